This design comes from an exercise in tuning for small area, a short achievable clock period and few clock cycles on the open sky130 flow, not from production work. At most, simulation tests tie the RTL to the original design; equivalence was not proved. The runs stand in the order in which they began. Some may have run side by side, so a run need not build on the results above it, and the first need not be the original design. The series may have gaps, and a smaller design here may also do less where the tests do not look. For runs 1 and 24, only the layout was checked, not whether the RTL still works.

==> flow/design.v <==
`timescale 1ns/100ps
`default_nettype none
module M1 (
	input logic Clock,
	input logic resetn,
	input logic [15:0] SRAM_read_data,
	input logic start,
	output logic [17:0] SRAM_address,
	output logic done,
	output logic [15:0] SRAM_write_data,
	output logic SRAM_we_n
);
typedef enum logic[5:0] {
	M1_IDLE,
	leadIn_0,
	leadIn_1,
	leadIn_2,
	leadIn_3,
	leadIn_4,
	leadIn_5,
	leadIn_6,
	leadIn_7,
	leadIn_8,
	leadIn_9,
	cc_0,
	cc_1,
	cc_2,
	cc_3,
	cc_4,
	cc_5,
	leadOut_0,
	leadOut_1,
	leadOut_2,
	leadOut_3,
	leadOut_4,
	leadOut_5,
	leadOut_6,
	leadOut_7,
	leadOut_8,
	leadOut_9,
	leadOut_10,
	leadOut_11,
	leadOut_12,
	leadOut_13,
	leadOut_14,
	leadOut_15,
	leadOut_16,
	leadOut_17,
	leadOut_18,
	leadOut_19,
	leadOut_20,
	leadOut_21,
	leadOut_22,
	leadOut_23,
	leadOut_24,
	leadOut_25,
	leadOut_26,
	leadOut_27,
	leadOut_28,
	leadOut_29,
	leadOut_30,
	leadOut_31,
	leadOut_32,
	M1_finish
} M1_state_type;
M1_state_type M1_state;	
logic [7:0] u_minus_5;
logic [7:0] u_minus_3;
logic [7:0] u_minus_1;
logic [7:0] u_plus_1;
logic [7:0] u_plus_3;
logic [7:0] u_plus_5;
logic [7:0] v_minus_5;
logic [7:0] v_minus_3;
logic [7:0] v_minus_1;
logic [7:0] v_plus_1;
logic [7:0] v_plus_3;
logic [7:0] v_plus_5;
logic signed [31:0] u_odd_prime;	
logic signed [31:0] u_even_prime;	
logic signed [31:0] v_odd_prime;	
logic signed [31:0] v_even_prime;	
logic signed [31:0] R[1:0];
logic signed [31:0] G[1:0];
logic signed [31:0] B[1:0];
logic [7:0] R_write[1:0];
logic [7:0] G_write[1:0];
logic [7:0] B_write[1:0];
logic [15:0] u_buf;
logic [15:0] v_buf;
logic [15:0] y_buf;
logic signed [31:0] a00y_odd_buff;	
logic signed [31:0] Mult1_op_1;
logic signed [31:0] Mult1_op_2;
logic signed [31:0] Mult1_result;
logic signed [31:0] Mult2_op_1;
logic signed [31:0] Mult2_op_2;
logic signed [31:0] Mult2_result;
logic signed [31:0] Mult3_op_1;
logic signed [31:0] Mult3_op_2;
logic signed [31:0] Mult3_result;
logic signed [31:0] Mult4_op_1;
logic signed [31:0] Mult4_op_2;
logic signed [31:0] Mult4_result;
logic [17:0] u_address;
logic [17:0] v_address;
logic [17:0] y_address;
logic [17:0] rgb_address;
logic signed [31:0] uAC;
logic signed [31:0] vAC;
logic [31:0]cc_num;	
assign Mult1_result = Mult1_op_1*Mult1_op_2;
assign Mult2_result = Mult2_op_1*Mult2_op_2;
assign Mult3_result = Mult3_op_1*Mult3_op_2;
assign Mult4_result = Mult4_op_1*Mult4_op_2;
assign R_write[1] = (R[1][31]) ? 8'd0 : (|R[1][30:24]) ? 8'd255 : R[1][23:16];
assign R_write[0] = (R[0][31]) ? 8'd0 : (|R[0][30:24]) ? 8'd255 : R[0][23:16];
assign G_write[1] = (G[1][31]) ? 8'd0 : (|G[1][30:24]) ? 8'd255 : G[1][23:16];
assign G_write[0] = (G[0][31]) ? 8'd0 : (|G[0][30:24]) ? 8'd255 : G[0][23:16];
assign B_write[1] = (B[1][31]) ? 8'd0 : (|B[1][30:24]) ? 8'd255 : B[1][23:16];
assign B_write[0] = (B[0][31]) ? 8'd0 : (|B[0][30:24]) ? 8'd255 : B[0][23:16];
always @(posedge Clock or negedge resetn) begin
	if (~resetn)begin
		done <= 1'b0;
		u_minus_5 <= 8'd0;
		u_minus_3 <= 8'd0;
		u_minus_1 <= 8'd0;
		u_plus_1 <= 8'd0;
		u_plus_3 <= 8'd0;
		u_plus_5 <= 8'd0;
		v_minus_5 <= 8'd0;
		v_minus_3 <= 8'd0;
		v_minus_1 <= 8'd0;
		v_plus_1 <= 8'd0;
		v_plus_3 <= 8'd0;
		v_plus_5 <= 8'd0;
		u_even_prime <= 32'd0;	
		u_odd_prime <= 32'd0;	
		v_even_prime <= 32'd0;	
		v_odd_prime <= 32'd0;	
		R[0] <= 32'd0;
		R[1] <= 32'd0;
		G[0] <= 32'd0;
		G[1] <= 32'd0;
		B[0] <= 32'd0;
		B[1] <= 32'd0;
		u_buf <= 16'd0;
		v_buf <= 16'd0;
		y_buf <= 16'd0;
		a00y_odd_buff <= 32'd0;
		Mult1_op_1 <= 32'd0;
		Mult1_op_2 <= 32'd0;
		Mult2_op_1 <= 32'd0;
		Mult2_op_2 <= 32'd0;
		Mult3_op_1 <= 32'd0;
		Mult3_op_2 <= 32'd0;
		Mult4_op_1 <= 32'd0;
		Mult4_op_2 <= 32'd0;
		u_address <= 18'd38400;
		v_address <= 18'd57600;
		y_address <= 18'd0;
		rgb_address <= 18'd146944;
		uAC <= 32'd0;	
		vAC <= 32'd0; 
		cc_num <= 16'd0;	
		SRAM_we_n <= 1'b1;
		SRAM_address <= 18'd0;
		SRAM_write_data <= 16'd0;
		M1_state <= M1_IDLE;
	end 
	else begin
		case (M1_state)
			M1_IDLE: begin
				done <= 1'b0;
				if(start)begin
					M1_state <= leadIn_0;
					SRAM_we_n <= 1'b1;
					cc_num <= 2;
					u_address <= 18'd38400;
					v_address <= 18'd57600;
					y_address <= 18'd0;
					rgb_address <= 18'd146944;
				end
			end		 
			leadIn_0: begin
				SRAM_we_n <= 1'b1;
				SRAM_address <= u_address;
				u_address <= u_address + 1'd1;
				M1_state <= leadIn_1;		 
			end
			leadIn_1: begin
	           SRAM_address <= v_address;
				  v_address <= v_address + 1'd1;
				  M1_state <= leadIn_2;	
			end
			leadIn_2: begin	
				SRAM_address <= u_address;
				u_address <= u_address + 1'd1;
				M1_state <= leadIn_3;	
			end
			leadIn_3: begin
				SRAM_address <= v_address;
				v_address <= v_address + 1'd1;
				u_even_prime <= SRAM_read_data[15:8];	
				u_minus_5 <= SRAM_read_data[15:8];
				u_minus_3 <= SRAM_read_data[15:8];
				u_minus_1 <= SRAM_read_data[15:8];
				u_plus_1 <= SRAM_read_data[7:0];				  
				u_buf <= SRAM_read_data;
				M1_state <= leadIn_4;
			 end
			leadIn_4: begin
			     SRAM_address <= y_address;
				  y_address <= y_address + 1'd1;
				  v_even_prime <= SRAM_read_data[15:8];		
				  v_minus_5 <= SRAM_read_data[15:8];
				  v_minus_3 <= SRAM_read_data[15:8];
				  v_minus_1 <= SRAM_read_data[15:8];
				  v_plus_1   <= SRAM_read_data[7:0];
				  v_buf <= SRAM_read_data;
				  Mult1_op_1 <= u_minus_5;
				  Mult1_op_2 <= 21;
				  Mult2_op_1 <= u_minus_3;
				  Mult2_op_2 <= -52;
				  Mult3_op_1 <= u_minus_1;
				  Mult3_op_2 <= 159;
				  Mult4_op_1 <= u_plus_1;
				  Mult4_op_2 <= 159;
				  M1_state <= leadIn_5;
			 end
			leadIn_5: begin	
			     SRAM_address <= u_address;
				  u_address <= u_address + 1'd1;
				  uAC <= Mult1_result+Mult2_result+Mult3_result+Mult4_result;	
				  u_plus_3 <= SRAM_read_data[15:8];
         	  u_plus_5 <= SRAM_read_data[7:0];
				  u_buf <= SRAM_read_data;
				  Mult1_op_1 <= {24'd0, SRAM_read_data[15:8]};
				  Mult1_op_2 <= -52;
				  Mult2_op_1 <= {24'd0, SRAM_read_data[7:0]};
				  Mult2_op_2 <= 21;
				  Mult3_op_1 <= v_minus_5;
				  Mult3_op_2 <= 21;
				  Mult4_op_1 <= v_minus_3;
				  Mult4_op_2 <= -52;		
				  M1_state <= leadIn_6;		  
			 end
			leadIn_6: begin
			     SRAM_address <= v_address;
				  v_address <= v_address + 1'd1;
				  uAC <= (uAC+Mult1_result+Mult2_result+128)>>>8;	
				  vAC <= Mult3_result+Mult4_result;
				  v_plus_3 <= SRAM_read_data[15:8];
		        v_plus_5 <= SRAM_read_data[7:0];
				  v_buf <= SRAM_read_data;
				  Mult1_op_1 <= v_minus_1;
				  Mult1_op_2 <= 159;
				  Mult2_op_1 <= v_plus_1;
				  Mult2_op_2 <= 159;
				  Mult3_op_1 <= {24'd0, SRAM_read_data[15:8]};
				  Mult3_op_2 <= -52;
				  Mult4_op_1 <= {24'd0, SRAM_read_data[7:0]};
				  Mult4_op_2 <= 21;		
				  M1_state <= leadIn_7;
			 end
			 leadIn_7: begin
				y_buf <= SRAM_read_data;
				u_odd_prime <= uAC;
				vAC <= (vAC+Mult1_result+Mult2_result+Mult3_result+Mult4_result+128)>>>8;
				Mult1_op_1 <= {24'd0, SRAM_read_data[15:8]}-32'd16;
				Mult1_op_2 <= 76284;
				Mult2_op_1 <= v_even_prime-128;
				Mult2_op_2 <= 104595;
				Mult3_op_1 <= u_even_prime-128;
				Mult3_op_2 <= -25624;
				Mult4_op_1 <= v_even_prime-128;
				Mult4_op_2 <= -53281;					  
				M1_state <= leadIn_8;
			 end
			 leadIn_8: begin
				u_buf <= SRAM_read_data;
				v_odd_prime <= vAC;
				u_plus_3 <= u_plus_5;
				u_plus_1 <= u_plus_3;	
				u_minus_1 <= u_plus_1;
				u_minus_3 <= u_minus_1;
				u_minus_5 <= u_minus_3;
				u_plus_5 <= SRAM_read_data[15:8];
				Mult3_op_1 <= u_even_prime-128;
				Mult3_op_2 <= 132251;
				Mult4_op_1 <= y_buf[7:0]-16;
				Mult4_op_2 <= 76284;		
				R[1] <= (Mult1_result+Mult2_result);
				G[1] <= (Mult1_result+Mult3_result+Mult4_result);
				M1_state <= leadIn_9;
			 end
			 leadIn_9: begin
					SRAM_address <= y_address;
					y_address <= y_address+1'd1;
					v_buf <= SRAM_read_data;
					v_minus_5 <= v_minus_3;
					v_minus_3 <= v_minus_1;
					v_minus_1 <= v_plus_1;
					v_plus_1 <= v_plus_3;		
					v_plus_3 <= v_plus_5;
					v_plus_5 <= SRAM_read_data[15:8];
					Mult1_op_1 <= v_odd_prime-128;
					Mult1_op_2 <= 104595;
					Mult2_op_1 <= u_odd_prime-128;
					Mult2_op_2 <= -25624;
					Mult3_op_1 <= v_odd_prime-128;
					Mult3_op_2 <= -53281;
					Mult4_op_1 <= u_odd_prime-128;
					Mult4_op_2 <= 132251;	
					a00y_odd_buff <= Mult4_result;
					B[1] <= (Mult1_result+Mult3_result);
					M1_state <= cc_0;
			 end
			 cc_0:begin
				SRAM_address <= rgb_address;
				rgb_address <= rgb_address+1'd1;
				SRAM_we_n <= 1'b0;
				SRAM_write_data[15:8] <= R_write[1];
				SRAM_write_data[7:0] <= G_write[1];
				R[0] <= (a00y_odd_buff+Mult1_result);
				G[0] <= (a00y_odd_buff+Mult2_result+Mult3_result);
				B[0] <= (a00y_odd_buff+Mult4_result);
				Mult1_op_1 <= u_minus_5;
				Mult1_op_2 <= 21;
				Mult2_op_1 <= u_minus_3;
				Mult2_op_2 <= -52;
				Mult3_op_1 <= u_minus_1;
				Mult3_op_2 <= 159;
				Mult4_op_1 <= u_plus_1;
				Mult4_op_2 <= 159;
				if(cc_num%2 == 1'd1)begin
					u_buf <= SRAM_read_data;
				end
				M1_state <= cc_1;
			 end
			cc_1:begin
				SRAM_address <= rgb_address;
				rgb_address <= rgb_address+1'd1;
				SRAM_write_data[15:8] <= B_write[1];
				SRAM_write_data[7:0] <= R_write[0];
				u_even_prime <= u_minus_1;
				v_even_prime <= v_minus_1;
				uAC <= Mult1_result+Mult2_result+Mult3_result+Mult4_result;	
				Mult1_op_1 <= u_plus_3;
				Mult1_op_2 <= -52;
				Mult2_op_1 <= u_plus_5;
				Mult2_op_2 <= 21;
				Mult3_op_1 <= v_minus_5;
				Mult3_op_2 <= 21;
				Mult4_op_1 <= v_minus_3;
				Mult4_op_2 <= -52;		
				M1_state <= leadIn_6;		
				if(cc_num%2 == 1'd1)begin
					v_buf <= SRAM_read_data;
				end
				M1_state <= cc_2;
			end
			cc_2:begin
				SRAM_address <= rgb_address;
				rgb_address <= rgb_address+1'd1;
				SRAM_write_data[15:8] <= G_write[0];
				SRAM_write_data[7:0] <= B_write[0];
				y_buf <= SRAM_read_data;
				u_odd_prime <= (uAC+Mult1_result+Mult2_result+128)>>>8;
				vAC <= Mult3_result+Mult4_result;
				Mult1_op_1 <= v_minus_1;
				Mult1_op_2 <= 159;
				Mult2_op_1 <= v_plus_1;
				Mult2_op_2 <= 159;
				Mult3_op_1 <= v_plus_3;
				Mult3_op_2 <= -52;
				Mult4_op_1 <= v_plus_5;
				Mult4_op_2 <= 21;		
				M1_state <= cc_3;
			end
			 cc_3:begin
				if(cc_num%2 != 1'd1)begin
					SRAM_address <= u_address;
					u_address <= u_address+1'd1;
				end
				v_odd_prime <= (vAC+Mult1_result+Mult2_result+Mult3_result+Mult4_result+128)>>>8;
				Mult1_op_1 <= {24'd0, y_buf[15:8]}-32'd16;
				Mult1_op_2 <= 76284;
				Mult2_op_1 <= v_even_prime-128;
				Mult2_op_2 <= 104595;
				Mult3_op_1 <= u_even_prime-128;
				Mult3_op_2 <= -25624;
				Mult4_op_1 <= v_even_prime-128;
				Mult4_op_2 <= -53281;		
				SRAM_we_n <= 1'b1;
				M1_state <= cc_4;
			 end
			  cc_4:begin
				  if(cc_num%2 != 1'd1)begin
						SRAM_address <= v_address;
						v_address <= v_address+1'd1;
				  end
					u_minus_5 <= u_minus_3;
					u_minus_3 <= u_minus_1;
					u_minus_1 <= u_plus_1;
					u_plus_1 <= u_plus_3;		
					u_plus_3 <= u_plus_5;
					if(cc_num%2 == 1'd1)begin
						u_plus_5 <= u_buf[15:8];
					end 
					else begin
						u_plus_5 <= u_buf[7:0];
					end
					v_minus_5 <= v_minus_3;
					v_minus_3 <= v_minus_1;
					v_minus_1 <= v_plus_1;
					v_plus_1 <= v_plus_3;		
					v_plus_3 <= v_plus_5;
					if(cc_num%2 == 1'd1)begin
						v_plus_5 <= v_buf[15:8];
					end
					else begin
						v_plus_5 <= v_buf[7:0];
					end
					R[1] <= (Mult1_result+Mult2_result);
					G[1] <= (Mult1_result+Mult3_result+Mult4_result);
					Mult3_op_1 <= u_even_prime-128;
					Mult3_op_2 <= 132251;
					Mult4_op_1 <= {24'd0,y_buf[7:0]} - 32'd16;
					Mult4_op_2 <= 76284;	
					M1_state <= cc_5;
			  end
			 cc_5:begin
				SRAM_address <= y_address;
				y_address <= y_address+1'd1;
				Mult1_op_1 <= v_odd_prime-128;
				Mult1_op_2 <= 104595;
				Mult2_op_1 <= u_odd_prime-128;
				Mult2_op_2 <= -25624;
				Mult3_op_1 <= v_odd_prime-128;
				Mult3_op_2 <= -53281;
				Mult4_op_1 <= u_odd_prime-128;
				Mult4_op_2 <= 132251;	
				a00y_odd_buff <= Mult4_result;
				B[1] <= (Mult1_result+Mult3_result);
				cc_num <= cc_num+1'd1;
				if(cc_num == 155)begin
					M1_state <= leadOut_0;
				end
				else begin
					M1_state <= cc_0;
				end
			 end
			 leadOut_0:begin
				SRAM_address <= rgb_address;
				rgb_address <= rgb_address+1'd1;
				SRAM_we_n <= 1'b0;
				SRAM_write_data[15:8] <= R_write[1];
				SRAM_write_data[7:0] <= G_write[1];
				R[0] <= a00y_odd_buff+Mult1_result;
				G[0] <= a00y_odd_buff+Mult2_result+Mult3_result;
				B[0] <= a00y_odd_buff+Mult4_result;
				Mult1_op_1 <= u_minus_5;
				Mult1_op_2 <= 21;
				Mult2_op_1 <= u_minus_3;
				Mult2_op_2 <= -52;
				Mult3_op_1 <= u_minus_1;
				Mult3_op_2 <= 159;
				Mult4_op_1 <= u_plus_1;
				Mult4_op_2 <= 159;
				M1_state <= leadOut_1;
			 end
			 leadOut_1:begin
				SRAM_address <= rgb_address;
				rgb_address <= rgb_address+1'd1;
				SRAM_write_data[15:8] <= B_write[1];
				SRAM_write_data[7:0] <= R_write[0];
				u_even_prime <= u_minus_1;
				v_even_prime <= v_minus_1;
				uAC <= Mult1_result+Mult2_result+Mult3_result+Mult4_result;	
				Mult1_op_1 <= u_plus_3;
				Mult1_op_2 <= -52;
				Mult2_op_1 <= u_plus_5;
				Mult2_op_2 <= 21;
				Mult3_op_1 <= v_minus_5;
				Mult3_op_2 <= 21;
				Mult4_op_1 <= v_minus_3;
				Mult4_op_2 <= -52;			
				M1_state <= leadOut_2;
			 end
			 leadOut_2:begin
				SRAM_address <= rgb_address;
				rgb_address <= rgb_address+1'd1;
				SRAM_write_data[15:8] <= G_write[0];
				SRAM_write_data[7:0] <= B_write[0];
				y_buf <= SRAM_read_data;
				u_odd_prime <= (uAC+Mult1_result+Mult2_result+128)>>>8;
				vAC <= Mult3_result+Mult4_result;
				Mult1_op_1 <= v_minus_1;
				Mult1_op_2 <= 159;
				Mult2_op_1 <= v_plus_1;
				Mult2_op_2 <= 159;
				Mult3_op_1 <= v_plus_3;
				Mult3_op_2 <= -52;
				Mult4_op_1 <= v_plus_5;
				Mult4_op_2 <= 21;		
				M1_state <= leadOut_3;
			 end
			 leadOut_3:begin
				v_odd_prime <= (vAC+Mult1_result+Mult2_result+Mult3_result+Mult4_result+128)>>>8;
				Mult1_op_1 <= {24'd0, y_buf[15:8]}-32'd16;
				Mult1_op_2 <= 76284;
				Mult2_op_1 <= v_even_prime-128;
				Mult2_op_2 <= 104595;
				Mult3_op_1 <= u_even_prime-128;
				Mult3_op_2 <= -25624;
				Mult4_op_1 <= v_even_prime-128;
				Mult4_op_2 <= -53281;		
				SRAM_we_n <= 1'b1;
				M1_state <= leadOut_4;
			 end
			 leadOut_4:begin
				u_minus_5 <= u_minus_3;
				u_minus_3 <= u_minus_1;
				u_minus_1 <= u_plus_1;
				u_plus_1 <= u_plus_3;		
				u_plus_3 <= u_plus_5;
				u_plus_5 <= u_buf[7:0];
				v_minus_5 <= v_minus_3;
				v_minus_3 <= v_minus_1;
				v_minus_1 <= v_plus_1;
				v_plus_1 <= v_plus_3;		
				v_plus_3 <= v_plus_5;
				v_plus_5 <= v_buf[7:0];
				R[1] <= Mult1_result+Mult2_result;
				G[1] <= Mult1_result+Mult3_result+Mult4_result;
				Mult3_op_1 <= u_even_prime-128;
				Mult3_op_2 <= 132251;
				Mult4_op_1 <= {24'd0,y_buf[7:0]} - 32'd16;
				Mult4_op_2 <= 76284;	
				M1_state <= leadOut_5;
			 end
			 leadOut_5:begin
				SRAM_address <= y_address;
				y_address <= y_address+1'd1;
				Mult1_op_1 <= v_odd_prime-128;
				Mult1_op_2 <= 104595;
				Mult2_op_1 <= u_odd_prime-128;
				Mult2_op_2 <= -25624;
				Mult3_op_1 <= v_odd_prime-128;
				Mult3_op_2 <= -53281;
				Mult4_op_1 <= u_odd_prime-128;
				Mult4_op_2 <= 132251;	
				a00y_odd_buff <= Mult4_result;
				B[1] <= Mult1_result+Mult3_result;
				M1_state <= leadOut_6;
			 end
			 leadOut_6:begin
				SRAM_address <= rgb_address;
				rgb_address <= rgb_address+1'd1;
				SRAM_we_n <= 1'b0;
				SRAM_write_data[15:8] <= R_write[1];
				SRAM_write_data[7:0] <= G_write[1];
				R[0] <= a00y_odd_buff+Mult1_result;
				G[0] <= a00y_odd_buff+Mult2_result+Mult3_result;
				B[0] <= a00y_odd_buff+Mult4_result;
				Mult1_op_1 <= u_minus_5;
				Mult1_op_2 <= 21;
				Mult2_op_1 <= u_minus_3;
				Mult2_op_2 <= -52;
				Mult3_op_1 <= u_minus_1;
				Mult3_op_2 <= 159;
				Mult4_op_1 <= u_plus_1;
				Mult4_op_2 <= 159;
				M1_state <= leadOut_7;
			 end
			 leadOut_7:begin
				SRAM_address <= rgb_address;
				rgb_address <= rgb_address+1'd1;
				SRAM_write_data[15:8] <= B_write[1];
				SRAM_write_data[7:0] <= R_write[0];
				u_even_prime <= u_minus_1;
				v_even_prime <= v_minus_1;
				uAC <= Mult1_result+Mult2_result+Mult3_result+Mult4_result;	
				Mult1_op_1 <= u_plus_3;
				Mult1_op_2 <= -52;
				Mult2_op_1 <= u_plus_5;
				Mult2_op_2 <= 21;
				Mult3_op_1 <= v_minus_5;
				Mult3_op_2 <= 21;
				Mult4_op_1 <= v_minus_3;
				Mult4_op_2 <= -52;			
				M1_state <= leadOut_8;
			 end
			 leadOut_8:begin
				SRAM_address <= rgb_address;
				rgb_address <= rgb_address+1'd1;
				SRAM_write_data[15:8] <= G_write[0];
				SRAM_write_data[7:0] <= B_write[0];
				y_buf <= SRAM_read_data;
				u_odd_prime <= (uAC+Mult1_result+Mult2_result+128)>>>8;
				vAC <= Mult3_result+Mult4_result;
				Mult1_op_1 <= v_minus_1;
				Mult1_op_2 <= 159;
				Mult2_op_1 <= v_plus_1;
				Mult2_op_2 <= 159;
				Mult3_op_1 <= v_plus_3;
				Mult3_op_2 <= -52;
				Mult4_op_1 <= v_plus_5;
				Mult4_op_2 <= 21;		
				M1_state <= leadOut_9;
			 end
			 leadOut_9:begin
				v_odd_prime <= (vAC+Mult1_result+Mult2_result+Mult3_result+Mult4_result+128)>>>8;
				Mult1_op_1 <={24'd0, y_buf[15:8]}-32'd16;
				Mult1_op_2 <= 76284;
				Mult2_op_1 <= v_even_prime-128;
				Mult2_op_2 <= 104595;
				Mult3_op_1 <= u_even_prime-128;
				Mult3_op_2 <= -25624;
				Mult4_op_1 <= v_even_prime-128;
				Mult4_op_2 <= -53281;		
				SRAM_we_n <= 1'b1;
				M1_state <= leadOut_10;
			 end
			  leadOut_10:begin
					u_minus_5 <= u_minus_3;
					u_minus_3 <= u_minus_1;
					u_minus_1 <= u_plus_1;
					u_plus_1 <= u_plus_3;		
					u_plus_3 <= u_plus_5;
					v_minus_5 <= v_minus_3;
					v_minus_3 <= v_minus_1;
					v_minus_1 <= v_plus_1;
					v_plus_1 <= v_plus_3;		
					v_plus_3 <= v_plus_5;
					R[1] <= Mult1_result+Mult2_result;
					G[1] <= Mult1_result+Mult3_result+Mult4_result;
					Mult3_op_1 <= u_even_prime-128;
					Mult3_op_2 <= 132251;
					Mult4_op_1 <= {24'd0,y_buf[7:0]} - 32'd16;
					Mult4_op_2 <= 76284;	
					M1_state <= leadOut_11;
			  end
			 leadOut_11:begin
			   SRAM_address <= y_address;
				y_address <= y_address+1'd1;
				Mult1_op_1 <= v_odd_prime-128;
				Mult1_op_2 <= 104595;
				Mult2_op_1 <= u_odd_prime-128;
				Mult2_op_2 <= -25624;
				Mult3_op_1 <= v_odd_prime-128;
				Mult3_op_2 <= -53281;
				Mult4_op_1 <= u_odd_prime-128;
				Mult4_op_2 <= 132251;	
				a00y_odd_buff <= Mult4_result;
				B[1] <= Mult1_result+Mult3_result;
				M1_state <= leadOut_12;
			 end
			 leadOut_12:begin
				SRAM_address <= rgb_address;
				rgb_address <= rgb_address+1'd1;
				SRAM_we_n <= 1'b0;
				SRAM_write_data[15:8] <= R_write[1];
				SRAM_write_data[7:0] <= G_write[1];
				R[0] <= a00y_odd_buff+Mult1_result;
				G[0] <= a00y_odd_buff+Mult2_result+Mult3_result;
				B[0] <= a00y_odd_buff+Mult4_result;
				Mult1_op_1 <= u_minus_5;
				Mult1_op_2 <= 21;
				Mult2_op_1 <= u_minus_3;
				Mult2_op_2 <= -52;
				Mult3_op_1 <= u_minus_1;
				Mult3_op_2 <= 159;
				Mult4_op_1 <= u_plus_1;
				Mult4_op_2 <= 159;
				M1_state <= leadOut_13;
			 end
			 leadOut_13:begin
				SRAM_address <= rgb_address;
				rgb_address <= rgb_address+1'd1;
				SRAM_write_data[15:8] <= B_write[1];
				SRAM_write_data[7:0] <= R_write[0];
				u_even_prime <= u_minus_1;
				v_even_prime <= v_minus_1;
				uAC <= Mult1_result+Mult2_result+Mult3_result+Mult4_result;	
				Mult1_op_1 <= u_plus_3;
				Mult1_op_2 <= -52;
				Mult2_op_1 <= u_plus_5;
				Mult2_op_2 <= 21;
				Mult3_op_1 <= v_minus_5;
				Mult3_op_2 <= 21;
				Mult4_op_1 <= v_minus_3;
				Mult4_op_2 <= -52;			
				M1_state <= leadOut_14;
			 end
			 leadOut_14:begin
				SRAM_address <= rgb_address;
				rgb_address <= rgb_address+1'd1;
				SRAM_write_data[15:8] <= G_write[0];
				SRAM_write_data[7:0] <= B_write[0];
				y_buf <= SRAM_read_data;
				u_odd_prime <= (uAC+Mult1_result+Mult2_result+128)>>>8;
				vAC <= Mult3_result+Mult4_result;
				Mult1_op_1 <= v_minus_1;
				Mult1_op_2 <= 159;
				Mult2_op_1 <= v_plus_1;
				Mult2_op_2 <= 159;
				Mult3_op_1 <= v_plus_3;
				Mult3_op_2 <= -52;
				Mult4_op_1 <= v_plus_5;
				Mult4_op_2 <= 21;		
				M1_state <= leadOut_15;
			 end
			 leadOut_15:begin
				v_odd_prime <= (vAC+Mult1_result+Mult2_result+Mult3_result+Mult4_result+128)>>>8;
				Mult1_op_1 <={24'd0, y_buf[15:8]}-32'd16;
				Mult1_op_2 <= 76284;
				Mult2_op_1 <= v_even_prime-128;
				Mult2_op_2 <= 104595;
				Mult3_op_1 <= u_even_prime-128;
				Mult3_op_2 <= -25624;
				Mult4_op_1 <= v_even_prime-128;
				Mult4_op_2 <= -53281;		
				SRAM_we_n <= 1'b1;
				M1_state <= leadOut_16;
			 end
			 leadOut_16:begin
				u_minus_5 <= u_minus_3;
				u_minus_3 <= u_minus_1;
				u_minus_1 <= u_plus_1;
				u_plus_1 <= u_plus_3;		
				u_plus_3 <= u_plus_5;
				v_minus_5 <= v_minus_3;
				v_minus_3 <= v_minus_1;
				v_minus_1 <= v_plus_1;
				v_plus_1 <= v_plus_3;		
				v_plus_3 <= v_plus_5;
				R[1] <= Mult1_result+Mult2_result;
				G[1] <= Mult1_result+Mult3_result+Mult4_result;
				Mult3_op_1 <= u_even_prime-128;
				Mult3_op_2 <= 132251;
				Mult4_op_1 <= {24'd0,y_buf[7:0]} - 32'd16;
				Mult4_op_2 <= 76284;	
				M1_state <= leadOut_17;
			 end
			 leadOut_17:begin
				SRAM_address <= y_address;
				y_address <= y_address+1'd1;
				Mult1_op_1 <= v_odd_prime-128;
				Mult1_op_2 <= 104595;
				Mult2_op_1 <= u_odd_prime-128;
				Mult2_op_2 <= -25624;
				Mult3_op_1 <= v_odd_prime-128;
				Mult3_op_2 <= -53281;
				Mult4_op_1 <= u_odd_prime-128;
				Mult4_op_2 <= 132251;	
				a00y_odd_buff <= Mult4_result;
				B[1] <= Mult1_result+Mult3_result;
				M1_state <= leadOut_18;
			 end
			 leadOut_18:begin
				SRAM_address <= rgb_address;
				rgb_address <= rgb_address+1'd1;
				SRAM_we_n <= 1'b0;
				SRAM_write_data[15:8] <= R_write[1];
				SRAM_write_data[7:0] <= G_write[1];
				R[0] <= a00y_odd_buff+Mult1_result;
				G[0] <= a00y_odd_buff+Mult2_result+Mult3_result;
				B[0] <= a00y_odd_buff+Mult4_result;
				Mult1_op_1 <= u_minus_5;
				Mult1_op_2 <= 21;
				Mult2_op_1 <= u_minus_3;
				Mult2_op_2 <= -52;
				Mult3_op_1 <= u_minus_1;
				Mult3_op_2 <= 159;
				Mult4_op_1 <= u_plus_1;
				Mult4_op_2 <= 159;
				M1_state <= leadOut_19;
			 end
			 leadOut_19:begin
				SRAM_address <= rgb_address;
				rgb_address <= rgb_address+1'd1;
				SRAM_write_data[15:8] <= B_write[1];
				SRAM_write_data[7:0] <= R_write[0];
				u_even_prime <= u_minus_1;
				v_even_prime <= v_minus_1;
				uAC <= Mult1_result+Mult2_result+Mult3_result+Mult4_result;	
				Mult1_op_1 <= u_plus_3;
				Mult1_op_2 <= -52;
				Mult2_op_1 <= u_plus_5;
				Mult2_op_2 <= 21;
				Mult3_op_1 <= v_minus_5;
				Mult3_op_2 <= 21;
				Mult4_op_1 <= v_minus_3;
				Mult4_op_2 <= -52;			
				M1_state <= leadOut_20;
			 end
			 leadOut_20:begin
				SRAM_address <= rgb_address;
				rgb_address <= rgb_address+1'd1;
				SRAM_write_data[15:8] <= G_write[0];
				SRAM_write_data[7:0] <= B_write[0];
				y_buf <= SRAM_read_data;
				u_odd_prime <= (uAC+Mult1_result+Mult2_result+128)>>>8;
				vAC <= Mult3_result+Mult4_result;
				Mult1_op_1 <= v_minus_1;
				Mult1_op_2 <= 159;
				Mult2_op_1 <= v_plus_1;
				Mult2_op_2 <= 159;
				Mult3_op_1 <= v_plus_3;
				Mult3_op_2 <= -52;
				Mult4_op_1 <= v_plus_5;
				Mult4_op_2 <= 21;		
				M1_state <= leadOut_21;
			 end
			 leadOut_21:begin
				v_odd_prime <= (vAC+Mult1_result+Mult2_result+Mult3_result+Mult4_result+128)>>>8;
				Mult1_op_1 <= {24'd0, y_buf[15:8]}-32'd16;
				Mult1_op_2 <= 76284;
				Mult2_op_1 <= v_even_prime-128;
				Mult2_op_2 <= 104595;
				Mult3_op_1 <= u_even_prime-128;
				Mult3_op_2 <= -25624;
				Mult4_op_1 <= v_even_prime-128;
				Mult4_op_2 <= -53281;		
				SRAM_we_n <= 1'b1;
				M1_state <= leadOut_22;
			 end
			 leadOut_22:begin
				u_minus_5 <= u_minus_3;
				u_minus_3 <= u_minus_1;
				u_minus_1 <= u_plus_1;
				u_plus_1 <= u_plus_3;		
				u_plus_3 <= u_plus_5;
				v_minus_5 <= v_minus_3;
				v_minus_3 <= v_minus_1;
				v_minus_1 <= v_plus_1;
				v_plus_1 <= v_plus_3;		
				v_plus_3 <= v_plus_5;
				R[1] <= Mult1_result+Mult2_result;
				G[1] <= Mult1_result+Mult3_result+Mult4_result;
				Mult3_op_1 <= u_even_prime-128;
				Mult3_op_2 <= 132251;
				Mult4_op_1 <= {24'd0,y_buf[7:0]} - 32'd16;
				Mult4_op_2 <= 76284;	
				M1_state <= leadOut_23;
			 end
			 leadOut_23:begin
				SRAM_address <= y_address;
				y_address <= y_address+1'd1;
				Mult1_op_1 <= v_odd_prime-128;
				Mult1_op_2 <= 104595;
				Mult2_op_1 <= u_odd_prime-128;
				Mult2_op_2 <= -25624;
				Mult3_op_1 <= v_odd_prime-128;
				Mult3_op_2 <= -53281;
				Mult4_op_1 <= u_odd_prime-128;
				Mult4_op_2 <= 132251;	
				a00y_odd_buff <= Mult4_result;
				B[1] <= Mult1_result+Mult3_result;
				M1_state <= leadOut_24;
			 end
			 leadOut_24:begin
				SRAM_address <= rgb_address;
				rgb_address <= rgb_address+1'd1;
				SRAM_we_n <= 1'b0;
				SRAM_write_data[15:8] <= R_write[1];
				SRAM_write_data[7:0] <= G_write[1];
				R[0] <= a00y_odd_buff+Mult1_result;
				G[0] <= a00y_odd_buff+Mult2_result+Mult3_result;
				B[0] <= a00y_odd_buff+Mult4_result;
				Mult1_op_1 <= u_minus_5;
				Mult1_op_2 <= 21;
				Mult2_op_1 <= u_minus_3;
				Mult2_op_2 <= -52;
				Mult3_op_1 <= u_minus_1;
				Mult3_op_2 <= 159;
				Mult4_op_1 <= u_plus_1;
				Mult4_op_2 <= 159;
				M1_state <= leadOut_25;
			 end
			 leadOut_25:begin
				SRAM_address <= rgb_address;
				rgb_address <= rgb_address+1'd1;
				SRAM_write_data[15:8] <= B_write[1];
				SRAM_write_data[7:0] <= R_write[0];
				u_even_prime <= u_minus_1;
				v_even_prime <= v_minus_1;
				uAC <= Mult1_result+Mult2_result+Mult3_result+Mult4_result;	
				Mult1_op_1 <= u_plus_3;
				Mult1_op_2 <= -52;
				Mult2_op_1 <= u_plus_5;
				Mult2_op_2 <= 21;
				Mult3_op_1 <= v_minus_5;
				Mult3_op_2 <= 21;
				Mult4_op_1 <= v_minus_3;
				Mult4_op_2 <= -52;			
				M1_state <= leadOut_26;
			 end
			 leadOut_26:begin
				SRAM_address <= rgb_address;
				rgb_address <= rgb_address+1'd1;
				SRAM_write_data[15:8] <= G_write[0];
				SRAM_write_data[7:0] <= B_write[0];
				y_buf <= SRAM_read_data;
				u_odd_prime <= (uAC+Mult1_result+Mult2_result+128)>>>8;
				vAC <= Mult3_result+Mult4_result;
				Mult1_op_1 <= v_minus_1;
				Mult1_op_2 <= 159;
				Mult2_op_1 <= v_plus_1;
				Mult2_op_2 <= 159;
				Mult3_op_1 <= v_plus_3;
				Mult3_op_2 <= -52;
				Mult4_op_1 <= v_plus_5;
				Mult4_op_2 <= 21;		
				M1_state <= leadOut_27;
			 end
			 leadOut_27:begin
				v_odd_prime <= (vAC+Mult1_result+Mult2_result+Mult3_result+Mult4_result+128)>>>8;
				Mult1_op_1 <= {24'd0, y_buf[15:8]}-32'd16;
				Mult1_op_2 <= 76284;
				Mult2_op_1 <= v_even_prime-128;
				Mult2_op_2 <= 104595;
				Mult3_op_1 <= u_even_prime-128;
				Mult3_op_2 <= -25624;
				Mult4_op_1 <= v_even_prime-128;
				Mult4_op_2 <= -53281;		
				SRAM_we_n <= 1'b1;
				M1_state <= leadOut_28;
			 end
			leadOut_28:begin
				R[1] <= Mult1_result+Mult2_result;
				G[1] <= Mult1_result+Mult3_result+Mult4_result;
				Mult3_op_1 <= u_even_prime-128;
				Mult3_op_2 <= 132251;
				Mult4_op_1 <= {24'd0,y_buf[7:0]} - 32'd16;
				Mult4_op_2 <= 76284;	
				M1_state <= leadOut_29;
			 end
			 leadOut_29:begin
				Mult1_op_1 <= v_odd_prime-128;
				Mult1_op_2 <= 104595;
				Mult2_op_1 <= u_odd_prime-128;
				Mult2_op_2 <= -25624;
				Mult3_op_1 <= v_odd_prime-128;
				Mult3_op_2 <= -53281;
				Mult4_op_1 <= u_odd_prime-128;
				Mult4_op_2 <= 132251;	
				a00y_odd_buff <= Mult4_result;
				B[1] <= Mult1_result+Mult3_result;
				M1_state <= leadOut_30;
			 end
			 leadOut_30:begin
				SRAM_address <= rgb_address;
				rgb_address <= rgb_address+1'd1;
				SRAM_we_n <= 1'b0;
				SRAM_write_data[15:8] <= R_write[1];
				SRAM_write_data[7:0] <= G_write[1];
				R[0] <= a00y_odd_buff+Mult1_result;
				G[0] <= a00y_odd_buff+Mult2_result+Mult3_result;
				B[0] <= a00y_odd_buff+Mult4_result;
				M1_state <= leadOut_31;
			 end
			 leadOut_31:begin
				SRAM_address <= rgb_address;
				rgb_address <= rgb_address+1'd1;
				SRAM_write_data[15:8] <= B_write[1];
				SRAM_write_data[7:0] <= R_write[0];	
				M1_state <= leadOut_32;
			 end
			 leadOut_32:begin
				SRAM_address <= rgb_address;
				rgb_address <= rgb_address+1'd1;
				SRAM_write_data[15:8] <= G_write[0];
				SRAM_write_data[7:0] <= B_write[0];
				if(y_address >= 38400)begin
					M1_state <= M1_finish;
				end else begin
					M1_state <= leadIn_0;
					cc_num <= 2;
				end
			 end
			 M1_finish:begin
				SRAM_we_n <= 1'b1;
				done <= 1'b1;
				M1_state <= M1_IDLE;
			 end
			endcase
	end
end
endmodule
==> flow/run.sh <==
#!/bin/bash
# synth_recipe.tcl (not shown) runs the flow's synth.tcl, then flattens the netlist and writes it again
# the make line also repeats each setting of config.mk as NAME=value (left out here)
make -C /OpenROAD-flow-scripts/flow DESIGN_CONFIG=/design/flow/config.mk WORK_HOME=/design/flow/orfs CLKGATE_MAP_FILE= SYNTH_SCRIPT=/design/flow/synth_recipe.tcl finish
==> flow/config.mk <==
export PLATFORM = sky130hd
export DESIGN_NAME = M1
export DESIGN_NICKNAME = M1
export VERILOG_FILES = /design/flow/design.v
export SDC_FILE = /design/flow/constraint.sdc
export NUM_CORES = 4
export LEC_CHECK = 0
export CAP_MARGIN = 20
export CORE_MARGIN = 2
export CORE_UTILIZATION = 45
export PLACE_DENSITY = 0.6
export SLEW_MARGIN = 20
==> flow/constraint.sdc <==
create_clock -name core_clock -period 14.0 [get_ports {Clock}]
set_input_delay 2.8000 -clock core_clock [delete_from_list [all_inputs] [get_ports {Clock}]]
set_output_delay 2.8000 -clock core_clock [all_outputs]
set_load 0.01 [all_outputs]
==> out/metrics.csv, run 1 <==
stage;metric;value;unit
worst_setup_path;Max FO, Critical Path;40;
finish;filler instances;22500;
yosys;number of flops mapped to enable cells by yosys;0;
cts;CTS tree;yes;
finish;Final #Nets;14200;
finish;layout cells sized above 1;0.0474;
drt;DR vias/cell;5.55;
worst_setup_path;Setup CP Type;flip-flop to flip-flop;
sta;max-slew violation count;0;
yosys;Yosys warnings;7;
cts;CTS H-tree depth;3;
yosys;Main synth FF type;dfrtp_1;
sta;Final Hold Fails;0;
floorplanning;CORE AREA;0.238;mm2
yosys;sequential cell area fraction in the yosys report;0.169;
cts;cts hold-fix bufs;0;
cts;Clock Tree Root;clkbuf_16;
sta;RSZ-0062 raised after global routing;no;
sta;period utilization;0.907;
worst_setup_path;CP peak stage delay;970;ps
worst_setup_path;CP most frequent cell;fa_1;
yosys;synthesized area;0.108;mm2
worst_setup_path;Buf/Inv on CP;7;
cts;CTS max path bufs;3;
drt;Wirelength per Cell;24.2;um
drt;Vias;81800;
cts;clock latency on the worst-skew pair;740;ps
drt;residual DRC count;0;
floorplanning;# rows;179;
worst_setup_path;Worst setup SP type;flip-flop;
yosys;top post-synthesis cells by count;inv_1, fa_1, nand2_1;
worst_setup_path;CP endpoint kind;flip-flop;
grt;vias in the first global route;86100;
worst_setup_path;CP arrival;13220;ps
sta;final setup TNS;0;ps
worst_setup_path;Top delay family on crit path;adder cells;
floorplanning;initial core utilization;0.453;
floorplanning;die area;0.243;mm2
yosys;syn_area_per_cell;9.29;um2
yosys;#FFs+latches synth;727;
yosys;area share of the largest cell type after synthesis;0.327;
finish;Area growth, synth to finish;7.19;%
sta;setup violators final;0;
cts;PostCTS Resize Cnt;0;
finish;area of the multi-input gates;0.0792;mm2
cts;Clk pin slew, worst setup/hold paths;60;ps
drt;WL final;357000;um
yosys;Netlist cell types;105;
finish;FF/Latch Area;0.0182;mm2
sta;Slew @ Worst Pin;1320;ps
grt;global-route wire length before repair;546000;um
grt;total track usage;0.298;
grt;remaining global-route overflow;0;
sta;Max Clk Rate;78.8;MHz
place;IO Port Bufs;54;
worst_setup_path;WP data required;14530;ps
sta;Relative slew margins;0.110;
cts;clock sink total;727;
floorplanning;# IOs;55;
run;MaxCap Viol Count;0;
sta;clock skew;78.9;ps
yosys;post-synthesis net count;14300;
place;final HPWL from detailed placement;297000;um
yosys;post-synth top area cell;fa_1;
min_path;class of the worst hold path;flip-flop to flip-flop;
drt;drt first pass iters;10;
floorplanning;Die H;493;um
floorplanning;die width;493;um
yosys;async set-reset flop share out of synthesis;1.00;
status;status;complete, no violations;
drt;Detail Route Antenna Nets;0;
drt;DR iter-0 viols;7479;
grt;pin count of the biggest net entering global routing;132;
yosys;most frequent cell after synthesis;inv_1;
cts;Post-CTS Setup Bufs;0;
sta;crit path time final;12700;ps
grt;initial antenna violation count;16;
worst_setup_path;reg2reg setup slack;1300;ps
worst_setup_path;Worst path slowest cell;xor2_1;
yosys;Post-Synthesis Cells;11600;
cts;CTS buffer count;85;
place;gp weighted congestion;0.991;
yosys;Synth area leaders;fa_1, dfrtp_1, ha_1, inv_1, nand2_1;
[layer usage]
metal / GRT usage / vias to the layer above / part of all wire
met5: 0 / - / 0.00029
met4: 0.120 / 16 / 0.050
met3: 0.0554 / 653 / 0.077
met2: 0.447 / 3094 / 0.43
met1: 0.427 / 41800 / 0.44
li1: - / 36300 / -
[logic make-up (layout without fill, tap and decap cells)]
group                      count (synthesis)  after routing  share of synthesized area
AOI/OAI and AO/OA                       1708           1708                      0.105
xor gates and xnor gates                 658            658                     0.0547
adders and majority gates               2716           2716                      0.438
buffers and inverters                   2809           2785                     0.0983
DFF                                      727            727                      0.169
muxes                                     71             71                    0.00723
other                                      0              6                          0
and+or+nand+nor                         2897           2897                      0.127
[stage by stage]
stage | setup WS (ps) | utilization | cells | hold slack, ps | area [um2]
6_report | 1300 | 0.485 | 14700 | 468 | 115000
5_1_grt | 516 | 0.485 | 14700 | 489 | 115000
4_1_cts | 1270 | 0.485 | 14700 | 472 | 115000
3_5_place_dp | 1390 | 0.472 | 14600 | 459 | 112000
3_3_place_gp | 1440 | 0.472 | 14600 | 449 | 112000
2_1_floorplan | 2990 | - | 11600 | 438 | 108000
[placed cells by master (no fill, tap or decap), types with 39 or more instances in the layout]
cell,count
and3_1,59
nand2_1,1252
a31oi_1,78
o21ai_0,438
a222oi_1,70
nand3_1,114
inv_1,2372
mux2_2,54
a21oi_1,394
fa_1,1756
o21a_1,60
or3_1,45
nor3_1,90
and2_1,627
clkbuf_16,85
xor2_1,237
dfrtp_1,705
a211o_1,72
nand2b_1,57
nand4_1,54
a22oi_1,61
nor2_1,433
a221o_1,39
a21o_1,159
ha_1,959
clkdlybuf4s50_1,53
xnor2_1,401
buf_4,197
nor2b_1,45
[tightest hold or removal path, delay by kind of cell (launching register included)]
| kind | cells | cell delay, ps |
|---|---|---|
| AND/OR/NAND/NOR | 2 | 100 |
| flip-flops | 1 | 340 |
[area by class of cell]
type / count / area share
inverter: 2373 / 0.0772
timing repair buffer: 253 / 0.0179
clock inverter: 48 / 0.00562
multi-input combinational: 8050 / 0.686
tap: 3167 / 0.0343
clock buffer: 111 / 0.0208
sequential: 727 / 0.158
antenna: 6 / 0.000130
[worst paths after layout]
kind | depth (start not counted) | endpoint | start
setup / recovery | 38 | v_odd_prime[23] | Mult1_op_2[3]
hold / removal | 2 | G[1][24] | G[1][24]
setup reg to reg | 38 | v_odd_prime[23] | Mult1_op_2[3]
hold reg to reg | 2 | G[1][24] | G[1][24]
max in group asynchronous | 3 | u_buf[13] | resetn
min in group asynchronous | 1 | R[0][25] | resetn
Power of run 1 is left out: the tool's default activity adds up to more than one toggle a clock period on the data nets, which glitch-free logic cannot reach.
==> inputs of run 2 (changes only) <==
==> flow/design.v (replaced) <==
`timescale 1ns/100ps
`default_nettype none
module M1 (
	input logic Clock,
	input logic resetn,
	input logic [15:0] SRAM_read_data,
	input logic start,
	output logic [17:0] SRAM_address,
	output logic done,
	output logic [15:0] SRAM_write_data,
	output logic SRAM_we_n
);
localparam logic [1:0] S_IDLE = 2'd0, S_RUN = 2'd1, S_LEAD = 2'd2, S_FIN = 2'd3;
logic [1:0]  state;
logic [2:0]  ph;         
logic [7:0]  m;          
logic [2:0]  lc;         
logic        first;      
logic [15:0] y_cnt;      
logic [14:0] uv_cnt;     
logic [17:0] rgb_cnt;    
wire last_row = (uv_cnt == 15'd19200);    
wire run = (state == S_RUN);
wire t0 = run && ph == 3'd0;
wire t1 = run && ph == 3'd1;
wire t2 = run && ph == 3'd2;
wire t3 = run && ph == 3'd3;
wire t4 = run && ph == 3'd4;
wire wr_ok = (m != 8'd0) && !first;                
wire cr_u_norm = !m[0] && (m <= 8'd154);
wire cr_v_norm =  m[0] && (m <= 8'd155);
wire lead_u0 = (m == 8'd159) && !last_row;        
wire lead_v0 = (m == 8'd160) && !last_row;        
logic [7:0]  win [0:11];
logic [15:0] uw, vw, ybuf;
logic signed [9:0] uo, vo;
logic       ins;
logic       ins_u;      
logic       ins_hi;     
wire  [7:0] ins_data = ins_u ? (ins_hi ? uw[15:8] : uw[7:0]) : (ins_hi ? vw[15:8] : vw[7:0]);
wire [7:0] kk = m - 8'd1;
wire ins_hi_norm = !kk[0] && (kk < 8'd156);
always_comb begin
	ins = 1'b0; ins_u = 1'b0; ins_hi = 1'b0;
	if (state == S_LEAD) begin
		ins = 1'b1;
		ins_u = !lc[0];
		ins_hi = !(lc == 3'd4 || lc == 3'd5);
	end else if (run) begin
		if (m == 8'd160 && ph == 3'd3) begin ins = 1'b1; ins_u = 1'b1; ins_hi = 1'b1; end        
		else if (m == 8'd160 && ph == 3'd4) begin ins = 1'b1; ins_u = 1'b0; ins_hi = 1'b1; end   
		else if (ph == 3'd0) begin ins = 1'b1; ins_u = 1'b1; ins_hi = ins_hi_norm; end
		else if (ph == 3'd4) begin ins = 1'b1; ins_u = 1'b0; ins_hi = ins_hi_norm; end
	end
end
wire [8:0] s1 = win[0] + win[10];
wire [8:0] s2 = win[2] + win[8];
wire [8:0] s3 = win[4] + win[6];
wire signed [17:0] fs1 = {9'd0, s1};
wire signed [17:0] fs2 = {9'd0, s2};
wire signed [17:0] fs3 = {9'd0, s3};
wire signed [17:0] fsum = fs1 * 18'sd21 - fs2 * 18'sd52 + fs3 * 18'sd159 + 18'sd128;
wire signed [9:0] filt = fsum[17:8];
wire odd = (ph == 3'd3) || (ph == 3'd4);
wire [7:0] opy = odd ? ybuf[7:0] : ybuf[15:8];
wire signed [9:0] opu = odd ? uo : {2'b00, win[3]};
wire signed [9:0] opv = odd ? vo : {2'b00, win[4]};
wire sel_b = (ph == 3'd2) || (ph == 3'd4);
wire signed [27:0] yx = {20'd0, opy};
wire signed [27:0] ux = {{18{opu[9]}}, opu};
wire signed [27:0] vx = {{18{opv[9]}}, opv};
wire signed [27:0] yt = yx * 28'sd76284 - 28'sd1220544;
wire signed [27:0] ut = ux - 28'sd128;
wire signed [27:0] vt = vx - 28'sd128;
wire signed [27:0] rb = yt + (sel_b ? ut * 28'sd132251 : vt * 28'sd104595);
wire signed [27:0] gg = yt - ut * 28'sd25624 - vt * 28'sd53281;
function automatic [7:0] clip(input logic signed [27:0] x);
	clip = x[27] ? 8'd0 : (|x[26:24]) ? 8'd255 : x[23:16];
endfunction
wire [7:0] rb8 = clip(rb);
wire [7:0] g8  = clip(gg);
always_ff @(posedge Clock) begin
	if (ins) begin
		for (int i = 0; i < 11; i++) win[i] <= win[i+1];
		win[11] <= ins_data;
	end
	if (t0) begin
		ybuf <= SRAM_read_data;
		uo <= filt;
	end
	if (t1) vo <= filt;
	if (t3 && (cr_u_norm || lead_u0)) uw <= SRAM_read_data;
	if (t3 && (cr_v_norm || lead_v0)) vw <= SRAM_read_data;
	if (state == S_LEAD && lc == 3'd4) uw <= SRAM_read_data;    
	if (state == S_LEAD && lc == 3'd5) vw <= SRAM_read_data;    
	if (t1) SRAM_write_data <= {rb8, g8};
	if (t2) SRAM_write_data[15:8] <= rb8;
	if (t3) SRAM_write_data[7:0] <= rb8;
	if (t4) SRAM_write_data <= {g8, rb8};
end
always_ff @(posedge Clock or negedge resetn) begin
	if (!resetn) begin
		state <= S_IDLE;
		ph <= 3'd0;
		m <= 8'd0;
		lc <= 3'd0;
		first <= 1'b0;
		y_cnt <= 16'd0;
		uv_cnt <= 15'd0;
		rgb_cnt <= 18'd146944;
		SRAM_address <= 18'd0;
		SRAM_we_n <= 1'b1;
		done <= 1'b0;
	end else begin
		case (state)
		S_IDLE: begin
			done <= 1'b0;
			SRAM_we_n <= 1'b1;
			if (start) begin
				state <= S_RUN;
				ph <= 3'd0;
				m <= 8'd159;
				first <= 1'b1;
				y_cnt <= 16'd0;
				uv_cnt <= 15'd0;
				rgb_cnt <= 18'd146944;
			end
		end
		S_RUN: begin
			ph <= (ph == 3'd4) ? 3'd0 : ph + 3'd1;
			case (ph)
			3'd0: begin
				SRAM_we_n <= 1'b1;
				if (cr_u_norm || lead_u0) SRAM_address <= 18'd38400 + uv_cnt;
				else if (cr_v_norm || lead_v0) begin
					SRAM_address <= 18'd57600 + uv_cnt;
					uv_cnt <= uv_cnt + 15'd1;
				end
			end
			3'd1, 3'd3, 3'd4: begin
				if (wr_ok) begin
					SRAM_we_n <= 1'b0;
					SRAM_address <= rgb_cnt;
					rgb_cnt <= rgb_cnt + 18'd1;
				end else SRAM_we_n <= 1'b1;
			end
			3'd2: begin
				SRAM_we_n <= 1'b1;
				if (m <= 8'd159 && !first) begin
					SRAM_address <= {2'b00, y_cnt};
					y_cnt <= y_cnt + 16'd1;
				end
			end
			default: ;
			endcase
			if (ph == 3'd4) begin
				if (m == 8'd160) begin
					first <= 1'b0;
					if (last_row && !first) state <= S_FIN;
					else begin state <= S_LEAD; lc <= 3'd0; end
				end else m <= m + 8'd1;
			end
		end
		S_LEAD: begin
			lc <= lc + 3'd1;
			SRAM_we_n <= 1'b1;
			if (lc == 3'd1) SRAM_address <= 18'd38400 + uv_cnt;
			if (lc == 3'd2) begin
				SRAM_address <= 18'd57600 + uv_cnt;
				uv_cnt <= uv_cnt + 15'd1;
			end
			if (lc == 3'd7) begin
				state <= S_RUN;
				m <= 8'd0;
				ph <= 3'd0;
			end
		end
		S_FIN: begin
			SRAM_we_n <= 1'b1;
			done <= 1'b1;
			state <= S_IDLE;
		end
		endcase
	end
end
endmodule
==> out/metrics.csv, run 2 <==
stage;metric;value;unit
status;status;complete, no violations;
sta;clock skew;30.8;ps
finish;fin area;0.0336;mm2
yosys;post-synthesis net count;3977;
finish;area of the multi-input gates;0.0210;mm2
finish;layout cells sized above 1;0.0432;
grt;initial antenna violation count;0;
yosys;most frequent cell after synthesis;ha_1;
finish;filler instances;6249;
worst_setup_path;Reg2Reg Depth;37;
place;IO Port Bufs;54;
yosys;async set-reset flop share out of synthesis;0.323;
worst_setup_path;Worst path slowest cell;mux2i_1;
yosys;Yosys warnings;2;
drt;Wirelength per Cell;18.0;um
worst_setup_path;WP data required;14290;ps
cts;PostCTS Resize Cnt;0;
yosys;top post-synthesis cells by count;ha_1, inv_1, fa_1;
floorplanning;Die H;266;um
yosys;Main synth FF type;edfxtp_1;
cts;CTS max path bufs;3;
drt;drt first pass iters;5;
grt;remaining global-route overflow;0;
finish;commonest non-fill, non-tap cell in the layout;ha_1;
grt;global-route wire length before repair;119000;um
yosys;#FFs+latches synth;266;
cts;clock latency on the worst-skew pair;580;ps
sta;Max Clk Rate;87.6;MHz
cts;CTS tree;yes;
worst_setup_path;CP arrival;11710;ps
yosys;number of flops mapped to enable cells by yosys;180;
cts;Clock Tree Root;clkbuf_16;
sta;Final Hold Fails;0;
sta;RSZ-0062 raised after global routing;no;
cts;Clk pin slew, worst setup/hold paths;70;ps
sta;crit path time final;11420;ps
finish;leading registers by flop count;win (96), SRAM_address (18), rgb_cnt (18);
drt;Detail Route Antenna Nets;0;
drt;residual DRC count;0;
place;gp weighted congestion;0.941;
sta;Relative slew margins;0.298;
worst_setup_path;RR Startpoint;ph[0];
min_path;worst hold path endpoint;win[8][2];
sta;Slew @ Worst Pin;1020;ps
floorplanning;# IOs;55;
cts;clock sink total;266;
worst_setup_path;Max FO, Critical Path;9;
cts;cts hold-fix bufs;0;
finish;largest register by flop count;win;
cts;Post-CTS Setup Bufs;0;
sta;period utilization;0.816;
yosys;post-synth top area cell;ha_1;
grt;vias in the first global route;22600;
drt;DR vias/cell;5.38;
finish;n_diodes;0;
worst_setup_path;Crit Reg-Reg Endpoint;SRAM_write_data[10];
cts;CTS H-tree depth;1;
floorplanning;die area;0.0709;mm2
grt;total track usage;0.211;
finish;Final #Nets;4042;
min_path;hold path depth;0;
floorplanning;die width;266;um
cts;CTS buffer count;30;
floorplanning;# rows;96;
place;Placed Instance Area;0.0326;mm2
run;MaxCap Viol Count;0;
worst_setup_path;CP endpoint kind;flip-flop;
sta;setup violators final;0;
min_path;class of the worst hold path;flip-flop to flip-flop;
drt;DR iter-0 viols;1207;
place;final HPWL from detailed placement;62100;um
yosys;Post-Synthesis Cells;3127;
worst_setup_path;CP most frequent cell;ha_1;
yosys;Netlist cell types;91;
floorplanning;initial core utilization;0.453;
yosys;syn_area_per_cell;9.90;um2
yosys;Synth area leaders;ha_1, edfxtp_1, fa_1, inv_1, dfrtp_1;
drt;Vias;22000;
sta;final setup TNS;0;ps
grt;pin count of the biggest net entering global routing;90;
worst_setup_path;CP peak stage delay;860;ps
yosys;synthesized area;0.0309;mm2
floorplanning;CORE AREA;0.0683;mm2
finish;commonest non-fill, non-tap cells in the layout;ha_1, inv_1, fa_1, edfxtp_1, a21oi_1;
drt;WL final;73800;um
worst_setup_path;Setup CP Type;flip-flop to flip-flop;
yosys;sequential cell area fraction in the yosys report;0.245;
worst_setup_path;Worst setup SP type;flip-flop;
yosys;area share of the largest cell type after synthesis;0.245;
worst_setup_path;reg2reg setup slack;2580;ps
finish;FF/Latch Area;0.00757;mm2
finish;max reg flops;96;
finish;Area growth, synth to finish;8.69;%
sta;max-slew violation count;0;
min_path;Hold Crit Start;win[9][2];
run 2: cell types whose count changed after synthesis, sizes merged, moves of 344 or more:
cell    change
and2      -612
dfrtp     -633
clkbuf    -344
nand2    -1095
fa       -1532
ha        -352
inv      -1790
run 2: worst max path at each step:
stage,start,end,slack (ps),depth (start not counted)
finish,ph[0],SRAM_write_data[10],2580,37
global route,ph[0],SRAM_write_data[12],2050,34
CTS,ph[0],SRAM_write_data[10],2620,34
detailed placement,ph[0],SRAM_write_data[9],2680,34
global placement,ph[0],SRAM_write_data[9],2910,34
floorplan,ph[0],SRAM_write_data[9],3720,35
run 2: area by class of cell:
class,instances,area share
sequential,266,0.225
clock inverter,22,0.00632
tap,882,0.0328
clock buffer,34,0.0241
timing repair buffer,76,0.0210
multi-input combinational,2236,0.626
inverter,582,0.0650
run 2: kinds of logic (layout without fill, tap and decap cells):
family,Yosys count,after routing,share of synthesized area
adder cells (fa/ha/maj),831,831,0.390
AND/OR/NAND/NOR,545,545,0.0835
XOR/XNOR,205,205,0.0585
flip-flops,266,266,0.245
buffers and inverters,625,714,0.0761
multiplexers,62,62,0.0211
AO/OA/AOI/OAI,593,593,0.126
run 2: stage by stage:
stage	hold slack, ps	cells	setup slack, ps	util
detailed placement	405	4042	2680	0.477
global route	427	4098	2050	0.492
global placement	401	4042	2910	0.477
finish	419	4098	2580	0.492
CTS	420	4098	2620	0.492
floorplan	400	3127	3720	-
run 2: routing by layer:
metal / up-vias / routed length [um] / part of all wire / GRT usage
li1: 10800 / - / - / -
met1: 10700 / 34800 / 0.47 / 0.298
met2: 390 / 34600 / 0.47 / 0.352
met3: 87 / 2750 / 0.037 / 0.0195
met4: 0 / 1650 / 0.022 / 0.0489
met5: - / 0 / 0 / 0
run 2: critical path, delay by kind of cell, from the launching register on:
kind                       cells  cell delay (ps)
DFF                            1              420
muxes                          2             1150
and+or+nand+nor                2              750
AOI/OAI and AO/OA             10             2040
xor gates and xnor gates       3              730
adders and majority gates     14             5690
buffers and inverters          6              360
Testbench counts for the RTL of run 2, summed over its fixed seeds: cycles 780,528.
Power of run 2 is left out for the same reason.
==> inputs of run 3 (changes only) <==
--- a/flow/design.v
+++ b/flow/design.v
@@ -56,24 +56,570 @@
 wire [8:0] s1 = win[0] + win[10];
 wire [8:0] s2 = win[2] + win[8];
 wire [8:0] s3 = win[4] + win[6];
-wire signed [17:0] fs1 = {9'd0, s1};
-wire signed [17:0] fs2 = {9'd0, s2};
-wire signed [17:0] fs3 = {9'd0, s3};
-wire signed [17:0] fsum = fs1 * 18'sd21 - fs2 * 18'sd52 + fs3 * 18'sd159 + 18'sd128;
+wire [17:0] fsum;
+wire fl_w1 = s1[0] ^ ~s3[0] ^ 1'b1;
+wire fl_w2 = (s1[0] & ~s3[0]) | (s1[0] & 1'b1) | (~s3[0] & 1'b1);
+wire fl_w3 = s1[1] ^ ~s3[1] ^ fl_w2;
+wire fl_w4 = (s1[1] & ~s3[1]) | (s1[1] & fl_w2) | (~s3[1] & fl_w2);
+wire fl_w5 = s1[0] ^ s1[2] ^ ~s2[0];
+wire fl_w6 = (s1[0] & s1[2]) | (s1[0] & ~s2[0]) | (s1[2] & ~s2[0]);
+wire fl_w7 = ~s3[2] ^ 1'b1 ^ fl_w5;
+wire fl_w8 = (~s3[2] & 1'b1) | (~s3[2] & fl_w5) | (1'b1 & fl_w5);
+wire fl_w9 = s1[1] ^ s1[3] ^ ~s2[1];
+wire fl_w10 = (s1[1] & s1[3]) | (s1[1] & ~s2[1]) | (s1[3] & ~s2[1]);
+wire fl_w11 = ~s3[3] ^ fl_w6 ^ fl_w9;
+wire fl_w12 = (~s3[3] & fl_w6) | (~s3[3] & fl_w9) | (fl_w6 & fl_w9);
+wire fl_w13 = s1[0] ^ s1[2] ^ s1[4];
+wire fl_w14 = (s1[0] & s1[2]) | (s1[0] & s1[4]) | (s1[2] & s1[4]);
+wire fl_w15 = s2[0] ^ ~s2[2] ^ ~s3[4];
+wire fl_w16 = (s2[0] & ~s2[2]) | (s2[0] & ~s3[4]) | (~s2[2] & ~s3[4]);
+wire fl_w17 = fl_w10 ^ fl_w13 ^ fl_w15;
+wire fl_w18 = (fl_w10 & fl_w13) | (fl_w10 & fl_w15) | (fl_w13 & fl_w15);
+wire fl_w19 = s1[1] ^ s1[3] ^ s1[5];
+wire fl_w20 = (s1[1] & s1[3]) | (s1[1] & s1[5]) | (s1[3] & s1[5]);
+wire fl_w21 = s2[1] ^ ~s2[3] ^ s3[0];
+wire fl_w22 = (s2[1] & ~s2[3]) | (s2[1] & s3[0]) | (~s2[3] & s3[0]);
+wire fl_w23 = ~s3[5] ^ fl_w14 ^ fl_w16;
+wire fl_w24 = (~s3[5] & fl_w14) | (~s3[5] & fl_w16) | (fl_w14 & fl_w16);
+wire fl_w25 = fl_w19 ^ fl_w21 ^ fl_w18;
+wire fl_w26 = (fl_w19 & fl_w21) | (fl_w19 & fl_w18) | (fl_w21 & fl_w18);
+wire fl_w27 = s1[2] ^ s1[4] ^ s1[6];
+wire fl_w28 = (s1[2] & s1[4]) | (s1[2] & s1[6]) | (s1[4] & s1[6]);
+wire fl_w29 = ~s2[0] ^ s2[2] ^ ~s2[4];
+wire fl_w30 = (~s2[0] & s2[2]) | (~s2[0] & ~s2[4]) | (s2[2] & ~s2[4]);
+wire fl_w31 = s3[1] ^ ~s3[6] ^ 1'b1;
+wire fl_w32 = (s3[1] & ~s3[6]) | (s3[1] & 1'b1) | (~s3[6] & 1'b1);
+wire fl_w33 = fl_w20 ^ fl_w22 ^ fl_w27;
+wire fl_w34 = (fl_w20 & fl_w22) | (fl_w20 & fl_w27) | (fl_w22 & fl_w27);
+wire fl_w35 = fl_w29 ^ fl_w31 ^ fl_w24;
+wire fl_w36 = (fl_w29 & fl_w31) | (fl_w29 & fl_w24) | (fl_w31 & fl_w24);
+wire fl_w37 = fl_w33 ^ fl_w26 ^ fl_w35;
+wire fl_w38 = (fl_w33 & fl_w26) | (fl_w33 & fl_w35) | (fl_w26 & fl_w35);
+wire fl_w39 = s1[3] ^ s1[5] ^ s1[7];
+wire fl_w40 = (s1[3] & s1[5]) | (s1[3] & s1[7]) | (s1[5] & s1[7]);
+wire fl_w41 = ~s2[1] ^ s2[3] ^ ~s2[5];
+wire fl_w42 = (~s2[1] & s2[3]) | (~s2[1] & ~s2[5]) | (s2[3] & ~s2[5]);
+wire fl_w43 = s3[0] ^ s3[2] ^ ~s3[7];
+wire fl_w44 = (s3[0] & s3[2]) | (s3[0] & ~s3[7]) | (s3[2] & ~s3[7]);
+wire fl_w45 = 1'b1 ^ fl_w28 ^ fl_w30;
+wire fl_w46 = (1'b1 & fl_w28) | (1'b1 & fl_w30) | (fl_w28 & fl_w30);
+wire fl_w47 = fl_w32 ^ fl_w39 ^ fl_w41;
+wire fl_w48 = (fl_w32 & fl_w39) | (fl_w32 & fl_w41) | (fl_w39 & fl_w41);
+wire fl_w49 = fl_w43 ^ fl_w34 ^ fl_w45;
+wire fl_w50 = (fl_w43 & fl_w34) | (fl_w43 & fl_w45) | (fl_w34 & fl_w45);
+wire fl_w51 = fl_w47 ^ fl_w36 ^ fl_w49;
+wire fl_w52 = (fl_w47 & fl_w36) | (fl_w47 & fl_w49) | (fl_w36 & fl_w49);
+wire fl_w53 = s1[4] ^ s1[6] ^ s1[8];
+wire fl_w54 = (s1[4] & s1[6]) | (s1[4] & s1[8]) | (s1[6] & s1[8]);
+wire fl_w55 = ~s2[2] ^ s2[4] ^ ~s2[6];
+wire fl_w56 = (~s2[2] & s2[4]) | (~s2[2] & ~s2[6]) | (s2[4] & ~s2[6]);
+wire fl_w57 = s3[1] ^ s3[3] ^ ~s3[8];
+wire fl_w58 = (s3[1] & s3[3]) | (s3[1] & ~s3[8]) | (s3[3] & ~s3[8]);
+wire fl_w59 = fl_w40 ^ fl_w42 ^ fl_w44;
+wire fl_w60 = (fl_w40 & fl_w42) | (fl_w40 & fl_w44) | (fl_w42 & fl_w44);
+wire fl_w61 = fl_w53 ^ fl_w55 ^ fl_w57;
+wire fl_w62 = (fl_w53 & fl_w55) | (fl_w53 & fl_w57) | (fl_w55 & fl_w57);
+wire fl_w63 = fl_w46 ^ fl_w48 ^ fl_w59;
+wire fl_w64 = (fl_w46 & fl_w48) | (fl_w46 & fl_w59) | (fl_w48 & fl_w59);
+wire fl_w65 = fl_w61 ^ fl_w50 ^ fl_w63;
+wire fl_w66 = (fl_w61 & fl_w50) | (fl_w61 & fl_w63) | (fl_w50 & fl_w63);
+wire fl_w67 = s1[5] ^ s1[7] ^ ~s2[3];
+wire fl_w68 = (s1[5] & s1[7]) | (s1[5] & ~s2[3]) | (s1[7] & ~s2[3]);
+wire fl_w69 = s2[5] ^ ~s2[7] ^ s3[2];
+wire fl_w70 = (s2[5] & ~s2[7]) | (s2[5] & s3[2]) | (~s2[7] & s3[2]);
+wire fl_w71 = s3[4] ^ 1'b1 ^ fl_w54;
+wire fl_w72 = (s3[4] & 1'b1) | (s3[4] & fl_w54) | (1'b1 & fl_w54);
+wire fl_w73 = fl_w56 ^ fl_w58 ^ fl_w67;
+wire fl_w74 = (fl_w56 & fl_w58) | (fl_w56 & fl_w67) | (fl_w58 & fl_w67);
+wire fl_w75 = fl_w69 ^ fl_w60 ^ fl_w62;
+wire fl_w76 = (fl_w69 & fl_w60) | (fl_w69 & fl_w62) | (fl_w60 & fl_w62);
+wire fl_w77 = fl_w71 ^ fl_w73 ^ fl_w64;
+wire fl_w78 = (fl_w71 & fl_w73) | (fl_w71 & fl_w64) | (fl_w73 & fl_w64);
+wire fl_w79 = fl_w75 ^ fl_w66 ^ fl_w77;
+wire fl_w80 = (fl_w75 & fl_w66) | (fl_w75 & fl_w77) | (fl_w66 & fl_w77);
+wire fl_w81 = s1[6] ^ s1[8] ^ ~s2[4];
+wire fl_w82 = (s1[6] & s1[8]) | (s1[6] & ~s2[4]) | (s1[8] & ~s2[4]);
+wire fl_w83 = s2[6] ^ ~s2[8] ^ s3[3];
+wire fl_w84 = (s2[6] & ~s2[8]) | (s2[6] & s3[3]) | (~s2[8] & s3[3]);
+wire fl_w85 = s3[5] ^ 1'b1 ^ fl_w68;
+wire fl_w86 = (s3[5] & 1'b1) | (s3[5] & fl_w68) | (1'b1 & fl_w68);
+wire fl_w87 = fl_w70 ^ fl_w81 ^ fl_w83;
+wire fl_w88 = (fl_w70 & fl_w81) | (fl_w70 & fl_w83) | (fl_w81 & fl_w83);
+wire fl_w89 = fl_w72 ^ fl_w74 ^ fl_w85;
+wire fl_w90 = (fl_w72 & fl_w74) | (fl_w72 & fl_w85) | (fl_w74 & fl_w85);
+wire fl_w91 = fl_w87 ^ fl_w76 ^ fl_w89;
+wire fl_w92 = (fl_w87 & fl_w76) | (fl_w87 & fl_w89) | (fl_w76 & fl_w89);
+wire fl_w93 = fl_w78 ^ fl_w91 ^ fl_w80;
+wire fl_w94 = (fl_w78 & fl_w91) | (fl_w78 & fl_w80) | (fl_w91 & fl_w80);
+wire fl_w95 = s1[7] ^ ~s2[5] ^ s2[7];
+wire fl_w96 = (s1[7] & ~s2[5]) | (s1[7] & s2[7]) | (~s2[5] & s2[7]);
+wire fl_w97 = s3[4] ^ s3[6] ^ fl_w82;
+wire fl_w98 = (s3[4] & s3[6]) | (s3[4] & fl_w82) | (s3[6] & fl_w82);
+wire fl_w99 = fl_w84 ^ fl_w95 ^ fl_w86;
+wire fl_w100 = (fl_w84 & fl_w95) | (fl_w84 & fl_w86) | (fl_w95 & fl_w86);
+wire fl_w101 = fl_w88 ^ fl_w97 ^ fl_w90;
+wire fl_w102 = (fl_w88 & fl_w97) | (fl_w88 & fl_w90) | (fl_w97 & fl_w90);
+wire fl_w103 = fl_w99 ^ fl_w92 ^ fl_w101;
+wire fl_w104 = (fl_w99 & fl_w92) | (fl_w99 & fl_w101) | (fl_w92 & fl_w101);
+wire fl_w105 = s1[8] ^ ~s2[6] ^ s2[8];
+wire fl_w106 = (s1[8] & ~s2[6]) | (s1[8] & s2[8]) | (~s2[6] & s2[8]);
+wire fl_w107 = s3[5] ^ s3[7] ^ 1'b1;
+wire fl_w108 = (s3[5] & s3[7]) | (s3[5] & 1'b1) | (s3[7] & 1'b1);
+wire fl_w109 = fl_w96 ^ fl_w105 ^ fl_w107;
+wire fl_w110 = (fl_w96 & fl_w105) | (fl_w96 & fl_w107) | (fl_w105 & fl_w107);
+wire fl_w111 = fl_w98 ^ fl_w109 ^ fl_w100;
+wire fl_w112 = (fl_w98 & fl_w109) | (fl_w98 & fl_w100) | (fl_w109 & fl_w100);
+wire fl_w113 = fl_w102 ^ fl_w111 ^ fl_w104;
+wire fl_w114 = (fl_w102 & fl_w111) | (fl_w102 & fl_w104) | (fl_w111 & fl_w104);
+wire fl_w115 = ~s2[7] ^ s3[6] ^ s3[8];
+wire fl_w116 = (~s2[7] & s3[6]) | (~s2[7] & s3[8]) | (s3[6] & s3[8]);
+wire fl_w117 = 1'b1 ^ fl_w106 ^ fl_w108;
+wire fl_w118 = (1'b1 & fl_w106) | (1'b1 & fl_w108) | (fl_w106 & fl_w108);
+wire fl_w119 = fl_w115 ^ fl_w110 ^ fl_w117;
+wire fl_w120 = (fl_w115 & fl_w110) | (fl_w115 & fl_w117) | (fl_w110 & fl_w117);
+wire fl_w121 = fl_w119 ^ fl_w112 ^ fl_w114;
+wire fl_w122 = (fl_w119 & fl_w112) | (fl_w119 & fl_w114) | (fl_w112 & fl_w114);
+wire fl_w123 = ~s2[8] ^ s3[7] ^ 1'b1;
+wire fl_w124 = (~s2[8] & s3[7]) | (~s2[8] & 1'b1) | (s3[7] & 1'b1);
+wire fl_w125 = fl_w116 ^ fl_w123 ^ fl_w118;
+wire fl_w126 = (fl_w116 & fl_w123) | (fl_w116 & fl_w118) | (fl_w123 & fl_w118);
+wire fl_w127 = fl_w120 ^ fl_w125 ^ fl_w122;
+wire fl_w128 = (fl_w120 & fl_w125) | (fl_w120 & fl_w122) | (fl_w125 & fl_w122);
+wire fl_w129 = s3[8] ^ fl_w124 ^ fl_w126;
+wire fl_w130 = (s3[8] & fl_w124) | (s3[8] & fl_w126) | (fl_w124 & fl_w126);
+wire [17:0] fl_a = {1'b1, 1'b1, fl_w128, fl_w127, fl_w121, fl_w113, fl_w94, fl_w93, fl_w79, fl_w52, fl_w38, fl_w37, fl_w23, fl_w12, fl_w8, fl_w4, fl_w3, fl_w1};
+wire [17:0] fl_b = {1'b0, fl_w130, fl_w129, 1'b0, 1'b0, 1'b0, fl_w103, 1'b0, 1'b0, fl_w65, fl_w51, 1'b0, fl_w25, fl_w17, fl_w11, fl_w7, 1'b0, 1'b0};
+assign fsum = fl_a + fl_b;
 wire signed [9:0] filt = fsum[17:8];
 wire odd = (ph == 3'd3) || (ph == 3'd4);
 wire [7:0] opy = odd ? ybuf[7:0] : ybuf[15:8];
 wire signed [9:0] opu = odd ? uo : {2'b00, win[3]};
 wire signed [9:0] opv = odd ? vo : {2'b00, win[4]};
 wire sel_b = (ph == 3'd2) || (ph == 3'd4);
-wire signed [27:0] yx = {20'd0, opy};
-wire signed [27:0] ux = {{18{opu[9]}}, opu};
-wire signed [27:0] vx = {{18{opv[9]}}, opv};
-wire signed [27:0] yt = yx * 28'sd76284 - 28'sd1220544;
-wire signed [27:0] ut = ux - 28'sd128;
-wire signed [27:0] vt = vx - 28'sd128;
-wire signed [27:0] rb = yt + (sel_b ? ut * 28'sd132251 : vt * 28'sd104595);
-wire signed [27:0] gg = yt - ut * 28'sd25624 - vt * 28'sd53281;
+wire [9:0] up = {~opu[9], opu[8:0]};
+wire [9:0] vp = {~opv[9], opv[8:0]};
+wire [9:0] xp = sel_b ? up : vp;
+wire [26:0] rbsum, gsum;
+wire rb_w1 = ~opy[0] ^ ~xp[2] ^ (xp[0] ^ sel_b);
+wire rb_w2 = (~opy[0] & ~xp[2]) | (~opy[0] & (xp[0] ^ sel_b)) | (~xp[2] & (xp[0] ^ sel_b));
+wire rb_w3 = ~opy[1] ^ ~xp[3] ^ (xp[1] ^ sel_b);
+wire rb_w4 = (~opy[1] & ~xp[3]) | (~opy[1] & (xp[1] ^ sel_b)) | (~xp[3] & (xp[1] ^ sel_b));
+wire rb_w5 = sel_b ^ rb_w2 ^ rb_w3;
+wire rb_w6 = (sel_b & rb_w2) | (sel_b & rb_w3) | (rb_w2 & rb_w3);
+wire rb_w7 = ~opy[2] ^ ~xp[4] ^ (xp[2] ^ sel_b);
+wire rb_w8 = (~opy[2] & ~xp[4]) | (~opy[2] & (xp[2] ^ sel_b)) | (~xp[4] & (xp[2] ^ sel_b));
+wire rb_w9 = (sel_b ? 1'b0 : xp[0]) ^ rb_w4 ^ rb_w7;
+wire rb_w10 = ((sel_b ? 1'b0 : xp[0]) & rb_w4) | ((sel_b ? 1'b0 : xp[0]) & rb_w7) | (rb_w4 & rb_w7);
+wire rb_w11 = ~opy[3] ^ ~xp[5] ^ (xp[3] ^ sel_b);
+wire rb_w12 = (~opy[3] & ~xp[5]) | (~opy[3] & (xp[3] ^ sel_b)) | (~xp[5] & (xp[3] ^ sel_b));
+wire rb_w13 = (sel_b ? xp[0] : xp[1]) ^ rb_w8 ^ rb_w11;
+wire rb_w14 = ((sel_b ? xp[0] : xp[1]) & rb_w8) | ((sel_b ? xp[0] : xp[1]) & rb_w11) | (rb_w8 & rb_w11);
+wire rb_w15 = ~opy[4] ^ ~xp[6] ^ 1'b1;
+wire rb_w16 = (~opy[4] & ~xp[6]) | (~opy[4] & 1'b1) | (~xp[6] & 1'b1);
+wire rb_w17 = (xp[4] ^ sel_b) ^ (sel_b ? xp[1] : xp[2]) ^ rb_w12;
+wire rb_w18 = ((xp[4] ^ sel_b) & (sel_b ? xp[1] : xp[2])) | ((xp[4] ^ sel_b) & rb_w12) | ((sel_b ? xp[1] : xp[2]) & rb_w12);
+wire rb_w19 = rb_w15 ^ rb_w14 ^ rb_w17;
+wire rb_w20 = (rb_w15 & rb_w14) | (rb_w15 & rb_w17) | (rb_w14 & rb_w17);
+wire rb_w21 = ~opy[5] ^ ~xp[7] ^ xp[0];
+wire rb_w22 = (~opy[5] & ~xp[7]) | (~opy[5] & xp[0]) | (~xp[7] & xp[0]);
+wire rb_w23 = 1'b1 ^ (xp[5] ^ sel_b) ^ (sel_b ? xp[2] : xp[3]);
+wire rb_w24 = (1'b1 & (xp[5] ^ sel_b)) | (1'b1 & (sel_b ? xp[2] : xp[3])) | ((xp[5] ^ sel_b) & (sel_b ? xp[2] : xp[3]));
+wire rb_w25 = rb_w16 ^ rb_w21 ^ rb_w23;
+wire rb_w26 = (rb_w16 & rb_w21) | (rb_w16 & rb_w23) | (rb_w21 & rb_w23);
+wire rb_w27 = rb_w18 ^ rb_w25 ^ rb_w20;
+wire rb_w28 = (rb_w18 & rb_w25) | (rb_w18 & rb_w20) | (rb_w25 & rb_w20);
+wire rb_w29 = ~opy[6] ^ ~xp[8] ^ xp[1];
+wire rb_w30 = (~opy[6] & ~xp[8]) | (~opy[6] & xp[1]) | (~xp[8] & xp[1]);
+wire rb_w31 = (xp[6] ^ sel_b) ^ (sel_b ? xp[3] : xp[4]) ^ rb_w22;
+wire rb_w32 = ((xp[6] ^ sel_b) & (sel_b ? xp[3] : xp[4])) | ((xp[6] ^ sel_b) & rb_w22) | ((sel_b ? xp[3] : xp[4]) & rb_w22);
+wire rb_w33 = rb_w24 ^ rb_w29 ^ rb_w31;
+wire rb_w34 = (rb_w24 & rb_w29) | (rb_w24 & rb_w31) | (rb_w29 & rb_w31);
+wire rb_w35 = rb_w26 ^ rb_w33 ^ rb_w28;
+wire rb_w36 = (rb_w26 & rb_w33) | (rb_w26 & rb_w28) | (rb_w33 & rb_w28);
+wire rb_w37 = opy[0] ^ ~opy[7] ^ ~xp[9];
+wire rb_w38 = (opy[0] & ~opy[7]) | (opy[0] & ~xp[9]) | (~opy[7] & ~xp[9]);
+wire rb_w39 = xp[2] ^ (xp[7] ^ sel_b) ^ (sel_b ? xp[4] : xp[5]);
+wire rb_w40 = (xp[2] & (xp[7] ^ sel_b)) | (xp[2] & (sel_b ? xp[4] : xp[5])) | ((xp[7] ^ sel_b) & (sel_b ? xp[4] : xp[5]));
+wire rb_w41 = rb_w30 ^ rb_w37 ^ rb_w39;
+wire rb_w42 = (rb_w30 & rb_w37) | (rb_w30 & rb_w39) | (rb_w37 & rb_w39);
+wire rb_w43 = rb_w32 ^ rb_w41 ^ rb_w34;
+wire rb_w44 = (rb_w32 & rb_w41) | (rb_w32 & rb_w34) | (rb_w41 & rb_w34);
+wire rb_w45 = opy[1] ^ xp[3] ^ (xp[8] ^ sel_b);
+wire rb_w46 = (opy[1] & xp[3]) | (opy[1] & (xp[8] ^ sel_b)) | (xp[3] & (xp[8] ^ sel_b));
+wire rb_w47 = (sel_b ? xp[5] : xp[6]) ^ (sel_b ? xp[0] : 1'b0) ^ sel_b;
+wire rb_w48 = ((sel_b ? xp[5] : xp[6]) & (sel_b ? xp[0] : 1'b0)) | ((sel_b ? xp[5] : xp[6]) & sel_b) | ((sel_b ? xp[0] : 1'b0) & sel_b);
+wire rb_w49 = rb_w38 ^ rb_w40 ^ rb_w45;
+wire rb_w50 = (rb_w38 & rb_w40) | (rb_w38 & rb_w45) | (rb_w40 & rb_w45);
+wire rb_w51 = rb_w47 ^ rb_w42 ^ rb_w49;
+wire rb_w52 = (rb_w47 & rb_w42) | (rb_w47 & rb_w49) | (rb_w42 & rb_w49);
+wire rb_w53 = opy[0] ^ opy[2] ^ xp[4];
+wire rb_w54 = (opy[0] & opy[2]) | (opy[0] & xp[4]) | (opy[2] & xp[4]);
+wire rb_w55 = (xp[9] ^ sel_b) ^ (sel_b ? xp[6] : xp[7]) ^ (sel_b ? xp[1] : ~xp[0]);
+wire rb_w56 = ((xp[9] ^ sel_b) & (sel_b ? xp[6] : xp[7])) | ((xp[9] ^ sel_b) & (sel_b ? xp[1] : ~xp[0])) | ((sel_b ? xp[6] : xp[7]) & (sel_b ? xp[1] : ~xp[0]));
+wire rb_w57 = rb_w46 ^ rb_w48 ^ rb_w53;
+wire rb_w58 = (rb_w46 & rb_w48) | (rb_w46 & rb_w53) | (rb_w48 & rb_w53);
+wire rb_w59 = rb_w55 ^ rb_w50 ^ rb_w57;
+wire rb_w60 = (rb_w55 & rb_w50) | (rb_w55 & rb_w57) | (rb_w50 & rb_w57);
+wire rb_w61 = opy[1] ^ opy[3] ^ xp[5];
+wire rb_w62 = (opy[1] & opy[3]) | (opy[1] & xp[5]) | (opy[3] & xp[5]);
+wire rb_w63 = (sel_b ? xp[7] : xp[8]) ^ (sel_b ? xp[2] : ~xp[1]) ^ ~sel_b;
+wire rb_w64 = ((sel_b ? xp[7] : xp[8]) & (sel_b ? xp[2] : ~xp[1])) | ((sel_b ? xp[7] : xp[8]) & ~sel_b) | ((sel_b ? xp[2] : ~xp[1]) & ~sel_b);
+wire rb_w65 = rb_w54 ^ rb_w56 ^ rb_w61;
+wire rb_w66 = (rb_w54 & rb_w56) | (rb_w54 & rb_w61) | (rb_w56 & rb_w61);
+wire rb_w67 = rb_w63 ^ rb_w58 ^ rb_w65;
+wire rb_w68 = (rb_w63 & rb_w58) | (rb_w63 & rb_w65) | (rb_w58 & rb_w65);
+wire rb_w69 = opy[0] ^ opy[2] ^ opy[4];
+wire rb_w70 = (opy[0] & opy[2]) | (opy[0] & opy[4]) | (opy[2] & opy[4]);
+wire rb_w71 = xp[6] ^ (sel_b ? xp[8] : xp[9]) ^ (sel_b ? xp[3] : ~xp[2]);
+wire rb_w72 = (xp[6] & (sel_b ? xp[8] : xp[9])) | (xp[6] & (sel_b ? xp[3] : ~xp[2])) | ((sel_b ? xp[8] : xp[9]) & (sel_b ? xp[3] : ~xp[2]));
+wire rb_w73 = (xp[0] & ~sel_b) ^ ~sel_b ^ rb_w62;
+wire rb_w74 = ((xp[0] & ~sel_b) & ~sel_b) | ((xp[0] & ~sel_b) & rb_w62) | (~sel_b & rb_w62);
+wire rb_w75 = rb_w64 ^ rb_w69 ^ rb_w71;
+wire rb_w76 = (rb_w64 & rb_w69) | (rb_w64 & rb_w71) | (rb_w69 & rb_w71);
+wire rb_w77 = rb_w66 ^ rb_w73 ^ rb_w75;
+wire rb_w78 = (rb_w66 & rb_w73) | (rb_w66 & rb_w75) | (rb_w73 & rb_w75);
+wire rb_w79 = opy[1] ^ opy[3] ^ opy[5];
+wire rb_w80 = (opy[1] & opy[3]) | (opy[1] & opy[5]) | (opy[3] & opy[5]);
+wire rb_w81 = xp[7] ^ 1'b1 ^ (sel_b ? xp[9] : 1'b0);
+wire rb_w82 = (xp[7] & 1'b1) | (xp[7] & (sel_b ? xp[9] : 1'b0)) | (1'b1 & (sel_b ? xp[9] : 1'b0));
+wire rb_w83 = (sel_b ? xp[4] : ~xp[3]) ^ (xp[1] & ~sel_b) ^ rb_w70;
+wire rb_w84 = ((sel_b ? xp[4] : ~xp[3]) & (xp[1] & ~sel_b)) | ((sel_b ? xp[4] : ~xp[3]) & rb_w70) | ((xp[1] & ~sel_b) & rb_w70);
+wire rb_w85 = rb_w72 ^ rb_w79 ^ rb_w81;
+wire rb_w86 = (rb_w72 & rb_w79) | (rb_w72 & rb_w81) | (rb_w79 & rb_w81);
+wire rb_w87 = rb_w74 ^ rb_w83 ^ rb_w76;
+wire rb_w88 = (rb_w74 & rb_w83) | (rb_w74 & rb_w76) | (rb_w83 & rb_w76);
+wire rb_w89 = rb_w85 ^ rb_w78 ^ rb_w87;
+wire rb_w90 = (rb_w85 & rb_w78) | (rb_w85 & rb_w87) | (rb_w78 & rb_w87);
+wire rb_w91 = opy[2] ^ opy[4] ^ opy[6];
+wire rb_w92 = (opy[2] & opy[4]) | (opy[2] & opy[6]) | (opy[4] & opy[6]);
+wire rb_w93 = xp[8] ^ (sel_b ? xp[5] : ~xp[4]) ^ (xp[2] & ~sel_b);
+wire rb_w94 = (xp[8] & (sel_b ? xp[5] : ~xp[4])) | (xp[8] & (xp[2] & ~sel_b)) | ((sel_b ? xp[5] : ~xp[4]) & (xp[2] & ~sel_b));
+wire rb_w95 = (~xp[0] & ~sel_b) ^ sel_b ^ rb_w80;
+wire rb_w96 = ((~xp[0] & ~sel_b) & sel_b) | ((~xp[0] & ~sel_b) & rb_w80) | (sel_b & rb_w80);
+wire rb_w97 = rb_w82 ^ rb_w91 ^ rb_w93;
+wire rb_w98 = (rb_w82 & rb_w91) | (rb_w82 & rb_w93) | (rb_w91 & rb_w93);
+wire rb_w99 = rb_w84 ^ rb_w95 ^ rb_w86;
+wire rb_w100 = (rb_w84 & rb_w95) | (rb_w84 & rb_w86) | (rb_w95 & rb_w86);
+wire rb_w101 = rb_w97 ^ rb_w88 ^ rb_w99;
+wire rb_w102 = (rb_w97 & rb_w88) | (rb_w97 & rb_w99) | (rb_w88 & rb_w99);
+wire rb_w103 = opy[0] ^ opy[3] ^ opy[5];
+wire rb_w104 = (opy[0] & opy[3]) | (opy[0] & opy[5]) | (opy[3] & opy[5]);
+wire rb_w105 = opy[7] ^ xp[9] ^ (sel_b ? xp[6] : ~xp[5]);
+wire rb_w106 = (opy[7] & xp[9]) | (opy[7] & (sel_b ? xp[6] : ~xp[5])) | (xp[9] & (sel_b ? xp[6] : ~xp[5]));
+wire rb_w107 = (xp[3] & ~sel_b) ^ (~xp[1] & ~sel_b) ^ sel_b;
+wire rb_w108 = ((xp[3] & ~sel_b) & (~xp[1] & ~sel_b)) | ((xp[3] & ~sel_b) & sel_b) | ((~xp[1] & ~sel_b) & sel_b);
+wire rb_w109 = rb_w92 ^ rb_w94 ^ rb_w103;
+wire rb_w110 = (rb_w92 & rb_w94) | (rb_w92 & rb_w103) | (rb_w94 & rb_w103);
+wire rb_w111 = rb_w105 ^ rb_w107 ^ rb_w96;
+wire rb_w112 = (rb_w105 & rb_w107) | (rb_w105 & rb_w96) | (rb_w107 & rb_w96);
+wire rb_w113 = rb_w98 ^ rb_w109 ^ rb_w111;
+wire rb_w114 = (rb_w98 & rb_w109) | (rb_w98 & rb_w111) | (rb_w109 & rb_w111);
+wire rb_w115 = rb_w100 ^ rb_w113 ^ rb_w102;
+wire rb_w116 = (rb_w100 & rb_w113) | (rb_w100 & rb_w102) | (rb_w113 & rb_w102);
+wire rb_w117 = opy[1] ^ opy[4] ^ opy[6];
+wire rb_w118 = (opy[1] & opy[4]) | (opy[1] & opy[6]) | (opy[4] & opy[6]);
+wire rb_w119 = xp[0] ^ (sel_b ? xp[7] : ~xp[6]) ^ (xp[4] & ~sel_b);
+wire rb_w120 = (xp[0] & (sel_b ? xp[7] : ~xp[6])) | (xp[0] & (xp[4] & ~sel_b)) | ((sel_b ? xp[7] : ~xp[6]) & (xp[4] & ~sel_b));
+wire rb_w121 = (~xp[2] & ~sel_b) ^ rb_w104 ^ rb_w106;
+wire rb_w122 = ((~xp[2] & ~sel_b) & rb_w104) | ((~xp[2] & ~sel_b) & rb_w106) | (rb_w104 & rb_w106);
+wire rb_w123 = rb_w108 ^ rb_w117 ^ rb_w119;
+wire rb_w124 = (rb_w108 & rb_w117) | (rb_w108 & rb_w119) | (rb_w117 & rb_w119);
+wire rb_w125 = rb_w110 ^ rb_w121 ^ rb_w112;
+wire rb_w126 = (rb_w110 & rb_w121) | (rb_w110 & rb_w112) | (rb_w121 & rb_w112);
+wire rb_w127 = rb_w123 ^ rb_w114 ^ rb_w125;
+wire rb_w128 = (rb_w123 & rb_w114) | (rb_w123 & rb_w125) | (rb_w114 & rb_w125);
+wire rb_w129 = opy[2] ^ opy[5] ^ opy[7];
+wire rb_w130 = (opy[2] & opy[5]) | (opy[2] & opy[7]) | (opy[5] & opy[7]);
+wire rb_w131 = xp[1] ^ (sel_b ? xp[8] : ~xp[7]) ^ (xp[5] & ~sel_b);
+wire rb_w132 = (xp[1] & (sel_b ? xp[8] : ~xp[7])) | (xp[1] & (xp[5] & ~sel_b)) | ((sel_b ? xp[8] : ~xp[7]) & (xp[5] & ~sel_b));
+wire rb_w133 = (~xp[3] & ~sel_b) ^ rb_w118 ^ rb_w120;
+wire rb_w134 = ((~xp[3] & ~sel_b) & rb_w118) | ((~xp[3] & ~sel_b) & rb_w120) | (rb_w118 & rb_w120);
+wire rb_w135 = rb_w129 ^ rb_w131 ^ rb_w122;
+wire rb_w136 = (rb_w129 & rb_w131) | (rb_w129 & rb_w122) | (rb_w131 & rb_w122);
+wire rb_w137 = rb_w124 ^ rb_w133 ^ rb_w135;
+wire rb_w138 = (rb_w124 & rb_w133) | (rb_w124 & rb_w135) | (rb_w133 & rb_w135);
+wire rb_w139 = rb_w126 ^ rb_w137 ^ rb_w128;
+wire rb_w140 = (rb_w126 & rb_w137) | (rb_w126 & rb_w128) | (rb_w137 & rb_w128);
+wire rb_w141 = opy[3] ^ opy[6] ^ xp[2];
+wire rb_w142 = (opy[3] & opy[6]) | (opy[3] & xp[2]) | (opy[6] & xp[2]);
+wire rb_w143 = (sel_b ? xp[9] : ~xp[8]) ^ (xp[6] & ~sel_b) ^ (~xp[4] & ~sel_b);
+wire rb_w144 = ((sel_b ? xp[9] : ~xp[8]) & (xp[6] & ~sel_b)) | ((sel_b ? xp[9] : ~xp[8]) & (~xp[4] & ~sel_b)) | ((xp[6] & ~sel_b) & (~xp[4] & ~sel_b));
+wire rb_w145 = rb_w130 ^ rb_w132 ^ rb_w141;
+wire rb_w146 = (rb_w130 & rb_w132) | (rb_w130 & rb_w141) | (rb_w132 & rb_w141);
+wire rb_w147 = rb_w143 ^ rb_w134 ^ rb_w145;
+wire rb_w148 = (rb_w143 & rb_w134) | (rb_w143 & rb_w145) | (rb_w134 & rb_w145);
+wire rb_w149 = rb_w136 ^ rb_w147 ^ rb_w138;
+wire rb_w150 = (rb_w136 & rb_w147) | (rb_w136 & rb_w138) | (rb_w147 & rb_w138);
+wire rb_w151 = opy[4] ^ opy[7] ^ xp[3];
+wire rb_w152 = (opy[4] & opy[7]) | (opy[4] & xp[3]) | (opy[7] & xp[3]);
+wire rb_w153 = (sel_b ? 1'b0 : ~xp[9]) ^ (xp[7] & ~sel_b) ^ (~xp[5] & ~sel_b);
+wire rb_w154 = ((sel_b ? 1'b0 : ~xp[9]) & (xp[7] & ~sel_b)) | ((sel_b ? 1'b0 : ~xp[9]) & (~xp[5] & ~sel_b)) | ((xp[7] & ~sel_b) & (~xp[5] & ~sel_b));
+wire rb_w155 = ~sel_b ^ rb_w142 ^ rb_w144;
+wire rb_w156 = (~sel_b & rb_w142) | (~sel_b & rb_w144) | (rb_w142 & rb_w144);
+wire rb_w157 = rb_w151 ^ rb_w153 ^ rb_w146;
+wire rb_w158 = (rb_w151 & rb_w153) | (rb_w151 & rb_w146) | (rb_w153 & rb_w146);
+wire rb_w159 = rb_w155 ^ rb_w148 ^ rb_w157;
+wire rb_w160 = (rb_w155 & rb_w148) | (rb_w155 & rb_w157) | (rb_w148 & rb_w157);
+wire rb_w161 = opy[5] ^ xp[4] ^ (xp[8] & ~sel_b);
+wire rb_w162 = (opy[5] & xp[4]) | (opy[5] & (xp[8] & ~sel_b)) | (xp[4] & (xp[8] & ~sel_b));
+wire rb_w163 = (~xp[6] & ~sel_b) ^ sel_b ^ rb_w152;
+wire rb_w164 = ((~xp[6] & ~sel_b) & sel_b) | ((~xp[6] & ~sel_b) & rb_w152) | (sel_b & rb_w152);
+wire rb_w165 = rb_w154 ^ rb_w161 ^ rb_w156;
+wire rb_w166 = (rb_w154 & rb_w161) | (rb_w154 & rb_w156) | (rb_w161 & rb_w156);
+wire rb_w167 = rb_w163 ^ rb_w158 ^ rb_w165;
+wire rb_w168 = (rb_w163 & rb_w158) | (rb_w163 & rb_w165) | (rb_w158 & rb_w165);
+wire rb_w169 = opy[6] ^ xp[5] ^ 1'b1;
+wire rb_w170 = (opy[6] & xp[5]) | (opy[6] & 1'b1) | (xp[5] & 1'b1);
+wire rb_w171 = (xp[9] & ~sel_b) ^ (~xp[7] & ~sel_b) ^ rb_w162;
+wire rb_w172 = ((xp[9] & ~sel_b) & (~xp[7] & ~sel_b)) | ((xp[9] & ~sel_b) & rb_w162) | ((~xp[7] & ~sel_b) & rb_w162);
+wire rb_w173 = rb_w169 ^ rb_w164 ^ rb_w171;
+wire rb_w174 = (rb_w169 & rb_w164) | (rb_w169 & rb_w171) | (rb_w164 & rb_w171);
+wire rb_w175 = rb_w166 ^ rb_w173 ^ rb_w168;
+wire rb_w176 = (rb_w166 & rb_w173) | (rb_w166 & rb_w168) | (rb_w173 & rb_w168);
+wire rb_w177 = opy[7] ^ xp[6] ^ 1'b1;
+wire rb_w178 = (opy[7] & xp[6]) | (opy[7] & 1'b1) | (xp[6] & 1'b1);
+wire rb_w179 = (~xp[8] & ~sel_b) ^ rb_w170 ^ rb_w177;
+wire rb_w180 = ((~xp[8] & ~sel_b) & rb_w170) | ((~xp[8] & ~sel_b) & rb_w177) | (rb_w170 & rb_w177);
+wire rb_w181 = rb_w172 ^ rb_w179 ^ rb_w174;
+wire rb_w182 = (rb_w172 & rb_w179) | (rb_w172 & rb_w174) | (rb_w179 & rb_w174);
+wire rb_w183 = xp[7] ^ (~xp[9] & ~sel_b) ^ ~sel_b;
+wire rb_w184 = (xp[7] & (~xp[9] & ~sel_b)) | (xp[7] & ~sel_b) | ((~xp[9] & ~sel_b) & ~sel_b);
+wire rb_w185 = rb_w178 ^ rb_w183 ^ rb_w180;
+wire rb_w186 = (rb_w178 & rb_w183) | (rb_w178 & rb_w180) | (rb_w183 & rb_w180);
+wire rb_w187 = xp[8] ^ sel_b ^ rb_w184;
+wire rb_w188 = (xp[8] & sel_b) | (xp[8] & rb_w184) | (sel_b & rb_w184);
+wire [26:0] rb_a = {xp[9], rb_w186, rb_w182, rb_w176, rb_w175, rb_w160, rb_w150, rb_w140, rb_w139, rb_w116, rb_w115, rb_w90, rb_w89, rb_w68, rb_w60, rb_w52, rb_w44, rb_w36, rb_w35, rb_w27, rb_w19, rb_w10, rb_w6, rb_w5, ~sel_b, ~xp[1], ~xp[0]};
+wire [26:0] rb_b = {rb_w188, rb_w187, rb_w185, rb_w181, 1'b0, rb_w167, rb_w159, rb_w149, 1'b0, rb_w127, 1'b0, rb_w101, 1'b0, rb_w77, rb_w67, rb_w59, rb_w51, rb_w43, 1'b0, 1'b0, 1'b0, rb_w13, rb_w9, 1'b0, rb_w1, 1'b0, 1'b1};
+assign rbsum = rb_a + rb_b;
+wire gg_w1 = ~opy[0] ^ ~vp[2] ^ 1'b1;
+wire gg_w2 = (~opy[0] & ~vp[2]) | (~opy[0] & 1'b1) | (~vp[2] & 1'b1);
+wire gg_w3 = ~opy[1] ^ up[0] ^ ~vp[3];
+wire gg_w4 = (~opy[1] & up[0]) | (~opy[1] & ~vp[3]) | (up[0] & ~vp[3]);
+wire gg_w5 = ~opy[2] ^ up[1] ^ ~vp[4];
+wire gg_w6 = (~opy[2] & up[1]) | (~opy[2] & ~vp[4]) | (up[1] & ~vp[4]);
+wire gg_w7 = ~opy[3] ^ up[2] ^ ~up[0];
+wire gg_w8 = (~opy[3] & up[2]) | (~opy[3] & ~up[0]) | (up[2] & ~up[0]);
+wire gg_w9 = ~vp[5] ^ ~vp[0] ^ gg_w6;
+wire gg_w10 = (~vp[5] & ~vp[0]) | (~vp[5] & gg_w6) | (~vp[0] & gg_w6);
+wire gg_w11 = ~opy[4] ^ up[3] ^ ~up[1];
+wire gg_w12 = (~opy[4] & up[3]) | (~opy[4] & ~up[1]) | (up[3] & ~up[1]);
+wire gg_w13 = ~vp[6] ^ ~vp[1] ^ gg_w8;
+wire gg_w14 = (~vp[6] & ~vp[1]) | (~vp[6] & gg_w8) | (~vp[1] & gg_w8);
+wire gg_w15 = gg_w11 ^ gg_w10 ^ gg_w13;
+wire gg_w16 = (gg_w11 & gg_w10) | (gg_w11 & gg_w13) | (gg_w10 & gg_w13);
+wire gg_w17 = ~opy[5] ^ up[4] ^ ~up[2];
+wire gg_w18 = (~opy[5] & up[4]) | (~opy[5] & ~up[2]) | (up[4] & ~up[2]);
+wire gg_w19 = ~vp[7] ^ ~vp[2] ^ gg_w12;
+wire gg_w20 = (~vp[7] & ~vp[2]) | (~vp[7] & gg_w12) | (~vp[2] & gg_w12);
+wire gg_w21 = gg_w17 ^ gg_w14 ^ gg_w19;
+wire gg_w22 = (gg_w17 & gg_w14) | (gg_w17 & gg_w19) | (gg_w14 & gg_w19);
+wire gg_w23 = ~opy[6] ^ up[5] ^ ~up[3];
+wire gg_w24 = (~opy[6] & up[5]) | (~opy[6] & ~up[3]) | (up[5] & ~up[3]);
+wire gg_w25 = ~vp[8] ^ ~vp[3] ^ 1'b1;
+wire gg_w26 = (~vp[8] & ~vp[3]) | (~vp[8] & 1'b1) | (~vp[3] & 1'b1);
+wire gg_w27 = gg_w18 ^ gg_w23 ^ gg_w25;
+wire gg_w28 = (gg_w18 & gg_w23) | (gg_w18 & gg_w25) | (gg_w23 & gg_w25);
+wire gg_w29 = gg_w20 ^ gg_w27 ^ gg_w22;
+wire gg_w30 = (gg_w20 & gg_w27) | (gg_w20 & gg_w22) | (gg_w27 & gg_w22);
+wire gg_w31 = opy[0] ^ ~opy[7] ^ up[6];
+wire gg_w32 = (opy[0] & ~opy[7]) | (opy[0] & up[6]) | (~opy[7] & up[6]);
+wire gg_w33 = ~up[4] ^ ~vp[9] ^ ~vp[4];
+wire gg_w34 = (~up[4] & ~vp[9]) | (~up[4] & ~vp[4]) | (~vp[9] & ~vp[4]);
+wire gg_w35 = 1'b1 ^ gg_w24 ^ gg_w26;
+wire gg_w36 = (1'b1 & gg_w24) | (1'b1 & gg_w26) | (gg_w24 & gg_w26);
+wire gg_w37 = gg_w31 ^ gg_w33 ^ gg_w28;
+wire gg_w38 = (gg_w31 & gg_w33) | (gg_w31 & gg_w28) | (gg_w33 & gg_w28);
+wire gg_w39 = gg_w35 ^ gg_w37 ^ gg_w30;
+wire gg_w40 = (gg_w35 & gg_w37) | (gg_w35 & gg_w30) | (gg_w37 & gg_w30);
+wire gg_w41 = opy[1] ^ up[7] ^ ~up[5];
+wire gg_w42 = (opy[1] & up[7]) | (opy[1] & ~up[5]) | (up[7] & ~up[5]);
+wire gg_w43 = ~up[0] ^ ~vp[5] ^ gg_w32;
+wire gg_w44 = (~up[0] & ~vp[5]) | (~up[0] & gg_w32) | (~vp[5] & gg_w32);
+wire gg_w45 = gg_w34 ^ gg_w41 ^ gg_w36;
+wire gg_w46 = (gg_w34 & gg_w41) | (gg_w34 & gg_w36) | (gg_w41 & gg_w36);
+wire gg_w47 = gg_w43 ^ gg_w38 ^ gg_w45;
+wire gg_w48 = (gg_w43 & gg_w38) | (gg_w43 & gg_w45) | (gg_w38 & gg_w45);
+wire gg_w49 = opy[0] ^ opy[2] ^ up[8];
+wire gg_w50 = (opy[0] & opy[2]) | (opy[0] & up[8]) | (opy[2] & up[8]);
+wire gg_w51 = ~up[6] ^ ~up[1] ^ ~vp[6];
+wire gg_w52 = (~up[6] & ~up[1]) | (~up[6] & ~vp[6]) | (~up[1] & ~vp[6]);
+wire gg_w53 = 1'b1 ^ gg_w42 ^ gg_w49;
+wire gg_w54 = (1'b1 & gg_w42) | (1'b1 & gg_w49) | (gg_w42 & gg_w49);
+wire gg_w55 = gg_w51 ^ gg_w44 ^ gg_w53;
+wire gg_w56 = (gg_w51 & gg_w44) | (gg_w51 & gg_w53) | (gg_w44 & gg_w53);
+wire gg_w57 = gg_w46 ^ gg_w55 ^ gg_w48;
+wire gg_w58 = (gg_w46 & gg_w55) | (gg_w46 & gg_w48) | (gg_w55 & gg_w48);
+wire gg_w59 = opy[1] ^ opy[3] ^ up[9];
+wire gg_w60 = (opy[1] & opy[3]) | (opy[1] & up[9]) | (opy[3] & up[9]);
+wire gg_w61 = ~up[7] ^ ~up[2] ^ ~vp[7];
+wire gg_w62 = (~up[7] & ~up[2]) | (~up[7] & ~vp[7]) | (~up[2] & ~vp[7]);
+wire gg_w63 = ~vp[0] ^ 1'b1 ^ gg_w50;
+wire gg_w64 = (~vp[0] & 1'b1) | (~vp[0] & gg_w50) | (1'b1 & gg_w50);
+wire gg_w65 = gg_w52 ^ gg_w59 ^ gg_w61;
+wire gg_w66 = (gg_w52 & gg_w59) | (gg_w52 & gg_w61) | (gg_w59 & gg_w61);
+wire gg_w67 = gg_w54 ^ gg_w63 ^ gg_w65;
+wire gg_w68 = (gg_w54 & gg_w63) | (gg_w54 & gg_w65) | (gg_w63 & gg_w65);
+wire gg_w69 = gg_w56 ^ gg_w67 ^ gg_w58;
+wire gg_w70 = (gg_w56 & gg_w67) | (gg_w56 & gg_w58) | (gg_w67 & gg_w58);
+wire gg_w71 = opy[0] ^ opy[2] ^ opy[4];
+wire gg_w72 = (opy[0] & opy[2]) | (opy[0] & opy[4]) | (opy[2] & opy[4]);
+wire gg_w73 = ~up[8] ^ ~up[3] ^ up[0];
+wire gg_w74 = (~up[8] & ~up[3]) | (~up[8] & up[0]) | (~up[3] & up[0]);
+wire gg_w75 = ~vp[8] ^ ~vp[1] ^ 1'b1;
+wire gg_w76 = (~vp[8] & ~vp[1]) | (~vp[8] & 1'b1) | (~vp[1] & 1'b1);
+wire gg_w77 = gg_w60 ^ gg_w62 ^ gg_w71;
+wire gg_w78 = (gg_w60 & gg_w62) | (gg_w60 & gg_w71) | (gg_w62 & gg_w71);
+wire gg_w79 = gg_w73 ^ gg_w75 ^ gg_w64;
+wire gg_w80 = (gg_w73 & gg_w75) | (gg_w73 & gg_w64) | (gg_w75 & gg_w64);
+wire gg_w81 = gg_w66 ^ gg_w77 ^ gg_w79;
+wire gg_w82 = (gg_w66 & gg_w77) | (gg_w66 & gg_w79) | (gg_w77 & gg_w79);
+wire gg_w83 = gg_w68 ^ gg_w81 ^ gg_w70;
+wire gg_w84 = (gg_w68 & gg_w81) | (gg_w68 & gg_w70) | (gg_w81 & gg_w70);
+wire gg_w85 = opy[1] ^ opy[3] ^ opy[5];
+wire gg_w86 = (opy[1] & opy[3]) | (opy[1] & opy[5]) | (opy[3] & opy[5]);
+wire gg_w87 = ~up[9] ^ ~up[4] ^ up[1];
+wire gg_w88 = (~up[9] & ~up[4]) | (~up[9] & up[1]) | (~up[4] & up[1]);
+wire gg_w89 = ~vp[9] ^ ~vp[2] ^ vp[0];
+wire gg_w90 = (~vp[9] & ~vp[2]) | (~vp[9] & vp[0]) | (~vp[2] & vp[0]);
+wire gg_w91 = 1'b1 ^ gg_w72 ^ gg_w74;
+wire gg_w92 = (1'b1 & gg_w72) | (1'b1 & gg_w74) | (gg_w72 & gg_w74);
+wire gg_w93 = gg_w76 ^ gg_w85 ^ gg_w87;
+wire gg_w94 = (gg_w76 & gg_w85) | (gg_w76 & gg_w87) | (gg_w85 & gg_w87);
+wire gg_w95 = gg_w89 ^ gg_w78 ^ gg_w91;
+wire gg_w96 = (gg_w89 & gg_w78) | (gg_w89 & gg_w91) | (gg_w78 & gg_w91);
+wire gg_w97 = gg_w93 ^ gg_w80 ^ gg_w95;
+wire gg_w98 = (gg_w93 & gg_w80) | (gg_w93 & gg_w95) | (gg_w80 & gg_w95);
+wire gg_w99 = gg_w82 ^ gg_w97 ^ gg_w84;
+wire gg_w100 = (gg_w82 & gg_w97) | (gg_w82 & gg_w84) | (gg_w97 & gg_w84);
+wire gg_w101 = opy[2] ^ opy[4] ^ opy[6];
+wire gg_w102 = (opy[2] & opy[4]) | (opy[2] & opy[6]) | (opy[4] & opy[6]);
+wire gg_w103 = ~up[5] ^ up[2] ^ ~up[0];
+wire gg_w104 = (~up[5] & up[2]) | (~up[5] & ~up[0]) | (up[2] & ~up[0]);
+wire gg_w105 = ~vp[3] ^ vp[1] ^ gg_w86;
+wire gg_w106 = (~vp[3] & vp[1]) | (~vp[3] & gg_w86) | (vp[1] & gg_w86);
+wire gg_w107 = gg_w88 ^ gg_w90 ^ gg_w101;
+wire gg_w108 = (gg_w88 & gg_w90) | (gg_w88 & gg_w101) | (gg_w90 & gg_w101);
+wire gg_w109 = gg_w103 ^ gg_w92 ^ gg_w94;
+wire gg_w110 = (gg_w103 & gg_w92) | (gg_w103 & gg_w94) | (gg_w92 & gg_w94);
+wire gg_w111 = gg_w105 ^ gg_w107 ^ gg_w96;
+wire gg_w112 = (gg_w105 & gg_w107) | (gg_w105 & gg_w96) | (gg_w107 & gg_w96);
+wire gg_w113 = gg_w109 ^ gg_w98 ^ gg_w111;
+wire gg_w114 = (gg_w109 & gg_w98) | (gg_w109 & gg_w111) | (gg_w98 & gg_w111);
+wire gg_w115 = opy[0] ^ opy[3] ^ opy[5];
+wire gg_w116 = (opy[0] & opy[3]) | (opy[0] & opy[5]) | (opy[3] & opy[5]);
+wire gg_w117 = opy[7] ^ ~up[6] ^ up[3];
+wire gg_w118 = (opy[7] & ~up[6]) | (opy[7] & up[3]) | (~up[6] & up[3]);
+wire gg_w119 = ~up[1] ^ ~vp[4] ^ vp[2];
+wire gg_w120 = (~up[1] & ~vp[4]) | (~up[1] & vp[2]) | (~vp[4] & vp[2]);
+wire gg_w121 = ~vp[0] ^ gg_w102 ^ gg_w104;
+wire gg_w122 = (~vp[0] & gg_w102) | (~vp[0] & gg_w104) | (gg_w102 & gg_w104);
+wire gg_w123 = gg_w115 ^ gg_w117 ^ gg_w119;
+wire gg_w124 = (gg_w115 & gg_w117) | (gg_w115 & gg_w119) | (gg_w117 & gg_w119);
+wire gg_w125 = gg_w106 ^ gg_w108 ^ gg_w121;
+wire gg_w126 = (gg_w106 & gg_w108) | (gg_w106 & gg_w121) | (gg_w108 & gg_w121);
+wire gg_w127 = gg_w123 ^ gg_w110 ^ gg_w125;
+wire gg_w128 = (gg_w123 & gg_w110) | (gg_w123 & gg_w125) | (gg_w110 & gg_w125);
+wire gg_w129 = gg_w112 ^ gg_w127 ^ gg_w114;
+wire gg_w130 = (gg_w112 & gg_w127) | (gg_w112 & gg_w114) | (gg_w127 & gg_w114);
+wire gg_w131 = opy[1] ^ opy[4] ^ opy[6];
+wire gg_w132 = (opy[1] & opy[4]) | (opy[1] & opy[6]) | (opy[4] & opy[6]);
+wire gg_w133 = ~up[7] ^ up[4] ^ ~up[2];
+wire gg_w134 = (~up[7] & up[4]) | (~up[7] & ~up[2]) | (up[4] & ~up[2]);
+wire gg_w135 = ~vp[5] ^ vp[3] ^ ~vp[1];
+wire gg_w136 = (~vp[5] & vp[3]) | (~vp[5] & ~vp[1]) | (vp[3] & ~vp[1]);
+wire gg_w137 = gg_w116 ^ gg_w118 ^ gg_w120;
+wire gg_w138 = (gg_w116 & gg_w118) | (gg_w116 & gg_w120) | (gg_w118 & gg_w120);
+wire gg_w139 = gg_w131 ^ gg_w133 ^ gg_w135;
+wire gg_w140 = (gg_w131 & gg_w133) | (gg_w131 & gg_w135) | (gg_w133 & gg_w135);
+wire gg_w141 = gg_w122 ^ gg_w124 ^ gg_w137;
+wire gg_w142 = (gg_w122 & gg_w124) | (gg_w122 & gg_w137) | (gg_w124 & gg_w137);
+wire gg_w143 = gg_w139 ^ gg_w126 ^ gg_w141;
+wire gg_w144 = (gg_w139 & gg_w126) | (gg_w139 & gg_w141) | (gg_w126 & gg_w141);
+wire gg_w145 = gg_w128 ^ gg_w143 ^ gg_w130;
+wire gg_w146 = (gg_w128 & gg_w143) | (gg_w128 & gg_w130) | (gg_w143 & gg_w130);
+wire gg_w147 = opy[2] ^ opy[5] ^ opy[7];
+wire gg_w148 = (opy[2] & opy[5]) | (opy[2] & opy[7]) | (opy[5] & opy[7]);
+wire gg_w149 = ~up[8] ^ up[5] ^ ~up[3];
+wire gg_w150 = (~up[8] & up[5]) | (~up[8] & ~up[3]) | (up[5] & ~up[3]);
+wire gg_w151 = ~vp[6] ^ vp[4] ^ ~vp[2];
+wire gg_w152 = (~vp[6] & vp[4]) | (~vp[6] & ~vp[2]) | (vp[4] & ~vp[2]);
+wire gg_w153 = gg_w132 ^ gg_w134 ^ gg_w136;
+wire gg_w154 = (gg_w132 & gg_w134) | (gg_w132 & gg_w136) | (gg_w134 & gg_w136);
+wire gg_w155 = gg_w147 ^ gg_w149 ^ gg_w151;
+wire gg_w156 = (gg_w147 & gg_w149) | (gg_w147 & gg_w151) | (gg_w149 & gg_w151);
+wire gg_w157 = gg_w138 ^ gg_w140 ^ gg_w153;
+wire gg_w158 = (gg_w138 & gg_w140) | (gg_w138 & gg_w153) | (gg_w140 & gg_w153);
+wire gg_w159 = gg_w155 ^ gg_w142 ^ gg_w157;
+wire gg_w160 = (gg_w155 & gg_w142) | (gg_w155 & gg_w157) | (gg_w142 & gg_w157);
+wire gg_w161 = gg_w144 ^ gg_w159 ^ gg_w146;
+wire gg_w162 = (gg_w144 & gg_w159) | (gg_w144 & gg_w146) | (gg_w159 & gg_w146);
+wire gg_w163 = opy[3] ^ opy[6] ^ ~up[9];
+wire gg_w164 = (opy[3] & opy[6]) | (opy[3] & ~up[9]) | (opy[6] & ~up[9]);
+wire gg_w165 = up[6] ^ ~up[4] ^ ~vp[7];
+wire gg_w166 = (up[6] & ~up[4]) | (up[6] & ~vp[7]) | (~up[4] & ~vp[7]);
+wire gg_w167 = vp[5] ^ ~vp[3] ^ gg_w148;
+wire gg_w168 = (vp[5] & ~vp[3]) | (vp[5] & gg_w148) | (~vp[3] & gg_w148);
+wire gg_w169 = gg_w150 ^ gg_w152 ^ gg_w163;
+wire gg_w170 = (gg_w150 & gg_w152) | (gg_w150 & gg_w163) | (gg_w152 & gg_w163);
+wire gg_w171 = gg_w165 ^ gg_w154 ^ gg_w156;
+wire gg_w172 = (gg_w165 & gg_w154) | (gg_w165 & gg_w156) | (gg_w154 & gg_w156);
+wire gg_w173 = gg_w167 ^ gg_w169 ^ gg_w158;
+wire gg_w174 = (gg_w167 & gg_w169) | (gg_w167 & gg_w158) | (gg_w169 & gg_w158);
+wire gg_w175 = gg_w171 ^ gg_w160 ^ gg_w173;
+wire gg_w176 = (gg_w171 & gg_w160) | (gg_w171 & gg_w173) | (gg_w160 & gg_w173);
+wire gg_w177 = opy[4] ^ opy[7] ^ up[7];
+wire gg_w178 = (opy[4] & opy[7]) | (opy[4] & up[7]) | (opy[7] & up[7]);
+wire gg_w179 = ~up[5] ^ ~vp[8] ^ vp[6];
+wire gg_w180 = (~up[5] & ~vp[8]) | (~up[5] & vp[6]) | (~vp[8] & vp[6]);
+wire gg_w181 = ~vp[4] ^ gg_w164 ^ gg_w166;
+wire gg_w182 = (~vp[4] & gg_w164) | (~vp[4] & gg_w166) | (gg_w164 & gg_w166);
+wire gg_w183 = gg_w177 ^ gg_w179 ^ gg_w168;
+wire gg_w184 = (gg_w177 & gg_w179) | (gg_w177 & gg_w168) | (gg_w179 & gg_w168);
+wire gg_w185 = gg_w170 ^ gg_w181 ^ gg_w172;
+wire gg_w186 = (gg_w170 & gg_w181) | (gg_w170 & gg_w172) | (gg_w181 & gg_w172);
+wire gg_w187 = gg_w183 ^ gg_w174 ^ gg_w185;
+wire gg_w188 = (gg_w183 & gg_w174) | (gg_w183 & gg_w185) | (gg_w174 & gg_w185);
+wire gg_w189 = opy[5] ^ up[8] ^ ~up[6];
+wire gg_w190 = (opy[5] & up[8]) | (opy[5] & ~up[6]) | (up[8] & ~up[6]);
+wire gg_w191 = ~vp[9] ^ vp[7] ^ ~vp[5];
+wire gg_w192 = (~vp[9] & vp[7]) | (~vp[9] & ~vp[5]) | (vp[7] & ~vp[5]);
+wire gg_w193 = 1'b1 ^ gg_w178 ^ gg_w180;
+wire gg_w194 = (1'b1 & gg_w178) | (1'b1 & gg_w180) | (gg_w178 & gg_w180);
+wire gg_w195 = gg_w189 ^ gg_w191 ^ gg_w182;
+wire gg_w196 = (gg_w189 & gg_w191) | (gg_w189 & gg_w182) | (gg_w191 & gg_w182);
+wire gg_w197 = gg_w193 ^ gg_w184 ^ gg_w195;
+wire gg_w198 = (gg_w193 & gg_w184) | (gg_w193 & gg_w195) | (gg_w184 & gg_w195);
+wire gg_w199 = gg_w186 ^ gg_w197 ^ gg_w188;
+wire gg_w200 = (gg_w186 & gg_w197) | (gg_w186 & gg_w188) | (gg_w197 & gg_w188);
+wire gg_w201 = opy[6] ^ up[9] ^ ~up[7];
+wire gg_w202 = (opy[6] & up[9]) | (opy[6] & ~up[7]) | (up[9] & ~up[7]);
+wire gg_w203 = vp[8] ^ ~vp[6] ^ gg_w190;
+wire gg_w204 = (vp[8] & ~vp[6]) | (vp[8] & gg_w190) | (~vp[6] & gg_w190);
+wire gg_w205 = gg_w192 ^ gg_w201 ^ gg_w194;
+wire gg_w206 = (gg_w192 & gg_w201) | (gg_w192 & gg_w194) | (gg_w201 & gg_w194);
+wire gg_w207 = gg_w203 ^ gg_w196 ^ gg_w205;
+wire gg_w208 = (gg_w203 & gg_w196) | (gg_w203 & gg_w205) | (gg_w196 & gg_w205);
+wire gg_w209 = gg_w198 ^ gg_w207 ^ gg_w200;
+wire gg_w210 = (gg_w198 & gg_w207) | (gg_w198 & gg_w200) | (gg_w207 & gg_w200);
+wire gg_w211 = opy[7] ^ ~up[8] ^ vp[9];
+wire gg_w212 = (opy[7] & ~up[8]) | (opy[7] & vp[9]) | (~up[8] & vp[9]);
+wire gg_w213 = ~vp[7] ^ 1'b1 ^ gg_w202;
+wire gg_w214 = (~vp[7] & 1'b1) | (~vp[7] & gg_w202) | (1'b1 & gg_w202);
+wire gg_w215 = gg_w211 ^ gg_w204 ^ gg_w213;
+wire gg_w216 = (gg_w211 & gg_w204) | (gg_w211 & gg_w213) | (gg_w204 & gg_w213);
+wire gg_w217 = gg_w206 ^ gg_w215 ^ gg_w208;
+wire gg_w218 = (gg_w206 & gg_w215) | (gg_w206 & gg_w208) | (gg_w215 & gg_w208);
+wire gg_w219 = ~up[9] ^ ~vp[8] ^ gg_w212;
+wire gg_w220 = (~up[9] & ~vp[8]) | (~up[9] & gg_w212) | (~vp[8] & gg_w212);
+wire gg_w221 = gg_w214 ^ gg_w219 ^ gg_w216;
+wire gg_w222 = (gg_w214 & gg_w219) | (gg_w214 & gg_w216) | (gg_w219 & gg_w216);
+wire gg_w223 = ~vp[9] ^ gg_w220 ^ gg_w222;
+wire gg_w224 = (~vp[9] & gg_w220) | (~vp[9] & gg_w222) | (gg_w220 & gg_w222);
+wire [26:0] gg_a = {1'b1, gg_w223, gg_w218, gg_w210, gg_w209, gg_w199, gg_w176, gg_w162, gg_w161, gg_w145, gg_w129, gg_w100, gg_w99, gg_w83, gg_w69, gg_w57, gg_w40, gg_w39, gg_w29, gg_w16, gg_w15, gg_w7, gg_w4, gg_w2, gg_w1, ~vp[1], ~vp[0]};
+wire [26:0] gg_b = {gg_w224, 1'b0, gg_w221, gg_w217, 1'b0, 1'b0, gg_w187, gg_w175, 1'b0, 1'b0, 1'b0, gg_w113, 1'b0, 1'b0, 1'b0, 1'b0, gg_w47, 1'b0, 1'b0, gg_w21, 1'b0, gg_w9, gg_w5, gg_w3, 1'b0, 1'b0, 1'b1};
+assign gsum = gg_a + gg_b;
+wire signed [27:0] rb = {rbsum[26], rbsum};
+wire signed [27:0] gg = {gsum[26], gsum};
 function automatic [7:0] clip(input logic signed [27:0] x);
 	clip = x[27] ? 8'd0 : (|x[26:24]) ? 8'd255 : x[23:16];
 endfunction
==> out/metrics.csv, run 3 <==
stage;metric;value;unit
grt;GR peak layer;met2;
yosys;Main synth FF type;edfxtp_1;
finish;Area growth, synth to finish;10.9;%
sta;final setup TNS;0;ps
cts;clock sink total;266;
sta;max-slew violation count;0;
sta;clock skew;13.7;ps
floorplanning;CORE AREA;0.0463;mm2
yosys;Synth area leaders;edfxtp_1, fa_1, dfrtp_1, ha_1, inv_1;
worst_setup_path;Worst setup SP type;flip-flop;
drt;residual DRC count;0;
worst_setup_path;worst setup path start;ph[0];
floorplanning;# rows;79;
sta;crit path time final;8420;ps
drt;drt first pass iters;6;
yosys;syn_area_per_cell;10.7;um2
cts;Clk pin slew, worst setup/hold paths;70;ps
finish;max reg flops;96;
floorplanning;die width;220;um
min_path;class of the worst hold path;flip-flop to flip-flop;
drt;WL final;53800;um
grt;remaining global-route overflow;0;
sta;Slew @ Worst Pin;1090;ps
yosys;async set-reset flop share out of synthesis;0.323;
yosys;Yosys warnings;2;
sta;period utilization;0.602;
floorplanning;# IOs;55;
place;gp weighted congestion;0.944;
sta;setup violators final;0;
grt;vias in the first global route;15000;
sta;RSZ-0062 raised after global routing;no;
run;MaxCap Viol Count;0;
yosys;post-synth top area cell;edfxtp_1;
cts;CTS max path bufs;3;
grt;met2 usage;0.375;
place;final HPWL from detailed placement;42500;um
worst_setup_path;Worst path slowest cell;mux2i_4;
yosys;Netlist cell types;82;
cts;Clock Tree Root;clkbuf_16;
finish;commonest non-fill, non-tap cell in the layout;inv_1;
cts;CTS buffer count;31;
cts;PostCTS Resize Cnt;0;
yosys;sequential cell area fraction in the yosys report;0.361;
worst_setup_path;CP most frequent cell;fa_1;
drt;Wirelength per Cell;20.2;um
place;IO Port Bufs;54;
finish;Final #Nets;2391;
worst_setup_path;Crit Reg-Reg Endpoint;SRAM_write_data[0];
status;status;complete, no violations;
grt;global-route wire length before repair;85200;um
yosys;Post-Synthesis Cells;1968;
yosys;area share of the largest cell type after synthesis;0.258;
drt;Detail Route Antenna Nets;0;
cts;cts hold-fix bufs;0;
worst_setup_path;Setup CP Type;flip-flop to flip-flop;
worst_setup_path;RR Startpoint;ph[0];
drt;Vias;14400;
finish;layout cells sized above 1;0.0609;
cts;CTS H-tree depth;1;
floorplanning;Die H;220;um
drt;DR vias/cell;5.41;
floorplanning;initial core utilization;0.454;
grt;met3 usage;0.0344;
grt;pin count of the biggest net entering global routing;61;
finish;commonest non-fill, non-tap cells in the layout;inv_1, fa_1, edfxtp_1, nand2_1, nor2_1;
worst_setup_path;Reg2Reg Depth;22;
worst_setup_path;CP peak stage delay;870;ps
worst_setup_path;critical path capture point;SRAM_write_data[0];
yosys;post-synthesis net count;2332;
worst_setup_path;Max FO, Critical Path;25;
sta;Max Clk Rate;119;MHz
finish;largest register by flop count;win;
worst_setup_path;CP cell instances;inv_1, ha_1, mux2i_4, mux2i_1, inv_1, fa_1, fa_1, fa_1, fa_1, fa_1, fa_1, fa_1, inv_1, fa_1, nand4b_1, a21oi_1, o21ai_0, a21oi_1, nor3_1, o31ai_1, nor2_1, o32ai_1;
sta;Relative slew margins;0.260;
worst_setup_path;WP data required;14390;ps
yosys;most frequent cell after synthesis;inv_1;
grt;initial antenna violation count;1;
grt;met1 Track Usage GR;0.323;
cts;clock latency on the worst-skew pair;590;ps
worst_setup_path;CP arrival;8820;ps
yosys;#FFs+latches synth;266;
yosys;synthesized area;0.0210;mm2
drt;DR iter-0 viols;1050;
worst_setup_path;reg2reg setup slack;5580;ps
floorplanning;die area;0.0484;mm2
grt;total track usage;0.232;
yosys;number of flops mapped to enable cells by yosys;180;
yosys;top post-synthesis cells by count;inv_1, fa_1, edfxtp_1;
finish;leading registers by flop count;win (96), SRAM_address (18), rgb_cnt (18);
cts;CTS tree;yes;
sta;Final Hold Fails;0;
cts;Post-CTS Setup Bufs;0;
worst_setup_path;CP endpoint kind;flip-flop;
run 3: cell families after synthesis:
family,share of synthesized area
compound gates,0.0971
xor+xnor,0.0363
fa+ha+maj,0.289
buf+inv,0.0769
flops,0.361
mux,0.0369
simple gates,0.103
run 3: worst min path at each step:
stage / start / slack, ps / cells after the start / to
global route: win[11][4] / 420 / 0 / win[10][4]
global placement: win[7][7] / 400 / 0 / win[6][7]
floorplan: win[1][0] / 400 / 0 / win[0][0]
CTS: win[9][0] / 410 / 0 / win[8][0]
detailed placement: win[11][4] / 400 / 0 / win[10][4]
finish: win[9][0] / 410 / 0 / win[8][0]
run 3: through the flow:
stage / hold slack, ps / instance area, um2 / util / instances / setup WS (ps)
2_1_floorplan: 400 / 21000 / - / 1968 / 5130
3_3_place_gp: 401 / 22200 / 0.480 / 2599 / 5500
3_5_place_dp: 405 / 22300 / 0.481 / 2600 / 5560
4_1_cts: 414 / 23200 / 0.503 / 2658 / 5490
5_1_grt: 423 / 23300 / 0.503 / 2659 / 5090
6_report: 414 / 23300 / 0.503 / 2660 / 5580
run 3: area by class of cell:
type	count	area, um2
multi-input cells	1278	11800
well taps	607	759
flip-flops and latches	266	7570
fillers	4243	23000
inverters	379	1420
clock inverters	24	209
clock buffers	34	787
repair buffers	71	686
diodes	1	2.50
run 3: per-layer routing:
metal	up-vias	routed length, um
met3	100	3150
met1	7196	23900
li1	6665	-
met5	-	0
met2	430	24900
met4	0	1850
run 3: critical path, delay by kind of cell, from the launching register on:
family | cells | cell delay, ps
fa+ha+maj | 9 | 3990
simple gates | 3 | 490
buf+inv | 3 | 430
flops | 1 | 400
compound gates | 5 | 1280
mux | 2 | 1600
Testbench counts for the RTL of run 3, summed over its fixed seeds: cycles 780,528.
Power of run 3 is left out for the same reason.
==> inputs of run 4 (changes only) <==
--- a/flow/design.v
+++ b/flow/design.v
@@ -12,59 +12,66 @@
 );
 localparam logic [1:0] S_IDLE = 2'd0, S_RUN = 2'd1, S_LEAD = 2'd2, S_FIN = 2'd3;
 logic [1:0]  state;
-logic [2:0]  ph;         
+logic [4:0]  ph;         
 logic [7:0]  m;          
 logic [2:0]  lc;         
 logic        first;      
 logic [15:0] y_cnt;      
 logic [14:0] uv_cnt;     
 logic [17:0] rgb_cnt;    
-wire last_row = (uv_cnt == 15'd19200);    
-wire run = (state == S_RUN);
-wire t0 = run && ph == 3'd0;
-wire t1 = run && ph == 3'd1;
-wire t2 = run && ph == 3'd2;
-wire t3 = run && ph == 3'd3;
-wire t4 = run && ph == 3'd4;
-wire wr_ok = (m != 8'd0) && !first;                
-wire cr_u_norm = !m[0] && (m <= 8'd154);
-wire cr_v_norm =  m[0] && (m <= 8'd155);
-wire lead_u0 = (m == 8'd159) && !last_row;        
-wire lead_v0 = (m == 8'd160) && !last_row;        
+wire run  = (state == S_RUN);
+wire lead = (state == S_LEAD);
+wire t0 = run && ph[0];
+wire t1 = run && ph[1];
+wire t2 = run && ph[2];
+wire t3 = run && ph[3];
+wire t4 = run && ph[4];
+wire last_row = (uv_cnt == 15'd19200);            
+wire wr_ok = (m != 8'd0) && !first;               
+wire cr_u = (m[0] && m <= 8'd153) || (m == 8'd158 && !last_row);
+wire cr_v = (!m[0] && m <= 8'd154 && !first) || (m == 8'd159 && !last_row);
 logic [7:0]  win [0:11];
 logic [15:0] uw, vw, ybuf;
-logic signed [9:0] uo, vo;
-logic       ins;
-logic       ins_u;      
-logic       ins_hi;     
+logic [9:0]  uo;
+logic        cr_u_d, cr_v_d;      
+logic       ins, ins_u, ins_hi;
 wire  [7:0] ins_data = ins_u ? (ins_hi ? uw[15:8] : uw[7:0]) : (ins_hi ? vw[15:8] : vw[7:0]);
-wire [7:0] kk = m - 8'd1;
-wire ins_hi_norm = !kk[0] && (kk < 8'd156);
-always_comb begin
-	ins = 1'b0; ins_u = 1'b0; ins_hi = 1'b0;
-	if (state == S_LEAD) begin
-		ins = 1'b1;
-		ins_u = !lc[0];
-		ins_hi = !(lc == 3'd4 || lc == 3'd5);
+wire  [2:0] lc1 = lc + 3'd1;
+always_ff @(posedge Clock) begin
+	ins <= 1'b0; ins_u <= 1'b0; ins_hi <= 1'b0;
+	if (lead) begin
+		ins <= 1'b1;
+		if (lc == 3'd6) begin
+			ins_u <= 1'b1; ins_hi <= 1'b0;                   
+		end else begin
+			ins_u <= lc1[0];                                 
+			ins_hi <= !(lc1 == 3'd3 || lc1 == 3'd4);
+		end
 	end else if (run) begin
-		if (m == 8'd160 && ph == 3'd3) begin ins = 1'b1; ins_u = 1'b1; ins_hi = 1'b1; end        
-		else if (m == 8'd160 && ph == 3'd4) begin ins = 1'b1; ins_u = 1'b0; ins_hi = 1'b1; end   
-		else if (ph == 3'd0) begin ins = 1'b1; ins_u = 1'b1; ins_hi = ins_hi_norm; end
-		else if (ph == 3'd4) begin ins = 1'b1; ins_u = 1'b0; ins_hi = ins_hi_norm; end
+		if (ph[0]) begin
+			ins <= 1'b1; ins_u <= 1'b0; ins_hi <= m[0] && m < 8'd157;                  
+		end else if (ph[3]) begin
+			ins <= 1'b1; ins_u <= 1'b1; ins_hi <= (!m[0] && m < 8'd156) || m == 8'd160;  
+		end else if (m == 8'd160 && ph[1]) begin
+			ins <= 1'b1; ins_u <= 1'b1; ins_hi <= 1'b1;       
+		end else if (m == 8'd160 && ph[2]) begin
+			ins <= 1'b1; ins_u <= 1'b0; ins_hi <= 1'b1;       
+		end else if (m == 8'd160 && ph[4]) begin
+			ins <= 1'b1; ins_u <= 1'b0; ins_hi <= 1'b1;       
+		end
 	end
 end
 wire [8:0] s1 = win[0] + win[10];
 wire [8:0] s2 = win[2] + win[8];
 wire [8:0] s3 = win[4] + win[6];
-wire [17:0] fsum;
-wire fl_w1 = s1[0] ^ ~s3[0] ^ 1'b1;
-wire fl_w2 = (s1[0] & ~s3[0]) | (s1[0] & 1'b1) | (~s3[0] & 1'b1);
-wire fl_w3 = s1[1] ^ ~s3[1] ^ fl_w2;
-wire fl_w4 = (s1[1] & ~s3[1]) | (s1[1] & fl_w2) | (~s3[1] & fl_w2);
+wire fl_w1 = s1[0] ^ ~s3[0];
+wire fl_w2 = s1[0] & ~s3[0];
+wire fl_w3 = s1[1] ^ ~s3[1];
+wire fl_w4 = s1[1] & ~s3[1];
 wire fl_w5 = s1[0] ^ s1[2] ^ ~s2[0];
 wire fl_w6 = (s1[0] & s1[2]) | (s1[0] & ~s2[0]) | (s1[2] & ~s2[0]);
-wire fl_w7 = ~s3[2] ^ 1'b1 ^ fl_w5;
-wire fl_w8 = (~s3[2] & 1'b1) | (~s3[2] & fl_w5) | (1'b1 & fl_w5);
+wire fl_w7 = ~s3[2] ^ 1'b1 ^ fl_w4;
+wire fl_w8 = (~s3[2] & 1'b1) | (~s3[2] & fl_w4) | (1'b1 & fl_w4);
 wire fl_w9 = s1[1] ^ s1[3] ^ ~s2[1];
 wire fl_w10 = (s1[1] & s1[3]) | (s1[1] & ~s2[1]) | (s1[3] & ~s2[1]);
 wire fl_w11 = ~s3[3] ^ fl_w6 ^ fl_w9;
@@ -93,8 +100,8 @@
 wire fl_w34 = (fl_w20 & fl_w22) | (fl_w20 & fl_w27) | (fl_w22 & fl_w27);
 wire fl_w35 = fl_w29 ^ fl_w31 ^ fl_w24;
 wire fl_w36 = (fl_w29 & fl_w31) | (fl_w29 & fl_w24) | (fl_w31 & fl_w24);
-wire fl_w37 = fl_w33 ^ fl_w26 ^ fl_w35;
-wire fl_w38 = (fl_w33 & fl_w26) | (fl_w33 & fl_w35) | (fl_w26 & fl_w35);
+wire fl_w37 = fl_w33 ^ fl_w26;
+wire fl_w38 = fl_w33 & fl_w26;
 wire fl_w39 = s1[3] ^ s1[5] ^ s1[7];
 wire fl_w40 = (s1[3] & s1[5]) | (s1[3] & s1[7]) | (s1[5] & s1[7]);
 wire fl_w41 = ~s2[1] ^ s2[3] ^ ~s2[5];
@@ -135,8 +142,8 @@
 wire fl_w76 = (fl_w69 & fl_w60) | (fl_w69 & fl_w62) | (fl_w60 & fl_w62);
 wire fl_w77 = fl_w71 ^ fl_w73 ^ fl_w64;
 wire fl_w78 = (fl_w71 & fl_w73) | (fl_w71 & fl_w64) | (fl_w73 & fl_w64);
-wire fl_w79 = fl_w75 ^ fl_w66 ^ fl_w77;
-wire fl_w80 = (fl_w75 & fl_w66) | (fl_w75 & fl_w77) | (fl_w66 & fl_w77);
+wire fl_w79 = fl_w75 ^ fl_w66;
+wire fl_w80 = fl_w75 & fl_w66;
 wire fl_w81 = s1[6] ^ s1[8] ^ ~s2[4];
 wire fl_w82 = (s1[6] & s1[8]) | (s1[6] & ~s2[4]) | (s1[8] & ~s2[4]);
 wire fl_w83 = s2[6] ^ ~s2[8] ^ s3[3];
@@ -149,8 +156,8 @@
 wire fl_w90 = (fl_w72 & fl_w74) | (fl_w72 & fl_w85) | (fl_w74 & fl_w85);
 wire fl_w91 = fl_w87 ^ fl_w76 ^ fl_w89;
 wire fl_w92 = (fl_w87 & fl_w76) | (fl_w87 & fl_w89) | (fl_w76 & fl_w89);
-wire fl_w93 = fl_w78 ^ fl_w91 ^ fl_w80;
-wire fl_w94 = (fl_w78 & fl_w91) | (fl_w78 & fl_w80) | (fl_w91 & fl_w80);
+wire fl_w93 = fl_w78 ^ fl_w91;
+wire fl_w94 = fl_w78 & fl_w91;
 wire fl_w95 = s1[7] ^ ~s2[5] ^ s2[7];
 wire fl_w96 = (s1[7] & ~s2[5]) | (s1[7] & s2[7]) | (~s2[5] & s2[7]);
 wire fl_w97 = s3[4] ^ s3[6] ^ fl_w82;
@@ -169,43 +176,43 @@
 wire fl_w110 = (fl_w96 & fl_w105) | (fl_w96 & fl_w107) | (fl_w105 & fl_w107);
 wire fl_w111 = fl_w98 ^ fl_w109 ^ fl_w100;
 wire fl_w112 = (fl_w98 & fl_w109) | (fl_w98 & fl_w100) | (fl_w109 & fl_w100);
-wire fl_w113 = fl_w102 ^ fl_w111 ^ fl_w104;
-wire fl_w114 = (fl_w102 & fl_w111) | (fl_w102 & fl_w104) | (fl_w111 & fl_w104);
+wire fl_w113 = fl_w102 ^ fl_w111;
+wire fl_w114 = fl_w102 & fl_w111;
 wire fl_w115 = ~s2[7] ^ s3[6] ^ s3[8];
 wire fl_w116 = (~s2[7] & s3[6]) | (~s2[7] & s3[8]) | (s3[6] & s3[8]);
 wire fl_w117 = 1'b1 ^ fl_w106 ^ fl_w108;
 wire fl_w118 = (1'b1 & fl_w106) | (1'b1 & fl_w108) | (fl_w106 & fl_w108);
 wire fl_w119 = fl_w115 ^ fl_w110 ^ fl_w117;
 wire fl_w120 = (fl_w115 & fl_w110) | (fl_w115 & fl_w117) | (fl_w110 & fl_w117);
-wire fl_w121 = fl_w119 ^ fl_w112 ^ fl_w114;
-wire fl_w122 = (fl_w119 & fl_w112) | (fl_w119 & fl_w114) | (fl_w112 & fl_w114);
+wire fl_w121 = fl_w119 ^ fl_w112;
+wire fl_w122 = fl_w119 & fl_w112;
 wire fl_w123 = ~s2[8] ^ s3[7] ^ 1'b1;
 wire fl_w124 = (~s2[8] & s3[7]) | (~s2[8] & 1'b1) | (s3[7] & 1'b1);
 wire fl_w125 = fl_w116 ^ fl_w123 ^ fl_w118;
 wire fl_w126 = (fl_w116 & fl_w123) | (fl_w116 & fl_w118) | (fl_w123 & fl_w118);
-wire fl_w127 = fl_w120 ^ fl_w125 ^ fl_w122;
-wire fl_w128 = (fl_w120 & fl_w125) | (fl_w120 & fl_w122) | (fl_w125 & fl_w122);
+wire fl_w127 = fl_w120 ^ fl_w125;
+wire fl_w128 = fl_w120 & fl_w125;
 wire fl_w129 = s3[8] ^ fl_w124 ^ fl_w126;
 wire fl_w130 = (s3[8] & fl_w124) | (s3[8] & fl_w126) | (fl_w124 & fl_w126);
-wire [17:0] fl_a = {1'b1, 1'b1, fl_w128, fl_w127, fl_w121, fl_w113, fl_w94, fl_w93, fl_w79, fl_w52, fl_w38, fl_w37, fl_w23, fl_w12, fl_w8, fl_w4, fl_w3, fl_w1};
-wire [17:0] fl_b = {1'b0, fl_w130, fl_w129, 1'b0, 1'b0, 1'b0, fl_w103, 1'b0, 1'b0, fl_w65, fl_w51, 1'b0, fl_w25, fl_w17, fl_w11, fl_w7, 1'b0, 1'b0};
-assign fsum = fl_a + fl_b;
-wire signed [9:0] filt = fsum[17:8];
-wire odd = (ph == 3'd3) || (ph == 3'd4);
-wire [7:0] opy = odd ? ybuf[7:0] : ybuf[15:8];
-wire signed [9:0] opu = odd ? uo : {2'b00, win[3]};
-wire signed [9:0] opv = odd ? vo : {2'b00, win[4]};
-wire sel_b = (ph == 3'd2) || (ph == 3'd4);
+wire [17:0] fl_a = {1'b1, 1'b1, fl_w128, fl_w122, fl_w114, fl_w104, fl_w94, fl_w80, fl_w77, fl_w52, fl_w38, fl_w35, fl_w23, fl_w12, fl_w8, fl_w5, fl_w2, 1'b1};
+wire [17:0] fl_b = {1'b0, fl_w130, fl_w129, fl_w127, fl_w121, fl_w113, fl_w103, fl_w93, fl_w79, fl_w65, fl_w51, fl_w37, fl_w25, fl_w17, fl_w11, fl_w7, fl_w3, fl_w1};
+wire [8:0] fl_lo = {1'b0, fl_a[7:0]} + {1'b0, fl_b[7:0]};
+logic [9:0] fla_r, flb_r;
+logic       flc_r;
+wire  [9:0] filt = fla_r + flb_r + {9'd0, flc_r};
+logic [7:0] opy;
+logic [9:0] opu, opv;
+logic selb_r;           
+wire sel_b = selb_r;
 wire [9:0] up = {~opu[9], opu[8:0]};
 wire [9:0] vp = {~opv[9], opv[8:0]};
 wire [9:0] xp = sel_b ? up : vp;
-wire [26:0] rbsum, gsum;
 wire rb_w1 = ~opy[0] ^ ~xp[2] ^ (xp[0] ^ sel_b);
 wire rb_w2 = (~opy[0] & ~xp[2]) | (~opy[0] & (xp[0] ^ sel_b)) | (~xp[2] & (xp[0] ^ sel_b));
 wire rb_w3 = ~opy[1] ^ ~xp[3] ^ (xp[1] ^ sel_b);
 wire rb_w4 = (~opy[1] & ~xp[3]) | (~opy[1] & (xp[1] ^ sel_b)) | (~xp[3] & (xp[1] ^ sel_b));
-wire rb_w5 = sel_b ^ rb_w2 ^ rb_w3;
-wire rb_w6 = (sel_b & rb_w2) | (sel_b & rb_w3) | (rb_w2 & rb_w3);
+wire rb_w5 = sel_b ^ rb_w2;
+wire rb_w6 = sel_b & rb_w2;
 wire rb_w7 = ~opy[2] ^ ~xp[4] ^ (xp[2] ^ sel_b);
 wire rb_w8 = (~opy[2] & ~xp[4]) | (~opy[2] & (xp[2] ^ sel_b)) | (~xp[4] & (xp[2] ^ sel_b));
 wire rb_w9 = (sel_b ? 1'b0 : xp[0]) ^ rb_w4 ^ rb_w7;
@@ -218,24 +225,24 @@
 wire rb_w16 = (~opy[4] & ~xp[6]) | (~opy[4] & 1'b1) | (~xp[6] & 1'b1);
 wire rb_w17 = (xp[4] ^ sel_b) ^ (sel_b ? xp[1] : xp[2]) ^ rb_w12;
 wire rb_w18 = ((xp[4] ^ sel_b) & (sel_b ? xp[1] : xp[2])) | ((xp[4] ^ sel_b) & rb_w12) | ((sel_b ? xp[1] : xp[2]) & rb_w12);
-wire rb_w19 = rb_w15 ^ rb_w14 ^ rb_w17;
-wire rb_w20 = (rb_w15 & rb_w14) | (rb_w15 & rb_w17) | (rb_w14 & rb_w17);
+wire rb_w19 = rb_w15 ^ rb_w14;
+wire rb_w20 = rb_w15 & rb_w14;
 wire rb_w21 = ~opy[5] ^ ~xp[7] ^ xp[0];
 wire rb_w22 = (~opy[5] & ~xp[7]) | (~opy[5] & xp[0]) | (~xp[7] & xp[0]);
 wire rb_w23 = 1'b1 ^ (xp[5] ^ sel_b) ^ (sel_b ? xp[2] : xp[3]);
 wire rb_w24 = (1'b1 & (xp[5] ^ sel_b)) | (1'b1 & (sel_b ? xp[2] : xp[3])) | ((xp[5] ^ sel_b) & (sel_b ? xp[2] : xp[3]));
 wire rb_w25 = rb_w16 ^ rb_w21 ^ rb_w23;
 wire rb_w26 = (rb_w16 & rb_w21) | (rb_w16 & rb_w23) | (rb_w21 & rb_w23);
-wire rb_w27 = rb_w18 ^ rb_w25 ^ rb_w20;
-wire rb_w28 = (rb_w18 & rb_w25) | (rb_w18 & rb_w20) | (rb_w25 & rb_w20);
+wire rb_w27 = rb_w18 ^ rb_w25;
+wire rb_w28 = rb_w18 & rb_w25;
 wire rb_w29 = ~opy[6] ^ ~xp[8] ^ xp[1];
 wire rb_w30 = (~opy[6] & ~xp[8]) | (~opy[6] & xp[1]) | (~xp[8] & xp[1]);
 wire rb_w31 = (xp[6] ^ sel_b) ^ (sel_b ? xp[3] : xp[4]) ^ rb_w22;
 wire rb_w32 = ((xp[6] ^ sel_b) & (sel_b ? xp[3] : xp[4])) | ((xp[6] ^ sel_b) & rb_w22) | ((sel_b ? xp[3] : xp[4]) & rb_w22);
 wire rb_w33 = rb_w24 ^ rb_w29 ^ rb_w31;
 wire rb_w34 = (rb_w24 & rb_w29) | (rb_w24 & rb_w31) | (rb_w29 & rb_w31);
-wire rb_w35 = rb_w26 ^ rb_w33 ^ rb_w28;
-wire rb_w36 = (rb_w26 & rb_w33) | (rb_w26 & rb_w28) | (rb_w33 & rb_w28);
+wire rb_w35 = rb_w26 ^ rb_w28;
+wire rb_w36 = rb_w26 & rb_w28;
 wire rb_w37 = opy[0] ^ ~opy[7] ^ ~xp[9];
 wire rb_w38 = (opy[0] & ~opy[7]) | (opy[0] & ~xp[9]) | (~opy[7] & ~xp[9]);
 wire rb_w39 = xp[2] ^ (xp[7] ^ sel_b) ^ (sel_b ? xp[4] : xp[5]);
@@ -288,8 +295,8 @@
 wire rb_w86 = (rb_w72 & rb_w79) | (rb_w72 & rb_w81) | (rb_w79 & rb_w81);
 wire rb_w87 = rb_w74 ^ rb_w83 ^ rb_w76;
 wire rb_w88 = (rb_w74 & rb_w83) | (rb_w74 & rb_w76) | (rb_w83 & rb_w76);
-wire rb_w89 = rb_w85 ^ rb_w78 ^ rb_w87;
-wire rb_w90 = (rb_w85 & rb_w78) | (rb_w85 & rb_w87) | (rb_w78 & rb_w87);
+wire rb_w89 = rb_w85 ^ rb_w78;
+wire rb_w90 = rb_w85 & rb_w78;
 wire rb_w91 = opy[2] ^ opy[4] ^ opy[6];
 wire rb_w92 = (opy[2] & opy[4]) | (opy[2] & opy[6]) | (opy[4] & opy[6]);
 wire rb_w93 = xp[8] ^ (sel_b ? xp[5] : ~xp[4]) ^ (xp[2] & ~sel_b);
@@ -314,8 +321,8 @@
 wire rb_w112 = (rb_w105 & rb_w107) | (rb_w105 & rb_w96) | (rb_w107 & rb_w96);
 wire rb_w113 = rb_w98 ^ rb_w109 ^ rb_w111;
 wire rb_w114 = (rb_w98 & rb_w109) | (rb_w98 & rb_w111) | (rb_w109 & rb_w111);
-wire rb_w115 = rb_w100 ^ rb_w113 ^ rb_w102;
-wire rb_w116 = (rb_w100 & rb_w113) | (rb_w100 & rb_w102) | (rb_w113 & rb_w102);
+wire rb_w115 = rb_w100 ^ rb_w113;
+wire rb_w116 = rb_w100 & rb_w113;
 wire rb_w117 = opy[1] ^ opy[4] ^ opy[6];
 wire rb_w118 = (opy[1] & opy[4]) | (opy[1] & opy[6]) | (opy[4] & opy[6]);
 wire rb_w119 = xp[0] ^ (sel_b ? xp[7] : ~xp[6]) ^ (xp[4] & ~sel_b);
@@ -338,8 +345,8 @@
 wire rb_w136 = (rb_w129 & rb_w131) | (rb_w129 & rb_w122) | (rb_w131 & rb_w122);
 wire rb_w137 = rb_w124 ^ rb_w133 ^ rb_w135;
 wire rb_w138 = (rb_w124 & rb_w133) | (rb_w124 & rb_w135) | (rb_w133 & rb_w135);
-wire rb_w139 = rb_w126 ^ rb_w137 ^ rb_w128;
-wire rb_w140 = (rb_w126 & rb_w137) | (rb_w126 & rb_w128) | (rb_w137 & rb_w128);
+wire rb_w139 = rb_w126 ^ rb_w137;
+wire rb_w140 = rb_w126 & rb_w137;
 wire rb_w141 = opy[3] ^ opy[6] ^ xp[2];
 wire rb_w142 = (opy[3] & opy[6]) | (opy[3] & xp[2]) | (opy[6] & xp[2]);
 wire rb_w143 = (sel_b ? xp[9] : ~xp[8]) ^ (xp[6] & ~sel_b) ^ (~xp[4] & ~sel_b);
@@ -374,8 +381,8 @@
 wire rb_w172 = ((xp[9] & ~sel_b) & (~xp[7] & ~sel_b)) | ((xp[9] & ~sel_b) & rb_w162) | ((~xp[7] & ~sel_b) & rb_w162);
 wire rb_w173 = rb_w169 ^ rb_w164 ^ rb_w171;
 wire rb_w174 = (rb_w169 & rb_w164) | (rb_w169 & rb_w171) | (rb_w164 & rb_w171);
-wire rb_w175 = rb_w166 ^ rb_w173 ^ rb_w168;
-wire rb_w176 = (rb_w166 & rb_w173) | (rb_w166 & rb_w168) | (rb_w173 & rb_w168);
+wire rb_w175 = rb_w166 ^ rb_w173;
+wire rb_w176 = rb_w166 & rb_w173;
 wire rb_w177 = opy[7] ^ xp[6] ^ 1'b1;
 wire rb_w178 = (opy[7] & xp[6]) | (opy[7] & 1'b1) | (xp[6] & 1'b1);
 wire rb_w179 = (~xp[8] & ~sel_b) ^ rb_w170 ^ rb_w177;
@@ -388,11 +395,10 @@
 wire rb_w186 = (rb_w178 & rb_w183) | (rb_w178 & rb_w180) | (rb_w183 & rb_w180);
 wire rb_w187 = xp[8] ^ sel_b ^ rb_w184;
 wire rb_w188 = (xp[8] & sel_b) | (xp[8] & rb_w184) | (sel_b & rb_w184);
-wire [26:0] rb_a = {xp[9], rb_w186, rb_w182, rb_w176, rb_w175, rb_w160, rb_w150, rb_w140, rb_w139, rb_w116, rb_w115, rb_w90, rb_w89, rb_w68, rb_w60, rb_w52, rb_w44, rb_w36, rb_w35, rb_w27, rb_w19, rb_w10, rb_w6, rb_w5, ~sel_b, ~xp[1], ~xp[0]};
-wire [26:0] rb_b = {rb_w188, rb_w187, rb_w185, rb_w181, 1'b0, rb_w167, rb_w159, rb_w149, 1'b0, rb_w127, 1'b0, rb_w101, 1'b0, rb_w77, rb_w67, rb_w59, rb_w51, rb_w43, 1'b0, 1'b0, 1'b0, rb_w13, rb_w9, 1'b0, rb_w1, 1'b0, 1'b1};
-assign rbsum = rb_a + rb_b;
-wire gg_w1 = ~opy[0] ^ ~vp[2] ^ 1'b1;
-wire gg_w2 = (~opy[0] & ~vp[2]) | (~opy[0] & 1'b1) | (~vp[2] & 1'b1);
+wire [26:0] rb_a = {xp[9], rb_w186, rb_w182, rb_w176, rb_w168, rb_w160, rb_w150, rb_w140, rb_w128, rb_w116, rb_w102, rb_w90, rb_w87, rb_w68, rb_w60, rb_w52, rb_w44, rb_w36, rb_w33, rb_w20, rb_w17, rb_w10, rb_w6, rb_w3, ~sel_b, ~xp[1], ~xp[0]};
+wire [26:0] rb_b = {rb_w188, rb_w187, rb_w185, rb_w181, rb_w175, rb_w167, rb_w159, rb_w149, rb_w139, rb_w127, rb_w115, rb_w101, rb_w89, rb_w77, rb_w67, rb_w59, rb_w51, rb_w43, rb_w35, rb_w27, rb_w19, rb_w13, rb_w9, rb_w5, rb_w1, 1'b0, 1'b1};
+wire gg_w1 = ~opy[0] ^ ~vp[2];
+wire gg_w2 = ~opy[0] & ~vp[2];
 wire gg_w3 = ~opy[1] ^ up[0] ^ ~vp[3];
 wire gg_w4 = (~opy[1] & up[0]) | (~opy[1] & ~vp[3]) | (up[0] & ~vp[3]);
 wire gg_w5 = ~opy[2] ^ up[1] ^ ~vp[4];
@@ -405,8 +411,8 @@
 wire gg_w12 = (~opy[4] & up[3]) | (~opy[4] & ~up[1]) | (up[3] & ~up[1]);
 wire gg_w13 = ~vp[6] ^ ~vp[1] ^ gg_w8;
 wire gg_w14 = (~vp[6] & ~vp[1]) | (~vp[6] & gg_w8) | (~vp[1] & gg_w8);
-wire gg_w15 = gg_w11 ^ gg_w10 ^ gg_w13;
-wire gg_w16 = (gg_w11 & gg_w10) | (gg_w11 & gg_w13) | (gg_w10 & gg_w13);
+wire gg_w15 = gg_w11 ^ gg_w10;
+wire gg_w16 = gg_w11 & gg_w10;
 wire gg_w17 = ~opy[5] ^ up[4] ^ ~up[2];
 wire gg_w18 = (~opy[5] & up[4]) | (~opy[5] & ~up[2]) | (up[4] & ~up[2]);
 wire gg_w19 = ~vp[7] ^ ~vp[2] ^ gg_w12;
@@ -419,8 +425,8 @@
 wire gg_w26 = (~vp[8] & ~vp[3]) | (~vp[8] & 1'b1) | (~vp[3] & 1'b1);
 wire gg_w27 = gg_w18 ^ gg_w23 ^ gg_w25;
 wire gg_w28 = (gg_w18 & gg_w23) | (gg_w18 & gg_w25) | (gg_w23 & gg_w25);
-wire gg_w29 = gg_w20 ^ gg_w27 ^ gg_w22;
-wire gg_w30 = (gg_w20 & gg_w27) | (gg_w20 & gg_w22) | (gg_w27 & gg_w22);
+wire gg_w29 = gg_w20 ^ gg_w27;
+wire gg_w30 = gg_w20 & gg_w27;
 wire gg_w31 = opy[0] ^ ~opy[7] ^ up[6];
 wire gg_w32 = (opy[0] & ~opy[7]) | (opy[0] & up[6]) | (~opy[7] & up[6]);
 wire gg_w33 = ~up[4] ^ ~vp[9] ^ ~vp[4];
@@ -429,8 +435,8 @@
 wire gg_w36 = (1'b1 & gg_w24) | (1'b1 & gg_w26) | (gg_w24 & gg_w26);
 wire gg_w37 = gg_w31 ^ gg_w33 ^ gg_w28;
 wire gg_w38 = (gg_w31 & gg_w33) | (gg_w31 & gg_w28) | (gg_w33 & gg_w28);
-wire gg_w39 = gg_w35 ^ gg_w37 ^ gg_w30;
-wire gg_w40 = (gg_w35 & gg_w37) | (gg_w35 & gg_w30) | (gg_w37 & gg_w30);
+wire gg_w39 = gg_w35 ^ gg_w30;
+wire gg_w40 = gg_w35 & gg_w30;
 wire gg_w41 = opy[1] ^ up[7] ^ ~up[5];
 wire gg_w42 = (opy[1] & up[7]) | (opy[1] & ~up[5]) | (up[7] & ~up[5]);
 wire gg_w43 = ~up[0] ^ ~vp[5] ^ gg_w32;
@@ -447,8 +453,8 @@
 wire gg_w54 = (1'b1 & gg_w42) | (1'b1 & gg_w49) | (gg_w42 & gg_w49);
 wire gg_w55 = gg_w51 ^ gg_w44 ^ gg_w53;
 wire gg_w56 = (gg_w51 & gg_w44) | (gg_w51 & gg_w53) | (gg_w44 & gg_w53);
-wire gg_w57 = gg_w46 ^ gg_w55 ^ gg_w48;
-wire gg_w58 = (gg_w46 & gg_w55) | (gg_w46 & gg_w48) | (gg_w55 & gg_w48);
+wire gg_w57 = gg_w46 ^ gg_w55;
+wire gg_w58 = gg_w46 & gg_w55;
 wire gg_w59 = opy[1] ^ opy[3] ^ up[9];
 wire gg_w60 = (opy[1] & opy[3]) | (opy[1] & up[9]) | (opy[3] & up[9]);
 wire gg_w61 = ~up[7] ^ ~up[2] ^ ~vp[7];
@@ -459,8 +465,8 @@
 wire gg_w66 = (gg_w52 & gg_w59) | (gg_w52 & gg_w61) | (gg_w59 & gg_w61);
 wire gg_w67 = gg_w54 ^ gg_w63 ^ gg_w65;
 wire gg_w68 = (gg_w54 & gg_w63) | (gg_w54 & gg_w65) | (gg_w63 & gg_w65);
-wire gg_w69 = gg_w56 ^ gg_w67 ^ gg_w58;
-wire gg_w70 = (gg_w56 & gg_w67) | (gg_w56 & gg_w58) | (gg_w67 & gg_w58);
+wire gg_w69 = gg_w56 ^ gg_w67;
+wire gg_w70 = gg_w56 & gg_w67;
 wire gg_w71 = opy[0] ^ opy[2] ^ opy[4];
 wire gg_w72 = (opy[0] & opy[2]) | (opy[0] & opy[4]) | (opy[2] & opy[4]);
 wire gg_w73 = ~up[8] ^ ~up[3] ^ up[0];
@@ -473,8 +479,8 @@
 wire gg_w80 = (gg_w73 & gg_w75) | (gg_w73 & gg_w64) | (gg_w75 & gg_w64);
 wire gg_w81 = gg_w66 ^ gg_w77 ^ gg_w79;
 wire gg_w82 = (gg_w66 & gg_w77) | (gg_w66 & gg_w79) | (gg_w77 & gg_w79);
-wire gg_w83 = gg_w68 ^ gg_w81 ^ gg_w70;
-wire gg_w84 = (gg_w68 & gg_w81) | (gg_w68 & gg_w70) | (gg_w81 & gg_w70);
+wire gg_w83 = gg_w68 ^ gg_w70;
+wire gg_w84 = gg_w68 & gg_w70;
 wire gg_w85 = opy[1] ^ opy[3] ^ opy[5];
 wire gg_w86 = (opy[1] & opy[3]) | (opy[1] & opy[5]) | (opy[3] & opy[5]);
 wire gg_w87 = ~up[9] ^ ~up[4] ^ up[1];
@@ -489,8 +495,8 @@
 wire gg_w96 = (gg_w89 & gg_w78) | (gg_w89 & gg_w91) | (gg_w78 & gg_w91);
 wire gg_w97 = gg_w93 ^ gg_w80 ^ gg_w95;
 wire gg_w98 = (gg_w93 & gg_w80) | (gg_w93 & gg_w95) | (gg_w80 & gg_w95);
-wire gg_w99 = gg_w82 ^ gg_w97 ^ gg_w84;
-wire gg_w100 = (gg_w82 & gg_w97) | (gg_w82 & gg_w84) | (gg_w97 & gg_w84);
+wire gg_w99 = gg_w82 ^ gg_w84;
+wire gg_w100 = gg_w82 & gg_w84;
 wire gg_w101 = opy[2] ^ opy[4] ^ opy[6];
 wire gg_w102 = (opy[2] & opy[4]) | (opy[2] & opy[6]) | (opy[4] & opy[6]);
 wire gg_w103 = ~up[5] ^ up[2] ^ ~up[0];
@@ -519,8 +525,8 @@
 wire gg_w126 = (gg_w106 & gg_w108) | (gg_w106 & gg_w121) | (gg_w108 & gg_w121);
 wire gg_w127 = gg_w123 ^ gg_w110 ^ gg_w125;
 wire gg_w128 = (gg_w123 & gg_w110) | (gg_w123 & gg_w125) | (gg_w110 & gg_w125);
-wire gg_w129 = gg_w112 ^ gg_w127 ^ gg_w114;
-wire gg_w130 = (gg_w112 & gg_w127) | (gg_w112 & gg_w114) | (gg_w127 & gg_w114);
+wire gg_w129 = gg_w112 ^ gg_w127;
+wire gg_w130 = gg_w112 & gg_w127;
 wire gg_w131 = opy[1] ^ opy[4] ^ opy[6];
 wire gg_w132 = (opy[1] & opy[4]) | (opy[1] & opy[6]) | (opy[4] & opy[6]);
 wire gg_w133 = ~up[7] ^ up[4] ^ ~up[2];
@@ -535,8 +541,8 @@
 wire gg_w142 = (gg_w122 & gg_w124) | (gg_w122 & gg_w137) | (gg_w124 & gg_w137);
 wire gg_w143 = gg_w139 ^ gg_w126 ^ gg_w141;
 wire gg_w144 = (gg_w139 & gg_w126) | (gg_w139 & gg_w141) | (gg_w126 & gg_w141);
-wire gg_w145 = gg_w128 ^ gg_w143 ^ gg_w130;
-wire gg_w146 = (gg_w128 & gg_w143) | (gg_w128 & gg_w130) | (gg_w143 & gg_w130);
+wire gg_w145 = gg_w128 ^ gg_w143;
+wire gg_w146 = gg_w128 & gg_w143;
 wire gg_w147 = opy[2] ^ opy[5] ^ opy[7];
 wire gg_w148 = (opy[2] & opy[5]) | (opy[2] & opy[7]) | (opy[5] & opy[7]);
 wire gg_w149 = ~up[8] ^ up[5] ^ ~up[3];
@@ -551,8 +557,8 @@
 wire gg_w158 = (gg_w138 & gg_w140) | (gg_w138 & gg_w153) | (gg_w140 & gg_w153);
 wire gg_w159 = gg_w155 ^ gg_w142 ^ gg_w157;
 wire gg_w160 = (gg_w155 & gg_w142) | (gg_w155 & gg_w157) | (gg_w142 & gg_w157);
-wire gg_w161 = gg_w144 ^ gg_w159 ^ gg_w146;
-wire gg_w162 = (gg_w144 & gg_w159) | (gg_w144 & gg_w146) | (gg_w159 & gg_w146);
+wire gg_w161 = gg_w144 ^ gg_w159;
+wire gg_w162 = gg_w144 & gg_w159;
 wire gg_w163 = opy[3] ^ opy[6] ^ ~up[9];
 wire gg_w164 = (opy[3] & opy[6]) | (opy[3] & ~up[9]) | (opy[6] & ~up[9]);
 wire gg_w165 = up[6] ^ ~up[4] ^ ~vp[7];
@@ -589,8 +595,8 @@
 wire gg_w196 = (gg_w189 & gg_w191) | (gg_w189 & gg_w182) | (gg_w191 & gg_w182);
 wire gg_w197 = gg_w193 ^ gg_w184 ^ gg_w195;
 wire gg_w198 = (gg_w193 & gg_w184) | (gg_w193 & gg_w195) | (gg_w184 & gg_w195);
-wire gg_w199 = gg_w186 ^ gg_w197 ^ gg_w188;
-wire gg_w200 = (gg_w186 & gg_w197) | (gg_w186 & gg_w188) | (gg_w197 & gg_w188);
+wire gg_w199 = gg_w186 ^ gg_w197;
+wire gg_w200 = gg_w186 & gg_w197;
 wire gg_w201 = opy[6] ^ up[9] ^ ~up[7];
 wire gg_w202 = (opy[6] & up[9]) | (opy[6] & ~up[7]) | (up[9] & ~up[7]);
 wire gg_w203 = vp[8] ^ ~vp[6] ^ gg_w190;
@@ -599,8 +605,8 @@
 wire gg_w206 = (gg_w192 & gg_w201) | (gg_w192 & gg_w194) | (gg_w201 & gg_w194);
 wire gg_w207 = gg_w203 ^ gg_w196 ^ gg_w205;
 wire gg_w208 = (gg_w203 & gg_w196) | (gg_w203 & gg_w205) | (gg_w196 & gg_w205);
-wire gg_w209 = gg_w198 ^ gg_w207 ^ gg_w200;
-wire gg_w210 = (gg_w198 & gg_w207) | (gg_w198 & gg_w200) | (gg_w207 & gg_w200);
+wire gg_w209 = gg_w198 ^ gg_w207;
+wire gg_w210 = gg_w198 & gg_w207;
 wire gg_w211 = opy[7] ^ ~up[8] ^ vp[9];
 wire gg_w212 = (opy[7] & ~up[8]) | (opy[7] & vp[9]) | (~up[8] & vp[9]);
 wire gg_w213 = ~vp[7] ^ 1'b1 ^ gg_w202;
@@ -613,48 +619,98 @@
 wire gg_w220 = (~up[9] & ~vp[8]) | (~up[9] & gg_w212) | (~vp[8] & gg_w212);
 wire gg_w221 = gg_w214 ^ gg_w219 ^ gg_w216;
 wire gg_w222 = (gg_w214 & gg_w219) | (gg_w214 & gg_w216) | (gg_w219 & gg_w216);
-wire gg_w223 = ~vp[9] ^ gg_w220 ^ gg_w222;
-wire gg_w224 = (~vp[9] & gg_w220) | (~vp[9] & gg_w222) | (gg_w220 & gg_w222);
-wire [26:0] gg_a = {1'b1, gg_w223, gg_w218, gg_w210, gg_w209, gg_w199, gg_w176, gg_w162, gg_w161, gg_w145, gg_w129, gg_w100, gg_w99, gg_w83, gg_w69, gg_w57, gg_w40, gg_w39, gg_w29, gg_w16, gg_w15, gg_w7, gg_w4, gg_w2, gg_w1, ~vp[1], ~vp[0]};
-wire [26:0] gg_b = {gg_w224, 1'b0, gg_w221, gg_w217, 1'b0, 1'b0, gg_w187, gg_w175, 1'b0, 1'b0, 1'b0, gg_w113, 1'b0, 1'b0, 1'b0, 1'b0, gg_w47, 1'b0, 1'b0, gg_w21, 1'b0, gg_w9, gg_w5, gg_w3, 1'b0, 1'b0, 1'b1};
-assign gsum = gg_a + gg_b;
-wire signed [27:0] rb = {rbsum[26], rbsum};
-wire signed [27:0] gg = {gsum[26], gsum};
-function automatic [7:0] clip(input logic signed [27:0] x);
-	clip = x[27] ? 8'd0 : (|x[26:24]) ? 8'd255 : x[23:16];
+wire gg_w223 = ~vp[9] ^ gg_w220;
+wire gg_w224 = ~vp[9] & gg_w220;
+wire [26:0] gg_a = {1'b1, gg_w222, gg_w218, gg_w210, gg_w200, gg_w188, gg_w176, gg_w162, gg_w146, gg_w130, gg_w114, gg_w100, gg_w97, gg_w81, gg_w58, gg_w48, gg_w40, gg_w37, gg_w22, gg_w16, gg_w13, gg_w7, gg_w4, gg_w2, 1'b1, ~vp[1], ~vp[0]};
+wire [26:0] gg_b = {gg_w224, gg_w223, gg_w221, gg_w217, gg_w209, gg_w199, gg_w187, gg_w175, gg_w161, gg_w145, gg_w129, gg_w113, gg_w99, gg_w83, gg_w69, gg_w57, gg_w47, gg_w39, gg_w29, gg_w21, gg_w15, gg_w9, gg_w5, gg_w3, gg_w1, 1'b0, 1'b1};
+wire [16:0] rb_lo = {1'b0, rb_a[15:0]} + {1'b0, rb_b[15:0]};
+wire [16:0] gg_lo = {1'b0, gg_a[15:0]} + {1'b0, gg_b[15:0]};
+logic [10:0] rba_r, rbb_r, gga_r, ggb_r;
+logic        rbc_r, ggc_r;
+wire  [10:0] rb_hi = rba_r + rbb_r + {10'd0, rbc_r};
+wire  [10:0] gg_hi = gga_r + ggb_r + {10'd0, ggc_r};
+function automatic [7:0] clip(input logic [10:0] x);
+	clip = x[10] ? 8'd0 : (|x[9:8]) ? 8'd255 : x[7:0];
 endfunction
-wire [7:0] rb8 = clip(rb);
-wire [7:0] g8  = clip(gg);
+wire [7:0] rb8 = clip(rb_hi);
+wire [7:0] g8  = clip(gg_hi);
 always_ff @(posedge Clock) begin
 	if (ins) begin
 		for (int i = 0; i < 11; i++) win[i] <= win[i+1];
 		win[11] <= ins_data;
 	end
-	if (t0) begin
-		ybuf <= SRAM_read_data;
-		uo <= filt;
+	if (t3) ybuf <= SRAM_read_data;
+	fla_r <= fl_a[17:8]; flb_r <= fl_b[17:8]; flc_r <= fl_lo[8];
+	if (t4) uo <= filt;
+	if (t4) begin
+		opy <= ybuf[15:8];
+		opu <= {2'b00, win[4]};    
+		opv <= {2'b00, win[5]};
+	end
+	if (t1) begin
+		opy <= ybuf[7:0];
+		opu <= uo;
+		opv <= filt;
 	end
-	if (t1) vo <= filt;
-	if (t3 && (cr_u_norm || lead_u0)) uw <= SRAM_read_data;
-	if (t3 && (cr_v_norm || lead_v0)) vw <= SRAM_read_data;
-	if (state == S_LEAD && lc == 3'd4) uw <= SRAM_read_data;    
-	if (state == S_LEAD && lc == 3'd5) vw <= SRAM_read_data;    
+	if (t2) begin
+		cr_u_d <= cr_u;
+		cr_v_d <= cr_v;
+	end else if (lead && lc == 3'd4) begin
+		cr_u_d <= 1'b1;     
+		cr_v_d <= 1'b0;
+	end
+	if ((t0 && cr_u_d) || (lead && lc == 3'd3)) uw <= SRAM_read_data;
+	if ((t0 && cr_v_d) || (lead && lc == 3'd4)) vw <= SRAM_read_data;
+	rba_r <= rb_a[26:16]; rbb_r <= rb_b[26:16]; rbc_r <= rb_lo[16];
+	gga_r <= gg_a[26:16]; ggb_r <= gg_b[26:16]; ggc_r <= gg_lo[16];
+	selb_r <= run && (ph[0] || ph[2]);
 	if (t1) SRAM_write_data <= {rb8, g8};
 	if (t2) SRAM_write_data[15:8] <= rb8;
 	if (t3) SRAM_write_data[7:0] <= rb8;
 	if (t4) SRAM_write_data <= {g8, rb8};
 end
-always_ff @(posedge Clock or negedge resetn) begin
-	if (!resetn) begin
-		state <= S_IDLE;
-		ph <= 3'd0;
-		m <= 8'd0;
-		lc <= 3'd0;
-		first <= 1'b0;
+always_ff @(posedge Clock) begin
+	if (state == S_IDLE) begin
+		m <= 8'd158;
+		first <= 1'b1;
 		y_cnt <= 16'd0;
 		uv_cnt <= 15'd0;
 		rgb_cnt <= 18'd146944;
-		SRAM_address <= 18'd0;
+		lc <= 3'd0;
+	end else if (run) begin
+		if (ph[0] && m <= 8'd159 && !first) begin
+			SRAM_address <= {2'b00, y_cnt};
+			y_cnt <= y_cnt + 16'd1;
+		end
+		if ((ph[1] || ph[3] || ph[4]) && wr_ok) begin
+			SRAM_address <= rgb_cnt;
+			rgb_cnt <= rgb_cnt + 18'd1;
+		end
+		if (ph[2] && cr_u) SRAM_address <= 18'd38400 + {3'd0, uv_cnt};
+		if (ph[2] && cr_v) begin
+			SRAM_address <= 18'd57600 + {3'd0, uv_cnt};
+			uv_cnt <= uv_cnt + 15'd1;
+		end
+		if (ph[4]) begin
+			if (m == 8'd160) begin
+				first <= 1'b0;
+				lc <= 3'd0;
+				m <= 8'd0;
+			end else m <= m + 8'd1;
+		end
+	end else if (lead) begin
+		lc <= lc + 3'd1;
+		if (lc == 3'd0 || lc == 3'd4) SRAM_address <= 18'd38400 + {3'd0, uv_cnt};
+		if (lc == 3'd1) begin
+			SRAM_address <= 18'd57600 + {3'd0, uv_cnt};
+			uv_cnt <= uv_cnt + 15'd1;
+		end
+	end
+end
+always_ff @(posedge Clock or negedge resetn) begin
+	if (!resetn) begin
+		state <= S_IDLE;
+		ph <= 5'b00001;
 		SRAM_we_n <= 1'b1;
 		done <= 1'b0;
 	end else begin
@@ -664,61 +720,22 @@
 			SRAM_we_n <= 1'b1;
 			if (start) begin
 				state <= S_RUN;
-				ph <= 3'd0;
-				m <= 8'd159;
-				first <= 1'b1;
-				y_cnt <= 16'd0;
-				uv_cnt <= 15'd0;
-				rgb_cnt <= 18'd146944;
+				ph <= 5'b00100;        
 			end
 		end
 		S_RUN: begin
-			ph <= (ph == 3'd4) ? 3'd0 : ph + 3'd1;
-			case (ph)
-			3'd0: begin
-				SRAM_we_n <= 1'b1;
-				if (cr_u_norm || lead_u0) SRAM_address <= 18'd38400 + uv_cnt;
-				else if (cr_v_norm || lead_v0) begin
-					SRAM_address <= 18'd57600 + uv_cnt;
-					uv_cnt <= uv_cnt + 15'd1;
-				end
-			end
-			3'd1, 3'd3, 3'd4: begin
-				if (wr_ok) begin
-					SRAM_we_n <= 1'b0;
-					SRAM_address <= rgb_cnt;
-					rgb_cnt <= rgb_cnt + 18'd1;
-				end else SRAM_we_n <= 1'b1;
-			end
-			3'd2: begin
-				SRAM_we_n <= 1'b1;
-				if (m <= 8'd159 && !first) begin
-					SRAM_address <= {2'b00, y_cnt};
-					y_cnt <= y_cnt + 16'd1;
-				end
-			end
-			default: ;
-			endcase
-			if (ph == 3'd4) begin
-				if (m == 8'd160) begin
-					first <= 1'b0;
-					if (last_row && !first) state <= S_FIN;
-					else begin state <= S_LEAD; lc <= 3'd0; end
-				end else m <= m + 8'd1;
+			ph <= {ph[3:0], ph[4]};
+			SRAM_we_n <= !((ph[1] || ph[3] || ph[4]) && wr_ok);
+			if (ph[4] && m == 8'd160) begin
+				if (last_row && !first) state <= S_FIN;
+				else state <= S_LEAD;
 			end
 		end
 		S_LEAD: begin
-			lc <= lc + 3'd1;
 			SRAM_we_n <= 1'b1;
-			if (lc == 3'd1) SRAM_address <= 18'd38400 + uv_cnt;
-			if (lc == 3'd2) begin
-				SRAM_address <= 18'd57600 + uv_cnt;
-				uv_cnt <= uv_cnt + 15'd1;
-			end
-			if (lc == 3'd7) begin
+			if (lc == 3'd6) begin
 				state <= S_RUN;
-				m <= 8'd0;
-				ph <= 3'd0;
+				ph <= 5'b00001;
 			end
 		end
 		S_FIN: begin
==> out/metrics.csv, run 4 <==
stage;metric;value;unit
finish;non-filler cells in the finished layout;2660;
drt;drt first pass iters;5;
worst_setup_path;CP arrival;5150;ps
worst_setup_path;CP endpoint kind;flip-flop;
cts;CTS tree;yes;
worst_setup_path;RR Startpoint;selb_r;
sta;RSZ-0062 raised after global routing;no;
sta;Relative slew margins;0.277;
cts;Clk pin slew, worst setup/hold paths;60;ps
sta;max-slew violation count;0;
min_path;worst hold path endpoint;win[0][7];
yosys;area share of the largest cell type after synthesis;0.293;
finish;Area growth, synth to finish;11.3;%
cts;CTS H-tree depth;2;
finish;commonest non-fill, non-tap cells in the layout;inv_1, edfxtp_1, fa_1, ha_1, nor2_1;
finish;layout cells sized above 1;0.0686;
worst_setup_path;Crit Reg-Reg Endpoint;rbc_r;
status;status;complete, no violations;
min_path;Hold Crit Start;win[1][7];
yosys;Synth Area in Compound Gates;0.0877;
place;IO Port Bufs;54;
yosys;sequential cell area fraction in the yosys report;0.418;
yosys;async set-reset flop share out of synthesis;0.0254;
drt;Detail Route Antenna Nets;0;
worst_setup_path;reg2reg setup slack;9270;ps
finish;commonest non-fill, non-tap cell in the layout;inv_1;
place;pre-CTS setup slack;9330;ps
drt;Vias;14100;
worst_setup_path;WP data required;14430;ps
yosys;Main synth FF type;edfxtp_1;
min_path;class of the worst hold path;flip-flop to flip-flop;
run;MaxCap Viol Count;0;
sta;setup violators final;0;
grt;remaining global-route overflow;0;
sta;Max Clk Rate;212;MHz
cts;clock sink total;355;
sta;Min Hold Slack;413;ps
cts;Post-CTS Setup Bufs;0;
sta;worst setup margin;9270;ps
floorplanning;die width;227;um
cts;cts hold-fix bufs;0;
grt;total track usage;0.204;
yosys;#FFs+latches synth;355;
yosys;main combinational cell family by area after synthesis;adder cells;
yosys;top post-synthesis cells by count;inv_1, edfxtp_1, fa_1;
drt;Wirelength per Cell;19.0;um
place;final HPWL from detailed placement;39600;um
floorplanning;Die H;227;um
worst_setup_path;Max FO, Critical Path;50;
cts;CTS max path bufs;3;
cts;Clock Tree Root;clkbuf_16;
drt;WL final;50500;um
finish;max reg flops;96;
cts;clock latency on the worst-skew pair;560;ps
floorplanning;# rows;81;
sta;final setup TNS;0;ps
finish;leading registers by flop count;win (96), SRAM_address (18), rgb_cnt (18);
sta;crit path time final;4730;ps
floorplanning;initial core utilization;0.457;
grt;global-route wire length before repair;80200;um
yosys;Netlist cell types;84;
floorplanning;CORE AREA;0.0490;mm2
finish;n_diodes;0;
cts;PostCTS Resize Cnt;0;
drt;DR iter-0 viols;925;
yosys;post-synthesis net count;2302;
yosys;most frequent cell after synthesis;inv_1;
yosys;Post-Synthesis Cells;1909;
finish;filler instances;4362;
place;gp weighted congestion;0.937;
finish;Final #Nets;2359;
sta;Final Hold Fails;0;
place;Post-Place Cells;2589;
grt;pin count of the biggest net entering global routing;66;
yosys;post-synthesis mux area share;0.0348;
finish;largest register by flop count;win;
yosys;Synth Area in Simple Gates;0.0790;
floorplanning;# IOs;55;
yosys;Synth Area in Adders;0.280;
grt;vias in the first global route;14600;
yosys;synthesized area;0.0224;mm2
yosys;Yosys warnings;2;
drt;DR vias/cell;5.30;
sta;Slew @ Worst Pin;1080;ps
yosys;number of flops mapped to enable cells by yosys;218;
sta;period utilization;0.338;
drt;residual DRC count;0;
yosys;post-synth top area cell;edfxtp_1;
yosys;syn_area_per_cell;11.7;um2
yosys;Synth area leaders;edfxtp_1, fa_1, dfxtp_1, ha_1, inv_1;
grt;initial antenna violation count;0;
min_path;hold path depth;0;
worst_setup_path;Worst setup SP type;flip-flop;
worst_setup_path;Reg2Reg Depth;19;
cts;CTS buffer count;39;
floorplanning;die area;0.0515;mm2
yosys;XOR/XNOR Fraction of Synth Area;0.0382;
worst_setup_path;Setup CP Type;flip-flop to flip-flop;
sta;clock skew;28.7;ps
==> run 4: final cells by class <==
type / instances / area (um2) / share of cell area
Clock inverter: 17 / 155 / 0.00624
Clock buffer: 54 / 1130 / 0.0453
Tap cell: 664 / 831 / 0.0334
Inverter: 316 / 1190 / 0.0477
Multi-Input combinational cell: 1193 / 11600 / 0.468
Sequential cell: 355 / 9340 / 0.375
Timing Repair Buffer: 61 / 593 / 0.0238
==> run 4: worst max-delay path by stage <==
stage	start	depth (start not counted)	to
2_1_floorplan	win[2][0]	14	flb_r[3]
3_3_place_gp	selb_r	19	rbc_r
3_5_place_dp	selb_r	19	rbc_r
4_1_cts	selb_r	19	rbc_r
5_1_grt	selb_r	19	rbc_r
6_report	selb_r	19	rbc_r
==> run 4: stage by stage <==
stage | utilization | area [um2]
final | 0.508 | 24900
after global routing | 0.508 | 24900
after CTS | 0.508 | 24900
after detailed placement | 0.482 | 23600
after global placement | 0.482 | 23600
after floorplan | - | 22400
==> run 4: layer usage <==
metal,global-route usage,part of all wire,up-vias
li1,-,-,6612
met1,0.273,0.44,7061
met2,0.339,0.48,327
met3,0.0307,0.045,100
met4,0.0700,0.031,0
met5,0,0,-
==> run 4: logic make-up after synthesis <==
| logic type | Yosys count |
|---|---|
| AOI/OAI and AO/OA | 295 |
| xor gates and xnor gates | 96 |
| adders and majority gates | 374 |
| buffers and inverters | 361 |
| DFF | 355 |
| muxes | 63 |
| and+or+nand+nor | 365 |
==> run 4: worst max-delay path, cell delays in order, from the launching register on <==
cell and delay [ps]:
dfxtp_1 320, buf_4 420, inv_1 400, nand2_1 220, inv_1 100, a21oi_1 290, fa_1 240, inv_1 50
fa_1 470, inv_1 50, fa_1 380, fa_1 500, inv_1 50, ha_1 300, a21o_1 160, a21o_1 170
a21oi_1 170, nand2_1 80, a21oi_1 120, o31ai_1 90
Testbench counts for the RTL of run 4, summed over its fixed seeds: cycles 779,580.
Power of run 4 is left out for the same reason.
==> inputs of run 5 (changes only) <==
--- a/flow/design.v
+++ b/flow/design.v
@@ -17,7 +17,6 @@
 logic [2:0]  lc;         
 logic        first;      
 logic [15:0] y_cnt;      
-logic [14:0] uv_cnt;     
 logic [17:0] rgb_cnt;    
 wire run  = (state == S_RUN);
 wire lead = (state == S_LEAD);
@@ -26,10 +25,20 @@
 wire t2 = run && ph[2];
 wire t3 = run && ph[3];
 wire t4 = run && ph[4];
-wire last_row = (uv_cnt == 15'd19200);            
+wire last_row = (y_cnt == 16'd38399) || (y_cnt == 16'd38400);
 wire wr_ok = (m != 8'd0) && !first;               
 wire cr_u = (m[0] && m <= 8'd153) || (m == 8'd158 && !last_row);
 wire cr_v = (!m[0] && m <= 8'd154 && !first) || (m == 8'd159 && !last_row);
+logic [17:0] cr_base;
+logic        cr_cin;
+always_comb begin
+	cr_cin = 1'b0;
+	if (lead) cr_base = (lc == 3'd1) ? 18'd57601 : (lc == 3'd4) ? 18'd38402 : 18'd38401;
+	else if (m == 8'd158) begin cr_base = 18'd38400; cr_cin = y_cnt[0]; end
+	else if (m == 8'd159) cr_base = 18'd57600;
+	else cr_base = cr_u ? 18'd38402 : 18'd57602;
+end
+wire [17:0] cr_addr = cr_base + {3'd0, y_cnt[15:1]} + {17'd0, cr_cin};
 logic [7:0]  win [0:11];
 logic [15:0] uw, vw, ybuf;
 logic [9:0]  uo;
@@ -674,7 +683,6 @@
 		m <= 8'd158;
 		first <= 1'b1;
 		y_cnt <= 16'd0;
-		uv_cnt <= 15'd0;
 		rgb_cnt <= 18'd146944;
 		lc <= 3'd0;
 	end else if (run) begin
@@ -686,11 +694,7 @@
 			SRAM_address <= rgb_cnt;
 			rgb_cnt <= rgb_cnt + 18'd1;
 		end
-		if (ph[2] && cr_u) SRAM_address <= 18'd38400 + {3'd0, uv_cnt};
-		if (ph[2] && cr_v) begin
-			SRAM_address <= 18'd57600 + {3'd0, uv_cnt};
-			uv_cnt <= uv_cnt + 15'd1;
-		end
+		if (ph[2] && (cr_u || cr_v)) SRAM_address <= cr_addr;
 		if (ph[4]) begin
 			if (m == 8'd160) begin
 				first <= 1'b0;
@@ -700,11 +704,7 @@
 		end
 	end else if (lead) begin
 		lc <= lc + 3'd1;
-		if (lc == 3'd0 || lc == 3'd4) SRAM_address <= 18'd38400 + {3'd0, uv_cnt};
-		if (lc == 3'd1) begin
-			SRAM_address <= 18'd57600 + {3'd0, uv_cnt};
-			uv_cnt <= uv_cnt + 15'd1;
-		end
+		if (lc == 3'd0 || lc == 3'd1 || lc == 3'd4) SRAM_address <= cr_addr;
 	end
 end
 always_ff @(posedge Clock or negedge resetn) begin
==> out/metrics.csv, run 5 <==
stage;metric;value;unit
drt;DR vias/cell;5.26;
cts;Clk pin slew, worst setup/hold paths;70;ps
worst_setup_path;CP most frequent cell;fa_1;
yosys;#FFs+latches synth;340;
grt;met2 usage;0.343;
finish;commonest non-fill, non-tap cells in the layout;inv_1, edfxtp_1, fa_1, ha_1, nor2_1;
drt;residual DRC count;0;
grt;vias in the first global route;14500;
yosys;Post-Synthesis Cells;1903;
yosys;number of flops mapped to enable cells by yosys;218;
sta;crit path time final;5130;ps
drt;Detail Route Antenna Nets;0;
status;status;complete, no violations;
yosys;area share of the largest cell type after synthesis;0.297;
finish;layout cells sized above 1;0.0618;
place;gp weighted congestion;0.929;
floorplanning;initial core utilization;0.453;
floorplanning;die width;225;um
yosys;sequential cell area fraction in the yosys report;0.410;
cts;clock sink total;340;
sta;Final Hold Fails;0;
grt;initial antenna violation count;0;
drt;drt first pass iters;5;
grt;global-route wire length before repair;79300;um
yosys;syn_area_per_cell;11.6;um2
finish;Final #Nets;2359;
floorplanning;# rows;81;
sta;clock skew;22.4;ps
min_path;class of the worst hold path;flip-flop to flip-flop;
sta;RSZ-0062 raised after global routing;no;
sta;final setup TNS;0;ps
cts;cts hold-fix bufs;0;
grt;remaining global-route overflow;0;
worst_setup_path;Worst setup SP type;flip-flop;
yosys;Yosys warnings;2;
yosys;Main synth FF type;edfxtp_1;
worst_setup_path;CP cell instances;buf_4, clkinv_1, nand2_1, o21ai_0, fa_1, fa_1, inv_1, fa_1, fa_1, inv_1, ha_1, a21o_1, a21o_1, a21oi_1, nand3b_1, a31oi_1, o21ai_0;
finish;max reg flops;96;
cts;CTS tree;yes;
sta;period utilization;0.366;
grt;pin count of the biggest net entering global routing;66;
finish;leading registers by flop count;win (96), SRAM_address (18), rgb_cnt (18);
cts;Post-CTS Setup Bufs;0;
grt;GR peak layer;met2;
run;MaxCap Viol Count;0;
min_path;hold path depth;0;
cts;CTS H-tree depth;2;
yosys;async set-reset flop share out of synthesis;0.0265;
grt;met3 usage;0.0276;
yosys;most frequent cell after synthesis;inv_1;
floorplanning;# IOs;55;
finish;n_diodes;0;
sta;Slew @ Worst Pin;1090;ps
cts;CTS buffer count;39;
drt;WL final;49500;um
cts;clock latency on the worst-skew pair;550;ps
worst_setup_path;WP data required;14440;ps
worst_setup_path;Max FO, Critical Path;45;
worst_setup_path;Reg2Reg Depth;17;
grt;total track usage;0.205;
grt;met1 Track Usage GR;0.276;
yosys;post-synth top area cell;edfxtp_1;
floorplanning;CORE AREA;0.0486;mm2
place;final HPWL from detailed placement;38600;um
drt;Wirelength per Cell;19.0;um
place;IO Port Bufs;54;
yosys;synthesized area;0.0221;mm2
finish;largest register by flop count;win;
drt;DR iter-0 viols;931;
finish;commonest non-fill, non-tap cell in the layout;inv_1;
cts;PostCTS Resize Cnt;0;
worst_setup_path;Setup CP Type;flip-flop to flip-flop;
sta;setup violators final;0;
cts;CTS max path bufs;3;
yosys;Netlist cell types;90;
yosys;post-synthesis net count;2301;
yosys;top post-synthesis cells by count;inv_1, edfxtp_1, fa_1;
worst_setup_path;Worst path slowest cell;clkinv_1;
worst_setup_path;CP arrival;5560;ps
sta;Relative slew margins;0.271;
finish;Area growth, synth to finish;11.2;%
floorplanning;die area;0.0508;mm2
cts;Clock Tree Root;clkbuf_16;
worst_setup_path;CP peak stage delay;660;ps
sta;max-slew violation count;0;
floorplanning;Die H;225;um
worst_setup_path;CP endpoint kind;flip-flop;
yosys;Synth area leaders;edfxtp_1, fa_1, dfxtp_1, ha_1, inv_1;
drt;Vias;13700;
sta;Max Clk Rate;195;MHz
-- run 5: cell count changes after synthesis, moves of 9 or more --
cell	before	now
a21oi_1	89	79
and3_1	23	7
dfxtp_1	128	113
mux2_2	38	23
nand2_1	79	92
nor2_1	128	117
nor2b_1	11	20
o21ai_1	3	12
xor2_1	48	37
-- run 5: layer usage --
metal / up-vias / share of wire / wire length (um)
met5: - / 0 / 0
met4: 0 / 0.030 / 1490
met3: 91 / 0.041 / 2030
met2: 293 / 0.48 / 23900
met1: 6776 / 0.45 / 22100
li1: 6575 / - / -
-- run 5: final cells by class --
type,instances,area [um2]
clock inverter,16,140
timing repair buffer,62,601
fill,4319,24100
inverter,323,1210
multi-input combinational,1195,11600
sequential,340,9040
tap,622,778
clock buffer,53,1120
-- run 5: final timing paths --
kind | start | end | slack (ps)
min in group asynchronous | resetn | ph[3] | 2580
max in group asynchronous | resetn | ph[0] | 11080
setup / recovery | selb_r | rbc_r | 8870
hold / removal | win[7][5] | win[6][5] | 420
hold reg to reg | win[7][5] | win[6][5] | 420
setup reg to reg | selb_r | rbc_r | 8870
-- run 5: logic make-up after synthesis --
logic type,after synthesis,synth area share
compound gates,290,0.0885
xor+xnor,90,0.0364
fa+ha+maj,379,0.288
buf+inv,368,0.0633
flops,340,0.410
mux,48,0.0283
simple gates,388,0.0863
-- run 5: stage by stage --
step	area, um2	utilization	std cells	setup slack (ps)	hold WS, ps
detailed placement	23300	0.478	2542	8910	405
floorplan	22100	-	1903	9740	400
global placement	23300	0.478	2542	8940	402
global route	24500	0.504	2611	8440	423
CTS	24500	0.504	2611	8910	418
finish	24500	0.504	2611	8870	416
-- run 5: worst max-delay path, delay by kind of cell (launching register included) --
| family | cells | cell delay [ps] |
|---|---|---|
| fa+ha+maj | 5 | 2100 |
| flops | 1 | 310 |
| buf+inv | 4 | 1130 |
| simple gates | 2 | 490 |
| compound gates | 6 | 970 |
Testbench counts for the RTL of run 5, summed over its fixed seeds: cycles 779,580.
Power of run 5 is not shown: the default activity estimate is doubtful for this run.
==> inputs of run 6 (changes only) <==
--- a/flow/config.mk
+++ b/flow/config.mk
@@ -8,5 +8,7 @@
 export CAP_MARGIN = 20
 export CORE_MARGIN = 2
 export CORE_UTILIZATION = 45
+export CTS_BUF_LIST = sky130_fd_sc_hd__clkbuf_4
+export CTS_CLUSTER_SIZE = 20
 export PLACE_DENSITY = 0.6
 export SLEW_MARGIN = 20
==> out/metrics.csv, run 6 <==
stage;metric;value;unit
status;status;complete, no violations;
finish;leading registers by flop count;win (96), SRAM_address (18), rgb_cnt (18);
min_path;class of the worst hold path;flip-flop to flip-flop;
yosys;Netlist cell types;90;
place;gp weighted congestion;0.929;
grt;initial antenna violation count;3;
floorplanning;initial core utilization;0.453;
yosys;async set-reset flop share out of synthesis;0.0265;
yosys;number of flops mapped to enable cells by yosys;218;
drt;WL final;49800;um
cts;clock latency on the worst-skew pair;830;ps
worst_setup_path;Setup CP Type;flip-flop to flip-flop;
yosys;#FFs+latches synth;340;
finish;largest register by flop count;win;
drt;Detail Route Antenna Nets;0;
finish;Area growth, synth to finish;10.9;%
sta;final setup TNS;0;ps
worst_setup_path;CP peak stage delay;660;ps
floorplanning;die area;0.0508;mm2
finish;max reg flops;96;
sta;Final Hold Fails;0;
yosys;Synth area leaders;edfxtp_1, fa_1, dfxtp_1, ha_1, inv_1;
cts;CTS H-tree depth;3;
floorplanning;die width;225;um
cts;Clk pin slew, worst setup/hold paths;70;ps
finish;layout cells sized above 1;0.102;
cts;clock sink total;340;
worst_setup_path;Max FO, Critical Path;45;
cts;Clock Tree Root;clkbuf_4;
sta;RSZ-0062 raised after global routing;no;
worst_setup_path;CP cell instances;buf_4, clkinv_1, nand2_1, o21ai_0, fa_1, fa_1, inv_1, fa_1, fa_1, inv_1, ha_1, a21o_1, a21o_1, a21oi_1, nand3b_1, a31oi_1, o21ai_0;
grt;total track usage;0.207;
sta;Max Clk Rate;195;MHz
floorplanning;Die H;225;um
worst_setup_path;Buf/Inv on CP;4;
cts;CTS buffer count;90;
grt;met2 usage;0.346;
drt;DR iter-0 viols;843;
cts;CTS tree;yes;
cts;CTS max path bufs;3;
drt;Wirelength per Cell;18.4;um
cts;PostCTS Resize Cnt;0;
run;MaxCap Viol Count;0;
grt;pin count of the biggest net entering global routing;66;
sta;clock skew;69.0;ps
floorplanning;# IOs;55;
yosys;Yosys warnings;2;
yosys;sequential cell area fraction in the yosys report;0.410;
yosys;synthesized area;0.0221;mm2
cts;Post-CTS Setup Bufs;0;
grt;met1 Track Usage GR;0.271;
grt;vias in the first global route;15000;
drt;Vias;14100;
drt;DR vias/cell;5.20;
sta;setup violators final;0;
place;final HPWL from detailed placement;38600;um
yosys;post-synthesis net count;2301;
finish;commonest non-fill, non-tap cell in the layout;inv_1;
sta;Slew @ Worst Pin;1090;ps
yosys;Main synth FF type;edfxtp_1;
sta;max-slew violation count;0;
yosys;syn_area_per_cell;11.6;um2
yosys;top post-synthesis cells by count;inv_1, edfxtp_1, fa_1;
worst_setup_path;Worst setup SP type;flip-flop;
finish;post-layout util;0.503;
sta;period utilization;0.367;
drt;drt first pass iters;5;
sta;Relative slew margins;0.270;
finish;Final #Nets;2410;
worst_setup_path;CP arrival;5850;ps
yosys;most frequent cell after synthesis;inv_1;
worst_setup_path;Top delay family on crit path;adder cells;
yosys;post-synth top area cell;edfxtp_1;
sta;crit path time final;5140;ps
grt;GR peak layer;met2;
worst_setup_path;CP endpoint kind;flip-flop;
worst_setup_path;CP most frequent cell;fa_1;
place;IO Port Bufs;54;
yosys;Post-Synthesis Cells;1903;
floorplanning;CORE AREA;0.0486;mm2
finish;commonest non-fill, non-tap cells in the layout;inv_1, edfxtp_1, fa_1, ha_1, clkbuf_4;
grt;met3 usage;0.0314;
drt;residual DRC count;0;
yosys;area share of the largest cell type after synthesis;0.297;
worst_setup_path;Worst path slowest cell;clkinv_1;
cts;cts hold-fix bufs;0;
floorplanning;# rows;81;
grt;remaining global-route overflow;0;
worst_setup_path;WP data required;14710;ps
grt;global-route wire length before repair;80100;um
## run 6: per-layer routing
metal  vias up  share of wire
met5         -        0.00024
met4         2          0.029
met3        94          0.042
met2       324           0.49
met1      6920           0.44
li1       6746              -
## run 6: final timing paths
kind	from	endpoint	slack, ps	cells past startpoint
max	selb_r	rbc_r	8860	17
min	win[7][5]	win[6][5]	410	0
max reg2reg	selb_r	rbc_r	8860	17
min reg2reg	win[7][5]	win[6][5]	410	0
max in group asynchronous	resetn	ph[0]	11350	1
min in group asynchronous	resetn	done	2300	1
## run 6: kinds of logic after synthesis
logic type               synth area share
adder cells (fa/ha/maj)             0.288
XOR/XNOR                           0.0364
AND/OR/NAND/NOR                    0.0863
buffers and inverters              0.0633
flip-flops                          0.410
multiplexers                       0.0283
AO/OA/AOI/OAI                      0.0885
## run 6: cell type report
type,count,area (um2)
clock buffer,135,1010
clock inverter,29,174
sequential,340,9040
timing repair buffer,62,601
tap,622,778
inverter,323,1210
fill,4411,24200
multi-input combinational,1195,11600
antenna,3,7.51
## run 6: per-stage QoR
stage | cell area [um2] | setup WS, ps | cells | hold slack (ps)
2_1_floorplan | 22100 | 9740 | 1903 | 400
3_3_place_gp | 23300 | 8940 | 2542 | 402
3_5_place_dp | 23300 | 8910 | 2542 | 405
4_1_cts | 24500 | 8910 | 2706 | 374
5_1_grt | 24500 | 8440 | 2709 | 379
6_report | 24500 | 8860 | 2709 | 408
Power of run 6 is not shown: the default activity estimate is doubtful for this run.
==> inputs of run 7 (changes only) <==
--- a/flow/design.v
+++ b/flow/design.v
@@ -211,95 +211,94 @@
 wire  [9:0] filt = fla_r + flb_r + {9'd0, flc_r};
 logic [7:0] opy;
 logic [9:0] opu, opv;
-logic selb_r;           
-wire sel_b = selb_r;
+logic sel_x, sel_a, sel_m, sel_r;
 wire [9:0] up = {~opu[9], opu[8:0]};
 wire [9:0] vp = {~opv[9], opv[8:0]};
-wire [9:0] xp = sel_b ? up : vp;
-wire rb_w1 = ~opy[0] ^ ~xp[2] ^ (xp[0] ^ sel_b);
-wire rb_w2 = (~opy[0] & ~xp[2]) | (~opy[0] & (xp[0] ^ sel_b)) | (~xp[2] & (xp[0] ^ sel_b));
-wire rb_w3 = ~opy[1] ^ ~xp[3] ^ (xp[1] ^ sel_b);
-wire rb_w4 = (~opy[1] & ~xp[3]) | (~opy[1] & (xp[1] ^ sel_b)) | (~xp[3] & (xp[1] ^ sel_b));
-wire rb_w5 = sel_b ^ rb_w2;
-wire rb_w6 = sel_b & rb_w2;
-wire rb_w7 = ~opy[2] ^ ~xp[4] ^ (xp[2] ^ sel_b);
-wire rb_w8 = (~opy[2] & ~xp[4]) | (~opy[2] & (xp[2] ^ sel_b)) | (~xp[4] & (xp[2] ^ sel_b));
-wire rb_w9 = (sel_b ? 1'b0 : xp[0]) ^ rb_w4 ^ rb_w7;
-wire rb_w10 = ((sel_b ? 1'b0 : xp[0]) & rb_w4) | ((sel_b ? 1'b0 : xp[0]) & rb_w7) | (rb_w4 & rb_w7);
-wire rb_w11 = ~opy[3] ^ ~xp[5] ^ (xp[3] ^ sel_b);
-wire rb_w12 = (~opy[3] & ~xp[5]) | (~opy[3] & (xp[3] ^ sel_b)) | (~xp[5] & (xp[3] ^ sel_b));
-wire rb_w13 = (sel_b ? xp[0] : xp[1]) ^ rb_w8 ^ rb_w11;
-wire rb_w14 = ((sel_b ? xp[0] : xp[1]) & rb_w8) | ((sel_b ? xp[0] : xp[1]) & rb_w11) | (rb_w8 & rb_w11);
+wire [9:0] xp = sel_x ? up : vp;
+wire rb_w1 = ~opy[0] ^ ~xp[2] ^ (xp[0] ^ sel_a);
+wire rb_w2 = (~opy[0] & ~xp[2]) | (~opy[0] & (xp[0] ^ sel_a)) | (~xp[2] & (xp[0] ^ sel_a));
+wire rb_w3 = ~opy[1] ^ ~xp[3] ^ (xp[1] ^ sel_a);
+wire rb_w4 = (~opy[1] & ~xp[3]) | (~opy[1] & (xp[1] ^ sel_a)) | (~xp[3] & (xp[1] ^ sel_a));
+wire rb_w5 = sel_a ^ rb_w2;
+wire rb_w6 = sel_a & rb_w2;
+wire rb_w7 = ~opy[2] ^ ~xp[4] ^ (xp[2] ^ sel_a);
+wire rb_w8 = (~opy[2] & ~xp[4]) | (~opy[2] & (xp[2] ^ sel_a)) | (~xp[4] & (xp[2] ^ sel_a));
+wire rb_w9 = (sel_m ? 1'b0 : xp[0]) ^ rb_w4 ^ rb_w7;
+wire rb_w10 = ((sel_m ? 1'b0 : xp[0]) & rb_w4) | ((sel_m ? 1'b0 : xp[0]) & rb_w7) | (rb_w4 & rb_w7);
+wire rb_w11 = ~opy[3] ^ ~xp[5] ^ (xp[3] ^ sel_a);
+wire rb_w12 = (~opy[3] & ~xp[5]) | (~opy[3] & (xp[3] ^ sel_a)) | (~xp[5] & (xp[3] ^ sel_a));
+wire rb_w13 = (sel_m ? xp[0] : xp[1]) ^ rb_w8 ^ rb_w11;
+wire rb_w14 = ((sel_m ? xp[0] : xp[1]) & rb_w8) | ((sel_m ? xp[0] : xp[1]) & rb_w11) | (rb_w8 & rb_w11);
 wire rb_w15 = ~opy[4] ^ ~xp[6] ^ 1'b1;
 wire rb_w16 = (~opy[4] & ~xp[6]) | (~opy[4] & 1'b1) | (~xp[6] & 1'b1);
-wire rb_w17 = (xp[4] ^ sel_b) ^ (sel_b ? xp[1] : xp[2]) ^ rb_w12;
-wire rb_w18 = ((xp[4] ^ sel_b) & (sel_b ? xp[1] : xp[2])) | ((xp[4] ^ sel_b) & rb_w12) | ((sel_b ? xp[1] : xp[2]) & rb_w12);
+wire rb_w17 = (xp[4] ^ sel_a) ^ (sel_m ? xp[1] : xp[2]) ^ rb_w12;
+wire rb_w18 = ((xp[4] ^ sel_a) & (sel_m ? xp[1] : xp[2])) | ((xp[4] ^ sel_a) & rb_w12) | ((sel_m ? xp[1] : xp[2]) & rb_w12);
 wire rb_w19 = rb_w15 ^ rb_w14;
 wire rb_w20 = rb_w15 & rb_w14;
 wire rb_w21 = ~opy[5] ^ ~xp[7] ^ xp[0];
 wire rb_w22 = (~opy[5] & ~xp[7]) | (~opy[5] & xp[0]) | (~xp[7] & xp[0]);
-wire rb_w23 = 1'b1 ^ (xp[5] ^ sel_b) ^ (sel_b ? xp[2] : xp[3]);
-wire rb_w24 = (1'b1 & (xp[5] ^ sel_b)) | (1'b1 & (sel_b ? xp[2] : xp[3])) | ((xp[5] ^ sel_b) & (sel_b ? xp[2] : xp[3]));
+wire rb_w23 = 1'b1 ^ (xp[5] ^ sel_a) ^ (sel_m ? xp[2] : xp[3]);
+wire rb_w24 = (1'b1 & (xp[5] ^ sel_a)) | (1'b1 & (sel_m ? xp[2] : xp[3])) | ((xp[5] ^ sel_a) & (sel_m ? xp[2] : xp[3]));
 wire rb_w25 = rb_w16 ^ rb_w21 ^ rb_w23;
 wire rb_w26 = (rb_w16 & rb_w21) | (rb_w16 & rb_w23) | (rb_w21 & rb_w23);
 wire rb_w27 = rb_w18 ^ rb_w25;
 wire rb_w28 = rb_w18 & rb_w25;
 wire rb_w29 = ~opy[6] ^ ~xp[8] ^ xp[1];
 wire rb_w30 = (~opy[6] & ~xp[8]) | (~opy[6] & xp[1]) | (~xp[8] & xp[1]);
-wire rb_w31 = (xp[6] ^ sel_b) ^ (sel_b ? xp[3] : xp[4]) ^ rb_w22;
-wire rb_w32 = ((xp[6] ^ sel_b) & (sel_b ? xp[3] : xp[4])) | ((xp[6] ^ sel_b) & rb_w22) | ((sel_b ? xp[3] : xp[4]) & rb_w22);
+wire rb_w31 = (xp[6] ^ sel_a) ^ (sel_m ? xp[3] : xp[4]) ^ rb_w22;
+wire rb_w32 = ((xp[6] ^ sel_a) & (sel_m ? xp[3] : xp[4])) | ((xp[6] ^ sel_a) & rb_w22) | ((sel_m ? xp[3] : xp[4]) & rb_w22);
 wire rb_w33 = rb_w24 ^ rb_w29 ^ rb_w31;
 wire rb_w34 = (rb_w24 & rb_w29) | (rb_w24 & rb_w31) | (rb_w29 & rb_w31);
 wire rb_w35 = rb_w26 ^ rb_w28;
 wire rb_w36 = rb_w26 & rb_w28;
 wire rb_w37 = opy[0] ^ ~opy[7] ^ ~xp[9];
 wire rb_w38 = (opy[0] & ~opy[7]) | (opy[0] & ~xp[9]) | (~opy[7] & ~xp[9]);
-wire rb_w39 = xp[2] ^ (xp[7] ^ sel_b) ^ (sel_b ? xp[4] : xp[5]);
-wire rb_w40 = (xp[2] & (xp[7] ^ sel_b)) | (xp[2] & (sel_b ? xp[4] : xp[5])) | ((xp[7] ^ sel_b) & (sel_b ? xp[4] : xp[5]));
+wire rb_w39 = xp[2] ^ (xp[7] ^ sel_a) ^ (sel_m ? xp[4] : xp[5]);
+wire rb_w40 = (xp[2] & (xp[7] ^ sel_a)) | (xp[2] & (sel_m ? xp[4] : xp[5])) | ((xp[7] ^ sel_a) & (sel_m ? xp[4] : xp[5]));
 wire rb_w41 = rb_w30 ^ rb_w37 ^ rb_w39;
 wire rb_w42 = (rb_w30 & rb_w37) | (rb_w30 & rb_w39) | (rb_w37 & rb_w39);
 wire rb_w43 = rb_w32 ^ rb_w41 ^ rb_w34;
 wire rb_w44 = (rb_w32 & rb_w41) | (rb_w32 & rb_w34) | (rb_w41 & rb_w34);
-wire rb_w45 = opy[1] ^ xp[3] ^ (xp[8] ^ sel_b);
-wire rb_w46 = (opy[1] & xp[3]) | (opy[1] & (xp[8] ^ sel_b)) | (xp[3] & (xp[8] ^ sel_b));
-wire rb_w47 = (sel_b ? xp[5] : xp[6]) ^ (sel_b ? xp[0] : 1'b0) ^ sel_b;
-wire rb_w48 = ((sel_b ? xp[5] : xp[6]) & (sel_b ? xp[0] : 1'b0)) | ((sel_b ? xp[5] : xp[6]) & sel_b) | ((sel_b ? xp[0] : 1'b0) & sel_b);
+wire rb_w45 = opy[1] ^ xp[3] ^ (xp[8] ^ sel_a);
+wire rb_w46 = (opy[1] & xp[3]) | (opy[1] & (xp[8] ^ sel_a)) | (xp[3] & (xp[8] ^ sel_a));
+wire rb_w47 = (sel_m ? xp[5] : xp[6]) ^ (sel_m ? xp[0] : 1'b0) ^ sel_a;
+wire rb_w48 = ((sel_m ? xp[5] : xp[6]) & (sel_m ? xp[0] : 1'b0)) | ((sel_m ? xp[5] : xp[6]) & sel_a) | ((sel_m ? xp[0] : 1'b0) & sel_a);
 wire rb_w49 = rb_w38 ^ rb_w40 ^ rb_w45;
 wire rb_w50 = (rb_w38 & rb_w40) | (rb_w38 & rb_w45) | (rb_w40 & rb_w45);
 wire rb_w51 = rb_w47 ^ rb_w42 ^ rb_w49;
 wire rb_w52 = (rb_w47 & rb_w42) | (rb_w47 & rb_w49) | (rb_w42 & rb_w49);
 wire rb_w53 = opy[0] ^ opy[2] ^ xp[4];
 wire rb_w54 = (opy[0] & opy[2]) | (opy[0] & xp[4]) | (opy[2] & xp[4]);
-wire rb_w55 = (xp[9] ^ sel_b) ^ (sel_b ? xp[6] : xp[7]) ^ (sel_b ? xp[1] : ~xp[0]);
-wire rb_w56 = ((xp[9] ^ sel_b) & (sel_b ? xp[6] : xp[7])) | ((xp[9] ^ sel_b) & (sel_b ? xp[1] : ~xp[0])) | ((sel_b ? xp[6] : xp[7]) & (sel_b ? xp[1] : ~xp[0]));
+wire rb_w55 = (xp[9] ^ sel_a) ^ (sel_m ? xp[6] : xp[7]) ^ (sel_m ? xp[1] : ~xp[0]);
+wire rb_w56 = ((xp[9] ^ sel_a) & (sel_m ? xp[6] : xp[7])) | ((xp[9] ^ sel_a) & (sel_m ? xp[1] : ~xp[0])) | ((sel_m ? xp[6] : xp[7]) & (sel_m ? xp[1] : ~xp[0]));
 wire rb_w57 = rb_w46 ^ rb_w48 ^ rb_w53;
 wire rb_w58 = (rb_w46 & rb_w48) | (rb_w46 & rb_w53) | (rb_w48 & rb_w53);
 wire rb_w59 = rb_w55 ^ rb_w50 ^ rb_w57;
 wire rb_w60 = (rb_w55 & rb_w50) | (rb_w55 & rb_w57) | (rb_w50 & rb_w57);
 wire rb_w61 = opy[1] ^ opy[3] ^ xp[5];
 wire rb_w62 = (opy[1] & opy[3]) | (opy[1] & xp[5]) | (opy[3] & xp[5]);
-wire rb_w63 = (sel_b ? xp[7] : xp[8]) ^ (sel_b ? xp[2] : ~xp[1]) ^ ~sel_b;
-wire rb_w64 = ((sel_b ? xp[7] : xp[8]) & (sel_b ? xp[2] : ~xp[1])) | ((sel_b ? xp[7] : xp[8]) & ~sel_b) | ((sel_b ? xp[2] : ~xp[1]) & ~sel_b);
+wire rb_w63 = (sel_m ? xp[7] : xp[8]) ^ (sel_m ? xp[2] : ~xp[1]) ^ ~sel_a;
+wire rb_w64 = ((sel_m ? xp[7] : xp[8]) & (sel_m ? xp[2] : ~xp[1])) | ((sel_m ? xp[7] : xp[8]) & ~sel_a) | ((sel_m ? xp[2] : ~xp[1]) & ~sel_a);
 wire rb_w65 = rb_w54 ^ rb_w56 ^ rb_w61;
 wire rb_w66 = (rb_w54 & rb_w56) | (rb_w54 & rb_w61) | (rb_w56 & rb_w61);
 wire rb_w67 = rb_w63 ^ rb_w58 ^ rb_w65;
 wire rb_w68 = (rb_w63 & rb_w58) | (rb_w63 & rb_w65) | (rb_w58 & rb_w65);
 wire rb_w69 = opy[0] ^ opy[2] ^ opy[4];
 wire rb_w70 = (opy[0] & opy[2]) | (opy[0] & opy[4]) | (opy[2] & opy[4]);
-wire rb_w71 = xp[6] ^ (sel_b ? xp[8] : xp[9]) ^ (sel_b ? xp[3] : ~xp[2]);
-wire rb_w72 = (xp[6] & (sel_b ? xp[8] : xp[9])) | (xp[6] & (sel_b ? xp[3] : ~xp[2])) | ((sel_b ? xp[8] : xp[9]) & (sel_b ? xp[3] : ~xp[2]));
-wire rb_w73 = (xp[0] & ~sel_b) ^ ~sel_b ^ rb_w62;
-wire rb_w74 = ((xp[0] & ~sel_b) & ~sel_b) | ((xp[0] & ~sel_b) & rb_w62) | (~sel_b & rb_w62);
+wire rb_w71 = xp[6] ^ (sel_m ? xp[8] : xp[9]) ^ (sel_m ? xp[3] : ~xp[2]);
+wire rb_w72 = (xp[6] & (sel_m ? xp[8] : xp[9])) | (xp[6] & (sel_m ? xp[3] : ~xp[2])) | ((sel_m ? xp[8] : xp[9]) & (sel_m ? xp[3] : ~xp[2]));
+wire rb_w73 = (xp[0] & sel_r) ^ ~sel_a ^ rb_w62;
+wire rb_w74 = ((xp[0] & sel_r) & ~sel_a) | ((xp[0] & sel_r) & rb_w62) | (~sel_a & rb_w62);
 wire rb_w75 = rb_w64 ^ rb_w69 ^ rb_w71;
 wire rb_w76 = (rb_w64 & rb_w69) | (rb_w64 & rb_w71) | (rb_w69 & rb_w71);
 wire rb_w77 = rb_w66 ^ rb_w73 ^ rb_w75;
 wire rb_w78 = (rb_w66 & rb_w73) | (rb_w66 & rb_w75) | (rb_w73 & rb_w75);
 wire rb_w79 = opy[1] ^ opy[3] ^ opy[5];
 wire rb_w80 = (opy[1] & opy[3]) | (opy[1] & opy[5]) | (opy[3] & opy[5]);
-wire rb_w81 = xp[7] ^ 1'b1 ^ (sel_b ? xp[9] : 1'b0);
-wire rb_w82 = (xp[7] & 1'b1) | (xp[7] & (sel_b ? xp[9] : 1'b0)) | (1'b1 & (sel_b ? xp[9] : 1'b0));
-wire rb_w83 = (sel_b ? xp[4] : ~xp[3]) ^ (xp[1] & ~sel_b) ^ rb_w70;
-wire rb_w84 = ((sel_b ? xp[4] : ~xp[3]) & (xp[1] & ~sel_b)) | ((sel_b ? xp[4] : ~xp[3]) & rb_w70) | ((xp[1] & ~sel_b) & rb_w70);
+wire rb_w81 = xp[7] ^ 1'b1 ^ (sel_m ? xp[9] : 1'b0);
+wire rb_w82 = (xp[7] & 1'b1) | (xp[7] & (sel_m ? xp[9] : 1'b0)) | (1'b1 & (sel_m ? xp[9] : 1'b0));
+wire rb_w83 = (sel_m ? xp[4] : ~xp[3]) ^ (xp[1] & sel_r) ^ rb_w70;
+wire rb_w84 = ((sel_m ? xp[4] : ~xp[3]) & (xp[1] & sel_r)) | ((sel_m ? xp[4] : ~xp[3]) & rb_w70) | ((xp[1] & sel_r) & rb_w70);
 wire rb_w85 = rb_w72 ^ rb_w79 ^ rb_w81;
 wire rb_w86 = (rb_w72 & rb_w79) | (rb_w72 & rb_w81) | (rb_w79 & rb_w81);
 wire rb_w87 = rb_w74 ^ rb_w83 ^ rb_w76;
@@ -308,10 +307,10 @@
 wire rb_w90 = rb_w85 & rb_w78;
 wire rb_w91 = opy[2] ^ opy[4] ^ opy[6];
 wire rb_w92 = (opy[2] & opy[4]) | (opy[2] & opy[6]) | (opy[4] & opy[6]);
-wire rb_w93 = xp[8] ^ (sel_b ? xp[5] : ~xp[4]) ^ (xp[2] & ~sel_b);
-wire rb_w94 = (xp[8] & (sel_b ? xp[5] : ~xp[4])) | (xp[8] & (xp[2] & ~sel_b)) | ((sel_b ? xp[5] : ~xp[4]) & (xp[2] & ~sel_b));
-wire rb_w95 = (~xp[0] & ~sel_b) ^ sel_b ^ rb_w80;
-wire rb_w96 = ((~xp[0] & ~sel_b) & sel_b) | ((~xp[0] & ~sel_b) & rb_w80) | (sel_b & rb_w80);
+wire rb_w93 = xp[8] ^ (sel_m ? xp[5] : ~xp[4]) ^ (xp[2] & sel_r);
+wire rb_w94 = (xp[8] & (sel_m ? xp[5] : ~xp[4])) | (xp[8] & (xp[2] & sel_r)) | ((sel_m ? xp[5] : ~xp[4]) & (xp[2] & sel_r));
+wire rb_w95 = (~xp[0] & sel_r) ^ sel_a ^ rb_w80;
+wire rb_w96 = ((~xp[0] & sel_r) & sel_a) | ((~xp[0] & sel_r) & rb_w80) | (sel_a & rb_w80);
 wire rb_w97 = rb_w82 ^ rb_w91 ^ rb_w93;
 wire rb_w98 = (rb_w82 & rb_w91) | (rb_w82 & rb_w93) | (rb_w91 & rb_w93);
 wire rb_w99 = rb_w84 ^ rb_w95 ^ rb_w86;
@@ -320,10 +319,10 @@
 wire rb_w102 = (rb_w97 & rb_w88) | (rb_w97 & rb_w99) | (rb_w88 & rb_w99);
 wire rb_w103 = opy[0] ^ opy[3] ^ opy[5];
 wire rb_w104 = (opy[0] & opy[3]) | (opy[0] & opy[5]) | (opy[3] & opy[5]);
-wire rb_w105 = opy[7] ^ xp[9] ^ (sel_b ? xp[6] : ~xp[5]);
-wire rb_w106 = (opy[7] & xp[9]) | (opy[7] & (sel_b ? xp[6] : ~xp[5])) | (xp[9] & (sel_b ? xp[6] : ~xp[5]));
-wire rb_w107 = (xp[3] & ~sel_b) ^ (~xp[1] & ~sel_b) ^ sel_b;
-wire rb_w108 = ((xp[3] & ~sel_b) & (~xp[1] & ~sel_b)) | ((xp[3] & ~sel_b) & sel_b) | ((~xp[1] & ~sel_b) & sel_b);
+wire rb_w105 = opy[7] ^ xp[9] ^ (sel_m ? xp[6] : ~xp[5]);
+wire rb_w106 = (opy[7] & xp[9]) | (opy[7] & (sel_m ? xp[6] : ~xp[5])) | (xp[9] & (sel_m ? xp[6] : ~xp[5]));
+wire rb_w107 = (xp[3] & sel_r) ^ (~xp[1] & sel_r) ^ sel_a;
+wire rb_w108 = ((xp[3] & sel_r) & (~xp[1] & sel_r)) | ((xp[3] & sel_r) & sel_a) | ((~xp[1] & sel_r) & sel_a);
 wire rb_w109 = rb_w92 ^ rb_w94 ^ rb_w103;
 wire rb_w110 = (rb_w92 & rb_w94) | (rb_w92 & rb_w103) | (rb_w94 & rb_w103);
 wire rb_w111 = rb_w105 ^ rb_w107 ^ rb_w96;
@@ -334,10 +333,10 @@
 wire rb_w116 = rb_w100 & rb_w113;
 wire rb_w117 = opy[1] ^ opy[4] ^ opy[6];
 wire rb_w118 = (opy[1] & opy[4]) | (opy[1] & opy[6]) | (opy[4] & opy[6]);
-wire rb_w119 = xp[0] ^ (sel_b ? xp[7] : ~xp[6]) ^ (xp[4] & ~sel_b);
-wire rb_w120 = (xp[0] & (sel_b ? xp[7] : ~xp[6])) | (xp[0] & (xp[4] & ~sel_b)) | ((sel_b ? xp[7] : ~xp[6]) & (xp[4] & ~sel_b));
-wire rb_w121 = (~xp[2] & ~sel_b) ^ rb_w104 ^ rb_w106;
-wire rb_w122 = ((~xp[2] & ~sel_b) & rb_w104) | ((~xp[2] & ~sel_b) & rb_w106) | (rb_w104 & rb_w106);
+wire rb_w119 = xp[0] ^ (sel_m ? xp[7] : ~xp[6]) ^ (xp[4] & sel_r);
+wire rb_w120 = (xp[0] & (sel_m ? xp[7] : ~xp[6])) | (xp[0] & (xp[4] & sel_r)) | ((sel_m ? xp[7] : ~xp[6]) & (xp[4] & sel_r));
+wire rb_w121 = (~xp[2] & sel_r) ^ rb_w104 ^ rb_w106;
+wire rb_w122 = ((~xp[2] & sel_r) & rb_w104) | ((~xp[2] & sel_r) & rb_w106) | (rb_w104 & rb_w106);
 wire rb_w123 = rb_w108 ^ rb_w117 ^ rb_w119;
 wire rb_w124 = (rb_w108 & rb_w117) | (rb_w108 & rb_w119) | (rb_w117 & rb_w119);
 wire rb_w125 = rb_w110 ^ rb_w121 ^ rb_w112;
@@ -346,10 +345,10 @@
 wire rb_w128 = (rb_w123 & rb_w114) | (rb_w123 & rb_w125) | (rb_w114 & rb_w125);
 wire rb_w129 = opy[2] ^ opy[5] ^ opy[7];
 wire rb_w130 = (opy[2] & opy[5]) | (opy[2] & opy[7]) | (opy[5] & opy[7]);
-wire rb_w131 = xp[1] ^ (sel_b ? xp[8] : ~xp[7]) ^ (xp[5] & ~sel_b);
-wire rb_w132 = (xp[1] & (sel_b ? xp[8] : ~xp[7])) | (xp[1] & (xp[5] & ~sel_b)) | ((sel_b ? xp[8] : ~xp[7]) & (xp[5] & ~sel_b));
-wire rb_w133 = (~xp[3] & ~sel_b) ^ rb_w118 ^ rb_w120;
-wire rb_w134 = ((~xp[3] & ~sel_b) & rb_w118) | ((~xp[3] & ~sel_b) & rb_w120) | (rb_w118 & rb_w120);
+wire rb_w131 = xp[1] ^ (sel_m ? xp[8] : ~xp[7]) ^ (xp[5] & sel_r);
+wire rb_w132 = (xp[1] & (sel_m ? xp[8] : ~xp[7])) | (xp[1] & (xp[5] & sel_r)) | ((sel_m ? xp[8] : ~xp[7]) & (xp[5] & sel_r));
+wire rb_w133 = (~xp[3] & sel_r) ^ rb_w118 ^ rb_w120;
+wire rb_w134 = ((~xp[3] & sel_r) & rb_w118) | ((~xp[3] & sel_r) & rb_w120) | (rb_w118 & rb_w120);
 wire rb_w135 = rb_w129 ^ rb_w131 ^ rb_w122;
 wire rb_w136 = (rb_w129 & rb_w131) | (rb_w129 & rb_w122) | (rb_w131 & rb_w122);
 wire rb_w137 = rb_w124 ^ rb_w133 ^ rb_w135;
@@ -358,8 +357,8 @@
 wire rb_w140 = rb_w126 & rb_w137;
 wire rb_w141 = opy[3] ^ opy[6] ^ xp[2];
 wire rb_w142 = (opy[3] & opy[6]) | (opy[3] & xp[2]) | (opy[6] & xp[2]);
-wire rb_w143 = (sel_b ? xp[9] : ~xp[8]) ^ (xp[6] & ~sel_b) ^ (~xp[4] & ~sel_b);
-wire rb_w144 = ((sel_b ? xp[9] : ~xp[8]) & (xp[6] & ~sel_b)) | ((sel_b ? xp[9] : ~xp[8]) & (~xp[4] & ~sel_b)) | ((xp[6] & ~sel_b) & (~xp[4] & ~sel_b));
+wire rb_w143 = (sel_m ? xp[9] : ~xp[8]) ^ (xp[6] & sel_r) ^ (~xp[4] & sel_r);
+wire rb_w144 = ((sel_m ? xp[9] : ~xp[8]) & (xp[6] & sel_r)) | ((sel_m ? xp[9] : ~xp[8]) & (~xp[4] & sel_r)) | ((xp[6] & sel_r) & (~xp[4] & sel_r));
 wire rb_w145 = rb_w130 ^ rb_w132 ^ rb_w141;
 wire rb_w146 = (rb_w130 & rb_w132) | (rb_w130 & rb_w141) | (rb_w132 & rb_w141);
 wire rb_w147 = rb_w143 ^ rb_w134 ^ rb_w145;
@@ -368,43 +367,43 @@
 wire rb_w150 = (rb_w136 & rb_w147) | (rb_w136 & rb_w138) | (rb_w147 & rb_w138);
 wire rb_w151 = opy[4] ^ opy[7] ^ xp[3];
 wire rb_w152 = (opy[4] & opy[7]) | (opy[4] & xp[3]) | (opy[7] & xp[3]);
-wire rb_w153 = (sel_b ? 1'b0 : ~xp[9]) ^ (xp[7] & ~sel_b) ^ (~xp[5] & ~sel_b);
-wire rb_w154 = ((sel_b ? 1'b0 : ~xp[9]) & (xp[7] & ~sel_b)) | ((sel_b ? 1'b0 : ~xp[9]) & (~xp[5] & ~sel_b)) | ((xp[7] & ~sel_b) & (~xp[5] & ~sel_b));
-wire rb_w155 = ~sel_b ^ rb_w142 ^ rb_w144;
-wire rb_w156 = (~sel_b & rb_w142) | (~sel_b & rb_w144) | (rb_w142 & rb_w144);
+wire rb_w153 = (sel_m ? 1'b0 : ~xp[9]) ^ (xp[7] & sel_r) ^ (~xp[5] & sel_r);
+wire rb_w154 = ((sel_m ? 1'b0 : ~xp[9]) & (xp[7] & sel_r)) | ((sel_m ? 1'b0 : ~xp[9]) & (~xp[5] & sel_r)) | ((xp[7] & sel_r) & (~xp[5] & sel_r));
+wire rb_w155 = ~sel_a ^ rb_w142 ^ rb_w144;
+wire rb_w156 = (~sel_a & rb_w142) | (~sel_a & rb_w144) | (rb_w142 & rb_w144);
 wire rb_w157 = rb_w151 ^ rb_w153 ^ rb_w146;
 wire rb_w158 = (rb_w151 & rb_w153) | (rb_w151 & rb_w146) | (rb_w153 & rb_w146);
 wire rb_w159 = rb_w155 ^ rb_w148 ^ rb_w157;
 wire rb_w160 = (rb_w155 & rb_w148) | (rb_w155 & rb_w157) | (rb_w148 & rb_w157);
-wire rb_w161 = opy[5] ^ xp[4] ^ (xp[8] & ~sel_b);
-wire rb_w162 = (opy[5] & xp[4]) | (opy[5] & (xp[8] & ~sel_b)) | (xp[4] & (xp[8] & ~sel_b));
-wire rb_w163 = (~xp[6] & ~sel_b) ^ sel_b ^ rb_w152;
-wire rb_w164 = ((~xp[6] & ~sel_b) & sel_b) | ((~xp[6] & ~sel_b) & rb_w152) | (sel_b & rb_w152);
+wire rb_w161 = opy[5] ^ xp[4] ^ (xp[8] & sel_r);
+wire rb_w162 = (opy[5] & xp[4]) | (opy[5] & (xp[8] & sel_r)) | (xp[4] & (xp[8] & sel_r));
+wire rb_w163 = (~xp[6] & sel_r) ^ sel_a ^ rb_w152;
+wire rb_w164 = ((~xp[6] & sel_r) & sel_a) | ((~xp[6] & sel_r) & rb_w152) | (sel_a & rb_w152);
 wire rb_w165 = rb_w154 ^ rb_w161 ^ rb_w156;
 wire rb_w166 = (rb_w154 & rb_w161) | (rb_w154 & rb_w156) | (rb_w161 & rb_w156);
 wire rb_w167 = rb_w163 ^ rb_w158 ^ rb_w165;
 wire rb_w168 = (rb_w163 & rb_w158) | (rb_w163 & rb_w165) | (rb_w158 & rb_w165);
 wire rb_w169 = opy[6] ^ xp[5] ^ 1'b1;
 wire rb_w170 = (opy[6] & xp[5]) | (opy[6] & 1'b1) | (xp[5] & 1'b1);
-wire rb_w171 = (xp[9] & ~sel_b) ^ (~xp[7] & ~sel_b) ^ rb_w162;
-wire rb_w172 = ((xp[9] & ~sel_b) & (~xp[7] & ~sel_b)) | ((xp[9] & ~sel_b) & rb_w162) | ((~xp[7] & ~sel_b) & rb_w162);
+wire rb_w171 = (xp[9] & sel_r) ^ (~xp[7] & sel_r) ^ rb_w162;
+wire rb_w172 = ((xp[9] & sel_r) & (~xp[7] & sel_r)) | ((xp[9] & sel_r) & rb_w162) | ((~xp[7] & sel_r) & rb_w162);
 wire rb_w173 = rb_w169 ^ rb_w164 ^ rb_w171;
 wire rb_w174 = (rb_w169 & rb_w164) | (rb_w169 & rb_w171) | (rb_w164 & rb_w171);
 wire rb_w175 = rb_w166 ^ rb_w173;
 wire rb_w176 = rb_w166 & rb_w173;
 wire rb_w177 = opy[7] ^ xp[6] ^ 1'b1;
 wire rb_w178 = (opy[7] & xp[6]) | (opy[7] & 1'b1) | (xp[6] & 1'b1);
-wire rb_w179 = (~xp[8] & ~sel_b) ^ rb_w170 ^ rb_w177;
-wire rb_w180 = ((~xp[8] & ~sel_b) & rb_w170) | ((~xp[8] & ~sel_b) & rb_w177) | (rb_w170 & rb_w177);
+wire rb_w179 = (~xp[8] & sel_r) ^ rb_w170 ^ rb_w177;
+wire rb_w180 = ((~xp[8] & sel_r) & rb_w170) | ((~xp[8] & sel_r) & rb_w177) | (rb_w170 & rb_w177);
 wire rb_w181 = rb_w172 ^ rb_w179 ^ rb_w174;
 wire rb_w182 = (rb_w172 & rb_w179) | (rb_w172 & rb_w174) | (rb_w179 & rb_w174);
-wire rb_w183 = xp[7] ^ (~xp[9] & ~sel_b) ^ ~sel_b;
-wire rb_w184 = (xp[7] & (~xp[9] & ~sel_b)) | (xp[7] & ~sel_b) | ((~xp[9] & ~sel_b) & ~sel_b);
+wire rb_w183 = xp[7] ^ (~xp[9] & sel_r) ^ ~sel_a;
+wire rb_w184 = (xp[7] & (~xp[9] & sel_r)) | (xp[7] & ~sel_a) | ((~xp[9] & sel_r) & ~sel_a);
 wire rb_w185 = rb_w178 ^ rb_w183 ^ rb_w180;
 wire rb_w186 = (rb_w178 & rb_w183) | (rb_w178 & rb_w180) | (rb_w183 & rb_w180);
-wire rb_w187 = xp[8] ^ sel_b ^ rb_w184;
-wire rb_w188 = (xp[8] & sel_b) | (xp[8] & rb_w184) | (sel_b & rb_w184);
-wire [26:0] rb_a = {xp[9], rb_w186, rb_w182, rb_w176, rb_w168, rb_w160, rb_w150, rb_w140, rb_w128, rb_w116, rb_w102, rb_w90, rb_w87, rb_w68, rb_w60, rb_w52, rb_w44, rb_w36, rb_w33, rb_w20, rb_w17, rb_w10, rb_w6, rb_w3, ~sel_b, ~xp[1], ~xp[0]};
+wire rb_w187 = xp[8] ^ sel_a ^ rb_w184;
+wire rb_w188 = (xp[8] & sel_a) | (xp[8] & rb_w184) | (sel_a & rb_w184);
+wire [26:0] rb_a = {xp[9], rb_w186, rb_w182, rb_w176, rb_w168, rb_w160, rb_w150, rb_w140, rb_w128, rb_w116, rb_w102, rb_w90, rb_w87, rb_w68, rb_w60, rb_w52, rb_w44, rb_w36, rb_w33, rb_w20, rb_w17, rb_w10, rb_w6, rb_w3, ~sel_a, ~xp[1], ~xp[0]};
 wire [26:0] rb_b = {rb_w188, rb_w187, rb_w185, rb_w181, rb_w175, rb_w167, rb_w159, rb_w149, rb_w139, rb_w127, rb_w115, rb_w101, rb_w89, rb_w77, rb_w67, rb_w59, rb_w51, rb_w43, rb_w35, rb_w27, rb_w19, rb_w13, rb_w9, rb_w5, rb_w1, 1'b0, 1'b1};
 wire gg_w1 = ~opy[0] ^ ~vp[2];
 wire gg_w2 = ~opy[0] & ~vp[2];
@@ -672,7 +671,10 @@
 	if ((t0 && cr_v_d) || (lead && lc == 3'd4)) vw <= SRAM_read_data;
 	rba_r <= rb_a[26:16]; rbb_r <= rb_b[26:16]; rbc_r <= rb_lo[16];
 	gga_r <= gg_a[26:16]; ggb_r <= gg_b[26:16]; ggc_r <= gg_lo[16];
-	selb_r <= run && (ph[0] || ph[2]);
+	sel_x <= ph[0] || ph[2];
+	sel_a <= run && (ph[0] || ph[2]);
+	sel_m <= (state != S_IDLE) && (ph[0] || ph[2]);
+	sel_r <= !(ph[0] || ph[2]);
 	if (t1) SRAM_write_data <= {rb8, g8};
 	if (t2) SRAM_write_data[15:8] <= rb8;
 	if (t3) SRAM_write_data[7:0] <= rb8;
--- a/flow/config.mk
+++ b/flow/config.mk
@@ -8,7 +8,5 @@
 export CAP_MARGIN = 20
 export CORE_MARGIN = 2
 export CORE_UTILIZATION = 45
-export CTS_BUF_LIST = sky130_fd_sc_hd__clkbuf_4
-export CTS_CLUSTER_SIZE = 20
 export PLACE_DENSITY = 0.6
 export SLEW_MARGIN = 20
==> out/metrics.csv, run 7 <==
stage;metric;value;unit
status;status;complete, no violations;
cts;CTS buffer count;39;
drt;Vias;13300;
drt;Detail Route Antenna Nets;0;
yosys;number of flops mapped to enable cells by yosys;218;
finish;layout cells sized above 1;0.0658;
cts;Post-CTS Setup Bufs;0;
yosys;#FFs+latches synth;343;
min_path;class of the worst hold path;flip-flop to flip-flop;
worst_setup_path;CP arrival;5530;ps
worst_setup_path;Worst setup SP type;flip-flop;
drt;DR vias/cell;5.23;
yosys;Main synth FF type;edfxtp_1;
grt;pin count of the biggest net entering global routing;70;
cts;cts hold-fix bufs;0;
yosys;Netlist cell types;77;
worst_setup_path;CP endpoint kind;flip-flop;
finish;leading registers by flop count;win (96), SRAM_address (18), rgb_cnt (18);
floorplanning;initial core utilization;0.457;
yosys;top post-synthesis cells by count;inv_1, fa_1, edfxtp_1;
finish;commonest non-fill, non-tap cells in the layout;inv_1, fa_1, edfxtp_1, ha_1, dfxtp_1;
yosys;async set-reset flop share out of synthesis;0.0262;
worst_setup_path;WP data required;14470;ps
drt;Wirelength per Cell;19.0;um
cts;PostCTS Resize Cnt;0;
yosys;Yosys warnings;2;
floorplanning;Die H;224;um
run;MaxCap Viol Count;0;
grt;remaining global-route overflow;0;
yosys;most frequent cell after synthesis;inv_1;
floorplanning;CORE AREA;0.0478;mm2
sta;setup violators final;0;
yosys;area share of the largest cell type after synthesis;0.300;
worst_setup_path;Setup CP Type;flip-flop to flip-flop;
sta;RSZ-0062 raised after global routing;no;
floorplanning;die area;0.0503;mm2
finish;max reg flops;96;
floorplanning;die width;224;um
sta;max-slew violation count;0;
place;IO Port Bufs;54;
yosys;Synth area leaders;edfxtp_1, fa_1, dfxtp_1, ha_1, inv_1;
drt;DR iter-0 viols;849;
sta;Slew @ Worst Pin;995;ps
finish;Area growth, synth to finish;11.3;%
drt;WL final;48300;um
drt;drt first pass iters;5;
finish;largest register by flop count;win;
yosys;Post-Synthesis Cells;1837;
grt;initial antenna violation count;0;
cts;clock sink total;343;
sta;Max Clk Rate;198;MHz
drt;residual DRC count;0;
finish;Final #Nets;2305;
cts;Clock Tree Root;clkbuf_16;
worst_setup_path;RR Startpoint;sel_a;
sta;Final Hold Fails;0;
place;gp weighted congestion;0.893;
sta;crit path time final;5060;ps
cts;CTS H-tree depth;2;
worst_setup_path;Max FO, Critical Path;12;
sta;Relative slew margins;0.334;
place;final HPWL from detailed placement;37400;um
finish;commonest non-fill, non-tap cell in the layout;inv_1;
min_path;Hold Crit Start;win[1][3];
cts;clock latency on the worst-skew pair;580;ps
floorplanning;# rows;80;
yosys;syn_area_per_cell;11.9;um2
sta;final setup TNS;0;ps
worst_setup_path;worst setup path start;sel_a;
yosys;synthesized area;0.0219;mm2
yosys;sequential cell area fraction in the yosys report;0.416;
cts;CTS max path bufs;3;
sta;clock skew;29.3;ps
grt;total track usage;0.200;
grt;vias in the first global route;14000;
floorplanning;# IOs;55;
cts;Clk pin slew, worst setup/hold paths;60;ps
yosys;post-synth top area cell;edfxtp_1;
yosys;post-synthesis net count;2243;
finish;n_diodes;0;
cts;CTS tree;yes;
sta;period utilization;0.361;
grt;global-route wire length before repair;77500;um
[run 7: metrics by stage]
step	area [um2]	cells	hold WS [ps]	setup WS, ps	utilization
2_1_floorplan	21900	1837	400	9570	-
3_3_place_gp	23000	2473	401	9150	0.481
6_report	24300	2545	415	8940	0.508
5_1_grt	24300	2545	411	8650	0.508
4_1_cts	24300	2545	410	8960	0.508
3_5_place_dp	23000	2473	405	8960	0.481
[run 7: worst paths after layout]
path                                   to  slack, ps  cells after the start
min in group asynchronous           ph[4]       2520                      1
max in group asynchronous           ph[0]      11160                      1
worst max-delay path                rbc_r       8940                     16
worst min-delay path            win[0][3]        420                      0
worst min register to register  win[0][3]        420                      0
worst max register to register      rbc_r       8940                     16
[run 7: kinds of logic (layout without fill, tap and decap cells)]
logic type / after synthesis / count (layout) / synth area share
XOR/XNOR: 96 / 96 / 0.0385
AO/OA/AOI/OAI: 270 / 270 / 0.0804
buffers and inverters: 360 / 453 / 0.0642
adder cells (fa/ha/maj): 387 / 387 / 0.297
flip-flops: 343 / 343 / 0.416
multiplexers: 49 / 49 / 0.0285
AND/OR/NAND/NOR: 332 / 332 / 0.0751
[run 7: layer usage]
metal / up-vias / share of wire / track usage / wire [um]
li1: 6298 / - / - / -
met1: 6643 / 0.45 / 0.268 / 21700
met2: 297 / 0.47 / 0.327 / 22700
met3: 79 / 0.053 / 0.0427 / 2540
met4: 0 / 0.028 / 0.0600 / 1340
met5: - / 0 / 0 / 0
[run 7: critical path: stages, from the launching register on]
cell,delay (ps)
dfxtp_1,850
clkinv_1,690
ha_1,510
inv_1,50
fa_1,470
fa_1,490
inv_1,50
fa_1,500
inv_1,50
ha_1,300
a21o_1,160
a21o_1,170
a21oi_1,150
nand2_1,100
a41oi_1,200
a21oi_1,70
o31a_1,120
[run 7: final cells by class]
class	instances	area, um2
Fill cell	4213	23500
Multi-Input combinational cell	1134	11400
Sequential cell	343	9100
Inverter	318	1190
Clock buffer	59	1110
Tap cell	615	769
Timing Repair Buffer	63	608
Clock inverter	13	171
Testbench counts for the RTL of run 7, summed over its fixed seeds: cycles 779,580.
Power of run 7 is not shown: the default activity estimate is doubtful for this run.
==> inputs of run 8 (changes only) <==
==> flow/flow/run.sh (new file) <==
#!/bin/bash
cat standard.sh > standard_sh.txt
export SETUP_SLACK_MARGIN=9.0
bash standard.sh > standard.log 2>&1
==> flow/standard.sh (new file) <==
#!/bin/bash
# synth_recipe.tcl (not shown) runs the flow's synth.tcl, then flattens the netlist and writes it again
# the make line also repeats each setting of config.mk as NAME=value (left out here)
make -C /OpenROAD-flow-scripts/flow DESIGN_CONFIG=/design/flow/config.mk WORK_HOME=/design/flow/orfs CLKGATE_MAP_FILE= SYNTH_SCRIPT=/design/flow/synth_recipe.tcl "${@:-finish}"
removed: flow/run.sh
==> out/metrics.csv, run 8 <==
stage;metric;value;unit
floorplanning;initial core utilization;0.457;
yosys;post-synthesis mux area share;0.0285;
min_path;class of the worst hold path;flip-flop to flip-flop;
finish;largest register by flop count;win;
floorplanning;die width;224;um
min_path;hold path depth;0;
drt;Vias;13300;
drt;WL final;48300;um
cts;CTS H-tree depth;2;
yosys;most frequent cell after synthesis;inv_1;
finish;max reg flops;96;
yosys;XOR/XNOR Fraction of Synth Area;0.0385;
finish;leading registers by flop count;win (96), SRAM_address (18), rgb_cnt (18);
grt;initial antenna violation count;0;
worst_setup_path;CP endpoint kind;flip-flop;
cts;CTS max path bufs;3;
yosys;async set-reset flop share out of synthesis;0.0262;
worst_setup_path;CP arrival;5190;ps
worst_setup_path;RR Startpoint;opy[6];
sta;Relative slew margins;0.334;
finish;Final #Nets;2305;
status;status;complete, no violations;
sta;Min Hold Slack;415;ps
worst_setup_path;WP data required;14430;ps
sta;period utilization;0.340;
place;final HPWL from detailed placement;37400;um
yosys;Netlist cell types;77;
grt;remaining global-route overflow;0;
worst_setup_path;Setup CP Type;flip-flop to flip-flop;
yosys;area share of the largest cell type after synthesis;0.300;
worst_setup_path;Worst setup SP type;flip-flop;
finish;Area growth, synth to finish;11.3;%
yosys;post-synth top area cell;edfxtp_1;
sta;Max Clk Rate;210;MHz
drt;DR iter-0 viols;901;
drt;Detail Route Antenna Nets;0;
worst_setup_path;Worst path slowest cell;fa_1;
yosys;Synth Area in Compound Gates;0.0804;
yosys;Synth Area in Adders;0.297;
worst_setup_path;Max FO, Critical Path;5;
floorplanning;# IOs;55;
floorplanning;CORE AREA;0.0478;mm2
yosys;Post-Synthesis Cells;1837;
grt;pin count of the biggest net entering global routing;70;
cts;Clock Tree Root;clkbuf_16;
cts;clock latency on the worst-skew pair;580;ps
min_path;worst hold path endpoint;win[0][3];
drt;Wirelength per Cell;19.0;um
yosys;Main synth FF type;edfxtp_1;
cts;Post-CTS Setup Bufs;0;
drt;DR vias/cell;5.24;
worst_setup_path;Reg2Reg Depth;13;
cts;CTS tree;yes;
finish;n_diodes;0;
sta;RSZ-0062 raised after global routing;no;
worst_setup_path;Crit Reg-Reg Endpoint;ggc_r;
worst_setup_path;CP most frequent cell;fa_1;
sta;setup violators final;0;
finish;layout cells sized above 1;0.0689;
sta;max-slew violation count;0;
sta;crit path time final;4760;ps
cts;Clk pin slew, worst setup/hold paths;60;ps
floorplanning;# rows;80;
sta;Final Hold Fails;0;
cts;CTS buffer count;39;
yosys;post-synthesis net count;2243;
sta;Slew @ Worst Pin;995;ps
run;MaxCap Viol Count;0;
yosys;synthesized area;0.0219;mm2
cts;clock sink total;343;
grt;global-route wire length before repair;77500;um
worst_setup_path;CP cell instances;inv_1, fa_1, inv_1, fa_1, fa_1, fa_1, inv_1, ha_1, and4_1, a221o_1, a31o_2, a2111oi_0, o21bai_1;
yosys;top post-synthesis cells by count;inv_1, fa_1, edfxtp_1;
worst_setup_path;reg2reg setup slack;9240;ps
drt;residual DRC count;0;
yosys;Synth area leaders;edfxtp_1, fa_1, dfxtp_1, ha_1, inv_1;
yosys;Synth Area in Simple Gates;0.0751;
grt;total track usage;0.200;
finish;commonest non-fill, non-tap cell in the layout;inv_1;
worst_setup_path;CP peak stage delay;620;ps
finish;filler instances;4212;
finish;commonest non-fill, non-tap cells in the layout;inv_1, fa_1, edfxtp_1, ha_1, dfxtp_1;
yosys;sequential cell area fraction in the yosys report;0.416;
floorplanning;Die H;224;um
sta;clock skew;29.5;ps
yosys;#FFs+latches synth;343;
place;IO Port Bufs;54;
floorplanning;die area;0.0503;mm2
yosys;main combinational cell family by area after synthesis;adder cells;
yosys;Yosys warnings;2;
min_path;Hold Crit Start;win[1][3];
grt;vias in the first global route;14000;
yosys;syn_area_per_cell;11.9;um2
yosys;number of flops mapped to enable cells by yosys;218;
sta;final setup TNS;0;ps
cts;cts hold-fix bufs;0;
drt;drt first pass iters;5;
place;gp weighted congestion;0.893;
worst_setup_path;worst setup path start;opy[6];
[run 8: how the worst max path moves through the flow]
stage / end / slack [ps] / cells after the start
global route: ggc_r / 9030 / 13
CTS: rbc_r / 9060 / 16
floorplan: rbc_r / 9570 / 17
detailed placement: rbc_r / 8960 / 16
finish: ggc_r / 9240 / 13
global placement: rbc_r / 9150 / 16
[run 8: per-layer routing]
| layer | GRT usage | wire length [um] | vias to the layer above | share of wire |
|---|---|---|---|---|
| li1 | - | - | 6297 | - |
| met1 | 0.268 | 21600 | 6644 | 0.45 |
| met2 | 0.327 | 22700 | 304 | 0.47 |
| met3 | 0.0427 | 2640 | 80 | 0.055 |
| met4 | 0.0600 | 1340 | 0 | 0.028 |
| met5 | 0 | 0 | - | 0 |
[run 8: per-stage QoR]
| step | cell area (um2) | cells | util | worst slack (ps) |
|---|---|---|---|---|
| after floorplan | 21900 | 1837 | - | 9570 |
| after global placement | 23000 | 2473 | 0.481 | 9150 |
| after detailed placement | 23000 | 2473 | 0.481 | 8960 |
| after CTS | 24300 | 2545 | 0.508 | 9060 |
| after global routing | 24300 | 2545 | 0.509 | 9030 |
| final | 24300 | 2545 | 0.509 | 9240 |
[run 8: cell families (layout without fill, tap and decap cells)]
kind of cell,count (synthesis),count (layout)
AND/OR/NAND/NOR,332,332
XOR/XNOR,96,96
flip-flops,343,343
multiplexers,49,49
buffers and inverters,360,453
AO/OA/AOI/OAI,270,270
adder cells (fa/ha/maj),387,387
[run 8: final cells by class]
class,instances,area [um2],share of cell area
clock buffer,59,1110,0.0457
clock inverter,13,171,0.00704
inverter,318,1190,0.0491
multi-input combinational,1134,11400,0.467
sequential,343,9100,0.374
tap,615,769,0.0316
timing repair buffer,63,608,0.0250
[run 8: worst max-delay path, delay by kind of cell (launching register included)]
| family | cells | cell delay (ps) |
|---|---|---|
| adders and majority gates | 5 | 2230 |
| AOI/OAI and AO/OA | 4 | 1150 |
| buffers and inverters | 3 | 410 |
| DFF | 1 | 610 |
| and+or+nand+nor | 1 | 220 |
[run 8: what timing repair did]
item                                    CTS  global route
endpoints found under the setup margin    1             1
gates resized for setup                   1             7
hold endpoints to repair                  0             0
Power of run 8 is not shown: the default activity estimate is doubtful for this run.
==> inputs of run 9 (changes only) <==
==> flow/flow/run.sh (replaced) <==
#!/bin/bash
cat standard.sh > standard_sh.txt
export SETUP_SLACK_MARGIN=11.0
bash standard.sh > standard.log 2>&1
==> out/metrics.csv, run 9 <==
stage;metric;value;unit
worst_setup_path;Worst setup SP type;flip-flop;
status;status;complete, no violations;
sta;crit path time final;4160;ps
cts;CTS buffer count;40;
finish;Area growth, synth to finish;21.9;%
worst_setup_path;Worst path slowest cell;fa_2;
sta;Slew @ Worst Pin;951;ps
yosys;async set-reset flop share out of synthesis;0.0262;
yosys;number of flops mapped to enable cells by yosys;218;
place;gp weighted congestion;0.902;
yosys;post-synthesis net count;2243;
yosys;Netlist cell types;77;
grt;global-route wire length before repair;79500;um
min_path;hold path depth;0;
sta;max-slew violation count;0;
sta;period utilization;0.297;
finish;commonest non-fill, non-tap cell in the layout;inv_1;
place;pre-CTS setup slack;9030;ps
yosys;sequential cell area fraction in the yosys report;0.416;
sta;setup violators final;0;
finish;Final #Nets;2442;
grt;pin count of the biggest net entering global routing;77;
place;IO Port Bufs;54;
worst_setup_path;CP most frequent cell;fa_2;
finish;layout cells sized above 1;0.281;
finish;max reg flops;96;
floorplanning;die area;0.0503;mm2
worst_setup_path;CP peak stage delay;430;ps
min_path;class of the worst hold path;flip-flop to flip-flop;
yosys;most frequent cell after synthesis;inv_1;
cts;CTS H-tree depth;2;
floorplanning;# IOs;55;
drt;Vias;14000;
yosys;Yosys warnings;2;
worst_setup_path;Setup CP Type;flip-flop to flip-flop;
floorplanning;initial core utilization;0.457;
floorplanning;die width;224;um
cts;CTS tree;yes;
floorplanning;CORE AREA;0.0478;mm2
cts;Clock Tree Root;clkbuf_16;
worst_setup_path;CP arrival;4630;ps
worst_setup_path;Max FO, Critical Path;2;
yosys;area share of the largest cell type after synthesis;0.300;
finish;largest register by flop count;win;
worst_setup_path;CP endpoint kind;flip-flop;
drt;Detail Route Antenna Nets;0;
cts;cts hold-fix bufs;0;
grt;remaining global-route overflow;0;
worst_setup_path;RR Startpoint;win[4][0];
yosys;post-synth top area cell;edfxtp_1;
run;MaxCap Viol Count;0;
cts;clock sink total;343;
finish;n_diodes;0;
sta;Relative slew margins;0.366;
grt;initial antenna violation count;1;
grt;vias in the first global route;14500;
finish;leading registers by flop count;win (96), SRAM_address (18), rgb_cnt (18);
sta;clock skew;29.2;ps
drt;DR iter-0 viols;734;
cts;Clk pin slew, worst setup/hold paths;70;ps
drt;WL final;50900;um
yosys;synthesized area;0.0219;mm2
worst_setup_path;WP data required;14470;ps
drt;drt first pass iters;4;
yosys;#FFs+latches synth;343;
cts;CTS max path bufs;3;
drt;Wirelength per Cell;19.0;um
sta;RSZ-0062 raised after global routing;yes;
min_path;worst hold path endpoint;win[0][0];
yosys;syn_area_per_cell;11.9;um2
yosys;top post-synthesis cells by count;inv_1, fa_1, edfxtp_1;
worst_setup_path;Reg2Reg Depth;17;
place;final HPWL from detailed placement;36900;um
floorplanning;Die H;224;um
worst_setup_path;Crit Reg-Reg Endpoint;flb_r[3];
sta;Final Hold Fails;0;
min_path;Hold Crit Start;win[1][0];
yosys;Post-Synthesis Cells;1837;
yosys;Main synth FF type;edfxtp_1;
drt;DR vias/cell;5.22;
yosys;Synth area leaders;edfxtp_1, fa_1, dfxtp_1, ha_1, inv_1;
drt;residual DRC count;0;
sta;final setup TNS;0;ps
worst_setup_path;CP cell instances;ha_2, fa_2, a21o_1, a21oi_2, o21bai_2, a21oi_2, nor2b_1, o21ai_1, nand2b_2, fa_2, inv_2, fa_2, inv_2, fa_1, inv_1, fa_2, fa_1;
grt;total track usage;0.205;
sta;worst setup margin;9840;ps
cts;clock latency on the worst-skew pair;590;ps
sta;Max Clk Rate;240;MHz
worst_setup_path;reg2reg setup slack;9840;ps
finish;commonest non-fill, non-tap cells in the layout;inv_1, edfxtp_1, fa_1, ha_1, buf_4;
floorplanning;# rows;80;
run 9: changes by cell type in the layout (fill, tap and decap cells not counted), sizes merged, moves of 2 or more:
cell           previous run  this run
clkbuf                   59        50
bufinv                    2         4
clkinvlp                  1         5
buf                       9       180
clkinv                    9        16
clkdlybuf4s50            54        17
run 9: logic make-up after synthesis:
family                     share of synthesized area
AOI/OAI and AO/OA                             0.0804
xor gates and xnor gates                      0.0385
adders and majority gates                      0.297
buffers and inverters                         0.0642
DFF                                            0.416
muxes                                         0.0285
and+or+nand+nor                               0.0751
run 9: per-layer routing:
layer	up-vias	part of all wire	GRT usage
met4	2	0.036	0.0731
met1	6993	0.44	0.277
met2	313	0.47	0.332
met3	114	0.048	0.0383
met5	-	0.00024	0
li1	6591	-	-
run 9: final cells by class:
cell class              instances  area [um2]
repair inverters                1        5.00
repair buffers                197        1580
clock buffers                  50        1050
flip-flops and latches        343        9140
fillers                      3993       21200
inverters                     318        1230
well taps                     615         769
multi-input cells            1135       12600
clock inverters                24         278
run 9: worst max-delay path by stage:
| stage | start | cells past startpoint | endpoint | slack (ps) |
|---|---|---|---|---|
| after floorplan | win[10][1] | 14 | flb_r[3] | 9840 |
| after global placement | sel_x | 16 | rbc_r | 9100 |
| after detailed placement | sel_x | 16 | rbc_r | 9030 |
| after CTS | win[0][1] | 14 | flb_r[3] | 9850 |
| after global routing | win[4][0] | 17 | flb_r[3] | 9690 |
| final | win[4][0] | 17 | flb_r[3] | 9840 |
run 9: critical path, delay by kind of cell, from the launching register on:
family / cells / cell delay (ps)
buffers and inverters: 3 / 180
DFF: 1 / 420
adders and majority gates: 7 / 2360
and+or+nand+nor: 2 / 210
AOI/OAI and AO/OA: 5 / 870
run 9: through the flow:
stage           util  hold slack (ps)  std cells  cell area [um2]
3_5_place_dp   0.486              405       2471            23200
4_1_cts        0.541              417       2649            25900
5_1_grt        0.557              422       2683            26600
2_1_floorplan      -              400       1837            22100
6_report       0.557              413       2683            26600
3_3_place_gp   0.486              401       2471            23200
run 9: repair_timing:
action / in CTS / in global routing
setup endpoints to repair: 153 / 142
cloned: 1 / 1
buffers inserted: 103 / 33
resized for setup: 335 / 119
pin swaps: 76 / 89
Power of run 9 is not shown: the default activity estimate is doubtful for this run.
==> inputs of run 10 (changes only) <==
==> flow/flow/run.sh (replaced) <==
#!/bin/bash
cat standard.sh > standard_sh.txt
export SETUP_SLACK_MARGIN=10.5
bash standard.sh > standard.log 2>&1
==> out/metrics.csv, run 10 <==
stage;metric;value;unit
min_path;Hold Crit Start;win[3][1];
worst_setup_path;Worst path slowest cell;fa_1;
yosys;Synth area leaders;edfxtp_1, fa_1, dfxtp_1, ha_1, inv_1;
floorplanning;die area;0.0503;mm2
yosys;number of flops mapped to enable cells by yosys;218;
floorplanning;# IOs;55;
finish;n_diodes;0;
drt;Vias;13800;
cts;clock latency on the worst-skew pair;600;ps
worst_setup_path;Worst setup SP type;flip-flop;
drt;M1 wire length;22700;um
finish;Final #Nets;2396;
floorplanning;die width;224;um
finish;commonest non-fill, non-tap cells in the layout;inv_1, edfxtp_1, fa_1, ha_1, dfxtp_1;
sta;period utilization;0.297;
sta;final setup TNS;0;ps
drt;wire length on met2;24300;um
drt;drt first pass iters;5;
yosys;sequential cell area fraction in the yosys report;0.416;
grt;pin count of the biggest net entering global routing;56;
grt;vias in the first global route;14700;
drt;DR top layer;met5;
finish;layout cells sized above 1;0.199;
worst_setup_path;Crit Reg-Reg Endpoint;rbc_r;
finish;leading registers by flop count;win (96), SRAM_address (18), rgb_cnt (18);
worst_setup_path;CP cell instances;buf_4, mux2i_4, or2_2, a21boi_0, fa_1, inv_1, fa_1, inv_1, fa_1, ha_1, ha_1, a21o_1, a21oi_2, nand2_1, a41oi_2, a21oi_1, o31a_1;
worst_setup_path;Buf/Inv on CP;3;
drt;DR iter-0 viols;778;
worst_setup_path;reg2reg setup slack;9850;ps
yosys;#FFs+latches synth;343;
yosys;syn_area_per_cell;11.9;um2
floorplanning;# rows;80;
grt;remaining global-route overflow;0;
finish;largest register by flop count;win;
drt;Detail Route Antenna Nets;0;
cts;Clk pin slew, worst setup/hold paths;60;ps
yosys;area share of the largest cell type after synthesis;0.300;
worst_setup_path;Max FO, Critical Path;7;
worst_setup_path;CP most frequent cell;fa_1;
worst_setup_path;worst setup path start;sel_x;
place;gp weighted congestion;0.901;
sta;Relative slew margins;0.349;
cts;CTS tree;yes;
run;MaxCap Viol Count;0;
worst_setup_path;Reg2Reg Depth;17;
sta;setup violators final;0;
yosys;post-synthesis net count;2243;
sta;Min Hold Slack;411;ps
yosys;top post-synthesis cells by count;inv_1, fa_1, edfxtp_1;
drt;WL final;50600;um
sta;Slew @ Worst Pin;976;ps
min_path;class of the worst hold path;flip-flop to flip-flop;
finish;max reg flops;96;
cts;CTS max path bufs;3;
yosys;post-synth top area cell;edfxtp_1;
yosys;Netlist cell types;77;
sta;worst setup margin;9850;ps
finish;commonest non-fill, non-tap cell in the layout;inv_1;
worst_setup_path;Setup CP Type;flip-flop to flip-flop;
worst_setup_path;CP peak stage delay;540;ps
worst_setup_path;CP endpoint kind;flip-flop;
grt;initial antenna violation count;2;
drt;Wirelength per Cell;19.2;um
min_path;worst hold path endpoint;win[2][1];
drt;DR WL met3;2270;um
sta;max-slew violation count;0;
floorplanning;CORE AREA;0.0478;mm2
floorplanning;Die H;224;um
grt;global-route wire length before repair;80400;um
grt;total track usage;0.208;
yosys;Main synth FF type;edfxtp_1;
cts;CTS H-tree depth;2;
cts;cts hold-fix bufs;0;
finish;Area growth, synth to finish;16.9;%
sta;Max Clk Rate;241;MHz
sta;RSZ-0062 raised after global routing;yes;
place;Placed Instance Area;0.0231;mm2
yosys;async set-reset flop share out of synthesis;0.0262;
worst_setup_path;RR Startpoint;sel_x;
yosys;Post-Synthesis Cells;1837;
worst_setup_path;CP arrival;4640;ps
drt;residual DRC count;0;
status;status;complete, no violations;
floorplanning;initial core utilization;0.457;
place;pre-CTS setup slack;9160;ps
cts;clock sink total;343;
place;IO Port Bufs;54;
cts;Clock Tree Root;clkbuf_16;
worst_setup_path;WP data required;14480;ps
worst_setup_path;Top delay family on crit path;adder cells;
place;final HPWL from detailed placement;38000;um
sta;crit path time final;4150;ps
finish;filler instances;4141;
drt;DR vias/cell;5.23;
sta;clock skew;36.0;ps
sta;Final Hold Fails;0;
yosys;Yosys warnings;2;
finish;fin area;0.0255;mm2
min_path;hold path depth;0;
yosys;most frequent cell after synthesis;inv_1;
cts;CTS buffer count;39;
yosys;synthesized area;0.0219;mm2
-- run 10: cell counts after synthesis --
No cell type changed its count.
-- run 10: worst max path at each step --
stage / cells past startpoint / end
2_1_floorplan: 19 / rbc_r
3_3_place_gp: 16 / rbc_r
3_5_place_dp: 16 / rbc_r
4_1_cts: 14 / flb_r[3]
5_1_grt: 17 / rbc_r
6_report: 17 / rbc_r
-- run 10: cell families (layout without fill, tap and decap cells) --
family          count (synthesis)  in the layout  share of synthesized area
compound gates                270            270                     0.0804
simple gates                  332            332                     0.0751
xor+xnor                       96             96                     0.0385
buf+inv                       360            543                     0.0642
fa+ha+maj                     387            387                      0.297
mux                            49             49                     0.0285
flops                         343            343                      0.416
-- run 10: area by class of cell --
| class | instances | area (um2) | area share |
|---|---|---|---|
| clock buffer | 56 | 1100 | 0.0431 |
| clock inverter | 15 | 183 | 0.00715 |
| inverter | 318 | 1220 | 0.0476 |
| multi-input combinational | 1134 | 12000 | 0.470 |
| sequential | 343 | 9120 | 0.357 |
| tap | 615 | 769 | 0.0301 |
| timing repair buffer | 154 | 1150 | 0.0452 |
-- run 10: repair_timing --
| item | 4_1_cts | 5_1_grt |
|---|---|---|
| pin swaps | 34 | 44 |
| setup buffers | 53 | 39 |
| resized for setup | 235 | 70 |
| endpoints found under the setup margin | 81 | 67 |
-- run 10: metrics by stage --
stage	cells	utilization
2_1_floorplan	1837	-
3_3_place_gp	2472	0.483
3_5_place_dp	2472	0.483
4_1_cts	2596	0.521
5_1_grt	2635	0.534
6_report	2635	0.534
-- run 10: metal layers --
metal	up-vias	GRT usage
met5	-	0
met4	4	0.0679
met3	85	0.0367
met2	295	0.343
met1	6899	0.280
li1	6492	-
Power of run 10 is not shown: the default activity estimate is doubtful for this run.
==> inputs of run 11 (changes only) <==
==> flow/flow/run.sh (replaced) <==
#!/bin/bash
cat standard.sh > standard_sh.txt
export SETUP_SLACK_MARGIN=10.0
bash standard.sh > standard.log 2>&1
==> out/metrics.csv, run 11 <==
stage;metric;value;unit
floorplanning;initial core utilization;0.457;
drt;WL final;49400;um
yosys;Yosys warnings;2;
finish;layout cells sized above 1;0.167;
floorplanning;Die H;224;um
worst_setup_path;worst setup path start;win[6][0];
min_path;Hold Crit Start;win[7][3];
finish;max reg flops;96;
place;final HPWL from detailed placement;37400;um
floorplanning;CORE AREA;0.0478;mm2
drt;M1 wire length;22600;um
floorplanning;die area;0.0503;mm2
grt;remaining global-route overflow;0;
drt;Wirelength per Cell;18.9;um
yosys;#FFs+latches synth;343;
cts;clock sink total;343;
status;status;complete, no violations;
floorplanning;# IOs;55;
finish;post-layout util;0.530;
place;gp weighted congestion;0.900;
drt;drt first pass iters;5;
finish;Final #Nets;2380;
yosys;Post-Synthesis Cells;1837;
drt;wire length on met2;23900;um
place;IO Port Bufs;54;
yosys;Main synth FF type;edfxtp_1;
floorplanning;die width;224;um
worst_setup_path;CP endpoint kind;flip-flop;
yosys;Synth area leaders;edfxtp_1, fa_1, dfxtp_1, ha_1, inv_1;
grt;pin count of the biggest net entering global routing;79;
yosys;synthesized area;0.0219;mm2
sta;Final Hold Fails;0;
yosys;sequential cell area fraction in the yosys report;0.416;
sta;setup violators final;0;
drt;Vias;13500;
drt;residual DRC count;0;
yosys;top post-synthesis cells by count;inv_1, fa_1, edfxtp_1;
cts;clock latency on the worst-skew pair;580;ps
sta;final setup TNS;0;ps
finish;Area growth, synth to finish;16.0;%
worst_setup_path;Setup CP Type;flip-flop to flip-flop;
worst_setup_path;CP peak stage delay;520;ps
cts;Clk pin slew, worst setup/hold paths;60;ps
sta;max-slew violation count;0;
drt;DR vias/cell;5.14;
yosys;Netlist cell types;77;
yosys;syn_area_per_cell;11.9;um2
sta;clock skew;17.6;ps
grt;vias in the first global route;14300;
worst_setup_path;CP most frequent cell;fa_2;
worst_setup_path;CP cell instances;ha_2, fa_2, a21o_1, a21oi_2, o21bai_2, a21oi_2, nor2b_1, o21ai_1, nand2b_1, fa_2, inv_2, fa_2, inv_2, fa_2, inv_2, fa_1, fa_2;
yosys;async set-reset flop share out of synthesis;0.0262;
worst_setup_path;WP data required;14530;ps
finish;leading registers by flop count;win (96), SRAM_address (18), rgb_cnt (18);
worst_setup_path;RR Startpoint;win[6][0];
yosys;number of flops mapped to enable cells by yosys;218;
drt;Detail Route Antenna Nets;0;
drt;DR iter-0 viols;659;
cts;CTS max path bufs;3;
drt;DR WL met3;1800;um
min_path;class of the worst hold path;flip-flop to flip-flop;
grt;initial antenna violation count;0;
grt;total track usage;0.204;
finish;n_diodes;0;
cts;CTS H-tree depth;2;
yosys;post-synthesis net count;2243;
cts;CTS tree;yes;
cts;Clock Tree Root;clkbuf_16;
worst_setup_path;Worst setup SP type;flip-flop;
sta;Max Clk Rate;243;MHz
worst_setup_path;Worst path slowest cell;fa_2;
finish;largest register by flop count;win;
sta;Relative slew margins;0.359;
worst_setup_path;Max FO, Critical Path;2;
yosys;area share of the largest cell type after synthesis;0.300;
finish;commonest non-fill, non-tap cell in the layout;inv_1;
run;MaxCap Viol Count;0;
floorplanning;# rows;80;
sta;crit path time final;4120;ps
yosys;post-synth top area cell;edfxtp_1;
grt;global-route wire length before repair;79300;um
sta;RSZ-0062 raised after global routing;yes;
finish;commonest non-fill, non-tap cells in the layout;inv_1, edfxtp_1, fa_1, ha_1, dfxtp_1;
drt;DR top layer;met4;
yosys;most frequent cell after synthesis;inv_1;
sta;Slew @ Worst Pin;961;ps
cts;CTS buffer count;38;
sta;period utilization;0.295;
worst_setup_path;CP arrival;4650;ps
[run 11: cell counts after synthesis]
Identical to the previous run, type by type.
[run 11: per-stage QoR]
| step | hold slack [ps] | area (um2) | setup WS (ps) | std cells |
|---|---|---|---|---|
| 3_5_place_dp | 405 | 23100 | 9120 | 2473 |
| 4_1_cts | 415 | 24900 | 9840 | 2586 |
| 3_3_place_gp | 400 | 23100 | 9210 | 2473 |
| 2_1_floorplan | 400 | 21900 | 9810 | 1837 |
| 6_report | 413 | 25300 | 9880 | 2619 |
| 5_1_grt | 423 | 25300 | 9720 | 2619 |
[run 11: final cells by class]
type / instances / area, um2
tap: 615 / 769
clock buffer: 58 / 1110
multi-input combinational: 1134 / 11800
fill: 4154 / 22500
clock inverter: 12 / 230
sequential: 343 / 9110
timing repair buffer: 139 / 1090
inverter: 318 / 1210
[run 11: critical path, delay by kind of cell (launching register included)]
kind / cells / cell delay, ps
fa+ha+maj: 7 / 2410
compound gates: 5 / 870
flops: 1 / 400
simple gates: 2 / 220
buf+inv: 3 / 170
[run 11: worst paths after layout]
path | endpoint | slack, ps | depth (start not counted)
worst max-delay path | flb_r[3] | 9880 | 17
worst max register to register | flb_r[3] | 9880 | 17
worst min register to register | win[6][3] | 410 | 0
min in group asynchronous | done | 2520 | 1
max in group asynchronous | ph[0] | 11150 | 1
worst min-delay path | win[6][3] | 410 | 0
[run 11: cell families (layout without fill, tap and decap cells)]
group           count (synthesis)  count (layout)  share of synthesized area
mux                            49              49                     0.0285
flops                         343             343                      0.416
compound gates                270             270                     0.0804
xor+xnor                       96              96                     0.0385
simple gates                  332             332                     0.0751
buf+inv                       360             527                     0.0642
fa+ha+maj                     387             387                      0.297
[run 11: layer usage]
layer  vias to the layer above  GRT usage
li1                       6455          -
met1                      6688      0.278
met2                       246      0.345
met3                        62     0.0291
met4                         0     0.0566
met5                         -          0
[run 11: what timing repair did]
action | 4_1_cts | 5_1_grt
resized for setup | 174 | 67
pin swaps | 24 | 58
endpoints found under the setup margin | 55 | 28
hold buffers | 0 | 0
gates cloned | 0 | 0
setup buffers | 43 | 33
Power of run 11 is not shown: the default activity estimate is doubtful for this run.
==> inputs of run 12 (changes only) <==
==> flow/flow/run.sh (replaced) <==
#!/bin/bash
export SETUP_SLACK_MARGIN=10.0
export CTS_BUF_LIST=sky130_fd_sc_hd__clkbuf_8
export CTS_CLUSTER_SIZE=30
bash standard.sh > standard.log 2>&1
==> out/metrics.csv, run 12 <==
stage;metric;value;unit
worst_setup_path;reg2reg setup slack;9870;ps
sta;RSZ-0062 raised after global routing;yes;
worst_setup_path;Setup CP Type;flip-flop to flip-flop;
grt;initial antenna violation count;0;
worst_setup_path;CP arrival;4710;ps
floorplanning;die area;0.0503;mm2
drt;Vias;13600;
sta;period utilization;0.295;
drt;DR iter-0 viols;625;
yosys;most frequent cell after synthesis;inv_1;
yosys;#FFs+latches synth;343;
place;gp weighted congestion;0.900;
finish;leading registers by flop count;win (96), SRAM_address (18), rgb_cnt (18);
yosys;top post-synthesis cells by count;inv_1, fa_1, edfxtp_1;
floorplanning;# IOs;55;
worst_setup_path;critical path capture point;rbc_r;
drt;Wirelength per Cell;18.8;um
min_path;hold path depth;0;
worst_setup_path;CP most frequent cell;inv_1;
finish;layout cells sized above 1;0.170;
yosys;syn_area_per_cell;11.9;um2
finish;n_diodes;0;
grt;global-route wire length before repair;80400;um
floorplanning;initial core utilization;0.457;
cts;Clk pin slew, worst setup/hold paths;60;ps
drt;Detail Route Antenna Nets;0;
worst_setup_path;Reg2Reg Depth;18;
min_path;class of the worst hold path;flip-flop to flip-flop;
finish;Area growth, synth to finish;14.6;%
finish;commonest non-fill, non-tap cells in the layout;inv_1, edfxtp_1, fa_1, ha_1, dfxtp_1;
cts;Clock Tree Root;clkbuf_8;
yosys;sequential cell area fraction in the yosys report;0.416;
worst_setup_path;RR Startpoint;opv[7];
sta;Min Hold Slack;411;ps
sta;crit path time final;4130;ps
grt;remaining global-route overflow;0;
cts;CTS max path bufs;3;
sta;final setup TNS;0;ps
worst_setup_path;WP data required;14580;ps
sta;clock skew;28.6;ps
worst_setup_path;CP peak stage delay;520;ps
yosys;area share of the largest cell type after synthesis;0.300;
finish;filler instances;4215;
yosys;synthesized area;0.0219;mm2
floorplanning;# rows;80;
sta;Max Clk Rate;242;MHz
yosys;Netlist cell types;77;
grt;pin count of the biggest net entering global routing;79;
drt;DR vias/cell;5.12;
grt;vias in the first global route;14600;
drt;WL final;49900;um
drt;drt first pass iters;5;
sta;max-slew violation count;0;
sta;Relative slew margins;0.355;
cts;CTS tree;yes;
worst_setup_path;Buf/Inv on CP;5;
yosys;async set-reset flop share out of synthesis;0.0262;
yosys;Main synth FF type;edfxtp_1;
drt;residual DRC count;0;
floorplanning;Die H;224;um
yosys;post-synth top area cell;edfxtp_1;
yosys;post-synthesis net count;2243;
worst_setup_path;Worst setup SP type;flip-flop;
status;status;complete, no violations;
floorplanning;die width;224;um
finish;max reg flops;96;
finish;FF/Latch Area;0.00911;mm2
yosys;number of flops mapped to enable cells by yosys;218;
worst_setup_path;Max FO, Critical Path;7;
floorplanning;CORE AREA;0.0478;mm2
worst_setup_path;worst setup path start;opv[7];
sta;Final Hold Fails;0;
sta;Slew @ Worst Pin;967;ps
finish;area of the multi-input gates;0.0118;mm2
grt;total track usage;0.206;
yosys;Post-Synthesis Cells;1837;
yosys;Yosys warnings;2;
finish;largest register by flop count;win;
run;MaxCap Viol Count;0;
yosys;Synth area leaders;edfxtp_1, fa_1, dfxtp_1, ha_1, inv_1;
worst_setup_path;Worst path slowest cell;fa_1;
cts;CTS buffer count;59;
finish;Final #Nets;2391;
finish;commonest non-fill, non-tap cell in the layout;inv_1;
worst_setup_path;Crit Reg-Reg Endpoint;rbc_r;
worst_setup_path;CP endpoint kind;flip-flop;
cts;clock sink total;343;
worst_setup_path;Critical Path Stages;18;
sta;setup violators final;0;
worst_setup_path;CP cell instances;inv_1, o21a_4, inv_1, ha_1, inv_1, fa_1, fa_1, inv_1, fa_1, inv_1, ha_1, a21o_1, a21o_1, a21oi_1, nand2_1, a41oi_1, a21oi_1, o31a_1;
worst_setup_path;Top delay family on crit path;adder cells;
place;final HPWL from detailed placement;37400;um
cts;clock latency on the worst-skew pair;690;ps
cts;CTS H-tree depth;2;
place;IO Port Bufs;54;
[run 12: kinds of logic after synthesis]
| kind of cell | count (synthesis) | synth area share |
|---|---|---|
| adder cells (fa/ha/maj) | 387 | 0.297 |
| buffers and inverters | 360 | 0.0642 |
| flip-flops | 343 | 0.416 |
| AND/OR/NAND/NOR | 332 | 0.0751 |
| AO/OA/AOI/OAI | 270 | 0.0804 |
| XOR/XNOR | 96 | 0.0385 |
| multiplexers | 49 | 0.0285 |
[run 12: area by class of cell]
cell class              instances  share of cell area
multi-input cells            1134               0.472
flip-flops and latches        343               0.364
inverters                     318              0.0481
repair buffers                129              0.0387
clock buffers                  67              0.0368
well taps                     615              0.0307
clock inverters                45             0.00979
[run 12: per-stage QoR]
stage / util / setup WS (ps) / cell area (um2) / std cells
floorplan: - / 9810 / 21900 / 1837
global placement: 0.482 / 9210 / 23100 / 2473
detailed placement: 0.482 / 9120 / 23100 / 2473
CTS: 0.515 / 9820 / 24600 / 2627
global route: 0.523 / 9700 / 25000 / 2651
finish: 0.523 / 9870 / 25000 / 2651
[run 12: worst min path at each step]
stage | end | start | slack, ps
2_1_floorplan | win[0][0] | win[1][0] | 400
3_3_place_gp | win[6][2] | win[7][2] | 400
3_5_place_dp | win[8][3] | win[9][3] | 410
4_1_cts | win[6][3] | win[7][3] | 410
5_1_grt | win[6][3] | win[7][3] | 420
6_report | win[6][3] | win[7][3] | 410
[run 12: what timing repair did]
| item | 4_1_cts | 5_1_grt |
|---|---|---|
| hold endpoints to repair | 0 | 0 |
| setup endpoints to repair | 55 | 48 |
| hold buffers | 0 | 0 |
| pin swaps | 21 | 38 |
| gates resized for setup | 215 | 50 |
| setup buffers | 42 | 24 |
[run 12: layer usage]
layer | share of wire | GRT usage
met1 | 0.46 | 0.277
met2 | 0.48 | 0.348
met3 | 0.039 | 0.0314
met4 | 0.024 | 0.0617
met5 | 0 | 0
Power of run 12 is not shown: the default activity estimate is doubtful for this run.
==> inputs of run 13 (changes only) <==
==> flow/design.v: back to that of run 4 <==
==> flow/flow/run.sh (replaced) <==
#!/bin/bash
cat standard.sh > standard_sh.txt
export SETUP_SLACK_MARGIN=10.0
bash standard.sh > standard.log 2>&1
==> out/metrics.csv, run 13 <==
stage;metric;value;unit
status;status;complete, no violations;
finish;n_diodes;0;
cts;cts hold-fix bufs;0;
floorplanning;CORE AREA;0.0490;mm2
grt;met3 usage;0.0342;
cts;clock sink total;355;
min_path;class of the worst hold path;flip-flop to flip-flop;
cts;Clock Tree Root;clkbuf_16;
yosys;#FFs+latches synth;355;
place;final HPWL from detailed placement;39600;um
drt;DR vias/cell;5.28;
yosys;async set-reset flop share out of synthesis;0.0254;
finish;largest register by flop count;win;
drt;residual DRC count;0;
yosys;area share of the largest cell type after synthesis;0.293;
sta;final setup TNS;0;ps
min_path;worst hold path endpoint;win[6][7];
cts;CTS buffer count;41;
sta;Relative slew margins;0.324;
grt;total track usage;0.211;
drt;DR iter-0 viols;921;
worst_setup_path;Crit Reg-Reg Endpoint;flc_r;
worst_setup_path;RR Startpoint;win[4][1];
yosys;Netlist cell types;84;
grt;remaining global-route overflow;0;
finish;filler instances;4270;
grt;GR peak layer;met2;
yosys;Main synth FF type;edfxtp_1;
grt;initial antenna violation count;0;
run;MaxCap Viol Count;0;
min_path;Hold Crit Start;win[7][7];
grt;vias in the first global route;15100;
floorplanning;# IOs;55;
yosys;synthesized area;0.0224;mm2
worst_setup_path;Reg2Reg Depth;16;
sta;clock skew;13.5;ps
sta;setup violators final;0;
yosys;syn_area_per_cell;11.7;um2
finish;commonest non-fill, non-tap cells in the layout;inv_1, edfxtp_1, fa_1, ha_1, dfxtp_1;
floorplanning;die area;0.0515;mm2
finish;commonest non-fill, non-tap cell in the layout;inv_1;
cts;Clk pin slew, worst setup/hold paths;70;ps
yosys;post-synth top area cell;edfxtp_1;
finish;FF/Latch Area;0.00934;mm2
grt;global-route wire length before repair;83000;um
drt;Detail Route Antenna Nets;0;
drt;Wirelength per Cell;19.1;um
sta;period utilization;0.290;
grt;met2 usage;0.357;
cts;CTS tree;yes;
worst_setup_path;Setup CP Type;flip-flop to flip-flop;
drt;drt first pass iters;5;
finish;max reg flops;96;
finish;Final #Nets;2423;
place;gp weighted congestion;0.955;
yosys;number of flops mapped to enable cells by yosys;218;
yosys;sequential cell area fraction in the yosys report;0.418;
min_path;hold path depth;0;
yosys;top post-synthesis cells by count;inv_1, edfxtp_1, fa_1;
sta;Slew @ Worst Pin;1010;ps
sta;Final Hold Fails;0;
cts;clock latency on the worst-skew pair;560;ps
floorplanning;# rows;81;
yosys;post-synthesis net count;2302;
floorplanning;initial core utilization;0.457;
sta;RSZ-0062 raised after global routing;yes;
worst_setup_path;Max FO, Critical Path;3;
worst_setup_path;reg2reg setup slack;9940;ps
yosys;most frequent cell after synthesis;inv_1;
grt;met1 Track Usage GR;0.276;
cts;CTS max path bufs;3;
sta;Max Clk Rate;246;MHz
worst_setup_path;CP endpoint kind;flip-flop;
grt;pin count of the biggest net entering global routing;69;
floorplanning;die width;227;um
drt;Vias;14400;
sta;max-slew violation count;0;
floorplanning;Die H;227;um
worst_setup_path;WP data required;14440;ps
yosys;Post-Synthesis Cells;1909;
place;IO Port Bufs;54;
finish;layout cells sized above 1;0.145;
finish;area of the multi-input gates;0.0120;mm2
finish;Area growth, synth to finish;14.7;%
cts;CTS H-tree depth;2;
worst_setup_path;CP arrival;4500;ps
sta;crit path time final;4060;ps
worst_setup_path;Worst setup SP type;flip-flop;
yosys;Yosys warnings;2;
yosys;Synth area leaders;edfxtp_1, fa_1, dfxtp_1, ha_1, inv_1;
drt;WL final;52000;um
finish;leading registers by flop count;win (96), SRAM_address (18), rgb_cnt (18);
[run 13: cell types whose count changed after synthesis, sizes merged, moves of 9 or more]
cell | previous run | this run
nor2 | 91 | 128
mux2 | 25 | 38
dfxtp | 116 | 128
a21oi | 80 | 90
nand3 | 35 | 25
nand4 | 14 | 24
fa | 220 | 211
nor2b | 20 | 11
xnor2 | 56 | 47
[run 13: what timing repair did]
item / CTS / global route
gates cloned: 0 / 2
setup endpoints to repair: 49 / 29
pin swaps: 21 / 23
endpoints found under the hold margin: 0 / 0
setup buffers: 27 / 33
resized for setup: 147 / 59
[run 13: per-layer routing]
layer,part of all wire,wire length (um)
met3,0.047,2420
met4,0.031,1600
met1,0.43,22500
met5,0,0
met2,0.49,25600
[run 13: area by class of cell]
type	count	area share
multi-input cells	1193	0.467
flip-flops and latches	355	0.364
clock buffers	65	0.0479
inverters	316	0.0464
repair buffers	123	0.0387
well taps	664	0.0324
clock inverters	10	0.00327
[run 13: cells by family (layout without fill, tap and decap cells)]
| kind of cell | Yosys count | in the layout | share of synthesized area |
|---|---|---|---|
| AOI/OAI and AO/OA | 295 | 295 | 0.0877 |
| buffers and inverters | 361 | 514 | 0.0625 |
| adders and majority gates | 374 | 374 | 0.280 |
| muxes | 63 | 63 | 0.0348 |
| xor gates and xnor gates | 96 | 96 | 0.0382 |
| and+or+nand+nor | 365 | 365 | 0.0790 |
| DFF | 355 | 355 | 0.418 |
[run 13: through the flow]
step | hold slack, ps | area (um2) | std cells | utilization | worst slack (ps)
final | 417 | 25600 | 2726 | 0.524 | 9940
after global routing | 423 | 25600 | 2726 | 0.524 | 9790
after CTS | 418 | 25300 | 2691 | 0.516 | 9870
after detailed placement | 405 | 23600 | 2589 | 0.482 | 9410
after global placement | 401 | 23600 | 2589 | 0.482 | 9380
after floorplan | 400 | 22400 | 1909 | - | 9980
[run 13: worst max path at each step]
stage | depth (start not counted) | slack, ps | from | end
after global routing | 16 | 9790 | win[4][1] | flc_r
after CTS | 16 | 9870 | opv[2] | rbc_r
final | 16 | 9940 | win[4][1] | flc_r
after detailed placement | 19 | 9410 | selb_r | rbc_r
after floorplan | 13 | 9980 | win[0][1] | flb_r[3]
after global placement | 19 | 9380 | selb_r | rbc_r
[run 13: worst max-delay path: stages, from the launching register on]
cell and delay, ps:
edfxtp_1 430, buf_6 150, buf_4 130, fa_2 370, a21o_1 220, a21oi_2 210
o21bai_1 130, a21oi_2 260, buf_4 190, xnor2_4 100, ha_4 170, fa_2 550
inv_1 60, fa_1 570, ha_4 210, a21oi_2 140, nand2_1 60
Testbench counts for the RTL of run 13, summed over its fixed seeds: cycles 779,580.
Power of run 13 is not shown: default switching activity piles up to over one toggle a cycle in this logic, so the estimate is an artifact.
==> inputs of run 14 (changes only) <==
--- a/flow/design.v
+++ b/flow/design.v
@@ -17,7 +17,6 @@
 logic [2:0]  lc;         
 logic        first;      
 logic [15:0] y_cnt;      
-logic [14:0] uv_cnt;     
 logic [17:0] rgb_cnt;    
 wire run  = (state == S_RUN);
 wire lead = (state == S_LEAD);
@@ -26,10 +25,20 @@
 wire t2 = run && ph[2];
 wire t3 = run && ph[3];
 wire t4 = run && ph[4];
-wire last_row = (uv_cnt == 15'd19200);            
+wire last_row = (y_cnt == 16'd38399) || (y_cnt == 16'd38400);
 wire wr_ok = (m != 8'd0) && !first;               
 wire cr_u = (m[0] && m <= 8'd153) || (m == 8'd158 && !last_row);
 wire cr_v = (!m[0] && m <= 8'd154 && !first) || (m == 8'd159 && !last_row);
+logic [17:0] cr_base;
+logic        cr_cin;
+always_comb begin
+	cr_cin = 1'b0;
+	if (lead) cr_base = (lc == 3'd1) ? 18'd57601 : (lc == 3'd4) ? 18'd38402 : 18'd38401;
+	else if (m == 8'd158) begin cr_base = 18'd38400; cr_cin = y_cnt[0]; end
+	else if (m == 8'd159) cr_base = 18'd57600;
+	else cr_base = cr_u ? 18'd38402 : 18'd57602;
+end
+wire [17:0] cr_addr = cr_base + {3'd0, y_cnt[15:1]} + {17'd0, cr_cin};
 logic [7:0]  win [0:11];
 logic [15:0] uw, vw, ybuf;
 logic [9:0]  uo;
@@ -674,7 +683,6 @@
 		m <= 8'd158;
 		first <= 1'b1;
 		y_cnt <= 16'd0;
-		uv_cnt <= 15'd0;
 		rgb_cnt <= 18'd146944;
 		lc <= 3'd0;
 	end else if (run) begin
@@ -686,11 +694,7 @@
 			SRAM_address <= rgb_cnt;
 			rgb_cnt <= rgb_cnt + 18'd1;
 		end
-		if (ph[2] && cr_u) SRAM_address <= 18'd38400 + {3'd0, uv_cnt};
-		if (ph[2] && cr_v) begin
-			SRAM_address <= 18'd57600 + {3'd0, uv_cnt};
-			uv_cnt <= uv_cnt + 15'd1;
-		end
+		if (ph[2] && (cr_u || cr_v)) SRAM_address <= cr_addr;
 		if (ph[4]) begin
 			if (m == 8'd160) begin
 				first <= 1'b0;
@@ -700,11 +704,7 @@
 		end
 	end else if (lead) begin
 		lc <= lc + 3'd1;
-		if (lc == 3'd0 || lc == 3'd4) SRAM_address <= 18'd38400 + {3'd0, uv_cnt};
-		if (lc == 3'd1) begin
-			SRAM_address <= 18'd57600 + {3'd0, uv_cnt};
-			uv_cnt <= uv_cnt + 15'd1;
-		end
+		if (lc == 3'd0 || lc == 3'd1 || lc == 3'd4) SRAM_address <= cr_addr;
 	end
 end
 always_ff @(posedge Clock or negedge resetn) begin
==> out/metrics.csv, run 14 <==
stage;metric;value;unit
status;status;complete, no violations;
yosys;Netlist cell types;90;
place;IO Port Bufs;54;
worst_setup_path;reg2reg setup slack;9910;ps
cts;cts hold-fix bufs;0;
worst_setup_path;WP data required;14430;ps
floorplanning;# rows;81;
sta;clock skew;30.2;ps
sta;Max Clk Rate;244;MHz
grt;global-route wire length before repair;81800;um
grt;vias in the first global route;14800;
run;MaxCap Viol Count;0;
floorplanning;Die H;225;um
worst_setup_path;CP arrival;4520;ps
finish;leading registers by flop count;win (96), SRAM_address (18), rgb_cnt (18);
finish;largest register by flop count;win;
cts;clock sink total;340;
finish;layout cells sized above 1;0.147;
finish;max reg flops;96;
drt;Wirelength per Cell;19.1;um
yosys;sequential cell area fraction in the yosys report;0.410;
yosys;Post-Synthesis Cells;1903;
finish;commonest non-fill, non-tap cells in the layout;inv_1, edfxtp_1, fa_1, ha_1, nor2_1;
yosys;syn_area_per_cell;11.6;um2
floorplanning;initial core utilization;0.453;
yosys;synthesized area;0.0221;mm2
drt;drt first pass iters;5;
drt;DR iter-0 viols;832;
worst_setup_path;Worst setup SP type;flip-flop;
sta;period utilization;0.292;
min_path;Hold Crit Start;win[7][3];
yosys;async set-reset flop share out of synthesis;0.0265;
yosys;Synth area leaders;edfxtp_1, fa_1, dfxtp_1, ha_1, inv_1;
sta;Slew @ Worst Pin;1050;ps
floorplanning;die width;225;um
cts;CTS H-tree depth;2;
worst_setup_path;RR Startpoint;win[4][1];
drt;DR vias/cell;5.24;
yosys;post-synthesis net count;2301;
sta;Final Hold Fails;0;
yosys;number of flops mapped to enable cells by yosys;218;
yosys;Main synth FF type;edfxtp_1;
finish;commonest non-fill, non-tap cell in the layout;inv_1;
yosys;most frequent cell after synthesis;inv_1;
finish;Final #Nets;2426;
place;final HPWL from detailed placement;38600;um
grt;remaining global-route overflow;0;
floorplanning;# IOs;55;
cts;Clk pin slew, worst setup/hold paths;70;ps
drt;residual DRC count;0;
sta;Relative slew margins;0.299;
place;pre-CTS setup slack;8870;ps
yosys;top post-synthesis cells by count;inv_1, edfxtp_1, fa_1;
sta;RSZ-0062 raised after global routing;yes;
sta;worst setup margin;9910;ps
sta;crit path time final;4090;ps
yosys;#FFs+latches synth;340;
worst_setup_path;Setup CP Type;flip-flop to flip-flop;
cts;CTS buffer count;39;
finish;Area growth, synth to finish;15.1;%
yosys;area share of the largest cell type after synthesis;0.297;
worst_setup_path;Reg2Reg Depth;15;
cts;CTS max path bufs;3;
worst_setup_path;Max FO, Critical Path;4;
worst_setup_path;CP endpoint kind;flip-flop;
grt;pin count of the biggest net entering global routing;68;
floorplanning;die area;0.0508;mm2
drt;Detail Route Antenna Nets;0;
grt;total track usage;0.210;
grt;initial antenna violation count;0;
worst_setup_path;Crit Reg-Reg Endpoint;flb_r[1];
drt;WL final;51100;um
cts;Clock Tree Root;clkbuf_16;
finish;n_diodes;0;
finish;filler instances;4265;
cts;CTS tree;yes;
yosys;post-synth top area cell;edfxtp_1;
sta;final setup TNS;0;ps
place;gp weighted congestion;0.929;
cts;clock latency on the worst-skew pair;560;ps
min_path;class of the worst hold path;flip-flop to flip-flop;
drt;Vias;14100;
min_path;hold path depth;0;
yosys;Yosys warnings;2;
sta;setup violators final;0;
sta;max-slew violation count;0;
min_path;worst hold path endpoint;win[6][3];
floorplanning;CORE AREA;0.0486;mm2
-- run 14: logic make-up (layout without fill, tap and decap cells) --
kind of cell	count (synthesis)	after routing	share of synthesized area
AO/OA/AOI/OAI	290	290	0.0885
XOR/XNOR	90	90	0.0364
adder cells (fa/ha/maj)	379	379	0.288
buffers and inverters	368	524	0.0633
flip-flops	340	340	0.410
multiplexers	48	48	0.0283
AND/OR/NAND/NOR	388	388	0.0863
-- run 14: layer usage --
layer	part of all wire	wire [um]	GRT usage
met1	0.45	22700	0.280
met2	0.48	24300	0.347
met3	0.042	2140	0.0355
met4	0.036	1850	0.0773
met5	0	0	0
-- run 14: cell type report --
class	count	area (um2)	share of cell area
clock inverter	24	180	0.00710
timing repair buffer	129	1090	0.0429
tap	622	778	0.0307
clock buffer	48	1100	0.0435
inverter	323	1240	0.0488
multi-input combinational	1195	11900	0.471
sequential	340	9040	0.356
-- run 14: how the worst max path moves through the flow --
stage / from / to / slack (ps) / cells past startpoint
floorplan: selb_r / rbc_r / 9950 / 17
global placement: selb_r / rbc_r / 8970 / 17
detailed placement: selb_r / rbc_r / 8870 / 17
CTS: opv[3] / rbc_r / 9890 / 15
global route: opv[5] / rbc_r / 9730 / 15
finish: win[4][1] / flb_r[1] / 9910 / 15
-- run 14: per-stage QoR --
step | std cells | instance area (um2) | hold slack, ps | utilization
floorplan | 1903 | 22100 | 400 | -
global placement | 2542 | 23300 | 401 | 0.479
detailed placement | 2543 | 23300 | 405 | 0.479
CTS | 2649 | 25100 | 417 | 0.515
global route | 2681 | 25400 | 408 | 0.522
finish | 2681 | 25400 | 411 | 0.522
-- run 14: worst max-delay path, cell delays in order, from the launching register on --
cell      delay, ps
edfxtp_1        460
ha_1            330
a21o_1          180
a21oi_2         170
nor2b_1          70
o21a_1          190
o41a_1          360
xor2_2          200
fa_2            230
inv_2            40
fa_2            520
inv_2            40
fa_1            510
inv_2            40
fa_2            380
ha_4            250
-- run 14: repair_timing --
action,4_1_cts,5_1_grt
endpoints found under the setup margin,55,38
gates cloned,2,0
setup buffers,32,32
resized for setup,144,66
pin swaps,21,35
Testbench counts for the RTL of run 14, summed over its fixed seeds: cycles 779,580.
Power of run 14 is not shown: the default activity estimate is doubtful for this run.
==> inputs of run 15 (changes only) <==
--- a/flow/design.v
+++ b/flow/design.v
@@ -211,95 +211,94 @@
 wire  [9:0] filt = fla_r + flb_r + {9'd0, flc_r};
 logic [7:0] opy;
 logic [9:0] opu, opv;
-logic selb_r;           
-wire sel_b = selb_r;
+logic sel_x, sel_a, sel_m, sel_r;
 wire [9:0] up = {~opu[9], opu[8:0]};
 wire [9:0] vp = {~opv[9], opv[8:0]};
-wire [9:0] xp = sel_b ? up : vp;
-wire rb_w1 = ~opy[0] ^ ~xp[2] ^ (xp[0] ^ sel_b);
-wire rb_w2 = (~opy[0] & ~xp[2]) | (~opy[0] & (xp[0] ^ sel_b)) | (~xp[2] & (xp[0] ^ sel_b));
-wire rb_w3 = ~opy[1] ^ ~xp[3] ^ (xp[1] ^ sel_b);
-wire rb_w4 = (~opy[1] & ~xp[3]) | (~opy[1] & (xp[1] ^ sel_b)) | (~xp[3] & (xp[1] ^ sel_b));
-wire rb_w5 = sel_b ^ rb_w2;
-wire rb_w6 = sel_b & rb_w2;
-wire rb_w7 = ~opy[2] ^ ~xp[4] ^ (xp[2] ^ sel_b);
-wire rb_w8 = (~opy[2] & ~xp[4]) | (~opy[2] & (xp[2] ^ sel_b)) | (~xp[4] & (xp[2] ^ sel_b));
-wire rb_w9 = (sel_b ? 1'b0 : xp[0]) ^ rb_w4 ^ rb_w7;
-wire rb_w10 = ((sel_b ? 1'b0 : xp[0]) & rb_w4) | ((sel_b ? 1'b0 : xp[0]) & rb_w7) | (rb_w4 & rb_w7);
-wire rb_w11 = ~opy[3] ^ ~xp[5] ^ (xp[3] ^ sel_b);
-wire rb_w12 = (~opy[3] & ~xp[5]) | (~opy[3] & (xp[3] ^ sel_b)) | (~xp[5] & (xp[3] ^ sel_b));
-wire rb_w13 = (sel_b ? xp[0] : xp[1]) ^ rb_w8 ^ rb_w11;
-wire rb_w14 = ((sel_b ? xp[0] : xp[1]) & rb_w8) | ((sel_b ? xp[0] : xp[1]) & rb_w11) | (rb_w8 & rb_w11);
+wire [9:0] xp = sel_x ? up : vp;
+wire rb_w1 = ~opy[0] ^ ~xp[2] ^ (xp[0] ^ sel_a);
+wire rb_w2 = (~opy[0] & ~xp[2]) | (~opy[0] & (xp[0] ^ sel_a)) | (~xp[2] & (xp[0] ^ sel_a));
+wire rb_w3 = ~opy[1] ^ ~xp[3] ^ (xp[1] ^ sel_a);
+wire rb_w4 = (~opy[1] & ~xp[3]) | (~opy[1] & (xp[1] ^ sel_a)) | (~xp[3] & (xp[1] ^ sel_a));
+wire rb_w5 = sel_a ^ rb_w2;
+wire rb_w6 = sel_a & rb_w2;
+wire rb_w7 = ~opy[2] ^ ~xp[4] ^ (xp[2] ^ sel_a);
+wire rb_w8 = (~opy[2] & ~xp[4]) | (~opy[2] & (xp[2] ^ sel_a)) | (~xp[4] & (xp[2] ^ sel_a));
+wire rb_w9 = (sel_m ? 1'b0 : xp[0]) ^ rb_w4 ^ rb_w7;
+wire rb_w10 = ((sel_m ? 1'b0 : xp[0]) & rb_w4) | ((sel_m ? 1'b0 : xp[0]) & rb_w7) | (rb_w4 & rb_w7);
+wire rb_w11 = ~opy[3] ^ ~xp[5] ^ (xp[3] ^ sel_a);
+wire rb_w12 = (~opy[3] & ~xp[5]) | (~opy[3] & (xp[3] ^ sel_a)) | (~xp[5] & (xp[3] ^ sel_a));
+wire rb_w13 = (sel_m ? xp[0] : xp[1]) ^ rb_w8 ^ rb_w11;
+wire rb_w14 = ((sel_m ? xp[0] : xp[1]) & rb_w8) | ((sel_m ? xp[0] : xp[1]) & rb_w11) | (rb_w8 & rb_w11);
 wire rb_w15 = ~opy[4] ^ ~xp[6] ^ 1'b1;
 wire rb_w16 = (~opy[4] & ~xp[6]) | (~opy[4] & 1'b1) | (~xp[6] & 1'b1);
-wire rb_w17 = (xp[4] ^ sel_b) ^ (sel_b ? xp[1] : xp[2]) ^ rb_w12;
-wire rb_w18 = ((xp[4] ^ sel_b) & (sel_b ? xp[1] : xp[2])) | ((xp[4] ^ sel_b) & rb_w12) | ((sel_b ? xp[1] : xp[2]) & rb_w12);
+wire rb_w17 = (xp[4] ^ sel_a) ^ (sel_m ? xp[1] : xp[2]) ^ rb_w12;
+wire rb_w18 = ((xp[4] ^ sel_a) & (sel_m ? xp[1] : xp[2])) | ((xp[4] ^ sel_a) & rb_w12) | ((sel_m ? xp[1] : xp[2]) & rb_w12);
 wire rb_w19 = rb_w15 ^ rb_w14;
 wire rb_w20 = rb_w15 & rb_w14;
 wire rb_w21 = ~opy[5] ^ ~xp[7] ^ xp[0];
 wire rb_w22 = (~opy[5] & ~xp[7]) | (~opy[5] & xp[0]) | (~xp[7] & xp[0]);
-wire rb_w23 = 1'b1 ^ (xp[5] ^ sel_b) ^ (sel_b ? xp[2] : xp[3]);
-wire rb_w24 = (1'b1 & (xp[5] ^ sel_b)) | (1'b1 & (sel_b ? xp[2] : xp[3])) | ((xp[5] ^ sel_b) & (sel_b ? xp[2] : xp[3]));
+wire rb_w23 = 1'b1 ^ (xp[5] ^ sel_a) ^ (sel_m ? xp[2] : xp[3]);
+wire rb_w24 = (1'b1 & (xp[5] ^ sel_a)) | (1'b1 & (sel_m ? xp[2] : xp[3])) | ((xp[5] ^ sel_a) & (sel_m ? xp[2] : xp[3]));
 wire rb_w25 = rb_w16 ^ rb_w21 ^ rb_w23;
 wire rb_w26 = (rb_w16 & rb_w21) | (rb_w16 & rb_w23) | (rb_w21 & rb_w23);
 wire rb_w27 = rb_w18 ^ rb_w25;
 wire rb_w28 = rb_w18 & rb_w25;
 wire rb_w29 = ~opy[6] ^ ~xp[8] ^ xp[1];
 wire rb_w30 = (~opy[6] & ~xp[8]) | (~opy[6] & xp[1]) | (~xp[8] & xp[1]);
-wire rb_w31 = (xp[6] ^ sel_b) ^ (sel_b ? xp[3] : xp[4]) ^ rb_w22;
-wire rb_w32 = ((xp[6] ^ sel_b) & (sel_b ? xp[3] : xp[4])) | ((xp[6] ^ sel_b) & rb_w22) | ((sel_b ? xp[3] : xp[4]) & rb_w22);
+wire rb_w31 = (xp[6] ^ sel_a) ^ (sel_m ? xp[3] : xp[4]) ^ rb_w22;
+wire rb_w32 = ((xp[6] ^ sel_a) & (sel_m ? xp[3] : xp[4])) | ((xp[6] ^ sel_a) & rb_w22) | ((sel_m ? xp[3] : xp[4]) & rb_w22);
 wire rb_w33 = rb_w24 ^ rb_w29 ^ rb_w31;
 wire rb_w34 = (rb_w24 & rb_w29) | (rb_w24 & rb_w31) | (rb_w29 & rb_w31);
 wire rb_w35 = rb_w26 ^ rb_w28;
 wire rb_w36 = rb_w26 & rb_w28;
 wire rb_w37 = opy[0] ^ ~opy[7] ^ ~xp[9];
 wire rb_w38 = (opy[0] & ~opy[7]) | (opy[0] & ~xp[9]) | (~opy[7] & ~xp[9]);
-wire rb_w39 = xp[2] ^ (xp[7] ^ sel_b) ^ (sel_b ? xp[4] : xp[5]);
-wire rb_w40 = (xp[2] & (xp[7] ^ sel_b)) | (xp[2] & (sel_b ? xp[4] : xp[5])) | ((xp[7] ^ sel_b) & (sel_b ? xp[4] : xp[5]));
+wire rb_w39 = xp[2] ^ (xp[7] ^ sel_a) ^ (sel_m ? xp[4] : xp[5]);
+wire rb_w40 = (xp[2] & (xp[7] ^ sel_a)) | (xp[2] & (sel_m ? xp[4] : xp[5])) | ((xp[7] ^ sel_a) & (sel_m ? xp[4] : xp[5]));
 wire rb_w41 = rb_w30 ^ rb_w37 ^ rb_w39;
 wire rb_w42 = (rb_w30 & rb_w37) | (rb_w30 & rb_w39) | (rb_w37 & rb_w39);
 wire rb_w43 = rb_w32 ^ rb_w41 ^ rb_w34;
 wire rb_w44 = (rb_w32 & rb_w41) | (rb_w32 & rb_w34) | (rb_w41 & rb_w34);
-wire rb_w45 = opy[1] ^ xp[3] ^ (xp[8] ^ sel_b);
-wire rb_w46 = (opy[1] & xp[3]) | (opy[1] & (xp[8] ^ sel_b)) | (xp[3] & (xp[8] ^ sel_b));
-wire rb_w47 = (sel_b ? xp[5] : xp[6]) ^ (sel_b ? xp[0] : 1'b0) ^ sel_b;
-wire rb_w48 = ((sel_b ? xp[5] : xp[6]) & (sel_b ? xp[0] : 1'b0)) | ((sel_b ? xp[5] : xp[6]) & sel_b) | ((sel_b ? xp[0] : 1'b0) & sel_b);
+wire rb_w45 = opy[1] ^ xp[3] ^ (xp[8] ^ sel_a);
+wire rb_w46 = (opy[1] & xp[3]) | (opy[1] & (xp[8] ^ sel_a)) | (xp[3] & (xp[8] ^ sel_a));
+wire rb_w47 = (sel_m ? xp[5] : xp[6]) ^ (sel_m ? xp[0] : 1'b0) ^ sel_a;
+wire rb_w48 = ((sel_m ? xp[5] : xp[6]) & (sel_m ? xp[0] : 1'b0)) | ((sel_m ? xp[5] : xp[6]) & sel_a) | ((sel_m ? xp[0] : 1'b0) & sel_a);
 wire rb_w49 = rb_w38 ^ rb_w40 ^ rb_w45;
 wire rb_w50 = (rb_w38 & rb_w40) | (rb_w38 & rb_w45) | (rb_w40 & rb_w45);
 wire rb_w51 = rb_w47 ^ rb_w42 ^ rb_w49;
 wire rb_w52 = (rb_w47 & rb_w42) | (rb_w47 & rb_w49) | (rb_w42 & rb_w49);
 wire rb_w53 = opy[0] ^ opy[2] ^ xp[4];
 wire rb_w54 = (opy[0] & opy[2]) | (opy[0] & xp[4]) | (opy[2] & xp[4]);
-wire rb_w55 = (xp[9] ^ sel_b) ^ (sel_b ? xp[6] : xp[7]) ^ (sel_b ? xp[1] : ~xp[0]);
-wire rb_w56 = ((xp[9] ^ sel_b) & (sel_b ? xp[6] : xp[7])) | ((xp[9] ^ sel_b) & (sel_b ? xp[1] : ~xp[0])) | ((sel_b ? xp[6] : xp[7]) & (sel_b ? xp[1] : ~xp[0]));
+wire rb_w55 = (xp[9] ^ sel_a) ^ (sel_m ? xp[6] : xp[7]) ^ (sel_m ? xp[1] : ~xp[0]);
+wire rb_w56 = ((xp[9] ^ sel_a) & (sel_m ? xp[6] : xp[7])) | ((xp[9] ^ sel_a) & (sel_m ? xp[1] : ~xp[0])) | ((sel_m ? xp[6] : xp[7]) & (sel_m ? xp[1] : ~xp[0]));
 wire rb_w57 = rb_w46 ^ rb_w48 ^ rb_w53;
 wire rb_w58 = (rb_w46 & rb_w48) | (rb_w46 & rb_w53) | (rb_w48 & rb_w53);
 wire rb_w59 = rb_w55 ^ rb_w50 ^ rb_w57;
 wire rb_w60 = (rb_w55 & rb_w50) | (rb_w55 & rb_w57) | (rb_w50 & rb_w57);
 wire rb_w61 = opy[1] ^ opy[3] ^ xp[5];
 wire rb_w62 = (opy[1] & opy[3]) | (opy[1] & xp[5]) | (opy[3] & xp[5]);
-wire rb_w63 = (sel_b ? xp[7] : xp[8]) ^ (sel_b ? xp[2] : ~xp[1]) ^ ~sel_b;
-wire rb_w64 = ((sel_b ? xp[7] : xp[8]) & (sel_b ? xp[2] : ~xp[1])) | ((sel_b ? xp[7] : xp[8]) & ~sel_b) | ((sel_b ? xp[2] : ~xp[1]) & ~sel_b);
+wire rb_w63 = (sel_m ? xp[7] : xp[8]) ^ (sel_m ? xp[2] : ~xp[1]) ^ ~sel_a;
+wire rb_w64 = ((sel_m ? xp[7] : xp[8]) & (sel_m ? xp[2] : ~xp[1])) | ((sel_m ? xp[7] : xp[8]) & ~sel_a) | ((sel_m ? xp[2] : ~xp[1]) & ~sel_a);
 wire rb_w65 = rb_w54 ^ rb_w56 ^ rb_w61;
 wire rb_w66 = (rb_w54 & rb_w56) | (rb_w54 & rb_w61) | (rb_w56 & rb_w61);
 wire rb_w67 = rb_w63 ^ rb_w58 ^ rb_w65;
 wire rb_w68 = (rb_w63 & rb_w58) | (rb_w63 & rb_w65) | (rb_w58 & rb_w65);
 wire rb_w69 = opy[0] ^ opy[2] ^ opy[4];
 wire rb_w70 = (opy[0] & opy[2]) | (opy[0] & opy[4]) | (opy[2] & opy[4]);
-wire rb_w71 = xp[6] ^ (sel_b ? xp[8] : xp[9]) ^ (sel_b ? xp[3] : ~xp[2]);
-wire rb_w72 = (xp[6] & (sel_b ? xp[8] : xp[9])) | (xp[6] & (sel_b ? xp[3] : ~xp[2])) | ((sel_b ? xp[8] : xp[9]) & (sel_b ? xp[3] : ~xp[2]));
-wire rb_w73 = (xp[0] & ~sel_b) ^ ~sel_b ^ rb_w62;
-wire rb_w74 = ((xp[0] & ~sel_b) & ~sel_b) | ((xp[0] & ~sel_b) & rb_w62) | (~sel_b & rb_w62);
+wire rb_w71 = xp[6] ^ (sel_m ? xp[8] : xp[9]) ^ (sel_m ? xp[3] : ~xp[2]);
+wire rb_w72 = (xp[6] & (sel_m ? xp[8] : xp[9])) | (xp[6] & (sel_m ? xp[3] : ~xp[2])) | ((sel_m ? xp[8] : xp[9]) & (sel_m ? xp[3] : ~xp[2]));
+wire rb_w73 = (xp[0] & sel_r) ^ ~sel_a ^ rb_w62;
+wire rb_w74 = ((xp[0] & sel_r) & ~sel_a) | ((xp[0] & sel_r) & rb_w62) | (~sel_a & rb_w62);
 wire rb_w75 = rb_w64 ^ rb_w69 ^ rb_w71;
 wire rb_w76 = (rb_w64 & rb_w69) | (rb_w64 & rb_w71) | (rb_w69 & rb_w71);
 wire rb_w77 = rb_w66 ^ rb_w73 ^ rb_w75;
 wire rb_w78 = (rb_w66 & rb_w73) | (rb_w66 & rb_w75) | (rb_w73 & rb_w75);
 wire rb_w79 = opy[1] ^ opy[3] ^ opy[5];
 wire rb_w80 = (opy[1] & opy[3]) | (opy[1] & opy[5]) | (opy[3] & opy[5]);
-wire rb_w81 = xp[7] ^ 1'b1 ^ (sel_b ? xp[9] : 1'b0);
-wire rb_w82 = (xp[7] & 1'b1) | (xp[7] & (sel_b ? xp[9] : 1'b0)) | (1'b1 & (sel_b ? xp[9] : 1'b0));
-wire rb_w83 = (sel_b ? xp[4] : ~xp[3]) ^ (xp[1] & ~sel_b) ^ rb_w70;
-wire rb_w84 = ((sel_b ? xp[4] : ~xp[3]) & (xp[1] & ~sel_b)) | ((sel_b ? xp[4] : ~xp[3]) & rb_w70) | ((xp[1] & ~sel_b) & rb_w70);
+wire rb_w81 = xp[7] ^ 1'b1 ^ (sel_m ? xp[9] : 1'b0);
+wire rb_w82 = (xp[7] & 1'b1) | (xp[7] & (sel_m ? xp[9] : 1'b0)) | (1'b1 & (sel_m ? xp[9] : 1'b0));
+wire rb_w83 = (sel_m ? xp[4] : ~xp[3]) ^ (xp[1] & sel_r) ^ rb_w70;
+wire rb_w84 = ((sel_m ? xp[4] : ~xp[3]) & (xp[1] & sel_r)) | ((sel_m ? xp[4] : ~xp[3]) & rb_w70) | ((xp[1] & sel_r) & rb_w70);
 wire rb_w85 = rb_w72 ^ rb_w79 ^ rb_w81;
 wire rb_w86 = (rb_w72 & rb_w79) | (rb_w72 & rb_w81) | (rb_w79 & rb_w81);
 wire rb_w87 = rb_w74 ^ rb_w83 ^ rb_w76;
@@ -308,10 +307,10 @@
 wire rb_w90 = rb_w85 & rb_w78;
 wire rb_w91 = opy[2] ^ opy[4] ^ opy[6];
 wire rb_w92 = (opy[2] & opy[4]) | (opy[2] & opy[6]) | (opy[4] & opy[6]);
-wire rb_w93 = xp[8] ^ (sel_b ? xp[5] : ~xp[4]) ^ (xp[2] & ~sel_b);
-wire rb_w94 = (xp[8] & (sel_b ? xp[5] : ~xp[4])) | (xp[8] & (xp[2] & ~sel_b)) | ((sel_b ? xp[5] : ~xp[4]) & (xp[2] & ~sel_b));
-wire rb_w95 = (~xp[0] & ~sel_b) ^ sel_b ^ rb_w80;
-wire rb_w96 = ((~xp[0] & ~sel_b) & sel_b) | ((~xp[0] & ~sel_b) & rb_w80) | (sel_b & rb_w80);
+wire rb_w93 = xp[8] ^ (sel_m ? xp[5] : ~xp[4]) ^ (xp[2] & sel_r);
+wire rb_w94 = (xp[8] & (sel_m ? xp[5] : ~xp[4])) | (xp[8] & (xp[2] & sel_r)) | ((sel_m ? xp[5] : ~xp[4]) & (xp[2] & sel_r));
+wire rb_w95 = (~xp[0] & sel_r) ^ sel_a ^ rb_w80;
+wire rb_w96 = ((~xp[0] & sel_r) & sel_a) | ((~xp[0] & sel_r) & rb_w80) | (sel_a & rb_w80);
 wire rb_w97 = rb_w82 ^ rb_w91 ^ rb_w93;
 wire rb_w98 = (rb_w82 & rb_w91) | (rb_w82 & rb_w93) | (rb_w91 & rb_w93);
 wire rb_w99 = rb_w84 ^ rb_w95 ^ rb_w86;
@@ -320,10 +319,10 @@
 wire rb_w102 = (rb_w97 & rb_w88) | (rb_w97 & rb_w99) | (rb_w88 & rb_w99);
 wire rb_w103 = opy[0] ^ opy[3] ^ opy[5];
 wire rb_w104 = (opy[0] & opy[3]) | (opy[0] & opy[5]) | (opy[3] & opy[5]);
-wire rb_w105 = opy[7] ^ xp[9] ^ (sel_b ? xp[6] : ~xp[5]);
-wire rb_w106 = (opy[7] & xp[9]) | (opy[7] & (sel_b ? xp[6] : ~xp[5])) | (xp[9] & (sel_b ? xp[6] : ~xp[5]));
-wire rb_w107 = (xp[3] & ~sel_b) ^ (~xp[1] & ~sel_b) ^ sel_b;
-wire rb_w108 = ((xp[3] & ~sel_b) & (~xp[1] & ~sel_b)) | ((xp[3] & ~sel_b) & sel_b) | ((~xp[1] & ~sel_b) & sel_b);
+wire rb_w105 = opy[7] ^ xp[9] ^ (sel_m ? xp[6] : ~xp[5]);
+wire rb_w106 = (opy[7] & xp[9]) | (opy[7] & (sel_m ? xp[6] : ~xp[5])) | (xp[9] & (sel_m ? xp[6] : ~xp[5]));
+wire rb_w107 = (xp[3] & sel_r) ^ (~xp[1] & sel_r) ^ sel_a;
+wire rb_w108 = ((xp[3] & sel_r) & (~xp[1] & sel_r)) | ((xp[3] & sel_r) & sel_a) | ((~xp[1] & sel_r) & sel_a);
 wire rb_w109 = rb_w92 ^ rb_w94 ^ rb_w103;
 wire rb_w110 = (rb_w92 & rb_w94) | (rb_w92 & rb_w103) | (rb_w94 & rb_w103);
 wire rb_w111 = rb_w105 ^ rb_w107 ^ rb_w96;
@@ -334,10 +333,10 @@
 wire rb_w116 = rb_w100 & rb_w113;
 wire rb_w117 = opy[1] ^ opy[4] ^ opy[6];
 wire rb_w118 = (opy[1] & opy[4]) | (opy[1] & opy[6]) | (opy[4] & opy[6]);
-wire rb_w119 = xp[0] ^ (sel_b ? xp[7] : ~xp[6]) ^ (xp[4] & ~sel_b);
-wire rb_w120 = (xp[0] & (sel_b ? xp[7] : ~xp[6])) | (xp[0] & (xp[4] & ~sel_b)) | ((sel_b ? xp[7] : ~xp[6]) & (xp[4] & ~sel_b));
-wire rb_w121 = (~xp[2] & ~sel_b) ^ rb_w104 ^ rb_w106;
-wire rb_w122 = ((~xp[2] & ~sel_b) & rb_w104) | ((~xp[2] & ~sel_b) & rb_w106) | (rb_w104 & rb_w106);
+wire rb_w119 = xp[0] ^ (sel_m ? xp[7] : ~xp[6]) ^ (xp[4] & sel_r);
+wire rb_w120 = (xp[0] & (sel_m ? xp[7] : ~xp[6])) | (xp[0] & (xp[4] & sel_r)) | ((sel_m ? xp[7] : ~xp[6]) & (xp[4] & sel_r));
+wire rb_w121 = (~xp[2] & sel_r) ^ rb_w104 ^ rb_w106;
+wire rb_w122 = ((~xp[2] & sel_r) & rb_w104) | ((~xp[2] & sel_r) & rb_w106) | (rb_w104 & rb_w106);
 wire rb_w123 = rb_w108 ^ rb_w117 ^ rb_w119;
 wire rb_w124 = (rb_w108 & rb_w117) | (rb_w108 & rb_w119) | (rb_w117 & rb_w119);
 wire rb_w125 = rb_w110 ^ rb_w121 ^ rb_w112;
@@ -346,10 +345,10 @@
 wire rb_w128 = (rb_w123 & rb_w114) | (rb_w123 & rb_w125) | (rb_w114 & rb_w125);
 wire rb_w129 = opy[2] ^ opy[5] ^ opy[7];
 wire rb_w130 = (opy[2] & opy[5]) | (opy[2] & opy[7]) | (opy[5] & opy[7]);
-wire rb_w131 = xp[1] ^ (sel_b ? xp[8] : ~xp[7]) ^ (xp[5] & ~sel_b);
-wire rb_w132 = (xp[1] & (sel_b ? xp[8] : ~xp[7])) | (xp[1] & (xp[5] & ~sel_b)) | ((sel_b ? xp[8] : ~xp[7]) & (xp[5] & ~sel_b));
-wire rb_w133 = (~xp[3] & ~sel_b) ^ rb_w118 ^ rb_w120;
-wire rb_w134 = ((~xp[3] & ~sel_b) & rb_w118) | ((~xp[3] & ~sel_b) & rb_w120) | (rb_w118 & rb_w120);
+wire rb_w131 = xp[1] ^ (sel_m ? xp[8] : ~xp[7]) ^ (xp[5] & sel_r);
+wire rb_w132 = (xp[1] & (sel_m ? xp[8] : ~xp[7])) | (xp[1] & (xp[5] & sel_r)) | ((sel_m ? xp[8] : ~xp[7]) & (xp[5] & sel_r));
+wire rb_w133 = (~xp[3] & sel_r) ^ rb_w118 ^ rb_w120;
+wire rb_w134 = ((~xp[3] & sel_r) & rb_w118) | ((~xp[3] & sel_r) & rb_w120) | (rb_w118 & rb_w120);
 wire rb_w135 = rb_w129 ^ rb_w131 ^ rb_w122;
 wire rb_w136 = (rb_w129 & rb_w131) | (rb_w129 & rb_w122) | (rb_w131 & rb_w122);
 wire rb_w137 = rb_w124 ^ rb_w133 ^ rb_w135;
@@ -358,8 +357,8 @@
 wire rb_w140 = rb_w126 & rb_w137;
 wire rb_w141 = opy[3] ^ opy[6] ^ xp[2];
 wire rb_w142 = (opy[3] & opy[6]) | (opy[3] & xp[2]) | (opy[6] & xp[2]);
-wire rb_w143 = (sel_b ? xp[9] : ~xp[8]) ^ (xp[6] & ~sel_b) ^ (~xp[4] & ~sel_b);
-wire rb_w144 = ((sel_b ? xp[9] : ~xp[8]) & (xp[6] & ~sel_b)) | ((sel_b ? xp[9] : ~xp[8]) & (~xp[4] & ~sel_b)) | ((xp[6] & ~sel_b) & (~xp[4] & ~sel_b));
+wire rb_w143 = (sel_m ? xp[9] : ~xp[8]) ^ (xp[6] & sel_r) ^ (~xp[4] & sel_r);
+wire rb_w144 = ((sel_m ? xp[9] : ~xp[8]) & (xp[6] & sel_r)) | ((sel_m ? xp[9] : ~xp[8]) & (~xp[4] & sel_r)) | ((xp[6] & sel_r) & (~xp[4] & sel_r));
 wire rb_w145 = rb_w130 ^ rb_w132 ^ rb_w141;
 wire rb_w146 = (rb_w130 & rb_w132) | (rb_w130 & rb_w141) | (rb_w132 & rb_w141);
 wire rb_w147 = rb_w143 ^ rb_w134 ^ rb_w145;
@@ -368,43 +367,43 @@
 wire rb_w150 = (rb_w136 & rb_w147) | (rb_w136 & rb_w138) | (rb_w147 & rb_w138);
 wire rb_w151 = opy[4] ^ opy[7] ^ xp[3];
 wire rb_w152 = (opy[4] & opy[7]) | (opy[4] & xp[3]) | (opy[7] & xp[3]);
-wire rb_w153 = (sel_b ? 1'b0 : ~xp[9]) ^ (xp[7] & ~sel_b) ^ (~xp[5] & ~sel_b);
-wire rb_w154 = ((sel_b ? 1'b0 : ~xp[9]) & (xp[7] & ~sel_b)) | ((sel_b ? 1'b0 : ~xp[9]) & (~xp[5] & ~sel_b)) | ((xp[7] & ~sel_b) & (~xp[5] & ~sel_b));
-wire rb_w155 = ~sel_b ^ rb_w142 ^ rb_w144;
-wire rb_w156 = (~sel_b & rb_w142) | (~sel_b & rb_w144) | (rb_w142 & rb_w144);
+wire rb_w153 = (sel_m ? 1'b0 : ~xp[9]) ^ (xp[7] & sel_r) ^ (~xp[5] & sel_r);
+wire rb_w154 = ((sel_m ? 1'b0 : ~xp[9]) & (xp[7] & sel_r)) | ((sel_m ? 1'b0 : ~xp[9]) & (~xp[5] & sel_r)) | ((xp[7] & sel_r) & (~xp[5] & sel_r));
+wire rb_w155 = ~sel_a ^ rb_w142 ^ rb_w144;
+wire rb_w156 = (~sel_a & rb_w142) | (~sel_a & rb_w144) | (rb_w142 & rb_w144);
 wire rb_w157 = rb_w151 ^ rb_w153 ^ rb_w146;
 wire rb_w158 = (rb_w151 & rb_w153) | (rb_w151 & rb_w146) | (rb_w153 & rb_w146);
 wire rb_w159 = rb_w155 ^ rb_w148 ^ rb_w157;
 wire rb_w160 = (rb_w155 & rb_w148) | (rb_w155 & rb_w157) | (rb_w148 & rb_w157);
-wire rb_w161 = opy[5] ^ xp[4] ^ (xp[8] & ~sel_b);
-wire rb_w162 = (opy[5] & xp[4]) | (opy[5] & (xp[8] & ~sel_b)) | (xp[4] & (xp[8] & ~sel_b));
-wire rb_w163 = (~xp[6] & ~sel_b) ^ sel_b ^ rb_w152;
-wire rb_w164 = ((~xp[6] & ~sel_b) & sel_b) | ((~xp[6] & ~sel_b) & rb_w152) | (sel_b & rb_w152);
+wire rb_w161 = opy[5] ^ xp[4] ^ (xp[8] & sel_r);
+wire rb_w162 = (opy[5] & xp[4]) | (opy[5] & (xp[8] & sel_r)) | (xp[4] & (xp[8] & sel_r));
+wire rb_w163 = (~xp[6] & sel_r) ^ sel_a ^ rb_w152;
+wire rb_w164 = ((~xp[6] & sel_r) & sel_a) | ((~xp[6] & sel_r) & rb_w152) | (sel_a & rb_w152);
 wire rb_w165 = rb_w154 ^ rb_w161 ^ rb_w156;
 wire rb_w166 = (rb_w154 & rb_w161) | (rb_w154 & rb_w156) | (rb_w161 & rb_w156);
 wire rb_w167 = rb_w163 ^ rb_w158 ^ rb_w165;
 wire rb_w168 = (rb_w163 & rb_w158) | (rb_w163 & rb_w165) | (rb_w158 & rb_w165);
 wire rb_w169 = opy[6] ^ xp[5] ^ 1'b1;
 wire rb_w170 = (opy[6] & xp[5]) | (opy[6] & 1'b1) | (xp[5] & 1'b1);
-wire rb_w171 = (xp[9] & ~sel_b) ^ (~xp[7] & ~sel_b) ^ rb_w162;
-wire rb_w172 = ((xp[9] & ~sel_b) & (~xp[7] & ~sel_b)) | ((xp[9] & ~sel_b) & rb_w162) | ((~xp[7] & ~sel_b) & rb_w162);
+wire rb_w171 = (xp[9] & sel_r) ^ (~xp[7] & sel_r) ^ rb_w162;
+wire rb_w172 = ((xp[9] & sel_r) & (~xp[7] & sel_r)) | ((xp[9] & sel_r) & rb_w162) | ((~xp[7] & sel_r) & rb_w162);
 wire rb_w173 = rb_w169 ^ rb_w164 ^ rb_w171;
 wire rb_w174 = (rb_w169 & rb_w164) | (rb_w169 & rb_w171) | (rb_w164 & rb_w171);
 wire rb_w175 = rb_w166 ^ rb_w173;
 wire rb_w176 = rb_w166 & rb_w173;
 wire rb_w177 = opy[7] ^ xp[6] ^ 1'b1;
 wire rb_w178 = (opy[7] & xp[6]) | (opy[7] & 1'b1) | (xp[6] & 1'b1);
-wire rb_w179 = (~xp[8] & ~sel_b) ^ rb_w170 ^ rb_w177;
-wire rb_w180 = ((~xp[8] & ~sel_b) & rb_w170) | ((~xp[8] & ~sel_b) & rb_w177) | (rb_w170 & rb_w177);
+wire rb_w179 = (~xp[8] & sel_r) ^ rb_w170 ^ rb_w177;
+wire rb_w180 = ((~xp[8] & sel_r) & rb_w170) | ((~xp[8] & sel_r) & rb_w177) | (rb_w170 & rb_w177);
 wire rb_w181 = rb_w172 ^ rb_w179 ^ rb_w174;
 wire rb_w182 = (rb_w172 & rb_w179) | (rb_w172 & rb_w174) | (rb_w179 & rb_w174);
-wire rb_w183 = xp[7] ^ (~xp[9] & ~sel_b) ^ ~sel_b;
-wire rb_w184 = (xp[7] & (~xp[9] & ~sel_b)) | (xp[7] & ~sel_b) | ((~xp[9] & ~sel_b) & ~sel_b);
+wire rb_w183 = xp[7] ^ (~xp[9] & sel_r) ^ ~sel_a;
+wire rb_w184 = (xp[7] & (~xp[9] & sel_r)) | (xp[7] & ~sel_a) | ((~xp[9] & sel_r) & ~sel_a);
 wire rb_w185 = rb_w178 ^ rb_w183 ^ rb_w180;
 wire rb_w186 = (rb_w178 & rb_w183) | (rb_w178 & rb_w180) | (rb_w183 & rb_w180);
-wire rb_w187 = xp[8] ^ sel_b ^ rb_w184;
-wire rb_w188 = (xp[8] & sel_b) | (xp[8] & rb_w184) | (sel_b & rb_w184);
-wire [26:0] rb_a = {xp[9], rb_w186, rb_w182, rb_w176, rb_w168, rb_w160, rb_w150, rb_w140, rb_w128, rb_w116, rb_w102, rb_w90, rb_w87, rb_w68, rb_w60, rb_w52, rb_w44, rb_w36, rb_w33, rb_w20, rb_w17, rb_w10, rb_w6, rb_w3, ~sel_b, ~xp[1], ~xp[0]};
+wire rb_w187 = xp[8] ^ sel_a ^ rb_w184;
+wire rb_w188 = (xp[8] & sel_a) | (xp[8] & rb_w184) | (sel_a & rb_w184);
+wire [26:0] rb_a = {xp[9], rb_w186, rb_w182, rb_w176, rb_w168, rb_w160, rb_w150, rb_w140, rb_w128, rb_w116, rb_w102, rb_w90, rb_w87, rb_w68, rb_w60, rb_w52, rb_w44, rb_w36, rb_w33, rb_w20, rb_w17, rb_w10, rb_w6, rb_w3, ~sel_a, ~xp[1], ~xp[0]};
 wire [26:0] rb_b = {rb_w188, rb_w187, rb_w185, rb_w181, rb_w175, rb_w167, rb_w159, rb_w149, rb_w139, rb_w127, rb_w115, rb_w101, rb_w89, rb_w77, rb_w67, rb_w59, rb_w51, rb_w43, rb_w35, rb_w27, rb_w19, rb_w13, rb_w9, rb_w5, rb_w1, 1'b0, 1'b1};
 wire gg_w1 = ~opy[0] ^ ~vp[2];
 wire gg_w2 = ~opy[0] & ~vp[2];
@@ -648,11 +647,11 @@
 		for (int i = 0; i < 11; i++) win[i] <= win[i+1];
 		win[11] <= ins_data;
 	end
-	if (t3) ybuf <= SRAM_read_data;
+	if (t3) ybuf <= SRAM_read_data;             
+	if (t3) opy <= SRAM_read_data[15:8];        
 	fla_r <= fl_a[17:8]; flb_r <= fl_b[17:8]; flc_r <= fl_lo[8];
 	if (t4) uo <= filt;
 	if (t4) begin
-		opy <= ybuf[15:8];
 		opu <= {2'b00, win[4]};    
 		opv <= {2'b00, win[5]};
 	end
@@ -672,7 +671,10 @@
 	if ((t0 && cr_v_d) || (lead && lc == 3'd4)) vw <= SRAM_read_data;
 	rba_r <= rb_a[26:16]; rbb_r <= rb_b[26:16]; rbc_r <= rb_lo[16];
 	gga_r <= gg_a[26:16]; ggb_r <= gg_b[26:16]; ggc_r <= gg_lo[16];
-	selb_r <= run && (ph[0] || ph[2]);
+	sel_x <= ph[0] || ph[2];
+	sel_a <= run && (ph[0] || ph[2]);
+	sel_m <= (state != S_IDLE) && (ph[0] || ph[2]);
+	sel_r <= !(ph[0] || ph[2]);
 	if (t1) SRAM_write_data <= {rb8, g8};
 	if (t2) SRAM_write_data[15:8] <= rb8;
 	if (t3) SRAM_write_data[7:0] <= rb8;
==> out/metrics.csv, run 15 <==
stage;metric;value;unit
sta;Relative slew margins;0.304;
sta;final setup TNS;0;ps
drt;residual DRC count;0;
sta;Max Clk Rate;243;MHz
floorplanning;initial core utilization;0.453;
floorplanning;die width;223;um
yosys;#FFs+latches synth;335;
worst_setup_path;Setup CP Type;flip-flop to flip-flop;
finish;max reg flops;96;
cts;clock latency on the worst-skew pair;570;ps
sta;setup violators final;0;
worst_setup_path;CP most frequent cell;fa_2;
cts;clock sink total;335;
worst_setup_path;CP endpoint kind;flip-flop;
yosys;most frequent cell after synthesis;inv_1;
worst_setup_path;Crit Reg-Reg Endpoint;flb_r[3];
floorplanning;CORE AREA;0.0475;mm2
yosys;top post-synthesis cells by count;inv_1, fa_1, edfxtp_1;
drt;Detail Route Antenna Nets;0;
sta;RSZ-0062 raised after global routing;yes;
yosys;sequential cell area fraction in the yosys report;0.411;
finish;leading registers by flop count;win (96), SRAM_address (18), rgb_cnt (18);
status;status;complete, no violations;
worst_setup_path;CP arrival;4550;ps
drt;WL final;49900;um
run;MaxCap Viol Count;0;
sta;clock skew;24.4;ps
grt;vias in the first global route;14100;
yosys;async set-reset flop share out of synthesis;0.0269;
cts;CTS tree;yes;
floorplanning;die area;0.0497;mm2
grt;pin count of the biggest net entering global routing;64;
place;IO Port Bufs;54;
yosys;Main synth FF type;edfxtp_1;
finish;commonest non-fill, non-tap cells in the layout;inv_1, edfxtp_1, fa_1, ha_1, dfxtp_1;
finish;post-layout util;0.526;
yosys;number of flops mapped to enable cells by yosys;210;
drt;Wirelength per Cell;19.0;um
floorplanning;Die H;223;um
worst_setup_path;RR Startpoint;win[0][1];
floorplanning;# rows;80;
cts;cts hold-fix bufs;0;
finish;commonest non-fill, non-tap cell in the layout;inv_1;
worst_setup_path;WP data required;14440;ps
cts;CTS buffer count;40;
sta;crit path time final;4120;ps
grt;global-route wire length before repair;77900;um
worst_setup_path;Reg2Reg Depth;14;
worst_setup_path;critical path capture point;flb_r[3];
drt;drt first pass iters;5;
worst_setup_path;Worst setup SP type;flip-flop;
yosys;Synth area leaders;edfxtp_1, fa_1, dfxtp_1, ha_1, inv_1;
worst_setup_path;Max FO, Critical Path;3;
place;Placed Instance Area;0.0228;mm2
sta;Slew @ Worst Pin;1040;ps
finish;largest register by flop count;win;
sta;max-slew violation count;0;
grt;remaining global-route overflow;0;
place;Post-Place Cells;2474;
sta;period utilization;0.294;
worst_setup_path;worst setup path start;win[0][1];
cts;CTS max path bufs;3;
cts;Clk pin slew, worst setup/hold paths;60;ps
place;gp weighted congestion;0.905;
worst_setup_path;CP cell instances;ha_1, a21o_1, a21oi_2, o21ai_2, a2111oi_4, nor3b_2, xor2_2, fa_1, fa_2, inv_2, fa_2, fa_2, inv_2, fa_2;
sta;Final Hold Fails;0;
finish;fin area;0.0250;mm2
finish;filler instances;4062;
cts;CTS H-tree depth;2;
finish;Final #Nets;2387;
floorplanning;# IOs;55;
yosys;synthesized area;0.0216;mm2
drt;DR iter-0 viols;891;
finish;Area growth, synth to finish;16.0;%
yosys;area share of the largest cell type after synthesis;0.293;
yosys;post-synthesis net count;2245;
yosys;syn_area_per_cell;11.7;um2
finish;layout cells sized above 1;0.155;
grt;total track usage;0.204;
worst_setup_path;CP peak stage delay;470;ps
yosys;post-synth top area cell;edfxtp_1;
cts;Clock Tree Root;clkbuf_16;
yosys;Yosys warnings;2;
grt;initial antenna violation count;1;
worst_setup_path;reg2reg setup slack;9880;ps
finish;n_diodes;0;
drt;DR vias/cell;5.21;
worst_setup_path;Worst path slowest cell;fa_1;
place;final HPWL from detailed placement;37800;um
finish;non-filler cells in the finished layout;2623;
yosys;Netlist cell types;76;
drt;Vias;13700;
yosys;Post-Synthesis Cells;1839;
min_path;class of the worst hold path;flip-flop to flip-flop;
==> run 15: cell types whose count changed in the layout (fill, tap and decap cells not counted), moves of 9 or more <==
cell,change
and3_1,+11
o21ai_0,+12
nor3_1,-12
buf_2,+14
clkbuf_2,-9
buf_4,+16
fa_1,+11
a211oi_1,-15
o21ai_1,-15
nor2_1,-11
==> run 15: worst max-delay path, delay by kind of cell, from the launching register on <==
family / cells / cell delay, ps
compound gates: 4 / 780
buf+inv: 2 / 130
fa+ha+maj: 6 / 2340
flops: 1 / 390
simple gates: 1 / 110
xor+xnor: 1 / 220
==> run 15: through the flow <==
step | hold WS, ps | setup slack [ps]
2_1_floorplan | 400 | 9810
5_1_grt | 423 | 9680
6_report | 415 | 9880
4_1_cts | 412 | 9830
3_3_place_gp | 401 | 9540
3_5_place_dp | 405 | 9460
==> run 15: metal layers <==
| metal | part of all wire | wire length (um) | global-route usage |
|---|---|---|---|
| met4 | 0.022 | 1120 | 0.0546 |
| met5 | 0 | 0 | 0 |
| met1 | 0.45 | 22700 | 0.280 |
| met3 | 0.049 | 2460 | 0.0373 |
| met2 | 0.47 | 23700 | 0.334 |
==> run 15: cell families after synthesis <==
family / Yosys count / synth area share
adder cells (fa/ha/maj): 387 / 0.301
buffers and inverters: 365 / 0.0645
AND/OR/NAND/NOR: 346 / 0.0767
flip-flops: 335 / 0.411
AO/OA/AOI/OAI: 264 / 0.0792
XOR/XNOR: 89 / 0.0368
multiplexers: 53 / 0.0308
==> run 15: cell type report <==
cell class                      count  area, um2  area share
Multi-Input combinational cell   1139      11700       0.466
Sequential cell                   335       8870       0.355
Inverter                          323       1230      0.0491
Clock buffer                       51       1150      0.0460
Timing Repair Buffer              142       1120      0.0446
Tap cell                          615        769      0.0308
Clock inverter                     18        215     0.00860
==> run 15: how the worst min path moves through the flow <==
stage / cells past startpoint / endpoint / from / slack, ps
global route: 0 / win[10][4] / win[11][4] / 420
CTS: 0 / win[2][2] / win[3][2] / 410
floorplan: 0 / win[0][0] / win[1][0] / 400
global placement: 0 / win[6][5] / win[7][5] / 400
finish: 0 / win[2][2] / win[3][2] / 420
detailed placement: 0 / win[8][0] / win[9][0] / 400
==> run 15: what timing repair did <==
item / CTS / global route
resized for setup: 158 / 71
setup buffers: 19 / 61
gates cloned: 0 / 0
pin swaps: 15 / 30
endpoints found under the hold margin: 0 / 0
endpoints found under the setup margin: 51 / 27
Testbench counts for the RTL of run 15, summed over its fixed seeds: cycles 779,580.
Power of run 15 is not shown: the default activity estimate is doubtful for this run.
==> inputs of run 16 (changes only) <==
==> flow/flow/run.sh (replaced) <==
#!/bin/bash
export SETUP_SLACK_MARGIN=10.0
export CTS_CLUSTER_SIZE=30
export CTS_CLUSTER_DIAMETER=200
bash standard.sh > standard.log 2>&1
==> out/metrics.csv, run 16 <==
stage;metric;value;unit
sta;Final Hold Fails;0;
floorplanning;# IOs;55;
sta;setup violators final;0;
min_path;class of the worst hold path;flip-flop to flip-flop;
finish;leading registers by flop count;win (96), SRAM_address (18), rgb_cnt (18);
worst_setup_path;Setup CP Type;flip-flop to flip-flop;
yosys;top post-synthesis cells by count;inv_1, fa_1, edfxtp_1;
finish;area of the multi-input gates;0.0117;mm2
worst_setup_path;Buf/Inv on CP;2;
yosys;area share of the largest cell type after synthesis;0.293;
yosys;post-synth top area cell;edfxtp_1;
yosys;post-synthesis net count;2245;
worst_setup_path;Worst setup SP type;flip-flop;
worst_setup_path;CP arrival;4510;ps
yosys;Post-Synthesis Cells;1839;
cts;Clock Tree Root;clkbuf_16;
floorplanning;Die H;223;um
worst_setup_path;Max FO, Critical Path;4;
sta;Slew @ Worst Pin;1000;ps
drt;Wirelength per Cell;18.9;um
finish;FF/Latch Area;0.00887;mm2
yosys;XOR/XNOR Fraction of Synth Area;0.0368;
yosys;Yosys warnings;2;
finish;largest register by flop count;win;
sta;worst setup margin;9920;ps
floorplanning;# rows;80;
finish;n_diodes;0;
place;gp weighted congestion;0.905;
finish;Final #Nets;2361;
grt;initial antenna violation count;1;
floorplanning;die width;223;um
place;final HPWL from detailed placement;37800;um
yosys;most frequent cell after synthesis;inv_1;
drt;DR vias/cell;5.19;
min_path;Hold Crit Start;win[11][7];
yosys;synthesized area;0.0216;mm2
sta;Relative slew margins;0.329;
yosys;Synth Area in Simple Gates;0.0767;
worst_setup_path;CP most frequent cell;fa_2;
worst_setup_path;RR Startpoint;win[0][1];
cts;CTS H-tree depth;1;
sta;period utilization;0.292;
worst_setup_path;CP endpoint kind;flip-flop;
floorplanning;initial core utilization;0.453;
worst_setup_path;Worst path slowest cell;fa_1;
finish;layout cells sized above 1;0.144;
worst_setup_path;Top delay family on crit path;adder cells;
grt;met3 usage;0.0286;
cts;clock sink total;335;
sta;clock skew;41.0;ps
cts;clock latency on the worst-skew pair;540;ps
finish;commonest non-fill, non-tap cells in the layout;inv_1, edfxtp_1, fa_1, ha_1, dfxtp_1;
yosys;Synth Area in Adders;0.301;
grt;met1 Track Usage GR;0.278;
sta;RSZ-0062 raised after global routing;yes;
yosys;number of flops mapped to enable cells by yosys;210;
cts;Clk pin slew, worst setup/hold paths;120;ps
yosys;Synth area leaders;edfxtp_1, fa_1, dfxtp_1, ha_1, inv_1;
grt;GR peak layer;met2;
yosys;main combinational cell family by area after synthesis;adder cells;
yosys;post-synthesis mux area share;0.0308;
yosys;async set-reset flop share out of synthesis;0.0269;
grt;remaining global-route overflow;0;
worst_setup_path;CP peak stage delay;470;ps
finish;commonest non-fill, non-tap cell in the layout;inv_1;
sta;crit path time final;4080;ps
yosys;Main synth FF type;edfxtp_1;
worst_setup_path;CP cell instances;ha_1, a21o_1, a21oi_2, o21ai_2, a2111oi_4, nor3b_2, xor2_2, fa_1, fa_2, inv_2, fa_2, fa_2, inv_2, fa_1;
yosys;syn_area_per_cell;11.7;um2
drt;WL final;48700;um
grt;met2 usage;0.331;
grt;pin count of the biggest net entering global routing;64;
grt;total track usage;0.198;
finish;max reg flops;96;
drt;Vias;13400;
yosys;sequential cell area fraction in the yosys report;0.411;
sta;final setup TNS;0;ps
drt;residual DRC count;0;
drt;Detail Route Antenna Nets;0;
finish;filler instances;4176;
drt;DR iter-0 viols;885;
cts;cts hold-fix bufs;0;
drt;drt first pass iters;5;
cts;CTS tree;yes;
yosys;Netlist cell types;76;
cts;CTS max path bufs;3;
run;MaxCap Viol Count;0;
floorplanning;die area;0.0497;mm2
yosys;Synth Area in Compound Gates;0.0792;
yosys;#FFs+latches synth;335;
grt;global-route wire length before repair;76400;um
place;IO Port Bufs;54;
worst_setup_path;WP data required;14420;ps
finish;Area growth, synth to finish;11.7;%
cts;CTS buffer count;15;
grt;vias in the first global route;13800;
worst_setup_path;worst setup path start;win[0][1];
floorplanning;CORE AREA;0.0475;mm2
status;status;complete, no violations;
sta;Max Clk Rate;245;MHz
sta;max-slew violation count;0;
place;pre-CTS setup slack;9460;ps
run 16: cells by family after synthesis:
kind of cell,Yosys count
buf+inv,365
simple gates,346
fa+ha+maj,387
xor+xnor,89
flops,335
mux,53
compound gates,264
run 16: routing by layer:
metal,routed length [um],up-vias
met5,0,-
met4,765,0
met3,2160,43
met2,23300,241
met1,22500,6734
li1,-,6372
run 16: final timing paths:
path / end / slack (ps) / cells past startpoint
min reg2reg: win[10][7] / 400 / 0
max: flb_r[3] / 9920 / 14
min in group asynchronous: state[1] / 2570 / 1
max in group asynchronous: ph[0] / 11090 / 1
max reg2reg: flb_r[3] / 9920 / 14
min: win[10][7] / 400 / 0
run 16: stage by stage:
step | area, um2 | util | instances | hold WS (ps)
6_report | 24100 | 0.507 | 2579 | 403
4_1_cts | 23600 | 0.496 | 2525 | 411
2_1_floorplan | 21600 | - | 1839 | 400
5_1_grt | 24100 | 0.507 | 2579 | 411
3_3_place_gp | 22800 | 0.479 | 2474 | 401
3_5_place_dp | 22800 | 0.479 | 2474 | 405
run 16: what timing repair did:
item | CTS | global route
pin swaps | 17 | 29
setup endpoints to repair | 50 | 41
resized for setup | 159 | 81
buffers inserted | 25 | 54
run 16: layout make-up:
type	instances	area share
clock inverter	3	0.00145
tap	615	0.0320
clock buffer	23	0.0168
inverter	323	0.0509
timing repair buffer	141	0.0442
sequential	335	0.368
multi-input combinational	1139	0.486
Power of run 16 is not shown: the default activity estimate is doubtful for this run.
==> inputs of run 17 (changes only) <==
==> flow/flow/run.sh (replaced) <==
#!/bin/bash
export SETUP_SLACK_MARGIN=10.0
export CTS_CLUSTER_SIZE=25
export CTS_CLUSTER_DIAMETER=300
bash standard.sh > standard.log 2>&1
==> out/metrics.csv, run 17 <==
stage;metric;value;unit
finish;Final #Nets;2363;
worst_setup_path;CP endpoint kind;flip-flop;
sta;final setup TNS;0;ps
drt;DR vias/cell;5.20;
yosys;Synth area leaders;edfxtp_1, fa_1, dfxtp_1, ha_1, inv_1;
yosys;synthesized area;0.0216;mm2
yosys;async set-reset flop share out of synthesis;0.0269;
worst_setup_path;Worst setup SP type;flip-flop;
floorplanning;die width;223;um
finish;post-layout util;0.507;
grt;pin count of the biggest net entering global routing;64;
finish;FF/Latch Area;0.00887;mm2
floorplanning;# IOs;55;
floorplanning;initial core utilization;0.453;
cts;CTS max path bufs;3;
sta;Max Clk Rate;244;MHz
sta;Slew @ Worst Pin;1050;ps
drt;drt first pass iters;5;
yosys;Synth Area in Compound Gates;0.0792;
grt;vias in the first global route;13900;
yosys;Yosys warnings;2;
finish;Area growth, synth to finish;11.8;%
drt;residual DRC count;0;
finish;leading registers by flop count;win (96), SRAM_address (18), rgb_cnt (18);
min_path;hold path depth;0;
place;gp weighted congestion;0.905;
floorplanning;# rows;80;
drt;Detail Route Antenna Nets;0;
yosys;area share of the largest cell type after synthesis;0.293;
yosys;XOR/XNOR Fraction of Synth Area;0.0368;
yosys;Post-Synthesis Cells;1839;
min_path;class of the worst hold path;flip-flop to flip-flop;
cts;CTS buffer count;17;
worst_setup_path;CP arrival;4530;ps
cts;CTS H-tree depth;1;
yosys;Synth Area in Adders;0.301;
sta;crit path time final;4110;ps
yosys;sequential cell area fraction in the yosys report;0.411;
yosys;syn_area_per_cell;11.7;um2
drt;DR iter-0 viols;871;
cts;Clk pin slew, worst setup/hold paths;110;ps
drt;Vias;13400;
yosys;number of flops mapped to enable cells by yosys;210;
yosys;post-synthesis mux area share;0.0308;
grt;global-route wire length before repair;76700;um
finish;commonest non-fill, non-tap cells in the layout;inv_1, edfxtp_1, fa_1, ha_1, dfxtp_1;
finish;commonest non-fill, non-tap cell in the layout;inv_1;
sta;period utilization;0.293;
yosys;#FFs+latches synth;335;
grt;total track usage;0.199;
finish;max reg flops;96;
grt;remaining global-route overflow;0;
run;MaxCap Viol Count;0;
place;IO Port Bufs;54;
cts;CTS tree;yes;
finish;n_diodes;0;
finish;area of the multi-input gates;0.0117;mm2
grt;initial antenna violation count;1;
worst_setup_path;reg2reg setup slack;9890;ps
cts;clock sink total;335;
sta;Final Hold Fails;0;
yosys;Netlist cell types;76;
floorplanning;die area;0.0497;mm2
worst_setup_path;Setup CP Type;flip-flop to flip-flop;
finish;largest register by flop count;win;
finish;filler instances;4190;
sta;clock skew;30.5;ps
sta;RSZ-0062 raised after global routing;yes;
worst_setup_path;Max FO, Critical Path;4;
status;status;complete, no violations;
finish;layout cells sized above 1;0.135;
yosys;Synth Area in Simple Gates;0.0767;
sta;max-slew violation count;0;
yosys;top post-synthesis cells by count;inv_1, fa_1, edfxtp_1;
floorplanning;CORE AREA;0.0475;mm2
drt;Wirelength per Cell;18.9;um
place;final HPWL from detailed placement;37800;um
cts;Clock Tree Root;clkbuf_16;
cts;clock latency on the worst-skew pair;550;ps
floorplanning;Die H;223;um
yosys;post-synthesis net count;2245;
sta;setup violators final;0;
worst_setup_path;WP data required;14420;ps
yosys;post-synth top area cell;edfxtp_1;
yosys;Main synth FF type;edfxtp_1;
sta;Relative slew margins;0.300;
yosys;most frequent cell after synthesis;inv_1;
drt;WL final;48800;um
worst_setup_path;Reg2Reg Depth;14;
yosys;main combinational cell family by area after synthesis;adder cells;
## run 17: cell type report
type,instances,area share
multi-input cells,1139,0.484
well taps,615,0.0319
flip-flops and latches,335,0.368
repair buffers,141,0.0445
clock buffers,28,0.0194
inverters,323,0.0509
clock inverters,2,0.00104
## run 17: layer usage
layer,wire (um),share of wire,track usage,up-vias
met5,0,0,0,-
met4,763,0.016,0.0414,0
met2,23200,0.48,0.331,249
met1,22700,0.46,0.281,6758
met3,2120,0.043,0.0277,41
li1,-,-,-,6373
## run 17: cell families after synthesis
| group | after synthesis |
|---|---|
| simple gates | 346 |
| buf+inv | 365 |
| compound gates | 264 |
| flops | 335 |
| mux | 53 |
| fa+ha+maj | 387 |
| xor+xnor | 89 |
## run 17: worst paths after layout
check                                from         to
worst max-delay path            win[0][1]   flb_r[3]
worst min-delay path            win[1][4]  win[0][4]
worst max register to register  win[0][1]   flb_r[3]
worst min register to register  win[1][4]  win[0][4]
max in group asynchronous          resetn      ph[0]
min in group asynchronous          resetn       done
## run 17: through the flow
stage	setup WS (ps)	hold slack [ps]	instance area, um2	std cells
2_1_floorplan	9810	400	21600	1839
3_5_place_dp	9460	405	22800	2474
5_1_grt	9720	419	24100	2583
3_3_place_gp	9540	401	22800	2474
4_1_cts	9850	408	23600	2528
6_report	9890	405	24100	2583
## run 17: what timing repair did
action / 4_1_cts / 5_1_grt
cloned: 0 / 0
setup buffers: 24 / 55
pin swaps: 15 / 25
resized for setup: 148 / 73
hold buffers: 0 / 0
setup endpoints to repair: 50 / 42
## run 17: critical path, cell delays in order, from the launching register on
cell	delay (ps)
edfxtp_1	410
ha_1	300
a21o_1	180
a21oi_2	170
o21ai_2	110
a2111oi_4	310
nor3b_2	110
xor2_2	260
fa_1	480
fa_2	360
inv_2	70
fa_1	430
fa_2	350
inv_2	60
fa_1	400
Power of run 17 is not shown: the default activity estimate is doubtful for this run.
==> inputs of run 18 (changes only) <==
--- a/flow/config.mk
+++ b/flow/config.mk
@@ -7,6 +7,6 @@
 export LEC_CHECK = 0
 export CAP_MARGIN = 20
 export CORE_MARGIN = 2
-export CORE_UTILIZATION = 45
-export PLACE_DENSITY = 0.6
+export CORE_UTILIZATION = 60
+export PLACE_DENSITY = 0.75
 export SLEW_MARGIN = 20
==> out/metrics.csv, run 18 <==
stage;metric;value;unit
status;status;complete, no violations;
yosys;Yosys warnings;2;
sta;Slew @ Worst Pin;1030;ps
grt;initial antenna violation count;0;
finish;commonest non-fill, non-tap cell in the layout;inv_1;
finish;largest register by flop count;win;
floorplanning;CORE AREA;0.0355;mm2
floorplanning;initial core utilization;0.608;
worst_setup_path;Max FO, Critical Path;4;
finish;n_diodes;0;
run;MaxCap Viol Count;0;
worst_setup_path;CP arrival;4550;ps
finish;max reg flops;96;
worst_setup_path;CP cell instances;ha_1, a21o_1, a21oi_2, o21ai_2, a2111oi_4, nor3b_2, xor2_2, fa_1, fa_2, inv_2, fa_1, fa_2, inv_2, fa_1;
cts;CTS max path bufs;3;
floorplanning;# rows;69;
drt;M1 wire length;20500;um
cts;CTS buffer count;17;
worst_setup_path;WP data required;14420;ps
worst_setup_path;CP peak stage delay;520;ps
sta;Relative slew margins;0.311;
yosys;number of flops mapped to enable cells by yosys;210;
place;IO Port Bufs;54;
yosys;Synth Area in Compound Gates;0.0792;
finish;Area growth, synth to finish;11.3;%
grt;vias in the first global route;14000;
drt;drt first pass iters;5;
yosys;XOR/XNOR Fraction of Synth Area;0.0368;
yosys;Synth Area in Simple Gates;0.0767;
sta;period utilization;0.296;
worst_setup_path;reg2reg setup slack;9860;ps
worst_setup_path;Reg2Reg Depth;14;
min_path;Hold Crit Start;win[11][1];
min_path;worst hold path endpoint;win[10][1];
finish;filler instances;2531;
drt;residual DRC count;0;
sta;Final Hold Fails;0;
floorplanning;Die H;194;um
yosys;Synth Area in Adders;0.301;
finish;area of the multi-input gates;0.0118;mm2
yosys;main combinational cell family by area after synthesis;adder cells;
place;gp weighted congestion;0.961;
grt;pin count of the biggest net entering global routing;63;
worst_setup_path;Worst path slowest cell;fa_1;
worst_setup_path;RR Startpoint;win[0][1];
grt;total track usage;0.249;
floorplanning;# IOs;55;
yosys;Main synth FF type;edfxtp_1;
sta;max-slew violation count;0;
drt;Detail Route Antenna Nets;0;
drt;DR vias/cell;5.64;
cts;CTS H-tree depth;1;
drt;Vias;13600;
drt;DR iter-0 viols;1088;
sta;clock skew;31.8;ps
finish;Final #Nets;2347;
drt;Wirelength per Cell;19.4;um
drt;DR top layer;met4;
yosys;post-synthesis net count;2245;
finish;layout cells sized above 1;0.124;
yosys;sequential cell area fraction in the yosys report;0.411;
drt;wire length on met2;22200;um
cts;clock latency on the worst-skew pair;530;ps
yosys;Netlist cell types;76;
sta;Max Clk Rate;242;MHz
cts;CTS tree;yes;
cts;Clock Tree Root;clkbuf_16;
finish;commonest non-fill, non-tap cells in the layout;inv_1, edfxtp_1, fa_1, ha_1, dfxtp_1;
cts;clock sink total;335;
sta;crit path time final;4140;ps
drt;WL final;46800;um
yosys;synthesized area;0.0216;mm2
cts;cts hold-fix bufs;0;
worst_setup_path;CP most frequent cell;fa_1;
sta;RSZ-0062 raised after global routing;yes;
worst_setup_path;CP endpoint kind;flip-flop;
yosys;post-synth top area cell;edfxtp_1;
drt;DR WL met3;2800;um
yosys;top post-synthesis cells by count;inv_1, fa_1, edfxtp_1;
yosys;syn_area_per_cell;11.7;um2
sta;final setup TNS;0;ps
yosys;async set-reset flop share out of synthesis;0.0269;
worst_setup_path;Crit Reg-Reg Endpoint;flb_r[3];
grt;global-route wire length before repair;74200;um
min_path;class of the worst hold path;flip-flop to flip-flop;
finish;FF/Latch Area;0.00887;mm2
yosys;post-synthesis mux area share;0.0308;
sta;setup violators final;0;
worst_setup_path;Setup CP Type;flip-flop to flip-flop;
yosys;Synth area leaders;edfxtp_1, fa_1, dfxtp_1, ha_1, inv_1;
yosys;Post-Synthesis Cells;1839;
finish;leading registers by flop count;win (96), SRAM_address (18), rgb_cnt (18);
yosys;#FFs+latches synth;335;
cts;Clk pin slew, worst setup/hold paths;100;ps
floorplanning;die width;194;um
min_path;hold path depth;0;
grt;remaining global-route overflow;0;
floorplanning;die area;0.0375;mm2
worst_setup_path;Worst setup SP type;flip-flop;
place;final HPWL from detailed placement;35200;um
yosys;most frequent cell after synthesis;inv_1;
yosys;area share of the largest cell type after synthesis;0.293;
## run 18: stage by stage
stage                     instance area [um2]  hold slack [ps]  instances   util  setup WS, ps
after global routing                    24000              412       2413  0.676          9660
final                                   24000              402       2413  0.676          9860
after global placement                  22600              400       2319  0.636          9500
after CTS                               23400              405       2374  0.660          9780
after detailed placement                22600              405       2319  0.636          9450
after floorplan                         21600              400       1839      -          9810
## run 18: kinds of logic after synthesis
family,after synthesis
adders and majority gates,387
buffers and inverters,365
muxes,53
and+or+nand+nor,346
AOI/OAI and AO/OA,264
xor gates and xnor gates,89
DFF,335
## run 18: repair_timing
action,CTS,global route
resized for setup,108,84
buffers inserted,25,39
endpoints found under the setup margin,50,37
pin swaps,17,48
endpoints found under the hold margin,0,0
## run 18: how the worst max path moves through the flow
stage,cells after the start,startpoint,to,slack (ps)
after floorplan,14,win[10][1],flb_r[3],9810
after global placement,16,opv[2],rbc_r,9500
after detailed placement,15,opv[2],rbc_r,9450
after CTS,13,sel_x,rbc_r,9780
after global routing,14,win[0][1],flb_r[3],9660
final,14,win[0][1],flb_r[3],9860
## run 18: cell type report
class / instances / share of cell area
Inverter: 323 / 0.0509
Clock buffer: 28 / 0.0195
Tap cell: 461 / 0.0240
Clock inverter: 2 / 0.00104
Multi-Input combinational cell: 1139 / 0.491
Sequential cell: 335 / 0.370
Timing Repair Buffer: 125 / 0.0438
## run 18: critical path: cells and delay by family (launching register included)
family	cells	cell delay [ps]
AND/OR/NAND/NOR	1	110
XOR/XNOR	1	220
adder cells (fa/ha/maj)	6	2350
AO/OA/AOI/OAI	4	830
flip-flops	1	400
buffers and inverters	2	120
## run 18: per-layer routing
| layer | global-route usage | vias up |
|---|---|---|
| met5 | 0 | - |
| li1 | - | 6340 |
| met3 | 0.0399 | 85 |
| met4 | 0.0594 | 0 |
| met1 | 0.355 | 6753 |
| met2 | 0.407 | 435 |
Power of run 18 is not shown: the default activity estimate is doubtful for this run.
==> inputs of run 19 (changes only) <==
==> flow/flow/run.sh (replaced) <==
#!/bin/bash
export SETUP_SLACK_MARGIN=10.0
export CTS_CLUSTER_SIZE=25
export CTS_CLUSTER_DIAMETER=300
export SYNTH_ARGS=-noabc
bash standard.sh > standard.log 2>&1
--- a/flow/config.mk
+++ b/flow/config.mk
@@ -7,6 +7,6 @@
 export LEC_CHECK = 0
 export CAP_MARGIN = 20
 export CORE_MARGIN = 2
-export CORE_UTILIZATION = 60
-export PLACE_DENSITY = 0.75
+export CORE_UTILIZATION = 45
+export PLACE_DENSITY = 0.6
 export SLEW_MARGIN = 20
==> out/metrics.csv, run 19 <==
stage;metric;value;unit
drt;Vias;13400;
sta;final setup TNS;0;ps
min_path;Hold Crit Start;win[9][5];
cts;CTS tree;yes;
floorplanning;initial core utilization;0.454;
drt;DR iter-0 viols;807;
sta;max-slew violation count;0;
worst_setup_path;RR Startpoint;win[0][0];
grt;remaining global-route overflow;0;
place;pre-CTS setup slack;9310;ps
place;IO Port Bufs;54;
finish;max reg flops;96;
drt;residual DRC count;0;
worst_setup_path;Setup CP Type;flip-flop to flip-flop;
yosys;Post-Synthesis Cells;1781;
drt;WL final;48500;um
sta;Final Hold Fails;0;
floorplanning;CORE AREA;0.0474;mm2
yosys;area share of the largest cell type after synthesis;0.293;
floorplanning;# rows;80;
floorplanning;# IOs;55;
sta;Slew @ Worst Pin;933;ps
worst_setup_path;Reg2Reg Depth;14;
cts;Clk pin slew, worst setup/hold paths;120;ps
cts;cts hold-fix bufs;0;
finish;commonest non-fill, non-tap cells in the layout;inv_1, edfxtp_1, fa_1, ha_1, dfxtp_1;
sta;Max Clk Rate;238;MHz
worst_setup_path;reg2reg setup slack;9790;ps
grt;total track usage;0.200;
min_path;hold path depth;0;
worst_setup_path;CP arrival;4630;ps
finish;commonest non-fill, non-tap cell in the layout;inv_1;
worst_setup_path;Worst setup SP type;flip-flop;
yosys;number of flops mapped to enable cells by yosys;210;
cts;CTS H-tree depth;1;
run;MaxCap Viol Count;0;
yosys;syn_area_per_cell;12.1;um2
place;gp weighted congestion;0.909;
yosys;top post-synthesis cells by count;inv_1, fa_1, edfxtp_1;
finish;leading registers by flop count;win (96), SRAM_address (18), rgb_cnt (18);
sta;crit path time final;4210;ps
status;status;complete, no violations;
drt;Detail Route Antenna Nets;0;
yosys;synthesized area;0.0215;mm2
cts;CTS max path bufs;3;
min_path;worst hold path endpoint;win[8][5];
grt;global-route wire length before repair;77600;um
yosys;async set-reset flop share out of synthesis;0.0269;
cts;Clock Tree Root;clkbuf_16;
floorplanning;die width;223;um
drt;drt first pass iters;5;
finish;filler instances;4181;
worst_setup_path;CP endpoint kind;flip-flop;
sta;Relative slew margins;0.377;
yosys;post-synthesis net count;2193;
worst_setup_path;WP data required;14420;ps
floorplanning;die area;0.0496;mm2
grt;vias in the first global route;14000;
sta;period utilization;0.301;
sta;worst setup margin;9790;ps
cts;CTS buffer count;17;
floorplanning;Die H;223;um
worst_setup_path;Max FO, Critical Path;2;
sta;clock skew;28.8;ps
finish;Area growth, synth to finish;12.2;%
sta;RSZ-0062 raised after global routing;yes;
finish;largest register by flop count;win;
yosys;Synth area leaders;edfxtp_1, fa_1, dfxtp_1, ha_1, inv_1;
finish;Final #Nets;2304;
place;final HPWL from detailed placement;37300;um
yosys;post-synth top area cell;edfxtp_1;
drt;Wirelength per Cell;19.3;um
sta;setup violators final;0;
yosys;Main synth FF type;edfxtp_1;
cts;clock sink total;335;
yosys;#FFs+latches synth;335;
grt;initial antenna violation count;2;
yosys;sequential cell area fraction in the yosys report;0.411;
yosys;most frequent cell after synthesis;inv_1;
yosys;Yosys warnings;2;
worst_setup_path;Crit Reg-Reg Endpoint;flc_r;
cts;clock latency on the worst-skew pair;550;ps
min_path;class of the worst hold path;flip-flop to flip-flop;
finish;layout cells sized above 1;0.133;
yosys;Netlist cell types;77;
grt;pin count of the biggest net entering global routing;74;
drt;DR vias/cell;5.34;
-- run 19: per-layer routing --
metal	GRT usage	up-vias	routed length, um
li1	-	6322	-
met1	0.285	6766	22300
met2	0.331	294	23000
met3	0.0208	65	2000
met4	0.0500	0	1140
met5	0	-	0
-- run 19: what timing repair did --
action                                  in CTS  in global routing
buffers inserted                            45                 26
endpoints found under the setup margin      51                 34
resized for setup                          107                 72
cloned                                       0                  0
pin swaps                                   37                 29
-- run 19: worst max path at each step --
stage	startpoint	endpoint	slack (ps)	cells after the start
global route	win[0][0]	flc_r	9650	14
floorplan	opv[7]	rbc_r	9930	14
global placement	sel_x	rbc_r	9310	11
finish	win[0][0]	flc_r	9790	14
detailed placement	sel_x	rbc_r	9310	11
CTS	opv[9]	rbc_r	9710	12
-- run 19: kinds of logic after synthesis --
| logic type | Yosys count | synth area share |
|---|---|---|
| fa+ha+maj | 393 | 0.307 |
| flops | 335 | 0.411 |
| simple gates | 314 | 0.0729 |
| buf+inv | 302 | 0.0540 |
| compound gates | 300 | 0.0898 |
| xor+xnor | 82 | 0.0334 |
| mux | 55 | 0.0317 |
-- run 19: final cells by class --
class | count | area [um2] | share of cell area
clock buffer | 28 | 467 | 0.0193
antenna | 1 | 2.50 | 0.000104
sequential | 335 | 8870 | 0.367
tap | 615 | 769 | 0.0319
multi-input combinational | 1144 | 11900 | 0.493
inverter | 259 | 972 | 0.0403
timing repair buffer | 135 | 1130 | 0.0470
clock inverter | 2 | 25.0 | 0.00104
-- run 19: worst max-delay path: stages (launching register included) --
cell and delay [ps]:
edfxtp_1 470, ha_4 200, fa_2 340, a21o_1 180, a21oi_2 150, o21bai_1 100
a21oi_2 200, xnor2_2 130, fa_1 500, fa_2 360, fa_1 520, fa_1 420
ha_1 320, a21oi_1 120, o21ai_1 70
-- run 19: metrics by stage --
| step | util | instance area, um2 | hold WS, ps | instances |
|---|---|---|---|---|
| global route | 0.509 | 24100 | 406 | 2518 |
| finish | 0.509 | 24100 | 408 | 2519 |
| detailed placement | 0.482 | 22900 | 405 | 2417 |
| CTS | 0.501 | 23800 | 409 | 2492 |
| global placement | 0.482 | 22900 | 402 | 2417 |
| floorplan | - | 21700 | 400 | 1781 |
Power of run 19 is not shown: the default activity estimate is doubtful for this run.
==> inputs of run 20 (changes only) <==
==> flow/flow/run.sh (replaced) <==
#!/bin/bash
export SETUP_SLACK_MARGIN=10.3
export CTS_CLUSTER_SIZE=25
export CTS_CLUSTER_DIAMETER=300
bash standard.sh > standard.log 2>&1
==> out/metrics.csv, run 20 <==
stage;metric;value;unit
cts;CTS tree;yes;
finish;Final #Nets;2383;
cts;clock sink total;335;
finish;Area growth, synth to finish;13.3;%
place;pre-CTS setup slack;9440;ps
sta;final setup TNS;0;ps
sta;worst setup margin;9880;ps
grt;initial antenna violation count;5;
grt;pin count of the biggest net entering global routing;63;
status;status;complete, no violations;
yosys;async set-reset flop share out of synthesis;0.0269;
finish;commonest non-fill, non-tap cells in the layout;inv_1, edfxtp_1, fa_1, ha_1, dfxtp_1;
floorplanning;Die H;223;um
run;MaxCap Viol Count;0;
worst_setup_path;CP endpoint kind;flip-flop;
yosys;Main synth FF type;edfxtp_1;
min_path;worst hold path endpoint;win[0][3];
sta;crit path time final;4120;ps
sta;RSZ-0062 raised after global routing;yes;
cts;CTS buffer count;17;
sta;period utilization;0.294;
yosys;synthesized area;0.0216;mm2
cts;clock latency on the worst-skew pair;560;ps
min_path;Hold Crit Start;win[1][3];
yosys;post-synthesis net count;2245;
worst_setup_path;reg2reg setup slack;9880;ps
drt;drt first pass iters;5;
place;IO Port Bufs;54;
sta;max-slew violation count;0;
grt;global-route wire length before repair;76000;um
finish;max reg flops;96;
yosys;Netlist cell types;76;
yosys;#FFs+latches synth;335;
drt;residual DRC count;0;
yosys;top post-synthesis cells by count;inv_1, fa_1, edfxtp_1;
drt;Vias;13500;
sta;Relative slew margins;0.303;
yosys;most frequent cell after synthesis;inv_1;
min_path;hold path depth;0;
yosys;number of flops mapped to enable cells by yosys;210;
yosys;area share of the largest cell type after synthesis;0.293;
grt;remaining global-route overflow;0;
cts;Clock Tree Root;clkbuf_16;
sta;Max Clk Rate;243;MHz
grt;vias in the first global route;13900;
place;gp weighted congestion;0.961;
sta;Slew @ Worst Pin;1040;ps
yosys;Yosys warnings;2;
place;final HPWL from detailed placement;37200;um
floorplanning;die area;0.0497;mm2
sta;setup violators final;0;
floorplanning;# rows;80;
worst_setup_path;Worst setup SP type;flip-flop;
finish;n_diodes;0;
grt;total track usage;0.197;
finish;filler instances;4152;
yosys;syn_area_per_cell;11.7;um2
worst_setup_path;Setup CP Type;flip-flop to flip-flop;
yosys;Post-Synthesis Cells;1839;
floorplanning;# IOs;55;
finish;FF/Latch Area;0.00887;mm2
finish;commonest non-fill, non-tap cell in the layout;inv_1;
worst_setup_path;RR Startpoint;win[0][1];
drt;DR vias/cell;5.17;
finish;area of the multi-input gates;0.0119;mm2
drt;Wirelength per Cell;18.4;um
worst_setup_path;Max FO, Critical Path;4;
sta;Final Hold Fails;0;
cts;Clk pin slew, worst setup/hold paths;110;ps
yosys;post-synth top area cell;edfxtp_1;
drt;Detail Route Antenna Nets;0;
worst_setup_path;Crit Reg-Reg Endpoint;flb_r[3];
floorplanning;die width;223;um
drt;DR iter-0 viols;875;
yosys;sequential cell area fraction in the yosys report;0.411;
finish;largest register by flop count;win;
finish;layout cells sized above 1;0.172;
worst_setup_path;worst setup path start;win[0][1];
cts;CTS H-tree depth;1;
worst_setup_path;CP arrival;4530;ps
sta;clock skew;35.9;ps
yosys;Synth area leaders;edfxtp_1, fa_1, dfxtp_1, ha_1, inv_1;
worst_setup_path;WP data required;14420;ps
drt;WL final;48000;um
worst_setup_path;Reg2Reg Depth;14;
cts;CTS max path bufs;3;
floorplanning;initial core utilization;0.453;
finish;leading registers by flop count;win (96), SRAM_address (18), rgb_cnt (18);
floorplanning;CORE AREA;0.0475;mm2
min_path;class of the worst hold path;flip-flop to flip-flop;
-- run 20: changes by cell type in the layout (fill, tap and decap cells not counted), sizes merged, moves of 16 or more --
cell,before,now
clkdlybuf4s15,18,0
nor2,80,105
inv,260,321
nand2,70,90
a21o,37,21
buf,87,143
-- run 20: worst max-delay path by stage --
stage                     to  slack [ps]  depth (start not counted)
floorplan           flb_r[3]        9810                         14
global placement       rbc_r        9540                         13
detailed placement     rbc_r        9440                         13
CTS                 flb_r[3]        9850                         14
global route        flb_r[3]        9700                         14
finish              flb_r[3]        9880                         14
-- run 20: timing repair --
item                                    CTS  global route
gates cloned                              0             0
buffers inserted                         39            60
hold endpoints to repair                  0             0
pin swaps                                27            28
resized for setup                       200            77
hold buffers                              0             0
endpoints found under the setup margin   65            77
-- run 20: cells by family (layout without fill, tap and decap cells) --
kind of cell / count (synthesis) / in the layout / share of synthesized area
adder cells (fa/ha/maj): 387 / 387 / 0.301
flip-flops: 335 / 335 / 0.411
AND/OR/NAND/NOR: 346 / 346 / 0.0767
XOR/XNOR: 89 / 89 / 0.0368
buffers and inverters: 365 / 514 / 0.0645
multiplexers: 53 / 53 / 0.0308
AO/OA/AOI/OAI: 264 / 264 / 0.0792
-- run 20: cell type report --
class | instances | share of cell area
clock inverters | 2 | 0.00102
repair buffers | 161 | 0.0492
inverters | 323 | 0.0503
clock buffers | 28 | 0.0191
well taps | 615 | 0.0315
multi-input cells | 1139 | 0.486
flip-flops and latches | 335 | 0.363
-- run 20: worst max-delay path, cell delays in order, from the launching register on --
cell       delay [ps]
edfxtp_1          400
ha_1              300
a21o_1            190
a21oi_2           170
o21ai_2            90
a2111oi_4         330
nor3b_2           110
xor2_2            290
fa_1              470
fa_2              350
inv_2              60
fa_1              420
fa_2              350
inv_2              60
fa_1              400
-- run 20: routing by layer --
layer	vias to the layer above	track usage	share of wire
met5	-	0	0
met4	0	0.0491	0.023
met3	52	0.0304	0.049
met2	285	0.321	0.46
met1	6723	0.277	0.46
li1	6405	-	-
-- run 20: stage by stage --
stage                     std cells  instance area (um2)  utilization  hold slack [ps]
after floorplan                1839                21700            -              400
after detailed placement       2474                22900        0.481              405
after global placement         2474                22900        0.481              400
after CTS                      2543                23700        0.498              392
after global routing           2603                24400        0.514              407
final                          2603                24400        0.514              393
Power of run 20 is not shown: the default activity estimate is doubtful for this run.
==> inputs of run 21 (changes only) <==
==> flow/flow/run.sh (replaced) <==
#!/bin/bash
export SETUP_SLACK_MARGIN=10.0
export CTS_CLUSTER_SIZE=20
export CTS_CLUSTER_DIAMETER=250
bash standard.sh > standard.log 2>&1
==> out/metrics.csv, run 21 <==
stage;metric;value;unit
status;status;complete, no violations;
worst_setup_path;Setup CP Type;flip-flop to flip-flop;
sta;period utilization;0.293;
finish;leading registers by flop count;win (96), SRAM_address (18), rgb_cnt (18);
grt;total track usage;0.200;
floorplanning;# rows;80;
drt;Detail Route Antenna Nets;0;
sta;Max Clk Rate;244;MHz
yosys;synthesized area;0.0216;mm2
place;final HPWL from detailed placement;37800;um
worst_setup_path;Max FO, Critical Path;4;
worst_setup_path;RR Startpoint;win[0][1];
yosys;async set-reset flop share out of synthesis;0.0269;
yosys;area share of the largest cell type after synthesis;0.293;
floorplanning;# IOs;55;
cts;Clk pin slew, worst setup/hold paths;90;ps
cts;CTS buffer count;20;
finish;layout cells sized above 1;0.136;
finish;filler instances;4189;
yosys;most frequent cell after synthesis;inv_1;
finish;fin area;0.0241;mm2
cts;CTS max path bufs;3;
cts;cts hold-fix bufs;0;
yosys;post-synthesis net count;2245;
grt;global-route wire length before repair;77100;um
yosys;Yosys warnings;2;
worst_setup_path;WP data required;14420;ps
grt;vias in the first global route;13900;
worst_setup_path;worst setup path start;win[0][1];
yosys;post-synth top area cell;edfxtp_1;
finish;commonest non-fill, non-tap cells in the layout;inv_1, edfxtp_1, fa_1, ha_1, dfxtp_1;
cts;clock sink total;335;
sta;Relative slew margins;0.300;
drt;residual DRC count;0;
cts;Clock Tree Root;clkbuf_16;
cts;clock latency on the worst-skew pair;560;ps
yosys;syn_area_per_cell;11.7;um2
place;gp weighted congestion;0.905;
floorplanning;die width;223;um
worst_setup_path;CP endpoint kind;flip-flop;
grt;pin count of the biggest net entering global routing;64;
yosys;#FFs+latches synth;335;
yosys;Main synth FF type;edfxtp_1;
yosys;Post-Synthesis Cells;1839;
finish;n_diodes;0;
grt;remaining global-route overflow;0;
yosys;top post-synthesis cells by count;inv_1, fa_1, edfxtp_1;
drt;DR iter-0 viols;883;
drt;drt first pass iters;5;
finish;largest register by flop count;win;
min_path;Hold Crit Start;win[1][3];
sta;RSZ-0062 raised after global routing;yes;
yosys;sequential cell area fraction in the yosys report;0.411;
finish;max reg flops;96;
cts;CTS H-tree depth;1;
place;Placed Instance Area;0.0228;mm2
finish;Area growth, synth to finish;12.0;%
finish;Final #Nets;2365;
yosys;Synth area leaders;edfxtp_1, fa_1, dfxtp_1, ha_1, inv_1;
yosys;number of flops mapped to enable cells by yosys;210;
sta;max-slew violation count;0;
floorplanning;Die H;223;um
sta;setup violators final;0;
worst_setup_path;Worst setup SP type;flip-flop;
sta;Final Hold Fails;0;
floorplanning;CORE AREA;0.0475;mm2
sta;clock skew;31.0;ps
sta;Slew @ Worst Pin;1050;ps
min_path;class of the worst hold path;flip-flop to flip-flop;
run;MaxCap Viol Count;0;
grt;initial antenna violation count;1;
drt;WL final;49100;um
finish;commonest non-fill, non-tap cell in the layout;inv_1;
floorplanning;die area;0.0497;mm2
drt;Wirelength per Cell;19.0;um
yosys;Netlist cell types;76;
sta;final setup TNS;0;ps
drt;Vias;13500;
place;IO Port Bufs;54;
drt;DR vias/cell;5.21;
floorplanning;initial core utilization;0.453;
cts;CTS tree;yes;
worst_setup_path;CP arrival;4520;ps
sta;crit path time final;4100;ps
run 21: area by class of cell:
class	count	area (um2)	area share
clock buffer	35	578	0.0239
multi-input combinational	1139	11700	0.483
timing repair buffer	140	1040	0.0430
tap	615	769	0.0319
inverter	323	1230	0.0509
clock inverter	1	6.26	0.000259
sequential	335	8870	0.367
run 21: kinds of logic (layout without fill, tap and decap cells):
family,Yosys count,count (layout),synth area share
flops,335,335,0.411
buf+inv,365,499,0.0645
simple gates,346,346,0.0767
compound gates,264,264,0.0792
mux,53,53,0.0308
xor+xnor,89,89,0.0368
fa+ha+maj,387,387,0.301
run 21: per-layer routing:
metal	track usage	vias up	wire length [um]
met5	0	-	0
met2	0.332	286	23300
li1	-	6378	-
met3	0.0324	59	2610
met4	0.0420	0	895
met1	0.280	6767	22300
run 21: path summary, 6_finish.rpt:
path	to	slack (ps)	cells after the start
worst max-delay path	flb_r[3]	9900	14
worst min-delay path	win[0][3]	410	0
worst max register to register	flb_r[3]	9900	14
worst min register to register	win[0][3]	410	0
max in group asynchronous	ph[0]	11100	1
min in group asynchronous	done	2560	1
run 21: through the flow:
| step | worst slack (ps) | util | std cells | hold WS, ps |
|---|---|---|---|---|
| CTS | 9860 | 0.497 | 2529 | 412 |
| floorplan | 9810 | - | 1839 | 400 |
| detailed placement | 9460 | 0.479 | 2474 | 405 |
| finish | 9900 | 0.508 | 2588 | 406 |
| global route | 9710 | 0.508 | 2588 | 419 |
| global placement | 9540 | 0.479 | 2474 | 401 |
run 21: what timing repair did:
action / 4_1_cts / 5_1_grt
setup endpoints to repair: 50 / 46
gates resized for setup: 139 / 77
buffers inserted: 19 / 59
hold endpoints to repair: 0 / 0
pin swaps: 15 / 22
run 21: worst max-delay path, stage by stage, from the launching register on:
cell       delay (ps)
edfxtp_1          400
ha_1              300
a21o_1            180
a21oi_2           170
o21ai_2           100
a2111oi_4         310
nor3b_2           100
xor2_2            260
fa_1              480
fa_2              360
inv_2              70
fa_1              430
fa_2              350
inv_2              60
fa_1              410
Power of run 21 is not shown: the default activity estimate is doubtful for this run.
==> inputs of run 22 (changes only) <==
==> flow/flow/run.sh (replaced) <==
#!/bin/bash
export SETUP_SLACK_MARGIN=10.0
export CTS_CLUSTER_SIZE=25
export CTS_CLUSTER_DIAMETER=300
bash standard.sh > standard.log 2>&1
--- a/flow/config.mk
+++ b/flow/config.mk
@@ -5,8 +5,8 @@
 export SDC_FILE = /design/flow/constraint.sdc
 export NUM_CORES = 4
 export LEC_CHECK = 0
-export CAP_MARGIN = 20
+export CAP_MARGIN = 10
 export CORE_MARGIN = 2
 export CORE_UTILIZATION = 45
 export PLACE_DENSITY = 0.6
-export SLEW_MARGIN = 20
+export SLEW_MARGIN = 10
==> out/metrics.csv, run 22 <==
stage;metric;value;unit
drt;residual DRC count;0;
cts;CTS tree;yes;
yosys;post-synthesis net count;2245;
worst_setup_path;CP peak stage delay;480;ps
finish;Final #Nets;2363;
floorplanning;initial core utilization;0.453;
drt;Vias;13400;
yosys;Netlist cell types;76;
yosys;synthesized area;0.0216;mm2
cts;Clk pin slew, worst setup/hold paths;110;ps
place;gp weighted congestion;0.905;
yosys;area share of the largest cell type after synthesis;0.293;
worst_setup_path;Worst setup SP type;flip-flop;
yosys;top post-synthesis cells by count;inv_1, fa_1, edfxtp_1;
sta;clock skew;30.5;ps
yosys;sequential cell area fraction in the yosys report;0.411;
finish;filler instances;4190;
status;status;complete, no violations;
sta;Slew @ Worst Pin;1050;ps
grt;total track usage;0.199;
grt;met2 usage;0.331;
sta;crit path time final;4110;ps
run;MaxCap Viol Count;0;
finish;commonest non-fill, non-tap cells in the layout;inv_1, edfxtp_1, fa_1, ha_1, dfxtp_1;
sta;Relative slew margins;0.300;
worst_setup_path;CP endpoint kind;flip-flop;
floorplanning;die width;223;um
yosys;most frequent cell after synthesis;inv_1;
worst_setup_path;Worst path slowest cell;fa_1;
sta;Max Clk Rate;244;MHz
floorplanning;Die H;223;um
cts;CTS max path bufs;3;
sta;period utilization;0.293;
floorplanning;# IOs;55;
grt;global-route wire length before repair;76700;um
yosys;async set-reset flop share out of synthesis;0.0269;
grt;GR peak layer;met2;
yosys;Yosys warnings;2;
min_path;Hold Crit Start;win[1][4];
finish;largest register by flop count;win;
floorplanning;CORE AREA;0.0475;mm2
yosys;number of flops mapped to enable cells by yosys;210;
worst_setup_path;WP data required;14420;ps
worst_setup_path;CP arrival;4530;ps
worst_setup_path;CP most frequent cell;fa_1;
floorplanning;die area;0.0497;mm2
yosys;Synth area leaders;edfxtp_1, fa_1, dfxtp_1, ha_1, inv_1;
drt;DR vias/cell;5.20;
drt;Wirelength per Cell;18.9;um
drt;Detail Route Antenna Nets;0;
worst_setup_path;critical path capture point;flb_r[3];
grt;remaining global-route overflow;0;
drt;DR iter-0 viols;871;
cts;Clock Tree Root;clkbuf_16;
min_path;class of the worst hold path;flip-flop to flip-flop;
finish;Area growth, synth to finish;11.8;%
cts;CTS buffer count;17;
yosys;post-synth top area cell;edfxtp_1;
finish;n_diodes;0;
yosys;Main synth FF type;edfxtp_1;
worst_setup_path;Reg2Reg Depth;14;
sta;max-slew violation count;0;
yosys;#FFs+latches synth;335;
grt;vias in the first global route;13900;
sta;Final Hold Fails;0;
worst_setup_path;Crit Reg-Reg Endpoint;flb_r[3];
worst_setup_path;Setup CP Type;flip-flop to flip-flop;
cts;clock latency on the worst-skew pair;550;ps
place;IO Port Bufs;54;
place;final HPWL from detailed placement;37800;um
yosys;Post-Synthesis Cells;1839;
finish;commonest non-fill, non-tap cell in the layout;inv_1;
grt;met1 Track Usage GR;0.281;
worst_setup_path;Max FO, Critical Path;4;
worst_setup_path;reg2reg setup slack;9890;ps
sta;RSZ-0062 raised after global routing;yes;
sta;final setup TNS;0;ps
grt;met3 usage;0.0277;
cts;CTS H-tree depth;1;
drt;drt first pass iters;5;
finish;leading registers by flop count;win (96), SRAM_address (18), rgb_cnt (18);
worst_setup_path;Top delay family on crit path;adder cells;
cts;cts hold-fix bufs;0;
floorplanning;# rows;80;
worst_setup_path;RR Startpoint;win[0][1];
sta;setup violators final;0;
drt;WL final;48800;um
yosys;syn_area_per_cell;11.7;um2
cts;clock sink total;335;
finish;layout cells sized above 1;0.135;
worst_setup_path;worst setup path start;win[0][1];
finish;max reg flops;96;
grt;initial antenna violation count;1;
worst_setup_path;Buf/Inv on CP;2;
worst_setup_path;CP cell instances;ha_1, a21o_1, a21oi_2, o21ai_2, a2111oi_4, nor3b_2, xor2_2, fa_1, fa_2, inv_2, fa_1, fa_2, inv_2, fa_1;
worst_setup_path;Critical Path Stages;14;
grt;pin count of the biggest net entering global routing;64;
run 22: cell types whose count changed in the layout (fill, tap and decap cells not counted), sizes merged:
| cell | before | now |
|---|---|---|
| buf | 98 | 104 |
| clkbuf | 58 | 44 |
| clkdlybuf4s15 | 1 | 3 |
| clkinv | 2 | 1 |
| inv | 320 | 322 |
run 22: worst register-to-register path: cells and delay by family (launching register included):
family | cells | cell delay, ps
compound gates | 4 | 770
xor+xnor | 1 | 260
simple gates | 1 | 110
flops | 1 | 410
fa+ha+maj | 6 | 2320
buf+inv | 2 | 130
run 22: area by class of cell:
| class | count | area [um2] | area share |
|---|---|---|---|
| multi-input combinational | 1139 | 11700 | 0.484 |
| tap | 615 | 769 | 0.0319 |
| sequential | 335 | 8870 | 0.368 |
| clock buffer | 28 | 467 | 0.0194 |
| clock inverter | 2 | 25.0 | 0.00104 |
| inverter | 323 | 1230 | 0.0509 |
| timing repair buffer | 141 | 1070 | 0.0445 |
run 22: logic make-up (layout without fill, tap and decap cells):
kind of cell / after synthesis / after routing / share of synthesized area
adders and majority gates: 387 / 387 / 0.301
buffers and inverters: 365 / 494 / 0.0645
and+or+nand+nor: 346 / 346 / 0.0767
DFF: 335 / 335 / 0.411
AOI/OAI and AO/OA: 264 / 264 / 0.0792
xor gates and xnor gates: 89 / 89 / 0.0368
muxes: 53 / 53 / 0.0308
run 22: through the flow:
stage	setup slack, ps	std cells	hold slack, ps	cell area, um2	utilization
2_1_floorplan	9810	1839	400	21600	-
3_3_place_gp	9540	2474	401	22800	0.479
3_5_place_dp	9460	2474	405	22800	0.479
4_1_cts	9850	2528	408	23600	0.496
5_1_grt	9720	2583	419	24100	0.507
6_report	9890	2583	405	24100	0.507
run 22: how the worst min path moves through the flow:
| stage | end | slack [ps] | cells past startpoint |
|---|---|---|---|
| after floorplan | win[0][0] | 400 | 0 |
| after global placement | win[6][5] | 400 | 0 |
| after detailed placement | win[8][0] | 400 | 0 |
| after CTS | win[0][4] | 410 | 0 |
| after global routing | win[0][4] | 420 | 0 |
| final | win[0][4] | 410 | 0 |
run 22: repair_timing:
action | CTS | global route
setup endpoints to repair | 50 | 42
setup buffers | 24 | 55
pin swaps | 15 | 25
cloned | 0 | 0
resized for setup | 148 | 73
run 22: routing by layer:
metal | up-vias | wire [um]
met3 | 41 | 2120
met2 | 249 | 23200
li1 | 6373 | -
met4 | 0 | 763
met1 | 6758 | 22700
met5 | - | 0
Power of run 22 is not shown: the default activity estimate is doubtful for this run.
==> inputs of run 23 (changes only) <==
--- a/flow/config.mk
+++ b/flow/config.mk
@@ -5,8 +5,8 @@
 export SDC_FILE = /design/flow/constraint.sdc
 export NUM_CORES = 4
 export LEC_CHECK = 0
-export CAP_MARGIN = 10
+export CAP_MARGIN = 0
 export CORE_MARGIN = 2
 export CORE_UTILIZATION = 45
 export PLACE_DENSITY = 0.6
-export SLEW_MARGIN = 10
+export SLEW_MARGIN = 0
==> out/metrics.csv, run 23 <==
stage;metric;value;unit
status;status;complete, no violations;
sta;RSZ-0062 raised after global routing;yes;
yosys;sequential cell area fraction in the yosys report;0.411;
yosys;Main synth FF type;edfxtp_1;
floorplanning;initial core utilization;0.453;
cts;CTS max path bufs;3;
cts;CTS H-tree depth;1;
worst_setup_path;RR Startpoint;win[0][1];
finish;commonest non-fill, non-tap cells in the layout;inv_1, edfxtp_1, fa_1, ha_1, dfxtp_1;
finish;leading registers by flop count;win (96), SRAM_address (18), rgb_cnt (18);
finish;layout cells sized above 1;0.135;
sta;Max Clk Rate;244;MHz
finish;filler instances;4190;
yosys;Netlist cell types;76;
yosys;post-synth top area cell;edfxtp_1;
yosys;number of flops mapped to enable cells by yosys;210;
worst_setup_path;Setup CP Type;flip-flop to flip-flop;
sta;worst setup margin;9890;ps
grt;global-route wire length before repair;76700;um
yosys;Synth Area in Adders;0.301;
sta;clock skew;30.5;ps
grt;initial antenna violation count;1;
yosys;#FFs+latches synth;335;
place;IO Port Bufs;54;
cts;clock latency on the worst-skew pair;550;ps
place;final HPWL from detailed placement;37800;um
sta;Relative slew margins;0.300;
drt;DR iter-0 viols;871;
yosys;Synth Area in Simple Gates;0.0767;
min_path;hold path depth;0;
sta;setup violators final;0;
drt;WL final;48800;um
sta;Final Hold Fails;0;
grt;total track usage;0.199;
yosys;Synth Area in Compound Gates;0.0792;
yosys;synthesized area;0.0216;mm2
drt;Detail Route Antenna Nets;0;
worst_setup_path;Buf/Inv on CP;2;
cts;clock sink total;335;
drt;DR vias/cell;5.20;
min_path;worst hold path endpoint;win[0][4];
sta;Min Hold Slack;405;ps
worst_setup_path;CP endpoint kind;flip-flop;
sta;final setup TNS;0;ps
yosys;top post-synthesis cells by count;inv_1, fa_1, edfxtp_1;
yosys;most frequent cell after synthesis;inv_1;
place;gp weighted congestion;0.905;
cts;cts hold-fix bufs;0;
worst_setup_path;Worst setup SP type;flip-flop;
grt;pin count of the biggest net entering global routing;64;
cts;CTS tree;yes;
sta;max-slew violation count;0;
yosys;post-synthesis net count;2245;
floorplanning;Die H;223;um
sta;crit path time final;4110;ps
yosys;syn_area_per_cell;11.7;um2
finish;Final #Nets;2363;
sta;period utilization;0.293;
drt;drt first pass iters;5;
grt;vias in the first global route;13900;
yosys;Yosys warnings;2;
finish;commonest non-fill, non-tap cell in the layout;inv_1;
drt;residual DRC count;0;
yosys;area share of the largest cell type after synthesis;0.293;
yosys;Post-Synthesis Cells;1839;
yosys;XOR/XNOR Fraction of Synth Area;0.0368;
floorplanning;# rows;80;
worst_setup_path;CP peak stage delay;480;ps
worst_setup_path;reg2reg setup slack;9890;ps
grt;remaining global-route overflow;0;
min_path;class of the worst hold path;flip-flop to flip-flop;
run;MaxCap Viol Count;0;
worst_setup_path;Max FO, Critical Path;4;
sta;Slew @ Worst Pin;1050;ps
floorplanning;CORE AREA;0.0475;mm2
worst_setup_path;WP data required;14420;ps
floorplanning;die width;223;um
yosys;post-synthesis mux area share;0.0308;
yosys;async set-reset flop share out of synthesis;0.0269;
cts;Clock Tree Root;clkbuf_16;
worst_setup_path;Worst path slowest cell;fa_1;
place;pre-CTS setup slack;9460;ps
min_path;Hold Crit Start;win[1][4];
finish;n_diodes;0;
finish;Area growth, synth to finish;11.8;%
drt;Vias;13400;
yosys;main combinational cell family by area after synthesis;adder cells;
cts;CTS buffer count;17;
floorplanning;# IOs;55;
finish;max reg flops;96;
worst_setup_path;Reg2Reg Depth;14;
finish;post-layout util;0.507;
drt;Wirelength per Cell;18.9;um
worst_setup_path;CP arrival;4530;ps
worst_setup_path;CP most frequent cell;fa_1;
worst_setup_path;Top delay family on crit path;adder cells;
yosys;Synth area leaders;edfxtp_1, fa_1, dfxtp_1, ha_1, inv_1;
worst_setup_path;CP cell instances;ha_1, a21o_1, a21oi_2, o21ai_2, a2111oi_4, nor3b_2, xor2_2, fa_1, fa_2, inv_2, fa_1, fa_2, inv_2, fa_1;
worst_setup_path;Crit Reg-Reg Endpoint;flb_r[3];
floorplanning;die area;0.0497;mm2
finish;largest register by flop count;win;
cts;Clk pin slew, worst setup/hold paths;110;ps
run 23: cell counts in the layout (fill, tap and decap cells not counted):
Identical to the previous run, type by type.
run 23: layout make-up:
cell class	count	area, um2	area share
Clock buffer	28	467	0.0194
Clock inverter	2	25.0	0.00104
Inverter	323	1230	0.0509
Multi-Input combinational cell	1139	11700	0.484
Sequential cell	335	8870	0.368
Tap cell	615	769	0.0319
Timing Repair Buffer	141	1070	0.0445
run 23: kinds of logic after synthesis:
family	after synthesis
xor+xnor	89
mux	53
fa+ha+maj	387
simple gates	346
buf+inv	365
flops	335
compound gates	264
run 23: how the worst max path moves through the flow:
stage / from / endpoint / slack [ps] / cells after the start
detailed placement: opv[8] / rbc_r / 9460 / 15
floorplan: win[10][1] / flb_r[3] / 9810 / 14
global route: win[0][1] / flb_r[3] / 9720 / 14
finish: win[0][1] / flb_r[3] / 9890 / 14
CTS: win[0][1] / flb_r[3] / 9850 / 14
global placement: opv[8] / rbc_r / 9540 / 15
run 23: metrics by stage:
step | instances | cell area, um2
4_1_cts | 2528 | 23600
3_5_place_dp | 2474 | 22800
2_1_floorplan | 1839 | 21600
5_1_grt | 2583 | 24100
3_3_place_gp | 2474 | 22800
6_report | 2583 | 24100
run 23: metal layers:
| metal | part of all wire | track usage |
|---|---|---|
| met5 | 0 | 0 |
| met4 | 0.016 | 0.0414 |
| met3 | 0.043 | 0.0277 |
| met2 | 0.48 | 0.331 |
| met1 | 0.46 | 0.281 |
run 23: worst reg2reg max path, cell delays in order, from the launching register on:
cell and delay (ps):
edfxtp_1 410, ha_1 300, a21o_1 180, a21oi_2 170
o21ai_2 110, a2111oi_4 310, nor3b_2 110, xor2_2 260
fa_1 480, fa_2 360, inv_2 70, fa_1 430
fa_2 350, inv_2 60, fa_1 400
run 23: repair_timing:
item / 4_1_cts / 5_1_grt
setup endpoints to repair: 50 / 42
gates resized for setup: 148 / 73
pin swaps: 15 / 25
endpoints found under the hold margin: 0 / 0
setup buffers: 24 / 55
Power of run 23 is not shown: the default activity estimate is doubtful for this run.
==> inputs of run 24 (changes only) <==
--- a/flow/design.v
+++ b/flow/design.v
@@ -205,10 +205,9 @@
 wire fl_w130 = (s3[8] & fl_w124) | (s3[8] & fl_w126) | (fl_w124 & fl_w126);
 wire [17:0] fl_a = {1'b1, 1'b1, fl_w128, fl_w122, fl_w114, fl_w104, fl_w94, fl_w80, fl_w77, fl_w52, fl_w38, fl_w35, fl_w23, fl_w12, fl_w8, fl_w5, fl_w2, 1'b1};
 wire [17:0] fl_b = {1'b0, fl_w130, fl_w129, fl_w127, fl_w121, fl_w113, fl_w103, fl_w93, fl_w79, fl_w65, fl_w51, fl_w37, fl_w25, fl_w17, fl_w11, fl_w7, fl_w3, fl_w1};
-wire [8:0] fl_lo = {1'b0, fl_a[7:0]} + {1'b0, fl_b[7:0]};
-logic [9:0] fla_r, flb_r;
-logic       flc_r;
-wire  [9:0] filt = fla_r + flb_r + {9'd0, flc_r};
+logic [17:0] fla_r, flb_r;
+wire  [17:0] fl_sum = fla_r + flb_r;
+wire  [9:0]  filt = fl_sum[17:8];
 logic [7:0] opy;
 logic [9:0] opu, opv;
 logic sel_x, sel_a, sel_m, sel_r;
@@ -649,7 +648,7 @@
 	end
 	if (t3) ybuf <= SRAM_read_data;             
 	if (t3) opy <= SRAM_read_data[15:8];        
-	fla_r <= fl_a[17:8]; flb_r <= fl_b[17:8]; flc_r <= fl_lo[8];
+	fla_r <= fl_a; flb_r <= fl_b;
 	if (t4) uo <= filt;
 	if (t4) begin
 		opu <= {2'b00, win[4]};    
--- a/flow/config.mk
+++ b/flow/config.mk
@@ -5,8 +5,8 @@
 export SDC_FILE = /design/flow/constraint.sdc
 export NUM_CORES = 4
 export LEC_CHECK = 0
-export CAP_MARGIN = 0
+export CAP_MARGIN = 20
 export CORE_MARGIN = 2
 export CORE_UTILIZATION = 45
 export PLACE_DENSITY = 0.6
-export SLEW_MARGIN = 0
+export SLEW_MARGIN = 20
==> out/metrics.csv, run 24 <==
stage;metric;value;unit
finish;filler instances;4218;
drt;WL final;47300;um
grt;pin count of the biggest net entering global routing;69;
cts;Clock Tree Root;clkbuf_16;
yosys;area share of the largest cell type after synthesis;0.289;
run;MaxCap Viol Count;0;
cts;CTS buffer count;17;
drt;Wirelength per Cell;18.4;um
yosys;number of flops mapped to enable cells by yosys;210;
finish;non-filler cells in the finished layout;2563;
sta;crit path time final;4130;ps
yosys;Synth Area in Simple Gates;0.0752;
grt;global-route wire length before repair;75700;um
floorplanning;initial core utilization;0.457;
cts;CTS tree;yes;
place;IO Port Bufs;54;
sta;RSZ-0062 raised after global routing;yes;
yosys;async set-reset flop share out of synthesis;0.0258;
finish;n_diodes;0;
worst_setup_path;Worst setup SP type;flip-flop;
floorplanning;Die H;224;um
place;Post-Place Cells;2470;
sta;final setup TNS;0;ps
finish;layout cells sized above 1;0.129;
worst_setup_path;CP arrival;4560;ps
cts;clock latency on the worst-skew pair;550;ps
sta;Relative slew margins;0.295;
yosys;Main synth FF type;edfxtp_1;
worst_setup_path;Worst path slowest cell;fa_1;
yosys;post-synthesis mux area share;0.0390;
finish;Final #Nets;2342;
worst_setup_path;Top delay family on crit path;adder cells;
yosys;top post-synthesis cells by count;inv_1, fa_1, edfxtp_1;
drt;drt first pass iters;5;
yosys;Synth Area in Compound Gates;0.0716;
worst_setup_path;Buf/Inv on CP;2;
yosys;Synth Area in Adders;0.297;
finish;max reg flops;96;
floorplanning;# IOs;55;
yosys;XOR/XNOR Fraction of Synth Area;0.0357;
worst_setup_path;CP endpoint kind;flip-flop;
worst_setup_path;CP cell instances;ha_1, a21o_1, a21oi_2, nor2b_1, o21a_2, o41ai_4, xnor2_2, fa_1, fa_2, inv_2, fa_2, fa_2, inv_2, fa_2;
finish;largest register by flop count;win;
place;gp weighted congestion;0.913;
cts;Clk pin slew, worst setup/hold paths;110;ps
yosys;post-synthesis net count;2237;
worst_setup_path;CP most frequent cell;fa_2;
cts;cts hold-fix bufs;0;
cts;clock sink total;349;
sta;setup violators final;0;
status;status;complete, no violations;
floorplanning;CORE AREA;0.0478;mm2
grt;total track usage;0.193;
floorplanning;# rows;80;
yosys;Synth area leaders;edfxtp_1, fa_1, dfxtp_1, ha_1, inv_1;
worst_setup_path;WP data required;14430;ps
floorplanning;die area;0.0503;mm2
worst_setup_path;CP peak stage delay;530;ps
grt;initial antenna violation count;1;
finish;post-layout util;0.509;
finish;commonest non-fill, non-tap cell in the layout;inv_1;
worst_setup_path;Max FO, Critical Path;4;
grt;remaining global-route overflow;0;
sta;clock skew;27.1;ps
drt;DR iter-0 viols;791;
drt;Detail Route Antenna Nets;0;
yosys;most frequent cell after synthesis;inv_1;
yosys;synthesized area;0.0219;mm2
floorplanning;die width;224;um
yosys;Post-Synthesis Cells;1832;
drt;residual DRC count;0;
grt;vias in the first global route;13900;
yosys;syn_area_per_cell;11.9;um2
drt;Vias;13300;
yosys;Netlist cell types;76;
sta;max-slew violation count;0;
sta;period utilization;0.295;
yosys;main combinational cell family by area after synthesis;adder cells;
finish;Area growth, synth to finish;11.4;%
place;final HPWL from detailed placement;36500;um
yosys;post-synth top area cell;edfxtp_1;
yosys;sequential cell area fraction in the yosys report;0.418;
sta;Max Clk Rate;242;MHz
yosys;Yosys warnings;2;
finish;commonest non-fill, non-tap cells in the layout;inv_1, edfxtp_1, fa_1, ha_1, dfxtp_1;
yosys;#FFs+latches synth;349;
cts;CTS max path bufs;3;
worst_setup_path;Setup CP Type;flip-flop to flip-flop;
sta;Final Hold Fails;0;
sta;Slew @ Worst Pin;1060;ps
finish;leading registers by flop count;win (96), SRAM_address (18), rgb_cnt (18);
drt;DR vias/cell;5.18;
min_path;class of the worst hold path;flip-flop to flip-flop;
cts;CTS H-tree depth;1;
run 24: changes by cell type after synthesis, sizes merged, moves of 4 or more:
| cell | change |
|---|---|
| a21oi | -22 |
| and3 | -9 |
| and4 | +5 |
| clkbuf | -4 |
| dfxtp | +14 |
| mux2i | +20 |
| nor2 | -4 |
| o21ai | -7 |
| or3 | +4 |
run 24: cell type report:
cell class | instances | area [um2] | share of cell area
multi-input combinational | 1122 | 11700 | 0.481
tap | 615 | 769 | 0.0316
clock inverter | 2 | 26.3 | 0.00108
sequential | 349 | 9150 | 0.376
timing repair buffer | 124 | 1000 | 0.0412
inverter | 323 | 1220 | 0.0501
clock buffer | 28 | 467 | 0.0192
run 24: layer usage:
metal,up-vias,part of all wire,global-route usage
met4,0,0.026,0.0483
li1,6317,-,-
met1,6604,0.45,0.265
met3,61,0.042,0.0212
met2,285,0.48,0.329
met5,-,0,0
run 24: worst register-to-register path, stage by stage, from the launching register on:
cell and delay (ps):
edfxtp_1 460, ha_1 330, a21o_1 170, a21oi_2 160, nor2b_1 80, o21a_2 230
o41ai_4 250, xnor2_2 160, fa_1 530, fa_2 350, inv_2 60, fa_2 430
fa_2 350, inv_2 60, fa_2 410
run 24: kinds of logic (layout without fill, tap and decap cells):
family	after synthesis	in the layout
buf+inv	361	477
flops	349	349
xor+xnor	89	89
compound gates	238	238
mux	72	72
simple gates	337	337
fa+ha+maj	386	386
run 24: worst paths after layout:
| kind | slack (ps) | start | to | cells past startpoint |
|---|---|---|---|---|
| max | 9870 | win[0][1] | flb_r[11] | 14 |
| min | 420 | win[3][3] | win[2][3] | 0 |
| max reg2reg | 9870 | win[0][1] | flb_r[11] | 14 |
| min reg2reg | 420 | win[3][3] | win[2][3] | 0 |
| max in group asynchronous | 11140 | resetn | ph[0] | 1 |
| min in group asynchronous | 2540 | resetn | done | 1 |
run 24: stage by stage:
step,instance area (um2),setup WS [ps],hold slack (ps)
global route,24400,9740,431
finish,24400,9870,422
detailed placement,23100,9450,405
CTS,24000,9820,428
floorplan,21900,9950,400
global placement,23100,9530,400
run 24: timing repair:
item                                    CTS  global route
setup buffers                            32            31
endpoints found under the setup margin   52            32
pin swaps                                23            34
gates resized for setup                 132            73
Power of run 24 is not shown: default switching activity piles up to over one toggle a cycle in this logic, so the estimate is an artifact.
==> inputs of run 25 (changes only) <==
--- a/flow/design.v
+++ b/flow/design.v
@@ -205,9 +205,10 @@
 wire fl_w130 = (s3[8] & fl_w124) | (s3[8] & fl_w126) | (fl_w124 & fl_w126);
 wire [17:0] fl_a = {1'b1, 1'b1, fl_w128, fl_w122, fl_w114, fl_w104, fl_w94, fl_w80, fl_w77, fl_w52, fl_w38, fl_w35, fl_w23, fl_w12, fl_w8, fl_w5, fl_w2, 1'b1};
 wire [17:0] fl_b = {1'b0, fl_w130, fl_w129, fl_w127, fl_w121, fl_w113, fl_w103, fl_w93, fl_w79, fl_w65, fl_w51, fl_w37, fl_w25, fl_w17, fl_w11, fl_w7, fl_w3, fl_w1};
-logic [17:0] fla_r, flb_r;
-wire  [17:0] fl_sum = fla_r + flb_r;
-wire  [9:0]  filt = fl_sum[17:8];
+wire [8:0] fl_lo = {1'b0, fl_a[7:0]} + {1'b0, fl_b[7:0]};
+logic [9:0] fla_r, flb_r;
+logic       flc_r;
+wire  [9:0] filt = fla_r + flb_r + {9'd0, flc_r};
 logic [7:0] opy;
 logic [9:0] opu, opv;
 logic sel_x, sel_a, sel_m, sel_r;
@@ -648,7 +649,7 @@
 	end
 	if (t3) ybuf <= SRAM_read_data;             
 	if (t3) opy <= SRAM_read_data[15:8];        
-	fla_r <= fl_a; flb_r <= fl_b;
+	fla_r <= fl_a[17:8]; flb_r <= fl_b[17:8]; flc_r <= fl_lo[8];
 	if (t4) uo <= filt;
 	if (t4) begin
 		opu <= {2'b00, win[4]};    
--- a/flow/config.mk
+++ b/flow/config.mk
@@ -8,5 +8,5 @@
 export CAP_MARGIN = 20
 export CORE_MARGIN = 2
 export CORE_UTILIZATION = 45
-export PLACE_DENSITY = 0.6
+export PLACE_DENSITY = 0.7
 export SLEW_MARGIN = 20
==> out/metrics.csv, run 25 <==
stage;metric;value;unit
grt;vias in the first global route;14100;
floorplanning;# rows;80;
cts;cts hold-fix bufs;0;
yosys;#FFs+latches synth;335;
yosys;area share of the largest cell type after synthesis;0.293;
cts;CTS buffer count;17;
worst_setup_path;Reg2Reg Depth;14;
place;IO Port Bufs;54;
worst_setup_path;RR Startpoint;win[0][1];
sta;clock skew;31.7;ps
yosys;Yosys warnings;2;
drt;residual DRC count;0;
place;final HPWL from detailed placement;37000;um
worst_setup_path;Setup CP Type;flip-flop to flip-flop;
yosys;Main synth FF type;edfxtp_1;
drt;drt first pass iters;5;
yosys;top post-synthesis cells by count;inv_1, fa_1, edfxtp_1;
min_path;Hold Crit Start;win[1][4];
yosys;Synth area leaders;edfxtp_1, fa_1, dfxtp_1, ha_1, inv_1;
sta;final setup TNS;0;ps
worst_setup_path;Max FO, Critical Path;4;
worst_setup_path;Worst path slowest cell;fa_1;
finish;post-layout util;0.507;
floorplanning;die area;0.0497;mm2
run;MaxCap Viol Count;0;
sta;Max Clk Rate;247;MHz
finish;filler instances;4089;
worst_setup_path;Crit Reg-Reg Endpoint;flb_r[3];
worst_setup_path;reg2reg setup slack;9960;ps
status;status;complete, no violations;
sta;crit path time final;4040;ps
worst_setup_path;Buf/Inv on CP;2;
sta;max-slew violation count;0;
yosys;async set-reset flop share out of synthesis;0.0269;
cts;Clock Tree Root;clkbuf_16;
cts;CTS tree;yes;
sta;Min Hold Slack;415;ps
grt;pin count of the biggest net entering global routing;65;
drt;DR iter-0 viols;878;
drt;Wirelength per Cell;18.5;um
place;gp weighted congestion;0.952;
drt;WL final;47800;um
worst_setup_path;CP most frequent cell;fa_1;
finish;Final #Nets;2362;
yosys;Post-Synthesis Cells;1839;
grt;initial antenna violation count;1;
worst_setup_path;CP cell instances;ha_1, a21o_1, a21oi_2, o21ai_2, a2111oi_4, nor3b_2, xor2_2, fa_1, fa_2, inv_2, fa_1, fa_2, inv_2, fa_1;
finish;layout cells sized above 1;0.138;
yosys;most frequent cell after synthesis;inv_1;
grt;total track usage;0.197;
worst_setup_path;WP data required;14420;ps
grt;global-route wire length before repair;76300;um
finish;largest register by flop count;win;
finish;area of the multi-input gates;0.0117;mm2
cts;clock latency on the worst-skew pair;540;ps
sta;Slew @ Worst Pin;1040;ps
finish;commonest non-fill, non-tap cells in the layout;inv_1, edfxtp_1, fa_1, ha_1, dfxtp_1;
worst_setup_path;CP peak stage delay;470;ps
finish;max reg flops;96;
sta;setup violators final;0;
yosys;post-synthesis net count;2245;
floorplanning;# IOs;55;
sta;Relative slew margins;0.307;
finish;Area growth, synth to finish;11.7;%
yosys;sequential cell area fraction in the yosys report;0.411;
finish;commonest non-fill, non-tap cell in the layout;inv_1;
cts;Clk pin slew, worst setup/hold paths;110;ps
min_path;worst hold path endpoint;win[0][4];
finish;FF/Latch Area;0.00887;mm2
min_path;class of the worst hold path;flip-flop to flip-flop;
floorplanning;Die H;223;um
worst_setup_path;Worst setup SP type;flip-flop;
sta;Final Hold Fails;0;
worst_setup_path;CP endpoint kind;flip-flop;
floorplanning;CORE AREA;0.0475;mm2
drt;Vias;13700;
worst_setup_path;CP arrival;4460;ps
finish;leading registers by flop count;win (96), SRAM_address (18), rgb_cnt (18);
drt;Detail Route Antenna Nets;0;
yosys;Netlist cell types;76;
yosys;number of flops mapped to enable cells by yosys;210;
sta;RSZ-0062 raised after global routing;yes;
yosys;synthesized area;0.0216;mm2
min_path;hold path depth;0;
sta;period utilization;0.289;
cts;CTS H-tree depth;1;
yosys;syn_area_per_cell;11.7;um2
floorplanning;initial core utilization;0.453;
cts;CTS max path bufs;3;
yosys;post-synth top area cell;edfxtp_1;
drt;DR vias/cell;5.30;
floorplanning;die width;223;um
grt;remaining global-route overflow;0;
worst_setup_path;Top delay family on crit path;adder cells;
cts;clock sink total;335;
[run 25: cell types whose count changed after synthesis, sizes merged, moves of 4 or more]
| cell | previous run | this run |
|---|---|---|
| a21oi | 63 | 85 |
| nor2 | 101 | 105 |
| dfxtp | 130 | 116 |
| o21ai | 51 | 58 |
| clkbuf | 26 | 30 |
| and3 | 9 | 18 |
| mux2i | 39 | 19 |
| and4 | 7 | 2 |
| or3 | 10 | 6 |
[run 25: per-layer routing]
layer / vias to the layer above / global-route usage / routed length (um)
met5: - / 0 / 13
met4: 2 / 0.0517 / 1290
met3: 78 / 0.0377 / 3130
met2: 376 / 0.324 / 22700
met1: 6851 / 0.268 / 20600
li1: 6369 / - / -
[run 25: final cells by class]
type                       count  area share
antenna                        1    0.000104
clock buffer                  27      0.0192
clock inverter                 1    0.000675
inverter                     323      0.0507
multi-input combinational   1139       0.486
sequential                   335       0.368
tap                          615      0.0319
timing repair buffer         140      0.0430
[run 25: timing repair]
item                       4_1_cts  5_1_grt
buffers inserted                29       50
hold endpoints to repair         0        0
pin swaps                       23       19
gates cloned                     0        0
setup endpoints to repair       51       46
resized for setup              160       61
[run 25: metrics by stage]
step	std cells	setup slack [ps]	area [um2]
finish	2581	9960	24100
global route	2580	9770	24100
CTS	2530	9880	23700
detailed placement	2473	9330	22800
global placement	2473	9340	22800
floorplan	1839	9810	21600
[run 25: worst max path at each step]
stage,slack [ps],start,end,depth (start not counted)
2_1_floorplan,9810,win[10][1],flb_r[3],14
3_3_place_gp,9340,opv[8],rbc_r,15
3_5_place_dp,9330,opv[8],rbc_r,15
4_1_cts,9880,opv[2],rbc_r,16
5_1_grt,9770,sel_x,rbc_r,17
6_report,9960,win[0][1],flb_r[3],14
[run 25: kinds of logic after synthesis]
family,share of synthesized area
fa+ha+maj,0.301
buf+inv,0.0645
simple gates,0.0767
flops,0.411
compound gates,0.0792
xor+xnor,0.0368
mux,0.0308
Testbench counts for the RTL of run 25, summed over its fixed seeds: cycles 779,580.
Power of run 25 is not shown: the default activity estimate is doubtful for this run.
==> inputs of run 26 (changes only) <==
--- a/flow/config.mk
+++ b/flow/config.mk
@@ -8,5 +8,5 @@
 export CAP_MARGIN = 20
 export CORE_MARGIN = 2
 export CORE_UTILIZATION = 45
-export PLACE_DENSITY = 0.7
+export PLACE_DENSITY = 0.8
 export SLEW_MARGIN = 20
==> out/metrics.csv, run 26 <==
stage;metric;value;unit
worst_setup_path;Max FO, Critical Path;4;
grt;vias in the first global route;14300;
yosys;post-synthesis net count;2245;
finish;post-layout util;0.509;
finish;largest register by flop count;win;
drt;Vias;13700;
worst_setup_path;WP data required;14440;ps
finish;commonest non-fill, non-tap cells in the layout;inv_1, edfxtp_1, fa_1, ha_1, dfxtp_1;
sta;Max Clk Rate;238;MHz
cts;CTS buffer count;17;
yosys;Yosys warnings;2;
cts;CTS H-tree depth;1;
drt;Detail Route Antenna Nets;0;
drt;WL final;48700;um
worst_setup_path;Reg2Reg Depth;14;
yosys;most frequent cell after synthesis;inv_1;
yosys;Synth area leaders;edfxtp_1, fa_1, dfxtp_1, ha_1, inv_1;
cts;Clk pin slew, worst setup/hold paths;110;ps
sta;setup violators final;0;
floorplanning;initial core utilization;0.453;
grt;total track usage;0.194;
sta;final setup TNS;0;ps
sta;period utilization;0.300;
drt;DR vias/cell;5.32;
min_path;class of the worst hold path;flip-flop to flip-flop;
floorplanning;Die H;223;um
drt;DR iter-0 viols;1017;
cts;clock latency on the worst-skew pair;540;ps
sta;max-slew violation count;0;
cts;clock sink total;335;
cts;CTS max path bufs;3;
worst_setup_path;CP cell instances;ha_1, a21o_1, a21oi_2, o21ai_2, a2111oi_4, nor3b_2, xor2_2, fa_1, fa_2, inv_2, fa_2, fa_2, inv_2, fa_2;
drt;Wirelength per Cell;18.9;um
floorplanning;CORE AREA;0.0475;mm2
finish;layout cells sized above 1;0.127;
finish;n_diodes;0;
worst_setup_path;CP arrival;4640;ps
status;status;complete, no violations;
run;MaxCap Viol Count;0;
yosys;synthesized area;0.0216;mm2
cts;CTS tree;yes;
drt;drt first pass iters;5;
yosys;post-synth top area cell;edfxtp_1;
floorplanning;die area;0.0497;mm2
grt;remaining global-route overflow;0;
yosys;async set-reset flop share out of synthesis;0.0269;
sta;Relative slew margins;0.325;
finish;Area growth, synth to finish;12.2;%
finish;Final #Nets;2353;
place;final HPWL from detailed placement;36700;um
finish;leading registers by flop count;win (96), SRAM_address (18), rgb_cnt (18);
finish;max reg flops;96;
min_path;hold path depth;0;
worst_setup_path;Worst path slowest cell;fa_1;
worst_setup_path;CP peak stage delay;470;ps
sta;Slew @ Worst Pin;1010;ps
worst_setup_path;CP endpoint kind;flip-flop;
floorplanning;die width;223;um
sta;Final Hold Fails;0;
finish;commonest non-fill, non-tap cell in the layout;inv_1;
yosys;area share of the largest cell type after synthesis;0.293;
grt;initial antenna violation count;4;
yosys;syn_area_per_cell;11.7;um2
floorplanning;# rows;80;
yosys;Post-Synthesis Cells;1839;
cts;Clock Tree Root;clkbuf_16;
finish;filler instances;3944;
yosys;number of flops mapped to enable cells by yosys;210;
yosys;Main synth FF type;edfxtp_1;
yosys;Netlist cell types;76;
yosys;sequential cell area fraction in the yosys report;0.411;
yosys;#FFs+latches synth;335;
cts;cts hold-fix bufs;0;
yosys;top post-synthesis cells by count;inv_1, fa_1, edfxtp_1;
sta;clock skew;24.3;ps
worst_setup_path;CP most frequent cell;fa_2;
drt;residual DRC count;0;
sta;RSZ-0062 raised after global routing;yes;
sta;crit path time final;4200;ps
floorplanning;# IOs;55;
place;IO Port Bufs;54;
worst_setup_path;Worst setup SP type;flip-flop;
grt;global-route wire length before repair;75800;um
grt;pin count of the biggest net entering global routing;74;
worst_setup_path;Setup CP Type;flip-flop to flip-flop;
place;gp weighted congestion;0.965;
run 26: path summary, 6_finish.rpt:
| check | slack [ps] | to | from |
|---|---|---|---|
| max in group asynchronous | 11100 | ph[0] | resetn |
| max reg2reg | 9800 | flb_r[3] | win[10][1] |
| max | 9800 | flb_r[3] | win[10][1] |
| min reg2reg | 410 | win[0][3] | win[1][3] |
| min in group asynchronous | 2560 | done | resetn |
| min | 410 | win[0][3] | win[1][3] |
run 26: cell families after synthesis:
| kind of cell | synth area share |
|---|---|
| adder cells (fa/ha/maj) | 0.301 |
| buffers and inverters | 0.0645 |
| AND/OR/NAND/NOR | 0.0767 |
| flip-flops | 0.411 |
| AO/OA/AOI/OAI | 0.0792 |
| multiplexers | 0.0308 |
| XOR/XNOR | 0.0368 |
run 26: area by class of cell:
| cell class | count | area (um2) | share of cell area |
|---|---|---|---|
| inverters | 323 | 1220 | 0.0505 |
| multi-input cells | 1139 | 11700 | 0.486 |
| repair buffers | 131 | 1090 | 0.0450 |
| clock inverters | 2 | 25.0 | 0.00103 |
| well taps | 615 | 769 | 0.0318 |
| flip-flops and latches | 335 | 8870 | 0.367 |
| clock buffers | 28 | 467 | 0.0193 |
run 26: metal layers:
metal	track usage	vias up	wire, um
li1	-	6343	-
met1	0.250	6807	20000
met2	0.343	455	24500
met3	0.0288	89	2950
met4	0.0528	0	1290
met5	0	-	0
run 26: what timing repair did:
action / 4_1_cts / 5_1_grt
resized for setup: 136 / 63
pin swaps: 34 / 52
buffers inserted: 32 / 36
endpoints found under the setup margin: 50 / 32
run 26: worst max-delay path, delay by kind of cell (launching register included):
kind                     cells  cell delay [ps]
adder cells (fa/ha/maj)      6             2320
AND/OR/NAND/NOR              1              100
buffers and inverters        2              120
flip-flops                   1              420
XOR/XNOR                     1              320
AO/OA/AOI/OAI                4              830
run 26: through the flow:
stage	instances	setup slack [ps]	cell area (um2)	hold slack (ps)
global placement	2475	9520	22800	401
finish	2573	9800	24200	407
global route	2573	9710	24200	420
detailed placement	2475	9490	22800	405
CTS	2537	9800	23700	408
floorplan	1839	9810	21600	400
Power of run 26 is not shown: the default activity estimate is doubtful for this run.
==> inputs of run 27 (changes only) <==
==> flow/run.sh (new file) <==
#!/bin/bash
# synth_recipe.tcl (not shown) runs the flow's synth.tcl, then flattens the netlist and writes it again
# the make line also repeats each setting of config.mk as NAME=value (left out here)
make -C /OpenROAD-flow-scripts/flow DESIGN_CONFIG=/design/flow/config.mk WORK_HOME=/design/flow/orfs CLKGATE_MAP_FILE= SYNTH_SCRIPT=/design/flow/synth_recipe.tcl finish
--- a/flow/config.mk
+++ b/flow/config.mk
@@ -8,5 +8,7 @@
 export CAP_MARGIN = 20
 export CORE_MARGIN = 2
 export CORE_UTILIZATION = 45
-export PLACE_DENSITY = 0.8
+export CTS_CLUSTER_DIAMETER = 300
+export CTS_CLUSTER_SIZE = 25
+export PLACE_DENSITY = 0.6
 export SLEW_MARGIN = 20
removed: flow/flow/run.sh
removed: flow/standard.sh
==> out/metrics.csv, run 27 <==
stage;metric;value;unit
floorplanning;initial core utilization;0.453;
cts;clock latency on the worst-skew pair;540;ps
finish;filler instances;4213;
floorplanning;# rows;80;
worst_setup_path;WP data required;14440;ps
sta;Final Hold Fails;0;
sta;final setup TNS;0;ps
floorplanning;die width;223;um
cts;CTS H-tree depth;1;
finish;layout cells sized above 1;0.0408;
yosys;#FFs+latches synth;335;
min_path;hold path depth;0;
drt;residual DRC count;0;
grt;vias in the first global route;13800;
yosys;post-synthesis net count;2245;
sta;Slew @ Worst Pin;1050;ps
finish;n_diodes;0;
sta;setup violators final;0;
grt;total track usage;0.196;
worst_setup_path;CP peak stage delay;850;ps
sta;clock skew;22.4;ps
worst_setup_path;Setup CP Type;flip-flop to flip-flop;
finish;largest register by flop count;win;
sta;Max Clk Rate;211;MHz
grt;remaining global-route overflow;0;
cts;CTS buffer count;17;
cts;Clk pin slew, worst setup/hold paths;120;ps
finish;commonest non-fill, non-tap cell in the layout;inv_1;
place;Post-Place Cells;2475;
min_path;class of the worst hold path;flip-flop to flip-flop;
yosys;area share of the largest cell type after synthesis;0.293;
place;final HPWL from detailed placement;37500;um
finish;FF/Latch Area;0.00886;mm2
cts;cts hold-fix bufs;0;
floorplanning;CORE AREA;0.0475;mm2
cts;clock sink total;335;
drt;Detail Route Antenna Nets;0;
worst_setup_path;CP cell instances;clkinv_1, ha_1, inv_1, fa_1, fa_1, inv_1, fa_1, inv_1, ha_1, a21o_1, a21o_1, a21oi_1, nand2_1, a2bb2oi_1;
drt;Wirelength per Cell;18.7;um
sta;RSZ-0062 raised after global routing;no;
sta;period utilization;0.338;
yosys;sequential cell area fraction in the yosys report;0.411;
finish;Area growth, synth to finish;7.88;%
cts;PostCTS Resize Cnt;0;
cts;CTS max path bufs;3;
drt;DR iter-0 viols;939;
grt;global-route wire length before repair;75500;um
sta;Relative slew margins;0.296;
yosys;Yosys warnings;2;
drt;drt first pass iters;5;
yosys;post-synth top area cell;edfxtp_1;
worst_setup_path;Max FO, Critical Path;12;
place;gp weighted congestion;0.974;
finish;leading registers by flop count;win (96), SRAM_address (18), rgb_cnt (18);
yosys;Netlist cell types;76;
cts;Clock Tree Root;clkbuf_16;
status;status;complete, no violations;
cts;CTS tree;yes;
finish;area of the multi-input gates;0.0113;mm2
finish;non-filler cells in the finished layout;2504;
sta;max-slew violation count;0;
floorplanning;die area;0.0497;mm2
cts;Post-CTS Setup Bufs;0;
floorplanning;Die H;223;um
finish;commonest non-fill, non-tap cells in the layout;inv_1, fa_1, edfxtp_1, ha_1, dfxtp_1;
drt;DR vias/cell;5.26;
worst_setup_path;Worst setup SP type;flip-flop;
worst_setup_path;CP endpoint kind;flip-flop;
floorplanning;# IOs;55;
sta;crit path time final;4730;ps
yosys;most frequent cell after synthesis;inv_1;
yosys;number of flops mapped to enable cells by yosys;210;
drt;Vias;13200;
grt;pin count of the biggest net entering global routing;74;
yosys;async set-reset flop share out of synthesis;0.0269;
place;Placed Instance Area;0.0228;mm2
finish;fin area;0.0233;mm2
run;MaxCap Viol Count;0;
yosys;Post-Synthesis Cells;1839;
place;IO Port Bufs;54;
worst_setup_path;Reg2Reg Depth;14;
yosys;top post-synthesis cells by count;inv_1, fa_1, edfxtp_1;
yosys;syn_area_per_cell;11.7;um2
yosys;synthesized area;0.0216;mm2
finish;Final #Nets;2285;
yosys;Synth area leaders;edfxtp_1, fa_1, dfxtp_1, ha_1, inv_1;
yosys;Main synth FF type;edfxtp_1;
finish;max reg flops;96;
drt;WL final;46800;um
grt;initial antenna violation count;1;
worst_setup_path;CP arrival;5180;ps
worst_setup_path;Worst path slowest cell;dfxtp_1;
run 27: path summary, 6_finish.rpt:
| kind | startpoint | endpoint | slack [ps] |
|---|---|---|---|
| worst min register to register | win[7][3] | win[6][3] | 400 |
| min in group asynchronous | resetn | done | 2580 |
| worst max-delay path | sel_a | rbc_r | 9270 |
| max in group asynchronous | resetn | ph[0] | 11070 |
| worst min-delay path | win[7][3] | win[6][3] | 400 |
| worst max register to register | sel_a | rbc_r | 9270 |
run 27: kinds of logic after synthesis:
kind of cell    after synthesis  share of synthesized area
buf+inv                     365                     0.0645
compound gates              264                     0.0792
mux                          53                     0.0308
simple gates                346                     0.0767
xor+xnor                     89                     0.0368
flops                       335                      0.411
fa+ha+maj                   387                      0.301
run 27: layout make-up:
class / count / area share
clock buffer: 28 / 0.0201
clock inverter: 1 / 0.000699
inverter: 323 / 0.0521
multi-input combinational: 1139 / 0.487
sequential: 335 / 0.381
tap: 615 / 0.0331
timing repair buffer: 63 / 0.0261
run 27: routing by layer:
layer	GRT usage	up-vias	wire length (um)
met5	0	-	0
met4	0.0513	0	1180
met3	0.0284	75	2220
met2	0.320	292	21800
met1	0.274	6588	21700
li1	-	6221	-
run 27: critical path, delay by kind of cell, from the launching register on:
kind | cells | cell delay, ps
AO/OA/AOI/OAI | 4 | 580
flip-flops | 1 | 850
adder cells (fa/ha/maj) | 5 | 2260
buffers and inverters | 4 | 870
AND/OR/NAND/NOR | 1 | 60
run 27: metrics by stage:
| step | utilization | setup WS [ps] | hold WS, ps |
|---|---|---|---|
| 2_1_floorplan | - | 9670 | 400 |
| 3_3_place_gp | 0.479 | 9400 | 401 |
| 3_5_place_dp | 0.479 | 9250 | 405 |
| 4_1_cts | 0.489 | 9230 | 409 |
| 5_1_grt | 0.489 | 8960 | 415 |
| 6_report | 0.489 | 9270 | 404 |
Power of run 27 is not shown: the default activity estimate is doubtful for this run.

static timing again, ports no longer ideal:
No port has a modelled driver above. Below, the same layouts with a new extraction and two added sets of constraints. Step 1: set_driving_cell puts a clkbuf_16 on Clock and a buf_2 on each other input, an assumption about the parent block. Step 2, shift: input delay + t, output delay - t, t = (earliest + latest rising clock arrival at the registers) / 2. This alone moves slack from input paths to output paths. Slacks: ideal ports / drivers / drivers and shift; pairs: ideal ports / drivers.
run | t, ns | setup slack, ns | clock arrival spread, ns | slew at the worst register clock pin (ns) | cell pins on the clock port's net
run 1 | 0.773 | 1.303 / 1.303 / 1.303 | 0.081 / 0.081 | 0.08 / 0.08 | 1
run 2 | 0.623 | 2.581 / 2.581 / 2.581 | 0.031 / 0.032 | 0.07 / 0.07 | 1
run 3 | 0.631 | 5.577 / 5.577 / 5.577 | 0.014 / 0.014 | 0.07 / 0.07 | 1
run 4 | 0.599 | 9.275 / 9.275 / 9.275 | 0.029 / 0.029 | 0.06 / 0.06 | 1
run 5 | 0.595 | 8.873 / 8.873 / 8.873 | 0.023 / 0.024 | 0.07 / 0.07 | 1
run 6 | 0.851 | 8.862 / 8.862 / 8.862 | 0.073 / 0.073 | 0.08 / 0.08 | 1
run 7 | 0.619 | 8.943 / 8.943 / 8.943 | 0.030 / 0.030 | 0.06 / 0.06 | 1
run 8 | 0.619 | 9.245 / 9.245 / 9.245 | 0.030 / 0.031 | 0.06 / 0.06 | 1
run 9 | 0.631 | 9.839 / 9.839 / 9.839 | 0.029 / 0.030 | 0.07 / 0.07 | 1
run 10 | 0.639 | 9.848 / 9.848 / 9.848 | 0.038 / 0.038 | 0.06 / 0.06 | 1
run 11 | 0.625 | 9.876 / 9.876 / 9.641 | 0.022 / 0.021 | 0.06 / 0.06 | 1
run 12 | 0.730 | 9.869 / 9.853 / 9.617 | 0.031 / 0.030 | 0.08 / 0.08 | 1
run 13 | 0.605 | 9.937 / 9.937 / 9.676 | 0.014 / 0.014 | 0.07 / 0.07 | 1
run 14 | 0.602 | 9.909 / 9.909 / 9.690 | 0.030 / 0.030 | 0.07 / 0.07 | 1
run 15 | 0.615 | 9.884 / 9.884 / 9.549 | 0.027 / 0.028 | 0.07 / 0.07 | 1
run 16 | 0.571 | 9.916 / 9.916 / 9.571 | 0.044 / 0.044 | 0.13 / 0.13 | 1
run 17 | 0.585 | 9.893 / 9.893 / 9.534 | 0.041 / 0.042 | 0.12 / 0.12 | 1
run 18 | 0.569 | 9.863 / 9.863 / 9.721 | 0.038 / 0.038 | 0.11 / 0.11 | 1
run 19 | 0.581 | 9.790 / 9.790 / 9.638 | 0.038 / 0.039 | 0.12 / 0.12 | 1
run 20 | 0.591 | 9.884 / 9.884 / 9.846 | 0.049 / 0.048 | 0.12 / 0.12 | 1
run 21 | 0.601 | 9.900 / 9.900 / 9.548 | 0.038 / 0.037 | 0.10 / 0.10 | 1
run 22 | 0.585 | 9.893 / 9.893 / 9.534 | 0.041 / 0.042 | 0.12 / 0.12 | 1
run 23 | 0.585 | 9.893 / 9.893 / 9.534 | 0.041 / 0.042 | 0.12 / 0.12 | 1
run 24 | 0.595 | 9.869 / 9.869 / 9.598 | 0.028 / 0.029 | 0.12 / 0.12 | 1
run 25 | 0.569 | 9.956 / 9.956 / 9.615 | 0.040 / 0.039 | 0.12 / 0.12 | 1
run 26 | 0.589 | 9.797 / 9.797 / 9.585 | 0.029 / 0.029 | 0.11 / 0.11 | 1
run 27 | 0.580 | 9.265 / 9.265 / 9.265 | 0.041 / 0.041 | 0.12 / 0.12 | 1
After both steps every run listed still meets setup and hold.
